This design comes from an exercise in tuning for small area and a short achievable clock period on the open sky130 flow, not from production work.
At most, simulation tests tie the RTL to the original design; equivalence was not proved.
Order is by start time. A run may have started before the one above it ended, and the first run may already hold edits.
Some runs may be left out. An edit can pass the tests and still lose a function that they never use.
The RTL of runs 3, 6, 10 to 13, 15 to 18, 20, 21, 23, 24, 31 to 34, 37, 38, 41, 42, 45 and 47 was laid out without a check of its function.
Power figures rest on the tool's default switching activity, not on a simulated workload.

File: flow/design.v
module adder(clk, rst, in_valid, operand_1, operand_2, out_valid, Sum);
input clk;
input rst;
input in_valid;
input [31:0] operand_1;
input [31:0] operand_2;
output out_valid;
output [31:0] Sum;
reg [31:0] sum;
reg [7:0] exponent_final;
reg [23:0] mantissa_final;
reg [24:0] mantissa_sum;
reg [23:0] shifted_mantissa_1,shifted_mantissa_2;
reg [7:0] tmp_new_exponent;
reg [7:0] exponent_sum;
reg sign_1, sign_2, sign_3;
reg valid_1, valid_2, valid_3, valid_4;
wire [7:0] diff_1 = operand_1[30:23]-operand_2[30:23];
wire [7:0] diff_2 = operand_2[30:23]-operand_1[30:23];
always @(posedge clk)
begin
    if(rst)
    begin
        valid_1<=0;
        valid_2<=0;
        valid_3<=0;
        valid_4<=0;
    end
    else begin
        valid_1<=in_valid;
        valid_2<=valid_1;
        valid_3<=valid_2;
        valid_4<=valid_3;
    end
end
always @(posedge clk)
begin
    sign_1<=operand_1[31];
    if(operand_1[30:23] == operand_2[30:23])
    begin
        shifted_mantissa_1<={1'b1,operand_1[22:0]};
        shifted_mantissa_2<={1'b1,operand_2[22:0]};
        tmp_new_exponent<=operand_1[30:23]+1'b1;
    end
    else if(operand_1[30:23]>operand_2[30:23])
    begin
        shifted_mantissa_1<={1'b1,operand_1[22:0]};
        shifted_mantissa_2<=({1'b1,operand_2[22:0]}>>diff_1);
        tmp_new_exponent<=operand_1[30:23]+1'b1;
    end
    else
    begin
        shifted_mantissa_2<={1'b1,operand_2[22:0]};
        shifted_mantissa_1<=({1'b1,operand_1[22:0]}>>diff_2);
        tmp_new_exponent<=operand_2[30:23]+1'b1;
    end
end
always @(posedge clk)
begin
    sign_2<=sign_1;
    mantissa_sum<=shifted_mantissa_1+shifted_mantissa_2;
    exponent_sum<=tmp_new_exponent;
end
always @(posedge clk)
begin
    sign_3<=sign_2;
    if(mantissa_sum[24]==0)
    begin
        mantissa_final<=(mantissa_sum[24:1]<<1'b1);
        exponent_final<=exponent_sum-1'b1;
    end
    else begin
        mantissa_final<=mantissa_sum[24:1];
        exponent_final<=exponent_sum;
    end
end
always @(posedge clk)
begin
    sum<={sign_3,exponent_final,mantissa_final[22:0]};
end
assign Sum = sum;
assign out_valid = valid_4;
endmodule
File: flow/run.sh
#!/bin/bash
# synth_recipe.tcl (not shown) runs the flow's synth.tcl, then flattens the netlist and writes it again
# the make line also repeats each setting of config.mk as NAME=value (left out here)
make -C /OpenROAD-flow-scripts/flow DESIGN_CONFIG=/design/flow/config.mk WORK_HOME=/design/flow/orfs CLKGATE_MAP_FILE= SYNTH_SCRIPT=/design/flow/synth_recipe.tcl finish
File: flow/config.mk
export PLATFORM = sky130hd
export DESIGN_NAME = adder
export DESIGN_NICKNAME = adder
export VERILOG_FILES = /design/flow/design.v
export SDC_FILE = /design/flow/constraint.sdc
export NUM_CORES = 4
export LEC_CHECK = 0
export CAP_MARGIN = 20
export CORE_MARGIN = 2
export CORE_UTILIZATION = 40
export SLEW_MARGIN = 20
File: flow/constraint.sdc
create_clock -name core_clock -period 4.0 [get_ports {clk}]
set_input_delay 0.8000 -clock core_clock [delete_from_list [all_inputs] [get_ports {clk}]]
set_output_delay 0.8000 -clock core_clock [all_outputs]
set_load 0.01 [all_outputs]
==> key figures, run 1 <==
Status
  • Status: timing/DRC/antenna clean

Final layout
  • Ant diodes: 0
  • Synthesis-to-finish area growth: 25.27%
  • Fraction of layout cells with a size suffix above 1: 13.86%
  • Nets: 1133
  • Final Non-Filler Cells: 1302
  • Util after Layout: 51.54%

STA
  • Fin Clk Skew: 10.17 ps
  • Final hold vios: 0
  • Setup Viol. Count Final: 0
  • Final setup TNS: 0 ps
  • Max-slew violations: 0
  • Unrepaired setup endpoints after global routing: false
  • Final worst slack: 546.0 ps
  • Worst slew pin tran: 655.4 ps
  • Final Critical Period: 3454 ps
  • Slew headroom: 55.85%
  • Fmax: 289.5 MHz
  • Final worst path period share: 86.35%

Synthesis
  • Syn_nets: 1022
  • Seq/Total Area, Yosys: 37.75%
  • Seq cells post-synth: 158
  • Syn avg cell area: 9.217 um2
  • Post-synth cell types: 72
  • Cell count after synthesis: 909
  • Warnings, synthesis: 1
  • Number of synthesized flops with an enable pin: 0
  • Main synth FF type: dfxtp_1
  • Syn Std Cell Area: 8378 um2
  • Post-synth ARST share: 0%

Clock tree
  • Max clock buf depth: 2
  • Root Buffer: clkbuf_16
  • CTS tree: built
  • CTS Sinks: 158
  • Clock transition at path regs: 60 ps
  • Post-CTS Setup Bufs: 0
  • Post-CTS Resized: 0
  • Hold Buf Count CTS: 0
  • CTS buffer count: 17
  • Worst skew pair latency: 430 ps
  • H-tree depth: 4

Placement
  • Placed Cells: 1271
  • Dpl hpwl: 17890 um
  • Pre-CTS setup slack: 144.7 ps
  • GP Congestion: 0.9106
  • Port buffer count: 98

Setup path
  • Critical-path cell with the highest stage delay: clkdlybuf4s50_1
  • Worst EP arrival: 3800 ps
  • Crit path launch type: input pin
  • CP peak stage delay: 530 ps
  • Most common cell on crit path: a21oi_1
  • Max FO, Critical Path: 5
  • WP data required: 4350 ps
  • WS Path Type: input pin to flip-flop
  • Critical-path cell list: clkdlybuf4s50_1 > inv_1 > ha_1 > fa_1 > and2b_1 > o21ai_2 > a21oi_1 > o311a_1 > o21a_1 > nand2_1 > or3_1 > a21oi_1
  • CP endpoint kind: flip-flop

Min path
  • Min-Delay Path Class: flip-flop to flip-flop

Global route
  • Largest net degree at the start of global routing: 42
  • Total GRT Usage: 21.15%
  • First-pass GRT wire length: 35860 um
  • Grt total ovfl: 0
  • Initial antenna violation count: 0
  • Vias in the first global route: 6759

Floorplan
  • DIE WIDTH: 148.7 um
  • Initial core utilization: 41.14%
  • Die height: 148.7 um
  • Core area: 20360 um2
  • # IOs: 100
  • Die area: 22120 um2
  • Site Rows: 52

Route
  • Vias per cell: 5.355
  • DRC Markers: 0
  • Drt wl/cell: 17.46 um
  • Router iterations before antenna repair: 5
  • Number of DRC markers in iteration 0: 367
  • Vias: 6972
  • Antenna viol nets, final: 0
  • Final wirelength: 22740 um

Power
  • Leakage power: 0.004370 uW
  • Pwr/cell area: 538.0 nW/um2
  • Worst VDD drop: 315.4 uV
  • Final Power: 5646 uW

Job
  • Max Cap Viol: 0
-- routing by layer --
layer | up-vias | wire length, um | GRT usage (%)
li1 | 3473 | - | -
met1 | 3221 | 10250 | 27.96
met2 | 233 | 10470 | 34.14
met3 | 45 | 1294 | 3.620
met4 | 0 | 717 | 9.143
met5 | - | 0 | 0
-- cell usage in the layout (no fill, tap or decap), drive strengths merged, types with 19 or more instances in the layout --
cell type        n
dfxtp          158
nand2          116
clkdlybuf4s50   98
o21ai           66
a21oi           58
nor2            46
inv             45
ha              43
xnor2           41
buf             39
mux2i           35
mux2            27
nand3           20
nor2b           19
-- power by group --
group	internal (uW)	switching, uW
Sequential	1990	135
Clock	992	662
Combinational	901	967
Total	3880	1770
-- path summary, 6_finish.rpt --
check | cells after the start | end | slack, ps | from
worst max register to register | 9 | mantissa_sum[24]$_DFF_P_ | 1290 | shifted_mantissa_1[9]$_DFF_P_
worst min register to register | 0 | exponent_sum[2]$_DFF_P_ | 320 | tmp_new_exponent[2]$_DFF_P_
worst max-delay path | 12 | shifted_mantissa_2[4]$_DFF_P_ | 550 | operand_1[23]
worst min-delay path | 0 | exponent_sum[2]$_DFF_P_ | 320 | tmp_new_exponent[2]$_DFF_P_
-- sequential cells by signal, indices dropped and copies added (netlist names) --
signal,flops
sum,32
mantissa_sum,24
shifted_mantissa_1,24
shifted_mantissa_2,24
mantissa_final,23
exponent_final,8
exponent_sum,8
tmp_new_exponent,8
sign_1,1
sign_2,1
sign_3,1
valid_1,1
valid_2,1
valid_3,1
valid_4,1
-- critical path, delay by kind of cell --
kind            cells  cell delay (ps)
compound gates      5              980
fa+ha+maj           2              600
buf+inv             2              640
simple gates        3              790
-- stage by stage --
step	area, um2	hold slack [ps]
4_1_cts	10500	322.4
3_5_place_dp	9888	312.1
6_report	10500	323.0
3_3_place_gp	9888	310.2
5_1_grt	10500	330.3
2_1_floorplan	8378	309.6
-- layout make-up --
type	instances	area [um2]
fill	1937	9869
inverter	40	150.1
clock inverter	14	181.4
timing repair buffer	137	1361
sequential	158	3163
tap	270	337.8
multi-input combinational	666	4876
clock buffer	17	425.4
-- kinds of logic after synthesis --
| kind of cell | count (synthesis) | share of synthesized area (%) |
|---|---|---|
| compound gates | 227 | 18.07 |
| xor+xnor | 52 | 5.526 |
| fa+ha+maj | 46 | 7.139 |
| buf+inv | 85 | 4.241 |
| flops | 158 | 37.75 |
| mux | 80 | 12.65 |
| simple gates | 261 | 14.62 |
-- synth_stat cells, types with 3 or more instances --
library cell,n,area [um2]
a311oi_1,3,26.28
a32o_1,6,60.06
o21bai_1,5,37.54
nor3_1,16,80.08
mux4_2,18,405.4
o21ai_0,52,260.3
a211oi_1,7,52.55
nand4_1,7,43.79
nand2_1,115,431.7
a221oi_1,7,61.31
nand3_1,20,100.1
nand2b_1,5,31.28
o31ai_1,6,45.04
buf_1,6,22.52
nor2_1,45,168.9
mux2i_1,35,350.3
o31a_1,4,35.03
o21ai_2,12,105.1
a22o_1,7,61.31
inv_1,38,142.6
fa_1,3,60.06
a21o_1,8,60.06
xnor2_1,40,350.3
o21a_1,10,75.07
xor2_1,11,96.34
clkbuf_1,22,82.58
buf_2,14,70.07
and3_1,6,37.54
nor2b_1,19,118.9
and2_1,7,43.79
a31oi_1,11,68.82
a32oi_1,4,35.03
o211ai_1,7,52.55
ha_1,43,538.0
mux2_2,27,304.0
dfxtp_1,158,3163
nor4_1,3,18.77
a21oi_1,57,285.3
==> run 2: changes to the inputs <==
==> flow/design.v (replaced) <==
module adder(clk, rst, in_valid, operand_1, operand_2, out_valid, Sum);
input clk;
input rst;
input in_valid;
input [31:0] operand_1;
input [31:0] operand_2;
output out_valid;
output [31:0] Sum;
reg [1:0] valid;
always @(posedge clk)
    if (rst) valid <= 0;
    else valid <= {valid[0:0], in_valid};
assign out_valid = valid[1];
wire [30:0] op2_iw = operand_2[30:0];
wire [31:0] a = operand_1;
wire [30:0] b = op2_iw;
wire [8:0] d12 = {1'b0, a[30:23]} - {1'b0, b[30:23]};
wire [7:0] d21 = b[30:23] - a[30:23];
wire ge = ~d12[8];
wire [7:0] dd = ge ? d12[7:0] : d21;
wire [0:0] sgn_aw = a[31];
wire [7:0] emax_aw = ge ? a[30:23] : b[30:23];
wire [22:0] fb_aw = ge ? a[22:0] : b[22:0];
wire [22:0] fs_aw = ge ? b[22:0] : a[22:0];
wire [4:0] sh_aw = dd[4:0];
wire [0:0] shz_aw = (dd[7:5] != 3'd0) || (dd[4:3] == 2'b11);
wire [23:0] x0 = shz_aw ? 24'd0 : {1'b1, fs_aw};
wire [23:0] x1 = sh_aw[0] ? (x0 >> 1) : x0;
wire [23:0] x2 = sh_aw[1] ? (x1 >> 2) : x1;
reg [0:0] sgn_s2;
reg [7:0] emax_s2;
reg [22:0] fb_s2;
reg [23:0] xs_s2;
reg [4:0] sh_s2;
always @(posedge clk) begin
    sgn_s2 <= sgn_aw;
    emax_s2 <= emax_aw;
    fb_s2 <= fb_aw;
    xs_s2 <= x2;
    sh_s2 <= sh_aw;
end
wire [23:0] x3 = sh_s2[2] ? (xs_s2 >> 4) : xs_s2;
wire [23:0] x4 = sh_s2[3] ? (x3 >> 8) : x3;
wire [23:0] x5 = sh_s2[4] ? (x4 >> 16) : x4;
wire [23:0] sml = x5;
wire [24:0] ms = {1'b1, fb_s2} + sml;
reg [0:0] sgn_c;
reg [7:0] emax_c;
reg [23:0] ms_c;
always @(posedge clk) begin
    sgn_c <= sgn_s2;
    emax_c <= emax_s2;
    ms_c <= ms[24:1];
end
wire [23:0] msn = ms_c;
wire [7:0] e = emax_c + {7'd0, msn[23]};
wire [22:0] f = msn[23] ? msn[22:0] : {msn[21:0], 1'b0};
wire [31:0] res_dw = {sgn_c, e, f};
assign Sum = res_dw;
endmodule
==> flow/flow/run.sh (new file) <==
#!/bin/bash
# Standard layout, with plain buf_1 cells as the port buffers.
export BUFFER_PORTS_ARGS="-buffer_cell sky130_fd_sc_hd__buf_1"
bash standard.sh > standard.log 2>&1
==> flow/standard.sh (new file) <==
#!/bin/bash
# synth_recipe.tcl (not shown) runs the flow's synth.tcl, then flattens the netlist and writes it again
# the make line also repeats each setting of config.mk as NAME=value (left out here)
make -C /OpenROAD-flow-scripts/flow DESIGN_CONFIG=/design/flow/config.mk WORK_HOME=/design/flow/orfs CLKGATE_MAP_FILE= SYNTH_SCRIPT=/design/flow/synth_recipe.tcl "${@:-finish}"
--- a/flow/config.mk
+++ b/flow/config.mk
@@ -6,6 +6,8 @@
 export NUM_CORES = 4
 export LEC_CHECK = 0
+export ABC_AREA = 1
 export CAP_MARGIN = 20
 export CORE_MARGIN = 2
 export CORE_UTILIZATION = 40
+export SETUP_SLACK_MARGIN = 1.3
 export SLEW_MARGIN = 20
removed: flow/run.sh
==> run 2 against run 1 <==
Hold slack worse by 1.1 ps. Sequential share of layout area is 6.0 points lower. Clock-buffer cell count is 6 lower. Sequential power is 42% lower. Global-route usage is 0.13 points higher. Routed wire length is 21% lower. Sequential cell count is 64 lower. First-iteration DRC count is 30% higher. Non-clock buffer count is 5 lower. Fmax is 31% higher. Register-to-register slack better by 70 ps. Critical endpoint is now ms_c[23]$_DFF_P_. Largest cell class unchanged.
==> key figures, run 2 <==
Status
  • Status: timing/DRC/antenna clean

Power
  • Worst VDD drop: 228.2 uV
  • Pwr/cell area: 470.3 nW/um2
  • Leakage power: 0.003720 uW

Route
  • Vias per cell: 4.923
  • Antenna viol nets, final: 0
  • Final wirelength: 17880 um
  • Router iterations before antenna repair: 5
  • Number of DRC markers in iteration 0: 477
  • Vias: 6488
  • Drt wl/cell: 13.57 um
  • DRC Markers: 0

Final layout
  • Layout Cell Area excl Fill: 7824 um2
  • Fraction of layout cells with a size suffix above 1: 11.92%
  • Commonest non-fill, non-tap cell in the layout: nand2_1
  • Synthesis-to-finish area growth: 24.04%
  • Nets: 1212
  • Util after Layout: 51.09%
  • Biggest regs: ms_c (24), xs_s2 (24), fb_s2 (23)
  • Most frequent cells in the layout: nand2_1 (341), inv_1 (111), dfxtp_1 (93)
  • Ant diodes: 0

Placement
  • Port buffer count: 98
  • Instance area at placement: 6853 um2
  • GP Congestion: 0.9296
  • Dpl hpwl: 13230 um

Setup path
  • Max FO, Critical Path: 19
  • Worst EP arrival: 2870 ps
  • CP endpoint kind: flip-flop
  • WP data required: 4230 ps
  • Critical R2R Launch: sh_s2[2]$_DFF_P_
  • WS Path Type: flip-flop to flip-flop
  • CP startpoint: sh_s2[2]$_DFF_P_
  • Crit path launch type: flip-flop

Clock tree
  • CTS Sinks: 94
  • Hold Buf Count CTS: 0
  • Worst skew pair latency: 350 ps
  • Root Buffer: clkbuf_16
  • CTS tree: built
  • H-tree depth: 3
  • CTS buffer count: 9
  • Max clock buf depth: 2
  • Clock transition at path regs: 60 ps

Synthesis
  • Post-synth ARST share: 0%
  • Cell taking the most area after synthesis: dfxtp_1
  • Warnings, synthesis: 1
  • Post-synth cell types: 37
  • Most frequent cells after synthesis: nand2_1 (344), inv_1 (114), o21ai_0 (108), dfxtp_1 (94), nor2_1 (55)
  • Seq/Total Area, Yosys: 29.84%
  • Syn Std Cell Area: 6307 um2
  • Cell count after synthesis: 997
  • Number of synthesized flops with an enable pin: 0
  • Synth area leaders: dfxtp_1 (30%), nand2_1 (20%), o21ai_0 (8.6%)
  • Syn_nets: 1106
  • Count leader, synth: nand2_1
  • Syn avg cell area: 6.326 um2
  • Main synth FF type: dfxtp_1
  • Top cell type's share of synthesized area: 29.84%
  • Seq cells post-synth: 94

Min path
  • Min-Delay Path Class: flip-flop to flip-flop
  • Worst Hold Launch: emax_s2[2]$_DFF_P_

STA
  • Fmax: 378.8 MHz
  • Final worst path period share: 66.00%
  • Worst slew pin tran: 671.8 ps
  • Unrepaired setup endpoints after global routing: true
  • Slew headroom: 55.17%
  • Final hold vios: 0
  • Setup Viol. Count Final: 0
  • Final setup TNS: 0 ps
  • Final Critical Period: 2640 ps
  • Max-slew violations: 0
  • Fin Clk Skew: 7.081 ps

Global route
  • Vias in the first global route: 5790
  • Total GRT Usage: 21.28%
  • Met3 usage: 3.922%
  • First-pass GRT wire length: 28080 um
  • Grt total ovfl: 0
  • Met1 Track Usage GR: 29.60%
  • Largest net degree at the start of global routing: 46
  • GR Layer Usage met2: 33.66%
  • Grt peak-use layer: met2
  • Initial antenna violation count: 0

Floorplan
  • DIE WIDTH: 129.6 um
  • Initial core utilization: 41.18%
  • # IOs: 100
  • Die area: 16790 um2
  • Die height: 129.6 um
  • Core area: 15310 um2
  • Site Rows: 45

Job
  • Max Cap Viol: 0
## run 2: changes by cell type after synthesis, moves of 12 or more
cell and change:
mux2i_1 -35, dfxtp_1 -64, xor2_1 +12, nand3_1 +28, o21ai_2 -12, o21ai_0 +56
inv_1 +76, mux2_2 -27, nand2_1 +229, xnor2_1 -35, nor2b_1 -19, mux4_2 -18
## run 2: repair_timing
item | in CTS | in global routing
resized for setup | 21 | 87
pin swaps | 6 | 15
gates cloned | 4 | 3
buffers inserted | 6 | 13
endpoints found under the setup margin | 41 | 41
endpoints found under the hold margin | 0 | 0
## run 2: final cells by class
| cell class | count | area (um2) |
|---|---|---|
| multi-input cells | 747 | 4144 |
| clock buffers | 11 | 242.7 |
| clock inverters | 4 | 56.30 |
| inverters | 119 | 454.2 |
| flip-flops and latches | 94 | 1886 |
| well taps | 211 | 264.0 |
| fillers | 1613 | 7491 |
| repair buffers | 132 | 777.0 |
## run 2: critical path: stages (launching register included)
cell and delay, ps:
dfxtp_1 320, clkinv_1 50, buf_4 210, nand2_1 100
nand3_1 70, o21ai_0 90, o21ai_0 300, ha_1 340
a21oi_1 220, o21ai_2 110, a21oi_4 190, inv_1 80
nand3_1 70, nand3_1 140, a21oi_1 160, nand2_1 70
## run 2: worst paths after layout
path	end	depth (start not counted)	slack, ps
setup / recovery	ms_c[23]$_DFF_P_	15	1360
hold / removal	emax_c[2]$_DFF_P_	0	320
setup reg to reg	ms_c[23]$_DFF_P_	15	1360
hold reg to reg	emax_c[2]$_DFF_P_	0	320
## run 2: cells by family (layout without fill, tap and decap cells)
group / after synthesis / in the layout / synth area share, %
fa+ha+maj: 42 / 42 / 8.689
flops: 94 / 94 / 29.84
xor+xnor: 28 / 28 / 3.888
simple gates: 482 / 486 / 31.07
buf+inv: 160 / 266 / 10.32
compound gates: 191 / 191 / 16.21
## run 2: report_power, final
| part | leakage (uW) | switching [uW] | internal [uW] |
|---|---|---|---|
| combinational | 0.00279 | 992 | 586 |
| sequential | 0.000785 | 106 | 1140 |
| clock | 0.000146 | 354 | 502 |
| total | 0.00372 | 1450 | 2230 |
## run 2: per-stage QoR
stage | hold slack, ps | total power [uW] | std cells | setup WS (ps)
floorplan | 309.6 | 2188 | 997 | 1324
global placement | 310.7 | 2559 | 1277 | 574.7
detailed placement | 312.1 | 2565 | 1277 | 567.8
CTS | 319.4 | 3525 | 1302 | 1300
global route | 321.3 | 3957 | 1318 | 1210
finish | 321.9 | 3679 | 1318 | 1360
## run 2: routing by layer
metal  up-vias  share of wire (%)
li1       3397                  -
met1      2906                 49
met2       167                 46
met3        18                4.2
met4         0                1.5
met5         -                  0
==> run 3: changes to the inputs <==
--- a/flow/design.v
+++ b/flow/design.v
@@ -44,5 +44,6 @@
 wire [23:0] x5 = sh_s2[4] ? (x4 >> 16) : x4;
 wire [23:0] sml = x5;
-wire [24:0] ms = {1'b1, fb_s2} + sml;
+wire [24:0] ms;
+madd u_madd(.a({1'b1, fb_s2}), .b(sml), .s(ms));
 reg [0:0] sgn_c;
 reg [7:0] emax_c;
@@ -59,2 +60,116 @@
 assign Sum = res_dw;
 endmodule
+module madd(a, b, s);
+input [23:0] a;
+input [23:0] b;
+output [24:0] s;
+wire [23:0] g0 = a & b;
+wire [23:0] p0 = a ^ b;
+wire g1_1 = g0[1] | (p0[1] & g0[0]);
+wire p1_1 = p0[1] & p0[0];
+wire g3_1 = g0[3] | (p0[3] & g0[2]);
+wire p3_1 = p0[3] & p0[2];
+wire g5_1 = g0[5] | (p0[5] & g0[4]);
+wire p5_1 = p0[5] & p0[4];
+wire g7_1 = g0[7] | (p0[7] & g0[6]);
+wire p7_1 = p0[7] & p0[6];
+wire g9_1 = g0[9] | (p0[9] & g0[8]);
+wire p9_1 = p0[9] & p0[8];
+wire g11_1 = g0[11] | (p0[11] & g0[10]);
+wire p11_1 = p0[11] & p0[10];
+wire g13_1 = g0[13] | (p0[13] & g0[12]);
+wire p13_1 = p0[13] & p0[12];
+wire g15_1 = g0[15] | (p0[15] & g0[14]);
+wire p15_1 = p0[15] & p0[14];
+wire g17_1 = g0[17] | (p0[17] & g0[16]);
+wire p17_1 = p0[17] & p0[16];
+wire g19_1 = g0[19] | (p0[19] & g0[18]);
+wire p19_1 = p0[19] & p0[18];
+wire g21_1 = g0[21] | (p0[21] & g0[20]);
+wire p21_1 = p0[21] & p0[20];
+wire g23_1 = g0[23] | (p0[23] & g0[22]);
+wire p23_1 = p0[23] & p0[22];
+wire g3_2 = g3_1 | (p3_1 & g1_1);
+wire p3_2 = p3_1 & p1_1;
+wire g7_2 = g7_1 | (p7_1 & g5_1);
+wire p7_2 = p7_1 & p5_1;
+wire g11_2 = g11_1 | (p11_1 & g9_1);
+wire p11_2 = p11_1 & p9_1;
+wire g15_2 = g15_1 | (p15_1 & g13_1);
+wire p15_2 = p15_1 & p13_1;
+wire g19_2 = g19_1 | (p19_1 & g17_1);
+wire p19_2 = p19_1 & p17_1;
+wire g23_2 = g23_1 | (p23_1 & g21_1);
+wire p23_2 = p23_1 & p21_1;
+wire g7_3 = g7_2 | (p7_2 & g3_2);
+wire p7_3 = p7_2 & p3_2;
+wire g15_3 = g15_2 | (p15_2 & g11_2);
+wire p15_3 = p15_2 & p11_2;
+wire g23_3 = g23_2 | (p23_2 & g19_2);
+wire p23_3 = p23_2 & p19_2;
+wire g15_4 = g15_3 | (p15_3 & g7_3);
+wire p15_4 = p15_3 & p7_3;
+wire g23_4 = g23_3 | (p23_3 & g15_4);
+wire p23_4 = p23_3 & p15_4;
+wire g11_3 = g11_2 | (p11_2 & g7_3);
+wire p11_3 = p11_2 & p7_3;
+wire g19_3 = g19_2 | (p19_2 & g15_4);
+wire p19_3 = p19_2 & p15_4;
+wire g5_2 = g5_1 | (p5_1 & g3_2);
+wire p5_2 = p5_1 & p3_2;
+wire g9_2 = g9_1 | (p9_1 & g7_3);
+wire p9_2 = p9_1 & p7_3;
+wire g13_2 = g13_1 | (p13_1 & g11_3);
+wire p13_2 = p13_1 & p11_3;
+wire g17_2 = g17_1 | (p17_1 & g15_4);
+wire p17_2 = p17_1 & p15_4;
+wire g21_2 = g21_1 | (p21_1 & g19_3);
+wire p21_2 = p21_1 & p19_3;
+wire g2_1 = g0[2] | (p0[2] & g1_1);
+wire p2_1 = p0[2] & p1_1;
+wire g4_1 = g0[4] | (p0[4] & g3_2);
+wire p4_1 = p0[4] & p3_2;
+wire g6_1 = g0[6] | (p0[6] & g5_2);
+wire p6_1 = p0[6] & p5_2;
+wire g8_1 = g0[8] | (p0[8] & g7_3);
+wire p8_1 = p0[8] & p7_3;
+wire g10_1 = g0[10] | (p0[10] & g9_2);
+wire p10_1 = p0[10] & p9_2;
+wire g12_1 = g0[12] | (p0[12] & g11_3);
+wire p12_1 = p0[12] & p11_3;
+wire g14_1 = g0[14] | (p0[14] & g13_2);
+wire p14_1 = p0[14] & p13_2;
+wire g16_1 = g0[16] | (p0[16] & g15_4);
+wire p16_1 = p0[16] & p15_4;
+wire g18_1 = g0[18] | (p0[18] & g17_2);
+wire p18_1 = p0[18] & p17_2;
+wire g20_1 = g0[20] | (p0[20] & g19_3);
+wire p20_1 = p0[20] & p19_3;
+wire g22_1 = g0[22] | (p0[22] & g21_2);
+wire p22_1 = p0[22] & p21_2;
+assign s[0] = p0[0];
+assign s[1] = p0[1] ^ g0[0];
+assign s[2] = p0[2] ^ g1_1;
+assign s[3] = p0[3] ^ g2_1;
+assign s[4] = p0[4] ^ g3_2;
+assign s[5] = p0[5] ^ g4_1;
+assign s[6] = p0[6] ^ g5_2;
+assign s[7] = p0[7] ^ g6_1;
+assign s[8] = p0[8] ^ g7_3;
+assign s[9] = p0[9] ^ g8_1;
+assign s[10] = p0[10] ^ g9_2;
+assign s[11] = p0[11] ^ g10_1;
+assign s[12] = p0[12] ^ g11_3;
+assign s[13] = p0[13] ^ g12_1;
+assign s[14] = p0[14] ^ g13_2;
+assign s[15] = p0[15] ^ g14_1;
+assign s[16] = p0[16] ^ g15_4;
+assign s[17] = p0[17] ^ g16_1;
+assign s[18] = p0[18] ^ g17_2;
+assign s[19] = p0[19] ^ g18_1;
+assign s[20] = p0[20] ^ g19_3;
+assign s[21] = p0[21] ^ g20_1;
+assign s[22] = p0[22] ^ g21_2;
+assign s[23] = p0[23] ^ g22_1;
+assign s[24] = g23_4;
+endmodule
==> run 3 against run 2 <==
Fmax shrank 11%. Critical endpoint is now ms_c[14]$_DFF_P_. Global-route usage shrank 1.0 points. Clock power is 7.6% higher. Critical path depth up 4. Cell count is 6.8% lower. Critical path type unchanged. Synthesized cell count decreased by 11%.
==> key figures, run 3 <==
Status
  • Status: timing/DRC/antenna clean

Route
  • Antenna viol nets, final: 0
  • Number of DRC markers in iteration 0: 569
  • DRC Markers: 0
  • Router iterations before antenna repair: 7
  • Vias per cell: 5.068
  • Final wirelength: 18130 um
  • Vias: 6223
  • Drt wl/cell: 14.76 um

Synthesis
  • Seq cells post-synth: 94
  • Cell taking the most area after synthesis: dfxtp_1
  • Count leader, synth: nand2_1
  • Seq/Total Area, Yosys: 31.04%
  • Top cell type's share of synthesized area: 31.04%
  • Main synth FF type: dfxtp_1
  • Warnings, synthesis: 1
  • Synth area leaders: dfxtp_1 (31%), nand2_1 (18%), ha_1 (7.8%)
  • Syn Std Cell Area: 6063 um2
  • Post-synth ARST share: 0%
  • Syn_nets: 1011
  • Post-synth cell types: 33
  • Cell count after synthesis: 892
  • Number of synthesized flops with an enable pin: 0
  • Most frequent cells after synthesis: nand2_1 (290), inv_1 (108), dfxtp_1 (94), o21ai_0 (76), nor2_1 (49)
  • Syn avg cell area: 6.797 um2

Clock tree
  • Max clock buf depth: 2
  • Hold Buf Count CTS: 0
  • CTS tree: built
  • Worst skew pair latency: 360 ps
  • Root Buffer: clkbuf_16
  • CTS Sinks: 94
  • H-tree depth: 3
  • Clock transition at path regs: 70 ps
  • CTS buffer count: 9

STA
  • Fin Clk Skew: 9.004 ps
  • Final hold vios: 0
  • Final setup TNS: 0 ps
  • Final Critical Period: 2977 ps
  • Final worst path period share: 74.42%
  • Max-slew violations: 0
  • Slew headroom: 51.62%
  • WHS: 326.8 ps
  • Setup Viol. Count Final: 0
  • Final worst slack: 1023 ps
  • Unrepaired setup endpoints after global routing: true
  • Worst slew pin tran: 725.0 ps
  • Fmax: 335.9 MHz

Final layout
  • Layout Cell Area excl Fill: 8112 um2
  • Fraction of layout cells with a size suffix above 1: 19.81%
  • Register Area: 1889 um2
  • Ant diodes: 0
  • Commonest non-fill, non-tap cell in the layout: nand2_1
  • Synthesis-to-finish area growth: 33.78%
  • Area occupied by multi-input gates: 3936 um2
  • Final Non-Filler Cells: 1228
  • Most frequent cells in the layout: nand2_1 (267), inv_1 (97), buf_1 (96)
  • Nets: 1155
  • Biggest regs: ms_c (24), xs_s2 (24), fb_s2 (23)
  • # fillers: 1451

Setup path
  • R2R setup slack: 1020 ps
  • CP endpoint kind: flip-flop
  • Worst EP arrival: 3220 ps
  • CP startpoint: sh_s2[2]$_DFF_P_
  • Max FO, Critical Path: 11
  • R2r worst-path depth: 19
  • Reg2reg end: ms_c[14]$_DFF_P_
  • WS Path Type: flip-flop to flip-flop
  • WP data required: 4240 ps
  • Crit path launch type: flip-flop
  • Critical R2R Launch: sh_s2[2]$_DFF_P_

Global route
  • Vias in the first global route: 5264
  • First-pass GRT wire length: 25900 um
  • Met1 Track Usage GR: 27.54%
  • Initial antenna violation count: 0
  • Met3 usage: 2.931%
  • Grt total ovfl: 0
  • Grt peak-use layer: met2
  • Total GRT Usage: 20.28%
  • Largest net degree at the start of global routing: 46
  • GR Layer Usage met2: 32.57%

Power
  • Leakage power: 0.003909 uW
  • Pwr/cell area: 500.8 nW/um2
  • Worst VDD drop: 267.3 uV

Min path
  • Min-Delay Path Class: flip-flop to flip-flop
  • Worst Hold End: emax_c[2]$_DFF_P_
  • Worst hold stages: 0
  • Worst Hold Launch: emax_s2[2]$_DFF_P_

Floorplan
  • Initial core utilization: 40.33%
  • Die area: 16160 um2
  • Site Rows: 45
  • Core area: 15030 um2
  • Die height: 127.1 um
  • # IOs: 100
  • DIE WIDTH: 127.1 um

Placement
  • GP Congestion: 0.8536
  • Instance area at placement: 6485 um2
  • Dpl hpwl: 11310 um
  • Port buffer count: 98
  • Placed Cells: 1135
  • Pre-CTS setup slack: 552.8 ps

Job
  • Max Cap Viol: 0
run 3: final cells by class:
class,count,area share [%]
clock buffers,9,2.776
clock inverters,6,1.064
inverters,109,5.399
multi-input cells,643,48.53
flip-flops and latches,94,23.29
well taps,188,2.900
repair buffers,177,15.84
repair inverters,2,0.2005
run 3: worst max-delay path, cell delays in order, from the launching register on:
cell	delay, ps
dfxtp_4	390
buf_8	150
clkinv_8	80
nand2_1	70
nand2_2	60
nand2_2	100
inv_2	40
o21ai_2	140
inv_1	60
ha_1	280
nand2_1	50
nor2_1	140
a211oi_2	90
o21ai_2	210
buf_4	150
inv_4	30
o21bai_4	170
a31oi_4	100
fa_1	410
xnor2_1	130
run 3: kinds of logic (layout without fill, tap and decap cells):
group                    count (synthesis)  after routing  synth area share, %
XOR/XNOR                                22             22                3.178
buffers and inverters                  162            303                11.51
AO/OA/AOI/OAI                          134            134                12.07
AND/OR/NAND/NOR                        428            435                29.74
adder cells (fa/ha/maj)                 52             52                12.46
flip-flops                              94             94                31.04
run 3: power by group:
part	switching, uW	internal, uW
logic	1080	823
clock network	376	544
registers	103	1130
run 3: how the worst max path moves through the flow:
stage,depth (start not counted),end
global route,19,ms_c[13]$_DFF_P_
global placement,20,ms_c[22]$_DFF_P_
finish,19,ms_c[14]$_DFF_P_
CTS,20,ms_c[22]$_DFF_P_
detailed placement,20,ms_c[22]$_DFF_P_
floorplan,21,ms_c[22]$_DFF_P_
run 3: metal layers:
metal	vias to the layer above	part of all wire (%)
met5	-	0
met4	0	3.5
met2	213	48
li1	3147	-
met1	2815	44
met3	48	5.0
run 3: through the flow:
step	power (uW)	utilization, %
finish	4062	53.96
global route	4314	53.96
CTS	3690	49.17
detailed placement	2481	43.14
floorplan	2192	-
global placement	2464	43.14
run 3: what timing repair did:
item | 4_1_cts | 5_1_grt
cloned | 8 | 10
setup endpoints to repair | 45 | 58
gates resized for setup | 47 | 108
pin swaps | 19 | 49
setup buffers | 42 | 18
==> run 4: changes to the inputs <==
==> flow/design.v (replaced) <==
module adder(clk, rst, in_valid, operand_1, operand_2, out_valid, Sum);
input clk;
input rst;
input in_valid;
input [31:0] operand_1;
input [31:0] operand_2;
output out_valid;
output [31:0] Sum;
reg [1:0] valid;
always @(posedge clk)
    if (rst) valid <= 0;
    else valid <= {valid[0:0], in_valid};
assign out_valid = valid[1];
wire [30:0] op2_iw = operand_2[30:0];
wire [31:0] a = operand_1;
wire [30:0] b = op2_iw;
wire [8:0] d12 = {1'b0, a[30:23]} - {1'b0, b[30:23]};
wire [7:0] d21 = b[30:23] - a[30:23];
wire ge = ~d12[8];
wire [7:0] dd = ge ? d12[7:0] : d21;
wire [0:0] sgn_aw = a[31];
wire [7:0] emax_aw = ge ? a[30:23] : b[30:23];
wire [22:0] fb_aw = ge ? a[22:0] : b[22:0];
wire [22:0] fs_aw = ge ? b[22:0] : a[22:0];
wire [4:0] sh_aw = dd[4:0];
wire [0:0] shz_aw = (dd[7:5] != 3'd0) || (dd[4:3] == 2'b11);
wire [23:0] x0 = shz_aw ? 24'd0 : {1'b1, fs_aw};
wire [23:0] x1 = sh_aw[0] ? (x0 >> 1) : x0;
wire [23:0] x2 = sh_aw[1] ? (x1 >> 2) : x1;
reg [0:0] sgn_s2;
reg [7:0] emax_s2;
reg [22:0] fb_s2;
reg [23:0] xs_s2;
reg [4:0] sh_s2;
always @(posedge clk) begin
    sgn_s2 <= sgn_aw;
    emax_s2 <= emax_aw;
    fb_s2 <= fb_aw;
    xs_s2 <= x2;
    sh_s2 <= sh_aw;
end
wire [23:0] x3 = sh_s2[2] ? (xs_s2 >> 4) : xs_s2;
wire [23:0] x4 = sh_s2[3] ? (x3 >> 8) : x3;
wire [23:0] x5 = sh_s2[4] ? (x4 >> 16) : x4;
wire [23:0] sml = x5;
wire [24:0] ms = {1'b1, fb_s2} + sml;
reg [0:0] sgn_c;
reg [7:0] emax_c;
reg [23:0] ms_c;
always @(posedge clk) begin
    sgn_c <= sgn_s2;
    emax_c <= emax_s2;
    ms_c <= ms[24:1];
end
wire [23:0] msn = ms_c;
wire [7:0] e = emax_c + {7'd0, msn[23]};
wire [22:0] f = msn[23] ? msn[22:0] : {msn[21:0], 1'b0};
wire [31:0] res_dw = {sgn_c, e, f};
assign Sum = res_dw;
endmodule
--- a/flow/config.mk
+++ b/flow/config.mk
@@ -6,5 +6,5 @@
 export NUM_CORES = 4
 export LEC_CHECK = 0
-export ABC_AREA = 1
+export ABC_AREA = 0
 export CAP_MARGIN = 20
 export CORE_MARGIN = 2
==> run 4 against run 3 <==
Still clean on timing, DRC and antenna. Synthesized cell count is 26% lower. Global-route usage is 0.31 points lower. Final area is 3.9% lower. Register-to-register slack worse by 100 ps. Clock skew is 3.6 ps higher. Hold slack better by 0.99 ps. Utilization is 0.11 points higher. Sequential power hardly changed. Combinational power is 21% lower. Via count is 19% lower. Clock-buffer cell count is 1 higher. First-iteration DRC count is 63% lower. Largest power group unchanged. Highest routed layer unchanged.
==> key figures, run 4 <==
Setup path
  • CP endpoint kind: flip-flop
  • WP data required: 4220 ps
  • Critical-path cell list: buf_6 > mux2i_2 > nor4_2 > nor2_1 > inv_1 > fa_2 > a21o_1 > a21oi_4 > o22ai_2 > a2111o_1 > a21oi_2 > o21bai_1 > a21oi_2 > o211ai_1
  • Critical R2R Launch: sh_s2[3]$_DFF_P_
  • R2r worst-path depth: 14
  • Worst EP arrival: 3300 ps
  • Most common cell on crit path: a21oi_2
  • Crit path launch type: flip-flop
  • Max FO, Critical Path: 6
  • Reg2reg end: ms_c[23]$_DFF_P_
  • WS Path Type: flip-flop to flip-flop
  • R2R setup slack: 920 ps
  • CP peak stage delay: 420 ps
  • Critical-path cell with the highest stage delay: a2111o_1

Power
  • Pwr/cell area: 460.4 nW/um2
  • Worst VDD drop: 236.8 uV
  • Leakage power: 0.003440 uW

Clock tree
  • H-tree depth: 3
  • Root Buffer: clkbuf_16
  • CTS tree: built
  • Worst skew pair latency: 350 ps
  • Hold Buf Count CTS: 0
  • CTS buffer count: 9
  • Clock transition at path regs: 70 ps
  • Max clock buf depth: 2
  • CTS Sinks: 94

Route
  • DRC Markers: 0
  • Antenna viol nets, final: 0
  • Number of DRC markers in iteration 0: 208
  • Drt wl/cell: 15.82 um
  • Router iterations before antenna repair: 5
  • Vias per cell: 5.149
  • Vias: 5056
  • Final wirelength: 15540 um

Placement
  • GP Congestion: 0.8869
  • Instance area at placement: 6506 um2
  • Port buffer count: 98
  • Placed Cells: 926
  • Dpl hpwl: 11310 um

STA
  • Fmax: 325.0 MHz
  • Fin Clk Skew: 12.64 ps
  • Slew headroom: 69.40%
  • Worst slew pin tran: 459.1 ps
  • Setup Viol. Count Final: 0
  • Max-slew violations: 0
  • Final hold vios: 0
  • Final Critical Period: 3077 ps
  • Final setup TNS: 0 ps
  • Unrepaired setup endpoints after global routing: true
  • Final worst path period share: 76.92%

Min path
  • Worst Hold Launch: emax_s2[7]$_DFF_P_
  • Worst hold stages: 0
  • Worst Hold End: emax_c[7]$_DFF_P_
  • Min-Delay Path Class: flip-flop to flip-flop

Synthesis
  • Warnings, synthesis: 1
  • Cell count after synthesis: 663
  • Syn avg cell area: 8.836 um2
  • Count leader, synth: nand2_1
  • Number of synthesized flops with an enable pin: 0
  • Syn Std Cell Area: 5858 um2
  • Seq cells post-synth: 94
  • Most frequent cells after synthesis: nand2_1 (96), dfxtp_1 (94), mux2i_1 (84), nor2_1 (57), ha_1 (39)
  • Seq/Total Area, Yosys: 32.12%
  • Synth area leaders: dfxtp_1 (32%), mux2i_1 (14%), ha_1 (8.3%)
  • Post-synth cell types: 61
  • Post-synth ARST share: 0%
  • Syn_nets: 772
  • Top cell type's share of synthesized area: 32.12%
  • Cell taking the most area after synthesis: dfxtp_1
  • Main synth FF type: dfxtp_1

Final layout
  • Nets: 903
  • Most frequent cells in the layout: nand2_1 (94), buf_1 (92), dfxtp_1 (91)
  • Biggest regs: ms_c (24), xs_s2 (24), fb_s2 (23)
  • Fraction of layout cells with a size suffix above 1: 25.81%
  • Ant diodes: 0
  • Final Non-Filler Cells: 982
  • Synthesis-to-finish area growth: 33.13%
  • Util after Layout: 54.07%
  • # fillers: 1338
  • Layout Cell Area excl Fill: 7799 um2
  • Commonest non-fill, non-tap cell in the layout: nand2_1

Status
  • Status: timing/DRC/antenna clean

Floorplan
  • Die area: 15630 um2
  • Die height: 125.0 um
  • # IOs: 100
  • Initial core utilization: 40.61%
  • DIE WIDTH: 125.0 um
  • Site Rows: 44
  • Core area: 14420 um2

Global route
  • Largest net degree at the start of global routing: 29
  • First-pass GRT wire length: 25450 um
  • Grt total ovfl: 0
  • Total GRT Usage: 19.97%
  • Initial antenna violation count: 0
  • Vias in the first global route: 5165

Job
  • Max Cap Viol: 0
==> run 4: final cells by class <==
class,count,area (um2),share of cell area [%]
multi-input cells,513,4339,55.64
inverters,27,113.9,1.460
flip-flops and latches,94,1888,24.21
repair buffers,149,938.4,12.03
well taps,184,230.2,2.952
clock inverters,5,60.06,0.7701
clock buffers,10,229.0,2.936
==> run 4: how the worst max path moves through the flow <==
stage / start / end / slack, ps / cells past startpoint
4_1_cts: sh_s2[3]$_DFF_P_ / ms_c[23]$_DFF_P_ / 960 / 14
6_report: sh_s2[3]$_DFF_P_ / ms_c[23]$_DFF_P_ / 920 / 14
3_3_place_gp: operand_1[23] / xs_s2[8]$_DFF_P_ / 390 / 13
5_1_grt: sh_s2[3]$_DFF_P_ / ms_c[22]$_DFF_P_ / 820 / 14
2_1_floorplan: sh_s2[3]$_DFF_P_ / ms_c[13]$_DFF_P_ / 1080 / 15
3_5_place_dp: operand_1[23] / xs_s2[0]$_DFF_P_ / 340 / 13
==> run 4: critical path: cells and delay by family (launching register included) <==
family / cells / cell delay [ps]
flip-flops: 1 / 410
buffers and inverters: 2 / 240
adder cells (fa/ha/maj): 1 / 370
AND/OR/NAND/NOR: 2 / 240
AO/OA/AOI/OAI: 8 / 1440
multiplexers: 1 / 250
==> run 4: routing by layer <==
layer	vias to the layer above	global-route usage, %	share of wire, %
met4	0	8.301	2.5
met2	116	33.66	48
met5	-	0	0
li1	2573	-	-
met1	2337	25.53	45
met3	30	3.124	4.0
==> run 4: logic make-up after synthesis <==
kind of cell,after synthesis,share of synthesized area (%)
flops,94,32.12
mux,113,20.16
xor+xnor,32,4.784
simple gates,200,14.82
buf+inv,56,4.357
fa+ha+maj,42,9.355
compound gates,126,14.40
==> run 4: timing repair <==
item	in CTS	in global routing
gates cloned	2	0
buffers inserted	35	4
setup endpoints to repair	55	41
pin swaps	32	16
gates resized for setup	87	67
endpoints found under the hold margin	0	0
==> run 4: where the power goes <==
group          internal (uW)  leakage [uW]  switching, uW
Combinational            722       0.00252            775
Sequential              1110      0.000784            124
Clock                    484      0.000139            373
==> run 4: stage by stage <==
stage,hold slack (ps),total power [uW],worst slack (ps)
3_5_place_dp,312.1,2379,342.3
3_3_place_gp,310.9,2356,392.3
4_1_cts,328.2,3494,959.9
6_report,327.8,3590,923.0
2_1_floorplan,309.6,2102,1079
5_1_grt,332.3,3793,816.5
==> run 5: changes to the inputs <==
--- a/flow/config.mk
+++ b/flow/config.mk
@@ -6,8 +6,9 @@
 export NUM_CORES = 4
 export LEC_CHECK = 0
-export ABC_AREA = 0
+export ABC_AREA = 1
 export CAP_MARGIN = 20
 export CORE_MARGIN = 2
 export CORE_UTILIZATION = 40
+export CTS_BUF_LIST = sky130_fd_sc_hd__clkbuf_4 sky130_fd_sc_hd__clkbuf_8
 export SETUP_SLACK_MARGIN = 1.3
 export SLEW_MARGIN = 20
==> run 5 against run 4 <==
Still clean on timing, DRC and antenna. Die area increased by 7.4%. Clock-buffer cell count up 1. First-iteration DRC count increased by 120%. Non-clock buffer count fell by 13. Cell count rose by 35%. Global-route usage up 1.0 points. Clock skew fell by 2.3 ps. Power down 3.6%. Fmax up 18%. Register-to-register slack better by 500 ps. Synthesized cell count grew 50%. Final area fell by 1.4%. Highest routed layer unchanged.
==> key figures, run 5 <==
Status
  • Status: timing/DRC/antenna clean

Clock tree
  • CTS buffer count: 9
  • Worst skew pair latency: 380 ps
  • Hold Buf Count CTS: 0
  • H-tree depth: 3
  • CTS Sinks: 94
  • Max clock buf depth: 2
  • CTS tree: built
  • Clock transition at path regs: 90 ps
  • Root Buffer: clkbuf_8

Min path
  • Worst Hold End: emax_c[2]$_DFF_P_
  • Worst Hold Launch: emax_s2[2]$_DFF_P_
  • Min-Delay Path Class: flip-flop to flip-flop
  • Worst hold stages: 0

Floorplan
  • Initial core utilization: 41.18%
  • Die height: 129.6 um
  • Core area: 15310 um2
  • Site Rows: 45
  • Die area: 16790 um2
  • # IOs: 100
  • DIE WIDTH: 129.6 um

Power
  • Pwr/cell area: 450.2 nW/um2
  • Leakage power: 0.003675 uW
  • Worst VDD drop: 187.3 uV

Global route
  • Largest net degree at the start of global routing: 46
  • Vias in the first global route: 5748
  • Initial antenna violation count: 0
  • First-pass GRT wire length: 27790 um
  • Grt total ovfl: 0
  • Total GRT Usage: 21.00%

STA
  • Final Critical Period: 2605 ps
  • Final worst path period share: 65.13%
  • Fin Clk Skew: 10.35 ps
  • Setup Viol. Count Final: 0
  • Fmax: 383.9 MHz
  • Final hold vios: 0
  • Max-slew violations: 0
  • Final setup TNS: 0 ps
  • Slew headroom: 54.55%
  • Final worst slack: 1395 ps
  • Worst slew pin tran: 681.0 ps
  • Unrepaired setup endpoints after global routing: true

Synthesis
  • Most frequent cells after synthesis: nand2_1 (344), inv_1 (114), o21ai_0 (108), dfxtp_1 (94), nor2_1 (55)
  • Seq cells post-synth: 94
  • Seq/Total Area, Yosys: 29.84%
  • Cell taking the most area after synthesis: dfxtp_1
  • Syn avg cell area: 6.326 um2
  • Syn Std Cell Area: 6307 um2
  • Main synth FF type: dfxtp_1
  • Synth area leaders: dfxtp_1 (30%), nand2_1 (20%), o21ai_0 (8.6%)
  • Cell count after synthesis: 997
  • Post-synth ARST share: 0%
  • Number of synthesized flops with an enable pin: 0
  • Syn_nets: 1106
  • Warnings, synthesis: 1
  • Post-synth cell types: 37
  • Count leader, synth: nand2_1
  • Top cell type's share of synthesized area: 29.84%

Job
  • Max Cap Viol: 0

Route
  • Drt wl/cell: 13.57 um
  • Router iterations before antenna repair: 5
  • Number of DRC markers in iteration 0: 451
  • Final wirelength: 17940 um
  • Vias: 6515
  • DRC Markers: 0
  • Antenna viol nets, final: 0
  • Vias per cell: 4.928

Placement
  • Placed Cells: 1277
  • GP Congestion: 0.9296
  • Dpl hpwl: 13230 um
  • Pre-CTS setup slack: 567.8 ps
  • Port buffer count: 98
  • Instance area at placement: 6853 um2

Setup path
  • Crit path launch type: input pin
  • Worst EP arrival: 2940 ps
  • Reg2reg end: ms_c[20]$_DFF_P_
  • Critical R2R Launch: sh_s2[2]$_DFF_P_
  • R2R setup slack: 1420 ps
  • R2r worst-path depth: 14
  • WS Path Type: input pin to flip-flop
  • CP endpoint kind: flip-flop
  • Max FO, Critical Path: 9
  • WP data required: 4330 ps

Final layout
  • Ant diodes: 0
  • Nets: 1216
  • Final Non-Filler Cells: 1322
  • Commonest non-fill, non-tap cell in the layout: nand2_1
  • Biggest regs: ms_c (24), xs_s2 (24), fb_s2 (23)
  • # fillers: 1636
  • Most frequent cells in the layout: nand2_1 (341), inv_1 (113), buf_1 (95)
  • Synthesis-to-finish area growth: 21.92%
  • Fraction of layout cells with a size suffix above 1: 11.79%
  • Layout Cell Area excl Fill: 7690 um2
==> run 5: repair_timing <==
item,4_1_cts,5_1_grt
buffers inserted,4,17
pin swaps,5,18
endpoints found under the setup margin,41,40
endpoints found under the hold margin,0,0
gates cloned,3,6
gates resized for setup,17,90
==> run 5: logic make-up (layout without fill, tap and decap cells) <==
| family | count (synthesis) | in the layout | share of synthesized area (%) |
|---|---|---|---|
| compound gates | 191 | 192 | 16.21 |
| xor+xnor | 28 | 28 | 3.888 |
| fa+ha+maj | 42 | 42 | 8.689 |
| buf+inv | 160 | 270 | 10.32 |
| flops | 94 | 94 | 29.84 |
| simple gates | 482 | 485 | 31.07 |
==> run 5: layer usage <==
metal | global-route usage [%] | vias to the layer above | share of wire [%]
met2 | 33.35 | 191 | 45
met1 | 29.48 | 2903 | 49
met3 | 3.716 | 20 | 4.9
met5 | 0 | - | 0
li1 | - | 3401 | -
met4 | 5.440 | 0 | 1.6
==> run 5: area by class of cell <==
type | count | area [um2] | area share, %
Clock buffer | 11 | 145.1 | 1.887
Clock inverter | 4 | 56.30 | 0.7322
Inverter | 119 | 449.2 | 5.841
Multi-Input combinational cell | 747 | 4121 | 53.60
Sequential cell | 94 | 1886 | 24.52
Tap cell | 211 | 264.0 | 3.433
Timing Repair Buffer | 136 | 768.2 | 9.990
==> run 5: worst max path at each step <==
stage	startpoint	end	slack, ps	cells past startpoint
5_1_grt	operand_1[23]	xs_s2[5]$_DFF_P_	1260	16
6_report	operand_1[23]	xs_s2[18]$_DFF_P_	1390	17
3_3_place_gp	operand_1[23]	xs_s2[5]$_DFF_P_	570	17
2_1_floorplan	operand_1[23]	xs_s2[16]$_DFF_P_	1320	18
4_1_cts	sh_s2[2]$_DFF_P_	ms_c[15]$_DFF_P_	1310	14
3_5_place_dp	operand_1[26]	xs_s2[5]$_DFF_P_	570	17
==> run 5: report_power, final <==
group,total [uW],switching [uW],internal [uW]
clock,644,330,314
combinational,1570,990,584
sequential,1240,107,1140
total,3460,1430,2040
==> run 5: worst max-delay path, stage by stage <==
cell      delay, ps
clkbuf_2        100
inv_1            50
ha_2            210
fa_2            340
inv_2           100
nand3_4         110
nand2_8         130
a21oi_4         100
buf_4           150
nand2_1          60
nand2_1          90
nor2_4          190
buf_6           140
nand2_8          80
a21oi_4         140
nand2_1          80
nand2_1          60
==> run 5: stage by stage <==
step / util, % / hold WS [ps] / power (uW)
final: 50.21 / 326.0 / 3462
after global routing: 50.21 / 322.5 / 3730
after detailed placement: 44.75 / 312.1 / 2565
after global placement: 44.75 / 310.7 / 2559
after floorplan: - / 309.6 / 2188
after CTS: 46.94 / 323.7 / 3269
==> run 6: changes to the inputs <==
==> flow/design.v (replaced) <==
module adder(clk, rst, in_valid, operand_1, operand_2, out_valid, Sum);
input clk;
input rst;
input in_valid;
input [31:0] operand_1;
input [31:0] operand_2;
output out_valid;
output [31:0] Sum;
reg [2:0] valid;
always @(posedge clk)
    if (rst) valid <= 0;
    else valid <= {valid[1:0], in_valid};
assign out_valid = valid[2];
wire [30:0] op2_iw = operand_2[30:0];
wire [31:0] a = operand_1;
wire [30:0] b = op2_iw;
wire [8:0] d12 = {1'b0, a[30:23]} - {1'b0, b[30:23]};
wire [7:0] d21 = b[30:23] - a[30:23];
wire ge = ~d12[8];
wire [7:0] dd = ge ? d12[7:0] : d21;
reg [0:0] sgn_a;
reg [7:0] emax_a;
reg [22:0] fb_a;
reg [22:0] fs_a;
reg [4:0] sh_a;
reg [0:0] shz_a;
always @(posedge clk) begin
    sgn_a <= a[31];
    emax_a <= ge ? a[30:23] : b[30:23];
    fb_a <= ge ? a[22:0] : b[22:0];
    fs_a <= ge ? b[22:0] : a[22:0];
    sh_a <= dd[4:0];
    shz_a <= (dd[7:5] != 3'd0) || (dd[4:3] == 2'b11);
end
wire [23:0] x0 = shz_a ? 24'd0 : {1'b1, fs_a};
wire [23:0] x1 = sh_a[0] ? (x0 >> 1) : x0;
wire [23:0] x2 = sh_a[1] ? (x1 >> 2) : x1;
wire [23:0] x3 = sh_a[2] ? (x2 >> 4) : x2;
wire [23:0] x4 = sh_a[3] ? (x3 >> 8) : x3;
wire [23:0] x5 = sh_a[4] ? (x4 >> 16) : x4;
wire [23:0] sml = x5;
reg [0:0] sgn_b;
reg [7:0] emax_b;
reg [22:0] fb_b;
reg [23:0] sml_b;
always @(posedge clk) begin
    sgn_b <= sgn_a;
    emax_b <= emax_a;
    fb_b <= fb_a;
    sml_b <= sml;
end
wire [24:0] ms = {1'b1, fb_b} + sml_b;
reg [0:0] sgn_c;
reg [7:0] emax_c;
reg [23:0] ms_c;
always @(posedge clk) begin
    sgn_c <= sgn_b;
    emax_c <= emax_b;
    ms_c <= ms[24:1];
end
wire [23:0] msn = ms_c;
wire [7:0] e = emax_c + {7'd0, msn[23]};
wire [22:0] f = msn[23] ? msn[22:0] : {msn[21:0], 1'b0};
wire [31:0] res_dw = {sgn_c, e, f};
assign Sum = res_dw;
endmodule
--- a/flow/config.mk
+++ b/flow/config.mk
@@ -11,4 +11,4 @@
 export CORE_UTILIZATION = 40
 export CTS_BUF_LIST = sky130_fd_sc_hd__clkbuf_4 sky130_fd_sc_hd__clkbuf_8
-export SETUP_SLACK_MARGIN = 1.3
+export SETUP_SLACK_MARGIN = 1.8
 export SLEW_MARGIN = 20
==> run 6 against run 5 <==
Power increased by 48%. Die area is 20% higher. Via count increased by 5.3%. Synthesized area grew 21%. Still clean on timing, DRC and antenna. Register-to-register slack better by 550 ps. Largest cell class unchanged. Sequential share of layout area rose by 10 points. Global-route usage shrank 2.1 points. Hold slack better by 5.6 ps. Non-clock buffer count decreased by 24. Clock-buffer cell count grew 7. Routed wire length up 6.9%. Final area grew 14%.
==> key figures, run 6 <==
Clock tree
  • CTS buffer count: 17
  • Worst skew pair latency: 470 ps
  • Root Buffer: clkbuf_8
  • Clock transition at path regs: 90 ps
  • CTS Sinks: 153
  • CTS tree: built
  • Max clock buf depth: 2
  • H-tree depth: 4
  • Hold Buf Count CTS: 0

Global route
  • Grt peak-use layer: met2
  • Total GRT Usage: 18.95%
  • Grt total ovfl: 0
  • Largest net degree at the start of global routing: 46
  • First-pass GRT wire length: 29990 um
  • Met3 usage: 4.139%
  • GR Layer Usage met2: 32.93%
  • Met1 Track Usage GR: 23.24%
  • Initial antenna violation count: 1
  • Vias in the first global route: 6326

Synthesis
  • Synth area leaders: dfxtp_1 (40%), nand2_1 (12%), nand3_1 (8.1%)
  • Cell count after synthesis: 1046
  • Top cell type's share of synthesized area: 40.17%
  • Post-synth ARST share: 0%
  • Seq cells post-synth: 153
  • Warnings, synthesis: 1
  • Post-synth cell types: 36
  • Syn avg cell area: 7.289 um2
  • Cell taking the most area after synthesis: dfxtp_1
  • Seq/Total Area, Yosys: 40.17%
  • Most frequent cells after synthesis: nand2_1 (253), dfxtp_1 (153), inv_1 (126), nand3_1 (123), o21ai_0 (77)
  • Syn_nets: 1155
  • Main synth FF type: dfxtp_1
  • Number of synthesized flops with an enable pin: 0
  • Count leader, synth: nand2_1
  • Syn Std Cell Area: 7625 um2

Floorplan
  • # IOs: 100
  • Core area: 18710 um2
  • Die area: 20180 um2
  • Site Rows: 50
  • Initial core utilization: 40.76%
  • Die height: 142.1 um
  • DIE WIDTH: 142.1 um

Route
  • Final wirelength: 19170 um
  • Router iterations before antenna repair: 5
  • Antenna viol nets, final: 0
  • Vias: 6859
  • Drt wl/cell: 13.88 um
  • Vias per cell: 4.967
  • Number of DRC markers in iteration 0: 440
  • DRC Markers: 0

STA
  • Final worst path period share: 62.78%
  • Setup Viol. Count Final: 0
  • Final worst slack: 1489 ps
  • Final Critical Period: 2511 ps
  • Final hold vios: 0
  • Final setup TNS: 0 ps
  • Slew headroom: 39.31%
  • Unrepaired setup endpoints after global routing: true
  • Max-slew violations: 0
  • Worst slew pin tran: 909.4 ps
  • Fmax: 398.2 MHz
  • WHS: 331.5 ps
  • Fin Clk Skew: 12.14 ps

Final layout
  • Final Non-Filler Cells: 1381
  • Fraction of layout cells with a size suffix above 1: 8.195%
  • Synthesis-to-finish area growth: 15.00%
  • Biggest regs: ms_c (24), sml_b (24)
  • Ant diodes: 0
  • Nets: 1243
  • Most frequent cells in the layout: nand2_1 (251), dfxtp_1 (150), inv_1 (125)
  • Commonest non-fill, non-tap cell in the layout: nand2_1

Setup path
  • Crit path launch type: flip-flop
  • CP endpoint kind: output pin
  • WP data required: 3200 ps
  • WS Path Type: flip-flop to output pin
  • Worst EP arrival: 1710 ps
  • Max FO, Critical Path: 2

Power
  • Leakage power: 0.004192 uW
  • Pwr/cell area: 584.1 nW/um2
  • Worst VDD drop: 254.7 uV

Min path
  • Min-Delay Path Class: flip-flop to flip-flop

Placement
  • Pre-CTS setup slack: 1178 ps
  • Placed Cells: 1336
  • Dpl hpwl: 14020 um
  • Port buffer count: 98
  • GP Congestion: 0.9235

Job
  • Max Cap Viol: 0

Status
  • Status: timing/DRC/antenna clean
run 6: layer usage:
layer	part of all wire, %	wire (um)
met1	45	8674
met2	48	9144
met3	4.7	909
met4	2.2	425
met5	0.068	13
run 6: path summary, 6_finish.rpt:
check                    startpoint              endpoint  slack, ps  cells after the start
setup / recovery   ms_c[23]$_DFF_P_               Sum[29]       1490                      6
hold / removal    emax_b[7]$_DFF_P_     emax_c[7]$_DFF_P_        330                      0
setup reg to reg      shz_a$_DFF_P_  sml_b[10]$_SDFF_PP0_       1970                     11
hold reg to reg   emax_b[7]$_DFF_P_     emax_c[7]$_DFF_P_        330                      0
run 6: layout make-up:
class | instances | area [um2]
tap | 234 | 292.8
clock inverter | 14 | 178.9
inverter | 128 | 481.7
multi-input combinational | 722 | 3973
clock buffer | 18 | 247.7
sequential | 153 | 3069
fill | 1903 | 9937
timing repair buffer | 112 | 525.5
run 6: report_power, final:
part           leakage, uW  internal [uW]  switching [uW]  total [uW]
combinational      0.00269            641            1180        1820
clock             0.000219            601             651        1250
sequential         0.00128           1870             185        2050
run 6: critical path, cell delays in order (launching register included):
cell and delay [ps]:
dfxtp_4 390, ha_4 170, ha_4 150, nand3_2 100, nor2_2 120, xor2_1 160
buf_2 150
run 6: logic make-up after synthesis:
family	synth area share, %
compound gates	13.06
xor+xnor	2.872
fa+ha+maj	7.187
buf+inv	9.649
flops	40.17
mux	0.1313
simple gates	26.93
run 6: stage by stage:
stage,instance area [um2],util [%],total power (uW)
3_5_place_dp,8065,43.12,3831
6_report,8768,46.88,5121
3_3_place_gp,8065,43.12,3815
5_1_grt,8768,46.88,5506
4_1_cts,8571,45.82,5102
2_1_floorplan,7630,-,3374
run 6: what timing repair did:
item | CTS | global route
cloned | 1 | 3
setup buffers | 1 | 8
setup endpoints to repair | 46 | 60
pin swaps | 2 | 8
gates resized for setup | 22 | 19
==> run 7: changes to the inputs <==
==> flow/design.v (replaced) <==
module adder(clk, rst, in_valid, operand_1, operand_2, out_valid, Sum);
input clk;
input rst;
input in_valid;
input [31:0] operand_1;
input [31:0] operand_2;
output out_valid;
output [31:0] Sum;
reg [1:0] valid;
always @(posedge clk)
    if (rst) valid <= 0;
    else valid <= {valid[0:0], in_valid};
assign out_valid = valid[1];
wire [30:0] op2_iw = operand_2[30:0];
wire [31:0] a = operand_1;
wire [30:0] b = op2_iw;
wire [8:0] d12 = {1'b0, a[30:23]} - {1'b0, b[30:23]};
wire [7:0] d21 = b[30:23] - a[30:23];
wire ge = ~d12[8];
wire [7:0] dd = ge ? d12[7:0] : d21;
wire [0:0] sgn_aw = a[31];
wire [7:0] emax_aw = ge ? a[30:23] : b[30:23];
wire [22:0] fb_aw = ge ? a[22:0] : b[22:0];
wire [22:0] fs_aw = ge ? b[22:0] : a[22:0];
wire [4:0] sh_aw = dd[4:0];
wire [0:0] shz_aw = (dd[7:5] != 3'd0) || (dd[4:3] == 2'b11);
wire [23:0] x0 = shz_aw ? 24'd0 : {1'b1, fs_aw};
wire [23:0] x1 = sh_aw[0] ? (x0 >> 1) : x0;
wire [23:0] x2 = sh_aw[1] ? (x1 >> 2) : x1;
reg [0:0] sgn_s2;
reg [7:0] emax_s2;
reg [22:0] fb_s2;
reg [23:0] xs_s2;
reg [4:0] sh_s2;
always @(posedge clk) begin
    sgn_s2 <= sgn_aw;
    emax_s2 <= emax_aw;
    fb_s2 <= fb_aw;
    xs_s2 <= x2;
    sh_s2 <= sh_aw;
end
wire [23:0] x3 = sh_s2[2] ? (xs_s2 >> 4) : xs_s2;
wire [23:0] x4 = sh_s2[3] ? (x3 >> 8) : x3;
wire [23:0] x5 = sh_s2[4] ? (x4 >> 16) : x4;
wire [23:0] sml = x5;
wire [24:0] ms = {1'b1, fb_s2} + sml;
reg [0:0] sgn_c;
reg [7:0] emax_c;
reg [23:0] ms_c;
always @(posedge clk) begin
    sgn_c <= sgn_s2;
    emax_c <= emax_s2;
    ms_c <= ms[24:1];
end
wire [23:0] msn = ms_c;
wire [7:0] e = emax_c + {7'd0, msn[23]};
wire [22:0] f = msn[23] ? msn[22:0] : {msn[21:0], 1'b0};
wire [31:0] res_dw = {sgn_c, e, f};
assign Sum = res_dw;
endmodule
--- a/flow/config.mk
+++ b/flow/config.mk
@@ -11,4 +11,4 @@
 export CORE_UTILIZATION = 40
 export CTS_BUF_LIST = sky130_fd_sc_hd__clkbuf_4 sky130_fd_sc_hd__clkbuf_8
-export SETUP_SLACK_MARGIN = 1.8
+export SETUP_SLACK_MARGIN = 1.1
 export SLEW_MARGIN = 20
==> run 7 against run 6 <==
Hold slack worse by 3.3 ps. Cell count down 5.1%. Power is 33% lower. Largest power group is now combinational logic. Critical path depth up 11. Clock power down about 40%. Still clean. Sequential power down about 40%. Register-to-register slack got worse by 650 ps. Clock skew up 3.1 ps. Synthesized cell count fell by 4.7%. Sequential share of layout area shrank 9.5 points. Sequential cell count shrank 59.
==> key figures, run 7 <==
Final layout
  • Most frequent cells in the layout: nand2_1 (344), inv_1 (113), buf_1 (97)
  • Ant diodes: 0
  • Final Non-Filler Cells: 1310
  • Biggest regs: ms_c (24), xs_s2 (24), fb_s2 (23)
  • Fraction of layout cells with a size suffix above 1: 7.643%
  • Commonest non-fill, non-tap cell in the layout: nand2_1
  • Nets: 1203
  • Synthesis-to-finish area growth: 16.92%

Power
  • Sequential power share: 36.3%
  • Sw frac: 39.81%
  • Combinational share of power: 41.8%
  • Clk network pwr share: 22.0%
  • Worst VDD drop: 197.8 uV
  • Switching power: 1364 uW
  • P_int: 2063 uW
  • Final Power: 3427 uW
  • Leakage power: 0.003594 uW
  • Pwr/cell area: 464.7 nW/um2

Synthesis
  • Post-synth cell types: 37
  • Count leader, synth: nand2_1
  • Seq/Total Area, Yosys: 29.84%
  • Main synth FF type: dfxtp_1
  • Top cell type's share of synthesized area: 29.84%
  • Number of synthesized flops with an enable pin: 0
  • Most frequent cells after synthesis: nand2_1 (344), inv_1 (114), o21ai_0 (108), dfxtp_1 (94), nor2_1 (55)
  • Warnings, synthesis: 1
  • Cell taking the most area after synthesis: dfxtp_1
  • Syn Std Cell Area: 6307 um2
  • Syn_nets: 1106
  • Post-synth ARST share: 0%
  • Seq cells post-synth: 94
  • Synth area leaders: dfxtp_1 (30%), nand2_1 (20%), o21ai_0 (8.6%)
  • Cell count after synthesis: 997
  • Syn avg cell area: 6.326 um2

Global route
  • Vias in the first global route: 5699
  • Initial antenna violation count: 0
  • Total GRT Usage: 20.42%
  • First-pass GRT wire length: 27130 um
  • Largest net degree at the start of global routing: 48
  • Grt total ovfl: 0

Setup path
  • Crit path launch type: input pin
  • R2r worst-path depth: 15
  • R2R setup slack: 1320 ps
  • Delay-heaviest family, CP: simple AND/OR/NAND/NOR gates
  • Critical R2R Launch: sh_s2[2]$_DFF_P_
  • Critical-path cell list: clkbuf_2 > inv_1 > ha_1 > fa_1 > inv_2 > nand3_1 > nand2_4 > nand2_4 > nand2_8 > nand2_1 > nand3_1 > nand2_2 > nor2_4 > nand2_4 > a21oi_1 > nand2_1 > nand2_1
  • CP startpoint: operand_1[23]
  • CP peak stage delay: 390 ps
  • WP data required: 4320 ps
  • CP Depth: 17
  • WS Path Type: input pin to flip-flop
  • CP endpoint kind: flip-flop
  • Max FO, Critical Path: 9
  • Critical path buffer and inverter count: 3
  • Reg2reg end: ms_c[23]$_DFF_P_
  • Critical-path cell with the highest stage delay: fa_1
  • Crit path to: xs_s2[13]$_DFF_P_
  • Worst EP arrival: 3090 ps

Min path
  • Worst Hold Launch: emax_s2[2]$_DFF_P_
  • Min-Delay Path Class: flip-flop to flip-flop
  • Worst hold stages: 0
  • Worst Hold End: emax_c[2]$_DFF_P_

Clock tree
  • CTS Sinks: 94
  • Hold Buf Count CTS: 0
  • Max clock buf depth: 2
  • Clock transition at path regs: 90 ps
  • Worst skew pair latency: 380 ps
  • CTS tree: built
  • H-tree depth: 3
  • Root Buffer: clkbuf_8
  • CTS buffer count: 9

Placement
  • Port buffer count: 98
  • GP Congestion: 0.9236
  • Placed Cells: 1278
  • Dpl hpwl: 13270 um

Route
  • Antenna viol nets, final: 0
  • Drt wl/cell: 13.22 um
  • Router iterations before antenna repair: 5
  • Final wirelength: 17310 um
  • Vias: 6407
  • DRC Markers: 0
  • Number of DRC markers in iteration 0: 397
  • Vias per cell: 4.891

STA
  • Fmax: 360.4 MHz
  • Unrepaired setup endpoints after global routing: true
  • Final setup TNS: 0 ps
  • Final hold vios: 0
  • Final worst path period share: 69.36%
  • Max-slew violations: 0
  • Slew headroom: 54.88%
  • WHS: 328.2 ps
  • Fin Clk Skew: 15.23 ps
  • Setup Viol. Count Final: 0
  • Worst slew pin tran: 676.1 ps
  • Final Critical Period: 2774 ps

Floorplan
  • Die height: 129.6 um
  • DIE WIDTH: 129.6 um
  • Die area: 16790 um2
  • Initial core utilization: 41.18%
  • Core area: 15310 um2
  • Site Rows: 45
  • # IOs: 100

Job
  • Max Cap Viol: 0

Status
  • Status: timing/DRC/antenna clean
[run 7: cell types whose count changed after synthesis, sizes merged, moves of 6 or more]
cell	before	now
o21ai	88	111
nand2	264	350
inv	128	117
a211oi	0	6
dfxtp	153	94
clkbuf	14	22
a21oi	46	59
nand3	124	48
buf	32	19
o211ai	30	1
[run 7: worst reg2reg max path, stage by stage (launching register included)]
cell and delay [ps]:
dfxtp_1 360, clkinv_1 80, buf_4 210, nand2_1 100, nand2_1 60, nand2_1 140
a21boi_1 80, nand2_1 200, inv_1 80, fa_1 500, a21oi_4 230, inv_1 80
nand3_1 70, nand3_1 130, a21oi_1 160, nand2_1 80
[run 7: timing repair]
action | in CTS | in global routing
cloned | 1 | 4
setup buffers | 2 | 9
gates resized for setup | 3 | 45
endpoints found under the setup margin | 21 | 41
pin swaps | 1 | 7
[run 7: power groups by stage]
stage / Combinational (uW) / Sequential [uW] / Clock (uW)
floorplan: 971 / 1220 / 0
global route: 1630 / 1260 / 812
detailed placement: 1300 / 1260 / 0
finish: 1430 / 1240 / 753
global placement: 1300 / 1260 / 0
CTS: 1330 / 1240 / 775
[run 7: metrics by stage]
stage | area (um2) | util (%) | setup WS (ps)
after floorplan | 6307 | - | 1233
after global placement | 6853 | 44.75 | 598.5
after detailed placement | 6853 | 44.75 | 549.8
after CTS | 7129 | 46.55 | 1096
after global routing | 7375 | 48.15 | 1079
final | 7375 | 48.15 | 1226
[run 7: metal layers]
metal | vias to the layer above | global-route usage (%) | share of wire, % | wire [um]
met4 | 0 | 7.021 | 2.8 | 477
met1 | 2811 | 28.66 | 50 | 8575
met3 | 36 | 3.055 | 4.8 | 835
met5 | - | 0 | 0 | 0
li1 | 3369 | - | - | -
met2 | 191 | 32.03 | 43 | 7423
[run 7: final cells by class]
type	instances	area [um2]
clock inverter	6	108.9
clock buffer	10	131.4
tap	211	264.0
inverter	119	446.7
fill	1669	7940
multi-input combinational	746	3909
timing repair buffer	124	631.9
sequential	94	1883
[run 7: cell families (layout without fill, tap and decap cells)]
group	after synthesis	in the layout	share of synthesized area, %
xor gates and xnor gates	28	28	3.888
and+or+nand+nor	482	484	31.07
DFF	94	94	29.84
adders and majority gates	42	42	8.689
AOI/OAI and AO/OA	191	192	16.21
buffers and inverters	160	259	10.32
==> run 8: changes to the inputs <==
--- a/flow/config.mk
+++ b/flow/config.mk
@@ -11,4 +11,4 @@
 export CORE_UTILIZATION = 40
 export CTS_BUF_LIST = sky130_fd_sc_hd__clkbuf_4 sky130_fd_sc_hd__clkbuf_8
-export SETUP_SLACK_MARGIN = 1.1
+export SETUP_SLACK_MARGIN = 1.5
 export SLEW_MARGIN = 20
==> run 8 against run 7 <==
Critical path depth rose by 1. Final area rose by 16%. Clock power fell by 7.6%. Worst setup slack improved by 280 ps. Combinational power is 31% higher. Clock-buffer cell count fell by 1. Utilization up 7.7 points. Sequential power about the same. Critical endpoint is now xs_s2[9]$_DFF_P_. Highest routed layer unchanged.
==> key figures, run 8 <==
Clock tree
  • Worst skew pair latency: 380 ps
  • CTS Sinks: 94
  • CTS buffer count: 9
  • Max clock buf depth: 2
  • Root Buffer: clkbuf_8
  • Clock transition at path regs: 90 ps
  • CTS tree: built
  • H-tree depth: 3

Synthesis
  • Post-synth ARST share: 0%
  • Cell taking the most area after synthesis: dfxtp_1
  • Main synth FF type: dfxtp_1
  • Synth area leaders: dfxtp_1 (30%), nand2_1 (20%), o21ai_0 (8.6%)
  • Cell count after synthesis: 997
  • Number of synthesized flops with an enable pin: 0
  • Most frequent cells after synthesis: nand2_1 (344), inv_1 (114), o21ai_0 (108), dfxtp_1 (94), nor2_1 (55)
  • Syn avg cell area: 6.326 um2
  • Seq cells post-synth: 94
  • Count leader, synth: nand2_1
  • Syn Std Cell Area: 6307 um2
  • Syn_nets: 1106
  • Post-synth cell types: 37
  • Top cell type's share of synthesized area: 29.84%
  • Warnings, synthesis: 1
  • Seq/Total Area, Yosys: 29.84%

Route
  • Vias per cell: 4.963
  • DRC Markers: 0
  • Antenna viol nets, final: 0
  • Final wirelength: 19410 um
  • Number of DRC markers in iteration 0: 443
  • Drt wl/cell: 14.31 um
  • Vias: 6730
  • Router iterations before antenna repair: 6

Global route
  • Largest net degree at the start of global routing: 46
  • Vias in the first global route: 5994
  • Total GRT Usage: 22.12%
  • Initial antenna violation count: 0
  • Grt total ovfl: 0
  • First-pass GRT wire length: 28990 um

Final layout
  • Fraction of layout cells with a size suffix above 1: 23.06%
  • Commonest non-fill, non-tap cell in the layout: nand2_1
  • Biggest regs: ms_c (24), xs_s2 (24), fb_s2 (23)
  • Synthesis-to-finish area growth: 35.55%
  • Ant diodes: 0
  • Most frequent cells in the layout: nand2_1 (322), inv_1 (105), dfxtp_1 (89)
  • Nets: 1249
  • # fillers: 1539
  • Util after Layout: 55.83%

Status
  • Status: timing/DRC/antenna clean

Floorplan
  • Site Rows: 45
  • Die area: 16790 um2
  • Die height: 129.6 um
  • DIE WIDTH: 129.6 um
  • Core area: 15310 um2
  • # IOs: 100
  • Initial core utilization: 41.18%

Placement
  • GP Congestion: 0.9027
  • Port buffer count: 98
  • Dpl hpwl: 13330 um

STA
  • Setup Viol. Count Final: 0
  • Unrepaired setup endpoints after global routing: true
  • Slew headroom: 50.45%
  • Final setup TNS: 0 ps
  • Worst slew pin tran: 742.4 ps
  • Fmax: 400.5 MHz
  • Max-slew violations: 0
  • Fin Clk Skew: 10.49 ps
  • Final worst path period share: 62.42%
  • Final Critical Period: 2497 ps
  • Final hold vios: 0

Setup path
  • Worst EP arrival: 2770 ps
  • CP endpoint kind: flip-flop
  • WP data required: 4270 ps
  • Critical-path cell with the highest stage delay: fa_2
  • R2r worst-path depth: 16
  • WS Path Type: input pin to flip-flop
  • CP peak stage delay: 350 ps
  • Most common cell on crit path: nand2_8
  • Critical-path cell list: buf_4 > ha_4 > fa_2 > inv_2 > nand3_4 > nand2_8 > nand2_8 > nand2_8 > nand2_2 > nand2_2 > inv_1 > nor2_4 > nor2_4 > buf_12 > nand2_4 > nor2_2 > nand2_1 > nand2_1
  • Max FO, Critical Path: 7
  • Crit path launch type: input pin

Power
  • Leakage power: 0.003985 uW
  • Pwr/cell area: 448.1 nW/um2
  • Worst VDD drop: 177.6 uV

Min path
  • Worst hold stages: 0
  • Min-Delay Path Class: flip-flop to flip-flop

Job
  • Max Cap Viol: 0
-- run 8: logic make-up after synthesis --
family	share of synthesized area [%]
AOI/OAI and AO/OA	16.21
xor gates and xnor gates	3.888
DFF	29.84
buffers and inverters	10.32
adders and majority gates	8.689
and+or+nand+nor	31.07
-- run 8: power by group --
| group | total, uW | switching, uW | internal (uW) |
|---|---|---|---|
| registers | 1260 | 124 | 1140 |
| logic | 1870 | 1100 | 767 |
| clock network | 696 | 343 | 354 |
| total | 3830 | 1570 | 2260 |
-- run 8: path summary, 6_finish.rpt --
kind / from / endpoint / slack, ps
setup / recovery: operand_2[23] / xs_s2[9]$_DFF_P_ / 1500
hold / removal: emax_s2[0]$_DFF_P_ / emax_c[0]$_DFF_P_ / 330
setup reg to reg: sh_s2[2]$_DFF_P_ / ms_c[19]$_DFF_P_ / 1590
hold reg to reg: emax_s2[0]$_DFF_P_ / emax_c[0]$_DFF_P_ / 330
-- run 8: routing by layer --
layer,global-route usage (%),vias up,part of all wire (%)
met2,35.20,181,46
met4,7.843,0,2.4
met5,0,-,0
li1,-,3486,-
met1,30.11,3030,46
met3,4.005,33,5.1
-- run 8: what timing repair did --
| action | in CTS | in global routing |
|---|---|---|
| setup endpoints to repair | 44 | 44 |
| pin swaps | 19 | 60 |
| hold buffers | 0 | 0 |
| buffers inserted | 20 | 29 |
| gates resized for setup | 75 | 176 |
| cloned | 8 | 5 |
-- run 8: critical path, delay by kind of cell --
family / cells / cell delay (ps)
adder cells (fa/ha/maj): 2 / 510
buffers and inverters: 4 / 420
AND/OR/NAND/NOR: 12 / 1030
-- run 8: final cells by class --
cell class,instances,area [um2],share of cell area [%]
clock inverter,7,97.59,1.142
clock buffer,9,123.9,1.449
multi-input combinational,749,4547,53.18
timing repair buffer,167,1157,13.54
tap,211,264.0,3.088
sequential,94,1893,22.14
inverter,119,466.7,5.459
-- run 8: through the flow --
stage	setup slack, ps	total power [uW]	cell area, um2	hold slack (ps)	cells
floorplan	1410	2198	6349	309.6	997
global placement	631.5	2573	6888	311.1	1278
detailed placement	606.2	2579	6888	313.5	1278
CTS	1465	3484	7626	325.0	1322
global route	1432	4108	8549	324.9	1356
finish	1503	3831	8549	325.3	1356
==> run 9: changes to the inputs <==
--- a/flow/config.mk
+++ b/flow/config.mk
@@ -9,6 +9,6 @@
 export CAP_MARGIN = 20
 export CORE_MARGIN = 2
-export CORE_UTILIZATION = 40
+export CORE_UTILIZATION = 60
 export CTS_BUF_LIST = sky130_fd_sc_hd__clkbuf_4 sky130_fd_sc_hd__clkbuf_8
-export SETUP_SLACK_MARGIN = 1.5
+export SETUP_SLACK_MARGIN = 1.3
 export SLEW_MARGIN = 20
==> run 9 against run 8 <==
Critical path depth is 1 lower. Critical endpoint is now xs_s2[0]$_DFF_P_. Worst setup slack worse by 210 ps. Clock-buffer cell count stayed put. Final area decreased by 10%. Via count about the same. Synthesized area stayed put. Routed wire length fell by 7.9%. First-iteration DRC count up 23%. Critical path type unchanged. Cell count shrank 7.2%. Combinational power down 15%.
==> key figures, run 9 <==
Setup path
  • Worst EP arrival: 3040 ps
  • Max FO, Critical Path: 5
  • WS Path Type: input pin to flip-flop
  • Crit path launch type: input pin
  • Crit path to: xs_s2[0]$_DFF_P_
  • Reg2reg end: ms_c[20]$_DFF_P_
  • Critical R2R Launch: sh_s2[3]$_DFF_P_
  • R2r worst-path depth: 13
  • WP data required: 4320 ps
  • CP endpoint kind: flip-flop
  • R2R setup slack: 1410 ps
  • CP startpoint: operand_1[23]

Job
  • Max Cap Viol: 0

Synthesis
  • Seq/Total Area, Yosys: 29.84%
  • Top cell type's share of synthesized area: 29.84%
  • Seq cells post-synth: 94
  • Post-synth ARST share: 0%
  • Most frequent cells after synthesis: nand2_1 (344), inv_1 (114), o21ai_0 (108), dfxtp_1 (94), nor2_1 (55)
  • Syn Std Cell Area: 6307 um2
  • Warnings, synthesis: 1
  • Main synth FF type: dfxtp_1
  • Syn_nets: 1106
  • Syn avg cell area: 6.326 um2
  • Cell count after synthesis: 997
  • Cell taking the most area after synthesis: dfxtp_1
  • Synth area leaders: dfxtp_1 (30%), nand2_1 (20%), o21ai_0 (8.6%)
  • Count leader, synth: nand2_1
  • Post-synth cell types: 37
  • Number of synthesized flops with an enable pin: 0

Clock tree
  • Max clock buf depth: 2
  • H-tree depth: 3
  • Hold Buf Count CTS: 0
  • CTS tree: built
  • Clock transition at path regs: 100 ps
  • CTS Sinks: 94
  • CTS buffer count: 9
  • Root Buffer: clkbuf_8
  • Worst skew pair latency: 380 ps

Route
  • M1 wire length: 7685 um
  • Number of DRC markers in iteration 0: 547
  • Met3 wire len: 1226 um
  • Vias per cell: 5.341
  • Router iterations before antenna repair: 5
  • DRC Markers: 0
  • Drt wl/cell: 14.20 um
  • Top Metal Used: met4
  • Vias: 6724
  • Antenna viol nets, final: 0
  • DR WL met2: 8345 um
  • Final wirelength: 17880 um

Power
  • Leakage power: 0.003694 uW
  • Final Power: 3449 uW
  • Pwr/cell area: 448.5 nW/um2
  • Worst VDD drop: 296.2 uV

Final layout
  • Most frequent cells in the layout: nand2_1 (341), inv_1 (111), buf_1 (94)
  • Commonest non-fill, non-tap cell in the layout: nand2_1
  • Fraction of layout cells with a size suffix above 1: 13.54%
  • # fillers: 891
  • Biggest regs: ms_c (24), xs_s2 (24), fb_s2 (23)
  • Ant diodes: 0
  • Layout Cell Area excl Fill: 7690 um2
  • Nets: 1227
  • Final Non-Filler Cells: 1259
  • Synthesis-to-finish area growth: 21.92%

STA
  • Final worst path period share: 67.79%
  • Final Critical Period: 2712 ps
  • Unrepaired setup endpoints after global routing: false
  • Final hold vios: 0
  • Worst slew pin tran: 756.1 ps
  • Max-slew violations: 0
  • Fmax: 368.8 MHz
  • WHS: 333.4 ps
  • Setup Viol. Count Final: 0
  • Slew headroom: 49.54%
  • Final setup TNS: 0 ps
  • Fin Clk Skew: 9.496 ps

Placement
  • Instance area at placement: 6746 um2
  • GP Congestion: 0.9894
  • Placed Cells: 1202
  • Dpl hpwl: 12620 um
  • Port buffer count: 98

Global route
  • Met3 usage: 4.292%
  • Grt peak-use layer: met2
  • Vias in the first global route: 5750
  • GR Layer Usage met2: 48.31%
  • Initial antenna violation count: 0
  • Total GRT Usage: 29.88%
  • Grt total ovfl: 0
  • Largest net degree at the start of global routing: 29
  • First-pass GRT wire length: 26740 um
  • Met1 Track Usage GR: 39.86%

Min path
  • Min-Delay Path Class: flip-flop to flip-flop

Floorplan
  • Die height: 106.5 um
  • Initial core utilization: 61.37%
  • Die area: 11350 um2
  • Core area: 10280 um2
  • DIE WIDTH: 106.5 um
  • Site Rows: 37
  • # IOs: 100

Status
  • Status: timing/DRC/antenna clean
-- run 9: cell counts after synthesis --
Identical to the previous run, type by type.
-- run 9: power breakdown --
part	internal, uW	total (uW)	switching, uW	leakage (uW)
sequential	1140	1250	109	0.000786
clock	240	608	368	0.0000903
combinational	600	1590	994	0.00282
total	1980	3450	1470	0.00369
-- run 9: kinds of logic (layout without fill, tap and decap cells) --
group / count (synthesis) / count (layout) / synth area share [%]
buf+inv: 160 / 280 / 10.32
xor+xnor: 28 / 28 / 3.888
flops: 94 / 94 / 29.84
fa+ha+maj: 42 / 42 / 8.689
simple gates: 482 / 486 / 31.07
compound gates: 191 / 193 / 16.21
-- run 9: metrics by stage --
step	util (%)	worst slack, ps
final	74.82	1288
after global routing	74.82	1248
after CTS	70.11	1297
after detailed placement	65.64	480.1
after global placement	65.64	545.6
after floorplan	-	1324
-- run 9: worst max-delay path, cell delays in order --
cell,delay [ps]
buf_2,120
inv_2,50
ha_4,170
fa_2,330
inv_2,90
nand3_2,100
nand2_4,130
buf_4,140
a21oi_4,80
buf_4,160
o21ai_0,430
inv_1,90
nor2_1,100
nand3_1,80
nand2_1,60
nor2_1,40
nor2_1,70
-- run 9: timing repair --
action | 4_1_cts | 5_1_grt
cloned | 5 | 4
pin swaps | 6 | 28
setup buffers | 11 | 21
resized for setup | 31 | 79
setup endpoints to repair | 41 | 49
-- run 9: how the worst min path moves through the flow --
stage	depth (start not counted)	startpoint	slack, ps	end
final	0	emax_s2[0]$_DFF_P_	330	emax_c[0]$_DFF_P_
after detailed placement	0	emax_s2[0]$_DFF_P_	310	emax_c[0]$_DFF_P_
after floorplan	0	emax_s2[0]$_DFF_P_	310	emax_c[0]$_DFF_P_
after global placement	0	emax_s2[0]$_DFF_P_	310	emax_c[0]$_DFF_P_
after CTS	0	emax_s2[0]$_DFF_P_	330	emax_c[0]$_DFF_P_
after global routing	0	emax_s2[1]$_DFF_P_	340	emax_c[1]$_DFF_P_
-- run 9: layout make-up --
| type | instances | area (um2) | share of cell area (%) |
|---|---|---|---|
| timing repair buffer | 144 | 849.6 | 11.05 |
| inverter | 119 | 455.4 | 5.923 |
| clock buffer | 9 | 123.9 | 1.611 |
| clock inverter | 7 | 63.81 | 0.8298 |
| multi-input combinational | 749 | 4129 | 53.69 |
| sequential | 94 | 1891 | 24.59 |
| tap | 136 | 170.2 | 2.213 |
| timing repair inverter | 1 | 7.507 | 0.09762 |
==> run 10: changes to the inputs <==
--- a/flow/design.v
+++ b/flow/design.v
@@ -25,5 +25,5 @@
 wire [4:0] sh_aw = dd[4:0];
 wire [0:0] shz_aw = (dd[7:5] != 3'd0) || (dd[4:3] == 2'b11);
-wire [23:0] x0 = shz_aw ? 24'd0 : {1'b1, fs_aw};
+wire [23:0] x0 = {1'b1, fs_aw};
 wire [23:0] x1 = sh_aw[0] ? (x0 >> 1) : x0;
 wire [23:0] x2 = sh_aw[1] ? (x1 >> 2) : x1;
@@ -33,4 +33,5 @@
 reg [23:0] xs_s2;
 reg [4:0] sh_s2;
+reg [0:0] shz_s2;
 always @(posedge clk) begin
     sgn_s2 <= sgn_aw;
@@ -39,6 +40,8 @@
     xs_s2 <= x2;
     sh_s2 <= sh_aw;
+    shz_s2 <= shz_aw;
 end
-wire [23:0] x3 = sh_s2[2] ? (xs_s2 >> 4) : xs_s2;
+wire [23:0] xz2 = shz_s2 ? 24'd0 : xs_s2;
+wire [23:0] x3 = sh_s2[2] ? (xz2 >> 4) : xz2;
 wire [23:0] x4 = sh_s2[3] ? (x3 >> 8) : x3;
 wire [23:0] x5 = sh_s2[4] ? (x4 >> 16) : x4;
--- a/flow/config.mk
+++ b/flow/config.mk
@@ -9,5 +9,5 @@
 export CAP_MARGIN = 20
 export CORE_MARGIN = 2
-export CORE_UTILIZATION = 60
+export CORE_UTILIZATION = 40
 export CTS_BUF_LIST = sky130_fd_sc_hd__clkbuf_4 sky130_fd_sc_hd__clkbuf_8
 export SETUP_SLACK_MARGIN = 1.3
==> run 10 against run 9 <==
Largest power group unchanged. Clock power barely moved. Final area grew 2.9%. Via count down 8.0%. Cell count shrank 0.95%. Clock-buffer cell count unchanged. Non-clock buffer count increased by 1. Sequential cell count is 1 higher. Hold slack is essentially flat. Worst setup slack gained 30 ps. Utilization shrank 25 points.
==> key figures, run 10 <==
Synthesis
  • Syn Std Cell Area: 6466 um2
  • Synth area leaders: dfxtp_1 (29%), nand2_1 (11%), ha_1 (7.5%)
  • Seq cells post-synth: 95
  • Top cell type's share of synthesized area: 29.41%
  • Post-synthesis mux area share: 0%
  • Most frequent cells after synthesis: nand2_1 (192), inv_1 (121), dfxtp_1 (95), o21ai_0 (86), nor2_1 (57)
  • Post-synthesis simple-gate area fraction: 21.40%
  • Main synth FF type: dfxtp_1
  • Seq/Total Area, Yosys: 29.41%
  • Count leader, synth: nand2_1
  • Post-synth ARST share: 0%
  • Post-Synth XOR/XNOR Area: 4.063%
  • Cell count after synthesis: 912
  • Syn_nets: 1021
  • Cell taking the most area after synthesis: dfxtp_1
  • Number of synthesized flops with an enable pin: 0
  • Synth Area in Compound Gates: 25.43%
  • Warnings, synthesis: 1
  • Syn avg cell area: 7.090 um2
  • Post-synth cell types: 42
  • Synth Area in Adders: 8.475%
  • Largest family of logic cells by synthesized area: compound AO/OA/AOI/OAI gates

Placement
  • Port buffer count: 98
  • Placed Cells: 1190
  • Dpl hpwl: 12260 um
  • GP Congestion: 0.9555

Clock tree
  • Max clock buf depth: 2
  • Clock transition at path regs: 100 ps
  • H-tree depth: 3
  • Worst skew pair latency: 380 ps
  • CTS Sinks: 95
  • CTS tree: built
  • CTS buffer count: 9
  • Root Buffer: clkbuf_8
  • Hold Buf Count CTS: 0

STA
  • Fin Clk Skew: 16.65 ps
  • Setup Viol. Count Final: 0
  • Worst slew pin tran: 627.1 ps
  • Max-slew violations: 0
  • Unrepaired setup endpoints after global routing: true
  • Fmax: 372.9 MHz
  • Final setup TNS: 0 ps
  • Slew headroom: 58.19%
  • Final Critical Period: 2682 ps
  • Final worst path period share: 67.05%
  • Final hold vios: 0

Global route
  • Largest net degree at the start of global routing: 64
  • First-pass GRT wire length: 26820 um
  • Grt total ovfl: 0
  • Total GRT Usage: 18.77%
  • Vias in the first global route: 5534
  • Initial antenna violation count: 0

Power
  • Leakage power: 0.003609 uW
  • Worst VDD drop: 173.9 uV
  • Sequential power share: 35.7%
  • Pwr/cell area: 469.0 nW/um2
  • Final Power: 3712 uW
  • Combinational share of power: 47.9%
  • P_int: 2130 uW
  • Sw frac: 42.60%
  • Clk network pwr share: 16.4%
  • Switching power: 1581 uW

Route
  • Router iterations before antenna repair: 5
  • Antenna viol nets, final: 0
  • Vias: 6185
  • Drt wl/cell: 13.29 um
  • Number of DRC markers in iteration 0: 383
  • Final wirelength: 16570 um
  • Vias per cell: 4.960
  • DRC Markers: 0

Final layout
  • Util after Layout: 50.00%
  • Fraction of layout cells with a size suffix above 1: 18.43%
  • Ant diodes: 0
  • Commonest non-fill, non-tap cell in the layout: nand2_1
  • Nets: 1135
  • Biggest regs: ms_c (24), xs_s2 (24), fb_s2 (23)
  • Synthesis-to-finish area growth: 22.39%
  • # fillers: 1631
  • Most frequent cells in the layout: nand2_1 (186), inv_1 (116), buf_1 (98)
  • Final Non-Filler Cells: 1247

Job
  • Max Cap Viol: 0

Min path
  • Min-Delay Path Class: flip-flop to flip-flop

Floorplan
  • Die height: 131.1 um
  • DIE WIDTH: 131.1 um
  • # IOs: 100
  • Die area: 17200 um2
  • Core area: 15830 um2
  • Initial core utilization: 40.85%
  • Site Rows: 46

Setup path
  • Worst EP arrival: 2940 ps
  • Crit path launch type: flip-flop
  • Max FO, Critical Path: 6
  • CP endpoint kind: flip-flop
  • WP data required: 4260 ps
  • WS Path Type: flip-flop to flip-flop

Status
  • Status: timing/DRC/antenna clean
## run 10: changes by cell type after synthesis, sizes merged, moves of 4 or more
cell,before,now
a211oi,6,1
a21o,2,7
inv,117,124
nand3,48,25
o22ai,0,9
nand2,350,211
nor4,0,4
o211ai,1,67
buf,19,23
a21oi,59,53
## run 10: layer usage
| layer | vias up | share of wire (%) | global-route usage [%] |
|---|---|---|---|
| li1 | 3292 | - | - |
| met1 | 2677 | 50 | 27.16 |
| met2 | 188 | 43 | 29.27 |
| met3 | 28 | 4.7 | 2.238 |
| met4 | 0 | 2.0 | 5.556 |
| met5 | - | 0 | 0 |
## run 10: cells by family after synthesis
| kind of cell | Yosys count |
|---|---|
| flops | 95 |
| buf+inv | 169 |
| simple gates | 317 |
| xor+xnor | 30 |
| compound gates | 259 |
| fa+ha+maj | 42 |
## run 10: layout make-up
class	instances	area, um2	share of cell area [%]
well taps	216	270.3	3.415
inverters	124	476.7	6.024
flip-flops and latches	95	1912	24.16
repair inverters	1	7.507	0.09486
clock inverters	7	63.81	0.8063
clock buffers	9	123.9	1.565
multi-input cells	650	4239	53.57
repair buffers	145	820.8	10.37
## run 10: path summary, 6_finish.rpt
| check | start | to | slack [ps] | depth (start not counted) |
|---|---|---|---|---|
| min reg2reg | emax_s2[0]$_DFF_P_ | emax_c[0]$_DFF_P_ | 330 | 0 |
| max | shz_s2$_DFF_P_ | ms_c[11]$_DFF_P_ | 1320 | 15 |
| min | emax_s2[0]$_DFF_P_ | emax_c[0]$_DFF_P_ | 330 | 0 |
| max reg2reg | shz_s2$_DFF_P_ | ms_c[11]$_DFF_P_ | 1320 | 15 |
## run 10: what timing repair did
item / CTS / global route
buffers inserted: 10 / 25
pin swaps: 7 / 27
setup endpoints to repair: 50 / 62
cloned: 2 / 4
resized for setup: 27 / 80
## run 10: critical path, cell delays in order (launching register included)
cell	delay, ps
dfxtp_2	370
nor2_4	150
clkinvlp_4	190
buf_6	170
o22ai_4	160
a21oi_2	80
a22oi_2	220
ha_4	260
a21oi_4	180
o21ai_4	90
a21oi_4	220
inv_2	60
a21o_1	170
nand2_1	60
nand2_1	50
xor2_1	150
## run 10: per-stage QoR
step | hold WS, ps | cell area (um2) | setup slack [ps]
floorplan | 309.6 | 6466 | 1403
global placement | 310.3 | 6932 | 736.2
detailed placement | 312.1 | 6932 | 750.0
CTS | 335.0 | 7333 | 1273
global route | 346.0 | 7914 | 1179
finish | 333.5 | 7914 | 1318
## run 10: power by group through the flow
stage               sequential, uW  clock (uW)  combinational (uW)
global placement              1330           0                1420
floorplan                     1280           0                1120
CTS                           1320         627                1520
finish                        1330         608                1780
global route                  1350         664                1990
detailed placement            1340           0                1430
==> run 11: changes to the inputs <==
--- a/flow/design.v
+++ b/flow/design.v
@@ -28,30 +28,30 @@
 wire [23:0] x1 = sh_aw[0] ? (x0 >> 1) : x0;
 wire [23:0] x2 = sh_aw[1] ? (x1 >> 2) : x1;
-reg [0:0] sgn_s2;
-reg [7:0] emax_s2;
-reg [22:0] fb_s2;
-reg [23:0] xs_s2;
-reg [4:0] sh_s2;
-reg [0:0] shz_s2;
+wire [23:0] x3 = sh_aw[2] ? (x2 >> 4) : x2;
+reg [0:0] sgn_s3;
+reg [7:0] emax_s3;
+reg [22:0] fb_s3;
+reg [23:0] xs_s3;
+reg [4:0] sh_s3;
+reg [0:0] shz_s3;
 always @(posedge clk) begin
-    sgn_s2 <= sgn_aw;
-    emax_s2 <= emax_aw;
-    fb_s2 <= fb_aw;
-    xs_s2 <= x2;
-    sh_s2 <= sh_aw;
-    shz_s2 <= shz_aw;
+    sgn_s3 <= sgn_aw;
+    emax_s3 <= emax_aw;
+    fb_s3 <= fb_aw;
+    xs_s3 <= x3;
+    sh_s3 <= sh_aw;
+    shz_s3 <= shz_aw;
 end
-wire [23:0] xz2 = shz_s2 ? 24'd0 : xs_s2;
-wire [23:0] x3 = sh_s2[2] ? (xz2 >> 4) : xz2;
-wire [23:0] x4 = sh_s2[3] ? (x3 >> 8) : x3;
-wire [23:0] x5 = sh_s2[4] ? (x4 >> 16) : x4;
+wire [23:0] xz3 = shz_s3 ? 24'd0 : xs_s3;
+wire [23:0] x4 = sh_s3[3] ? (xz3 >> 8) : xz3;
+wire [23:0] x5 = sh_s3[4] ? (x4 >> 16) : x4;
 wire [23:0] sml = x5;
-wire [24:0] ms = {1'b1, fb_s2} + sml;
+wire [24:0] ms = {1'b1, fb_s3} + sml;
 reg [0:0] sgn_c;
 reg [7:0] emax_c;
 reg [23:0] ms_c;
 always @(posedge clk) begin
-    sgn_c <= sgn_s2;
-    emax_c <= emax_s2;
+    sgn_c <= sgn_s3;
+    emax_c <= emax_s3;
     ms_c <= ms[24:1];
 end
==> run 11 against run 10 <==
Combinational power down 19%. Power fell by 10%. Non-clock buffer count is 21 lower. Largest cell class unchanged. Clock skew fell by 3.7 ps. Largest power group unchanged. Sequential share of layout area is 1.4 points higher. Cell count increased by 4.4%. Sequential power barely moved.
==> key figures, run 11 <==
Setup path
  • CP peak stage delay: 410 ps
  • Max FO, Critical Path: 31
  • Worst EP arrival: 2800 ps
  • R2R setup slack: 1540 ps
  • Critical-path cell with the highest stage delay: fa_2
  • Critical path buffer and inverter count: 5
  • WP data required: 4220 ps
  • CP endpoint kind: flip-flop
  • Critical R2R Launch: sh_s3[3]$_DFF_P_
  • Most common cell on crit path: inv_1
  • Critical-path cell list: buf_1 > inv_1 > ha_1 > inv_1 > fa_2 > nand3_1 > nand3_2 > nand2_4 > nand2_8 > buf_4 > clkbuf_16 > o21ai_0
  • Reg2reg end: ms_c[21]$_DFF_P_
  • Delay-heaviest family, CP: buffers and inverters
  • R2r worst-path depth: 12
  • Crit path launch type: input pin
  • WS Path Type: input pin to flip-flop

STA
  • Final Critical Period: 2576 ps
  • Max-slew violations: 0
  • Final hold vios: 0
  • Worst slew pin tran: 771.1 ps
  • Slew headroom: 48.54%
  • Final worst path period share: 64.40%
  • Unrepaired setup endpoints after global routing: false
  • Final worst slack: 1424 ps
  • Fin Clk Skew: 12.90 ps
  • Final setup TNS: 0 ps
  • Fmax: 388.2 MHz
  • Setup Viol. Count Final: 0

Route
  • Drt wl/cell: 12.90 um
  • Vias per cell: 4.840
  • Antenna viol nets, final: 0
  • DRC Markers: 0
  • Number of DRC markers in iteration 0: 394
  • Final wirelength: 16790 um
  • Vias: 6302
  • Router iterations before antenna repair: 5

Power
  • Pwr/cell area: 451.5 nW/um2
  • Worst VDD drop: 153.3 uV
  • Leakage power: 0.003584 uW

Global route
  • Initial antenna violation count: 0
  • Total GRT Usage: 19.64%
  • Largest net degree at the start of global routing: 63
  • First-pass GRT wire length: 26710 um
  • Vias in the first global route: 5468
  • Grt total ovfl: 0

Clock tree
  • CTS buffer count: 9
  • CTS Sinks: 94
  • Hold Buf Count CTS: 0
  • CTS tree: built
  • Worst skew pair latency: 360 ps
  • Root Buffer: clkbuf_8
  • H-tree depth: 3
  • Clock transition at path regs: 90 ps
  • Max clock buf depth: 2

Status
  • Status: timing/DRC/antenna clean

Floorplan
  • Site Rows: 46
  • DIE WIDTH: 130.4 um
  • Die area: 17010 um2
  • Die height: 130.4 um
  • Initial core utilization: 40.55%
  • Core area: 15770 um2
  • # IOs: 100

Synthesis
  • Seq cells post-synth: 94
  • Post-synth ARST share: 0%
  • Synth area leaders: dfxtp_1 (29%), nand2_1 (15%), nand3_1 (13%)
  • Syn Std Cell Area: 6395 um2
  • Cell count after synthesis: 986
  • Post-synth cell types: 34
  • Most frequent cells after synthesis: nand2_1 (252), nand3_1 (162), inv_1 (100), dfxtp_1 (94), nor2_1 (65)
  • Cell taking the most area after synthesis: dfxtp_1
  • Seq/Total Area, Yosys: 29.43%
  • Syn avg cell area: 6.486 um2
  • Main synth FF type: dfxtp_1
  • Top cell type's share of synthesized area: 29.43%
  • Warnings, synthesis: 1
  • Number of synthesized flops with an enable pin: 0
  • Count leader, synth: nand2_1
  • Syn_nets: 1095

Placement
  • GP Congestion: 0.9598
  • Port buffer count: 98
  • Pre-CTS setup slack: 691.7 ps
  • Dpl hpwl: 12800 um

Min path
  • Worst Hold End: emax_c[4]$_DFF_P_
  • Min-Delay Path Class: flip-flop to flip-flop
  • Worst hold stages: 0
  • Worst Hold Launch: emax_s3[4]$_DFF_P_

Final layout
  • Util after Layout: 46.88%
  • Nets: 1190
  • Synthesis-to-finish area growth: 15.61%
  • Biggest regs: ms_c (24), xs_s3 (24), fb_s3 (23)
  • Most frequent cells in the layout: nand2_1 (250), nand3_1 (160), inv_1 (100)
  • Fraction of layout cells with a size suffix above 1: 6.814%
  • Ant diodes: 0
  • Commonest non-fill, non-tap cell in the layout: nand2_1

Job
  • Max Cap Viol: 0
run 11: changes by cell type in the layout (fill, tap and decap cells not counted), moves of 14 or more:
cell	before	now
buf_4	38	21
o21ai_1	16	2
nand2_1	186	250
nand3_1	19	160
a21oi_1	41	61
inv_1	116	100
nand3b_1	0	23
o211ai_1	55	2
run 11: logic make-up (layout without fill, tap and decap cells):
family | count (synthesis) | in the layout | share of synthesized area (%)
xor gates and xnor gates | 29 | 29 | 3.972
AOI/OAI and AO/OA | 142 | 144 | 11.95
adders and majority gates | 42 | 42 | 8.570
and+or+nand+nor | 529 | 530 | 36.39
DFF | 94 | 94 | 29.43
buffers and inverters | 150 | 247 | 9.685
run 11: cell type report:
class	instances	area (um2)
Fill cell	1690	8377
Timing Repair Buffer	124	634.4
Inverter	105	411.6
Sequential cell	94	1892
Tap cell	216	270.3
Multi-Input combinational cell	745	3991
Timing Repair inverter	2	12.51
Clock inverter	7	57.56
Clock buffer	9	123.9
run 11: routing by layer:
metal | global-route usage [%] | up-vias | wire, um
met1 | 29.11 | 2716 | 8672
met5 | 0 | - | 0
li1 | - | 3416 | -
met4 | 3.755 | 0 | 176
met2 | 30.83 | 159 | 7253
met3 | 2.565 | 11 | 689
run 11: worst max-delay path by stage:
stage | start | to | cells past startpoint
finish | operand_1[23] | fb_s3[5]$_DFF_P_ | 12
global route | sh_s3[3]$_DFF_P_ | ms_c[21]$_DFF_P_ | 12
CTS | shz_s3$_DFF_P_ | ms_c[17]$_DFF_P_ | 14
detailed placement | operand_1[23] | xs_s3[10]$_DFF_P_ | 13
global placement | operand_1[23] | xs_s3[12]$_DFF_P_ | 13
floorplan | sh_s3[3]$_DFF_P_ | ms_c[17]$_DFF_P_ | 15
run 11: timing repair:
action                                  in CTS  in global routing
buffers inserted                             1                 15
endpoints found under the setup margin      33                 36
pin swaps                                    3                  5
endpoints found under the hold margin        0                  0
gates cloned                                 3                  4
resized for setup                           13                 25
run 11: where the power goes:
group	total [uW]	switching, uW	internal [uW]	leakage [uW]
Combinational	1440	909	527	0.00270
Sequential	1310	131	1180	0.000792
Clock	592	356	236	0.0000934
Total	3340	1400	1940	0.00358
run 11: through the flow:
| stage | area, um2 | power (uW) | instances | hold WS (ps) |
|---|---|---|---|---|
| after floorplan | 6395 | 2290 | 986 | 309.6 |
| after CTS | 7144 | 3254 | 1283 | 337.6 |
| after global placement | 6880 | 2629 | 1263 | 311.2 |
| after detailed placement | 6880 | 2630 | 1263 | 312.1 |
| final | 7393 | 3338 | 1302 | 334.8 |
| after global routing | 7393 | 3630 | 1302 | 346.8 |
==> run 12: changes to the inputs <==
--- a/flow/config.mk
+++ b/flow/config.mk
@@ -11,4 +11,4 @@
 export CORE_UTILIZATION = 40
 export CTS_BUF_LIST = sky130_fd_sc_hd__clkbuf_4 sky130_fd_sc_hd__clkbuf_8
-export SETUP_SLACK_MARGIN = 1.3
+export SETUP_SLACK_MARGIN = 1.4
 export SLEW_MARGIN = 20
==> run 12 against run 11 <==
Largest cell class unchanged. Synthesized area unchanged. Register-to-register slack better by 40 ps. Sequential cell count unchanged. Global-route usage down 0.22 points. Final area up 2.3%. Critical endpoint is now fb_s3[9]$_DFF_P_. Utilization up 1.1 points. Clock skew up 1.3 ps. Via count up 0.86%. Hold slack worse by 1.5 ps. Worst setup slack better by 9.1 ps. Highest routed layer unchanged. Sequential power about the same.
==> key figures, run 12 <==
Synthesis
  • Warnings, synthesis: 1
  • Cell taking the most area after synthesis: dfxtp_1
  • Number of synthesized flops with an enable pin: 0
  • Synth area leaders: dfxtp_1 (29%), nand2_1 (15%), nand3_1 (13%)
  • Top cell type's share of synthesized area: 29.43%
  • Syn avg cell area: 6.486 um2
  • Post-synth cell types: 34
  • Seq cells post-synth: 94
  • Count leader, synth: nand2_1
  • Post-synth ARST share: 0%
  • Seq/Total Area, Yosys: 29.43%
  • Most frequent cells after synthesis: nand2_1 (252), nand3_1 (162), inv_1 (100), dfxtp_1 (94), nor2_1 (65)
  • Syn_nets: 1095
  • Syn Std Cell Area: 6395 um2
  • Cell count after synthesis: 986
  • Main synth FF type: dfxtp_1

Global route
  • Vias in the first global route: 5392
  • Total GRT Usage: 19.43%
  • Largest net degree at the start of global routing: 63
  • Initial antenna violation count: 0
  • First-pass GRT wire length: 26210 um
  • Grt total ovfl: 0

STA
  • Worst slew pin tran: 755.8 ps
  • Max-slew violations: 0
  • Final worst path period share: 64.18%
  • Final hold vios: 0
  • Final setup TNS: 0 ps
  • Slew headroom: 49.56%
  • Final Critical Period: 2567 ps
  • Unrepaired setup endpoints after global routing: true
  • Fin Clk Skew: 14.18 ps
  • Fmax: 389.5 MHz
  • Setup Viol. Count Final: 0
  • WHS: 333.3 ps

Route
  • Router iterations before antenna repair: 5
  • DRC Markers: 0
  • M1 wire length: 8845 um
  • Top Metal Used: met4
  • Final wirelength: 17310 um
  • DR WL met2: 7525 um
  • Vias: 6356
  • Met3 wire len: 694 um
  • Drt wl/cell: 13.23 um
  • Number of DRC markers in iteration 0: 324
  • Antenna viol nets, final: 0
  • Vias per cell: 4.859

Final layout
  • Nets: 1196
  • Most frequent cells in the layout: nand2_1 (250), nand3_1 (152), inv_1 (99)
  • Final Non-Filler Cells: 1308
  • Biggest regs: ms_c (24), xs_s3 (24), fb_s3 (23)
  • Fraction of layout cells with a size suffix above 1: 8.883%
  • Commonest non-fill, non-tap cell in the layout: nand2_1
  • Synthesis-to-finish area growth: 18.31%
  • Ant diodes: 0

Clock tree
  • CTS tree: built
  • Worst skew pair latency: 370 ps
  • Clock transition at path regs: 100 ps
  • H-tree depth: 3
  • CTS Sinks: 94
  • CTS buffer count: 9
  • Max clock buf depth: 2
  • Root Buffer: clkbuf_8
  • Hold Buf Count CTS: 0

Setup path
  • WP data required: 4230 ps
  • WS Path Type: input pin to flip-flop
  • Max FO, Critical Path: 31
  • Crit path launch type: input pin
  • Worst EP arrival: 2800 ps
  • CP endpoint kind: flip-flop

Status
  • Status: timing/DRC/antenna clean

Power
  • Pwr/cell area: 448.8 nW/um2
  • Leakage power: 0.003643 uW
  • Worst VDD drop: 158.8 uV

Floorplan
  • # IOs: 100
  • DIE WIDTH: 130.4 um
  • Die area: 17010 um2
  • Initial core utilization: 40.55%
  • Core area: 15770 um2
  • Die height: 130.4 um
  • Site Rows: 46

Min path
  • Min-Delay Path Class: flip-flop to flip-flop

Placement
  • Dpl hpwl: 12850 um
  • Placed Cells: 1262
  • Port buffer count: 98
  • GP Congestion: 0.9357

Job
  • Max Cap Viol: 0
run 12: stage by stage:
stage	util, %	area [um2]	setup slack [ps]	total power (uW)
CTS	45.35	7152	1406	3263
floorplan	-	6397	1407	2291
global route	47.98	7566	1355	3671
finish	47.98	7566	1433	3395
detailed placement	43.60	6875	777.1	2631
global placement	43.60	6875	778.0	2627
run 12: worst paths after layout:
check,start,end,slack [ps],cells after the start
setup / recovery,operand_1[23],fb_s3[9]$_DFF_P_,1430,12
hold / removal,emax_s3[6]$_DFF_P_,emax_c[6]$_DFF_P_,330,0
setup reg to reg,shz_s3$_DFF_P_,ms_c[17]$_DFF_P_,1580,13
hold reg to reg,emax_s3[6]$_DFF_P_,emax_c[6]$_DFF_P_,330,0
run 12: area by class of cell:
cell class,count,area (um2)
Tap cell,216,270.3
Fill cell,1686,8204
Sequential cell,94,1894
Inverter,105,416.7
Clock inverter,7,55.05
Clock buffer,9,123.9
Timing Repair Buffer,129,711.9
Multi-Input combinational cell,746,4081
Timing Repair inverter,2,12.51
run 12: power by group:
group	switching, uW	internal (uW)
Clock	355	234
Sequential	131	1180
Combinational	938	558
Total	1420	1970
run 12: cells by family after synthesis:
group                      after synthesis  synth area share [%]
buffers and inverters                  150                 9.685
adders and majority gates               42                 8.570
AOI/OAI and AO/OA                      142                 11.95
DFF                                     94                 29.43
and+or+nand+nor                        529                 36.39
xor gates and xnor gates                29                 3.972
run 12: metal layers:
metal  GRT usage (%)  vias up
met4           5.382        0
met3           2.362       19
met5               0        -
met1           28.54     2731
li1                -     3440
met2           30.12      166
run 12: critical path, cell delays in order:
cell	delay (ps)
buf_1	100
inv_1	70
ha_2	160
inv_2	50
fa_2	400
nand3_2	80
nand3_2	100
nand2_4	160
nand2_8	120
buf_4	170
clkbuf_16	180
o21ai_0	390
run 12: timing repair:
action | CTS | global route
endpoints found under the setup margin | 45 | 40
gates cloned | 3 | 6
gates resized for setup | 20 | 42
pin swaps | 3 | 16
buffers inserted | 1 | 20
==> run 13: changes to the inputs <==
--- a/flow/config.mk
+++ b/flow/config.mk
@@ -11,4 +11,4 @@
 export CORE_UTILIZATION = 40
 export CTS_BUF_LIST = sky130_fd_sc_hd__clkbuf_4 sky130_fd_sc_hd__clkbuf_8
-export SETUP_SLACK_MARGIN = 1.4
+export SETUP_SLACK_MARGIN = 1.5
 export SLEW_MARGIN = 20
==> run 13 against run 12 <==
Die area stayed put. Largest power group unchanged. Fmax is 2.5% higher. Routed wire length is 1.8% higher. Hold slack worse by 0.75 ps. First-iteration DRC count is 15% higher. Sequential cell count stayed put. Still clean on timing, DRC and antenna. Cell count is 0.31% higher. Synthesized cell count stayed put. Via count is 2.0% higher. Largest cell class unchanged. Worst setup slack better by 62 ps.
==> key figures, run 13 <==
Clock tree
  • Clock transition at path regs: 90 ps
  • Max clock buf depth: 2
  • CTS buffer count: 9
  • H-tree depth: 3
  • Worst skew pair latency: 380 ps
  • Hold Buf Count CTS: 0
  • CTS tree: built
  • Root Buffer: clkbuf_8
  • CTS Sinks: 94

Route
  • Antenna viol nets, final: 0
  • Met3 wire len: 884 um
  • Final wirelength: 17610 um
  • Vias: 6484
  • Top Metal Used: met4
  • M1 wire length: 8611 um
  • Drt wl/cell: 13.42 um
  • DRC Markers: 0
  • Number of DRC markers in iteration 0: 374
  • Vias per cell: 4.942
  • Router iterations before antenna repair: 5
  • DR WL met2: 7819 um

Setup path
  • Crit path launch type: input pin
  • Critical path buffer and inverter count: 5
  • Delay-heaviest family, CP: buffers and inverters
  • R2r worst-path depth: 14
  • Critical-path cell list: buf_2 > inv_12 > ha_4 > inv_4 > fa_2 > nand3_2 > nand3_4 > nand2_8 > nand2_8 > buf_4 > clkbuf_16 > o21ai_0
  • R2R setup slack: 1630 ps
  • CP endpoint kind: flip-flop
  • CP peak stage delay: 390 ps
  • Max FO, Critical Path: 31
  • Reg2reg end: ms_c[21]$_DFF_P_
  • Worst EP arrival: 2720 ps
  • WP data required: 4220 ps
  • Most common cell on crit path: nand2_8
  • Critical R2R Launch: sh_s3[3]$_DFF_P_
  • Critical-path cell with the highest stage delay: fa_2
  • WS Path Type: input pin to flip-flop

STA
  • Final hold vios: 0
  • Fmax: 399.3 MHz
  • Max-slew violations: 0
  • Setup Viol. Count Final: 0
  • Final setup TNS: 0 ps
  • Final Critical Period: 2505 ps
  • Final worst path period share: 62.62%
  • Fin Clk Skew: 21.40 ps
  • Unrepaired setup endpoints after global routing: true
  • Slew headroom: 48.62%
  • Worst slew pin tran: 769.9 ps

Synthesis
  • Synth area leaders: dfxtp_1 (29%), nand2_1 (15%), nand3_1 (13%)
  • Post-synth ARST share: 0%
  • Syn_nets: 1095
  • Cell count after synthesis: 986
  • Syn Std Cell Area: 6395 um2
  • Seq/Total Area, Yosys: 29.43%
  • Warnings, synthesis: 1
  • Seq cells post-synth: 94
  • Post-synth cell types: 34
  • Number of synthesized flops with an enable pin: 0
  • Cell taking the most area after synthesis: dfxtp_1
  • Count leader, synth: nand2_1
  • Most frequent cells after synthesis: nand2_1 (252), nand3_1 (162), inv_1 (100), dfxtp_1 (94), nor2_1 (65)
  • Syn avg cell area: 6.486 um2
  • Top cell type's share of synthesized area: 29.43%
  • Main synth FF type: dfxtp_1

Min path
  • Worst Hold End: emax_c[6]$_DFF_P_
  • Worst hold stages: 0
  • Min-Delay Path Class: flip-flop to flip-flop
  • Worst Hold Launch: emax_s3[6]$_DFF_P_

Global route
  • Total GRT Usage: 20.00%
  • Largest net degree at the start of global routing: 63
  • Grt total ovfl: 0
  • First-pass GRT wire length: 27030 um
  • Vias in the first global route: 5618
  • Initial antenna violation count: 0

Floorplan
  • # IOs: 100
  • Site Rows: 46
  • Die height: 130.4 um
  • Initial core utilization: 40.55%
  • DIE WIDTH: 130.4 um
  • Core area: 15770 um2
  • Die area: 17010 um2

Final layout
  • Commonest non-fill, non-tap cell in the layout: nand2_1
  • Final Non-Filler Cells: 1312
  • Most frequent cells in the layout: nand2_1 (248), nand3_1 (146), inv_1 (98)
  • Synthesis-to-finish area growth: 22.15%
  • Biggest regs: ms_c (24), xs_s3 (24), fb_s3 (23)
  • Fraction of layout cells with a size suffix above 1: 12.04%
  • Ant diodes: 0
  • Nets: 1200

Placement
  • Port buffer count: 98
  • Placed Cells: 1261
  • GP Congestion: 0.9199
  • Dpl hpwl: 12950 um

Power
  • Leakage power: 0.003709 uW
  • Worst VDD drop: 178.3 uV
  • Pwr/cell area: 453.3 nW/um2

Status
  • Status: timing/DRC/antenna clean

Job
  • Max Cap Viol: 0
==> run 13: layout make-up <==
class                   count  area [um2]
fillers                  1704        7959
multi-input cells         745        4219
flip-flops and latches     94        1894
repair buffers            134       775.7
inverters                 105       429.2
well taps                 216       270.3
clock buffers              11       145.1
clock inverters             5       63.81
repair inverters            2       13.76
==> run 13: through the flow <==
stage / hold WS, ps / power (uW) / utilization (%) / setup slack, ps / cell area, um2
after global routing: 337.9 / 3826 / 49.53 / 1443 / 7811
after floorplan: 309.6 / 2303 / - / 1450 / 6471
after CTS: 334.8 / 3381 / 46.65 / 1473 / 7357
after detailed placement: 312.1 / 2649 / 44.01 / 531.8 / 6940
final: 332.6 / 3540 / 49.53 / 1495 / 7811
after global placement: 310.4 / 2643 / 44.01 / 551.9 / 6940
==> run 13: layer usage <==
layer / track usage [%] / vias up
met5: 0 / -
met4: 5.069 / 0
met3: 3.909 / 25
met2: 31.78 / 177
met1: 28.04 / 2836
li1: - / 3446
==> run 13: power breakdown <==
part | total (uW) | internal, uW | switching, uW
clock | 669 | 319 | 350
sequential | 1300 | 1180 | 122
combinational | 1570 | 598 | 972
==> run 13: kinds of logic after synthesis <==
kind of cell / share of synthesized area [%]
compound gates: 11.95
flops: 29.43
buf+inv: 9.685
xor+xnor: 3.972
simple gates: 36.39
fa+ha+maj: 8.570
==> run 13: repair_timing <==
| item | in CTS | in global routing |
|---|---|---|
| setup buffers | 6 | 20 |
| pin swaps | 6 | 18 |
| endpoints found under the setup margin | 76 | 49 |
| gates cloned | 3 | 6 |
| resized for setup | 37 | 53 |
==> run 13: worst max path at each step <==
stage                             end              from  slack [ps]  cells after the start
floorplan            xs_s3[8]$_DFF_P_     operand_1[23]        1450                     14
global placement    xs_s3[12]$_DFF_P_     operand_1[23]         550                     15
detailed placement  xs_s3[10]$_DFF_P_     operand_1[23]         530                     16
CTS                           Sum[30]  ms_c[23]$_DFF_P_        1470                      6
global route         ms_c[21]$_DFF_P_  sh_s3[3]$_DFF_P_        1440                     14
finish               fb_s3[6]$_DFF_P_     operand_1[23]        1500                     12
==> run 14: changes to the inputs <==
--- a/flow/design.v
+++ b/flow/design.v
@@ -17,5 +17,18 @@
 wire [8:0] d12 = {1'b0, a[30:23]} - {1'b0, b[30:23]};
 wire [7:0] d21 = b[30:23] - a[30:23];
-wire ge = ~d12[8];
+wire [7:0] cgt = a[30:23] & ~b[30:23];
+wire [7:0] ceq = ~(a[30:23] ^ b[30:23]);
+wire [3:0] cgt1, ceq1;
+wire [1:0] cgt2, ceq2;
+genvar ci;
+generate for (ci = 0; ci < 4; ci = ci + 1) begin : cmp1
+    assign cgt1[ci] = cgt[2*ci+1] | (ceq[2*ci+1] & cgt[2*ci]);
+    assign ceq1[ci] = ceq[2*ci+1] & ceq[2*ci];
+end endgenerate
+generate for (ci = 0; ci < 2; ci = ci + 1) begin : cmp2
+    assign cgt2[ci] = cgt1[2*ci+1] | (ceq1[2*ci+1] & cgt1[2*ci]);
+    assign ceq2[ci] = ceq1[2*ci+1] & ceq1[2*ci];
+end endgenerate
+wire ge = cgt2[1] | (ceq2[1] & (cgt2[0] | ceq2[0]));
 wire [7:0] dd = ge ? d12[7:0] : d21;
 wire [0:0] sgn_aw = a[31];
==> run 14 against run 13 <==
Routed wire length increased by 2.0%. Utilization rose by 0.78 points. Non-clock buffer count shrank 5. Via count increased by 1.7%. Final area rose by 2.0%. Clock power increased by 3.9%. Register-to-register slack about the same. Power rose by 7.7%. Cell count is 1.4% higher. Worst setup slack improved by 4.0 ps. Critical path depth is 3 higher. Critical endpoint is now xs_s3[1]$_DFF_P_.
==> key figures, run 14 <==
Clock tree
  • CTS buffer count: 9
  • Hold Buf Count CTS: 0
  • CTS Sinks: 94
  • CTS tree: built
  • Max clock buf depth: 2
  • Clock transition at path regs: 90 ps
  • H-tree depth: 3
  • Worst skew pair latency: 370 ps
  • Root Buffer: clkbuf_8

STA
  • Final hold vios: 0
  • Fmax: 399.9 MHz
  • WHS: 329.8 ps
  • Fin Clk Skew: 11.16 ps
  • Final worst path period share: 62.52%
  • Final Critical Period: 2501 ps
  • Final setup TNS: 0 ps
  • Max-slew violations: 0
  • Unrepaired setup endpoints after global routing: true
  • Worst slew pin tran: 470.1 ps
  • Setup Viol. Count Final: 0
  • Slew headroom: 68.33%

Setup path
  • Critical R2R Launch: sh_s3[3]$_DFF_P_
  • Worst EP arrival: 2770 ps
  • CP endpoint kind: flip-flop
  • Max FO, Critical Path: 6
  • WS Path Type: input pin to flip-flop
  • R2R setup slack: 1640 ps
  • WP data required: 4260 ps
  • Reg2reg end: ms_c[16]$_DFF_P_
  • R2r worst-path depth: 12
  • Crit path launch type: input pin

Power
  • Leakage power: 0.003876 uW
  • Sequential power share: 35.1%
  • Combinational share of power: 46.6%
  • Switching power: 1579 uW
  • Clk network pwr share: 18.2%
  • P_int: 2235 uW
  • Pwr/cell area: 479.0 nW/um2
  • Worst VDD drop: 221.5 uV
  • Sw frac: 41.40%

Floorplan
  • # IOs: 100
  • Die height: 131.1 um
  • Core area: 15830 um2
  • DIE WIDTH: 131.1 um
  • Die area: 17190 um2
  • Initial core utilization: 40.83%
  • Site Rows: 46

Global route
  • First-pass GRT wire length: 27560 um
  • Vias in the first global route: 5768
  • Initial antenna violation count: 0
  • Total GRT Usage: 19.46%
  • Largest net degree at the start of global routing: 46
  • Grt total ovfl: 0

Final layout
  • Fraction of layout cells with a size suffix above 1: 14.36%
  • # fillers: 1614
  • Synthesis-to-finish area growth: 23.23%
  • Nets: 1218
  • Area occupied by multi-input gates: 4229 um2
  • Register Area: 1896 um2
  • Most frequent cells in the layout: nand2_1 (221), nand3_1 (149), inv_1 (125)
  • Biggest regs: ms_c (24), xs_s3 (24), fb_s3 (23)
  • Commonest non-fill, non-tap cell in the layout: nand2_1
  • Ant diodes: 0

Route
  • Final wirelength: 17970 um
  • Router iterations before antenna repair: 5
  • Vias per cell: 4.956
  • Number of DRC markers in iteration 0: 437
  • Antenna viol nets, final: 0
  • Vias: 6591
  • Drt wl/cell: 13.51 um
  • DRC Markers: 0

Placement
  • GP Congestion: 0.9337
  • Port buffer count: 98
  • Dpl hpwl: 12830 um

Synthesis
  • Seq cells post-synth: 94
  • Count leader, synth: nand2_1
  • Warnings, synthesis: 1
  • Top cell type's share of synthesized area: 29.12%
  • Post-synth cell types: 38
  • Post-synth ARST share: 0%
  • Seq/Total Area, Yosys: 29.12%
  • Cell taking the most area after synthesis: dfxtp_1
  • Number of synthesized flops with an enable pin: 0
  • Cell count after synthesis: 1005
  • Main synth FF type: dfxtp_1
  • Synth area leaders: dfxtp_1 (29%), nand3_1 (14%), nand2_1 (13%)
  • Syn_nets: 1114
  • Syn Std Cell Area: 6462 um2
  • Syn avg cell area: 6.430 um2
  • Most frequent cells after synthesis: nand2_1 (228), nand3_1 (182), inv_1 (129), dfxtp_1 (94), nor2_1 (68)

Min path
  • Min-Delay Path Class: flip-flop to flip-flop
  • Worst hold stages: 0
  • Worst Hold Launch: emax_s3[2]$_DFF_P_
  • Worst Hold End: emax_c[2]$_DFF_P_

Job
  • Max Cap Viol: 0

Status
  • Status: timing/DRC/antenna clean
run 14: through the flow:
stage                     setup WS (ps)  power, uW  util, %  instances  area (um2)
final                              1499       3814    50.32       1330        7964
after global routing               1380       4105    50.32       1330        7964
after CTS                          1482       3591    46.46       1308        7353
after detailed placement          866.1       2816    43.87       1283        6944
after global placement            869.8       2811    43.87       1283        6944
after floorplan                    1514       2442        -       1005        6474
run 14: area by class of cell:
cell class | instances | area share (%)
Inverter | 135 | 6.646
Timing Repair inverter | 4 | 0.3142
Timing Repair Buffer | 129 | 9.914
Tap cell | 216 | 3.394
Multi-Input combinational cell | 736 | 53.10
Clock buffer | 10 | 1.650
Clock inverter | 6 | 1.178
Sequential cell | 94 | 23.80
run 14: logic make-up (layout without fill, tap and decap cells):
kind of cell | Yosys count | in the layout | share of synthesized area [%]
compound gates | 148 | 149 | 12.62
xor+xnor | 28 | 28 | 3.795
fa+ha+maj | 42 | 42 | 8.480
buf+inv | 178 | 284 | 11.31
flops | 94 | 94 | 29.12
simple gates | 515 | 517 | 34.68
run 14: critical path, cell delays in order:
cell and delay, ps:
clkbuf_2 100, inv_2 50, ha_4 160, fa_2 380, inv_2 70, nand2_1 50, nand2_1 60, nand2_2 60
nand2_4 120, nand2_8 90, o21ai_4 310, clkbuf_16 230, nand3_2 110, nand3_2 100, nand2_1 50
run 14: timing repair:
| item | CTS | global route |
|---|---|---|
| cloned | 4 | 9 |
| gates resized for setup | 25 | 91 |
| endpoints found under the setup margin | 46 | 43 |
| pin swaps | 5 | 20 |
| buffers inserted | 5 | 13 |
run 14: layer usage:
layer | track usage (%) | up-vias | routed length (um) | part of all wire [%]
met3 | 2.431 | 26 | 968 | 5.4
met1 | 27.55 | 2870 | 8563 | 48
met4 | 5.012 | 0 | 308 | 1.7
met2 | 31.40 | 219 | 8129 | 45
li1 | - | 3476 | - | -
met5 | 0 | - | 0 | 0
run 14: worst max path at each step:
stage                     cells after the start          endpoint  slack [ps]              from
final                                        15  xs_s3[1]$_DFF_P_        1500     operand_2[23]
after global routing                         15  xs_s3[1]$_DFF_P_        1380     operand_2[23]
after CTS                                    14  ms_c[15]$_DFF_P_        1480  sh_s3[3]$_DFF_P_
after detailed placement                     16  xs_s3[6]$_DFF_P_         870     operand_2[23]
after global placement                       16  xs_s3[6]$_DFF_P_         870     operand_2[23]
after floorplan                              17    shz_s3$_DFF_P_        1510     operand_2[23]
run 14: power by group through the flow:
stage	registers [uW]	logic (uW)	clock network (uW)
finish	1340	1780	695
global placement	1350	1460	0
detailed placement	1350	1460	0
floorplan	1290	1150	0
global route	1360	1990	750
CTS	1340	1530	717
==> run 15: changes to the inputs <==
--- a/flow/design.v
+++ b/flow/design.v
@@ -17,18 +17,5 @@
 wire [8:0] d12 = {1'b0, a[30:23]} - {1'b0, b[30:23]};
 wire [7:0] d21 = b[30:23] - a[30:23];
-wire [7:0] cgt = a[30:23] & ~b[30:23];
-wire [7:0] ceq = ~(a[30:23] ^ b[30:23]);
-wire [3:0] cgt1, ceq1;
-wire [1:0] cgt2, ceq2;
-genvar ci;
-generate for (ci = 0; ci < 4; ci = ci + 1) begin : cmp1
-    assign cgt1[ci] = cgt[2*ci+1] | (ceq[2*ci+1] & cgt[2*ci]);
-    assign ceq1[ci] = ceq[2*ci+1] & ceq[2*ci];
-end endgenerate
-generate for (ci = 0; ci < 2; ci = ci + 1) begin : cmp2
-    assign cgt2[ci] = cgt1[2*ci+1] | (ceq1[2*ci+1] & cgt1[2*ci]);
-    assign ceq2[ci] = ceq1[2*ci+1] & ceq1[2*ci];
-end endgenerate
-wire ge = cgt2[1] | (ceq2[1] & (cgt2[0] | ceq2[0]));
+wire ge = ~d12[8];
 wire [7:0] dd = ge ? d12[7:0] : d21;
 wire [0:0] sgn_aw = a[31];
==> flow/flow/run.sh (replaced) <==
#!/bin/bash
# Standard layout with two changes:
#  - the ABC script that maps the logic (ABC_AREA=1) is flow/abc_area.script,
#    an area-oriented mapping; the registers are untouched by it;
#  - plain buf_1 cells as the port buffers.
set -e
rm -rf scripts
cp -r "$FLOW_HOME/scripts" scripts
cp flow/abc_area.script scripts/abc_area.script
export BUFFER_PORTS_ARGS="-buffer_cell sky130_fd_sc_hd__buf_1"
bash standard.sh SCRIPTS_DIR="$PWD/scripts" finish > standard.log 2>&1
==> flow/flow/abc_area.script (new file) <==
strash
dch
map -a
topo
stime -c
buffer -c
upsize -c
dnsize -c
--- a/flow/config.mk
+++ b/flow/config.mk
@@ -11,4 +11,4 @@
 export CORE_UTILIZATION = 40
 export CTS_BUF_LIST = sky130_fd_sc_hd__clkbuf_4 sky130_fd_sc_hd__clkbuf_8
-export SETUP_SLACK_MARGIN = 1.5
+export SETUP_SLACK_MARGIN = 1.3
 export SLEW_MARGIN = 20
==> run 15 against run 14 <==
Final area decreased by 2.5%. Critical endpoint is now xs_s3[8]$_DFF_P_. Critical path depth up 1. Critical path type unchanged. Largest cell class unchanged. Clock-buffer cell count stayed put.
==> key figures, run 15 <==
Route
  • Vias per cell: 5.054
  • Vias: 5762
  • Antenna viol nets, final: 0
  • Drt wl/cell: 14.97 um
  • DRC Markers: 0
  • Number of DRC markers in iteration 0: 293
  • Router iterations before antenna repair: 6
  • Final wirelength: 17060 um

Clock tree
  • Max clock buf depth: 2
  • Root Buffer: clkbuf_8
  • Clock transition at path regs: 90 ps
  • CTS Sinks: 94
  • CTS buffer count: 9
  • H-tree depth: 3
  • Worst skew pair latency: 390 ps
  • CTS tree: built
  • Hold Buf Count CTS: 0

Final layout
  • # fillers: 1378
  • Synthesis-to-finish area growth: 33.24%
  • Register Area: 1893 um2
  • Commonest non-fill, non-tap cell in the layout: nand2_1
  • Final Non-Filler Cells: 1140
  • Fraction of layout cells with a size suffix above 1: 20.92%
  • Most frequent cells in the layout: nand2_1 (170), buf_1 (92), dfxtp_1 (91)
  • Ant diodes: 0
  • Layout Cell Area excl Fill: 7769 um2
  • Biggest regs: ms_c (24), xs_s3 (24), fb_s3 (23)
  • Nets: 1060
  • Area occupied by multi-input gates: 4056 um2
  • Util after Layout: 54.07%

Power
  • Sequential power share: 35.0%
  • Clk network pwr share: 17.1%
  • Pwr/cell area: 504.0 nW/um2
  • P_int: 2299 uW
  • Switching power: 1616 uW
  • Leakage power: 0.003509 uW
  • Worst VDD drop: 224.7 uV
  • Combinational share of power: 48.0%
  • Sw frac: 41.28%

STA
  • Worst slew pin tran: 526.6 ps
  • Slew headroom: 64.85%
  • Final worst slack: 1256 ps
  • Setup Viol. Count Final: 0
  • Unrepaired setup endpoints after global routing: true
  • Fmax: 364.5 MHz
  • Final worst path period share: 68.59%
  • Fin Clk Skew: 13.10 ps
  • Final setup TNS: 0 ps
  • Max-slew violations: 0
  • Final hold vios: 0
  • Final Critical Period: 2744 ps

Synthesis
  • Synth area leaders: dfxtp_1 (32%), nand2_1 (11%), a21oi_1 (9.4%)
  • Cell taking the most area after synthesis: dfxtp_1
  • Cell count after synthesis: 823
  • Count leader, synth: nand2_1
  • Seq cells post-synth: 94
  • Syn avg cell area: 7.085 um2
  • Seq/Total Area, Yosys: 32.27%
  • Syn_nets: 932
  • Number of synthesized flops with an enable pin: 0
  • Post-synth cell types: 43
  • Syn Std Cell Area: 5831 um2
  • Top cell type's share of synthesized area: 32.27%
  • Post-synth ARST share: 0%
  • Most frequent cells after synthesis: nand2_1 (177), a21oi_1 (109), dfxtp_1 (94), nor2_1 (94), inv_1 (79)
  • Main synth FF type: dfxtp_1
  • Warnings, synthesis: 1

Floorplan
  • Site Rows: 44
  • Die height: 124.7 um
  • DIE WIDTH: 124.7 um
  • # IOs: 100
  • Initial core utilization: 40.58%
  • Core area: 14370 um2
  • Die area: 15560 um2

Setup path
  • WS Path Type: input pin to flip-flop
  • Critical-path cell list: buf_8 > inv_4 > ha_4 > inv_2 > fa_2 > a21oi_2 > o21bai_2 > nand4_2 > nand3_4 > buf_12 > clkbuf_16 > nor2_4 > a21oi_4 > mux2i_2 > mux2i_4 > mux2i_1
  • WP data required: 4300 ps
  • Crit path launch type: input pin
  • CP endpoint kind: flip-flop
  • Worst EP arrival: 3040 ps
  • Max FO, Critical Path: 8
  • Critical-path cell with the highest stage delay: fa_2
  • CP peak stage delay: 350 ps

Global route
  • Largest net degree at the start of global routing: 41
  • First-pass GRT wire length: 24650 um
  • Vias in the first global route: 5048
  • Grt total ovfl: 0
  • Total GRT Usage: 19.62%
  • Initial antenna violation count: 0

Placement
  • Port buffer count: 98
  • GP Congestion: 0.9188
  • Placed Cells: 1075
  • Instance area at placement: 6320 um2
  • Pre-CTS setup slack: 429.4 ps
  • Dpl hpwl: 11390 um

Job
  • Max Cap Viol: 0

Min path
  • Min-Delay Path Class: flip-flop to flip-flop

Status
  • Status: timing/DRC/antenna clean
run 15: cell count changes after synthesis, sizes merged, moves of 11 or more:
cell   before  now
a21oi      60  111
inv       134   85
nor2       68   94
mux2i       0   27
nor3       16    5
nand2     242  177
nand3     182   28
run 15: critical path: cells and delay by family:
family                     cells  cell delay (ps)
buffers and inverters          5              530
and+or+nand+nor                3              320
adders and majority gates      2              470
AOI/OAI and AO/OA              3              320
muxes                          3              570
run 15: final timing paths:
path,cells after the start,from,slack [ps],to
worst max register to register,13,sh_s3[3]$_DFF_P_,1400,ms_c[17]$_DFF_P_
worst min register to register,0,emax_s3[1]$_DFF_P_,330,emax_c[1]$_DFF_P_
worst min-delay path,0,emax_s3[1]$_DFF_P_,330,emax_c[1]$_DFF_P_
worst max-delay path,16,operand_1[23],1260,xs_s3[8]$_DFF_P_
run 15: area by class of cell:
class	count	share of cell area [%]
Timing Repair inverter	1	0.09663
Sequential cell	94	24.37
Clock buffer	10	1.772
Inverter	87	4.606
Tap cell	184	2.963
Multi-Input combinational cell	609	52.21
Timing Repair Buffer	149	13.05
Clock inverter	6	0.9341
run 15: timing repair:
| item | CTS | global route |
|---|---|---|
| setup buffers | 12 | 24 |
| pin swaps | 4 | 10 |
| cloned | 4 | 9 |
| gates resized for setup | 30 | 156 |
| setup endpoints to repair | 64 | 39 |
run 15: power groups by stage:
stage,clock (uW),sequential [uW],combinational (uW)
after floorplan,0,1310,1100
after global placement,0,1380,1390
after detailed placement,0,1380,1400
after CTS,682,1360,1500
after global routing,717,1400,2080
final,668,1370,1880
run 15: kinds of logic after synthesis:
kind of cell,synth area share [%]
and+or+nand+nor,21.05
AOI/OAI and AO/OA,18.54
buffers and inverters,8.863
DFF,32.27
adders and majority gates,9.399
xor gates and xnor gates,5.236
muxes,4.635
run 15: metal layers:
metal  GRT usage (%)  vias up  share of wire [%]
met3           2.921       39                5.3
met5               0        -                  0
li1                -     2960                  -
met2           32.30      212                 47
met1           26.14     2551                 44
met4           6.940        0                2.9
run 15: metrics by stage:
| stage | hold WS, ps | total power, uW |
|---|---|---|
| 2_1_floorplan | 309.6 | 2412 |
| 3_3_place_gp | 312.2 | 2769 |
| 3_5_place_dp | 312.1 | 2775 |
| 4_1_cts | 333.7 | 3550 |
| 5_1_grt | 342.3 | 4191 |
| 6_report | 333.1 | 3916 |
==> run 16: changes to the inputs <==
==> flow/flow/abc_area.script (replaced) <==
strash
dch
amap
topo
stime -c
buffer -c
upsize -c
dnsize -c
==> run 16 against run 15 <==
Still clean. Critical path depth is 2 lower. Routed wire length up 2.4%. Global-route usage up 3.1 points. Register-to-register slack lost 470 ps. Cell count fell by 11%. Non-clock buffer count increased by 18. Utilization is 4.5 points higher. Synthesized area decreased by 5.8%. Sequential cell count is the same. Sequential share of layout area down 0.18 points. Hold slack barely moved. Clock power down 12%. Critical endpoint is now ms_c[23]$_DFF_P_. Highest routed layer unchanged.
==> key figures, run 16 <==
Clock tree
  • CTS tree: built
  • Worst skew pair latency: 370 ps
  • CTS Sinks: 94
  • Clock transition at path regs: 90 ps
  • Max clock buf depth: 2
  • CTS buffer count: 9
  • H-tree depth: 3
  • Hold Buf Count CTS: 0
  • Root Buffer: clkbuf_8

Setup path
  • Max FO, Critical Path: 6
  • CP peak stage delay: 380 ps
  • Most common cell on crit path: o31ai_4
  • R2r worst-path depth: 14
  • CP startpoint: shz_s3$_DFF_P_
  • CP Depth: 14
  • Critical-path cell with the highest stage delay: dfxtp_4
  • Delay-heaviest family, CP: simple AND/OR/NAND/NOR gates
  • Crit path launch type: flip-flop
  • Critical-path cell list: buf_6 > or2_4 > o22ai_4 > inv_2 > fa_2 > nor2_4 > a221oi_4 > o31ai_4 > and3_4 > nor2b_4 > o31ai_4 > nor3b_4 > nor2_2 > o311ai_1
  • Critical path buffer and inverter count: 2
  • WS Path Type: flip-flop to flip-flop
  • Critical R2R Launch: shz_s3$_DFF_P_
  • WP data required: 4270 ps
  • Worst EP arrival: 3340 ps
  • CP endpoint kind: flip-flop

Route
  • DRC Markers: 0
  • Vias per cell: 5.680
  • Number of DRC markers in iteration 0: 298
  • Final wirelength: 17470 um
  • Antenna viol nets, final: 0
  • Vias: 5794
  • Router iterations before antenna repair: 5
  • Drt wl/cell: 17.12 um

Final layout
  • Nets: 948
  • Most frequent cells in the layout: dfxtp_1 (91), buf_1 (90), inv_1 (71)
  • Ant diodes: 0
  • Commonest non-fill, non-tap cell in the layout: dfxtp_1
  • Synthesis-to-finish area growth: 42.25%
  • Util after Layout: 58.55%
  • Layout Cell Area excl Fill: 7815 um2
  • Fraction of layout cells with a size suffix above 1: 27.37%
  • Biggest regs: ms_c (24), xs_s3 (24), fb_s3 (23)

Power
  • P_int: 2223 uW
  • Final Power: 3655 uW
  • Worst VDD drop: 239.1 uV
  • Leakage power: 0.003162 uW
  • Clk network pwr share: 16.1%
  • Sw frac: 39.17%
  • Combinational share of power: 49.8%
  • Sequential power share: 34.1%
  • Pwr/cell area: 467.6 nW/um2
  • Switching power: 1431 uW

STA
  • Setup Viol. Count Final: 0
  • Fmax: 326.3 MHz
  • Final Critical Period: 3065 ps
  • Final setup TNS: 0 ps
  • Fin Clk Skew: 14.51 ps
  • Max-slew violations: 0
  • Worst slew pin tran: 627.3 ps
  • Unrepaired setup endpoints after global routing: true
  • Slew headroom: 58.14%
  • WHS: 332.9 ps
  • Final hold vios: 0
  • Final worst path period share: 76.63%

Synthesis
  • Seq/Total Area, Yosys: 34.25%
  • Warnings, synthesis: 1
  • Syn avg cell area: 7.793 um2
  • Number of synthesized flops with an enable pin: 0
  • Post-synthesis mux area share: 0%
  • Count leader, synth: dfxtp_1
  • Synth area leaders: dfxtp_1 (34%), o22ai_1 (9.8%), ha_1 (8.9%)
  • Cell taking the most area after synthesis: dfxtp_1
  • Syn Std Cell Area: 5494 um2
  • Post-synth cell types: 46
  • Largest family of logic cells by synthesized area: compound AO/OA/AOI/OAI gates
  • Synth Area in Compound Gates: 34.32%
  • Post-Synth XOR/XNOR Area: 0.1594%
  • Most frequent cells after synthesis: dfxtp_1 (94), o22ai_1 (86), inv_1 (83), nor2_1 (62), o21ai_0 (51)
  • Synth Area in Adders: 9.975%
  • Seq cells post-synth: 94
  • Cell count after synthesis: 705
  • Main synth FF type: dfxtp_1
  • Post-synth ARST share: 0%
  • Post-synthesis simple-gate area fraction: 12.05%
  • Top cell type's share of synthesized area: 34.25%
  • Syn_nets: 814

Floorplan
  • Die area: 14690 um2
  • Die height: 121.2 um
  • Core area: 13350 um2
  • # IOs: 100
  • Initial core utilization: 41.16%
  • DIE WIDTH: 121.2 um
  • Site Rows: 42

Min path
  • Min-Delay Path Class: flip-flop to flip-flop
  • Worst Hold Launch: sgn_s3$_DFF_P_
  • Worst hold stages: 0

Global route
  • First-pass GRT wire length: 26320 um
  • Largest net degree at the start of global routing: 26
  • Total GRT Usage: 22.67%
  • Vias in the first global route: 5387
  • Grt total ovfl: 0
  • Initial antenna violation count: 0

Placement
  • Dpl hpwl: 12120 um
  • GP Congestion: 0.9497
  • Instance area at placement: 6128 um2
  • Port buffer count: 98

Status
  • Status: timing/DRC/antenna clean

Job
  • Max Cap Viol: 0
run 16: cell families after synthesis:
family | count (synthesis)
adder cells (fa/ha/maj) | 42
AO/OA/AOI/OAI | 282
buffers and inverters | 134
flip-flops | 94
XOR/XNOR | 1
AND/OR/NAND/NOR | 152
run 16: repair_timing:
action / in CTS / in global routing
cloned: 9 / 4
buffers inserted: 28 / 20
endpoints found under the hold margin: 0 / 0
setup endpoints to repair: 41 / 40
resized for setup: 115 / 72
pin swaps: 42 / 28
run 16: metrics by stage:
stage	cells	setup WS [ps]
floorplan	705	1007
global placement	943	539.4
detailed placement	943	485.3
CTS	996	926.1
global route	1020	766.8
finish	1020	935.0
run 16: layout make-up:
class | count | area (um2)
repair buffers | 167 | 1279
repair inverters | 4 | 30.03
inverters | 86 | 357.8
clock inverters | 5 | 41.29
multi-input cells | 477 | 3851
clock buffers | 11 | 145.1
well taps | 176 | 220.2
fillers | 1192 | 5533
flip-flops and latches | 94 | 1891
run 16: path summary, 6_finish.rpt:
check	end	slack [ps]
worst min-delay path	sgn_c$_DFF_P_	330
worst min register to register	sgn_c$_DFF_P_	330
worst max register to register	ms_c[23]$_DFF_P_	930
worst max-delay path	ms_c[23]$_DFF_P_	930
run 16: power by group through the flow:
| stage | Clock [uW] | Combinational [uW] | Sequential (uW) |
|---|---|---|---|
| 5_1_grt | 646 | 1970 | 1270 |
| 3_5_place_dp | 0 | 1240 | 1260 |
| 3_3_place_gp | 0 | 1230 | 1260 |
| 4_1_cts | 598 | 1560 | 1240 |
| 6_report | 589 | 1820 | 1240 |
| 2_1_floorplan | 0 | 936 | 1230 |
run 16: per-layer routing:
metal | vias to the layer above | track usage [%] | routed length [um]
li1 | 2830 | - | -
met1 | 2660 | 29.65 | 7776
met2 | 255 | 37.43 | 8081
met3 | 49 | 3.947 | 1013
met4 | 0 | 8.405 | 595
met5 | - | 0 | 0
==> run 17: changes to the inputs <==
==> flow/design.v (replaced) <==
module adder(clk, rst, in_valid, operand_1, operand_2, out_valid, Sum);
input clk;
input rst;
input in_valid;
input [31:0] operand_1;
input [31:0] operand_2;
output out_valid;
output [31:0] Sum;
reg [1:0] valid;
always @(posedge clk)
    if (rst) valid <= 0;
    else valid <= {valid[0:0], in_valid};
assign out_valid = valid[1];
wire [30:0] op2_iw = operand_2[30:0];
wire [31:0] a = operand_1;
wire [30:0] b = op2_iw;
wire [8:0] d12 = {1'b0, a[30:23]} - {1'b0, b[30:23]};
wire [7:0] d21 = b[30:23] - a[30:23];
wire [7:0] cgt = a[30:23] & ~b[30:23];
wire [7:0] ceq = ~(a[30:23] ^ b[30:23]);
wire [3:0] cgt1, ceq1;
wire [1:0] cgt2, ceq2;
genvar ci;
generate for (ci = 0; ci < 4; ci = ci + 1) begin : cmp1
    assign cgt1[ci] = cgt[2*ci+1] | (ceq[2*ci+1] & cgt[2*ci]);
    assign ceq1[ci] = ceq[2*ci+1] & ceq[2*ci];
end endgenerate
generate for (ci = 0; ci < 2; ci = ci + 1) begin : cmp2
    assign cgt2[ci] = cgt1[2*ci+1] | (ceq1[2*ci+1] & cgt1[2*ci]);
    assign ceq2[ci] = ceq1[2*ci+1] & ceq1[2*ci];
end endgenerate
wire ge = cgt2[1] | (ceq2[1] & (cgt2[0] | ceq2[0]));
wire [7:0] dd = ge ? d12[7:0] : d21;
wire [0:0] sgn_aw = a[31];
wire [7:0] emax_aw = ge ? a[30:23] : b[30:23];
wire [22:0] fb_aw = ge ? a[22:0] : b[22:0];
wire [22:0] fs_aw = ge ? b[22:0] : a[22:0];
wire [4:0] sh_aw = dd[4:0];
wire [0:0] shz_aw = (dd[7:5] != 3'd0) || (dd[4:3] == 2'b11);
wire [23:0] x0 = {1'b1, fs_aw};
wire [23:0] x1 = sh_aw[0] ? (x0 >> 1) : x0;
wire [23:0] x2 = sh_aw[1] ? (x1 >> 2) : x1;
reg [0:0] sgn_s2;
reg [7:0] emax_s2;
reg [22:0] fb_s2;
reg [23:0] xs_s2;
reg [4:0] sh_s2;
reg [0:0] shz_s2;
always @(posedge clk) begin
    sgn_s2 <= sgn_aw;
    emax_s2 <= emax_aw;
    fb_s2 <= fb_aw;
    xs_s2 <= x2;
    sh_s2 <= sh_aw;
    shz_s2 <= shz_aw;
end
wire [23:0] xz2 = shz_s2 ? 24'd0 : xs_s2;
wire [23:0] x3 = sh_s2[2] ? (xz2 >> 4) : xz2;
wire [23:0] x4 = sh_s2[3] ? (x3 >> 8) : x3;
wire [23:0] x5 = sh_s2[4] ? (x4 >> 16) : x4;
wire [23:0] sml = x5;
wire [16:0] sl = {1'b0, fb_s2[15:0]} + {1'b0, sml[15:0]};
wire [8:0] sh_top = {1'b1, fb_s2[22:16]} + {1'b0, sml[23:16]};
reg [0:0] sgn_c;
reg [7:0] emax_c;
reg [14:0] msl_c;
reg [0:0] cl_c;
reg [8:0] mst_c;
reg [7:0] emaxp_c;
always @(posedge clk) begin
    sgn_c <= sgn_s2;
    emax_c <= emax_s2;
    msl_c <= sl[15:1];
    cl_c <= sl[16];
    mst_c <= sh_top;
    emaxp_c <= emax_s2 + 8'd1;
end
wire [8:0] mt = mst_c;
wire [8:0] mti;
assign mti[0] = mt[0] ^ cl_c;
assign mti[1] = mt[1] ^ (cl_c & (&mt[0:0]));
assign mti[2] = mt[2] ^ (cl_c & (&mt[1:0]));
assign mti[3] = mt[3] ^ (cl_c & (&mt[2:0]));
assign mti[4] = mt[4] ^ (cl_c & (&mt[3:0]));
assign mti[5] = mt[5] ^ (cl_c & (&mt[4:0]));
assign mti[6] = mt[6] ^ (cl_c & (&mt[5:0]));
assign mti[7] = mt[7] ^ (cl_c & (&mt[6:0]));
assign mti[8] = mt[8] ^ (cl_c & (&mt[7:0]));
wire [24:0] ms = {mti, msl_c, 1'b0};
wire [23:0] msn = ms[24:1];
wire [7:0] e = msn[23] ? emaxp_c : emax_c;
wire [22:0] f = msn[23] ? msn[22:0] : {msn[21:0], 1'b0};
wire [31:0] res_dw = {sgn_c, e, f};
assign Sum = res_dw;
endmodule
==> flow/flow/run.sh (replaced) <==
#!/bin/bash
# Standard layout, with plain buf_1 cells as the port buffers.
export BUFFER_PORTS_ARGS="-buffer_cell sky130_fd_sc_hd__buf_1"
bash standard.sh > standard.log 2>&1
--- a/flow/config.mk
+++ b/flow/config.mk
@@ -11,4 +11,4 @@
 export CORE_UTILIZATION = 40
 export CTS_BUF_LIST = sky130_fd_sc_hd__clkbuf_4 sky130_fd_sc_hd__clkbuf_8
-export SETUP_SLACK_MARGIN = 1.3
+export SETUP_SLACK_MARGIN = 1.4
 export SLEW_MARGIN = 20
removed: flow/flow/abc_area.script
==> run 17 against run 16 <==
Worst setup slack better by 96 ps. First-iteration DRC count up 45%. Power up 9.5%. Synthesized cell count up 31%. Synthesized area up 14%. Critical path type is now flip-flop to output pin.
==> key figures, run 17 <==
STA
  • Slew headroom: 49.10%
  • Final worst path period share: 74.23%
  • Worst slew pin tran: 762.6 ps
  • Setup Viol. Count Final: 0
  • Max-slew violations: 0
  • Fmax: 336.8 MHz
  • Final setup TNS: 0 ps
  • Final Critical Period: 2969 ps
  • Final worst slack: 1031 ps
  • Unrepaired setup endpoints after global routing: true
  • Final hold vios: 0
  • Fin Clk Skew: 9.739 ps

Clock tree
  • Hold Buf Count CTS: 0
  • Worst skew pair latency: 390 ps
  • H-tree depth: 3
  • CTS tree: built
  • Clock transition at path regs: 100 ps
  • Root Buffer: clkbuf_8
  • CTS Sinks: 104
  • Max clock buf depth: 2
  • CTS buffer count: 9

Floorplan
  • Die area: 16620 um2
  • Initial core utilization: 41.05%
  • Core area: 15200 um2
  • DIE WIDTH: 128.9 um
  • # IOs: 100
  • Site Rows: 45
  • Die height: 128.9 um

Route
  • Drt wl/cell: 13.94 um
  • Vias: 6184
  • M1 wire length: 8102 um
  • Router iterations before antenna repair: 5
  • Top Metal Used: met4
  • Number of DRC markers in iteration 0: 431
  • Met3 wire len: 1001 um
  • DRC Markers: 0
  • Antenna viol nets, final: 0
  • Vias per cell: 4.983
  • Final wirelength: 17300 um
  • DR WL met2: 7815 um

Synthesis
  • Largest family of logic cells by synthesized area: simple AND/OR/NAND/NOR gates
  • Count leader, synth: nand2_1
  • Number of synthesized flops with an enable pin: 0
  • Syn avg cell area: 6.762 um2
  • Syn_nets: 1033
  • Cell taking the most area after synthesis: dfxtp_1
  • Post-synthesis mux area share: 0%
  • Syn Std Cell Area: 6241 um2
  • Post-Synth XOR/XNOR Area: 4.771%
  • Cell count after synthesis: 923
  • Synth Area in Compound Gates: 11.85%
  • Seq/Total Area, Yosys: 33.36%
  • Post-synth cell types: 38
  • Most frequent cells after synthesis: nand2_1 (323), dfxtp_1 (104), nand3_1 (104), inv_1 (80), o21ai_0 (49)
  • Warnings, synthesis: 1
  • Main synth FF type: dfxtp_1
  • Synth Area in Adders: 9.102%
  • Seq cells post-synth: 104
  • Post-synth ARST share: 0%
  • Post-synthesis simple-gate area fraction: 32.38%
  • Synth area leaders: dfxtp_1 (33%), nand2_1 (19%), nand3_1 (8.3%)
  • Top cell type's share of synthesized area: 33.36%

Final layout
  • # fillers: 1517
  • Max FFs per register: 24
  • Biggest regs: xs_s2 (24), fb_s2 (23), msl_c (15)
  • Nets: 1158
  • Reg with most FFs: xs_s2
  • Fraction of layout cells with a size suffix above 1: 21.75%
  • Commonest non-fill, non-tap cell in the layout: nand2_1
  • Most frequent cells in the layout: nand2_1 (290), dfxtp_1 (97), nand3_1 (90)
  • Synthesis-to-finish area growth: 29.81%
  • Ant diodes: 0

Job
  • Max Cap Viol: 0

Setup path
  • CP endpoint kind: output pin
  • Crit path launch type: flip-flop
  • WP data required: 3200 ps
  • WS Path Type: flip-flop to output pin
  • Worst EP arrival: 2170 ps
  • Max FO, Critical Path: 7

Min path
  • Min-Delay Path Class: flip-flop to flip-flop

Global route
  • Initial antenna violation count: 0
  • Total GRT Usage: 20.17%
  • Grt total ovfl: 0
  • Largest net degree at the start of global routing: 47
  • First-pass GRT wire length: 26330 um
  • Vias in the first global route: 5330

Power
  • Final Power: 4002 uW
  • Pwr/cell area: 494.0 nW/um2
  • Worst VDD drop: 172.3 uV
  • Leakage power: 0.003879 uW

Placement
  • Port buffer count: 98
  • GP Congestion: 0.9230
  • Pre-CTS setup slack: 654.3 ps
  • Dpl hpwl: 11890 um

Status
  • Status: timing/DRC/antenna clean
run 17: kinds of logic after synthesis:
logic type | Yosys count
AND/OR/NAND/NOR | 488
flip-flops | 104
AO/OA/AOI/OAI | 129
XOR/XNOR | 34
buffers and inverters | 125
adder cells (fa/ha/maj) | 43
run 17: layout make-up:
| type | count | area [um2] | share of cell area (%) |
|---|---|---|---|
| Multi-Input combinational cell | 696 | 4173 | 51.51 |
| Sequential cell | 104 | 2096 | 25.87 |
| Timing Repair Buffer | 146 | 968.4 | 11.95 |
| Inverter | 84 | 352.8 | 4.355 |
| Tap cell | 188 | 235.2 | 2.903 |
| Clock buffer | 9 | 123.9 | 1.529 |
| Clock inverter | 7 | 83.83 | 1.035 |
| Timing Repair inverter | 7 | 68.82 | 0.8494 |
run 17: layer usage:
metal  global-route usage (%)  up-vias
met5                        0        -
met4                    7.225        0
met3                    2.827       27
met2                    31.34      196
met1                    28.63     2706
li1                         -     3255
run 17: final timing paths:
| check | start | end | slack (ps) | cells past startpoint |
|---|---|---|---|---|
| setup / recovery | mst_c[1]$_DFF_P_ | Sum[1] | 1030 | 15 |
| hold / removal | sgn_s2$_DFF_P_ | sgn_c$_DFF_P_ | 340 | 0 |
| hold reg to reg | sgn_s2$_DFF_P_ | sgn_c$_DFF_P_ | 340 | 0 |
| setup reg to reg | sh_s2[2]$_DFF_P_ | cl_c$_DFF_P_ | 1420 | 13 |
run 17: report_power, final:
group / switching (uW) / total, uW / internal (uW)
Clock: 391 / 695 / 304
Combinational: 1070 / 1840 / 771
Sequential: 166 / 1470 / 1300
run 17: metrics by stage:
stage,utilization (%),hold WS (ps),area [um2],instances
2_1_floorplan,-,309.6,6250,923
4_1_cts,48.81,339.4,7421,1216
5_1_grt,53.29,350.1,8102,1241
3_5_place_dp,43.99,322.4,6688,1175
3_3_place_gp,43.99,313.1,6688,1175
6_report,53.29,335.1,8102,1241
run 17: what timing repair did:
action / CTS / global route
endpoints found under the setup margin: 73 / 64
resized for setup: 91 / 141
pin swaps: 12 / 49
gates cloned: 9 / 2
setup buffers: 16 / 23
run 17: critical path, stage by stage (launching register included):
cell and delay, ps:
dfxtp_2 350, nand2_2 60, nor2_4 90, nand2_2 80
nor2_4 110, nand2_2 70, nor2_4 120, nand2_2 80
nor2_4 120, inv_2 80, nand2_8 100, nand2_8 120
buf_12 160, nand2_2 40, o21ai_1 50, buf_2 140
==> run 18: changes to the inputs <==
--- a/flow/design.v
+++ b/flow/design.v
@@ -41,25 +41,25 @@
 wire [23:0] x1 = sh_aw[0] ? (x0 >> 1) : x0;
 wire [23:0] x2 = sh_aw[1] ? (x1 >> 2) : x1;
-reg [0:0] sgn_s2;
-reg [7:0] emax_s2;
-reg [22:0] fb_s2;
-reg [23:0] xs_s2;
-reg [4:0] sh_s2;
-reg [0:0] shz_s2;
+wire [23:0] x3 = sh_aw[2] ? (x2 >> 4) : x2;
+reg [0:0] sgn_s3;
+reg [7:0] emax_s3;
+reg [22:0] fb_s3;
+reg [23:0] xs_s3;
+reg [4:0] sh_s3;
+reg [0:0] shz_s3;
 always @(posedge clk) begin
-    sgn_s2 <= sgn_aw;
-    emax_s2 <= emax_aw;
-    fb_s2 <= fb_aw;
-    xs_s2 <= x2;
-    sh_s2 <= sh_aw;
-    shz_s2 <= shz_aw;
+    sgn_s3 <= sgn_aw;
+    emax_s3 <= emax_aw;
+    fb_s3 <= fb_aw;
+    xs_s3 <= x3;
+    sh_s3 <= sh_aw;
+    shz_s3 <= shz_aw;
 end
-wire [23:0] xz2 = shz_s2 ? 24'd0 : xs_s2;
-wire [23:0] x3 = sh_s2[2] ? (xz2 >> 4) : xz2;
-wire [23:0] x4 = sh_s2[3] ? (x3 >> 8) : x3;
-wire [23:0] x5 = sh_s2[4] ? (x4 >> 16) : x4;
+wire [23:0] xz3 = shz_s3 ? 24'd0 : xs_s3;
+wire [23:0] x4 = sh_s3[3] ? (xz3 >> 8) : xz3;
+wire [23:0] x5 = sh_s3[4] ? (x4 >> 16) : x4;
 wire [23:0] sml = x5;
-wire [16:0] sl = {1'b0, fb_s2[15:0]} + {1'b0, sml[15:0]};
-wire [8:0] sh_top = {1'b1, fb_s2[22:16]} + {1'b0, sml[23:16]};
+wire [16:0] sl = {1'b0, fb_s3[15:0]} + {1'b0, sml[15:0]};
+wire [8:0] sh_top = {1'b1, fb_s3[22:16]} + {1'b0, sml[23:16]};
 reg [0:0] sgn_c;
 reg [7:0] emax_c;
@@ -69,10 +69,10 @@
 reg [7:0] emaxp_c;
 always @(posedge clk) begin
-    sgn_c <= sgn_s2;
-    emax_c <= emax_s2;
+    sgn_c <= sgn_s3;
+    emax_c <= emax_s3;
     msl_c <= sl[15:1];
     cl_c <= sl[16];
     mst_c <= sh_top;
-    emaxp_c <= emax_s2 + 8'd1;
+    emaxp_c <= emax_s3 + 8'd1;
 end
 wire [8:0] mt = mst_c;
==> run 18 against run 17 <==
Still clean on timing, DRC and antenna. Combinational power decreased by 9.8%. Power decreased by 3.8%. Worst setup slack better by 52 ps. Fmax up 1.8%. Synthesized cell count rose by 6.8%. Global-route usage is 0.58 points lower. Largest power group unchanged.
==> key figures, run 18 <==
Final layout
  • Nets: 1203
  • Reg with most FFs: xs_s3
  • Fraction of layout cells with a size suffix above 1: 13.95%
  • Most frequent cells in the layout: nand2_1 (278), nand3_1 (170), inv_1 (100)
  • # fillers: 1735
  • Biggest regs: xs_s3 (24), fb_s3 (23), msl_c (15)
  • Area occupied by multi-input gates: 4139 um2
  • Final Non-Filler Cells: 1313
  • Synthesis-to-finish area growth: 21.69%
  • Max FFs per register: 24
  • Register Area: 2071 um2
  • Ant diodes: 0
  • Commonest non-fill, non-tap cell in the layout: nand2_1

Synthesis
  • Cell count after synthesis: 986
  • Number of synthesized flops with an enable pin: 0
  • Syn avg cell area: 6.670 um2
  • Post-synthesis simple-gate area fraction: 35.71%
  • Post-Synth XOR/XNOR Area: 4.528%
  • Warnings, synthesis: 1
  • Syn_nets: 1097
  • Post-synthesis mux area share: 0%
  • Seq cells post-synth: 103
  • Most frequent cells after synthesis: nand2_1 (298), nand3_1 (171), inv_1 (104), dfxtp_1 (103), o21ai_0 (55)
  • Synth Area in Compound Gates: 9.532%
  • Post-synth ARST share: 0%
  • Post-synth cell types: 37
  • Top cell type's share of synthesized area: 31.35%
  • Count leader, synth: nand2_1
  • Largest family of logic cells by synthesized area: simple AND/OR/NAND/NOR gates
  • Synth area leaders: dfxtp_1 (31%), nand2_1 (17%), nand3_1 (13%)
  • Seq/Total Area, Yosys: 31.35%
  • Cell taking the most area after synthesis: dfxtp_1
  • Synth Area in Adders: 8.828%
  • Syn Std Cell Area: 6576 um2
  • Main synth FF type: dfxtp_1

Status
  • Status: timing/DRC/antenna clean

Clock tree
  • CTS Sinks: 103
  • CTS buffer count: 9
  • H-tree depth: 3
  • Max clock buf depth: 2
  • Root Buffer: clkbuf_8
  • Clock transition at path regs: 90 ps
  • Worst skew pair latency: 370 ps
  • CTS tree: built
  • Hold Buf Count CTS: 0

Floorplan
  • Core area: 16000 um2
  • # IOs: 100
  • Die area: 17480 um2
  • Site Rows: 46
  • DIE WIDTH: 132.2 um
  • Initial core utilization: 41.10%
  • Die height: 132.2 um

Power
  • Combinational share of power: 43.0%
  • Seq pwr: 1470 uW
  • Switching power: 1539 uW
  • P_int: 2310 uW
  • Worst VDD drop: 179.0 uV
  • Top power group: combinational logic
  • Comb. pwr: 1660 uW
  • Sequential power share: 38.1%
  • Sw frac: 39.98%
  • Pwr/cell area: 480.9 nW/um2
  • Leakage power: 0.003966 uW
  • Power Clock: 728 uW
  • Clk network pwr share: 18.9%

STA
  • Final Critical Period: 2917 ps
  • Unrepaired setup endpoints after global routing: true
  • Max-slew violations: 0
  • Final setup TNS: 0 ps
  • Final hold vios: 0
  • Final worst path period share: 72.93%
  • Fmax: 342.8 MHz
  • Worst slew pin tran: 537.2 ps
  • Fin Clk Skew: 13.07 ps
  • Slew headroom: 63.81%
  • Setup Viol. Count Final: 0

Route
  • DRC Markers: 0
  • Final wirelength: 17820 um
  • Vias: 6471
  • Vias per cell: 4.928
  • Antenna viol nets, final: 0
  • Router iterations before antenna repair: 5
  • Drt wl/cell: 13.57 um
  • Number of DRC markers in iteration 0: 524

Setup path
  • Worst EP arrival: 2120 ps
  • WP data required: 3200 ps
  • Crit path launch type: flip-flop
  • WS Path Type: flip-flop to output pin
  • Max FO, Critical Path: 21
  • CP endpoint kind: output pin
  • R2R setup slack: 1550 ps

Placement
  • Dpl hpwl: 12510 um
  • Placed Cells: 1262
  • GP Congestion: 0.9057
  • Port buffer count: 98

Global route
  • Vias in the first global route: 5840
  • Initial antenna violation count: 0
  • Grt total ovfl: 0
  • First-pass GRT wire length: 27980 um
  • Total GRT Usage: 19.60%
  • Largest net degree at the start of global routing: 55

Job
  • Max Cap Viol: 0

Min path
  • Min-Delay Path Class: flip-flop to flip-flop
==> run 18: cell count changes after synthesis, moves of 6 or more <==
cell      before  now
nand3_1      104  171
nand2_1      323  298
inv_1         80  104
o211ai_1      17    3
a21oi_1       36   45
clkbuf_1      11   19
nor2_1        38   30
nor3_1         4   12
o22ai_1        8    0
buf_2         19   12
buf_4          2    9
a31oi_1        6    0
o21ai_0       49   55
==> run 18: worst paths after layout <==
check / from / to / cells after the start
hold / removal: sgn_s3$_DFF_P_ / sgn_c$_DFF_P_ / 0
setup reg to reg: shz_s3$_DFF_P_ / msl_c[11]$_DFF_P_ / 12
setup / recovery: cl_c$_DFF_P_ / Sum[15] / 13
hold reg to reg: sgn_s3$_DFF_P_ / sgn_c$_DFF_P_ / 0
==> run 18: area by class of cell <==
class                           count  area share [%]
Clock inverter                      6           1.141
Inverter                          107           5.253
Tap cell                          216           3.377
Sequential cell                   103           25.88
Clock buffer                       10           1.720
Multi-Input combinational cell    736           51.72
Timing Repair inverter              4          0.3752
Timing Repair Buffer              131           10.54
==> run 18: through the flow <==
stage / setup WS (ps) / hold WS, ps / instance area (um2) / power [uW] / utilization (%)
2_1_floorplan: 1471 / 309.6 / 6578 / 2521 / -
3_3_place_gp: 544.6 / 312.7 / 7030 / 2887 / 43.94
3_5_place_dp: 522.6 / 320.0 / 7030 / 2896 / 43.94
4_1_cts: 1025 / 339.2 / 7686 / 3750 / 48.04
5_1_grt: 929.4 / 352.0 / 8003 / 4149 / 50.02
6_report: 1083 / 334.5 / 8003 / 3849 / 50.02
==> run 18: logic make-up (layout without fill, tap and decap cells) <==
group                      after synthesis  count (layout)
buffers and inverters                  153             258
adders and majority gates               44              44
xor gates and xnor gates                34              34
DFF                                    103             103
and+or+nand+nor                        538             541
AOI/OAI and AO/OA                      114             117
==> run 18: routing by layer <==
metal	GRT usage, %	share of wire (%)	up-vias
li1	-	-	3411
met1	26.95	46	2811
met2	31.31	45	213
met3	2.691	6.0	36
met4	7.348	2.6	0
met5	0	0	-
==> run 18: worst max-delay path, cell delays in order (launching register included) <==
cell	delay, ps
dfxtp_2	340
nand2_2	60
nor2_4	100
nand2_2	60
nor2_2	100
nand2_2	80
nor2_4	110
nand3_4	110
buf_6	150
xor2_4	200
buf_12	170
nand2_1	70
nand2_1	60
buf_1	140
==> run 18: what timing repair did <==
| action | 4_1_cts | 5_1_grt |
|---|---|---|
| buffers inserted | 10 | 11 |
| endpoints found under the setup margin | 81 | 63 |
| cloned | 10 | 4 |
| gates resized for setup | 71 | 52 |
| pin swaps | 9 | 11 |
==> run 19: changes to the inputs <==
--- a/flow/design.v
+++ b/flow/design.v
@@ -60,34 +60,15 @@
 wire [23:0] x5 = sh_s3[4] ? (x4 >> 16) : x4;
 wire [23:0] sml = x5;
-wire [16:0] sl = {1'b0, fb_s3[15:0]} + {1'b0, sml[15:0]};
-wire [8:0] sh_top = {1'b1, fb_s3[22:16]} + {1'b0, sml[23:16]};
+wire [24:0] ms = {1'b1, fb_s3} + sml;
 reg [0:0] sgn_c;
 reg [7:0] emax_c;
-reg [14:0] msl_c;
-reg [0:0] cl_c;
-reg [8:0] mst_c;
-reg [7:0] emaxp_c;
+reg [23:0] ms_c;
 always @(posedge clk) begin
     sgn_c <= sgn_s3;
     emax_c <= emax_s3;
-    msl_c <= sl[15:1];
-    cl_c <= sl[16];
-    mst_c <= sh_top;
-    emaxp_c <= emax_s3 + 8'd1;
+    ms_c <= ms[24:1];
 end
-wire [8:0] mt = mst_c;
-wire [8:0] mti;
-assign mti[0] = mt[0] ^ cl_c;
-assign mti[1] = mt[1] ^ (cl_c & (&mt[0:0]));
-assign mti[2] = mt[2] ^ (cl_c & (&mt[1:0]));
-assign mti[3] = mt[3] ^ (cl_c & (&mt[2:0]));
-assign mti[4] = mt[4] ^ (cl_c & (&mt[3:0]));
-assign mti[5] = mt[5] ^ (cl_c & (&mt[4:0]));
-assign mti[6] = mt[6] ^ (cl_c & (&mt[5:0]));
-assign mti[7] = mt[7] ^ (cl_c & (&mt[6:0]));
-assign mti[8] = mt[8] ^ (cl_c & (&mt[7:0]));
-wire [24:0] ms = {mti, msl_c, 1'b0};
-wire [23:0] msn = ms[24:1];
-wire [7:0] e = msn[23] ? emaxp_c : emax_c;
+wire [23:0] msn = ms_c;
+wire [7:0] e = emax_c + {7'd0, msn[23]};
 wire [22:0] f = msn[23] ? msn[22:0] : {msn[21:0], 1'b0};
 wire [31:0] res_dw = {sgn_c, e, f};
--- a/flow/config.mk
+++ b/flow/config.mk
@@ -11,4 +11,4 @@
 export CORE_UTILIZATION = 40
 export CTS_BUF_LIST = sky130_fd_sc_hd__clkbuf_4 sky130_fd_sc_hd__clkbuf_8
-export SETUP_SLACK_MARGIN = 1.4
+export SETUP_SLACK_MARGIN = 1.3
 export SLEW_MARGIN = 20
==> run 19 against run 18 <==
Still clean. Critical path depth rose by 3. Sequential power down 9%. Synthesized area is 1.7% lower. Non-clock buffer count shrank 14. Clock-buffer cell count did not move. Worst setup slack improved by 350 ps. Die area down 1.7%. Critical path type is now input pin to flip-flop. Largest power group unchanged.
==> key figures, run 19 <==
Route
  • Vias: 6352
  • Router iterations before antenna repair: 5
  • Antenna viol nets, final: 0
  • DRC Markers: 0
  • Drt wl/cell: 12.62 um
  • Final wirelength: 16560 um
  • Number of DRC markers in iteration 0: 479
  • Vias per cell: 4.841

Floorplan
  • Site Rows: 46
  • DIE WIDTH: 131.1 um
  • Die height: 131.1 um
  • Initial core utilization: 40.83%
  • # IOs: 100
  • Die area: 17190 um2
  • Core area: 15830 um2

Synthesis
  • Number of synthesized flops with an enable pin: 0
  • Post-synth cell types: 38
  • Seq/Total Area, Yosys: 29.12%
  • Seq cells post-synth: 94
  • Cell count after synthesis: 1005
  • Post-synth ARST share: 0%
  • Count leader, synth: nand2_1
  • Warnings, synthesis: 1
  • Top cell type's share of synthesized area: 29.12%
  • Synth area leaders: dfxtp_1 (29%), nand3_1 (14%), nand2_1 (13%)
  • Main synth FF type: dfxtp_1
  • Syn avg cell area: 6.430 um2
  • Syn_nets: 1114
  • Syn Std Cell Area: 6462 um2
  • Cell taking the most area after synthesis: dfxtp_1
  • Most frequent cells after synthesis: nand2_1 (228), nand3_1 (182), inv_1 (129), dfxtp_1 (94), nor2_1 (68)

Clock tree
  • CTS buffer count: 9
  • Clock transition at path regs: 90 ps
  • H-tree depth: 3
  • CTS tree: built
  • Root Buffer: clkbuf_8
  • Max clock buf depth: 2
  • Hold Buf Count CTS: 0
  • CTS Sinks: 94
  • Worst skew pair latency: 370 ps

Final layout
  • Util after Layout: 46.55%
  • Synthesis-to-finish area growth: 14.02%
  • Biggest regs: ms_c (24), xs_s3 (24), fb_s3 (23)
  • Layout Cell Area excl Fill: 7368 um2
  • Ant diodes: 0
  • Fraction of layout cells with a size suffix above 1: 6.661%
  • Commonest non-fill, non-tap cell in the layout: nand2_1
  • Nets: 1202
  • Most frequent cells in the layout: nand2_1 (228), nand3_1 (180), inv_1 (129)

STA
  • Worst slew pin tran: 751.7 ps
  • Unrepaired setup endpoints after global routing: true
  • Slew headroom: 49.83%
  • Setup Viol. Count Final: 0
  • Final setup TNS: 0 ps
  • Final Critical Period: 2567 ps
  • WHS: 331.2 ps
  • Fin Clk Skew: 7.065 ps
  • Max-slew violations: 0
  • Final worst path period share: 64.17%
  • Final hold vios: 0
  • Fmax: 389.6 MHz

Global route
  • Largest net degree at the start of global routing: 92
  • Initial antenna violation count: 0
  • Vias in the first global route: 5676
  • First-pass GRT wire length: 26700 um
  • Total GRT Usage: 18.84%
  • Grt total ovfl: 0

Setup path
  • Crit path launch type: input pin
  • Worst EP arrival: 2830 ps
  • WS Path Type: input pin to flip-flop
  • CP endpoint kind: flip-flop
  • WP data required: 4270 ps
  • Max FO, Critical Path: 20
  • R2R setup slack: 1530 ps

Placement
  • Port buffer count: 98
  • Dpl hpwl: 12860 um
  • GP Congestion: 0.9306
  • Instance area at placement: 6942 um2

Status
  • Status: timing/DRC/antenna clean

Power
  • Leakage power: 0.003675 uW
  • Worst VDD drop: 191.6 uV
  • Pwr/cell area: 485.1 nW/um2

Min path
  • Min-Delay Path Class: flip-flop to flip-flop

Job
  • Max Cap Viol: 0
[run 19: power breakdown]
group          leakage, uW  switching [uW]  internal (uW)
logic              0.00278             997            568
registers         0.000793             139           1200
clock network     0.000104             309            361
total              0.00367            1450           2130
[run 19: timing repair]
item / in CTS / in global routing
setup buffers: 0 / 11
cloned: 1 / 3
resized for setup: 9 / 18
pin swaps: 0 / 3
setup endpoints to repair: 35 / 36
[run 19: layer usage]
metal	global-route usage [%]	up-vias	part of all wire, %	routed length (um)
met1	27.03	2716	50	8253
met4	5.495	0	2.0	337
met2	28.98	185	43	7085
li1	-	3424	-	-
met5	0	-	0	0
met3	3.241	27	5.3	883
[run 19: final timing paths]
kind	start	to	depth (start not counted)
setup / recovery	operand_2[23]	xs_s3[6]$_DFF_P_	16
hold / removal	emax_s3[3]$_DFF_P_	emax_c[3]$_DFF_P_	0
setup reg to reg	sh_s3[3]$_DFF_P_	ms_c[15]$_DFF_P_	14
hold reg to reg	emax_s3[3]$_DFF_P_	emax_c[3]$_DFF_P_	0
[run 19: final cells by class]
type | count | area [um2]
timing repair inverter | 1 | 7.507
tap | 216 | 270.3
clock buffer | 10 | 137.6
clock inverter | 4 | 72.57
multi-input combinational | 735 | 3905
inverter | 135 | 516.7
fill | 1680 | 8459
timing repair buffer | 117 | 565.5
sequential | 94 | 1893
[run 19: cells by family after synthesis]
family | count (synthesis) | share of synthesized area [%]
simple gates | 515 | 34.68
buf+inv | 178 | 11.31
compound gates | 148 | 12.62
xor+xnor | 28 | 3.795
flops | 94 | 29.12
fa+ha+maj | 42 | 8.480
[run 19: critical path: stages]
cell and delay (ps):
buf_1 100, inv_1 60, ha_1 200, fa_1 360
inv_1 110, nand2_1 70, nand2_1 50, nand2_1 60
nand2_2 90, nand2_4 140, inv_2 150, nand3_2 160
nand2_4 170, inv_4 110, nand3_1 120, nand2_1 70
[run 19: through the flow]
stage	power (uW)	setup WS (ps)	cells
4_1_cts	3512	1328	1298
3_3_place_gp	2812	834.8	1283
6_report	3574	1433	1312
2_1_floorplan	2437	1450	1005
5_1_grt	3877	1291	1312
3_5_place_dp	2821	811.2	1283
==> run 20: changes to the inputs <==
--- a/flow/design.v
+++ b/flow/design.v
@@ -63,12 +63,14 @@
 reg [0:0] sgn_c;
 reg [7:0] emax_c;
+reg [7:0] emaxp_c;
 reg [23:0] ms_c;
 always @(posedge clk) begin
     sgn_c <= sgn_s3;
     emax_c <= emax_s3;
+    emaxp_c <= emax_s3 + 8'd1;
     ms_c <= ms[24:1];
 end
 wire [23:0] msn = ms_c;
-wire [7:0] e = emax_c + {7'd0, msn[23]};
+wire [7:0] e = msn[23] ? emaxp_c : emax_c;
 wire [22:0] f = msn[23] ? msn[22:0] : {msn[21:0], 1'b0};
 wire [31:0] res_dw = {sgn_c, e, f};
--- a/flow/config.mk
+++ b/flow/config.mk
@@ -11,4 +11,4 @@
 export CORE_UTILIZATION = 40
 export CTS_BUF_LIST = sky130_fd_sc_hd__clkbuf_4 sky130_fd_sc_hd__clkbuf_8
-export SETUP_SLACK_MARGIN = 1.3
+export SETUP_SLACK_MARGIN = 1.4
 export SLEW_MARGIN = 20
==> run 20 against run 19 <==
Still clean on timing, DRC and antenna. Fmax increased by 1.1%. Synthesized area increased by 3.6%. Power increased by 6.5%. Critical endpoint is now xs_s3[9]$_DFF_P_. Largest cell class unchanged. Highest routed layer unchanged.
==> key figures, run 20 <==
Job
  • Max Cap Viol: 0

Global route
  • Total GRT Usage: 20.32%
  • Initial antenna violation count: 0
  • Grt total ovfl: 0
  • Largest net degree at the start of global routing: 54
  • Vias in the first global route: 6074
  • First-pass GRT wire length: 29260 um

Floorplan
  • Site Rows: 47
  • Die area: 17800 um2
  • # IOs: 100
  • Core area: 16470 um2
  • Initial core utilization: 40.68%
  • DIE WIDTH: 133.4 um
  • Die height: 133.4 um

Route
  • Vias per cell: 4.930
  • Drt wl/cell: 13.21 um
  • DRC Markers: 0
  • Number of DRC markers in iteration 0: 380
  • Final wirelength: 17910 um
  • Antenna viol nets, final: 0
  • Router iterations before antenna repair: 5
  • Vias: 6685

Clock tree
  • Clock transition at path regs: 100 ps
  • Max clock buf depth: 2
  • Root Buffer: clkbuf_8
  • CTS Sinks: 102
  • CTS buffer count: 9
  • Worst skew pair latency: 390 ps
  • H-tree depth: 3
  • CTS tree: built
  • Hold Buf Count CTS: 0

Synthesis
  • Seq/Total Area, Yosys: 30.49%
  • Syn Std Cell Area: 6698 um2
  • Warnings, synthesis: 1
  • Post-synth cell types: 35
  • Main synth FF type: dfxtp_1
  • Count leader, synth: nand2_1
  • Syn avg cell area: 6.490 um2
  • Seq cells post-synth: 102
  • Synth area leaders: dfxtp_1 (30%), nand2_1 (15%), nand3_1 (13%)
  • Syn_nets: 1140
  • Post-synth ARST share: 0%
  • Cell taking the most area after synthesis: dfxtp_1
  • Cell count after synthesis: 1032
  • Number of synthesized flops with an enable pin: 0
  • Most frequent cells after synthesis: nand2_1 (261), nand3_1 (179), inv_1 (129), dfxtp_1 (102), nor2_1 (67)
  • Top cell type's share of synthesized area: 30.49%

Setup path
  • Most common cell on crit path: nand2_1
  • CP endpoint kind: flip-flop
  • R2R setup slack: 1620 ps
  • WP data required: 4280 ps
  • Delay-heaviest family, CP: buffers and inverters
  • Critical R2R Launch: sh_s3[3]$_DFF_P_
  • CP peak stage delay: 330 ps
  • Critical-path cell list: buf_1 > inv_1 > ha_2 > fa_2 > inv_2 > nand2_1 > nand2_1 > nand2_2 > nand2_4 > nand2_8 > buf_16 > o21ai_4 > buf_6 > buf_16 > nand3_2 > nand3_2 > nand2_1
  • Max FO, Critical Path: 12
  • Critical path buffer and inverter count: 6
  • Worst EP arrival: 2820 ps
  • CP startpoint: operand_2[23]
  • Crit path launch type: input pin
  • WS Path Type: input pin to flip-flop
  • Critical-path cell with the highest stage delay: fa_2

STA
  • Unrepaired setup endpoints after global routing: true
  • Final hold vios: 0
  • Final worst path period share: 63.47%
  • Final setup TNS: 0 ps
  • Final worst slack: 1461 ps
  • Max-slew violations: 0
  • Worst slew pin tran: 484.6 ps
  • Final Critical Period: 2539 ps
  • Setup Viol. Count Final: 0
  • Fin Clk Skew: 10.62 ps
  • Slew headroom: 67.63%
  • WHS: 336.6 ps
  • Fmax: 393.9 MHz

Power
  • Final Power: 3807 uW
  • Worst VDD drop: 195.0 uV
  • Sequential power share: 38.0%
  • Switching power: 1608 uW
  • Clk network pwr share: 16.5%
  • Leakage power: 0.003931 uW
  • Sw frac: 42.24%
  • Combinational share of power: 45.6%
  • Pwr/cell area: 474.9 nW/um2
  • P_int: 2199 uW

Final layout
  • Synthesis-to-finish area growth: 19.69%
  • Util after Layout: 48.69%
  • Fraction of layout cells with a size suffix above 1: 11.53%
  • Final Non-Filler Cells: 1356
  • Nets: 1239
  • # fillers: 1761
  • Layout Cell Area excl Fill: 8016 um2
  • Most frequent cells in the layout: nand2_1 (258), nand3_1 (143), inv_1 (126)
  • Ant diodes: 0
  • Commonest non-fill, non-tap cell in the layout: nand2_1
  • Biggest regs: ms_c (24), xs_s3 (24), fb_s3 (23)

Placement
  • Port buffer count: 98
  • GP Congestion: 0.8685
  • Pre-CTS setup slack: 400.7 ps
  • Placed Cells: 1314
  • Instance area at placement: 7166 um2
  • Dpl hpwl: 13090 um

Min path
  • Min-Delay Path Class: flip-flop to flip-flop
  • Worst Hold Launch: sgn_s3$_DFF_P_

Status
  • Status: timing/DRC/antenna clean
-- run 20: cell count changes in the layout (fill, tap and decap cells not counted), sizes merged, moves of 3 or more --
| cell | previous run | this run |
|---|---|---|
| buf | 115 | 124 |
| clkbuf | 12 | 9 |
| clkinvlp | 2 | 6 |
| dfxtp | 94 | 102 |
| mux2 | 0 | 8 |
| nand2 | 243 | 268 |
| nand3 | 182 | 179 |
| o21ai | 71 | 68 |
-- run 20: cell families after synthesis --
kind of cell	synth area share, %
flip-flops	30.49
XOR/XNOR	3.400
buffers and inverters	10.98
AND/OR/NAND/NOR	34.32
adder cells (fa/ha/maj)	7.996
AO/OA/AOI/OAI	11.47
multiplexers	1.345
-- run 20: cell type report --
type,instances,area [um2],share of cell area (%)
flip-flops and latches,102,2053,25.61
repair inverters,3,22.52,0.2809
well taps,220,275.3,3.434
repair buffers,126,730.7,9.115
inverters,133,511.7,6.384
clock inverters,7,65.06,0.8116
clock buffers,9,123.9,1.545
multi-input cells,756,4234,52.82
-- run 20: path summary, 6_finish.rpt --
kind,to,cells past startpoint
worst max-delay path,xs_s3[9]$_DFF_P_,17
worst min-delay path,sgn_c$_DFF_P_,0
worst max register to register,ms_c[15]$_DFF_P_,15
worst min register to register,sgn_c$_DFF_P_,0
-- run 20: repair_timing --
action                                  4_1_cts  5_1_grt
endpoints found under the setup margin       56       35
pin swaps                                     6       26
cloned                                       10        0
resized for setup                            36       59
setup buffers                                 9        7
-- run 20: worst reg2reg max path, delay by kind of cell (launching register included) --
family | cells | cell delay [ps]
XOR/XNOR | 1 | 150
AND/OR/NAND/NOR | 7 | 620
adder cells (fa/ha/maj) | 1 | 390
flip-flops | 1 | 370
buffers and inverters | 4 | 460
AO/OA/AOI/OAI | 2 | 350
-- run 20: power groups by stage --
stage	sequential (uW)	combinational [uW]	clock [uW]
finish	1450	1730	627
global route	1480	1960	691
CTS	1450	1620	643
detailed placement	1470	1470	0
global placement	1460	1460	0
floorplan	1390	1160	0
-- run 20: routing by layer --
| layer | vias up | track usage, % | part of all wire, % |
|---|---|---|---|
| li1 | 3534 | - | - |
| met1 | 2955 | 28.79 | 49 |
| met2 | 173 | 32.33 | 45 |
| met3 | 23 | 3.234 | 4.8 |
| met4 | 0 | 5.142 | 1.3 |
| met5 | - | 0 | 0 |
==> run 21: changes to the inputs <==
--- a/flow/design.v
+++ b/flow/design.v
@@ -38,7 +38,8 @@
 wire [4:0] sh_aw = dd[4:0];
 wire [0:0] shz_aw = (dd[7:5] != 3'd0) || (dd[4:3] == 2'b11);
-wire [23:0] x0 = {1'b1, fs_aw};
-wire [23:0] x1 = sh_aw[0] ? (x0 >> 1) : x0;
-wire [23:0] x2 = sh_aw[1] ? (x1 >> 2) : x1;
+wire [23:0] pa = {1'b1, a[22:0]} >> d21[1:0];
+wire [23:0] pb = {1'b1, b[22:0]} >> d12[1:0];
+wire [23:0] fsp = ge ? pb : pa;
+wire [23:0] x2 = fsp;
 wire [23:0] x3 = sh_aw[2] ? (x2 >> 4) : x2;
 reg [0:0] sgn_s3;
@@ -63,14 +64,12 @@
 reg [0:0] sgn_c;
 reg [7:0] emax_c;
-reg [7:0] emaxp_c;
 reg [23:0] ms_c;
 always @(posedge clk) begin
     sgn_c <= sgn_s3;
     emax_c <= emax_s3;
-    emaxp_c <= emax_s3 + 8'd1;
     ms_c <= ms[24:1];
 end
 wire [23:0] msn = ms_c;
-wire [7:0] e = msn[23] ? emaxp_c : emax_c;
+wire [7:0] e = emax_c + {7'd0, msn[23]};
 wire [22:0] f = msn[23] ? msn[22:0] : {msn[21:0], 1'b0};
 wire [31:0] res_dw = {sgn_c, e, f};
==> run 21 against run 20 <==
Power decreased by 6.8%. Sequential power decreased by 9%. Cell count up 0.44%. Non-clock buffer count shrank 14. Critical endpoint is now xs_s3[16]$_DFF_P_.
==> key figures, run 21 <==
STA
  • Fin Clk Skew: 11.36 ps
  • Final Critical Period: 2425 ps
  • Unrepaired setup endpoints after global routing: true
  • Final worst path period share: 60.63%
  • Slew headroom: 63.37%
  • Final hold vios: 0
  • Max-slew violations: 0
  • Setup Viol. Count Final: 0
  • WHS: 329.2 ps
  • Fmax: 412.4 MHz
  • Final setup TNS: 0 ps
  • Worst slew pin tran: 543.7 ps

Floorplan
  • Site Rows: 47
  • Die height: 133.7 um
  • DIE WIDTH: 133.7 um
  • Die area: 17870 um2
  • # IOs: 100
  • Core area: 16520 um2
  • Initial core utilization: 40.70%

Status
  • Status: timing/DRC/antenna clean

Clock tree
  • Max clock buf depth: 2
  • Worst skew pair latency: 370 ps
  • CTS tree: built
  • Hold Buf Count CTS: 0
  • H-tree depth: 3
  • Root Buffer: clkbuf_8
  • CTS Sinks: 94
  • Clock transition at path regs: 90 ps
  • CTS buffer count: 9

Final layout
  • Util after Layout: 46.15%
  • Most frequent cells in the layout: nand2_1 (315), o21ai_0 (131), inv_1 (115)
  • Nets: 1246
  • Area occupied by multi-input gates: 4218 um2
  • Ant diodes: 0
  • Biggest regs: ms_c (24), xs_s3 (24), fb_s3 (23)
  • # fillers: 1777
  • Commonest non-fill, non-tap cell in the layout: nand2_1
  • Register Area: 1891 um2
  • Layout Cell Area excl Fill: 7626 um2
  • Synthesis-to-finish area growth: 13.40%
  • Fraction of layout cells with a size suffix above 1: 7.618%

Route
  • Vias per cell: 4.821
  • DRC Markers: 0
  • Drt wl/cell: 12.76 um
  • Router iterations before antenna repair: 5
  • Final wirelength: 17380 um
  • Vias: 6566
  • Number of DRC markers in iteration 0: 374
  • Antenna viol nets, final: 0

Placement
  • Dpl hpwl: 13810 um
  • GP Congestion: 0.8824
  • Instance area at placement: 7186 um2
  • Port buffer count: 98

Power
  • Combinational share of power: 44.0%
  • Sw frac: 42.31%
  • Final Power: 3548 uW
  • P_int: 2046 uW
  • Sequential power share: 37.2%
  • Pwr/cell area: 465.2 nW/um2
  • Worst VDD drop: 207.2 uV
  • Clk network pwr share: 18.7%
  • Switching power: 1501 uW
  • Leakage power: 0.003673 uW

Synthesis
  • Top cell type's share of synthesized area: 27.98%
  • Seq cells post-synth: 94
  • Main synth FF type: dfxtp_1
  • Syn Std Cell Area: 6725 um2
  • Syn avg cell area: 6.339 um2
  • Warnings, synthesis: 1
  • Most frequent cells after synthesis: nand2_1 (315), o21ai_0 (135), inv_1 (117), dfxtp_1 (94), nor2_1 (86)
  • Count leader, synth: nand2_1
  • Post-synth ARST share: 0%
  • Post-synth cell types: 39
  • Cell count after synthesis: 1061
  • Seq/Total Area, Yosys: 27.98%
  • Syn_nets: 1170
  • Cell taking the most area after synthesis: dfxtp_1
  • Number of synthesized flops with an enable pin: 0
  • Synth area leaders: dfxtp_1 (28%), nand2_1 (18%), o21ai_0 (10%)

Global route
  • First-pass GRT wire length: 28510 um
  • Initial antenna violation count: 0
  • Total GRT Usage: 19.48%
  • Grt total ovfl: 0
  • Vias in the first global route: 6034
  • Largest net degree at the start of global routing: 62

Setup path
  • CP endpoint kind: flip-flop
  • Critical R2R Launch: sh_s3[3]$_DFF_P_
  • CP startpoint: operand_2[23]
  • WS Path Type: input pin to flip-flop
  • WP data required: 4250 ps
  • R2r worst-path depth: 14
  • R2R setup slack: 1600 ps
  • Crit path to: xs_s3[16]$_DFF_P_
  • Crit path launch type: input pin
  • Worst EP arrival: 2670 ps
  • Reg2reg end: ms_c[21]$_DFF_P_
  • Max FO, Critical Path: 7

Job
  • Max Cap Viol: 0

Min path
  • Min-Delay Path Class: flip-flop to flip-flop
  • Worst Hold Launch: emax_s3[4]$_DFF_P_
[run 21: stage by stage]
stage          std cells  worst slack, ps
6_report            1362             1575
3_3_place_gp        1339            881.0
5_1_grt             1362             1381
2_1_floorplan       1061             1562
4_1_cts             1355             1396
3_5_place_dp        1339            860.2
[run 21: worst min path at each step]
stage / end / cells past startpoint
2_1_floorplan: emax_c[0]$_DFF_P_ / 0
3_3_place_gp: emax_c[0]$_DFF_P_ / 0
3_5_place_dp: emax_c[2]$_DFF_P_ / 0
4_1_cts: emax_c[4]$_DFF_P_ / 0
5_1_grt: emax_c[5]$_DFF_P_ / 0
6_report: emax_c[4]$_DFF_P_ / 0
[run 21: cell type report]
type                       count  area share (%)
inverter                     121           6.284
timing repair buffer         112           7.039
clock buffer                   9           1.624
timing repair inverter         2          0.1969
sequential                    94           24.79
tap                          220           3.610
multi-input combinational    797           55.31
clock inverter                 7           1.148
[run 21: metal layers]
| metal | track usage [%] | up-vias | routed length, um |
|---|---|---|---|
| li1 | - | 3561 | - |
| met1 | 28.61 | 2821 | 8986 |
| met2 | 29.73 | 156 | 7399 |
| met3 | 2.397 | 28 | 639 |
| met4 | 5.969 | 0 | 352 |
| met5 | 0 | - | 0 |
[run 21: critical path, stage by stage]
cell,delay [ps]
buf_1,100
inv_1,60
ha_1,200
fa_2,650
clkinvlp_4,200
buf_4,210
nand2_1,60
o21ai_0,60
o21ai_0,230
o21ai_0,110
[run 21: power by group through the flow]
stage                     registers, uW  logic [uW]  clock network [uW]
final                              1320        1560                 664
after global routing               1360        1800                 727
after CTS                          1310        1490                 681
after detailed placement           1330        1470                   0
after global placement             1330        1460                   0
after floorplan                    1270        1140                   0
[run 21: logic make-up after synthesis]
| logic type | count (synthesis) | share of synthesized area, % |
|---|---|---|
| AO/OA/AOI/OAI | 253 | 20.52 |
| XOR/XNOR | 25 | 3.256 |
| adder cells (fa/ha/maj) | 42 | 8.149 |
| buffers and inverters | 170 | 10.53 |
| flip-flops | 94 | 27.98 |
| multiplexers | 13 | 1.935 |
| AND/OR/NAND/NOR | 464 | 27.63 |
[run 21: repair_timing]
action | 4_1_cts | 5_1_grt
setup buffers | 0 | 4
resized for setup | 12 | 40
cloned | 0 | 3
hold endpoints to repair | 0 | 0
pin swaps | 0 | 4
setup endpoints to repair | 39 | 49
==> run 22: changes to the inputs <==
--- a/flow/design.v
+++ b/flow/design.v
@@ -38,8 +38,7 @@
 wire [4:0] sh_aw = dd[4:0];
 wire [0:0] shz_aw = (dd[7:5] != 3'd0) || (dd[4:3] == 2'b11);
-wire [23:0] pa = {1'b1, a[22:0]} >> d21[1:0];
-wire [23:0] pb = {1'b1, b[22:0]} >> d12[1:0];
-wire [23:0] fsp = ge ? pb : pa;
-wire [23:0] x2 = fsp;
+wire [23:0] x0 = {1'b1, fs_aw};
+wire [23:0] x1 = sh_aw[0] ? (x0 >> 1) : x0;
+wire [23:0] x2 = sh_aw[1] ? (x1 >> 2) : x1;
 wire [23:0] x3 = sh_aw[2] ? (x2 >> 4) : x2;
 reg [0:0] sgn_s3;
@@ -61,5 +60,6 @@
 wire [23:0] x5 = sh_s3[4] ? (x4 >> 16) : x4;
 wire [23:0] sml = x5;
-wire [24:0] ms = {1'b1, fb_s3} + sml;
+wire [24:0] ms;
+madd u_madd(.a({1'b1, fb_s3}), .b(sml), .s(ms));
 reg [0:0] sgn_c;
 reg [7:0] emax_c;
@@ -76,2 +76,116 @@
 assign Sum = res_dw;
 endmodule
+module madd(a, b, s);
+input [23:0] a;
+input [23:0] b;
+output [24:0] s;
+wire [23:0] g0 = a & b;
+wire [23:0] p0 = a ^ b;
+wire g1_1 = g0[1] | (p0[1] & g0[0]);
+wire p1_1 = p0[1] & p0[0];
+wire g3_1 = g0[3] | (p0[3] & g0[2]);
+wire p3_1 = p0[3] & p0[2];
+wire g5_1 = g0[5] | (p0[5] & g0[4]);
+wire p5_1 = p0[5] & p0[4];
+wire g7_1 = g0[7] | (p0[7] & g0[6]);
+wire p7_1 = p0[7] & p0[6];
+wire g9_1 = g0[9] | (p0[9] & g0[8]);
+wire p9_1 = p0[9] & p0[8];
+wire g11_1 = g0[11] | (p0[11] & g0[10]);
+wire p11_1 = p0[11] & p0[10];
+wire g13_1 = g0[13] | (p0[13] & g0[12]);
+wire p13_1 = p0[13] & p0[12];
+wire g15_1 = g0[15] | (p0[15] & g0[14]);
+wire p15_1 = p0[15] & p0[14];
+wire g17_1 = g0[17] | (p0[17] & g0[16]);
+wire p17_1 = p0[17] & p0[16];
+wire g19_1 = g0[19] | (p0[19] & g0[18]);
+wire p19_1 = p0[19] & p0[18];
+wire g21_1 = g0[21] | (p0[21] & g0[20]);
+wire p21_1 = p0[21] & p0[20];
+wire g23_1 = g0[23] | (p0[23] & g0[22]);
+wire p23_1 = p0[23] & p0[22];
+wire g3_2 = g3_1 | (p3_1 & g1_1);
+wire p3_2 = p3_1 & p1_1;
+wire g7_2 = g7_1 | (p7_1 & g5_1);
+wire p7_2 = p7_1 & p5_1;
+wire g11_2 = g11_1 | (p11_1 & g9_1);
+wire p11_2 = p11_1 & p9_1;
+wire g15_2 = g15_1 | (p15_1 & g13_1);
+wire p15_2 = p15_1 & p13_1;
+wire g19_2 = g19_1 | (p19_1 & g17_1);
+wire p19_2 = p19_1 & p17_1;
+wire g23_2 = g23_1 | (p23_1 & g21_1);
+wire p23_2 = p23_1 & p21_1;
+wire g7_3 = g7_2 | (p7_2 & g3_2);
+wire p7_3 = p7_2 & p3_2;
+wire g15_3 = g15_2 | (p15_2 & g11_2);
+wire p15_3 = p15_2 & p11_2;
+wire g23_3 = g23_2 | (p23_2 & g19_2);
+wire p23_3 = p23_2 & p19_2;
+wire g15_4 = g15_3 | (p15_3 & g7_3);
+wire p15_4 = p15_3 & p7_3;
+wire g23_4 = g23_3 | (p23_3 & g15_4);
+wire p23_4 = p23_3 & p15_4;
+wire g11_3 = g11_2 | (p11_2 & g7_3);
+wire p11_3 = p11_2 & p7_3;
+wire g19_3 = g19_2 | (p19_2 & g15_4);
+wire p19_3 = p19_2 & p15_4;
+wire g5_2 = g5_1 | (p5_1 & g3_2);
+wire p5_2 = p5_1 & p3_2;
+wire g9_2 = g9_1 | (p9_1 & g7_3);
+wire p9_2 = p9_1 & p7_3;
+wire g13_2 = g13_1 | (p13_1 & g11_3);
+wire p13_2 = p13_1 & p11_3;
+wire g17_2 = g17_1 | (p17_1 & g15_4);
+wire p17_2 = p17_1 & p15_4;
+wire g21_2 = g21_1 | (p21_1 & g19_3);
+wire p21_2 = p21_1 & p19_3;
+wire g2_1 = g0[2] | (p0[2] & g1_1);
+wire p2_1 = p0[2] & p1_1;
+wire g4_1 = g0[4] | (p0[4] & g3_2);
+wire p4_1 = p0[4] & p3_2;
+wire g6_1 = g0[6] | (p0[6] & g5_2);
+wire p6_1 = p0[6] & p5_2;
+wire g8_1 = g0[8] | (p0[8] & g7_3);
+wire p8_1 = p0[8] & p7_3;
+wire g10_1 = g0[10] | (p0[10] & g9_2);
+wire p10_1 = p0[10] & p9_2;
+wire g12_1 = g0[12] | (p0[12] & g11_3);
+wire p12_1 = p0[12] & p11_3;
+wire g14_1 = g0[14] | (p0[14] & g13_2);
+wire p14_1 = p0[14] & p13_2;
+wire g16_1 = g0[16] | (p0[16] & g15_4);
+wire p16_1 = p0[16] & p15_4;
+wire g18_1 = g0[18] | (p0[18] & g17_2);
+wire p18_1 = p0[18] & p17_2;
+wire g20_1 = g0[20] | (p0[20] & g19_3);
+wire p20_1 = p0[20] & p19_3;
+wire g22_1 = g0[22] | (p0[22] & g21_2);
+wire p22_1 = p0[22] & p21_2;
+assign s[0] = p0[0];
+assign s[1] = p0[1] ^ g0[0];
+assign s[2] = p0[2] ^ g1_1;
+assign s[3] = p0[3] ^ g2_1;
+assign s[4] = p0[4] ^ g3_2;
+assign s[5] = p0[5] ^ g4_1;
+assign s[6] = p0[6] ^ g5_2;
+assign s[7] = p0[7] ^ g6_1;
+assign s[8] = p0[8] ^ g7_3;
+assign s[9] = p0[9] ^ g8_1;
+assign s[10] = p0[10] ^ g9_2;
+assign s[11] = p0[11] ^ g10_1;
+assign s[12] = p0[12] ^ g11_3;
+assign s[13] = p0[13] ^ g12_1;
+assign s[14] = p0[14] ^ g13_2;
+assign s[15] = p0[15] ^ g14_1;
+assign s[16] = p0[16] ^ g15_4;
+assign s[17] = p0[17] ^ g16_1;
+assign s[18] = p0[18] ^ g17_2;
+assign s[19] = p0[19] ^ g18_1;
+assign s[20] = p0[20] ^ g19_3;
+assign s[21] = p0[21] ^ g20_1;
+assign s[22] = p0[22] ^ g21_2;
+assign s[23] = p0[23] ^ g22_1;
+assign s[24] = g23_4;
+endmodule
--- a/flow/config.mk
+++ b/flow/config.mk
@@ -11,4 +11,4 @@
 export CORE_UTILIZATION = 40
 export CTS_BUF_LIST = sky130_fd_sc_hd__clkbuf_4 sky130_fd_sc_hd__clkbuf_8
-export SETUP_SLACK_MARGIN = 1.4
+export SETUP_SLACK_MARGIN = 1.3
 export SLEW_MARGIN = 20
==> run 22 against run 21 <==
Still clean on timing, DRC and antenna. Clock skew down 3.6 ps. Routed wire length down 12%. Synthesized area shrank 12%. Non-clock buffer count is 16 higher. First-iteration DRC count stayed put. Sequential power hardly changed. Clock-buffer cell count up 3. Cell count is 16% lower. Via count fell by 15%. Fmax is 12% lower. Sequential cell count stayed put. Utilization rose by 3.1 points. Critical path type is now flip-flop to flip-flop. Critical endpoint is now ms_c[20]$_DFF_P_. Largest cell class unchanged.
==> key figures, run 22 <==
Final layout
  • Nets: 1070
  • Area occupied by multi-input gates: 3695 um2
  • # fillers: 1486
  • Ant diodes: 0
  • Commonest non-fill, non-tap cell in the layout: nand2_1
  • Layout Cell Area excl Fill: 7124 um2
  • Util after Layout: 49.21%
  • Final Non-Filler Cells: 1139
  • Synthesis-to-finish area growth: 20.46%
  • Register Area: 1893 um2
  • Most frequent cells in the layout: nand2_1 (185), nand3_1 (162), inv_1 (101)
  • Fraction of layout cells with a size suffix above 1: 11.94%
  • Biggest regs: ms_c (24), xs_s3 (24), fb_s3 (23)

Synthesis
  • Post-synth ARST share: 0%
  • Cell taking the most area after synthesis: dfxtp_1
  • Syn_nets: 965
  • Cell count after synthesis: 845
  • Warnings, synthesis: 1
  • Seq/Total Area, Yosys: 31.82%
  • Main synth FF type: dfxtp_1
  • Synth area leaders: dfxtp_1 (32%), nand3_1 (14%), nand2_1 (12%)
  • Seq cells post-synth: 94
  • Syn avg cell area: 6.999 um2
  • Top cell type's share of synthesized area: 31.82%
  • Syn Std Cell Area: 5914 um2
  • Post-synth cell types: 36
  • Most frequent cells after synthesis: nand2_1 (195), nand3_1 (167), inv_1 (107), dfxtp_1 (94), o21ai_0 (52)
  • Count leader, synth: nand2_1
  • Number of synthesized flops with an enable pin: 0

Setup path
  • Crit path launch type: flip-flop
  • Crit path to: ms_c[20]$_DFF_P_
  • Max FO, Critical Path: 7
  • Reg2reg end: ms_c[20]$_DFF_P_
  • R2r worst-path depth: 16
  • Critical R2R Launch: sh_s3[3]$_DFF_P_
  • WS Path Type: flip-flop to flip-flop
  • WP data required: 4240 ps
  • Worst EP arrival: 2990 ps
  • CP startpoint: sh_s3[3]$_DFF_P_
  • CP endpoint kind: flip-flop
  • R2R setup slack: 1250 ps

Route
  • Drt wl/cell: 13.42 um
  • Final wirelength: 15280 um
  • Number of DRC markers in iteration 0: 374
  • Router iterations before antenna repair: 5
  • Antenna viol nets, final: 0
  • DRC Markers: 0
  • Vias per cell: 4.909
  • Vias: 5591

Floorplan
  • Die area: 15770 um2
  • Initial core utilization: 40.85%
  • # IOs: 100
  • Die height: 125.6 um
  • DIE WIDTH: 125.6 um
  • Site Rows: 44
  • Core area: 14480 um2

Clock tree
  • Clock transition at path regs: 80 ps
  • Hold Buf Count CTS: 0
  • H-tree depth: 3
  • CTS tree: built
  • CTS buffer count: 9
  • Root Buffer: clkbuf_8
  • Worst skew pair latency: 360 ps
  • CTS Sinks: 94
  • Max clock buf depth: 2

STA
  • Setup Viol. Count Final: 0
  • Fmax: 363.5 MHz
  • Final setup TNS: 0 ps
  • Unrepaired setup endpoints after global routing: true
  • Final Critical Period: 2751 ps
  • Final hold vios: 0
  • Fin Clk Skew: 7.737 ps
  • Worst slew pin tran: 476.5 ps
  • Slew headroom: 67.90%
  • Max-slew violations: 0
  • Final worst path period share: 68.77%

Power
  • Pwr/cell area: 446.3 nW/um2
  • Combinational share of power: 40.7%
  • Leakage power: 0.003440 uW
  • Sw frac: 38.97%
  • Clk network pwr share: 18.7%
  • Worst VDD drop: 149.6 uV
  • P_int: 1940 uW
  • Switching power: 1239 uW
  • Sequential power share: 40.6%
  • Final Power: 3179 uW

Job
  • Max Cap Viol: 0

Status
  • Status: timing/DRC/antenna clean

Placement
  • Instance area at placement: 6355 um2
  • Dpl hpwl: 11160 um
  • GP Congestion: 0.8701
  • Port buffer count: 98
  • Placed Cells: 1093

Global route
  • Initial antenna violation count: 0
  • Total GRT Usage: 18.91%
  • First-pass GRT wire length: 24320 um
  • Vias in the first global route: 5062
  • Largest net degree at the start of global routing: 60
  • Grt total ovfl: 0

Min path
  • Min-Delay Path Class: flip-flop to flip-flop
-- run 22: cell families (layout without fill, tap and decap cells) --
logic type	Yosys count	count (layout)	synth area share [%]
AO/OA/AOI/OAI	108	111	10.35
adder cells (fa/ha/maj)	53	53	12.99
XOR/XNOR	26	26	3.850
buffers and inverters	152	256	10.58
AND/OR/NAND/NOR	412	415	30.42
flip-flops	94	94	31.82
-- run 22: worst min-delay path by stage --
stage	from	end	depth (start not counted)	slack, ps
6_report	emax_s3[6]$_DFF_P_	emax_c[6]$_DFF_P_	0	330
5_1_grt	emax_s3[7]$_DFF_P_	emax_c[7]$_DFF_P_	0	340
4_1_cts	emax_s3[6]$_DFF_P_	emax_c[6]$_DFF_P_	0	330
3_5_place_dp	emax_s3[2]$_DFF_P_	emax_c[2]$_DFF_P_	0	310
3_3_place_gp	emax_s3[3]$_DFF_P_	emax_c[3]$_DFF_P_	0	310
2_1_floorplan	emax_s3[0]$_DFF_P_	emax_c[0]$_DFF_P_	0	310
-- run 22: cell type report --
type | instances | share of cell area (%)
inverter | 112 | 6.112
clock inverter | 4 | 0.4215
timing repair buffer | 128 | 9.484
multi-input combinational | 605 | 51.86
clock buffer | 12 | 2.318
tap | 184 | 3.231
sequential | 94 | 26.57
-- run 22: layer usage --
layer,track usage (%),share of wire [%],vias up
li1,-,-,2966
met1,27.19,47,2429
met2,29.28,45,171
met3,2.910,6.1,25
met4,5.686,2.2,0
met5,0,0,-
-- run 22: stage by stage --
| step | hold slack [ps] | worst slack (ps) |
|---|---|---|
| 6_report | 332.0 | 1249 |
| 2_1_floorplan | 309.6 | 1284 |
| 5_1_grt | 337.1 | 1123 |
| 3_3_place_gp | 311.5 | 353.1 |
| 4_1_cts | 333.0 | 1276 |
| 3_5_place_dp | 312.1 | 332.2 |
-- run 22: power by group through the flow --
| stage | clock network [uW] | logic [uW] | registers (uW) |
|---|---|---|---|
| after detailed placement | 0 | 1080 | 1310 |
| final | 593 | 1290 | 1290 |
| after global routing | 649 | 1460 | 1320 |
| after CTS | 609 | 1210 | 1290 |
| after global placement | 0 | 1080 | 1300 |
| after floorplan | 0 | 828 | 1260 |
-- run 22: timing repair --
item,CTS,global route
setup endpoints to repair,60,37
pin swaps,18,19
resized for setup,56,28
cloned,4,3
setup buffers,17,6
-- run 22: worst max-delay path, cell delays in order, from the launching register on --
cell	delay, ps
dfxtp_4	370
buf_6	130
buf_4	130
a21oi_1	100
o21ai_0	130
o21ai_2	120
ha_4	230
a21o_1	210
a21boi_2	180
nand2_4	90
nand3_2	80
nand2_2	60
nand2_2	80
nand2_4	60
buf_6	130
fa_2	370
xor2_1	170
==> run 23: changes to the inputs <==
--- a/flow/design.v
+++ b/flow/design.v
@@ -38,7 +38,8 @@
 wire [4:0] sh_aw = dd[4:0];
 wire [0:0] shz_aw = (dd[7:5] != 3'd0) || (dd[4:3] == 2'b11);
-wire [23:0] x0 = {1'b1, fs_aw};
-wire [23:0] x1 = sh_aw[0] ? (x0 >> 1) : x0;
-wire [23:0] x2 = sh_aw[1] ? (x1 >> 2) : x1;
+wire [23:0] pa = {1'b1, a[22:0]} >> d21[1:0];
+wire [23:0] pb = {1'b1, b[22:0]} >> d12[1:0];
+wire [23:0] fsp = ge ? pb : pa;
+wire [23:0] x2 = fsp;
 wire [23:0] x3 = sh_aw[2] ? (x2 >> 4) : x2;
 reg [0:0] sgn_s3;
@@ -106,62 +107,84 @@
 wire g23_1 = g0[23] | (p0[23] & g0[22]);
 wire p23_1 = p0[23] & p0[22];
+wire g2_1 = g0[2] | (p0[2] & g1_1);
+wire p2_1 = p0[2] & p1_1;
 wire g3_2 = g3_1 | (p3_1 & g1_1);
 wire p3_2 = p3_1 & p1_1;
+wire g6_1 = g0[6] | (p0[6] & g5_1);
+wire p6_1 = p0[6] & p5_1;
 wire g7_2 = g7_1 | (p7_1 & g5_1);
 wire p7_2 = p7_1 & p5_1;
+wire g10_1 = g0[10] | (p0[10] & g9_1);
+wire p10_1 = p0[10] & p9_1;
 wire g11_2 = g11_1 | (p11_1 & g9_1);
 wire p11_2 = p11_1 & p9_1;
+wire g14_1 = g0[14] | (p0[14] & g13_1);
+wire p14_1 = p0[14] & p13_1;
 wire g15_2 = g15_1 | (p15_1 & g13_1);
 wire p15_2 = p15_1 & p13_1;
+wire g18_1 = g0[18] | (p0[18] & g17_1);
+wire p18_1 = p0[18] & p17_1;
 wire g19_2 = g19_1 | (p19_1 & g17_1);
 wire p19_2 = p19_1 & p17_1;
+wire g22_1 = g0[22] | (p0[22] & g21_1);
+wire p22_1 = p0[22] & p21_1;
 wire g23_2 = g23_1 | (p23_1 & g21_1);
 wire p23_2 = p23_1 & p21_1;
+wire g4_1 = g0[4] | (p0[4] & g3_2);
+wire p4_1 = p0[4] & p3_2;
+wire g5_2 = g5_1 | (p5_1 & g3_2);
+wire p5_2 = p5_1 & p3_2;
+wire g6_2 = g6_1 | (p6_1 & g3_2);
+wire p6_2 = p6_1 & p3_2;
 wire g7_3 = g7_2 | (p7_2 & g3_2);
 wire p7_3 = p7_2 & p3_2;
+wire g12_1 = g0[12] | (p0[12] & g11_2);
+wire p12_1 = p0[12] & p11_2;
+wire g13_2 = g13_1 | (p13_1 & g11_2);
+wire p13_2 = p13_1 & p11_2;
+wire g14_2 = g14_1 | (p14_1 & g11_2);
+wire p14_2 = p14_1 & p11_2;
 wire g15_3 = g15_2 | (p15_2 & g11_2);
 wire p15_3 = p15_2 & p11_2;
+wire g20_1 = g0[20] | (p0[20] & g19_2);
+wire p20_1 = p0[20] & p19_2;
+wire g21_2 = g21_1 | (p21_1 & g19_2);
+wire p21_2 = p21_1 & p19_2;
+wire g22_2 = g22_1 | (p22_1 & g19_2);
+wire p22_2 = p22_1 & p19_2;
 wire g23_3 = g23_2 | (p23_2 & g19_2);
 wire p23_3 = p23_2 & p19_2;
+wire g8_1 = g0[8] | (p0[8] & g7_3);
+wire p8_1 = p0[8] & p7_3;
+wire g9_2 = g9_1 | (p9_1 & g7_3);
+wire p9_2 = p9_1 & p7_3;
+wire g10_2 = g10_1 | (p10_1 & g7_3);
+wire p10_2 = p10_1 & p7_3;
+wire g11_3 = g11_2 | (p11_2 & g7_3);
+wire p11_3 = p11_2 & p7_3;
+wire g12_2 = g12_1 | (p12_1 & g7_3);
+wire p12_2 = p12_1 & p7_3;
+wire g13_3 = g13_2 | (p13_2 & g7_3);
+wire p13_3 = p13_2 & p7_3;
+wire g14_3 = g14_2 | (p14_2 & g7_3);
+wire p14_3 = p14_2 & p7_3;
 wire g15_4 = g15_3 | (p15_3 & g7_3);
 wire p15_4 = p15_3 & p7_3;
+wire g16_1 = g0[16] | (p0[16] & g15_4);
+wire p16_1 = p0[16] & p15_4;
+wire g17_2 = g17_1 | (p17_1 & g15_4);
+wire p17_2 = p17_1 & p15_4;
+wire g18_2 = g18_1 | (p18_1 & g15_4);
+wire p18_2 = p18_1 & p15_4;
+wire g19_3 = g19_2 | (p19_2 & g15_4);
+wire p19_3 = p19_2 & p15_4;
+wire g20_2 = g20_1 | (p20_1 & g15_4);
+wire p20_2 = p20_1 & p15_4;
+wire g21_3 = g21_2 | (p21_2 & g15_4);
+wire p21_3 = p21_2 & p15_4;
+wire g22_3 = g22_2 | (p22_2 & g15_4);
+wire p22_3 = p22_2 & p15_4;
 wire g23_4 = g23_3 | (p23_3 & g15_4);
 wire p23_4 = p23_3 & p15_4;
-wire g11_3 = g11_2 | (p11_2 & g7_3);
-wire p11_3 = p11_2 & p7_3;
-wire g19_3 = g19_2 | (p19_2 & g15_4);
-wire p19_3 = p19_2 & p15_4;
-wire g5_2 = g5_1 | (p5_1 & g3_2);
-wire p5_2 = p5_1 & p3_2;
-wire g9_2 = g9_1 | (p9_1 & g7_3);
-wire p9_2 = p9_1 & p7_3;
-wire g13_2 = g13_1 | (p13_1 & g11_3);
-wire p13_2 = p13_1 & p11_3;
-wire g17_2 = g17_1 | (p17_1 & g15_4);
-wire p17_2 = p17_1 & p15_4;
-wire g21_2 = g21_1 | (p21_1 & g19_3);
-wire p21_2 = p21_1 & p19_3;
-wire g2_1 = g0[2] | (p0[2] & g1_1);
-wire p2_1 = p0[2] & p1_1;
-wire g4_1 = g0[4] | (p0[4] & g3_2);
-wire p4_1 = p0[4] & p3_2;
-wire g6_1 = g0[6] | (p0[6] & g5_2);
-wire p6_1 = p0[6] & p5_2;
-wire g8_1 = g0[8] | (p0[8] & g7_3);
-wire p8_1 = p0[8] & p7_3;
-wire g10_1 = g0[10] | (p0[10] & g9_2);
-wire p10_1 = p0[10] & p9_2;
-wire g12_1 = g0[12] | (p0[12] & g11_3);
-wire p12_1 = p0[12] & p11_3;
-wire g14_1 = g0[14] | (p0[14] & g13_2);
-wire p14_1 = p0[14] & p13_2;
-wire g16_1 = g0[16] | (p0[16] & g15_4);
-wire p16_1 = p0[16] & p15_4;
-wire g18_1 = g0[18] | (p0[18] & g17_2);
-wire p18_1 = p0[18] & p17_2;
-wire g20_1 = g0[20] | (p0[20] & g19_3);
-wire p20_1 = p0[20] & p19_3;
-wire g22_1 = g0[22] | (p0[22] & g21_2);
-wire p22_1 = p0[22] & p21_2;
 assign s[0] = p0[0];
 assign s[1] = p0[1] ^ g0[0];
@@ -171,21 +194,21 @@
 assign s[5] = p0[5] ^ g4_1;
 assign s[6] = p0[6] ^ g5_2;
-assign s[7] = p0[7] ^ g6_1;
+assign s[7] = p0[7] ^ g6_2;
 assign s[8] = p0[8] ^ g7_3;
 assign s[9] = p0[9] ^ g8_1;
 assign s[10] = p0[10] ^ g9_2;
-assign s[11] = p0[11] ^ g10_1;
+assign s[11] = p0[11] ^ g10_2;
 assign s[12] = p0[12] ^ g11_3;
-assign s[13] = p0[13] ^ g12_1;
-assign s[14] = p0[14] ^ g13_2;
-assign s[15] = p0[15] ^ g14_1;
+assign s[13] = p0[13] ^ g12_2;
+assign s[14] = p0[14] ^ g13_3;
+assign s[15] = p0[15] ^ g14_3;
 assign s[16] = p0[16] ^ g15_4;
 assign s[17] = p0[17] ^ g16_1;
 assign s[18] = p0[18] ^ g17_2;
-assign s[19] = p0[19] ^ g18_1;
+assign s[19] = p0[19] ^ g18_2;
 assign s[20] = p0[20] ^ g19_3;
-assign s[21] = p0[21] ^ g20_1;
-assign s[22] = p0[22] ^ g21_2;
-assign s[23] = p0[23] ^ g22_1;
+assign s[21] = p0[21] ^ g20_2;
+assign s[22] = p0[22] ^ g21_3;
+assign s[23] = p0[23] ^ g22_3;
 assign s[24] = g23_4;
 endmodule
--- a/flow/config.mk
+++ b/flow/config.mk
@@ -11,4 +11,4 @@
 export CORE_UTILIZATION = 40
 export CTS_BUF_LIST = sky130_fd_sc_hd__clkbuf_4 sky130_fd_sc_hd__clkbuf_8
-export SETUP_SLACK_MARGIN = 1.3
+export SETUP_SLACK_MARGIN = 1.5
 export SLEW_MARGIN = 20
==> run 23 against run 22 <==
Still clean. Global-route usage is 0.68 points lower. Utilization fell by 2.3 points. Synthesized cell count increased by 18%. Power grew 2.4%. Sequential cell count did not move. Fmax grew 12%. Register-to-register slack better by 350 ps. Sequential power about the same. Non-clock buffer count is 16 lower. Critical path depth fell by 4. Routed wire length rose by 4.6%. Clock skew down 0.87 ps. Critical endpoint is now fb_s3[19]$_DFF_P_.
==> key figures, run 23 <==
Clock tree
  • Clock transition at path regs: 90 ps
  • Worst skew pair latency: 360 ps
  • CTS tree: built
  • Root Buffer: clkbuf_8
  • CTS Sinks: 94
  • CTS buffer count: 9
  • Hold Buf Count CTS: 0
  • H-tree depth: 3
  • Max clock buf depth: 2

STA
  • Final setup TNS: 0 ps
  • Final worst path period share: 61.40%
  • Setup Viol. Count Final: 0
  • Fmax: 407.1 MHz
  • Slew headroom: 69.03%
  • Max-slew violations: 0
  • Final Critical Period: 2456 ps
  • WHS: 332.5 ps
  • Worst slew pin tran: 459.8 ps
  • Unrepaired setup endpoints after global routing: true
  • Fin Clk Skew: 6.871 ps
  • Final hold vios: 0

Final layout
  • Area occupied by multi-input gates: 3998 um2
  • Biggest regs: ms_c (24), xs_s3 (24), fb_s3 (23)
  • Register Area: 1892 um2
  • Commonest non-fill, non-tap cell in the layout: nand2_1
  • Nets: 1194
  • Final Non-Filler Cells: 1304
  • Layout Cell Area excl Fill: 7417 um2
  • Fraction of layout cells with a size suffix above 1: 8.740%
  • Synthesis-to-finish area growth: 14.68%
  • # fillers: 1705
  • Util after Layout: 46.86%
  • Most frequent cells in the layout: nand2_1 (307), inv_1 (116), buf_1 (96)

Setup path
  • CP startpoint: operand_2[23]
  • CP endpoint kind: flip-flop
  • WP data required: 4220 ps
  • Worst EP arrival: 2670 ps
  • Crit path launch type: input pin
  • Max FO, Critical Path: 37
  • Critical R2R Launch: shz_s3$_DFF_P_
  • WS Path Type: input pin to flip-flop

Power
  • Combinational share of power: 39.2%
  • Sequential power share: 39.1%
  • Switching power: 1284 uW
  • Clk network pwr share: 21.6%
  • Leakage power: 0.003663 uW
  • Pwr/cell area: 439.2 nW/um2
  • P_int: 1973 uW
  • Sw frac: 39.42%
  • Worst VDD drop: 236.6 uV

Floorplan
  • # IOs: 100
  • Core area: 15830 um2
  • Site Rows: 46
  • DIE WIDTH: 131.2 um
  • Die area: 17200 um2
  • Die height: 131.2 um
  • Initial core utilization: 40.86%

Synthesis
  • Cell taking the most area after synthesis: dfxtp_1
  • Count leader, synth: nand2_1
  • Post-synth ARST share: 0%
  • Most frequent cells after synthesis: nand2_1 (314), inv_1 (121), dfxtp_1 (94), nor2_1 (91), o21ai_0 (90)
  • Synth area leaders: dfxtp_1 (29%), nand2_1 (18%), ha_1 (7.4%)
  • Syn avg cell area: 6.467 um2
  • Syn_nets: 1112
  • Warnings, synthesis: 1
  • Syn Std Cell Area: 6467 um2
  • Seq/Total Area, Yosys: 29.10%
  • Main synth FF type: dfxtp_1
  • Seq cells post-synth: 94
  • Post-synth cell types: 39
  • Top cell type's share of synthesized area: 29.10%
  • Number of synthesized flops with an enable pin: 0
  • Cell count after synthesis: 1000

Global route
  • Initial antenna violation count: 0
  • Total GRT Usage: 18.22%
  • Grt total ovfl: 0
  • Largest net degree at the start of global routing: 81
  • Vias in the first global route: 5365
  • First-pass GRT wire length: 26080 um

Route
  • Vias per cell: 4.661
  • Antenna viol nets, final: 0
  • Vias: 6078
  • Drt wl/cell: 12.25 um
  • Final wirelength: 15980 um
  • Number of DRC markers in iteration 0: 389
  • Router iterations before antenna repair: 5
  • DRC Markers: 0

Job
  • Max Cap Viol: 0

Min path
  • Min-Delay Path Class: flip-flop to flip-flop
  • Worst Hold Launch: emax_s3[4]$_DFF_P_

Status
  • Status: timing/DRC/antenna clean

Placement
  • Port buffer count: 98
  • GP Congestion: 0.8861
  • Instance area at placement: 6875 um2
  • Placed Cells: 1275
  • Dpl hpwl: 12070 um
run 23: critical path, cell delays in order:
cell     delay, ps
buf_1          100
inv_1           60
ha_1           210
fa_2           350
inv_1          100
nand2_1         70
nand2_2         60
nand2_2         90
nand2_4        130
nand2_8        120
buf_12         190
o21ai_0        380
run 23: cell families after synthesis:
family	synth area share (%)
compound gates	15.28
xor+xnor	2.708
fa+ha+maj	9.518
buf+inv	11.82
flops	29.10
mux	2.012
simple gates	29.56
run 23: final timing paths:
path	to	slack (ps)	depth (start not counted)
worst max register to register	ms_c[8]$_DFF_P_	1600	10
worst max-delay path	fb_s3[19]$_DFF_P_	1540	12
worst min register to register	emax_c[4]$_DFF_P_	330	0
worst min-delay path	emax_c[4]$_DFF_P_	330	0
run 23: stage by stage:
stage / total power [uW] / setup slack [ps]
floorplan: 2159 / 1477
global placement: 2437 / 843.4
detailed placement: 2445 / 814.7
CTS: 3199 / 1463
global route: 3525 / 1471
finish: 3257 / 1544
run 23: layout make-up:
class,count,area share (%)
inverter,126,6.680
timing repair inverter,2,0.2024
antenna,1,0.03374
multi-input combinational,737,53.90
clock inverter,7,1.383
sequential,94,25.51
clock buffer,9,1.670
tap,216,3.644
timing repair buffer,112,6.984
run 23: metal layers:
| layer | GRT usage (%) | up-vias | wire, um |
|---|---|---|---|
| met2 | 25.79 | 115 | 6453 |
| met3 | 2.894 | 11 | 602 |
| met1 | 28.41 | 2625 | 8725 |
| li1 | - | 3327 | - |
| met5 | 0 | - | 0 |
| met4 | 4.589 | 0 | 199 |
run 23: timing repair:
item,in CTS,in global routing
endpoints found under the hold margin,0,0
buffers inserted,2,5
resized for setup,33,38
setup endpoints to repair,53,39
gates cloned,1,4
pin swaps,2,5
run 23: power by group through the flow:
stage                     logic (uW)  clock network [uW]  registers (uW)
after floorplan                  914                   0            1240
after global placement          1150                   0            1290
after detailed placement        1160                   0            1290
after CTS                       1200                 725            1270
after global routing            1460                 764            1300
final                           1280                 704            1270
==> run 24: changes to the inputs <==
--- a/flow/design.v
+++ b/flow/design.v
@@ -38,9 +38,8 @@
 wire [4:0] sh_aw = dd[4:0];
 wire [0:0] shz_aw = (dd[7:5] != 3'd0) || (dd[4:3] == 2'b11);
-wire [23:0] pa = {1'b1, a[22:0]} >> d21[1:0];
-wire [23:0] pb = {1'b1, b[22:0]} >> d12[1:0];
+wire [23:0] pa = {1'b1, a[22:0]} >> d21[2:0];
+wire [23:0] pb = {1'b1, b[22:0]} >> d12[2:0];
 wire [23:0] fsp = ge ? pb : pa;
-wire [23:0] x2 = fsp;
-wire [23:0] x3 = sh_aw[2] ? (x2 >> 4) : x2;
+wire [23:0] x3 = fsp;
 reg [0:0] sgn_s3;
 reg [7:0] emax_s3;
==> run 24 against run 23 <==
Register-to-register slack worse by 60 ps. Worst setup slack better by 1.1 ps. Power up 4.8%. Die area up 1.2%. Sequential power about the same. Critical path type is now flip-flop to flip-flop. Largest cell class unchanged.
==> key figures, run 24 <==
Global route
  • First-pass GRT wire length: 27590 um
  • Vias in the first global route: 5496
  • Total GRT Usage: 19.30%
  • GR Layer Usage met2: 27.92%
  • Met3 usage: 2.422%
  • Grt peak-use layer: met1
  • Initial antenna violation count: 0
  • Largest net degree at the start of global routing: 73
  • Met1 Track Usage GR: 29.72%
  • Grt total ovfl: 0

Placement
  • Pre-CTS setup slack: 676.5 ps
  • Dpl hpwl: 13350 um
  • GP Congestion: 0.8841
  • Port buffer count: 98
  • Placed Cells: 1305

Setup path
  • CP endpoint kind: flip-flop
  • Crit path to: ms_c[16]$_DFF_P_
  • CP startpoint: sh_s3[3]$_DFF_P_
  • R2R setup slack: 1540 ps
  • WP data required: 4250 ps
  • Worst EP arrival: 2710 ps
  • Max FO, Critical Path: 8
  • Crit path launch type: flip-flop
  • Reg2reg end: ms_c[16]$_DFF_P_
  • Critical R2R Launch: sh_s3[3]$_DFF_P_
  • WS Path Type: flip-flop to flip-flop
  • R2r worst-path depth: 10

STA
  • Final hold vios: 0
  • Unrepaired setup endpoints after global routing: true
  • Fin Clk Skew: 11.13 ps
  • Max-slew violations: 0
  • Final worst path period share: 61.38%
  • Final setup TNS: 0 ps
  • WHS: 331.4 ps
  • Setup Viol. Count Final: 0
  • Fmax: 407.3 MHz
  • Final Critical Period: 2455 ps
  • Final worst slack: 1545 ps
  • Worst slew pin tran: 459.8 ps
  • Slew headroom: 69.02%

Floorplan
  • DIE WIDTH: 132.0 um
  • Die height: 132.0 um
  • Initial core utilization: 41.08%
  • Site Rows: 46
  • Core area: 15940 um2
  • Die area: 17410 um2
  • # IOs: 100

Synthesis
  • Post-synth ARST share: 0%
  • Most frequent cells after synthesis: nand2_1 (358), o21ai_0 (128), inv_1 (120), dfxtp_1 (94), nand3_1 (62)
  • Warnings, synthesis: 1
  • Seq/Total Area, Yosys: 28.74%
  • Top cell type's share of synthesized area: 28.74%
  • Syn_nets: 1144
  • Main synth FF type: dfxtp_1
  • Count leader, synth: nand2_1
  • Synth area leaders: dfxtp_1 (29%), nand2_1 (21%), o21ai_0 (9.8%)
  • Seq cells post-synth: 94
  • Cell taking the most area after synthesis: dfxtp_1
  • Syn avg cell area: 6.346 um2
  • Cell count after synthesis: 1032
  • Number of synthesized flops with an enable pin: 0
  • Post-synth cell types: 38
  • Syn Std Cell Area: 6549 um2

Final layout
  • Most frequent cells in the layout: nand2_1 (350), inv_1 (112), buf_1 (96)
  • Ant diodes: 0
  • Final Non-Filler Cells: 1359
  • Util after Layout: 49.27%
  • Commonest non-fill, non-tap cell in the layout: nand2_1
  • Synthesis-to-finish area growth: 19.95%
  • Biggest regs: ms_c (24), xs_s3 (24), fb_s3 (23)
  • Nets: 1250
  • Fraction of layout cells with a size suffix above 1: 11.64%

Power
  • Clk network pwr share: 18.7%
  • Combinational share of power: 44.3%
  • Worst VDD drop: 163.9 uV
  • Leakage power: 0.003783 uW
  • Sw frac: 40.26%
  • Pwr/cell area: 434.5 nW/um2
  • Switching power: 1374 uW
  • Sequential power share: 37.1%
  • P_int: 2039 uW

Route
  • DRC Markers: 0
  • Router iterations before antenna repair: 5
  • Number of DRC markers in iteration 0: 453
  • Drt wl/cell: 13.08 um
  • Antenna viol nets, final: 0
  • Vias per cell: 4.815
  • Vias: 6543
  • Final wirelength: 17770 um

Clock tree
  • Worst skew pair latency: 370 ps
  • Clock transition at path regs: 90 ps
  • CTS Sinks: 94
  • Root Buffer: clkbuf_8
  • H-tree depth: 3
  • Max clock buf depth: 2
  • CTS buffer count: 9
  • CTS tree: built

Status
  • Status: timing/DRC/antenna clean

Min path
  • Min-Delay Path Class: flip-flop to flip-flop

Job
  • Max Cap Viol: 0
[run 24: power groups by stage]
stage | Sequential (uW) | Combinational (uW) | Clock (uW)
CTS | 1270 | 1320 | 663
detailed placement | 1290 | 1250 | 0
global route | 1290 | 1700 | 701
floorplan | 1240 | 946 | 0
finish | 1260 | 1510 | 637
global placement | 1290 | 1240 | 0
[run 24: cell families after synthesis]
logic type                 share of synthesized area, %
buffers and inverters                             11.08
adders and majority gates                         9.400
DFF                                               28.74
muxes                                            0.4586
AOI/OAI and AO/OA                                 17.44
xor gates and xnor gates                          3.076
and+or+nand+nor                                   29.81
[run 24: final cells by class]
type	instances	area, um2
fillers	1716	8088
multi-input cells	767	4203
flip-flops and latches	94	1894
repair buffers	138	770.7
inverters	124	485.5
well taps	216	270.3
clock buffers	11	138.9
clock inverters	5	65.06
repair inverters	4	27.53
[run 24: routing by layer]
| layer | vias to the layer above | share of wire, % |
|---|---|---|
| met5 | - | 0 |
| met1 | 2806 | 50 |
| li1 | 3519 | - |
| met4 | 0 | 1.9 |
| met3 | 22 | 5.6 |
| met2 | 196 | 42 |
[run 24: timing repair]
action | CTS | global route
setup endpoints to repair | 66 | 57
pin swaps | 5 | 28
setup buffers | 10 | 21
gates cloned | 2 | 5
hold buffers | 0 | 0
resized for setup | 38 | 83
[run 24: per-stage QoR]
step                      area (um2)  total power [uW]
after floorplan                 6550              2191
final                           7855              3413
after global routing            7855              3688
after detailed placement        6994              2536
after CTS                       7406              3253
after global placement          6994              2532
[run 24: how the worst min path moves through the flow]
stage                                  start                 to  slack (ps)  depth (start not counted)
after global placement    emax_s3[6]$_DFF_P_  emax_c[6]$_DFF_P_         310                          0
after detailed placement  emax_s3[6]$_DFF_P_  emax_c[6]$_DFF_P_         320                          0
final                         sgn_s3$_DFF_P_      sgn_c$_DFF_P_         330                          0
after global routing          sgn_s3$_DFF_P_      sgn_c$_DFF_P_         340                          0
after CTS                 emax_s3[6]$_DFF_P_  emax_c[6]$_DFF_P_         340                          0
after floorplan           emax_s3[0]$_DFF_P_  emax_c[0]$_DFF_P_         310                          0
[run 24: worst max-delay path, stage by stage, from the launching register on]
cell      delay, ps
dfxtp_4         370
clkbuf_4        170
nand2_2         160
a22oi_1         270
ha_1            320
nand3_1         110
nand2_2         100
a21oi_2         200
nand2_4          80
fa_1            410
xor2_1          150
==> run 25: changes to the inputs <==
--- a/flow/design.v
+++ b/flow/design.v
@@ -38,8 +38,8 @@
 wire [4:0] sh_aw = dd[4:0];
 wire [0:0] shz_aw = (dd[7:5] != 3'd0) || (dd[4:3] == 2'b11);
-wire [23:0] pa = {1'b1, a[22:0]} >> d21[2:0];
-wire [23:0] pb = {1'b1, b[22:0]} >> d12[2:0];
-wire [23:0] fsp = ge ? pb : pa;
-wire [23:0] x3 = fsp;
+wire [23:0] x0 = {1'b1, fs_aw};
+wire [23:0] x1 = sh_aw[0] ? (x0 >> 1) : x0;
+wire [23:0] x2 = sh_aw[1] ? (x1 >> 2) : x1;
+wire [23:0] x3 = sh_aw[2] ? (x2 >> 4) : x2;
 reg [0:0] sgn_s3;
 reg [7:0] emax_s3;
--- a/flow/config.mk
+++ b/flow/config.mk
@@ -11,4 +11,4 @@
 export CORE_UTILIZATION = 40
 export CTS_BUF_LIST = sky130_fd_sc_hd__clkbuf_4 sky130_fd_sc_hd__clkbuf_8
-export SETUP_SLACK_MARGIN = 1.5
+export SETUP_SLACK_MARGIN = 1.4
 export SLEW_MARGIN = 20
==> run 25 against run 24 <==
Fmax fell by 2.4%. Critical path depth did not move. Die area fell by 8.8%. Power fell by 3.7%. Clock skew fell by 1.4 ps. Sequential share of layout area rose by 2.6 points. Synthesized cell count fell by 14%. Sequential cell count did not move. Register-to-register slack got worse by 60 ps. Critical endpoint unchanged. Largest cell class unchanged.
==> key figures, run 25 <==
Status
  • Status: timing/DRC/antenna clean

Global route
  • Initial antenna violation count: 0
  • Grt total ovfl: 0
  • First-pass GRT wire length: 23360 um
  • Largest net degree at the start of global routing: 58
  • Vias in the first global route: 4845
  • Total GRT Usage: 18.14%

Setup path
  • CP peak stage delay: 410 ps
  • Delay-heaviest family, CP: compound AO/OA/AOI/OAI gates
  • Worst EP arrival: 2790 ps
  • CP endpoint kind: flip-flop
  • Critical-path cell list: nor2_2 > inv_2 > o32ai_2 > ha_1 > a21oi_1 > o21ai_1 > a21oi_1 > nand3_2 > fa_1 > xor2_1
  • R2r worst-path depth: 10
  • Max FO, Critical Path: 12
  • CP startpoint: sh_s3[4]$_DFF_P_
  • Crit path launch type: flip-flop
  • Crit path to: ms_c[16]$_DFF_P_
  • Critical path buffer and inverter count: 1
  • Critical R2R Launch: sh_s3[4]$_DFF_P_
  • Reg2reg end: ms_c[16]$_DFF_P_
  • WS Path Type: flip-flop to flip-flop
  • Most common cell on crit path: a21oi_1
  • Critical-path cell with the highest stage delay: fa_1
  • R2R setup slack: 1480 ps
  • CP Depth: 10
  • WP data required: 4280 ps

STA
  • Fmax: 397.4 MHz
  • Fin Clk Skew: 9.754 ps
  • Unrepaired setup endpoints after global routing: false
  • Final setup TNS: 0 ps
  • Max-slew violations: 0
  • Final Critical Period: 2516 ps
  • Worst slew pin tran: 745.4 ps
  • Setup Viol. Count Final: 0
  • WHS: 334.2 ps
  • Final worst path period share: 62.91%
  • Slew headroom: 50.25%
  • Final hold vios: 0

Synthesis
  • Cell taking the most area after synthesis: dfxtp_1
  • Syn Std Cell Area: 5952 um2
  • Most frequent cells after synthesis: nand2_1 (223), nand3_1 (174), inv_1 (127), dfxtp_1 (94), o21ai_0 (59)
  • Seq/Total Area, Yosys: 31.62%
  • Post-synth ARST share: 0%
  • Top cell type's share of synthesized area: 31.62%
  • Syn avg cell area: 6.673 um2
  • Synth area leaders: dfxtp_1 (32%), nand3_1 (15%), nand2_1 (14%)
  • Cell count after synthesis: 892
  • Seq cells post-synth: 94
  • Syn_nets: 1004
  • Post-synth cell types: 35
  • Count leader, synth: nand2_1
  • Number of synthesized flops with an enable pin: 0
  • Main synth FF type: dfxtp_1
  • Warnings, synthesis: 1

Final layout
  • Biggest regs: ms_c (24), xs_s3 (24), fb_s3 (23)
  • Nets: 1108
  • Commonest non-fill, non-tap cell in the layout: nand2_1
  • Synthesis-to-finish area growth: 19.09%
  • # fillers: 1530
  • Ant diodes: 0
  • Fraction of layout cells with a size suffix above 1: 10.29%
  • Most frequent cells in the layout: nand2_1 (219), nand3_1 (164), inv_1 (122)

Route
  • Vias: 5891
  • DRC Markers: 0
  • Vias per cell: 4.971
  • Router iterations before antenna repair: 5
  • Antenna viol nets, final: 0
  • Drt wl/cell: 12.69 um
  • Final wirelength: 15030 um
  • Number of DRC markers in iteration 0: 376

Placement
  • Dpl hpwl: 11200 um
  • GP Congestion: 0.8617
  • Port buffer count: 98

Floorplan
  • Die height: 126.0 um
  • DIE WIDTH: 126.0 um
  • Initial core utilization: 40.95%
  • Site Rows: 44
  • Die area: 15870 um2
  • Core area: 14530 um2
  • # IOs: 100

Power
  • Pwr/cell area: 463.7 nW/um2
  • Worst VDD drop: 203.0 uV
  • Leakage power: 0.003598 uW

Clock tree
  • CTS buffer count: 9
  • Worst skew pair latency: 380 ps
  • Max clock buf depth: 2
  • Root Buffer: clkbuf_8
  • CTS tree: built
  • H-tree depth: 3
  • Clock transition at path regs: 100 ps
  • CTS Sinks: 94

Min path
  • Min-Delay Path Class: flip-flop to flip-flop

Job
  • Max Cap Viol: 0
## run 25: cell count changes after synthesis, sizes merged, moves of 6 or more
cell	delta
o211ai	-8
nand2	-139
nor2	-9
o21ai	-67
nand3	+111
a21oi	-9
inv	+6
buf	-8
a31oi	-9
## run 25: logic make-up (layout without fill, tap and decap cells)
group                    Yosys count  count (layout)  share of synthesized area (%)
buffers and inverters            167             272                          11.39
AO/OA/AOI/OAI                    116             117                          11.18
AND/OR/NAND/NOR                  450             453                          32.52
XOR/XNOR                          20              20                          2.943
adder cells (fa/ha/maj)           45              45                          10.34
flip-flops                        94              94                          31.62
## run 25: layout make-up
type | count | area (um2) | area share [%]
Inverter | 130 | 499.2 | 7.043
Sequential cell | 94 | 1894 | 26.73
Clock inverter | 7 | 88.84 | 1.253
Timing Repair inverter | 3 | 22.52 | 0.3177
Clock buffer | 9 | 123.9 | 1.748
Multi-Input combinational cell | 635 | 3601 | 50.80
Timing Repair Buffer | 123 | 628.1 | 8.861
Tap cell | 184 | 230.2 | 3.248
## run 25: how the worst min path moves through the flow
stage / start / end / slack, ps / cells after the start
4_1_cts: emax_s3[6]$_DFF_P_ / emax_c[6]$_DFF_P_ / 330 / 0
2_1_floorplan: emax_s3[0]$_DFF_P_ / emax_c[0]$_DFF_P_ / 310 / 0
3_3_place_gp: sgn_s3$_DFF_P_ / sgn_c$_DFF_P_ / 310 / 0
3_5_place_dp: emax_s3[2]$_DFF_P_ / emax_c[2]$_DFF_P_ / 310 / 0
5_1_grt: emax_s3[5]$_DFF_P_ / emax_c[5]$_DFF_P_ / 340 / 0
6_report: emax_s3[2]$_DFF_P_ / emax_c[2]$_DFF_P_ / 330 / 0
## run 25: report_power, final
part / switching, uW / leakage, uW / internal (uW)
registers: 119 / 0.000792 / 1180
logic: 833 / 0.00270 / 488
clock network: 363 / 0.000104 / 302
total: 1310 / 0.00360 / 1970
## run 25: layer usage
metal	part of all wire, %	GRT usage, %
met1	48	25.92
met2	45	28.62
met3	5.8	3.144
met4	0.96	4.266
met5	0	0
## run 25: repair_timing
item                       4_1_cts  5_1_grt
pin swaps                        5       14
resized for setup               29       41
hold buffers                     0        0
cloned                           5        3
setup endpoints to repair       39       36
setup buffers                    4       12
## run 25: per-stage QoR
step | instances | instance area, um2 | total power (uW) | setup slack (ps) | utilization [%]
final | 1185 | 7088 | 3287 | 1484 | 48.77
after global placement | 1145 | 6430 | 2476 | 755.5 | 44.24
after CTS | 1170 | 6800 | 3213 | 1413 | 46.79
after floorplan | 892 | 5964 | 2166 | 1398 | -
after detailed placement | 1145 | 6430 | 2484 | 719.3 | 44.24
after global routing | 1185 | 7088 | 3538 | 1368 | 48.77
==> run 26: changes to the inputs <==
--- a/flow/config.mk
+++ b/flow/config.mk
@@ -11,4 +11,4 @@
 export CORE_UTILIZATION = 40
 export CTS_BUF_LIST = sky130_fd_sc_hd__clkbuf_4 sky130_fd_sc_hd__clkbuf_8
-export SETUP_SLACK_MARGIN = 1.4
+export SETUP_SLACK_MARGIN = 1.2
 export SLEW_MARGIN = 20
==> run 26 against run 25 <==
Clock power down 2%. Final area down 3.4%. Synthesized area unchanged. Routed wire length down 2.3%. Largest cell class unchanged. Critical path type is now input pin to flip-flop.
==> key figures, run 26 <==
STA
  • Setup Viol. Count Final: 0
  • Final Critical Period: 2648 ps
  • Fmax: 377.7 MHz
  • Final hold vios: 0
  • Fin Clk Skew: 9.876 ps
  • Worst slew pin tran: 742.8 ps
  • Max-slew violations: 0
  • Final worst path period share: 66.19%
  • Final setup TNS: 0 ps
  • Final worst slack: 1352 ps
  • Slew headroom: 50.42%
  • Unrepaired setup endpoints after global routing: false

Placement
  • Pre-CTS setup slack: 695.3 ps
  • Port buffer count: 98
  • Dpl hpwl: 11310 um
  • GP Congestion: 0.8615

Clock tree
  • Clock transition at path regs: 90 ps
  • Worst skew pair latency: 380 ps
  • H-tree depth: 3
  • Max clock buf depth: 2
  • Hold Buf Count CTS: 0
  • CTS Sinks: 94
  • CTS buffer count: 9
  • CTS tree: built
  • Root Buffer: clkbuf_8

Setup path
  • CP endpoint kind: flip-flop
  • WP data required: 4280 ps
  • R2R setup slack: 1360 ps
  • Critical-path cell with the highest stage delay: ha_1
  • Critical R2R Launch: sh_s3[3]$_DFF_P_
  • R2r worst-path depth: 12
  • Worst EP arrival: 2930 ps
  • Most common cell on crit path: nand2_1
  • Critical-path cell list: buf_1 > inv_1 > ha_1 > nand2_1 > nand2_1 > a21oi_4 > nand2_8 > inv_4 > nand3_1 > nand2_4 > clkinvlp_4 > nand3_1 > nand2_1
  • Reg2reg end: ms_c[16]$_DFF_P_
  • Crit path launch type: input pin
  • CP peak stage delay: 370 ps
  • Max FO, Critical Path: 11
  • WS Path Type: input pin to flip-flop

Route
  • Router iterations before antenna repair: 7
  • DRC Markers: 0
  • Vias per cell: 4.787
  • Number of DRC markers in iteration 0: 428
  • Met3 wire len: 639 um
  • Final wirelength: 14690 um
  • Vias: 5596
  • M1 wire length: 7330 um
  • Drt wl/cell: 12.57 um
  • Antenna viol nets, final: 0
  • Top Metal Used: met4
  • DR WL met2: 6562 um

Floorplan
  • Site Rows: 44
  • # IOs: 100
  • Die height: 126.0 um
  • Initial core utilization: 40.95%
  • Die area: 15870 um2
  • Core area: 14530 um2
  • DIE WIDTH: 126.0 um

Synthesis
  • Post-synth ARST share: 0%
  • Main synth FF type: dfxtp_1
  • Syn Std Cell Area: 5952 um2
  • Post-synth cell types: 35
  • Number of synthesized flops with an enable pin: 0
  • Seq cells post-synth: 94
  • Syn_nets: 1004
  • Synth area leaders: dfxtp_1 (32%), nand3_1 (15%), nand2_1 (14%)
  • Seq/Total Area, Yosys: 31.62%
  • Most frequent cells after synthesis: nand2_1 (223), nand3_1 (174), inv_1 (127), dfxtp_1 (94), o21ai_0 (59)
  • Cell taking the most area after synthesis: dfxtp_1
  • Syn avg cell area: 6.673 um2
  • Top cell type's share of synthesized area: 31.62%
  • Count leader, synth: nand2_1
  • Warnings, synthesis: 1
  • Cell count after synthesis: 892

Power
  • Sw frac: 39.55%
  • Pwr/cell area: 466.5 nW/um2
  • Combinational share of power: 39.2%
  • P_int: 1930 uW
  • Leakage power: 0.003489 uW
  • Worst VDD drop: 162.9 uV
  • Clk network pwr share: 20.4%
  • Switching power: 1263 uW
  • Sequential power share: 40.4%

Final layout
  • Synthesis-to-finish area growth: 14.99%
  • Most frequent cells in the layout: nand2_1 (221), nand3_1 (171), inv_1 (124)
  • Util after Layout: 47.09%
  • Biggest regs: ms_c (24), xs_s3 (24), fb_s3 (23)
  • Commonest non-fill, non-tap cell in the layout: nand2_1
  • Ant diodes: 0
  • Fraction of layout cells with a size suffix above 1: 6.193%
  • Nets: 1092

Status
  • Status: timing/DRC/antenna clean

Job
  • Max Cap Viol: 0

Min path
  • Worst Hold End: emax_c[7]$_DFF_P_
  • Worst hold stages: 0
  • Worst Hold Launch: emax_s3[7]$_DFF_P_
  • Min-Delay Path Class: flip-flop to flip-flop

Global route
  • First-pass GRT wire length: 23870 um
  • Largest net degree at the start of global routing: 58
  • Total GRT Usage: 18.63%
  • Grt total ovfl: 0
  • Initial antenna violation count: 0
  • Vias in the first global route: 4887
-- run 26: cell counts after synthesis --
No cell type changed its count.
-- run 26: power groups by stage --
stage / logic, uW / registers (uW) / clock network (uW)
6_report: 1250 / 1290 / 652
5_1_grt: 1430 / 1310 / 720
4_1_cts: 1220 / 1290 / 672
3_5_place_dp: 1180 / 1300 / 0
3_3_place_gp: 1170 / 1300 / 0
2_1_floorplan: 897 / 1270 / 0
-- run 26: layer usage --
| metal | GRT usage (%) | vias up |
|---|---|---|
| met2 | 28.37 | 117 |
| li1 | - | 3050 |
| met4 | 5.430 | 0 |
| met5 | 0 | - |
| met3 | 3.144 | 11 |
| met1 | 27.12 | 2418 |
-- run 26: how the worst max path moves through the flow --
| stage | end | startpoint | depth (start not counted) |
|---|---|---|---|
| after floorplan | ms_c[16]$_DFF_P_ | sh_s3[3]$_DFF_P_ | 12 |
| after global placement | xs_s3[14]$_DFF_P_ | operand_2[23] | 14 |
| after detailed placement | xs_s3[7]$_DFF_P_ | operand_2[23] | 14 |
| after CTS | ms_c[16]$_DFF_P_ | sh_s3[3]$_DFF_P_ | 11 |
| after global routing | xs_s3[14]$_DFF_P_ | operand_2[23] | 16 |
| final | xs_s3[17]$_DFF_P_ | operand_1[28] | 13 |
-- run 26: area by class of cell --
class                      instances  area, um2
fill                            1521       7690
sequential                        94       1887
tap                              184      230.2
multi-input combinational        634       3525
clock inverter                     6      67.56
timing repair inverter             3      22.52
inverter                         130      499.2
timing repair buffer             108      475.5
clock buffer                      10      137.6
-- run 26: stage by stage --
step | std cells | instance area (um2) | power (uW) | hold WS, ps
after global routing | 1169 | 6844 | 3466 | 338.5
after CTS | 1165 | 6714 | 3176 | 330.3
after global placement | 1145 | 6420 | 2475 | 310.2
final | 1169 | 6844 | 3192 | 330.1
after floorplan | 892 | 5953 | 2163 | 309.6
after detailed placement | 1145 | 6420 | 2484 | 312.1
-- run 26: cell families after synthesis --
logic type | Yosys count | share of synthesized area (%)
DFF | 94 | 31.62
buffers and inverters | 167 | 11.39
adders and majority gates | 45 | 10.34
xor gates and xnor gates | 20 | 2.943
AOI/OAI and AO/OA | 116 | 11.18
and+or+nand+nor | 450 | 32.52
-- run 26: what timing repair did --
item	4_1_cts	5_1_grt
gates resized for setup	19	23
buffers inserted	0	2
cloned	4	2
endpoints found under the setup margin	31	27
pin swaps	1	3
-- run 26: critical path: cells and delay by family --
family,cells,cell delay [ps]
AND/OR/NAND/NOR,7,910
buffers and inverters,4,500
adder cells (fa/ha/maj),1,370
AO/OA/AOI/OAI,1,330
==> run 27: changes to the inputs <==
--- a/flow/config.mk
+++ b/flow/config.mk
@@ -11,4 +11,4 @@
 export CORE_UTILIZATION = 40
 export CTS_BUF_LIST = sky130_fd_sc_hd__clkbuf_4 sky130_fd_sc_hd__clkbuf_8
-export SETUP_SLACK_MARGIN = 1.2
+export SETUP_SLACK_MARGIN = 1.3
 export SLEW_MARGIN = 20
==> run 27 against run 26 <==
Register-to-register slack improved by 70 ps. Clock-buffer cell count is 1 higher. Non-clock buffer count rose by 3. Critical path depth decreased by 2. Cell count is 0.26% higher. Hold slack gained 2.5 ps. Global-route usage decreased by 0.079 points. Clock skew increased by 0.73 ps. Critical endpoint is now ms_c[16]$_DFF_P_. Highest routed layer unchanged.
==> key figures, run 27 <==
STA
  • Final worst path period share: 64.35%
  • Fin Clk Skew: 10.61 ps
  • Final hold vios: 0
  • Slew headroom: 52.02%
  • Final setup TNS: 0 ps
  • Unrepaired setup endpoints after global routing: false
  • Worst slew pin tran: 718.9 ps
  • WHS: 332.6 ps
  • Setup Viol. Count Final: 0
  • Max-slew violations: 0
  • Final Critical Period: 2574 ps
  • Fmax: 388.5 MHz

Setup path
  • R2r worst-path depth: 11
  • Crit path to: ms_c[16]$_DFF_P_
  • CP startpoint: sh_s3[3]$_DFF_P_
  • Reg2reg end: ms_c[16]$_DFF_P_
  • Crit path launch type: flip-flop
  • Critical-path cell with the highest stage delay: fa_1
  • R2R setup slack: 1430 ps
  • WS Path Type: flip-flop to flip-flop
  • CP peak stage delay: 410 ps
  • Critical-path cell list: buf_6 > nor2_2 > inv_2 > o32ai_1 > ha_1 > a21oi_2 > o21ai_1 > a21oi_1 > nand3_2 > fa_1 > xor2_1
  • Critical R2R Launch: sh_s3[3]$_DFF_P_
  • Max FO, Critical Path: 18
  • WP data required: 4260 ps
  • Worst EP arrival: 2830 ps
  • CP endpoint kind: flip-flop

Route
  • Vias per cell: 4.829
  • Met3 wire len: 611 um
  • DRC Markers: 0
  • DR WL met2: 6364 um
  • Vias: 5660
  • Antenna viol nets, final: 0
  • Drt wl/cell: 12.49 um
  • Number of DRC markers in iteration 0: 402
  • Router iterations before antenna repair: 5
  • M1 wire length: 7563 um
  • Final wirelength: 14640 um
  • Top Metal Used: met4

Clock tree
  • CTS buffer count: 9
  • Root Buffer: clkbuf_8
  • Worst skew pair latency: 370 ps
  • H-tree depth: 3
  • CTS Sinks: 94
  • Max clock buf depth: 2
  • CTS tree: built
  • Clock transition at path regs: 90 ps
  • Hold Buf Count CTS: 0

Synthesis
  • Cell count after synthesis: 892
  • Syn_nets: 1004
  • Warnings, synthesis: 1
  • Post-synth cell types: 35
  • Seq/Total Area, Yosys: 31.62%
  • Post-synth ARST share: 0%
  • Synth area leaders: dfxtp_1 (32%), nand3_1 (15%), nand2_1 (14%)
  • Seq cells post-synth: 94
  • Top cell type's share of synthesized area: 31.62%
  • Syn avg cell area: 6.673 um2
  • Count leader, synth: nand2_1
  • Cell taking the most area after synthesis: dfxtp_1
  • Syn Std Cell Area: 5952 um2
  • Main synth FF type: dfxtp_1
  • Most frequent cells after synthesis: nand2_1 (223), nand3_1 (174), inv_1 (127), dfxtp_1 (94), o21ai_0 (59)
  • Number of synthesized flops with an enable pin: 0

Power
  • Clk network pwr share: 19.0%
  • Switching power: 1262 uW
  • Combinational share of power: 40.0%
  • Leakage power: 0.003498 uW
  • Final Power: 3151 uW
  • Worst VDD drop: 173.8 uV
  • Sw frac: 40.03%
  • Sequential power share: 41.0%
  • P_int: 1890 uW
  • Pwr/cell area: 460.5 nW/um2

Global route
  • First-pass GRT wire length: 23950 um
  • Grt total ovfl: 0
  • Initial antenna violation count: 0
  • Vias in the first global route: 4885
  • Largest net degree at the start of global routing: 58
  • Total GRT Usage: 18.55%

Final layout
  • Commonest non-fill, non-tap cell in the layout: nand2_1
  • Nets: 1095
  • Biggest regs: ms_c (24), xs_s3 (24), fb_s3 (23)
  • Most frequent cells in the layout: nand2_1 (220), nand3_1 (171), inv_1 (124)
  • Synthesis-to-finish area growth: 14.97%
  • # fillers: 1660
  • Layout Cell Area excl Fill: 6843 um2
  • Ant diodes: 0
  • Fraction of layout cells with a size suffix above 1: 6.781%
  • Final Non-Filler Cells: 1172

Floorplan
  • DIE WIDTH: 126.0 um
  • Site Rows: 44
  • # IOs: 100
  • Core area: 14530 um2
  • Initial core utilization: 40.95%
  • Die area: 15870 um2
  • Die height: 126.0 um

Placement
  • Placed Cells: 1145
  • Instance area at placement: 6420 um2
  • GP Congestion: 0.8468
  • Port buffer count: 98
  • Dpl hpwl: 11180 um

Status
  • Status: timing/DRC/antenna clean

Min path
  • Min-Delay Path Class: flip-flop to flip-flop

Job
  • Max Cap Viol: 0
[run 27: what timing repair did]
action / 4_1_cts / 5_1_grt
resized for setup: 23 / 24
gates cloned: 5 / 1
pin swaps: 2 / 6
setup buffers: 1 / 4
endpoints found under the setup margin: 37 / 34
[run 27: worst max-delay path, delay by kind of cell (launching register included)]
kind / cells / cell delay (ps)
adder cells (fa/ha/maj): 2 / 740
AND/OR/NAND/NOR: 2 / 240
AO/OA/AOI/OAI: 4 / 740
flip-flops: 1 / 310
XOR/XNOR: 1 / 160
buffers and inverters: 2 / 270
[run 27: routing by layer]
layer  vias up  GRT usage, %
met5         -             0
met4         0         4.072
met3         9         2.761
met2       133         28.15
met1      2460         27.86
li1       3058             -
[run 27: cell families (layout without fill, tap and decap cells)]
| family | after synthesis | after routing | synth area share (%) |
|---|---|---|---|
| AOI/OAI and AO/OA | 116 | 117 | 11.18 |
| xor gates and xnor gates | 20 | 20 | 2.943 |
| adders and majority gates | 45 | 45 | 10.34 |
| buffers and inverters | 167 | 260 | 11.39 |
| DFF | 94 | 94 | 31.62 |
| and+or+nand+nor | 450 | 452 | 32.52 |
[run 27: worst min path at each step]
stage,from,end,slack [ps],cells after the start
4_1_cts,emax_s3[6]$_DFF_P_,emax_c[6]$_DFF_P_,330,0
6_report,emax_s3[7]$_DFF_P_,emax_c[7]$_DFF_P_,330,0
5_1_grt,sgn_s3$_DFF_P_,sgn_c$_DFF_P_,340,0
3_3_place_gp,sgn_s3$_DFF_P_,sgn_c$_DFF_P_,310,0
3_5_place_dp,emax_s3[0]$_DFF_P_,emax_c[0]$_DFF_P_,310,0
2_1_floorplan,emax_s3[0]$_DFF_P_,emax_c[0]$_DFF_P_,310,0
[run 27: cell type report]
type | count | area (um2) | share of cell area [%]
multi-input cells | 634 | 3525 | 51.51
flip-flops and latches | 94 | 1886 | 27.56
inverters | 130 | 499.2 | 7.296
repair buffers | 111 | 490.5 | 7.168
well taps | 184 | 230.2 | 3.364
clock buffers | 11 | 151.4 | 2.212
clock inverters | 5 | 38.79 | 0.5668
repair inverters | 3 | 22.52 | 0.3291
[run 27: through the flow]
step           utilization, %  setup WS (ps)
2_1_floorplan               -           1309
3_3_place_gp            44.17          734.7
3_5_place_dp            44.17          714.7
4_1_cts                 46.31           1289
5_1_grt                 47.08           1298
6_report                47.08           1426
[run 27: power groups by stage]
stage                     Sequential, uW  Clock, uW  Combinational, uW
after floorplan                     1270          0                898
after global placement              1300          0               1170
after detailed placement            1310          0               1180
after CTS                           1290        620               1230
after global routing                1320        665               1440
final                               1290        598               1260
==> run 28: changes to the inputs <==
--- a/flow/config.mk
+++ b/flow/config.mk
@@ -7,8 +7,8 @@
 export LEC_CHECK = 0
 export ABC_AREA = 1
-export CAP_MARGIN = 20
+export CAP_MARGIN = 0
 export CORE_MARGIN = 2
 export CORE_UTILIZATION = 40
 export CTS_BUF_LIST = sky130_fd_sc_hd__clkbuf_4 sky130_fd_sc_hd__clkbuf_8
 export SETUP_SLACK_MARGIN = 1.3
-export SLEW_MARGIN = 20
+export SLEW_MARGIN = 0
==> run 28 against run 27 <==
Still clean on timing, DRC and antenna. Power did not move. Combinational power barely moved. Synthesized cell count did not move. Sequential power barely moved. Utilization did not move. Clock power barely moved. Die area did not move. Clock-buffer cell count did not move. Hold slack did not move. Clock skew did not move. Register-to-register slack barely moved. Largest cell class unchanged.
==> key figures, run 28 <==
Status
  • Status: timing/DRC/antenna clean

Synthesis
  • Post-synth cell types: 35
  • Warnings, synthesis: 1
  • Count leader, synth: nand2_1
  • Seq cells post-synth: 94
  • Post-synth ARST share: 0%
  • Cell taking the most area after synthesis: dfxtp_1
  • Syn avg cell area: 6.673 um2
  • Cell count after synthesis: 892
  • Synth area leaders: dfxtp_1 (32%), nand3_1 (15%), nand2_1 (14%)
  • Top cell type's share of synthesized area: 31.62%
  • Most frequent cells after synthesis: nand2_1 (223), nand3_1 (174), inv_1 (127), dfxtp_1 (94), o21ai_0 (59)
  • Syn Std Cell Area: 5952 um2
  • Main synth FF type: dfxtp_1
  • Number of synthesized flops with an enable pin: 0
  • Syn_nets: 1004
  • Seq/Total Area, Yosys: 31.62%

STA
  • Fmax: 388.5 MHz
  • Unrepaired setup endpoints after global routing: false
  • Final hold vios: 0
  • Fin Clk Skew: 10.61 ps
  • Max-slew violations: 0
  • Final worst path period share: 64.35%
  • Final Critical Period: 2574 ps
  • Final setup TNS: 0 ps
  • Slew headroom: 52.02%
  • Worst slew pin tran: 718.9 ps
  • Setup Viol. Count Final: 0

Setup path
  • Reg2reg end: ms_c[16]$_DFF_P_
  • Critical-path cell list: buf_6 > nor2_2 > inv_2 > o32ai_1 > ha_1 > a21oi_2 > o21ai_1 > a21oi_1 > nand3_2 > fa_1 > xor2_1
  • WS Path Type: flip-flop to flip-flop
  • R2r worst-path depth: 11
  • R2R setup slack: 1430 ps
  • Crit path to: ms_c[16]$_DFF_P_
  • CP endpoint kind: flip-flop
  • Critical-path cell with the highest stage delay: fa_1
  • Max FO, Critical Path: 18
  • CP peak stage delay: 410 ps
  • Crit path launch type: flip-flop
  • Critical R2R Launch: sh_s3[3]$_DFF_P_
  • Worst EP arrival: 2830 ps
  • WP data required: 4260 ps
  • CP startpoint: sh_s3[3]$_DFF_P_

Route
  • Final wirelength: 14640 um
  • DRC Markers: 0
  • Vias: 5660
  • Router iterations before antenna repair: 5
  • Antenna viol nets, final: 0
  • Vias per cell: 4.829
  • Drt wl/cell: 12.49 um
  • Number of DRC markers in iteration 0: 402

Final layout
  • Layout Cell Area excl Fill: 6843 um2
  • Synthesis-to-finish area growth: 14.97%
  • Commonest non-fill, non-tap cell in the layout: nand2_1
  • Biggest regs: ms_c (24), xs_s3 (24), fb_s3 (23)
  • # fillers: 1660
  • Most frequent cells in the layout: nand2_1 (220), nand3_1 (171), inv_1 (124)
  • Fraction of layout cells with a size suffix above 1: 6.781%
  • Nets: 1095
  • Ant diodes: 0

Floorplan
  • Core area: 14530 um2
  • Initial core utilization: 40.95%
  • DIE WIDTH: 126.0 um
  • Site Rows: 44
  • # IOs: 100
  • Die area: 15870 um2
  • Die height: 126.0 um

Power
  • Worst VDD drop: 173.8 uV
  • Leakage power: 0.003498 uW
  • Pwr/cell area: 460.5 nW/um2

Clock tree
  • Hold Buf Count CTS: 0
  • CTS buffer count: 9
  • CTS Sinks: 94
  • Root Buffer: clkbuf_8
  • Max clock buf depth: 2
  • H-tree depth: 3
  • Clock transition at path regs: 90 ps
  • CTS tree: built
  • Worst skew pair latency: 370 ps

Global route
  • Vias in the first global route: 4885
  • Largest net degree at the start of global routing: 58
  • Grt total ovfl: 0
  • First-pass GRT wire length: 23950 um
  • Total GRT Usage: 18.55%
  • Initial antenna violation count: 0

Min path
  • Worst hold stages: 0
  • Min-Delay Path Class: flip-flop to flip-flop

Placement
  • Dpl hpwl: 11180 um
  • Instance area at placement: 6420 um2
  • Port buffer count: 98
  • GP Congestion: 0.8468

Job
  • Max Cap Viol: 0
-- run 28: cell counts after synthesis --
Identical to the previous run, type by type.
-- run 28: how the worst min path moves through the flow --
stage	from	end	slack (ps)
2_1_floorplan	emax_s3[0]$_DFF_P_	emax_c[0]$_DFF_P_	310
3_3_place_gp	sgn_s3$_DFF_P_	sgn_c$_DFF_P_	310
3_5_place_dp	emax_s3[0]$_DFF_P_	emax_c[0]$_DFF_P_	310
4_1_cts	emax_s3[6]$_DFF_P_	emax_c[6]$_DFF_P_	330
5_1_grt	sgn_s3$_DFF_P_	sgn_c$_DFF_P_	340
6_report	emax_s3[7]$_DFF_P_	emax_c[7]$_DFF_P_	330
-- run 28: logic make-up (layout without fill, tap and decap cells) --
kind of cell,after synthesis,after routing,share of synthesized area [%]
flip-flops,94,94,31.62
adder cells (fa/ha/maj),45,45,10.34
buffers and inverters,167,260,11.39
XOR/XNOR,20,20,2.943
AO/OA/AOI/OAI,116,117,11.18
AND/OR/NAND/NOR,450,452,32.52
-- run 28: layout make-up --
cell class / instances / area, um2 / share of cell area [%]
inverter: 130 / 499.2 / 7.296
sequential: 94 / 1886 / 27.56
clock inverter: 5 / 38.79 / 0.5668
tap: 184 / 230.2 / 3.364
multi-input combinational: 634 / 3525 / 51.51
timing repair buffer: 111 / 490.5 / 7.168
timing repair inverter: 3 / 22.52 / 0.3291
clock buffer: 11 / 151.4 / 2.212
-- run 28: per-stage QoR --
step	util [%]	hold WS (ps)	cells	worst slack, ps	total power [uW]
after floorplan	-	309.6	892	1309	2164
after global placement	44.17	310.0	1145	734.7	2475
after detailed placement	44.17	313.5	1145	714.7	2481
after CTS	46.31	334.4	1167	1289	3135
after global routing	47.08	343.5	1172	1298	3422
final	47.08	332.6	1172	1426	3151
-- run 28: repair_timing --
item	CTS	global route
setup buffers	1	4
pin swaps	2	6
gates cloned	5	1
gates resized for setup	23	24
endpoints found under the setup margin	37	34
-- run 28: per-layer routing --
layer	vias up	global-route usage (%)	part of all wire, %
met5	-	0	0
met4	0	4.072	0.69
met3	9	2.761	4.2
met2	133	28.15	43
met1	2460	27.86	52
li1	3058	-	-
-- run 28: critical path: cells and delay by family (launching register included) --
family	cells	cell delay, ps
compound gates	4	740
buf+inv	2	270
fa+ha+maj	2	740
xor+xnor	1	160
flops	1	310
simple gates	2	240
-- run 28: where the power goes --
part	switching, uW	internal, uW	leakage, uW
clock network	333	264	0.0000963
logic	815	446	0.00261
registers	113	1180	0.000791
total	1260	1890	0.00350
==> run 29: changes to the inputs <==
--- a/flow/config.mk
+++ b/flow/config.mk
@@ -7,8 +7,8 @@
 export LEC_CHECK = 0
 export ABC_AREA = 1
-export CAP_MARGIN = 0
+export CAP_MARGIN = 20
 export CORE_MARGIN = 2
-export CORE_UTILIZATION = 40
+export CORE_UTILIZATION = 30
 export CTS_BUF_LIST = sky130_fd_sc_hd__clkbuf_4 sky130_fd_sc_hd__clkbuf_8
 export SETUP_SLACK_MARGIN = 1.3
-export SLEW_MARGIN = 0
+export SLEW_MARGIN = 20
==> run 29 against run 28 <==
Still clean on timing, DRC and antenna. Synthesized cell count unchanged. Non-clock buffer count increased by 2. Final area increased by 2.8%. Fmax decreased by 1.2%. Clock skew increased by 1.7 ps. Synthesized area unchanged. Clock power increased by 12%. Utilization decreased by 11 points. Worst setup slack got worse by 32 ps. Register-to-register slack improved by 30 ps. Global-route usage decreased by 3.7 points. Cell count increased by 6.9%. Critical path type is now flip-flop to output pin. Critical endpoint is now Sum[29]. Largest power group unchanged.
==> key figures, run 29 <==
Clock tree
  • Root Buffer: clkbuf_8
  • CTS Sinks: 94
  • CTS buffer count: 9
  • Worst skew pair latency: 360 ps
  • Hold Buf Count CTS: 0
  • Clock transition at path regs: 100 ps
  • Max clock buf depth: 2
  • H-tree depth: 3
  • CTS tree: built

Final layout
  • Synthesis-to-finish area growth: 18.23%
  • Fraction of layout cells with a size suffix above 1: 7.591%
  • Biggest regs: ms_c (24), xs_s3 (24), fb_s3 (23)
  • Util after Layout: 36.16%
  • Commonest non-fill, non-tap cell in the layout: nand2_1
  • Ant diodes: 0
  • Layout Cell Area excl Fill: 7037 um2
  • Most frequent cells in the layout: nand2_1 (217), nand3_1 (171), inv_1 (123)
  • Nets: 1095

Route
  • Final wirelength: 15830 um
  • Number of DRC markers in iteration 0: 372
  • Router iterations before antenna repair: 5
  • Vias per cell: 4.560
  • Vias: 5714
  • DRC Markers: 0
  • Antenna viol nets, final: 0
  • Drt wl/cell: 12.63 um

Synthesis
  • Warnings, synthesis: 1
  • Cell taking the most area after synthesis: dfxtp_1
  • Number of synthesized flops with an enable pin: 0
  • Post-synth cell types: 35
  • Syn Std Cell Area: 5952 um2
  • Count leader, synth: nand2_1
  • Cell count after synthesis: 892
  • Top cell type's share of synthesized area: 31.62%
  • Syn_nets: 1004
  • Post-synth ARST share: 0%
  • Synth area leaders: dfxtp_1 (32%), nand3_1 (15%), nand2_1 (14%)
  • Syn avg cell area: 6.673 um2
  • Main synth FF type: dfxtp_1
  • Most frequent cells after synthesis: nand2_1 (223), nand3_1 (174), inv_1 (127), dfxtp_1 (94), o21ai_0 (59)
  • Seq cells post-synth: 94
  • Seq/Total Area, Yosys: 31.62%

Placement
  • Pre-CTS setup slack: 818.6 ps
  • GP Congestion: 0.8674
  • Dpl hpwl: 12120 um
  • Instance area at placement: 6534 um2
  • Port buffer count: 98

Floorplan
  • # IOs: 100
  • Die height: 144.9 um
  • Core area: 19460 um2
  • DIE WIDTH: 144.9 um
  • Die area: 20980 um2
  • Site Rows: 51
  • Initial core utilization: 30.58%

Global route
  • Total GRT Usage: 14.81%
  • Grt total ovfl: 0
  • Largest net degree at the start of global routing: 81
  • Vias in the first global route: 5148
  • Initial antenna violation count: 0
  • First-pass GRT wire length: 24720 um

Setup path
  • Max FO, Critical Path: 23
  • R2r worst-path depth: 11
  • Worst EP arrival: 1810 ps
  • CP endpoint kind: output pin
  • R2R setup slack: 1460 ps
  • Crit path launch type: flip-flop
  • WS Path Type: flip-flop to output pin
  • WP data required: 3200 ps
  • Reg2reg end: ms_c[16]$_DFF_P_
  • Crit path to: Sum[29]
  • Critical R2R Launch: sh_s3[3]$_DFF_P_
  • CP startpoint: ms_c[23]$_DFF_P_

STA
  • Final Critical Period: 2606 ps
  • Final setup TNS: 0 ps
  • Setup Viol. Count Final: 0
  • Final hold vios: 0
  • Fmax: 383.7 MHz
  • Fin Clk Skew: 12.33 ps
  • Worst slew pin tran: 759.3 ps
  • Unrepaired setup endpoints after global routing: true
  • Final worst path period share: 65.16%
  • Max-slew violations: 0
  • Slew headroom: 49.32%
  • Final worst slack: 1394 ps

Power
  • Worst VDD drop: 174.9 uV
  • Leakage power: 0.003515 uW
  • Final Power: 3255 uW
  • Pwr/cell area: 462.5 nW/um2

Job
  • Max Cap Viol: 0

Status
  • Status: timing/DRC/antenna clean

Min path
  • Min-Delay Path Class: flip-flop to flip-flop
==> run 29: cell types whose count changed in the layout (fill, tap and decap cells not counted), sizes merged <==
| cell | delta |
|---|---|
| bufbuf | +1 |
| inv | +1 |
| nand2 | -2 |
| buf | -1 |
| bufinv | +1 |
==> run 29: kinds of logic (layout without fill, tap and decap cells) <==
logic type | after synthesis | count (layout) | synth area share, %
DFF | 94 | 94 | 31.62
AOI/OAI and AO/OA | 116 | 117 | 11.18
and+or+nand+nor | 450 | 450 | 32.52
buffers and inverters | 167 | 262 | 11.39
adders and majority gates | 45 | 45 | 10.34
xor gates and xnor gates | 20 | 20 | 2.943
==> run 29: what timing repair did <==
item	4_1_cts	5_1_grt
setup endpoints to repair	35	29
gates resized for setup	18	40
setup buffers	0	5
pin swaps	1	7
cloned	2	4
==> run 29: worst min-delay path by stage <==
stage,cells after the start,slack (ps),start,endpoint
2_1_floorplan,0,310,emax_s3[0]$_DFF_P_,emax_c[0]$_DFF_P_
3_3_place_gp,0,310,emax_s3[6]$_DFF_P_,emax_c[6]$_DFF_P_
3_5_place_dp,0,310,emax_s3[6]$_DFF_P_,emax_c[6]$_DFF_P_
4_1_cts,0,340,emax_s3[7]$_DFF_P_,emax_c[7]$_DFF_P_
5_1_grt,0,340,emax_s3[7]$_DFF_P_,emax_c[7]$_DFF_P_
6_report,0,330,emax_s3[7]$_DFF_P_,emax_c[7]$_DFF_P_
==> run 29: per-stage QoR <==
| stage | instances | hold WS [ps] |
|---|---|---|
| floorplan | 892 | 309.6 |
| global placement | 1226 | 310.6 |
| detailed placement | 1226 | 312.1 |
| CTS | 1244 | 336.2 |
| global route | 1253 | 340.6 |
| finish | 1253 | 333.2 |
==> run 29: area by class of cell <==
class	instances	area, um2
Multi-Input combinational cell	632	3510
Fill cell	2137	12430
Timing Repair Buffer	113	569.3
Timing Repair inverter	3	22.52
Clock buffer	9	123.9
Tap cell	265	331.6
Clock inverter	7	88.84
Inverter	130	499.2
Sequential cell	94	1892
==> run 29: critical path, cell delays in order (launching register included) <==
cell	delay (ps)
dfxtp_2	370
buf_12	160
ha_2	210
ha_2	210
nand2_1	60
nor2_1	120
xor2_1	160
clkbuf_2	150
==> run 29: metal layers <==
metal	global-route usage, %	wire, um
met3	1.941	713
met4	4.854	342
met5	0	0
met2	24.58	7315
met1	19.89	7460
==> run 29: where the power goes <==
part / leakage [uW] / internal (uW) / switching [uW]
Clock: 0.000104 / 302 / 370
Sequential: 0.000792 / 1180 / 122
Combinational: 0.00262 / 458 / 820
Total: 0.00352 / 1940 / 1310
==> run 30: changes to the inputs <==
--- a/flow/config.mk
+++ b/flow/config.mk
@@ -9,6 +9,8 @@
 export CAP_MARGIN = 20
 export CORE_MARGIN = 2
-export CORE_UTILIZATION = 30
+export CORE_UTILIZATION = 40
 export CTS_BUF_LIST = sky130_fd_sc_hd__clkbuf_4 sky130_fd_sc_hd__clkbuf_8
+export CTS_CLUSTER_DIAMETER = 100
+export CTS_CLUSTER_SIZE = 30
 export SETUP_SLACK_MARGIN = 1.3
 export SLEW_MARGIN = 20
==> run 30 against run 29 <==
Critical path depth increased by 4. Critical path type is now flip-flop to flip-flop. Hold slack got worse by 0.58 ps. Synthesized cell count unchanged. Still clean on timing, DRC and antenna.
==> key figures, run 30 <==
Global route
  • First-pass GRT wire length: 23950 um
  • Grt total ovfl: 0
  • Initial antenna violation count: 0
  • Largest net degree at the start of global routing: 58
  • GR Layer Usage met2: 28.15%
  • Vias in the first global route: 4885
  • Total GRT Usage: 18.55%
  • Met3 usage: 2.761%
  • Met1 Track Usage GR: 27.86%
  • Grt peak-use layer: met2

Route
  • Vias per cell: 4.829
  • Router iterations before antenna repair: 5
  • DRC Markers: 0
  • Antenna viol nets, final: 0
  • Drt wl/cell: 12.49 um
  • Vias: 5660
  • Number of DRC markers in iteration 0: 402
  • Final wirelength: 14640 um

Floorplan
  • Site Rows: 44
  • Die area: 15870 um2
  • Core area: 14530 um2
  • Initial core utilization: 40.95%
  • Die height: 126.0 um
  • # IOs: 100
  • DIE WIDTH: 126.0 um

STA
  • Final Critical Period: 2574 ps
  • Fin Clk Skew: 10.61 ps
  • Slew headroom: 52.02%
  • Max-slew violations: 0
  • Fmax: 388.5 MHz
  • Worst slew pin tran: 718.9 ps
  • Final worst path period share: 64.35%
  • Setup Viol. Count Final: 0
  • Final hold vios: 0
  • Unrepaired setup endpoints after global routing: false
  • Final setup TNS: 0 ps

Clock tree
  • H-tree depth: 3
  • CTS Sinks: 94
  • CTS tree: built
  • Max clock buf depth: 2
  • Clock transition at path regs: 90 ps
  • Worst skew pair latency: 370 ps
  • Root Buffer: clkbuf_8
  • CTS buffer count: 9

Power
  • Clk network pwr share: 19.0%
  • Sequential power share: 41.0%
  • Switching power: 1262 uW
  • Sw frac: 40.03%
  • Leakage power: 0.003498 uW
  • Worst VDD drop: 173.8 uV
  • Pwr/cell area: 460.5 nW/um2
  • Combinational share of power: 40.0%
  • Final Power: 3151 uW
  • P_int: 1890 uW

Placement
  • GP Congestion: 0.8468
  • Port buffer count: 98
  • Dpl hpwl: 11180 um
  • Placed Cells: 1145

Setup path
  • R2r worst-path depth: 11
  • CP startpoint: sh_s3[3]$_DFF_P_
  • Crit path launch type: flip-flop
  • Crit path to: ms_c[16]$_DFF_P_
  • Max FO, Critical Path: 18
  • R2R setup slack: 1430 ps
  • Worst EP arrival: 2830 ps
  • CP endpoint kind: flip-flop
  • WP data required: 4260 ps
  • Critical R2R Launch: sh_s3[3]$_DFF_P_
  • WS Path Type: flip-flop to flip-flop
  • Reg2reg end: ms_c[16]$_DFF_P_

Min path
  • Min-Delay Path Class: flip-flop to flip-flop
  • Worst Hold Launch: emax_s3[7]$_DFF_P_

Synthesis
  • Seq/Total Area, Yosys: 31.62%
  • Post-synth cell types: 35
  • Syn Std Cell Area: 5952 um2
  • Seq cells post-synth: 94
  • Main synth FF type: dfxtp_1
  • Number of synthesized flops with an enable pin: 0
  • Most frequent cells after synthesis: nand2_1 (223), nand3_1 (174), inv_1 (127), dfxtp_1 (94), o21ai_0 (59)
  • Count leader, synth: nand2_1
  • Warnings, synthesis: 1
  • Syn_nets: 1004
  • Synth area leaders: dfxtp_1 (32%), nand3_1 (15%), nand2_1 (14%)
  • Cell count after synthesis: 892
  • Top cell type's share of synthesized area: 31.62%
  • Post-synth ARST share: 0%
  • Syn avg cell area: 6.673 um2
  • Cell taking the most area after synthesis: dfxtp_1

Final layout
  • Most frequent cells in the layout: nand2_1 (220), nand3_1 (171), inv_1 (124)
  • # fillers: 1660
  • Final Non-Filler Cells: 1172
  • Fraction of layout cells with a size suffix above 1: 6.781%
  • Util after Layout: 47.08%
  • Nets: 1095
  • Commonest non-fill, non-tap cell in the layout: nand2_1
  • Biggest regs: ms_c (24), xs_s3 (24), fb_s3 (23)
  • Synthesis-to-finish area growth: 14.97%
  • Ant diodes: 0

Status
  • Status: timing/DRC/antenna clean

Job
  • Max Cap Viol: 0
-- run 30: cell counts after synthesis --
Identical to the previous run, type by type.
-- run 30: critical path, cell delays in order (launching register included) --
cell and delay (ps):
dfxtp_1 310, buf_6 150, nor2_2 120, inv_2 120
o32ai_1 270, ha_1 330, a21oi_2 180, o21ai_1 110
a21oi_1 180, nand3_2 120, fa_1 410, xor2_1 160
-- run 30: cell type report --
cell class              instances  area [um2]  area share, %
well taps                     184       230.2          3.364
flip-flops and latches         94        1886          27.56
repair buffers                111       490.5          7.168
clock buffers                  11       151.4          2.212
repair inverters                3       22.52         0.3291
clock inverters                 5       38.79         0.5668
multi-input cells             634        3525          51.51
inverters                     130       499.2          7.296
-- run 30: power by group through the flow --
stage	combinational [uW]	clock, uW	sequential [uW]
global placement	1170	0	1300
floorplan	898	0	1270
CTS	1230	620	1290
finish	1260	598	1290
global route	1440	665	1320
detailed placement	1180	0	1310
-- run 30: worst min path at each step --
stage / end / slack [ps] / cells past startpoint
after detailed placement: emax_c[0]$_DFF_P_ / 310 / 0
after floorplan: emax_c[0]$_DFF_P_ / 310 / 0
final: emax_c[7]$_DFF_P_ / 330 / 0
after global placement: sgn_c$_DFF_P_ / 310 / 0
after global routing: sgn_c$_DFF_P_ / 340 / 0
after CTS: emax_c[6]$_DFF_P_ / 330 / 0
-- run 30: layer usage --
metal | share of wire, % | up-vias
li1 | - | 3058
met2 | 43 | 133
met3 | 4.2 | 9
met5 | 0 | -
met1 | 52 | 2460
met4 | 0.69 | 0
-- run 30: timing repair --
action,in CTS,in global routing
resized for setup,23,24
cloned,5,1
pin swaps,2,6
buffers inserted,1,4
hold buffers,0,0
setup endpoints to repair,37,34
-- run 30: kinds of logic (layout without fill, tap and decap cells) --
logic type / after synthesis / in the layout / share of synthesized area, %
AO/OA/AOI/OAI: 116 / 117 / 11.18
buffers and inverters: 167 / 260 / 11.39
AND/OR/NAND/NOR: 450 / 452 / 32.52
XOR/XNOR: 20 / 20 / 2.943
flip-flops: 94 / 94 / 31.62
adder cells (fa/ha/maj): 45 / 45 / 10.34
-- run 30: per-stage QoR --
step / worst slack (ps) / hold slack, ps / instance area, um2
floorplan: 1309 / 309.6 / 5954
global placement: 734.7 / 310.0 / 6420
detailed placement: 714.7 / 313.5 / 6420
CTS: 1289 / 334.4 / 6730
global route: 1298 / 343.5 / 6843
finish: 1426 / 332.6 / 6843
==> run 31: changes to the inputs <==
--- a/flow/design.v
+++ b/flow/design.v
@@ -38,7 +38,8 @@
 wire [4:0] sh_aw = dd[4:0];
 wire [0:0] shz_aw = (dd[7:5] != 3'd0) || (dd[4:3] == 2'b11);
-wire [23:0] x0 = {1'b1, fs_aw};
-wire [23:0] x1 = sh_aw[0] ? (x0 >> 1) : x0;
-wire [23:0] x2 = sh_aw[1] ? (x1 >> 2) : x1;
+wire [23:0] pa = {1'b1, a[22:0]} >> d21[1:0];
+wire [23:0] pb = {1'b1, b[22:0]} >> d12[1:0];
+wire [23:0] fsp = ge ? pb : pa;
+wire [23:0] x2 = fsp;
 wire [23:0] x3 = sh_aw[2] ? (x2 >> 4) : x2;
 reg [0:0] sgn_s3;
--- a/flow/config.mk
+++ b/flow/config.mk
@@ -11,6 +11,4 @@
 export CORE_UTILIZATION = 40
 export CTS_BUF_LIST = sky130_fd_sc_hd__clkbuf_4 sky130_fd_sc_hd__clkbuf_8
-export CTS_CLUSTER_DIAMETER = 100
-export CTS_CLUSTER_SIZE = 30
-export SETUP_SLACK_MARGIN = 1.3
+export SETUP_SLACK_MARGIN = 1.4
 export SLEW_MARGIN = 20
==> run 31 against run 30 <==
Via count rose by 7.4%. Sequential cell count did not move. Largest cell class unchanged. Synthesized cell count is 12% higher. Global-route usage fell by 0.57 points. Critical path type is now input pin to flip-flop. Die area up 8.4%. Still clean on timing, DRC and antenna. Cell count up 11%. Hold slack about the same. Routed wire length rose by 9.6%.
==> key figures, run 31 <==
Synthesis
  • Cell count after synthesis: 1000
  • Seq/Total Area, Yosys: 29.10%
  • Count leader, synth: nand2_1
  • Post-synth ARST share: 0%
  • Top cell type's share of synthesized area: 29.10%
  • Cell taking the most area after synthesis: dfxtp_1
  • Synth area leaders: dfxtp_1 (29%), nand2_1 (18%), ha_1 (7.4%)
  • Syn_nets: 1112
  • Warnings, synthesis: 1
  • Most frequent cells after synthesis: nand2_1 (314), inv_1 (121), dfxtp_1 (94), nor2_1 (91), o21ai_0 (90)
  • Seq cells post-synth: 94
  • Syn avg cell area: 6.467 um2
  • Post-synth cell types: 39
  • Number of synthesized flops with an enable pin: 0
  • Syn Std Cell Area: 6467 um2
  • Main synth FF type: dfxtp_1

Status
  • Status: timing/DRC/antenna clean

Clock tree
  • Worst skew pair latency: 350 ps
  • CTS buffer count: 9
  • CTS Sinks: 94
  • H-tree depth: 3
  • Clock transition at path regs: 90 ps
  • CTS tree: built
  • Root Buffer: clkbuf_8
  • Max clock buf depth: 2

Setup path
  • WP data required: 4200 ps
  • CP endpoint kind: flip-flop
  • Worst EP arrival: 2740 ps
  • WS Path Type: input pin to flip-flop
  • Max FO, Critical Path: 35
  • Crit path launch type: input pin

Floorplan
  • Core area: 15830 um2
  • Initial core utilization: 40.86%
  • Die height: 131.2 um
  • # IOs: 100
  • Site Rows: 46
  • DIE WIDTH: 131.2 um
  • Die area: 17200 um2

STA
  • Worst slew pin tran: 551.3 ps
  • Slew headroom: 63.25%
  • Fmax: 392.6 MHz
  • Final Critical Period: 2547 ps
  • Final hold vios: 0
  • Fin Clk Skew: 14.13 ps
  • Final worst path period share: 63.68%
  • Max-slew violations: 0
  • Unrepaired setup endpoints after global routing: true
  • Setup Viol. Count Final: 0
  • Final setup TNS: 0 ps

Route
  • Vias: 6078
  • Number of DRC markers in iteration 0: 425
  • Antenna viol nets, final: 0
  • Drt wl/cell: 12.32 um
  • Vias per cell: 4.668
  • Final wirelength: 16040 um
  • DRC Markers: 0
  • Router iterations before antenna repair: 7

Power
  • Pwr/cell area: 425.5 nW/um2
  • Leakage power: 0.003645 uW
  • Worst VDD drop: 146.1 uV

Final layout
  • Nets: 1194
  • Register Area: 1891 um2
  • # fillers: 1720
  • Layout Cell Area excl Fill: 7375 um2
  • Commonest non-fill, non-tap cell in the layout: nand2_1
  • Area occupied by multi-input gates: 4003 um2
  • Most frequent cells in the layout: nand2_1 (306), inv_1 (116), buf_1 (97)
  • Util after Layout: 46.59%
  • Synthesis-to-finish area growth: 14.03%
  • Ant diodes: 0
  • Biggest regs: ms_c (24), xs_s3 (24), fb_s3 (23)
  • Fraction of layout cells with a size suffix above 1: 8.471%

Global route
  • Grt total ovfl: 0
  • Total GRT Usage: 17.98%
  • Largest net degree at the start of global routing: 81
  • First-pass GRT wire length: 25850 um
  • Initial antenna violation count: 0
  • Vias in the first global route: 5423

Placement
  • Instance area at placement: 6874 um2
  • Dpl hpwl: 12150 um
  • Port buffer count: 98
  • GP Congestion: 0.9061

Job
  • Max Cap Viol: 0

Min path
  • Min-Delay Path Class: flip-flop to flip-flop
-- run 31: cell count changes after synthesis, moves of 8 or more --
cell,delta
nand2_2,+8
o21ai_1,+26
nand2_1,+91
mux2i_1,+13
nor2_1,+48
o21ai_0,+31
nand3_1,-128
-- run 31: cell type report --
type / count / area share (%)
clock buffer: 11 / 2.053
tap: 216 / 3.665
clock inverter: 4 / 0.4072
sequential: 94 / 25.64
multi-input combinational: 737 / 54.28
inverter: 126 / 6.753
timing repair buffer: 113 / 7.109
timing repair inverter: 1 / 0.1018
-- run 31: timing repair --
action / 4_1_cts / 5_1_grt
endpoints found under the setup margin: 33 / 39
cloned: 0 / 5
resized for setup: 24 / 36
buffers inserted: 0 / 8
hold buffers: 0 / 0
pin swaps: 1 / 4
-- run 31: logic make-up after synthesis --
logic type	after synthesis	share of synthesized area, %
adders and majority gates	45	9.518
buffers and inverters	172	11.82
AOI/OAI and AO/OA	182	15.28
muxes	13	2.012
DFF	94	29.10
xor gates and xnor gates	20	2.708
and+or+nand+nor	474	29.56
-- run 31: layer usage --
metal | vias up | global-route usage, % | wire length, um
met3 | 13 | 2.585 | 726
li1 | 3327 | - | -
met5 | - | 0 | 0
met2 | 132 | 26.46 | 6672
met1 | 2606 | 27.39 | 8446
met4 | 0 | 4.469 | 198
-- run 31: path summary, 6_finish.rpt --
| kind | startpoint | endpoint | slack [ps] | cells after the start |
|---|---|---|---|---|
| max | operand_2[23] | fb_s3[14]$_DFF_P_ | 1450 | 12 |
| min | emax_s3[0]$_DFF_P_ | emax_c[0]$_DFF_P_ | 330 | 0 |
| max reg2reg | shz_s3$_DFF_P_ | ms_c[16]$_DFF_P_ | 1510 | 11 |
| min reg2reg | emax_s3[0]$_DFF_P_ | emax_c[0]$_DFF_P_ | 330 | 0 |
-- run 31: through the flow --
step	power [uW]	setup slack, ps	cells	hold slack [ps]
5_1_grt	3412	1380	1302	337.2
6_report	3138	1453	1302	332.4
3_5_place_dp	2447	798.3	1274	312.1
3_3_place_gp	2438	847.8	1274	311.4
4_1_cts	3055	1405	1289	328.5
2_1_floorplan	2155	1408	1000	309.6
-- run 31: power by group --
group	internal, uW	leakage (uW)	switching, uW
combinational	451	0.00276	836
clock	260	0.0000922	317
sequential	1160	0.000791	109
-- run 31: critical path: stages --
cell and delay, ps:
buf_1 90, inv_1 60, ha_1 210, fa_2 350, inv_1 100, nand2_1 70, nand2_2 60, nand2_2 90
nand2_4 130, nand2_8 120, buf_16 200, o21ai_0 450
==> run 32: changes to the inputs <==
--- a/flow/design.v
+++ b/flow/design.v
@@ -38,8 +38,9 @@
 wire [4:0] sh_aw = dd[4:0];
 wire [0:0] shz_aw = (dd[7:5] != 3'd0) || (dd[4:3] == 2'b11);
-wire [23:0] pa = {1'b1, a[22:0]} >> d21[1:0];
-wire [23:0] pb = {1'b1, b[22:0]} >> d12[1:0];
+wire [23:0] pa = {1'b1, a[22:0]} >> d21[0:0];
+wire [23:0] pb = {1'b1, b[22:0]} >> d12[0:0];
 wire [23:0] fsp = ge ? pb : pa;
-wire [23:0] x2 = fsp;
+wire [23:0] x1 = fsp;
+wire [23:0] x2 = sh_aw[1] ? (x1 >> 2) : x1;
 wire [23:0] x3 = sh_aw[2] ? (x2 >> 4) : x2;
 reg [0:0] sgn_s3;
==> run 32 against run 31 <==
Largest power group is now sequential cells. Still clean on timing, DRC and antenna. Cell count is 2.2% lower. Clock power is 27% higher. Global-route usage is 0.92 points higher. Routed wire length is 2.8% lower. First-iteration DRC count is 8.5% lower.
==> key figures, run 32 <==
Status
  • Status: timing/DRC/antenna clean

Setup path
  • Worst EP arrival: 2790 ps
  • Max FO, Critical Path: 31
  • Critical R2R Launch: shz_s3$_DFF_P_
  • CP endpoint kind: flip-flop
  • WP data required: 4330 ps
  • R2r worst-path depth: 11
  • CP startpoint: operand_2[23]
  • Crit path launch type: input pin
  • R2R setup slack: 1540 ps
  • WS Path Type: input pin to flip-flop
  • Reg2reg end: ms_c[16]$_DFF_P_

Route
  • Vias per cell: 4.696
  • Number of DRC markers in iteration 0: 389
  • Drt wl/cell: 12.24 um
  • DRC Markers: 0
  • Final wirelength: 15590 um
  • Antenna viol nets, final: 0
  • Router iterations before antenna repair: 4
  • Vias: 5983

Synthesis
  • Synth Area in Adders: 9.651%
  • Count leader, synth: nand2_1
  • Warnings, synthesis: 1
  • Seq cells post-synth: 94
  • Cell taking the most area after synthesis: dfxtp_1
  • Syn avg cell area: 6.583 um2
  • Post-Synth XOR/XNOR Area: 2.746%
  • Seq/Total Area, Yosys: 29.50%
  • Post-synth cell types: 37
  • Synth Area in Compound Gates: 10.91%
  • Main synth FF type: dfxtp_1
  • Syn Std Cell Area: 6379 um2
  • Post-synthesis simple-gate area fraction: 32.86%
  • Synth area leaders: dfxtp_1 (30%), nand2_1 (19%), nand3_1 (7.6%)
  • Top cell type's share of synthesized area: 29.50%
  • Syn_nets: 1081
  • Most frequent cells after synthesis: nand2_1 (327), inv_1 (117), nand3_1 (97), dfxtp_1 (94), o21ai_0 (61)
  • Post-synth ARST share: 0%
  • Post-synthesis mux area share: 2.825%
  • Cell count after synthesis: 969
  • Number of synthesized flops with an enable pin: 0
  • Largest family of logic cells by synthesized area: simple AND/OR/NAND/NOR gates

Clock tree
  • Root Buffer: clkbuf_8
  • CTS tree: built
  • Hold Buf Count CTS: 0
  • Worst skew pair latency: 380 ps
  • Clock transition at path regs: 90 ps
  • H-tree depth: 3
  • CTS buffer count: 9
  • Max clock buf depth: 2
  • CTS Sinks: 94

STA
  • Final worst path period share: 61.58%
  • Unrepaired setup endpoints after global routing: true
  • Final setup TNS: 0 ps
  • Setup Viol. Count Final: 0
  • Fin Clk Skew: 10.35 ps
  • Fmax: 406.0 MHz
  • Max-slew violations: 0
  • Worst slew pin tran: 502.9 ps
  • Slew headroom: 66.47%
  • Final hold vios: 0
  • Final Critical Period: 2463 ps

Final layout
  • Nets: 1165
  • Fraction of layout cells with a size suffix above 1: 8.318%
  • Synthesis-to-finish area growth: 14.54%
  • Most frequent cells in the layout: nand2_1 (319), inv_1 (113), buf_1 (97)
  • # fillers: 1701
  • Layout Cell Area excl Fill: 7306 um2
  • Ant diodes: 0
  • Biggest regs: ms_c (24), xs_s3 (24), fb_s3 (23)
  • Util after Layout: 46.50%
  • Commonest non-fill, non-tap cell in the layout: nand2_1
  • Final Non-Filler Cells: 1274

Placement
  • Placed Cells: 1245
  • Instance area at placement: 6769 um2
  • Port buffer count: 98
  • Dpl hpwl: 11920 um
  • GP Congestion: 0.8637

Global route
  • Vias in the first global route: 5207
  • Total GRT Usage: 18.90%
  • Grt total ovfl: 0
  • First-pass GRT wire length: 25100 um
  • Largest net degree at the start of global routing: 69
  • Initial antenna violation count: 1

Floorplan
  • DIE WIDTH: 130.3 um
  • Die area: 16970 um2
  • Die height: 130.3 um
  • Site Rows: 46
  • # IOs: 100
  • Core area: 15710 um2
  • Initial core utilization: 40.60%

Power
  • Leakage power: 0.003673 uW
  • Worst VDD drop: 213.7 uV
  • Pwr/cell area: 455.3 nW/um2

Min path
  • Min-Delay Path Class: flip-flop to flip-flop
  • Worst hold stages: 0
  • Worst Hold End: emax_c[1]$_DFF_P_
  • Worst Hold Launch: emax_s3[1]$_DFF_P_

Job
  • Max Cap Viol: 0
run 32: critical path, cell delays in order:
cell,delay (ps)
buf_1,100
inv_1,60
ha_1,210
fa_2,360
inv_1,100
nand2_1,60
nand2_1,90
nand2_4,100
nand2_8,110
nand2_4,70
buf_12,180
nand2_2,110
nand2_8,130
nand2_1,120
nand3_1,90
nand2_1,80
run 32: cell type report:
cell class              count  area, um2  share of cell area, %
clock buffers              12      158.9                  2.175
clock inverters             4      77.57                  1.062
inverters                 121      467.9                  6.405
multi-input cells         715       3938                  53.90
flip-flops and latches     94       1891                  25.88
well taps                 216      270.3                  3.699
repair buffers            112      503.0                  6.885
run 32: what timing repair did:
| action | 4_1_cts | 5_1_grt |
|---|---|---|
| buffers inserted | 5 | 5 |
| resized for setup | 31 | 30 |
| gates cloned | 3 | 0 |
| pin swaps | 5 | 5 |
| endpoints found under the setup margin | 45 | 34 |
| endpoints found under the hold margin | 0 | 0 |
run 32: per-stage QoR:
step	hold slack, ps	worst slack (ps)	power [uW]
floorplan	309.6	1400	2214
global route	339.5	1391	3590
detailed placement	315.1	734.8	2502
global placement	310.6	734.0	2492
finish	327.2	1537	3326
CTS	331.3	1423	3310
run 32: power by group:
part | internal (uW) | total, uW | switching, uW
combinational | 459 | 1280 | 825
sequential | 1180 | 1310 | 128
clock | 397 | 733 | 337
run 32: worst max path at each step:
stage,endpoint,depth (start not counted)
after global routing,xs_s3[6]$_DFF_P_,16
after global placement,ms_c[16]$_DFF_P_,11
after detailed placement,ms_c[16]$_DFF_P_,11
final,xs_s3[16]$_DFF_P_,16
after floorplan,ms_c[16]$_DFF_P_,12
after CTS,xs_s3[6]$_DFF_P_,15
run 32: cells by family (layout without fill, tap and decap cells):
logic type | after synthesis | after routing
DFF | 94 | 94
buffers and inverters | 163 | 249
xor gates and xnor gates | 20 | 20
adders and majority gates | 45 | 45
AOI/OAI and AO/OA | 131 | 131
muxes | 18 | 18
and+or+nand+nor | 498 | 501
run 32: metal layers:
metal | GRT usage (%) | wire (um) | vias up
li1 | - | - | 3251
met1 | 26.87 | 7958 | 2579
met2 | 28.77 | 6515 | 132
met3 | 3.034 | 743 | 21
met4 | 7.147 | 375 | 0
met5 | 0 | 0 | -
==> run 33: changes to the inputs <==
--- a/flow/design.v
+++ b/flow/design.v
@@ -38,36 +38,34 @@
 wire [4:0] sh_aw = dd[4:0];
 wire [0:0] shz_aw = (dd[7:5] != 3'd0) || (dd[4:3] == 2'b11);
-wire [23:0] pa = {1'b1, a[22:0]} >> d21[0:0];
-wire [23:0] pb = {1'b1, b[22:0]} >> d12[0:0];
-wire [23:0] fsp = ge ? pb : pa;
-wire [23:0] x1 = fsp;
+wire [23:0] x0 = {1'b1, fs_aw};
+wire [23:0] x1 = sh_aw[0] ? (x0 >> 1) : x0;
 wire [23:0] x2 = sh_aw[1] ? (x1 >> 2) : x1;
-wire [23:0] x3 = sh_aw[2] ? (x2 >> 4) : x2;
-reg [0:0] sgn_s3;
-reg [7:0] emax_s3;
-reg [22:0] fb_s3;
-reg [23:0] xs_s3;
-reg [4:0] sh_s3;
-reg [0:0] shz_s3;
+reg [0:0] sgn_s2;
+reg [7:0] emax_s2;
+reg [22:0] fb_s2;
+reg [23:0] xs_s2;
+reg [4:0] sh_s2;
+reg [0:0] shz_s2;
 always @(posedge clk) begin
-    sgn_s3 <= sgn_aw;
-    emax_s3 <= emax_aw;
-    fb_s3 <= fb_aw;
-    xs_s3 <= x3;
-    sh_s3 <= sh_aw;
-    shz_s3 <= shz_aw;
+    sgn_s2 <= sgn_aw;
+    emax_s2 <= emax_aw;
+    fb_s2 <= fb_aw;
+    xs_s2 <= x2;
+    sh_s2 <= sh_aw;
+    shz_s2 <= shz_aw;
 end
-wire [23:0] xz3 = shz_s3 ? 24'd0 : xs_s3;
-wire [23:0] x4 = sh_s3[3] ? (xz3 >> 8) : xz3;
-wire [23:0] x5 = sh_s3[4] ? (x4 >> 16) : x4;
+wire [23:0] xz2 = shz_s2 ? 24'd0 : xs_s2;
+wire [23:0] x3 = sh_s2[2] ? (xz2 >> 4) : xz2;
+wire [23:0] x4 = sh_s2[3] ? (x3 >> 8) : x3;
+wire [23:0] x5 = sh_s2[4] ? (x4 >> 16) : x4;
 wire [23:0] sml = x5;
 wire [24:0] ms;
-madd u_madd(.a({1'b1, fb_s3}), .b(sml), .s(ms));
+madd u_madd(.a({1'b1, fb_s2}), .b(sml), .s(ms));
 reg [0:0] sgn_c;
 reg [7:0] emax_c;
 reg [23:0] ms_c;
 always @(posedge clk) begin
-    sgn_c <= sgn_s3;
-    emax_c <= emax_s3;
+    sgn_c <= sgn_s2;
+    emax_c <= emax_s2;
     ms_c <= ms[24:1];
 end
==> flow/flow/run.sh (replaced) <==
#!/bin/bash
# Standard layout with two changes:
#  - synthesis leaves the adder logic to ABC instead of first mapping it to
#    the library's full- and half-adder cells (ADDER_MAP_FILE empty); the
#    registers are not affected;
#  - plain buf_1 cells as the port buffers.
export BUFFER_PORTS_ARGS="-buffer_cell sky130_fd_sc_hd__buf_1"
bash standard.sh ADDER_MAP_FILE= finish > standard.log 2>&1
--- a/flow/config.mk
+++ b/flow/config.mk
@@ -11,4 +11,4 @@
 export CORE_UTILIZATION = 40
 export CTS_BUF_LIST = sky130_fd_sc_hd__clkbuf_4 sky130_fd_sc_hd__clkbuf_8
-export SETUP_SLACK_MARGIN = 1.4
+export SETUP_SLACK_MARGIN = 1.5
 export SLEW_MARGIN = 20
==> run 33 against run 32 <==
Still clean. Synthesized cell count increased by 3.6%. Via count is 2.1% higher. First-iteration DRC count shrank 19%. Clock skew fell by 3.6 ps. Register-to-register slack improved by 120 ps. Final area fell by 5.2%. Worst setup slack better by 15 ps. Critical endpoint is now Sum[30]. Largest cell class unchanged. Largest power group unchanged.
==> key figures, run 33 <==
Job
  • Max Cap Viol: 0

Synthesis
  • Seq cells post-synth: 95
  • Post-Synth XOR/XNOR Area: 3.248%
  • Largest family of logic cells by synthesized area: simple AND/OR/NAND/NOR gates
  • Synth area leaders: dfxtp_1 (32%), nand2_1 (25%), inv_1 (8.1%)
  • Top cell type's share of synthesized area: 32.06%
  • Synth Area in Compound Gates: 13.37%
  • Cell taking the most area after synthesis: dfxtp_1
  • Seq/Total Area, Yosys: 32.06%
  • Count leader, synth: nand2_1
  • Number of synthesized flops with an enable pin: 0
  • Syn_nets: 1071
  • Syn Std Cell Area: 5932 um2
  • Main synth FF type: dfxtp_1
  • Post-synth ARST share: 0%
  • Post-synthesis simple-gate area fraction: 39.11%
  • Syn avg cell area: 5.908 um2
  • Most frequent cells after synthesis: nand2_1 (393), inv_1 (128), dfxtp_1 (95), nor2_1 (70), o21ai_0 (68)
  • Synth Area in Adders: 0%
  • Post-synth cell types: 40
  • Cell count after synthesis: 1004
  • Post-synthesis mux area share: 0.1687%
  • Warnings, synthesis: 1

Setup path
  • CP endpoint kind: output pin
  • R2r worst-path depth: 14
  • WS Path Type: flip-flop to output pin
  • WP data required: 3200 ps
  • Critical-path cell with the highest stage delay: dfxtp_4
  • Max FO, Critical Path: 3
  • Reg2reg end: ms_c[22]$_DFF_P_
  • R2R setup slack: 1660 ps
  • Critical-path cell list: nand2_4 > nor2_4 > nand2_1 > nor2_2 > and2_4 > nand2_2 > xnor2_1 > buf_2
  • Crit path launch type: flip-flop
  • Worst EP arrival: 1650 ps
  • CP peak stage delay: 370 ps
  • Critical R2R Launch: shz_s2$_DFF_P_

STA
  • Final setup TNS: 0 ps
  • Final Critical Period: 2448 ps
  • Max-slew violations: 0
  • Fmax: 408.5 MHz
  • Fin Clk Skew: 6.789 ps
  • Final worst slack: 1552 ps
  • Final worst path period share: 61.20%
  • Final hold vios: 0
  • Unrepaired setup endpoints after global routing: true
  • WHS: 328.4 ps
  • Worst slew pin tran: 713.5 ps
  • Setup Viol. Count Final: 0
  • Slew headroom: 52.38%

Placement
  • Pre-CTS setup slack: 861.6 ps
  • Dpl hpwl: 11380 um
  • Port buffer count: 98
  • Instance area at placement: 6390 um2
  • GP Congestion: 0.9117

Global route
  • Grt total ovfl: 0
  • Largest net degree at the start of global routing: 48
  • Vias in the first global route: 5014
  • First-pass GRT wire length: 23890 um
  • Initial antenna violation count: 0
  • Total GRT Usage: 18.34%

Clock tree
  • CTS tree: built
  • Root Buffer: clkbuf_8
  • Clock transition at path regs: 80 ps
  • Worst skew pair latency: 370 ps
  • CTS Sinks: 95
  • CTS buffer count: 9
  • H-tree depth: 3
  • Max clock buf depth: 2

Floorplan
  • Die area: 15820 um2
  • # IOs: 100
  • Die height: 125.8 um
  • Initial core utilization: 40.81%
  • Site Rows: 44
  • DIE WIDTH: 125.8 um
  • Core area: 14530 um2

Min path
  • Worst hold stages: 0
  • Worst Hold Launch: emax_s2[0]$_DFF_P_
  • Min-Delay Path Class: flip-flop to flip-flop
  • Worst Hold End: emax_c[0]$_DFF_P_

Route
  • Final wirelength: 15180 um
  • Antenna viol nets, final: 0
  • Drt wl/cell: 11.79 um
  • Router iterations before antenna repair: 5
  • Vias: 6107
  • Number of DRC markers in iteration 0: 317
  • DRC Markers: 0
  • Vias per cell: 4.745

Final layout
  • Most frequent cells in the layout: nand2_1 (385), inv_1 (127), buf_1 (95)
  • Synthesis-to-finish area growth: 16.75%
  • Commonest non-fill, non-tap cell in the layout: nand2_1
  • Nets: 1166
  • Ant diodes: 0
  • Fraction of layout cells with a size suffix above 1: 9.519%
  • Biggest regs: ms_c (24), xs_s2 (24), fb_s2 (23)
  • Layout Cell Area excl Fill: 6925 um2

Power
  • Worst VDD drop: 156.4 uV
  • Leakage power: 0.003571 uW
  • Pwr/cell area: 444.8 nW/um2

Status
  • Status: timing/DRC/antenna clean
run 33: cell count changes after synthesis, sizes merged, moves of 6 or more:
cell	delta
fa	-7
ha	-38
nand3	-30
inv	+18
nand2	+60
mux2i	-17
buf	-6
nor2	+30
o21ai	+11
run 33: cells by family (layout without fill, tap and decap cells):
kind of cell / count (synthesis) / count (layout)
buf+inv: 177 / 276
compound gates: 143 / 143
xor+xnor: 22 / 22
simple gates: 566 / 566
flops: 95 / 95
mux: 1 / 1
run 33: worst max path at each step:
stage / endpoint / cells after the start / startpoint
2_1_floorplan: xs_s2[11]$_DFF_P_ / 17 / operand_2[24]
3_3_place_gp: xs_s2[1]$_DFF_P_ / 16 / operand_1[26]
3_5_place_dp: xs_s2[1]$_DFF_P_ / 16 / operand_1[26]
4_1_cts: Sum[30] / 8 / emax_c[1]$_DFF_P_
5_1_grt: Sum[30] / 8 / ms_c[23]$_DFF_P_
6_report: Sum[30] / 8 / emax_c[0]$_DFF_P_
run 33: worst max-delay path, delay by kind of cell, from the launching register on:
| family | cells | cell delay (ps) |
|---|---|---|
| buffers and inverters | 1 | 140 |
| AND/OR/NAND/NOR | 6 | 620 |
| flip-flops | 1 | 370 |
| XOR/XNOR | 1 | 140 |
run 33: layout make-up:
type                       count  area [um2]
sequential                    95        1916
timing repair inverter         2       15.01
timing repair buffer         120       643.1
multi-input combinational    732        3401
clock inverter                 3       20.02
clock buffer                  12       152.6
tap                          184       230.2
fill                        1619        7609
inverter                     139       548.0
run 33: per-stage QoR:
stage	instances	util, %	power (uW)
after floorplan	1004	-	2126
after global placement	1255	43.97	2409
after detailed placement	1255	43.97	2417
after CTS	1271	45.60	3018
after global routing	1287	47.65	3344
final	1287	47.65	3081
run 33: metal layers:
metal  vias to the layer above  GRT usage [%]  part of all wire (%)
met1                      2574          27.92                    50
met4                         0          5.818                   1.8
li1                       3310              -                     -
met2                       202          26.04                    42
met3                        21          3.314                   6.4
met5                         -              0                     0
run 33: what timing repair did:
action / in CTS / in global routing
gates cloned: 1 / 4
setup buffers: 0 / 12
gates resized for setup: 20 / 51
hold buffers: 0 / 0
pin swaps: 1 / 11
setup endpoints to repair: 50 / 53
run 33: power breakdown:
part | internal [uW] | switching [uW]
Combinational | 434 | 792
Clock | 252 | 318
Sequential | 1160 | 124
==> run 34: changes to the inputs <==
--- a/flow/config.mk
+++ b/flow/config.mk
@@ -11,4 +11,4 @@
 export CORE_UTILIZATION = 40
 export CTS_BUF_LIST = sky130_fd_sc_hd__clkbuf_4 sky130_fd_sc_hd__clkbuf_8
-export SETUP_SLACK_MARGIN = 1.5
+export SETUP_SLACK_MARGIN = 1.7
 export SLEW_MARGIN = 20
==> run 34 against run 33 <==
Die area stayed put. Final area up 11%. Clock power increased by 14%. Combinational power increased by 19%. Hold slack improved by 3.3 ps. Clock-buffer cell count is 1 lower. Sequential share of layout area shrank 2.7 points. Clock skew rose by 9.7 ps. Worst setup slack better by 120 ps. Power grew 11%. Critical path depth did not move. Sequential cell count unchanged. Critical path type unchanged. Critical endpoint unchanged.
==> key figures, run 34 <==
Setup path
  • Critical-path cell with the highest stage delay: dfxtp_2
  • Critical path buffer and inverter count: 1
  • Max FO, Critical Path: 3
  • R2r worst-path depth: 15
  • CP Depth: 8
  • Critical R2R Launch: shz_s2$_DFF_P_
  • WP data required: 3200 ps
  • CP startpoint: ms_c[23]$_DFF_P_
  • Delay-heaviest family, CP: simple AND/OR/NAND/NOR gates
  • Crit path launch type: flip-flop
  • WS Path Type: flip-flop to output pin
  • R2R setup slack: 1710 ps
  • Critical-path cell list: nand2_2 > nor2_4 > nand2_2 > nor2_2 > and2_4 > nand2_2 > xnor2_1 > buf_2
  • Most common cell on crit path: nand2_2
  • CP peak stage delay: 340 ps
  • CP endpoint kind: output pin
  • Worst EP arrival: 1530 ps
  • Crit path to: Sum[30]
  • Reg2reg end: ms_c[22]$_DFF_P_

STA
  • Fin Clk Skew: 16.48 ps
  • Final worst slack: 1672 ps
  • Unrepaired setup endpoints after global routing: true
  • Slew headroom: 55.40%
  • Final Critical Period: 2328 ps
  • Final hold vios: 0
  • Setup Viol. Count Final: 0
  • Final setup TNS: 0 ps
  • Max-slew violations: 0
  • Final worst path period share: 58.20%
  • Worst slew pin tran: 668.3 ps
  • Fmax: 429.5 MHz

Floorplan
  • Core area: 14530 um2
  • Site Rows: 44
  • DIE WIDTH: 125.8 um
  • # IOs: 100
  • Initial core utilization: 40.81%
  • Die area: 15820 um2
  • Die height: 125.8 um

Synthesis
  • Count leader, synth: nand2_1
  • Warnings, synthesis: 1
  • Seq cells post-synth: 95
  • Post-synth cell types: 40
  • Syn avg cell area: 5.908 um2
  • Syn Std Cell Area: 5932 um2
  • Main synth FF type: dfxtp_1
  • Post-synth ARST share: 0%
  • Cell taking the most area after synthesis: dfxtp_1
  • Syn_nets: 1071
  • Cell count after synthesis: 1004
  • Most frequent cells after synthesis: nand2_1 (393), inv_1 (128), dfxtp_1 (95), nor2_1 (70), o21ai_0 (68)
  • Number of synthesized flops with an enable pin: 0
  • Synth area leaders: dfxtp_1 (32%), nand2_1 (25%), inv_1 (8.1%)
  • Seq/Total Area, Yosys: 32.06%
  • Top cell type's share of synthesized area: 32.06%

Route
  • Vias: 6294
  • Number of DRC markers in iteration 0: 347
  • DRC Markers: 0
  • Drt wl/cell: 12.69 um
  • Final wirelength: 16800 um
  • Top Metal Used: met4
  • Met3 wire len: 847 um
  • M1 wire length: 8128 um
  • DR WL met2: 7448 um
  • Antenna viol nets, final: 0
  • Router iterations before antenna repair: 5
  • Vias per cell: 4.754

Power
  • Pwr/cell area: 442.7 nW/um2
  • Sequential power share: 38.1%
  • Leakage power: 0.003934 uW
  • P_int: 2029 uW
  • Combinational share of power: 42.9%
  • Sw frac: 40.48%
  • Clk network pwr share: 19.0%
  • Worst VDD drop: 191.7 uV
  • Switching power: 1380 uW
  • Final Power: 3410 uW

Final layout
  • # fillers: 1527
  • Biggest regs: ms_c (24), xs_s2 (24), fb_s2 (23)
  • Most frequent cells in the layout: nand2_1 (354), inv_1 (122), buf_1 (89)
  • Commonest non-fill, non-tap cell in the layout: nand2_1
  • Nets: 1203
  • Util after Layout: 52.99%
  • Layout Cell Area excl Fill: 7701 um2
  • Ant diodes: 0
  • Fraction of layout cells with a size suffix above 1: 19.82%
  • Synthesis-to-finish area growth: 29.83%

Min path
  • Min-Delay Path Class: flip-flop to flip-flop

Clock tree
  • Root Buffer: clkbuf_8
  • CTS tree: built
  • CTS Sinks: 95
  • Worst skew pair latency: 390 ps
  • H-tree depth: 3
  • Hold Buf Count CTS: 0
  • Max clock buf depth: 2
  • CTS buffer count: 9
  • Clock transition at path regs: 90 ps

Global route
  • Grt total ovfl: 0
  • Initial antenna violation count: 0
  • First-pass GRT wire length: 25250 um
  • Vias in the first global route: 5276
  • Largest net degree at the start of global routing: 54
  • Total GRT Usage: 19.70%

Placement
  • Port buffer count: 98
  • GP Congestion: 0.9308
  • Instance area at placement: 6435 um2
  • Pre-CTS setup slack: 624.9 ps
  • Dpl hpwl: 11460 um

Job
  • Max Cap Viol: 0

Status
  • Status: timing/DRC/antenna clean
## run 34: cell counts after synthesis
No cell type changed its count.
## run 34: what timing repair did
action / CTS / global route
pin swaps: 9 / 37
cloned: 8 / 3
resized for setup: 49 / 127
setup endpoints to repair: 84 / 95
setup buffers: 17 / 28
## run 34: power groups by stage
| stage | clock network (uW) | registers, uW | logic [uW] |
|---|---|---|---|
| 6_report | 649 | 1300 | 1460 |
| 5_1_grt | 710 | 1320 | 1630 |
| 4_1_cts | 669 | 1280 | 1240 |
| 3_5_place_dp | 0 | 1310 | 1120 |
| 3_3_place_gp | 0 | 1310 | 1110 |
| 2_1_floorplan | 0 | 1250 | 900 |
## run 34: how the worst min path moves through the flow
stage / depth (start not counted) / end / from / slack (ps)
after floorplan: 0 / emax_c[0]$_DFF_P_ / emax_s2[0]$_DFF_P_ / 310
after global placement: 0 / sgn_c$_DFF_P_ / sgn_s2$_DFF_P_ / 310
after detailed placement: 0 / emax_c[0]$_DFF_P_ / emax_s2[0]$_DFF_P_ / 310
after CTS: 0 / emax_c[0]$_DFF_P_ / emax_s2[0]$_DFF_P_ / 330
after global routing: 0 / emax_c[0]$_DFF_P_ / emax_s2[0]$_DFF_P_ / 340
final: 0 / emax_c[1]$_DFF_P_ / emax_s2[1]$_DFF_P_ / 330
## run 34: layout make-up
cell class	instances	area (um2)	area share [%]
clock buffers	11	145.1	1.885
clock inverters	4	55.05	0.7149
inverters	139	584.3	7.587
multi-input cells	733	3792	49.24
flip-flops and latches	95	1919	24.92
well taps	184	230.2	2.989
repair buffers	152	922.1	11.97
repair inverters	6	52.55	0.6824
## run 34: per-layer routing
metal | vias up | global-route usage [%]
met5 | - | 0
met4 | 0 | 5.947
met1 | 2706 | 27.98
li1 | 3386 | -
met3 | 27 | 4.588
met2 | 175 | 29.79
## run 34: cells by family after synthesis
family	share of synthesized area (%)
xor+xnor	3.248
flops	32.06
simple gates	39.11
buf+inv	12.04
mux	0.1687
compound gates	13.37
## run 34: per-stage QoR
stage          std cells  hold slack, ps
2_1_floorplan       1004           309.6
3_3_place_gp        1253           310.5
3_5_place_dp        1253           312.1
4_1_cts             1293           329.7
5_1_grt             1324           337.1
6_report            1324           331.7
==> run 35: changes to the inputs <==
--- a/flow/design.v
+++ b/flow/design.v
@@ -41,31 +41,31 @@
 wire [23:0] x1 = sh_aw[0] ? (x0 >> 1) : x0;
 wire [23:0] x2 = sh_aw[1] ? (x1 >> 2) : x1;
-reg [0:0] sgn_s2;
-reg [7:0] emax_s2;
-reg [22:0] fb_s2;
-reg [23:0] xs_s2;
-reg [4:0] sh_s2;
-reg [0:0] shz_s2;
+wire [23:0] x3 = sh_aw[2] ? (x2 >> 4) : x2;
+reg [0:0] sgn_s3;
+reg [7:0] emax_s3;
+reg [22:0] fb_s3;
+reg [23:0] xs_s3;
+reg [4:0] sh_s3;
+reg [0:0] shz_s3;
 always @(posedge clk) begin
-    sgn_s2 <= sgn_aw;
-    emax_s2 <= emax_aw;
-    fb_s2 <= fb_aw;
-    xs_s2 <= x2;
-    sh_s2 <= sh_aw;
-    shz_s2 <= shz_aw;
+    sgn_s3 <= sgn_aw;
+    emax_s3 <= emax_aw;
+    fb_s3 <= fb_aw;
+    xs_s3 <= x3;
+    sh_s3 <= sh_aw;
+    shz_s3 <= shz_aw;
 end
-wire [23:0] xz2 = shz_s2 ? 24'd0 : xs_s2;
-wire [23:0] x3 = sh_s2[2] ? (xz2 >> 4) : xz2;
-wire [23:0] x4 = sh_s2[3] ? (x3 >> 8) : x3;
-wire [23:0] x5 = sh_s2[4] ? (x4 >> 16) : x4;
+wire [23:0] xz3 = shz_s3 ? 24'd0 : xs_s3;
+wire [23:0] x4 = sh_s3[3] ? (xz3 >> 8) : xz3;
+wire [23:0] x5 = sh_s3[4] ? (x4 >> 16) : x4;
 wire [23:0] sml = x5;
 wire [24:0] ms;
-madd u_madd(.a({1'b1, fb_s2}), .b(sml), .s(ms));
+madd u_madd(.a({1'b1, fb_s3}), .b(sml), .s(ms));
 reg [0:0] sgn_c;
 reg [7:0] emax_c;
 reg [23:0] ms_c;
 always @(posedge clk) begin
-    sgn_c <= sgn_s2;
-    emax_c <= emax_s2;
+    sgn_c <= sgn_s3;
+    emax_c <= emax_s3;
     ms_c <= ms[24:1];
 end
==> run 35 against run 34 <==
Sequential cell count shrank 1. Critical path depth grew 6. Hold slack lost 2.3 ps. Non-clock buffer count is the same. Clock skew fell by 8.6 ps. Utilization is 0.64 points lower. Worst setup slack improved by 3.8 ps. Clock-buffer cell count up 2. Synthesized area is 2.5% higher. Die area up 2.4%. Cell count shrank 4.4%.
==> key figures, run 35 <==
Power
  • Leakage power: 0.003737 uW
  • Worst VDD drop: 161.2 uV
  • Pwr/cell area: 436.6 nW/um2

STA
  • Max-slew violations: 0
  • Final worst path period share: 58.11%
  • Setup Viol. Count Final: 0
  • Final Critical Period: 2324 ps
  • Unrepaired setup endpoints after global routing: true
  • Worst slew pin tran: 408.4 ps
  • WHS: 329.4 ps
  • Fmax: 430.2 MHz
  • Final hold vios: 0
  • Slew headroom: 72.49%
  • Final setup TNS: 0 ps
  • Fin Clk Skew: 7.876 ps

Final layout
  • Biggest regs: ms_c (24), xs_s3 (24), fb_s3 (23)
  • Ant diodes: 0
  • Commonest non-fill, non-tap cell in the layout: nand2_1
  • Most frequent cells in the layout: nand2_1 (262), inv_1 (94), buf_1 (88)
  • Synthesis-to-finish area growth: 29.45%
  • Fraction of layout cells with a size suffix above 1: 21.99%
  • Nets: 1140
  • # fillers: 1475

Synthesis
  • Cell taking the most area after synthesis: dfxtp_1
  • Count leader, synth: nand2_1
  • Main synth FF type: dfxtp_1
  • Syn_nets: 1017
  • Seq/Total Area, Yosys: 30.95%
  • Most frequent cells after synthesis: nand2_1 (270), nand3_1 (105), inv_1 (102), dfxtp_1 (94), nor2_1 (64)
  • Cell count after synthesis: 950
  • Seq cells post-synth: 94
  • Post-synth cell types: 42
  • Syn avg cell area: 6.400 um2
  • Post-synth ARST share: 0%
  • Syn Std Cell Area: 6080 um2
  • Synth area leaders: dfxtp_1 (31%), nand2_1 (17%), nand3_1 (8.6%)
  • Top cell type's share of synthesized area: 30.95%
  • Warnings, synthesis: 1
  • Number of synthesized flops with an enable pin: 0

Setup path
  • Crit path launch type: input pin
  • Critical path buffer and inverter count: 4
  • Max FO, Critical Path: 7
  • Worst EP arrival: 2580 ps
  • Delay-heaviest family, CP: simple AND/OR/NAND/NOR gates
  • Most common cell on crit path: nor2_4
  • CP endpoint kind: flip-flop
  • CP peak stage delay: 350 ps
  • WP data required: 4250 ps
  • WS Path Type: input pin to flip-flop
  • Critical-path cell list: buf_1 > inv_2 > nand2_4 > inv_4 > nor2_4 > a21oi_4 > nor2_4 > nor2_4 > nand2_8 > buf_6 > o211ai_1 > nand3_2 > nand3_1 > nand2_1
  • Critical-path cell with the highest stage delay: o211ai_1

Route
  • DRC Markers: 0
  • Router iterations before antenna repair: 5
  • Antenna viol nets, final: 0
  • Final wirelength: 16860 um
  • Drt wl/cell: 13.31 um
  • Number of DRC markers in iteration 0: 499
  • Vias: 6334
  • Vias per cell: 5.003

Clock tree
  • CTS buffer count: 9
  • H-tree depth: 3
  • CTS tree: built
  • Root Buffer: clkbuf_8
  • Worst skew pair latency: 360 ps
  • CTS Sinks: 94
  • Max clock buf depth: 2
  • Hold Buf Count CTS: 0
  • Clock transition at path regs: 90 ps

Job
  • Max Cap Viol: 0

Floorplan
  • Core area: 15030 um2
  • DIE WIDTH: 127.3 um
  • Die area: 16200 um2
  • Initial core utilization: 40.44%
  • Die height: 127.3 um
  • Site Rows: 45
  • # IOs: 100

Global route
  • Initial antenna violation count: 1
  • Total GRT Usage: 19.50%
  • Vias in the first global route: 5280
  • First-pass GRT wire length: 25700 um
  • Grt total ovfl: 0
  • Largest net degree at the start of global routing: 48

Min path
  • Min-Delay Path Class: flip-flop to flip-flop

Placement
  • GP Congestion: 0.8463
  • Dpl hpwl: 11540 um
  • Port buffer count: 98

Status
  • Status: timing/DRC/antenna clean
-- run 35: cell count changes after synthesis, moves of 6 or more --
cell	change
o21ai_0	-9
nor2_1	-6
inv_1	-26
nand3_1	+40
nand2_2	+13
o211ai_1	+38
o21ai_1	-9
nand2_1	-123
-- run 35: cell type report --
class	instances	area, um2	area share (%)
Clock buffer	13	178.9	2.273
Clock inverter	3	25.02	0.3180
Inverter	115	483.0	6.137
Multi-Input combinational cell	701	4059	51.57
Sequential cell	94	1898	24.12
Tap cell	188	235.2	2.989
Timing Repair Buffer	152	991.0	12.59
-- run 35: cell families after synthesis --
family,synth area share [%]
flops,30.95
xor+xnor,4.157
simple gates,36.98
compound gates,16.36
buf+inv,11.55
-- run 35: through the flow --
| stage | utilization [%] | worst slack (ps) | cells | total power [uW] | area (um2) |
|---|---|---|---|---|---|
| finish | 52.35 | 1676 | 1266 | 3436 | 7870 |
| floorplan | - | 1707 | 950 | 2225 | 6087 |
| global placement | 42.99 | 722.0 | 1198 | 2490 | 6462 |
| detailed placement | 42.99 | 719.0 | 1198 | 2500 | 6462 |
| global route | 52.35 | 1549 | 1266 | 3696 | 7870 |
| CTS | 47.27 | 1648 | 1240 | 3247 | 7106 |
-- run 35: worst reg2reg max path, stage by stage, from the launching register on --
cell      delay (ps)
dfxtp_4          400
buf_4            190
o211ai_1         290
nand2_1           90
nand2_1          100
nand2_1           70
inv_2             70
nand2_1           60
nor2_1           120
nand2_2           80
nand2_4          110
nand2_4           80
nand2_8          100
nand2_2           70
nand3_2           60
nand2_1           80
-- run 35: power by group --
part,total (uW),switching (uW),internal (uW)
sequential,1300,140,1160
clock,627,330,298
combinational,1510,937,571
total,3440,1410,2030
-- run 35: final timing paths --
| path | slack (ps) | depth (start not counted) | endpoint | startpoint |
|---|---|---|---|---|
| max reg2reg | 1900 | 15 | ms_c[22]$_DFF_P_ | sh_s3[3]$_DFF_P_ |
| min | 330 | 0 | emax_c[2]$_DFF_P_ | emax_s3[2]$_DFF_P_ |
| min reg2reg | 330 | 0 | emax_c[2]$_DFF_P_ | emax_s3[2]$_DFF_P_ |
| max | 1680 | 14 | xs_s3[7]$_DFF_P_ | operand_2[28] |
-- run 35: layer usage --
layer	part of all wire (%)	track usage, %	vias to the layer above	wire [um]
met3	5.5	2.303	21	929
met1	48	28.16	2759	8059
li1	-	-	3344	-
met5	0	0	-	0
met2	45	30.89	210	7648
met4	1.3	5.171	0	218
-- run 35: timing repair --
item | CTS | global route
setup endpoints to repair | 63 | 68
gates cloned | 5 | 6
gates resized for setup | 54 | 122
pin swaps | 16 | 67
buffers inserted | 21 | 20
==> run 36: changes to the inputs <==
--- a/flow/config.mk
+++ b/flow/config.mk
@@ -11,4 +11,4 @@
 export CORE_UTILIZATION = 40
 export CTS_BUF_LIST = sky130_fd_sc_hd__clkbuf_4 sky130_fd_sc_hd__clkbuf_8
-export SETUP_SLACK_MARGIN = 1.7
+export SETUP_SLACK_MARGIN = 1.5
 export SLEW_MARGIN = 20
==> run 36 against run 35 <==
Still clean. Fmax decreased by 3.0%. Global-route usage decreased by 0.81 points. Hold slack got worse by 1.9 ps. Sequential power about the same. Power decreased by 8.6%. Sequential share of layout area increased by 3.1 points. Via count decreased by 5.9%. Sequential cell count unchanged.
==> key figures, run 36 <==
Clock tree
  • Max clock buf depth: 2
  • CTS buffer count: 9
  • Worst skew pair latency: 370 ps
  • Hold Buf Count CTS: 0
  • CTS tree: built
  • Clock transition at path regs: 80 ps
  • CTS Sinks: 94
  • H-tree depth: 3
  • Root Buffer: clkbuf_8

Route
  • Router iterations before antenna repair: 5
  • Number of DRC markers in iteration 0: 338
  • DRC Markers: 0
  • Vias: 5958
  • Drt wl/cell: 12.49 um
  • Final wirelength: 15340 um
  • Vias per cell: 4.852
  • Antenna viol nets, final: 0

Synthesis
  • Main synth FF type: dfxtp_1
  • Post-Synth XOR/XNOR Area: 4.157%
  • Seq cells post-synth: 94
  • Cell taking the most area after synthesis: dfxtp_1
  • Seq/Total Area, Yosys: 30.95%
  • Warnings, synthesis: 1
  • Synth Area in Compound Gates: 16.36%
  • Number of synthesized flops with an enable pin: 0
  • Synth Area in Adders: 0%
  • Cell count after synthesis: 950
  • Top cell type's share of synthesized area: 30.95%
  • Post-synthesis mux area share: 0%
  • Syn_nets: 1017
  • Count leader, synth: nand2_1
  • Post-synth cell types: 42
  • Syn avg cell area: 6.400 um2
  • Syn Std Cell Area: 6080 um2
  • Most frequent cells after synthesis: nand2_1 (270), nand3_1 (105), inv_1 (102), dfxtp_1 (94), nor2_1 (64)
  • Synth area leaders: dfxtp_1 (31%), nand2_1 (17%), nand3_1 (8.6%)
  • Post-synthesis simple-gate area fraction: 36.98%
  • Post-synth ARST share: 0%
  • Largest family of logic cells by synthesized area: simple AND/OR/NAND/NOR gates

Placement
  • GP Congestion: 0.8229
  • Port buffer count: 98
  • Dpl hpwl: 11420 um

Setup path
  • Critical path buffer and inverter count: 1
  • Max FO, Critical Path: 3
  • Critical-path cell list: nand2_2 > nor2_4 > nand2_1 > nor2_2 > and2_4 > nand2_1 > xnor2_1 > buf_2
  • WP data required: 3200 ps
  • Critical-path cell with the highest stage delay: dfxtp_2
  • CP peak stage delay: 350 ps
  • Worst EP arrival: 1600 ps
  • CP endpoint kind: output pin
  • Crit path launch type: flip-flop
  • Delay-heaviest family, CP: simple AND/OR/NAND/NOR gates
  • WS Path Type: flip-flop to output pin
  • Most common cell on crit path: nand2_1

Floorplan
  • Site Rows: 45
  • Initial core utilization: 40.44%
  • Core area: 15030 um2
  • Die area: 16200 um2
  • Die height: 127.3 um
  • DIE WIDTH: 127.3 um
  • # IOs: 100

Power
  • Combinational share of power: 39.9%
  • Clk network pwr share: 18.5%
  • Sequential power share: 41.6%
  • Switching power: 1285 uW
  • P_int: 1854 uW
  • Sw frac: 40.94%
  • Worst VDD drop: 167.1 uV
  • Leakage power: 0.003335 uW
  • Pwr/cell area: 451.9 nW/um2

STA
  • Fmax: 417.3 MHz
  • Max-slew violations: 0
  • Final worst path period share: 59.91%
  • Final hold vios: 0
  • WHS: 327.5 ps
  • Slew headroom: 66.91%
  • Unrepaired setup endpoints after global routing: true
  • Worst slew pin tran: 491.1 ps
  • Final Critical Period: 2396 ps
  • Fin Clk Skew: 6.645 ps
  • Final setup TNS: 0 ps
  • Setup Viol. Count Final: 0

Global route
  • Initial antenna violation count: 0
  • Grt total ovfl: 0
  • Vias in the first global route: 5061
  • Total GRT Usage: 18.69%
  • First-pass GRT wire length: 24550 um
  • Largest net degree at the start of global routing: 48

Status
  • Status: timing/DRC/antenna clean

Final layout
  • Most frequent cells in the layout: nand2_1 (266), nand3_1 (105), inv_1 (100)
  • Nets: 1102
  • Fraction of layout cells with a size suffix above 1: 11.73%
  • Ant diodes: 0
  • Commonest non-fill, non-tap cell in the layout: nand2_1
  • Synthesis-to-finish area growth: 14.28%
  • Biggest regs: ms_c (24), xs_s3 (24), fb_s3 (23)

Job
  • Max Cap Viol: 0

Min path
  • Min-Delay Path Class: flip-flop to flip-flop
run 36: cell count changes in the layout (fill, tap and decap cells not counted), sizes merged:
cell | before | now
buf | 142 | 112
clkbuf | 22 | 13
clkinv | 2 | 4
nand2 | 293 | 292
run 36: layout make-up:
| type | instances | area [um2] |
|---|---|---|
| inverters | 115 | 449.2 |
| well taps | 188 | 235.2 |
| clock inverters | 5 | 35.03 |
| fillers | 1609 | 8085 |
| flip-flops and latches | 94 | 1893 |
| clock buffers | 11 | 145.1 |
| repair buffers | 115 | 575.6 |
| multi-input cells | 700 | 3615 |
run 36: worst reg2reg max path, delay by kind of cell, from the launching register on:
kind / cells / cell delay, ps
AND/OR/NAND/NOR: 15 / 1420
flip-flops: 1 / 420
buffers and inverters: 1 / 240
run 36: logic make-up after synthesis:
kind of cell    Yosys count
compound gates          163
simple gates            507
buf+inv                 158
xor+xnor                 28
flops                    94
run 36: final timing paths:
check	from	endpoint	slack, ps	cells past startpoint
setup / recovery	emax_c[0]$_DFF_P_	Sum[30]	1600	8
hold / removal	emax_s3[0]$_DFF_P_	emax_c[0]$_DFF_P_	330	0
setup reg to reg	shz_s3$_DFF_P_	ms_c[22]$_DFF_P_	1810	16
hold reg to reg	emax_s3[0]$_DFF_P_	emax_c[0]$_DFF_P_	330	0
run 36: power groups by stage:
stage | logic (uW) | registers [uW] | clock network (uW)
3_5_place_dp | 1180 | 1320 | 0
2_1_floorplan | 977 | 1250 | 0
4_1_cts | 1220 | 1300 | 599
6_report | 1250 | 1310 | 580
5_1_grt | 1420 | 1330 | 640
3_3_place_gp | 1180 | 1320 | 0
run 36: stage by stage:
step | power (uW) | util [%] | area [um2] | cells | worst slack (ps)
after floorplan | 2224 | - | 6080 | 950 | 1699
after global placement | 2495 | 43.02 | 6467 | 1198 | 811.9
after detailed placement | 2504 | 43.02 | 6467 | 1198 | 798.8
after CTS | 3117 | 44.99 | 6763 | 1218 | 1523
after global routing | 3394 | 46.22 | 6948 | 1228 | 1488
final | 3140 | 46.22 | 6948 | 1228 | 1604
run 36: what timing repair did:
action,in CTS,in global routing
buffers inserted,1,9
gates resized for setup,17,32
endpoints found under the setup margin,43,43
gates cloned,3,1
pin swaps,3,11
run 36: metal layers:
layer,GRT usage [%],wire [um]
met1,28.25,7885
met2,27.56,6526
met3,2.764,695
met4,5.171,229
met5,0,0
==> run 37: changes to the inputs <==
==> flow/design.v (replaced) <==
module adder(clk, rst, in_valid, operand_1, operand_2, out_valid, Sum);
input clk;
input rst;
input in_valid;
input [31:0] operand_1;
input [31:0] operand_2;
output out_valid;
output [31:0] Sum;
reg [1:0] valid;
always @(posedge clk)
    if (rst) valid <= 0;
    else valid <= {valid[0:0], in_valid};
assign out_valid = valid[1];
wire [30:0] op2_iw = operand_2[30:0];
wire [31:0] a = operand_1;
wire [30:0] b = op2_iw;
wire [8:0] d12 = {1'b0, a[30:23]} - {1'b0, b[30:23]};
wire [7:0] d21 = b[30:23] - a[30:23];
wire [7:0] cgt = a[30:23] & ~b[30:23];
wire [7:0] ceq = ~(a[30:23] ^ b[30:23]);
wire [3:0] cgt1, ceq1;
wire [1:0] cgt2, ceq2;
genvar ci;
generate for (ci = 0; ci < 4; ci = ci + 1) begin : cmp1
    assign cgt1[ci] = cgt[2*ci+1] | (ceq[2*ci+1] & cgt[2*ci]);
    assign ceq1[ci] = ceq[2*ci+1] & ceq[2*ci];
end endgenerate
generate for (ci = 0; ci < 2; ci = ci + 1) begin : cmp2
    assign cgt2[ci] = cgt1[2*ci+1] | (ceq1[2*ci+1] & cgt1[2*ci]);
    assign ceq2[ci] = ceq1[2*ci+1] & ceq1[2*ci];
end endgenerate
wire ge = cgt2[1] | (ceq2[1] & (cgt2[0] | ceq2[0]));
wire [7:0] dd = ge ? d12[7:0] : d21;
wire [0:0] sgn_aw = a[31];
wire [7:0] emax_aw = ge ? a[30:23] : b[30:23];
wire [22:0] fb_aw = ge ? a[22:0] : b[22:0];
wire [22:0] fs_aw = ge ? b[22:0] : a[22:0];
wire [4:0] sh_aw = dd[4:0];
wire [0:0] shz_aw = (dd[7:5] != 3'd0) || (dd[4:3] == 2'b11);
wire [23:0] x0 = {1'b1, fs_aw};
wire [23:0] x1 = sh_aw[0] ? (x0 >> 1) : x0;
wire [23:0] x2 = sh_aw[1] ? (x1 >> 2) : x1;
reg [0:0] sgn_s2;
reg [7:0] emax_s2;
reg [22:0] fb_s2;
reg [23:0] xs_s2;
reg [4:0] sh_s2;
reg [0:0] shz_s2;
always @(posedge clk) begin
    sgn_s2 <= sgn_aw;
    emax_s2 <= emax_aw;
    fb_s2 <= fb_aw;
    xs_s2 <= x2;
    sh_s2 <= sh_aw;
    shz_s2 <= shz_aw;
end
wire [23:0] xz2 = shz_s2 ? 24'd0 : xs_s2;
wire [23:0] x3 = sh_s2[2] ? (xz2 >> 4) : xz2;
wire [23:0] x4 = sh_s2[3] ? (x3 >> 8) : x3;
wire [23:0] x5 = sh_s2[4] ? (x4 >> 16) : x4;
wire [23:0] sml = x5;
wire [24:0] ms;
madd u_madd(.a({1'b1, fb_s2}), .b(sml), .s(ms));
reg [0:0] sgn_c;
reg [7:0] emax_c;
reg [23:0] ms_c;
always @(posedge clk) begin
    sgn_c <= sgn_s2;
    emax_c <= emax_s2;
    ms_c <= ms[24:1];
end
wire [23:0] msn = ms_c;
wire [7:0] e = emax_c + {7'd0, msn[23]};
wire [22:0] f = msn[23] ? msn[22:0] : {msn[21:0], 1'b0};
wire [31:0] res_dw = {sgn_c, e, f};
assign Sum = res_dw;
endmodule
module madd(a, b, s);
input [23:0] a;
input [23:0] b;
output [24:0] s;
wire [23:0] g0 = a & b;
wire [23:0] p0 = a ^ b;
wire g1_1 = g0[1] | (p0[1] & g0[0]);
wire p1_1 = p0[1] & p0[0];
wire g3_1 = g0[3] | (p0[3] & g0[2]);
wire p3_1 = p0[3] & p0[2];
wire g5_1 = g0[5] | (p0[5] & g0[4]);
wire p5_1 = p0[5] & p0[4];
wire g7_1 = g0[7] | (p0[7] & g0[6]);
wire p7_1 = p0[7] & p0[6];
wire g9_1 = g0[9] | (p0[9] & g0[8]);
wire p9_1 = p0[9] & p0[8];
wire g11_1 = g0[11] | (p0[11] & g0[10]);
wire p11_1 = p0[11] & p0[10];
wire g13_1 = g0[13] | (p0[13] & g0[12]);
wire p13_1 = p0[13] & p0[12];
wire g15_1 = g0[15] | (p0[15] & g0[14]);
wire p15_1 = p0[15] & p0[14];
wire g17_1 = g0[17] | (p0[17] & g0[16]);
wire p17_1 = p0[17] & p0[16];
wire g19_1 = g0[19] | (p0[19] & g0[18]);
wire p19_1 = p0[19] & p0[18];
wire g21_1 = g0[21] | (p0[21] & g0[20]);
wire p21_1 = p0[21] & p0[20];
wire g23_1 = g0[23] | (p0[23] & g0[22]);
wire p23_1 = p0[23] & p0[22];
wire g3_2 = g3_1 | (p3_1 & g1_1);
wire p3_2 = p3_1 & p1_1;
wire g7_2 = g7_1 | (p7_1 & g5_1);
wire p7_2 = p7_1 & p5_1;
wire g11_2 = g11_1 | (p11_1 & g9_1);
wire p11_2 = p11_1 & p9_1;
wire g15_2 = g15_1 | (p15_1 & g13_1);
wire p15_2 = p15_1 & p13_1;
wire g19_2 = g19_1 | (p19_1 & g17_1);
wire p19_2 = p19_1 & p17_1;
wire g23_2 = g23_1 | (p23_1 & g21_1);
wire p23_2 = p23_1 & p21_1;
wire g7_3 = g7_2 | (p7_2 & g3_2);
wire p7_3 = p7_2 & p3_2;
wire g15_3 = g15_2 | (p15_2 & g11_2);
wire p15_3 = p15_2 & p11_2;
wire g23_3 = g23_2 | (p23_2 & g19_2);
wire p23_3 = p23_2 & p19_2;
wire g15_4 = g15_3 | (p15_3 & g7_3);
wire p15_4 = p15_3 & p7_3;
wire g23_4 = g23_3 | (p23_3 & g15_4);
wire p23_4 = p23_3 & p15_4;
wire g11_3 = g11_2 | (p11_2 & g7_3);
wire p11_3 = p11_2 & p7_3;
wire g19_3 = g19_2 | (p19_2 & g15_4);
wire p19_3 = p19_2 & p15_4;
wire g5_2 = g5_1 | (p5_1 & g3_2);
wire p5_2 = p5_1 & p3_2;
wire g9_2 = g9_1 | (p9_1 & g7_3);
wire p9_2 = p9_1 & p7_3;
wire g13_2 = g13_1 | (p13_1 & g11_3);
wire p13_2 = p13_1 & p11_3;
wire g17_2 = g17_1 | (p17_1 & g15_4);
wire p17_2 = p17_1 & p15_4;
wire g21_2 = g21_1 | (p21_1 & g19_3);
wire p21_2 = p21_1 & p19_3;
wire g2_1 = g0[2] | (p0[2] & g1_1);
wire p2_1 = p0[2] & p1_1;
wire g4_1 = g0[4] | (p0[4] & g3_2);
wire p4_1 = p0[4] & p3_2;
wire g6_1 = g0[6] | (p0[6] & g5_2);
wire p6_1 = p0[6] & p5_2;
wire g8_1 = g0[8] | (p0[8] & g7_3);
wire p8_1 = p0[8] & p7_3;
wire g10_1 = g0[10] | (p0[10] & g9_2);
wire p10_1 = p0[10] & p9_2;
wire g12_1 = g0[12] | (p0[12] & g11_3);
wire p12_1 = p0[12] & p11_3;
wire g14_1 = g0[14] | (p0[14] & g13_2);
wire p14_1 = p0[14] & p13_2;
wire g16_1 = g0[16] | (p0[16] & g15_4);
wire p16_1 = p0[16] & p15_4;
wire g18_1 = g0[18] | (p0[18] & g17_2);
wire p18_1 = p0[18] & p17_2;
wire g20_1 = g0[20] | (p0[20] & g19_3);
wire p20_1 = p0[20] & p19_3;
wire g22_1 = g0[22] | (p0[22] & g21_2);
wire p22_1 = p0[22] & p21_2;
assign s[0] = p0[0];
assign s[1] = p0[1] ^ g0[0];
assign s[2] = p0[2] ^ g1_1;
assign s[3] = p0[3] ^ g2_1;
assign s[4] = p0[4] ^ g3_2;
assign s[5] = p0[5] ^ g4_1;
assign s[6] = p0[6] ^ g5_2;
assign s[7] = p0[7] ^ g6_1;
assign s[8] = p0[8] ^ g7_3;
assign s[9] = p0[9] ^ g8_1;
assign s[10] = p0[10] ^ g9_2;
assign s[11] = p0[11] ^ g10_1;
assign s[12] = p0[12] ^ g11_3;
assign s[13] = p0[13] ^ g12_1;
assign s[14] = p0[14] ^ g13_2;
assign s[15] = p0[15] ^ g14_1;
assign s[16] = p0[16] ^ g15_4;
assign s[17] = p0[17] ^ g16_1;
assign s[18] = p0[18] ^ g17_2;
assign s[19] = p0[19] ^ g18_1;
assign s[20] = p0[20] ^ g19_3;
assign s[21] = p0[21] ^ g20_1;
assign s[22] = p0[22] ^ g21_2;
assign s[23] = p0[23] ^ g22_1;
assign s[24] = g23_4;
endmodule
==> run 37 against run 36 <==
Fmax fell by 2.9%. Routed wire length fell by 0.89%. Hold slack barely moved. Utilization rose by 5.0 points. Synthesized area fell by 3.0%. Critical path type is now flip-flop to flip-flop.
==> key figures, run 37 <==
Synthesis
  • Synth area leaders: dfxtp_1 (32%), nand2_1 (17%), inv_1 (7.1%)
  • Syn avg cell area: 6.496 um2
  • Syn Std Cell Area: 5898 um2
  • Cell taking the most area after synthesis: dfxtp_1
  • Warnings, synthesis: 1
  • Syn_nets: 975
  • Most frequent cells after synthesis: nand2_1 (262), inv_1 (111), dfxtp_1 (95), o21ai_0 (75), nand3_1 (65)
  • Main synth FF type: dfxtp_1
  • Post-synth cell types: 48
  • Count leader, synth: nand2_1
  • Post-synth ARST share: 0%
  • Top cell type's share of synthesized area: 32.24%
  • Cell count after synthesis: 908
  • Seq cells post-synth: 95
  • Number of synthesized flops with an enable pin: 0
  • Seq/Total Area, Yosys: 32.24%

Final layout
  • # fillers: 1486
  • Nets: 1096
  • Fraction of layout cells with a size suffix above 1: 21.37%
  • Commonest non-fill, non-tap cell in the layout: nand2_1
  • Most frequent cells in the layout: nand2_1 (240), inv_1 (104), buf_1 (92)
  • Ant diodes: 0
  • Synthesis-to-finish area growth: 25.82%
  • Biggest regs: ms_c (24), xs_s2 (24), fb_s2 (23)

Global route
  • First-pass GRT wire length: 24350 um
  • Largest net degree at the start of global routing: 48
  • Initial antenna violation count: 0
  • Vias in the first global route: 5133
  • Total GRT Usage: 18.89%
  • Grt total ovfl: 0

Route
  • Antenna viol nets, final: 0
  • M1 wire length: 7302 um
  • Vias per cell: 4.865
  • Vias: 5926
  • DR WL met2: 6737 um
  • Met3 wire len: 797 um
  • Drt wl/cell: 12.48 um
  • Router iterations before antenna repair: 5
  • Top Metal Used: met4
  • Number of DRC markers in iteration 0: 360
  • DRC Markers: 0
  • Final wirelength: 15200 um

Setup path
  • Reg2reg end: ms_c[22]$_DFF_P_
  • R2R setup slack: 1530 ps
  • WS Path Type: flip-flop to flip-flop
  • Most common cell on crit path: nand2_4
  • Worst EP arrival: 2730 ps
  • WP data required: 4260 ps
  • Crit path launch type: flip-flop
  • Max FO, Critical Path: 6
  • CP endpoint kind: flip-flop
  • Critical-path cell list: nor2_4 > buf_6 > nand2_4 > a21oi_4 > o21ai_2 > or2_4 > nand2_4 > nor2_2 > inv_2 > nor2_2 > a21oi_2 > nand2_4 > nand2_4 > nand2_4 > nand2_2 > nand2_2 > nand2_2 > nand2_2 > nand2_1 > nand2_1
  • R2r worst-path depth: 20
  • CP startpoint: shz_s2$_DFF_P_
  • Critical-path cell with the highest stage delay: dfxtp_4
  • Crit path to: ms_c[22]$_DFF_P_
  • Critical R2R Launch: shz_s2$_DFF_P_
  • CP peak stage delay: 400 ps

Power
  • Final Power: 3494 uW
  • Pwr/cell area: 470.9 nW/um2
  • Worst VDD drop: 182.3 uV
  • Leakage power: 0.003517 uW

Clock tree
  • CTS buffer count: 9
  • Max clock buf depth: 2
  • CTS Sinks: 95
  • H-tree depth: 3
  • Clock transition at path regs: 90 ps
  • Hold Buf Count CTS: 0
  • CTS tree: built
  • Worst skew pair latency: 360 ps
  • Root Buffer: clkbuf_8

STA
  • Fmax: 405.0 MHz
  • Slew headroom: 57.22%
  • Fin Clk Skew: 14.02 ps
  • Setup Viol. Count Final: 0
  • Unrepaired setup endpoints after global routing: true
  • Final worst path period share: 61.72%
  • Final Critical Period: 2469 ps
  • Final hold vios: 0
  • Final setup TNS: 0 ps
  • Worst slew pin tran: 641.0 ps
  • Max-slew violations: 0

Floorplan
  • Initial core utilization: 40.74%
  • DIE WIDTH: 125.4 um
  • Core area: 14480 um2
  • # IOs: 100
  • Site Rows: 44
  • Die area: 15730 um2
  • Die height: 125.4 um

Min path
  • Min-Delay Path Class: flip-flop to flip-flop

Status
  • Status: timing/DRC/antenna clean

Placement
  • GP Congestion: 0.8762
  • Dpl hpwl: 11020 um
  • Port buffer count: 98

Job
  • Max Cap Viol: 0
## run 37: cell families (layout without fill, tap and decap cells)
group / after synthesis / in the layout / synth area share (%)
and+or+nand+nor: 455 / 456 / 34.79
AOI/OAI and AO/OA: 166 / 166 / 16.16
buffers and inverters: 157 / 282 / 11.41
DFF: 95 / 95 / 32.24
xor gates and xnor gates: 32 / 32 / 4.879
muxes: 3 / 3 / 0.5091
## run 37: per-stage QoR
step / cell area [um2] / setup WS [ps] / hold slack, ps / std cells / util [%]
final: 7421 / 1531 / 327.1 / 1218 / 51.25
after global routing: 7421 / 1387 / 326.0 / 1218 / 51.25
after CTS: 6897 / 1500 / 328.4 / 1195 / 47.63
after detailed placement: 6411 / 592.3 / 312.1 / 1159 / 44.28
after global placement: 6411 / 642.6 / 310.0 / 1159 / 44.28
after floorplan: 5979 / 1438 / 309.6 / 908 / -
## run 37: worst min-delay path by stage
stage | start | endpoint | slack [ps] | depth (start not counted)
2_1_floorplan | emax_s2[0]$_DFF_P_ | emax_c[0]$_DFF_P_ | 310 | 0
3_3_place_gp | sgn_s2$_DFF_P_ | sgn_c$_DFF_P_ | 310 | 0
3_5_place_dp | emax_s2[3]$_DFF_P_ | emax_c[3]$_DFF_P_ | 310 | 0
4_1_cts | emax_s2[6]$_DFF_P_ | emax_c[6]$_DFF_P_ | 330 | 0
5_1_grt | emax_s2[6]$_DFF_P_ | emax_c[6]$_DFF_P_ | 330 | 0
6_report | emax_s2[1]$_DFF_P_ | emax_c[1]$_DFF_P_ | 330 | 0
## run 37: worst max-delay path: cells and delay by family, from the launching register on
| kind | cells | cell delay, ps |
|---|---|---|
| AND/OR/NAND/NOR | 15 | 1310 |
| buffers and inverters | 2 | 240 |
| AO/OA/AOI/OAI | 3 | 410 |
| flip-flops | 1 | 400 |
## run 37: what timing repair did
item / in CTS / in global routing
cloned: 7 / 3
setup endpoints to repair: 42 / 38
pin swaps: 4 / 31
resized for setup: 35 / 113
buffers inserted: 13 / 20
## run 37: routing by layer
metal / track usage (%) / up-vias
li1: - / 3136
met1: 26.52 / 2594
met2: 29.67 / 164
met3: 3.252 / 32
met4: 5.817 / 0
met5: 0 / -
## run 37: layout make-up
type	instances	area, um2	area share (%)
multi-input cells	657	3676	49.54
flip-flops and latches	95	1918	25.85
repair buffers	144	857.1	11.55
inverters	117	474.2	6.390
well taps	184	230.2	3.102
clock buffers	10	137.6	1.855
clock inverters	6	90.09	1.214
repair inverters	5	37.54	0.5058
## run 37: where the power goes
part           leakage, uW  internal, uW  switching [uW]
logic              0.00260           571             900
clock network     0.000113           372             337
registers         0.000801          1170             141
total              0.00352          2120            1380
==> run 38: changes to the inputs <==
--- a/flow/design.v
+++ b/flow/design.v
@@ -38,34 +38,36 @@
 wire [4:0] sh_aw = dd[4:0];
 wire [0:0] shz_aw = (dd[7:5] != 3'd0) || (dd[4:3] == 2'b11);
-wire [23:0] x0 = {1'b1, fs_aw};
-wire [23:0] x1 = sh_aw[0] ? (x0 >> 1) : x0;
+wire [23:0] pa = {1'b1, a[22:0]} >> d21[0:0];
+wire [23:0] pb = {1'b1, b[22:0]} >> d12[0:0];
+wire [23:0] fsp = ge ? pb : pa;
+wire [23:0] x1 = fsp;
 wire [23:0] x2 = sh_aw[1] ? (x1 >> 2) : x1;
-reg [0:0] sgn_s2;
-reg [7:0] emax_s2;
-reg [22:0] fb_s2;
-reg [23:0] xs_s2;
-reg [4:0] sh_s2;
-reg [0:0] shz_s2;
+wire [23:0] x3 = sh_aw[2] ? (x2 >> 4) : x2;
+reg [0:0] sgn_s3;
+reg [7:0] emax_s3;
+reg [22:0] fb_s3;
+reg [23:0] xs_s3;
+reg [4:0] sh_s3;
+reg [0:0] shz_s3;
 always @(posedge clk) begin
-    sgn_s2 <= sgn_aw;
-    emax_s2 <= emax_aw;
-    fb_s2 <= fb_aw;
-    xs_s2 <= x2;
-    sh_s2 <= sh_aw;
-    shz_s2 <= shz_aw;
+    sgn_s3 <= sgn_aw;
+    emax_s3 <= emax_aw;
+    fb_s3 <= fb_aw;
+    xs_s3 <= x3;
+    sh_s3 <= sh_aw;
+    shz_s3 <= shz_aw;
 end
-wire [23:0] xz2 = shz_s2 ? 24'd0 : xs_s2;
-wire [23:0] x3 = sh_s2[2] ? (xz2 >> 4) : xz2;
-wire [23:0] x4 = sh_s2[3] ? (x3 >> 8) : x3;
-wire [23:0] x5 = sh_s2[4] ? (x4 >> 16) : x4;
+wire [23:0] xz3 = shz_s3 ? 24'd0 : xs_s3;
+wire [23:0] x4 = sh_s3[3] ? (xz3 >> 8) : xz3;
+wire [23:0] x5 = sh_s3[4] ? (x4 >> 16) : x4;
 wire [23:0] sml = x5;
 wire [24:0] ms;
-madd u_madd(.a({1'b1, fb_s2}), .b(sml), .s(ms));
+madd u_madd(.a({1'b1, fb_s3}), .b(sml), .s(ms));
 reg [0:0] sgn_c;
 reg [7:0] emax_c;
 reg [23:0] ms_c;
 always @(posedge clk) begin
-    sgn_c <= sgn_s2;
-    emax_c <= emax_s2;
+    sgn_c <= sgn_s3;
+    emax_c <= emax_s3;
     ms_c <= ms[24:1];
 end
==> run 38 against run 37 <==
Combinational power decreased by 3%. Sequential share of layout area rose by 0.15 points. Clock skew fell by 5.9 ps. Critical path depth is 2 lower. Hold slack improved by 3.9 ps. Fmax down 1.7%. Global-route usage is 0.41 points lower. Critical path type is now input pin to flip-flop. Critical endpoint is now xs_s3[19]$_DFF_P_.
==> key figures, run 38 <==
Setup path
  • Critical path buffer and inverter count: 7
  • Critical-path cell list: buf_1 > inv_2 > nor2_4 > inv_2 > o21a_4 > a21oi_4 > o21ai_4 > nand3_4 > nand2_8 > buf_12 > o21ai_4 > o21ai_4 > xor2_4 > buf_12 > buf_12 > buf_16 > nand2_1 > o21ai_1
  • CP endpoint kind: flip-flop
  • Delay-heaviest family, CP: buffers and inverters
  • CP peak stage delay: 180 ps
  • WS Path Type: input pin to flip-flop
  • Max FO, Critical Path: 6
  • WP data required: 4260 ps
  • Critical-path cell with the highest stage delay: nor2_4
  • Crit path launch type: input pin
  • Worst EP arrival: 2770 ps

Floorplan
  • Die area: 15900 um2
  • Site Rows: 44
  • Initial core utilization: 41.04%
  • # IOs: 100
  • DIE WIDTH: 126.1 um
  • Die height: 126.1 um
  • Core area: 14530 um2

Min path
  • Min-Delay Path Class: flip-flop to flip-flop

STA
  • Slew headroom: 65.99%
  • Worst slew pin tran: 504.9 ps
  • Final worst path period share: 62.82%
  • Unrepaired setup endpoints after global routing: true
  • Fmax: 398.0 MHz
  • Final hold vios: 0
  • Fin Clk Skew: 8.165 ps
  • Setup Viol. Count Final: 0
  • Max-slew violations: 0
  • Final Critical Period: 2513 ps
  • WHS: 331.0 ps
  • Final setup TNS: 0 ps

Synthesis
  • Cell count after synthesis: 957
  • Syn avg cell area: 6.232 um2
  • Syn Std Cell Area: 5964 um2
  • Top cell type's share of synthesized area: 31.55%
  • Warnings, synthesis: 1
  • Syn_nets: 1024
  • Synth area leaders: dfxtp_1 (32%), nand2_1 (21%), o21ai_0 (9.1%)
  • Seq cells post-synth: 94
  • Number of synthesized flops with an enable pin: 0
  • Most frequent cells after synthesis: nand2_1 (335), o21ai_0 (108), inv_1 (104), dfxtp_1 (94), nor2_1 (65)
  • Cell taking the most area after synthesis: dfxtp_1
  • Seq/Total Area, Yosys: 31.55%
  • Post-synth cell types: 44
  • Post-synth ARST share: 0%
  • Main synth FF type: dfxtp_1
  • Count leader, synth: nand2_1

Final layout
  • Nets: 1124
  • Ant diodes: 0
  • Fraction of layout cells with a size suffix above 1: 14.50%
  • Biggest regs: ms_c (24), xs_s3 (24), fb_s3 (23)
  • Synthesis-to-finish area growth: 22.42%
  • Most frequent cells in the layout: nand2_1 (326), inv_1 (96), o21ai_0 (94)
  • Util after Layout: 50.24%
  • Commonest non-fill, non-tap cell in the layout: nand2_1
  • # fillers: 1519

Clock tree
  • Hold Buf Count CTS: 0
  • CTS buffer count: 9
  • H-tree depth: 3
  • CTS tree: built
  • Max clock buf depth: 2
  • Worst skew pair latency: 370 ps
  • CTS Sinks: 94
  • Clock transition at path regs: 90 ps
  • Root Buffer: clkbuf_8

Power
  • Leakage power: 0.003525 uW
  • Worst VDD drop: 160.7 uV
  • Pwr/cell area: 461.0 nW/um2

Route
  • DRC Markers: 0
  • Drt wl/cell: 12.30 um
  • Vias: 5965
  • Number of DRC markers in iteration 0: 435
  • Router iterations before antenna repair: 5
  • Vias per cell: 4.787
  • Final wirelength: 15330 um
  • Antenna viol nets, final: 0

Global route
  • Grt total ovfl: 0
  • Largest net degree at the start of global routing: 58
  • Met1 Track Usage GR: 28.11%
  • Met3 usage: 1.912%
  • Grt peak-use layer: met1
  • GR Layer Usage met2: 27.20%
  • Total GRT Usage: 18.48%
  • First-pass GRT wire length: 24280 um
  • Initial antenna violation count: 1
  • Vias in the first global route: 5022

Placement
  • Dpl hpwl: 11450 um
  • Port buffer count: 98
  • GP Congestion: 0.8764

Job
  • Max Cap Viol: 0

Status
  • Status: timing/DRC/antenna clean
[run 38: cell count changes after synthesis, sizes merged, moves of 6 or more]
cell,before,now
nand2,288,350
nand3,79,51
o21a,16,2
o21ai,97,125
or2,7,0
xor2,21,27
[run 38: area by class of cell]
cell class,count,area [um2],share of cell area [%]
clock buffers,10,137.6,1.885
clock inverters,6,68.82,0.9424
inverters,114,473.0,6.477
multi-input cells,707,3681,50.41
flip-flops and latches,94,1898,25.99
well taps,184,230.2,3.153
repair buffers,129,795.8,10.90
repair inverters,2,17.52,0.2399
[run 38: worst paths after layout]
path / from / to / slack [ps] / cells after the start
setup / recovery: operand_2[24] / xs_s3[19]$_DFF_P_ / 1490 / 18
hold / removal: emax_s3[2]$_DFF_P_ / emax_c[2]$_DFF_P_ / 330 / 0
setup reg to reg: sh_s3[4]$_DFF_P_ / ms_c[22]$_DFF_P_ / 1730 / 21
hold reg to reg: emax_s3[2]$_DFF_P_ / emax_c[2]$_DFF_P_ / 330 / 0
[run 38: report_power, final]
group	switching [uW]	internal (uW)
clock network	330	309
registers	124	1180
logic	887	541
total	1340	2030
[run 38: layer usage]
layer	up-vias	part of all wire, %	routed length (um)
met5	-	0	0
met4	0	1.7	264
met3	21	4.6	704
met2	162	43	6587
met1	2551	51	7774
li1	3231	-	-
[run 38: repair_timing]
item	CTS	global route
resized for setup	37	111
buffers inserted	6	12
endpoints found under the setup margin	29	36
pin swaps	5	20
gates cloned	2	5
[run 38: stage by stage]
step	worst slack, ps	instances	power (uW)	area (um2)
after floorplan	1530	957	2200	5964
after global routing	1425	1246	3629	7302
after global placement	750.2	1205	2472	6359
final	1487	1246	3366	7302
after CTS	1503	1229	3197	6804
after detailed placement	725.5	1205	2484	6359
[run 38: cells by family (layout without fill, tap and decap cells)]
group           after synthesis  in the layout  share of synthesized area, %
flops                        94             94                         31.55
buf+inv                     157            261                         11.85
xor+xnor                     34             34                         5.433
mux                           3              3                        0.5035
simple gates                493            494                         34.19
compound gates              176            176                         16.47
==> run 39: changes to the inputs <==
--- a/flow/design.v
+++ b/flow/design.v
@@ -38,8 +38,6 @@
 wire [4:0] sh_aw = dd[4:0];
 wire [0:0] shz_aw = (dd[7:5] != 3'd0) || (dd[4:3] == 2'b11);
-wire [23:0] pa = {1'b1, a[22:0]} >> d21[0:0];
-wire [23:0] pb = {1'b1, b[22:0]} >> d12[0:0];
-wire [23:0] fsp = ge ? pb : pa;
-wire [23:0] x1 = fsp;
+wire [23:0] x0 = {1'b1, fs_aw};
+wire [23:0] x1 = sh_aw[0] ? (x0 >> 1) : x0;
 wire [23:0] x2 = sh_aw[1] ? (x1 >> 2) : x1;
 wire [23:0] x3 = sh_aw[2] ? (x2 >> 4) : x2;
==> run 39 against run 38 <==
Synthesized area shrank 1.7%. Clock skew increased by 1.7 ps. Utilization decreased by 2.9 points. Global-route usage decreased by 0.72 points. Fmax increased by 4.3%. Cell count is 2.3% lower. Power is 5.5% lower. First-iteration DRC count decreased by 35%. Synthesized cell count fell by 2.2%. Hold slack better by 1.7 ps. Largest cell class unchanged.
==> key figures, run 39 <==
Setup path
  • CP endpoint kind: output pin
  • R2R setup slack: 1740 ps
  • Max FO, Critical Path: 3
  • R2r worst-path depth: 18
  • Critical R2R Launch: sh_s3[3]$_DFF_P_
  • WS Path Type: flip-flop to output pin
  • Worst EP arrival: 1610 ps
  • Reg2reg end: ms_c[22]$_DFF_P_
  • Crit path launch type: flip-flop
  • WP data required: 3200 ps

Placement
  • Dpl hpwl: 10890 um
  • GP Congestion: 0.8842
  • Port buffer count: 98
  • Pre-CTS setup slack: 698.6 ps
  • Placed Cells: 1186

Synthesis
  • Seq cells post-synth: 94
  • Warnings, synthesis: 1
  • Top cell type's share of synthesized area: 32.10%
  • Count leader, synth: nand2_1
  • Cell taking the most area after synthesis: dfxtp_1
  • Seq/Total Area, Yosys: 32.10%
  • Syn Std Cell Area: 5863 um2
  • Synth area leaders: dfxtp_1 (32%), nand2_1 (22%), o21ai_0 (6.7%)
  • Post-synth ARST share: 0%
  • Number of synthesized flops with an enable pin: 0
  • Syn_nets: 1003
  • Syn avg cell area: 6.264 um2
  • Post-synth cell types: 44
  • Most frequent cells after synthesis: nand2_1 (338), inv_1 (104), dfxtp_1 (94), o21ai_0 (78), nor2_1 (59)
  • Cell count after synthesis: 936
  • Main synth FF type: dfxtp_1

Clock tree
  • Worst skew pair latency: 380 ps
  • Clock transition at path regs: 100 ps
  • Max clock buf depth: 2
  • CTS tree: built
  • CTS Sinks: 94
  • CTS buffer count: 9
  • Hold Buf Count CTS: 0
  • H-tree depth: 3
  • Root Buffer: clkbuf_8

STA
  • Fin Clk Skew: 9.854 ps
  • Final hold vios: 0
  • Max-slew violations: 0
  • Slew headroom: 52.11%
  • Setup Viol. Count Final: 0
  • Worst slew pin tran: 717.6 ps
  • Final worst path period share: 60.22%
  • Final worst slack: 1591 ps
  • Final setup TNS: 0 ps
  • Fmax: 415.1 MHz
  • Final Critical Period: 2409 ps
  • Unrepaired setup endpoints after global routing: true

Min path
  • Worst Hold Launch: emax_s3[1]$_DFF_P_
  • Worst hold stages: 0
  • Min-Delay Path Class: flip-flop to flip-flop
  • Worst Hold End: emax_c[1]$_DFF_P_

Final layout
  • Final Non-Filler Cells: 1217
  • Biggest regs: ms_c (24), xs_s3 (24), fb_s3 (23)
  • Ant diodes: 0
  • Commonest non-fill, non-tap cell in the layout: nand2_1
  • Util after Layout: 47.36%
  • Fraction of layout cells with a size suffix above 1: 11.52%
  • Most frequent cells in the layout: nand2_1 (331), inv_1 (104), buf_1 (95)
  • Nets: 1095
  • Synthesis-to-finish area growth: 16.52%

Floorplan
  • Die area: 15640 um2
  • DIE WIDTH: 125.1 um
  • # IOs: 100
  • Initial core utilization: 40.65%
  • Die height: 125.1 um
  • Core area: 14420 um2
  • Site Rows: 44

Route
  • Final wirelength: 14190 um
  • DRC Markers: 0
  • Router iterations before antenna repair: 6
  • Vias: 5640
  • Vias per cell: 4.634
  • Drt wl/cell: 11.66 um
  • Antenna viol nets, final: 0
  • Number of DRC markers in iteration 0: 283

Global route
  • Initial antenna violation count: 0
  • Total GRT Usage: 17.76%
  • Vias in the first global route: 4782
  • Grt total ovfl: 0
  • First-pass GRT wire length: 22770 um
  • Largest net degree at the start of global routing: 48

Power
  • Pwr/cell area: 465.8 nW/um2
  • Leakage power: 0.003391 uW
  • Worst VDD drop: 176.4 uV
  • Final Power: 3182 uW

Status
  • Status: timing/DRC/antenna clean

Job
  • Max Cap Viol: 0
==> run 39: cells by family (layout without fill, tap and decap cells) <==
| group | count (synthesis) | after routing | synth area share (%) |
|---|---|---|---|
| simple gates | 511 | 512 | 37.79 |
| mux | 1 | 1 | 0.1707 |
| compound gates | 146 | 146 | 13.53 |
| flops | 94 | 94 | 32.10 |
| xor+xnor | 33 | 33 | 5.378 |
| buf+inv | 151 | 247 | 11.03 |
==> run 39: worst max-delay path by stage <==
stage / startpoint / to / slack, ps / cells after the start
2_1_floorplan: operand_2[24] / xs_s3[2]$_DFF_P_ / 1520 / 15
3_3_place_gp: operand_2[26] / xs_s3[2]$_DFF_P_ / 760 / 17
3_5_place_dp: operand_1[26] / xs_s3[2]$_DFF_P_ / 700 / 17
4_1_cts: emax_c[1]$_DFF_P_ / Sum[30] / 1510 / 8
5_1_grt: operand_1[25] / xs_s3[16]$_DFF_P_ / 1470 / 15
6_report: emax_c[0]$_DFF_P_ / Sum[30] / 1590 / 8
==> run 39: critical path: stages (launching register included) <==
cell     delay [ps]
dfxtp_2         370
nand2_4          60
nor2_4          120
nand2_2          70
nor2_4          120
and2_4          170
nand2_2          50
xnor2_1         130
buf_2           140
==> run 39: timing repair <==
action,CTS,global route
buffers inserted,5,7
resized for setup,19,55
endpoints found under the hold margin,0,0
endpoints found under the setup margin,43,39
pin swaps,2,13
cloned,1,2
==> run 39: layout make-up <==
type	count	area [um2]
sequential	94	1898
clock buffer	9	123.9
fill	1578	7592
clock inverter	7	78.83
timing repair buffer	118	604.3
tap	184	230.2
multi-input combinational	692	3445
inverter	113	451.7
==> run 39: layer usage <==
layer / share of wire [%] / track usage, %
met4: 1.9 / 5.556
met2: 43 / 27.27
met3: 4.3 / 2.867
met1: 51 / 25.57
met5: 0 / 0
==> run 39: metrics by stage <==
step / hold slack (ps) / instance area [um2]
after CTS: 337.5 / 6603
after global routing: 338.3 / 6832
after detailed placement: 312.1 / 6284
final: 332.7 / 6832
after global placement: 311.9 / 6284
after floorplan: 309.6 / 5863
==> run 39: power breakdown <==
group,internal [uW],leakage [uW],switching [uW]
registers,1170,0.000792,148
logic,449,0.00250,794
clock network,247,0.000102,375
==> run 40: changes to the inputs <==
--- a/flow/config.mk
+++ b/flow/config.mk
@@ -11,4 +11,4 @@
 export CORE_UTILIZATION = 40
 export CTS_BUF_LIST = sky130_fd_sc_hd__clkbuf_4 sky130_fd_sc_hd__clkbuf_8
-export SETUP_SLACK_MARGIN = 1.5
+export SETUP_SLACK_MARGIN = 1.6
 export SLEW_MARGIN = 20
==> run 40 against run 39 <==
Register-to-register slack improved by 50 ps. Cell count is 2.0% higher. Clock skew increased by 1.2 ps. First-iteration DRC count up 34%. Final area rose by 10%. Sequential power about the same. Synthesized cell count stayed put. Global-route usage is 0.84 points higher. Critical path type is now input pin to flip-flop. Critical endpoint is now xs_s3[9]$_DFF_P_. Largest power group is now combinational logic.
==> key figures, run 40 <==
Status
  • Status: timing/DRC/antenna clean

Synthesis
  • Warnings, synthesis: 1
  • Cell count after synthesis: 936
  • Cell taking the most area after synthesis: dfxtp_1
  • Post-synth cell types: 44
  • Number of synthesized flops with an enable pin: 0
  • Seq/Total Area, Yosys: 32.10%
  • Syn avg cell area: 6.264 um2
  • Top cell type's share of synthesized area: 32.10%
  • Post-synth ARST share: 0%
  • Synth area leaders: dfxtp_1 (32%), nand2_1 (22%), o21ai_0 (6.7%)
  • Syn Std Cell Area: 5863 um2
  • Most frequent cells after synthesis: nand2_1 (338), inv_1 (104), dfxtp_1 (94), o21ai_0 (78), nor2_1 (59)
  • Seq cells post-synth: 94
  • Syn_nets: 1003
  • Main synth FF type: dfxtp_1
  • Count leader, synth: nand2_1

Final layout
  • Biggest regs: ms_c (24), xs_s3 (24), fb_s3 (23)
  • Final Non-Filler Cells: 1241
  • Most frequent cells in the layout: nand2_1 (312), inv_1 (99), buf_1 (92)
  • Ant diodes: 0
  • # fillers: 1464
  • Fraction of layout cells with a size suffix above 1: 19.21%
  • Layout Cell Area excl Fill: 7536 um2
  • Commonest non-fill, non-tap cell in the layout: nand2_1
  • Nets: 1120
  • Synthesis-to-finish area growth: 28.53%

Setup path
  • Critical-path cell with the highest stage delay: o21bai_4
  • WS Path Type: input pin to flip-flop
  • Max FO, Critical Path: 7
  • Critical-path cell list: clkbuf_2 > inv_1 > nand2_2 > buf_4 > a21oi_4 > o21bai_4 > nand3_4 > nand2_8 > buf_12 > clkbuf_16 > nand2_1 > o21ai_2 > nand2_1 > nand2_1 > nand2_1 > nand3_1 > nand2_1
  • Most common cell on crit path: nand2_1
  • WP data required: 4260 ps
  • CP endpoint kind: flip-flop
  • Worst EP arrival: 2650 ps
  • CP peak stage delay: 160 ps
  • Delay-heaviest family, CP: simple AND/OR/NAND/NOR gates
  • Critical path buffer and inverter count: 5
  • Crit path launch type: input pin

Route
  • DRC Markers: 0
  • Final wirelength: 15630 um
  • Vias per cell: 4.757
  • Number of DRC markers in iteration 0: 379
  • Antenna viol nets, final: 0
  • Drt wl/cell: 12.60 um
  • Vias: 5904
  • Router iterations before antenna repair: 5

STA
  • Unrepaired setup endpoints after global routing: true
  • Final hold vios: 0
  • Fmax: 418.7 MHz
  • Worst slew pin tran: 497.8 ps
  • Final setup TNS: 0 ps
  • Slew headroom: 66.46%
  • Final worst path period share: 59.70%
  • Fin Clk Skew: 11.00 ps
  • Max-slew violations: 0
  • Setup Viol. Count Final: 0
  • Final Critical Period: 2388 ps

Global route
  • Total GRT Usage: 18.60%
  • First-pass GRT wire length: 24050 um
  • Largest net degree at the start of global routing: 48
  • Initial antenna violation count: 0
  • Vias in the first global route: 4972
  • Grt total ovfl: 0

Clock tree
  • Hold Buf Count CTS: 0
  • Max clock buf depth: 2
  • Clock transition at path regs: 90 ps
  • CTS buffer count: 9
  • Worst skew pair latency: 370 ps
  • CTS tree: built
  • CTS Sinks: 94
  • Root Buffer: clkbuf_8
  • H-tree depth: 3

Power
  • Worst VDD drop: 167.2 uV
  • Leakage power: 0.003698 uW
  • Pwr/cell area: 476.8 nW/um2
  • Final Power: 3593 uW

Job
  • Max Cap Viol: 0

Floorplan
  • Site Rows: 44
  • Core area: 14420 um2
  • Initial core utilization: 40.65%
  • # IOs: 100
  • Die height: 125.1 um
  • Die area: 15640 um2
  • DIE WIDTH: 125.1 um

Placement
  • GP Congestion: 0.8937
  • Instance area at placement: 6307 um2
  • Port buffer count: 98
  • Placed Cells: 1187
  • Dpl hpwl: 10830 um

Min path
  • Min-Delay Path Class: flip-flop to flip-flop
[run 40: cell count changes in the layout (fill, tap and decap cells not counted), moves of 4 or more]
cell,previous run,this run
buf_12,2,7
buf_4,13,23
bufinv_16,0,4
inv_1,104,99
nand2_1,331,312
nand2_2,26,42
nand3_1,50,44
nand3_2,2,8
o21ai_0,66,53
o21ai_1,29,19
o21ai_2,2,23
[run 40: kinds of logic after synthesis]
logic type / after synthesis / share of synthesized area [%]
buffers and inverters: 151 / 11.03
and+or+nand+nor: 511 / 37.79
AOI/OAI and AO/OA: 146 / 13.53
muxes: 1 / 0.1707
xor gates and xnor gates: 33 / 5.378
DFF: 94 / 32.10
[run 40: timing repair]
| action | CTS | global route |
|---|---|---|
| cloned | 4 | 7 |
| pin swaps | 9 | 33 |
| buffers inserted | 9 | 19 |
| setup endpoints to repair | 44 | 38 |
| gates resized for setup | 48 | 119 |
[run 40: final cells by class]
class	count	area [um2]	area share, %
Multi-Input combinational cell	692	3700	49.10
Sequential cell	94	1894	25.14
Timing Repair Buffer	141	967.2	12.83
Inverter	113	470.5	6.243
Tap cell	184	230.2	3.055
Clock inverter	6	133.9	1.777
Clock buffer	9	123.9	1.644
Timing Repair inverter	2	16.27	0.2158
[run 40: path summary, 6_finish.rpt]
| check | startpoint | slack [ps] | cells past startpoint | end |
|---|---|---|---|---|
| worst max-delay path | operand_2[26] | 1610 | 17 | xs_s3[9]$_DFF_P_ |
| worst min-delay path | emax_s3[4]$_DFF_P_ | 320 | 0 | emax_c[4]$_DFF_P_ |
| worst max register to register | shz_s3$_DFF_P_ | 1790 | 16 | ms_c[22]$_DFF_P_ |
| worst min register to register | emax_s3[4]$_DFF_P_ | 320 | 0 | emax_c[4]$_DFF_P_ |
[run 40: stage by stage]
step	hold WS [ps]	worst slack, ps	util, %
after global placement	312.6	957.2	43.73
after floorplan	309.6	1599	-
after CTS	319.1	1586	47.73
final	324.3	1612	52.25
after global routing	321.4	1537	52.25
after detailed placement	312.1	960.8	43.73
[run 40: metal layers]
| layer | vias to the layer above | part of all wire (%) | global-route usage (%) |
|---|---|---|---|
| li1 | 3177 | - | - |
| met1 | 2527 | 49 | 27.77 |
| met2 | 175 | 44 | 27.91 |
| met3 | 25 | 5.1 | 2.311 |
| met4 | 0 | 2.0 | 5.686 |
| met5 | - | 0 | 0 |
[run 40: power by group]
| group | switching (uW) | internal [uW] |
|---|---|---|
| Sequential | 125 | 1170 |
| Combinational | 921 | 575 |
| Clock | 328 | 476 |
| Total | 1370 | 2220 |
==> run 41: changes to the inputs <==
--- a/flow/design.v
+++ b/flow/design.v
@@ -15,20 +15,10 @@
 wire [31:0] a = operand_1;
 wire [30:0] b = op2_iw;
-wire [8:0] d12 = {1'b0, a[30:23]} - {1'b0, b[30:23]};
-wire [7:0] d21 = b[30:23] - a[30:23];
-wire [7:0] cgt = a[30:23] & ~b[30:23];
-wire [7:0] ceq = ~(a[30:23] ^ b[30:23]);
-wire [3:0] cgt1, ceq1;
-wire [1:0] cgt2, ceq2;
-genvar ci;
-generate for (ci = 0; ci < 4; ci = ci + 1) begin : cmp1
-    assign cgt1[ci] = cgt[2*ci+1] | (ceq[2*ci+1] & cgt[2*ci]);
-    assign ceq1[ci] = ceq[2*ci+1] & ceq[2*ci];
-end endgenerate
-generate for (ci = 0; ci < 2; ci = ci + 1) begin : cmp2
-    assign cgt2[ci] = cgt1[2*ci+1] | (ceq1[2*ci+1] & cgt1[2*ci]);
-    assign ceq2[ci] = ceq1[2*ci+1] & ceq1[2*ci];
-end endgenerate
-wire ge = cgt2[1] | (ceq2[1] & (cgt2[0] | ceq2[0]));
+wire [9:0] s12, s21;
+esub u_s12(.a({a[30:23], 1'b1}), .b({~b[30:23], 1'b1}), .s(s12));
+esub u_s21(.a({b[30:23], 1'b1}), .b({~a[30:23], 1'b1}), .s(s21));
+wire [8:0] d12 = {~s12[9], s12[8:1]};
+wire [7:0] d21 = s21[8:1];
+wire ge = ~d12[8];
 wire [7:0] dd = ge ? d12[7:0] : d21;
 wire [0:0] sgn_aw = a[31];
@@ -75,4 +65,47 @@
 wire [31:0] res_dw = {sgn_c, e, f};
 assign Sum = res_dw;
+endmodule
+module esub(a, b, s);
+input [8:0] a;
+input [8:0] b;
+output [9:0] s;
+wire [8:0] g0 = a & b;
+wire [8:0] p0 = a ^ b;
+wire g1_1 = g0[1] | (p0[1] & g0[0]);
+wire p1_1 = p0[1] & p0[0];
+wire g3_1 = g0[3] | (p0[3] & g0[2]);
+wire p3_1 = p0[3] & p0[2];
+wire g5_1 = g0[5] | (p0[5] & g0[4]);
+wire p5_1 = p0[5] & p0[4];
+wire g7_1 = g0[7] | (p0[7] & g0[6]);
+wire p7_1 = p0[7] & p0[6];
+wire g2_1 = g0[2] | (p0[2] & g1_1);
+wire p2_1 = p0[2] & p1_1;
+wire g3_2 = g3_1 | (p3_1 & g1_1);
+wire p3_2 = p3_1 & p1_1;
+wire g6_1 = g0[6] | (p0[6] & g5_1);
+wire p6_1 = p0[6] & p5_1;
+wire g7_2 = g7_1 | (p7_1 & g5_1);
+wire p7_2 = p7_1 & p5_1;
+wire g4_1 = g0[4] | (p0[4] & g3_2);
+wire p4_1 = p0[4] & p3_2;
+wire g5_2 = g5_1 | (p5_1 & g3_2);
+wire p5_2 = p5_1 & p3_2;
+wire g6_2 = g6_1 | (p6_1 & g3_2);
+wire p6_2 = p6_1 & p3_2;
+wire g7_3 = g7_2 | (p7_2 & g3_2);
+wire p7_3 = p7_2 & p3_2;
+wire g8_1 = g0[8] | (p0[8] & g7_3);
+wire p8_1 = p0[8] & p7_3;
+assign s[0] = p0[0];
+assign s[1] = p0[1] ^ g0[0];
+assign s[2] = p0[2] ^ g1_1;
+assign s[3] = p0[3] ^ g2_1;
+assign s[4] = p0[4] ^ g3_2;
+assign s[5] = p0[5] ^ g4_1;
+assign s[6] = p0[6] ^ g5_2;
+assign s[7] = p0[7] ^ g6_2;
+assign s[8] = p0[8] ^ g7_3;
+assign s[9] = g8_1;
 endmodule
 module madd(a, b, s);
--- a/flow/config.mk
+++ b/flow/config.mk
@@ -11,4 +11,4 @@
 export CORE_UTILIZATION = 40
 export CTS_BUF_LIST = sky130_fd_sc_hd__clkbuf_4 sky130_fd_sc_hd__clkbuf_8
-export SETUP_SLACK_MARGIN = 1.6
+export SETUP_SLACK_MARGIN = 1.5
 export SLEW_MARGIN = 20
==> run 41 against run 40 <==
Sequential share of layout area increased by 0.42 points. Combinational power decreased by 3%. Clock power decreased by 21%. Worst setup slack got worse by 110 ps. Final area decreased by 1.6%. First-iteration DRC count decreased by 14%. Clock-buffer cell count increased by 1. Power decreased by 5.5%. Cell count decreased by 4.2%. Utilization increased by 0.99 points. Sequential cell count unchanged. Non-clock buffer count decreased by 17. Critical endpoint is now xs_s3[13]$_DFF_P_. Largest cell class unchanged.
==> key figures, run 41 <==
Status
  • Status: timing/DRC/antenna clean

Route
  • Number of DRC markers in iteration 0: 325
  • Antenna viol nets, final: 0
  • Final wirelength: 15760 um
  • Vias: 5836
  • DRC Markers: 0
  • Router iterations before antenna repair: 5
  • Drt wl/cell: 13.25 um
  • Vias per cell: 4.908

Setup path
  • Crit path launch type: input pin
  • Critical-path cell with the highest stage delay: or2_4
  • Reg2reg end: ms_c[22]$_DFF_P_
  • WS Path Type: input pin to flip-flop
  • Most common cell on crit path: nand2_2
  • Delay-heaviest family, CP: simple AND/OR/NAND/NOR gates
  • Max FO, Critical Path: 20
  • Worst EP arrival: 2770 ps
  • Critical-path cell list: buf_4 > inv_1 > nand2_2 > nand2_2 > nor2_2 > nand2_2 > nand2_2 > a21oi_2 > o21ai_1 > nand2_1 > nand2_4 > buf_6 > buf_16 > or2_4 > nand3_2 > nand3_2 > nand3_2 > nand2_1
  • Critical R2R Launch: sh_s3[3]$_DFF_P_
  • CP peak stage delay: 250 ps
  • CP Depth: 18
  • Critical path buffer and inverter count: 4
  • R2r worst-path depth: 20
  • R2R setup slack: 1690 ps
  • WP data required: 4270 ps
  • CP endpoint kind: flip-flop

Job
  • Max Cap Viol: 0

Power
  • Pwr/cell area: 457.9 nW/um2
  • Switching power: 1393 uW
  • P_int: 2004 uW
  • Final Power: 3397 uW
  • Leakage power: 0.003553 uW
  • Combinational share of power: 42.8%
  • Clk network pwr share: 18.8%
  • Sw frac: 41.02%
  • Sequential power share: 38.4%
  • Worst VDD drop: 164.9 uV

Final layout
  • Synthesis-to-finish area growth: 29.03%
  • Biggest regs: ms_c (24), xs_s3 (24), fb_s3 (23)
  • Commonest non-fill, non-tap cell in the layout: nand2_1
  • Ant diodes: 0
  • Util after Layout: 53.24%
  • Fraction of layout cells with a size suffix above 1: 24.08%
  • Nets: 1071
  • Most frequent cells in the layout: nand2_1 (237), inv_1 (92), buf_1 (92)
  • Final Non-Filler Cells: 1189

Clock tree
  • Clock transition at path regs: 90 ps
  • H-tree depth: 3
  • Worst skew pair latency: 370 ps
  • CTS Sinks: 94
  • Max clock buf depth: 2
  • CTS tree: built
  • Root Buffer: clkbuf_8
  • CTS buffer count: 9

Placement
  • Dpl hpwl: 10810 um
  • Pre-CTS setup slack: 576.2 ps
  • Placed Cells: 1145
  • GP Congestion: 0.8839
  • Port buffer count: 98

STA
  • Final Critical Period: 2501 ps
  • Final setup TNS: 0 ps
  • Final hold vios: 0
  • Setup Viol. Count Final: 0
  • Slew headroom: 24.09%
  • Final worst path period share: 62.54%
  • Max-slew violations: 0
  • Worst slew pin tran: 1137 ps
  • Unrepaired setup endpoints after global routing: true
  • Fmax: 399.8 MHz
  • Fin Clk Skew: 10.72 ps
  • Final worst slack: 1499 ps

Synthesis
  • Post-synthesis simple-gate area fraction: 40.65%
  • Number of synthesized flops with an enable pin: 0
  • Synth Area in Compound Gates: 10.45%
  • Main synth FF type: dfxtp_1
  • Cell taking the most area after synthesis: dfxtp_1
  • Most frequent cells after synthesis: nand2_1 (256), nand3_1 (137), inv_1 (96), dfxtp_1 (94), o21ai_0 (54)
  • Syn avg cell area: 6.388 um2
  • Post-synth ARST share: 0%
  • Seq/Total Area, Yosys: 32.73%
  • Post-synth cell types: 42
  • Synth Area in Adders: 0%
  • Syn_nets: 967
  • Synth area leaders: dfxtp_1 (33%), nand2_1 (17%), nand3_1 (12%)
  • Top cell type's share of synthesized area: 32.73%
  • Largest family of logic cells by synthesized area: simple AND/OR/NAND/NOR gates
  • Seq cells post-synth: 94
  • Count leader, synth: nand2_1
  • Syn Std Cell Area: 5749 um2
  • Post-Synth XOR/XNOR Area: 5.615%
  • Cell count after synthesis: 900
  • Warnings, synthesis: 1
  • Post-synthesis mux area share: 0%

Global route
  • Initial antenna violation count: 1
  • Grt total ovfl: 0
  • Largest net degree at the start of global routing: 48
  • First-pass GRT wire length: 23040 um
  • Vias in the first global route: 4825
  • Total GRT Usage: 19.35%

Min path
  • Worst hold stages: 0
  • Worst Hold End: sgn_c$_DFF_P_
  • Min-Delay Path Class: flip-flop to flip-flop
  • Worst Hold Launch: sgn_s3$_DFF_P_

Floorplan
  • # IOs: 100
  • Site Rows: 43
  • DIE WIDTH: 123.9 um
  • Die height: 123.9 um
  • Initial core utilization: 41.26%
  • Core area: 13930 um2
  • Die area: 15350 um2
run 41: cell families after synthesis:
kind of cell,Yosys count
XOR/XNOR,36
flip-flops,94
AO/OA/AOI/OAI,108
buffers and inverters,143
AND/OR/NAND/NOR,519
run 41: how the worst max path moves through the flow:
| stage | start | to | slack [ps] |
|---|---|---|---|
| global placement | operand_1[25] | xs_s3[13]$_DFF_P_ | 620 |
| floorplan | operand_2[27] | xs_s3[14]$_DFF_P_ | 1500 |
| detailed placement | operand_1[25] | xs_s3[13]$_DFF_P_ | 580 |
| finish | operand_1[24] | xs_s3[13]$_DFF_P_ | 1500 |
| global route | operand_1[24] | xs_s3[13]$_DFF_P_ | 1400 |
| CTS | operand_1[25] | fb_s3[16]$_DFF_P_ | 1510 |
run 41: metrics by stage:
step	hold slack, ps	area (um2)
final	331.4	7418
after global routing	340.9	7418
after CTS	333.0	6584
after detailed placement	312.1	6175
after global placement	309.9	6175
after floorplan	309.6	5761
run 41: cell type report:
cell class | count | area, um2
Inverter | 105 | 422.9
Multi-Input combinational cell | 666 | 3959
Timing Repair Buffer | 124 | 680.7
Fill cell | 1371 | 6516
Sequential cell | 94 | 1896
Tap cell | 180 | 225.2
Timing Repair inverter | 4 | 33.78
Clock inverter | 6 | 70.07
Clock buffer | 10 | 131.4
run 41: power by group through the flow:
| stage | registers (uW) | clock network (uW) | logic (uW) |
|---|---|---|---|
| 3_5_place_dp | 1330 | 0 | 1160 |
| 3_3_place_gp | 1320 | 0 | 1150 |
| 2_1_floorplan | 1260 | 0 | 937 |
| 4_1_cts | 1310 | 656 | 1230 |
| 6_report | 1300 | 637 | 1460 |
| 5_1_grt | 1330 | 698 | 1630 |
run 41: what timing repair did:
item	CTS	global route
pin swaps	4	31
gates cloned	6	3
gates resized for setup	33	172
setup endpoints to repair	62	52
buffers inserted	4	15
hold buffers	0	0
run 41: layer usage:
layer	global-route usage [%]	part of all wire (%)	wire [um]
met2	28.54	43	6811
met1	28.04	48	7540
met4	8.357	3.9	610
met3	2.747	5.1	797
met5	0	0	0
==> run 42: changes to the inputs <==
--- a/flow/design.v
+++ b/flow/design.v
@@ -20,5 +20,18 @@
 wire [8:0] d12 = {~s12[9], s12[8:1]};
 wire [7:0] d21 = s21[8:1];
-wire ge = ~d12[8];
+wire [7:0] cgt = a[30:23] & ~b[30:23];
+wire [7:0] ceq = ~(a[30:23] ^ b[30:23]);
+wire [3:0] cgt1, ceq1;
+wire [1:0] cgt2, ceq2;
+genvar ci;
+generate for (ci = 0; ci < 4; ci = ci + 1) begin : cmp1
+    assign cgt1[ci] = cgt[2*ci+1] | (ceq[2*ci+1] & cgt[2*ci]);
+    assign ceq1[ci] = ceq[2*ci+1] & ceq[2*ci];
+end endgenerate
+generate for (ci = 0; ci < 2; ci = ci + 1) begin : cmp2
+    assign cgt2[ci] = cgt1[2*ci+1] | (ceq1[2*ci+1] & cgt1[2*ci]);
+    assign ceq2[ci] = ceq1[2*ci+1] & ceq1[2*ci];
+end endgenerate
+wire ge = cgt2[1] | (ceq2[1] & (cgt2[0] | ceq2[0]));
 wire [7:0] dd = ge ? d12[7:0] : d21;
 wire [0:0] sgn_aw = a[31];
@@ -72,40 +85,56 @@
 wire [8:0] g0 = a & b;
 wire [8:0] p0 = a ^ b;
+wire g8_1 = g0[8] | (p0[8] & g0[7]);
+wire p8_1 = p0[8] & p0[7];
+wire g7_1 = g0[7] | (p0[7] & g0[6]);
+wire p7_1 = p0[7] & p0[6];
+wire g6_1 = g0[6] | (p0[6] & g0[5]);
+wire p6_1 = p0[6] & p0[5];
+wire g5_1 = g0[5] | (p0[5] & g0[4]);
+wire p5_1 = p0[5] & p0[4];
+wire g4_1 = g0[4] | (p0[4] & g0[3]);
+wire p4_1 = p0[4] & p0[3];
+wire g3_1 = g0[3] | (p0[3] & g0[2]);
+wire p3_1 = p0[3] & p0[2];
+wire g2_1 = g0[2] | (p0[2] & g0[1]);
+wire p2_1 = p0[2] & p0[1];
 wire g1_1 = g0[1] | (p0[1] & g0[0]);
 wire p1_1 = p0[1] & p0[0];
-wire g3_1 = g0[3] | (p0[3] & g0[2]);
-wire p3_1 = p0[3] & p0[2];
-wire g5_1 = g0[5] | (p0[5] & g0[4]);
-wire p5_1 = p0[5] & p0[4];
-wire g7_1 = g0[7] | (p0[7] & g0[6]);
-wire p7_1 = p0[7] & p0[6];
-wire g2_1 = g0[2] | (p0[2] & g1_1);
-wire p2_1 = p0[2] & p1_1;
+wire g8_2 = g8_1 | (p8_1 & g6_1);
+wire p8_2 = p8_1 & p6_1;
+wire g7_2 = g7_1 | (p7_1 & g5_1);
+wire p7_2 = p7_1 & p5_1;
+wire g6_2 = g6_1 | (p6_1 & g4_1);
+wire p6_2 = p6_1 & p4_1;
+wire g5_2 = g5_1 | (p5_1 & g3_1);
+wire p5_2 = p5_1 & p3_1;
+wire g4_2 = g4_1 | (p4_1 & g2_1);
+wire p4_2 = p4_1 & p2_1;
 wire g3_2 = g3_1 | (p3_1 & g1_1);
 wire p3_2 = p3_1 & p1_1;
-wire g6_1 = g0[6] | (p0[6] & g5_1);
-wire p6_1 = p0[6] & p5_1;
-wire g7_2 = g7_1 | (p7_1 & g5_1);
-wire p7_2 = p7_1 & p5_1;
-wire g4_1 = g0[4] | (p0[4] & g3_2);
-wire p4_1 = p0[4] & p3_2;
-wire g5_2 = g5_1 | (p5_1 & g3_2);
-wire p5_2 = p5_1 & p3_2;
-wire g6_2 = g6_1 | (p6_1 & g3_2);
-wire p6_2 = p6_1 & p3_2;
+wire g2_2 = g2_1 | (p2_1 & g0[0]);
+wire p2_2 = p2_1 & p0[0];
+wire g8_3 = g8_2 | (p8_2 & g4_2);
+wire p8_3 = p8_2 & p4_2;
 wire g7_3 = g7_2 | (p7_2 & g3_2);
 wire p7_3 = p7_2 & p3_2;
-wire g8_1 = g0[8] | (p0[8] & g7_3);
-wire p8_1 = p0[8] & p7_3;
+wire g6_3 = g6_2 | (p6_2 & g2_2);
+wire p6_3 = p6_2 & p2_2;
+wire g5_3 = g5_2 | (p5_2 & g1_1);
+wire p5_3 = p5_2 & p1_1;
+wire g4_3 = g4_2 | (p4_2 & g0[0]);
+wire p4_3 = p4_2 & p0[0];
+wire g8_4 = g8_3 | (p8_3 & g0[0]);
+wire p8_4 = p8_3 & p0[0];
 assign s[0] = p0[0];
 assign s[1] = p0[1] ^ g0[0];
 assign s[2] = p0[2] ^ g1_1;
-assign s[3] = p0[3] ^ g2_1;
+assign s[3] = p0[3] ^ g2_2;
 assign s[4] = p0[4] ^ g3_2;
-assign s[5] = p0[5] ^ g4_1;
-assign s[6] = p0[6] ^ g5_2;
-assign s[7] = p0[7] ^ g6_2;
+assign s[5] = p0[5] ^ g4_3;
+assign s[6] = p0[6] ^ g5_3;
+assign s[7] = p0[7] ^ g6_3;
 assign s[8] = p0[8] ^ g7_3;
-assign s[9] = g8_1;
+assign s[9] = g8_4;
 endmodule
 module madd(a, b, s);
==> run 42 against run 41 <==
Critical path depth shrank 9. Highest routed layer unchanged. Worst setup slack improved by 19 ps. Synthesized cell count grew 1.6%. Non-clock buffer count increased by 8. Still clean on timing, DRC and antenna. Sequential cell count unchanged. Global-route usage fell by 1.1 points. Synthesized area is 2.4% higher. Cell count is 1.8% higher. Register-to-register slack better by 50 ps. Via count is 0.24% lower. Clock-buffer cell count fell by 1. Power down 3.4%.
==> key figures, run 42 <==
Final layout
  • Synthesis-to-finish area growth: 20.65%
  • Most frequent cells in the layout: nand2_1 (282), inv_1 (101), buf_1 (94)
  • Biggest regs: ms_c (24), xs_s3 (24), fb_s3 (23)
  • Final Non-Filler Cells: 1210
  • Ant diodes: 0
  • Commonest non-fill, non-tap cell in the layout: nand2_1
  • Nets: 1088
  • Fraction of layout cells with a size suffix above 1: 14.33%

Setup path
  • Critical-path cell with the highest stage delay: o21ai_0
  • Crit path to: fb_s3[7]$_DFF_P_
  • Critical-path cell list: buf_1 > or2_4 > a21oi_1 > o21ai_4 > nand3_4 > nand2_4 > buf_4 > bufbuf_16 > o21ai_0
  • Reg2reg end: ms_c[22]$_DFF_P_
  • R2r worst-path depth: 20
  • CP startpoint: operand_1[26]
  • CP Depth: 9
  • Crit path launch type: input pin
  • Critical path buffer and inverter count: 3
  • Critical R2R Launch: sh_s3[4]$_DFF_P_
  • Max FO, Critical Path: 42
  • CP endpoint kind: flip-flop
  • Worst EP arrival: 2730 ps
  • Delay-heaviest family, CP: compound AO/OA/AOI/OAI gates
  • WP data required: 4240 ps
  • R2R setup slack: 1740 ps
  • CP peak stage delay: 390 ps
  • WS Path Type: input pin to flip-flop

Synthesis
  • Syn Std Cell Area: 5884 um2
  • Cell taking the most area after synthesis: dfxtp_1
  • Syn avg cell area: 6.438 um2
  • Seq cells post-synth: 94
  • Synth area leaders: dfxtp_1 (32%), nand2_1 (19%), inv_1 (6.5%)
  • Cell count after synthesis: 914
  • Post-synth cell types: 42
  • Seq/Total Area, Yosys: 31.98%
  • Main synth FF type: dfxtp_1
  • Most frequent cells after synthesis: nand2_1 (293), inv_1 (102), dfxtp_1 (94), o21ai_0 (70), nor2_1 (57)
  • Syn_nets: 981
  • Count leader, synth: nand2_1
  • Post-synth ARST share: 0%
  • Top cell type's share of synthesized area: 31.98%
  • Warnings, synthesis: 1
  • Number of synthesized flops with an enable pin: 0

Min path
  • Min-Delay Path Class: flip-flop to flip-flop
  • Worst hold stages: 0

Route
  • Router iterations before antenna repair: 5
  • Antenna viol nets, final: 0
  • DRC Markers: 0
  • Number of DRC markers in iteration 0: 327
  • Final wirelength: 15450 um
  • Vias: 5822
  • Drt wl/cell: 12.77 um
  • Vias per cell: 4.812

Floorplan
  • Core area: 14480 um2
  • Site Rows: 44
  • DIE WIDTH: 125.3 um
  • Die area: 15700 um2
  • # IOs: 100
  • Die height: 125.3 um
  • Initial core utilization: 40.64%

Clock tree
  • Root Buffer: clkbuf_8
  • Hold Buf Count CTS: 0
  • Worst skew pair latency: 380 ps
  • CTS Sinks: 94
  • CTS tree: built
  • Max clock buf depth: 2
  • H-tree depth: 3
  • Clock transition at path regs: 100 ps
  • CTS buffer count: 9

STA
  • Slew headroom: 66.92%
  • Final setup TNS: 0 ps
  • Max-slew violations: 0
  • Fmax: 402.9 MHz
  • Unrepaired setup endpoints after global routing: true
  • Final worst path period share: 62.05%
  • Final hold vios: 0
  • Fin Clk Skew: 14.54 ps
  • Setup Viol. Count Final: 0
  • Final Critical Period: 2482 ps
  • Worst slew pin tran: 495.6 ps

Status
  • Status: timing/DRC/antenna clean

Placement
  • GP Congestion: 0.8893
  • Placed Cells: 1160
  • Port buffer count: 98
  • Dpl hpwl: 10950 um

Job
  • Max Cap Viol: 0

Global route
  • Largest net degree at the start of global routing: 48
  • Initial antenna violation count: 0
  • Vias in the first global route: 4952
  • Total GRT Usage: 18.27%
  • Grt total ovfl: 0
  • First-pass GRT wire length: 23460 um

Power
  • Pwr/cell area: 462.5 nW/um2
  • Leakage power: 0.003413 uW
  • Worst VDD drop: 193.8 uV
## run 42: cells by family (layout without fill, tap and decap cells)
kind of cell,count (synthesis),in the layout,synth area share [%]
AOI/OAI and AO/OA,168,168,17.10
xor gates and xnor gates,34,34,5.061
buffers and inverters,149,258,11.55
DFF,94,94,31.98
muxes,1,1,0.1701
and+or+nand+nor,468,471,34.15
## run 42: worst reg2reg max path, stage by stage (launching register included)
cell     delay [ps]
dfxtp_4         430
nor2_4          230
nand3_1         140
nand2_1         100
nand2_1          60
nand2_2          70
nand2_1          60
nand2_2          80
nand2_1          70
nand2_2          90
nand2_1          70
nand2_2         120
nand2_2          70
nand2_2          90
nand2_2          60
nand2_2          90
nand2_1          60
nand2_1          90
nand2_2          70
nand3_2          70
nand2_1          50
## run 42: cell type report
cell class / count / area, um2
Tap cell: 184 / 230.2
Inverter: 109 / 444.2
Fill cell: 1491 / 7380
Sequential cell: 94 / 1898
Clock inverter: 7 / 65.06
Timing Repair Buffer: 132 / 795.8
Clock buffer: 9 / 123.9
Multi-Input combinational cell: 674 / 3536
Timing Repair inverter: 1 / 6.256
## run 42: worst min-delay path by stage
stage	startpoint	endpoint	slack (ps)
CTS	emax_s3[1]$_DFF_P_	emax_c[1]$_DFF_P_	330
global route	emax_s3[1]$_DFF_P_	emax_c[1]$_DFF_P_	320
detailed placement	emax_s3[0]$_DFF_P_	emax_c[0]$_DFF_P_	310
finish	emax_s3[1]$_DFF_P_	emax_c[1]$_DFF_P_	330
floorplan	emax_s3[0]$_DFF_P_	emax_c[0]$_DFF_P_	310
global placement	sgn_s3$_DFF_P_	sgn_c$_DFF_P_	310
## run 42: repair_timing
item	4_1_cts	5_1_grt
pin swaps	4	22
endpoints found under the setup margin	40	37
gates resized for setup	23	65
buffers inserted	11	12
cloned	4	7
## run 42: metal layers
layer	vias to the layer above	GRT usage, %	part of all wire [%]
li1	3138	-	-
met5	-	0	0
met1	2506	25.37	48
met2	146	28.20	44
met4	0	7.124	3.0
met3	32	3.338	5.0
## run 42: report_power, final
group	internal (uW)	switching (uW)	leakage (uW)
clock network	241	361	0.0000943
registers	1170	143	0.000792
logic	511	852	0.00253
## run 42: stage by stage
stage,util (%),instance area [um2],hold slack [ps],setup slack (ps),power [uW]
after floorplan,-,5887,309.6,1503,2230
after global placement,43.25,6262,310.8,729.4,2496
after detailed placement,43.25,6262,312.1,708.8,2504
after CTS,46.14,6680,328.7,1500,3170
after global routing,49.03,7099,320.3,1438,3546
final,49.03,7099,325.1,1518,3283
==> run 43: changes to the inputs <==
--- a/flow/design.v
+++ b/flow/design.v
@@ -85,56 +85,40 @@
 wire [8:0] g0 = a & b;
 wire [8:0] p0 = a ^ b;
-wire g8_1 = g0[8] | (p0[8] & g0[7]);
-wire p8_1 = p0[8] & p0[7];
+wire g1_1 = g0[1] | (p0[1] & g0[0]);
+wire p1_1 = p0[1] & p0[0];
+wire g3_1 = g0[3] | (p0[3] & g0[2]);
+wire p3_1 = p0[3] & p0[2];
+wire g5_1 = g0[5] | (p0[5] & g0[4]);
+wire p5_1 = p0[5] & p0[4];
 wire g7_1 = g0[7] | (p0[7] & g0[6]);
 wire p7_1 = p0[7] & p0[6];
-wire g6_1 = g0[6] | (p0[6] & g0[5]);
-wire p6_1 = p0[6] & p0[5];
-wire g5_1 = g0[5] | (p0[5] & g0[4]);
-wire p5_1 = p0[5] & p0[4];
-wire g4_1 = g0[4] | (p0[4] & g0[3]);
-wire p4_1 = p0[4] & p0[3];
-wire g3_1 = g0[3] | (p0[3] & g0[2]);
-wire p3_1 = p0[3] & p0[2];
-wire g2_1 = g0[2] | (p0[2] & g0[1]);
-wire p2_1 = p0[2] & p0[1];
-wire g1_1 = g0[1] | (p0[1] & g0[0]);
-wire p1_1 = p0[1] & p0[0];
-wire g8_2 = g8_1 | (p8_1 & g6_1);
-wire p8_2 = p8_1 & p6_1;
+wire g2_1 = g0[2] | (p0[2] & g1_1);
+wire p2_1 = p0[2] & p1_1;
+wire g3_2 = g3_1 | (p3_1 & g1_1);
+wire p3_2 = p3_1 & p1_1;
+wire g6_1 = g0[6] | (p0[6] & g5_1);
+wire p6_1 = p0[6] & p5_1;
 wire g7_2 = g7_1 | (p7_1 & g5_1);
 wire p7_2 = p7_1 & p5_1;
-wire g6_2 = g6_1 | (p6_1 & g4_1);
-wire p6_2 = p6_1 & p4_1;
-wire g5_2 = g5_1 | (p5_1 & g3_1);
-wire p5_2 = p5_1 & p3_1;
-wire g4_2 = g4_1 | (p4_1 & g2_1);
-wire p4_2 = p4_1 & p2_1;
-wire g3_2 = g3_1 | (p3_1 & g1_1);
-wire p3_2 = p3_1 & p1_1;
-wire g2_2 = g2_1 | (p2_1 & g0[0]);
-wire p2_2 = p2_1 & p0[0];
-wire g8_3 = g8_2 | (p8_2 & g4_2);
-wire p8_3 = p8_2 & p4_2;
+wire g4_1 = g0[4] | (p0[4] & g3_2);
+wire p4_1 = p0[4] & p3_2;
+wire g5_2 = g5_1 | (p5_1 & g3_2);
+wire p5_2 = p5_1 & p3_2;
+wire g6_2 = g6_1 | (p6_1 & g3_2);
+wire p6_2 = p6_1 & p3_2;
 wire g7_3 = g7_2 | (p7_2 & g3_2);
 wire p7_3 = p7_2 & p3_2;
-wire g6_3 = g6_2 | (p6_2 & g2_2);
-wire p6_3 = p6_2 & p2_2;
-wire g5_3 = g5_2 | (p5_2 & g1_1);
-wire p5_3 = p5_2 & p1_1;
-wire g4_3 = g4_2 | (p4_2 & g0[0]);
-wire p4_3 = p4_2 & p0[0];
-wire g8_4 = g8_3 | (p8_3 & g0[0]);
-wire p8_4 = p8_3 & p0[0];
+wire g8_1 = g0[8] | (p0[8] & g7_3);
+wire p8_1 = p0[8] & p7_3;
 assign s[0] = p0[0];
 assign s[1] = p0[1] ^ g0[0];
 assign s[2] = p0[2] ^ g1_1;
-assign s[3] = p0[3] ^ g2_2;
+assign s[3] = p0[3] ^ g2_1;
 assign s[4] = p0[4] ^ g3_2;
-assign s[5] = p0[5] ^ g4_3;
-assign s[6] = p0[6] ^ g5_3;
-assign s[7] = p0[7] ^ g6_3;
+assign s[5] = p0[5] ^ g4_1;
+assign s[6] = p0[6] ^ g5_2;
+assign s[7] = p0[7] ^ g6_2;
 assign s[8] = p0[8] ^ g7_3;
-assign s[9] = g8_4;
+assign s[9] = g8_1;
 endmodule
 module madd(a, b, s);
==> run 43 against run 42 <==
First-iteration DRC count is 16% lower. Critical endpoint is now Sum[30]. Highest routed layer unchanged. Utilization fell by 0.47 points. Sequential cell count unchanged. Sequential share of layout area increased by 1.4 points. Combinational power down 6%. Routed wire length down 10%. Non-clock buffer count is 13 lower.
==> key figures, run 43 <==
Global route
  • First-pass GRT wire length: 22370 um
  • Grt total ovfl: 0
  • Total GRT Usage: 18.71%
  • Vias in the first global route: 4650
  • Initial antenna violation count: 0
  • Largest net degree at the start of global routing: 48

STA
  • Fin Clk Skew: 11.77 ps
  • Final setup TNS: 0 ps
  • Final Critical Period: 2379 ps
  • Slew headroom: 58.74%
  • Fmax: 420.3 MHz
  • Final hold vios: 0
  • Max-slew violations: 0
  • Final worst path period share: 59.48%
  • Unrepaired setup endpoints after global routing: true
  • Setup Viol. Count Final: 0
  • Final worst slack: 1621 ps
  • Worst slew pin tran: 618.2 ps

Synthesis
  • Top cell type's share of synthesized area: 32.98%
  • Post-synth cell types: 41
  • Most frequent cells after synthesis: nand2_1 (353), inv_1 (100), dfxtp_1 (94), o21ai_0 (83), nand3_1 (52)
  • Syn_nets: 989
  • Cell count after synthesis: 922
  • Main synth FF type: dfxtp_1
  • Number of synthesized flops with an enable pin: 0
  • Cell taking the most area after synthesis: dfxtp_1
  • Seq/Total Area, Yosys: 32.98%
  • Synth area leaders: dfxtp_1 (33%), nand2_1 (23%), o21ai_0 (7.3%)
  • Syn Std Cell Area: 5705 um2
  • Syn avg cell area: 6.188 um2
  • Warnings, synthesis: 1
  • Count leader, synth: nand2_1
  • Seq cells post-synth: 94
  • Post-synth ARST share: 0%

Status
  • Status: timing/DRC/antenna clean

Final layout
  • Fraction of layout cells with a size suffix above 1: 10.76%
  • Ant diodes: 0
  • Util after Layout: 48.56%
  • Commonest non-fill, non-tap cell in the layout: nand2_1
  • # fillers: 1502
  • Biggest regs: ms_c (24), xs_s3 (24), fb_s3 (23)
  • Most frequent cells in the layout: nand2_1 (342), inv_1 (99), buf_1 (95)
  • Area occupied by multi-input gates: 3347 um2
  • Synthesis-to-finish area growth: 18.14%
  • Nets: 1084
  • Register Area: 1898 um2

Clock tree
  • CTS tree: built
  • Worst skew pair latency: 380 ps
  • Root Buffer: clkbuf_8
  • CTS Sinks: 94
  • H-tree depth: 3
  • CTS buffer count: 9
  • Max clock buf depth: 2
  • Hold Buf Count CTS: 0
  • Clock transition at path regs: 90 ps

Floorplan
  • Die area: 15240 um2
  • Initial core utilization: 41.10%
  • Core area: 13880 um2
  • Site Rows: 43
  • # IOs: 100
  • DIE WIDTH: 123.4 um
  • Die height: 123.4 um

Power
  • Worst VDD drop: 174.3 uV
  • Leakage power: 0.003334 uW
  • Pwr/cell area: 484.8 nW/um2

Route
  • Vias per cell: 4.647
  • Number of DRC markers in iteration 0: 276
  • Router iterations before antenna repair: 4
  • DRC Markers: 0
  • Final wirelength: 13860 um
  • Drt wl/cell: 11.53 um
  • Vias: 5586
  • Antenna viol nets, final: 0

Placement
  • Pre-CTS setup slack: 806.7 ps
  • Dpl hpwl: 10480 um
  • Port buffer count: 98
  • GP Congestion: 0.8482

Setup path
  • CP endpoint kind: output pin
  • WP data required: 3200 ps
  • Worst EP arrival: 1580 ps
  • R2R setup slack: 1740 ps
  • WS Path Type: flip-flop to output pin
  • Crit path launch type: flip-flop
  • Max FO, Critical Path: 3

Min path
  • Min-Delay Path Class: flip-flop to flip-flop

Job
  • Max Cap Viol: 0
run 43: final timing paths:
kind | from | endpoint | cells after the start
setup reg to reg | sh_s3[3]$_DFF_P_ | ms_c[22]$_DFF_P_ | 19
setup / recovery | emax_c[0]$_DFF_P_ | Sum[30] | 8
hold reg to reg | emax_s3[6]$_DFF_P_ | emax_c[6]$_DFF_P_ | 0
hold / removal | emax_s3[6]$_DFF_P_ | emax_c[6]$_DFF_P_ | 0
run 43: power by group:
group / internal, uW / switching [uW]
combinational: 464 / 820
clock: 332 / 338
sequential: 1180 / 135
run 43: worst max-delay path, stage by stage, from the launching register on:
cell	delay, ps
dfxtp_2	340
nand2_2	70
nor2_4	140
nand2_2	70
nor2_4	120
and2_4	160
nand2_1	60
xnor2_1	120
buf_2	140
run 43: per-layer routing:
metal	vias to the layer above	track usage (%)	wire length, um
li1	3091	-	-
met2	143	27.27	5795
met5	-	0	0
met3	19	2.952	713
met4	0	5.327	237
met1	2333	28.21	7116
run 43: area by class of cell:
cell class              count  area share [%]
multi-input cells         684           49.66
flip-flops and latches     94           28.16
repair buffers            119           9.133
inverters                 106           6.256
well taps                 180           3.341
clock buffers              12           2.358
clock inverters             4          0.7982
repair inverters            3          0.2970
run 43: logic make-up after synthesis:
| kind of cell | count (synthesis) | synth area share [%] |
|---|---|---|
| buffers and inverters | 145 | 10.70 |
| AND/OR/NAND/NOR | 508 | 37.08 |
| AO/OA/AOI/OAI | 138 | 13.40 |
| multiplexers | 1 | 0.1754 |
| flip-flops | 94 | 32.98 |
| XOR/XNOR | 36 | 5.658 |
run 43: stage by stage:
| step | area [um2] | cells | hold slack, ps | power, uW |
|---|---|---|---|---|
| after floorplan | 5705 | 922 | 309.6 | 2218 |
| after detailed placement | 6143 | 1167 | 312.1 | 2504 |
| after CTS | 6530 | 1193 | 335.6 | 3226 |
| final | 6740 | 1202 | 334.5 | 3268 |
| after global routing | 6740 | 1202 | 341.2 | 3542 |
| after global placement | 6143 | 1167 | 311.2 | 2491 |
run 43: timing repair:
| action | in CTS | in global routing |
|---|---|---|
| gates cloned | 5 | 1 |
| setup endpoints to repair | 34 | 39 |
| setup buffers | 5 | 8 |
| pin swaps | 3 | 10 |
| resized for setup | 25 | 51 |
==> run 44: changes to the inputs <==
--- a/flow/config.mk
+++ b/flow/config.mk
@@ -6,5 +6,5 @@
 export NUM_CORES = 4
 export LEC_CHECK = 0
-export ABC_AREA = 1
+export ABC_AREA = 0
 export CAP_MARGIN = 20
 export CORE_MARGIN = 2
==> run 44 against run 43 <==
Cell count shrank 16%. Final area increased by 28%. Clock skew grew 1.1 ps. Clock power shrank 6.9%. Synthesized area up 7.7%. Sequential share of layout area decreased by 6.1 points. Worst setup slack lost 680 ps.
==> key figures, run 44 <==
Status
  • Status: timing/DRC/antenna clean

Synthesis
  • Seq cells post-synth: 94
  • Count leader, synth: dfxtp_1
  • Top cell type's share of synthesized area: 30.62%
  • Syn Std Cell Area: 6146 um2
  • Cell count after synthesis: 655
  • Seq/Total Area, Yosys: 30.62%
  • Post-synth cell types: 71
  • Syn_nets: 722
  • Syn avg cell area: 9.383 um2
  • Synth area leaders: dfxtp_1 (31%), mux2_2 (14%), mux2i_1 (9.4%)
  • Post-synth ARST share: 0%
  • Most frequent cells after synthesis: dfxtp_1 (94), mux2_2 (78), mux2i_1 (58), xnor2_1 (43), nand2_1 (38)
  • Number of synthesized flops with an enable pin: 0
  • Warnings, synthesis: 1
  • Cell taking the most area after synthesis: dfxtp_1
  • Main synth FF type: dfxtp_1

STA
  • Worst slew pin tran: 559.0 ps
  • Fmax: 326.5 MHz
  • Setup Viol. Count Final: 0
  • Unrepaired setup endpoints after global routing: true
  • Max-slew violations: 0
  • Final Critical Period: 3063 ps
  • Slew headroom: 62.46%
  • Final worst slack: 937.5 ps
  • Final hold vios: 0
  • Final worst path period share: 76.56%
  • Fin Clk Skew: 12.92 ps
  • Final setup TNS: 0 ps

Placement
  • Instance area at placement: 6838 um2
  • GP Congestion: 0.8400
  • Pre-CTS setup slack: 395.1 ps
  • Dpl hpwl: 11460 um
  • Port buffer count: 98
  • Placed Cells: 914

Final layout
  • Fraction of layout cells with a size suffix above 1: 39.00%
  • Layout Cell Area excl Fill: 8594 um2
  • Nets: 880
  • Final Non-Filler Cells: 1006
  • Biggest regs: ms_c (24), xs_s3 (24), fb_s3 (23)
  • Commonest non-fill, non-tap cell in the layout: buf_1
  • Synthesis-to-finish area growth: 39.84%
  • Most frequent cells in the layout: buf_1 (93), dfxtp_1 (89), mux2_2 (51)
  • Ant diodes: 0

Min path
  • Min-Delay Path Class: flip-flop to flip-flop

Floorplan
  • Die area: 16370 um2
  • DIE WIDTH: 128.0 um
  • Core area: 15090 um2
  • Die height: 128.0 um
  • Site Rows: 45
  • # IOs: 100
  • Initial core utilization: 40.73%

Setup path
  • Worst EP arrival: 3330 ps
  • Max FO, Critical Path: 5
  • CP peak stage delay: 330 ps
  • Critical-path cell with the highest stage delay: maj3_2
  • CP endpoint kind: flip-flop
  • WP data required: 4270 ps
  • R2R setup slack: 950 ps
  • Crit path launch type: input pin
  • WS Path Type: input pin to flip-flop
  • Most common cell on crit path: mux2_4
  • Critical-path cell list: clkbuf_4 > nand2b_4 > maj3_2 > o221ai_4 > a31oi_4 > o221ai_2 > nand2_2 > mux2i_4 > xnor2_4 > buf_6 > buf_12 > buf_16 > mux2_4 > mux2_4

Route
  • Final wirelength: 17460 um
  • Vias per cell: 5.425
  • Antenna viol nets, final: 0
  • Drt wl/cell: 17.35 um
  • Vias: 5458
  • DRC Markers: 0
  • Router iterations before antenna repair: 4
  • Number of DRC markers in iteration 0: 210

Clock tree
  • CTS buffer count: 9
  • H-tree depth: 3
  • Root Buffer: clkbuf_8
  • Worst skew pair latency: 380 ps
  • Clock transition at path regs: 90 ps
  • Max clock buf depth: 2
  • CTS Sinks: 94
  • CTS tree: built

Power
  • Leakage power: 0.003352 uW
  • Worst VDD drop: 209.1 uV
  • Final Power: 3940 uW
  • Pwr/cell area: 458.5 nW/um2

Global route
  • Initial antenna violation count: 0
  • Largest net degree at the start of global routing: 76
  • Grt total ovfl: 0
  • First-pass GRT wire length: 25650 um
  • Total GRT Usage: 19.62%
  • Vias in the first global route: 5109

Job
  • Max Cap Viol: 0
## run 44: changes by cell type after synthesis, moves of 13 or more
cell,previous run,this run
nand2_1,353,38
inv_1,100,19
mux2_2,0,78
o21ai_0,83,15
mux2i_1,1,58
nand3_1,52,10
xnor2_1,10,43
nor2b_1,0,32
a211oi_1,0,25
nor2_1,51,29
xor2_1,25,10
buf_2,17,4
maj3_2,0,13
## run 44: worst paths after layout
kind	startpoint	to	depth (start not counted)
setup / recovery	operand_2[23]	xs_s3[2]$_DFF_P_	14
hold / removal	emax_s3[0]$_DFF_P_	emax_c[0]$_DFF_P_	0
setup reg to reg	sh_s3[3]$_DFF_P_	ms_c[10]$_DFF_P_	11
hold reg to reg	emax_s3[0]$_DFF_P_	emax_c[0]$_DFF_P_	0
## run 44: final cells by class
| class | count | area, um2 |
|---|---|---|
| fillers | 1264 | 6495 |
| multi-input cells | 504 | 4837 |
| repair buffers | 185 | 1369 |
| flip-flops and latches | 94 | 1893 |
| clock buffers | 10 | 137.6 |
| clock inverters | 6 | 51.30 |
| inverters | 19 | 71.32 |
| well taps | 188 | 235.2 |
## run 44: routing by layer
| metal | share of wire (%) | global-route usage (%) | wire length [um] |
|---|---|---|---|
| met1 | 46 | 27.38 | 8072 |
| met2 | 47 | 31.36 | 8173 |
| met3 | 4.4 | 1.962 | 764 |
| met4 | 2.6 | 7.498 | 447 |
| met5 | 0 | 0 | 0 |
## run 44: cell families after synthesis
kind of cell / count (synthesis) / share of synthesized area [%]
flip-flops: 94 / 30.62
adder cells (fa/ha/maj): 25 / 4.336
XOR/XNOR: 54 / 7.818
AND/OR/NAND/NOR: 160 / 13.84
multiplexers: 137 / 23.98
buffers and inverters: 57 / 4.703
AO/OA/AOI/OAI: 128 / 14.70
## run 44: power breakdown
part	switching, uW	leakage (uW)	internal, uW
registers	223	0.000792	1160
clock network	371	0.0000943	253
logic	899	0.00247	1040
total	1490	0.00335	2450
## run 44: through the flow
step | hold slack (ps) | util (%)
3_5_place_dp | 313.6 | 45.32
2_1_floorplan | 309.6 | -
3_3_place_gp | 310.9 | 45.32
5_1_grt | 346.0 | 56.96
6_report | 331.2 | 56.96
4_1_cts | 336.3 | 52.83
## run 44: critical path: cells and delay by family
family	cells	cell delay (ps)
XOR/XNOR	1	250
AND/OR/NAND/NOR	2	190
AO/OA/AOI/OAI	3	460
buffers and inverters	4	520
multiplexers	3	780
adder cells (fa/ha/maj)	1	330
## run 44: repair_timing
item	CTS	global route
buffers inserted	50	20
hold buffers	0	0
gates resized for setup	88	92
setup endpoints to repair	54	74
pin swaps	41	29
cloned	4	2
--- run 45: outline of the changes from run 44 ---
flow/design.v: 237 -> 259 lines; modules unchanged: 1
  adder: edited, 80 -> 80 lines, not shown
  madd: edited, 114 -> 136 lines, not shown
--- a/flow/config.mk
+++ b/flow/config.mk
@@ -6,9 +6,9 @@
 export NUM_CORES = 4
 export LEC_CHECK = 0
-export ABC_AREA = 0
+export ABC_AREA = 1
 export CAP_MARGIN = 20
 export CORE_MARGIN = 2
 export CORE_UTILIZATION = 40
 export CTS_BUF_LIST = sky130_fd_sc_hd__clkbuf_4 sky130_fd_sc_hd__clkbuf_8
-export SETUP_SLACK_MARGIN = 1.5
+export SETUP_SLACK_MARGIN = 1.6
 export SLEW_MARGIN = 20
==> run 45 against run 44 <==
Critical endpoint is now Sum[30]. Routed wire length is 12% lower. Synthesized cell count is 48% higher. Clock skew is 8.1 ps higher. Largest power group unchanged. Via count is 10% higher. Clock power is 7.1% higher. Clock-buffer cell count is 1 lower.
==> key figures, run 45 <==
Final layout
  • Biggest regs: ms_c (24), xs_s2 (24), fb_s2 (23)
  • Fraction of layout cells with a size suffix above 1: 13.41%
  • Ant diodes: 0
  • # fillers: 1544
  • Register Area: 1916 um2
  • Most frequent cells in the layout: nand2_1 (312), inv_1 (122), buf_1 (96)
  • Commonest non-fill, non-tap cell in the layout: nand2_1
  • Nets: 1143
  • Area occupied by multi-input gates: 3528 um2
  • Synthesis-to-finish area growth: 18.98%
  • Layout Cell Area excl Fill: 7098 um2

Route
  • Vias per cell: 4.752
  • Final wirelength: 15330 um
  • Vias: 6011
  • Router iterations before antenna repair: 6
  • Number of DRC markers in iteration 0: 289
  • Drt wl/cell: 12.12 um
  • DRC Markers: 0
  • Antenna viol nets, final: 0

Synthesis
  • Top cell type's share of synthesized area: 31.88%
  • Most frequent cells after synthesis: nand2_1 (322), inv_1 (124), nand3_1 (97), dfxtp_1 (95), o21ai_0 (81)
  • Count leader, synth: nand2_1
  • Post-synth cell types: 41
  • Number of synthesized flops with an enable pin: 0
  • Cell taking the most area after synthesis: dfxtp_1
  • Synth area leaders: dfxtp_1 (32%), nand2_1 (20%), nand3_1 (8.1%)
  • Main synth FF type: dfxtp_1
  • Seq/Total Area, Yosys: 31.88%
  • Warnings, synthesis: 1
  • Syn avg cell area: 6.150 um2
  • Cell count after synthesis: 970
  • Syn Std Cell Area: 5966 um2
  • Syn_nets: 1037
  • Seq cells post-synth: 95
  • Post-synth ARST share: 0%

Power
  • Worst VDD drop: 187.9 uV
  • Leakage power: 0.003559 uW
  • Pwr/cell area: 475.6 nW/um2

Global route
  • Largest net degree at the start of global routing: 48
  • Vias in the first global route: 5224
  • Initial antenna violation count: 0
  • Grt total ovfl: 0
  • Total GRT Usage: 19.10%
  • First-pass GRT wire length: 24830 um

STA
  • Final Critical Period: 2420 ps
  • Final worst slack: 1580 ps
  • Unrepaired setup endpoints after global routing: true
  • Max-slew violations: 0
  • Fmax: 413.2 MHz
  • Final hold vios: 0
  • Fin Clk Skew: 21.03 ps
  • Slew headroom: 51.84%
  • Final worst path period share: 60.50%
  • Final setup TNS: 0 ps
  • Setup Viol. Count Final: 0
  • Worst slew pin tran: 721.6 ps

Setup path
  • CP peak stage delay: 350 ps
  • Critical-path cell list: nand2_2 > nor2_4 > nand2_2 > nor2_4 > and2_4 > nand2_4 > xnor2_2 > buf_2
  • Crit path launch type: flip-flop
  • WS Path Type: flip-flop to output pin
  • CP endpoint kind: output pin
  • WP data required: 3200 ps
  • Critical-path cell with the highest stage delay: dfxtp_2
  • Max FO, Critical Path: 3
  • Worst EP arrival: 1620 ps

Floorplan
  • DIE WIDTH: 126.1 um
  • Core area: 14530 um2
  • # IOs: 100
  • Site Rows: 44
  • Die area: 15910 um2
  • Die height: 126.1 um
  • Initial core utilization: 41.05%

Placement
  • Pre-CTS setup slack: 764.5 ps
  • Instance area at placement: 6415 um2
  • GP Congestion: 0.8602
  • Dpl hpwl: 11040 um
  • Port buffer count: 98

Clock tree
  • Worst skew pair latency: 400 ps
  • Root Buffer: clkbuf_8
  • CTS buffer count: 9
  • Max clock buf depth: 2
  • H-tree depth: 3
  • Clock transition at path regs: 100 ps
  • CTS tree: built
  • Hold Buf Count CTS: 0
  • CTS Sinks: 95

Job
  • Max Cap Viol: 0

Min path
  • Min-Delay Path Class: flip-flop to flip-flop

Status
  • Status: timing/DRC/antenna clean
==> run 45: cell types whose count changed in the layout (fill, tap and decap cells not counted), moves of 24 or more <==
cell     before  now
nand3_1      10   95
xnor2_1      30    5
mux2i_1      40    0
o21ai_0      10   69
inv_1        19  122
nor2_1       24   59
nand2_1      35  312
mux2_2       51    0
buf_4        46   22
mux2_4       28    0
nor2b_1      29    0
==> run 45: kinds of logic after synthesis <==
kind of cell / synth area share (%)
simple gates: 39.41
buf+inv: 12.00
compound gates: 12.90
flops: 31.88
xor+xnor: 3.817
==> run 45: path summary, 6_finish.rpt <==
check / start / to / slack, ps / depth (start not counted)
setup / recovery: ms_c[23]$_DFF_P_ / Sum[30] / 1580 / 8
hold / removal: emax_s2[0]$_DFF_P_ / emax_c[0]$_DFF_P_ / 330 / 0
setup reg to reg: sh_s2[3]$_DFF_P_ / ms_c[22]$_DFF_P_ / 1790 / 14
hold reg to reg: emax_s2[0]$_DFF_P_ / emax_c[0]$_DFF_P_ / 330 / 0
==> run 45: report_power, final <==
part / switching, uW / internal, uW / total [uW]
Clock: 372 / 296 / 668
Sequential: 140 / 1180 / 1320
Combinational: 888 / 504 / 1390
==> run 45: final cells by class <==
class,count,area share [%]
clock inverter,7,1.111
timing repair inverter,5,0.5288
tap,184,3.243
multi-input combinational,705,49.71
inverter,135,7.492
clock buffer,9,1.745
sequential,95,26.99
timing repair buffer,125,9.184
==> run 45: per-layer routing <==
metal	vias up	global-route usage, %	wire, um	part of all wire [%]
li1	3267	-	-	-
met1	2551	27.36	7606	50
met2	166	29.03	6661	43
met3	27	2.761	741	4.8
met4	0	7.304	321	2.1
met5	-	0	0	0
==> run 45: worst max-delay path, delay by kind of cell, from the launching register on <==
family | cells | cell delay (ps)
xor gates and xnor gates | 1 | 130
and+or+nand+nor | 6 | 620
DFF | 1 | 350
buffers and inverters | 1 | 140
==> run 45: timing repair <==
item                       in CTS  in global routing
setup endpoints to repair      47                 78
pin swaps                       5                 13
cloned                          7                  3
gates resized for setup        29                 51
buffers inserted                6                 14
==> run 45: metrics by stage <==
stage	hold slack, ps	std cells	power [uW]	utilization, %
after floorplan	309.6	970	2268	-
after global placement	310.0	1219	2557	44.14
after detailed placement	312.1	1219	2566	44.14
after CTS	331.9	1248	3298	46.78
after global routing	334.0	1265	3643	48.84
final	331.6	1265	3376	48.84
==> run 46: changes to the inputs <==
==> flow/design.v: back to that of run 43 <==
--- a/flow/config.mk
+++ b/flow/config.mk
@@ -11,4 +11,4 @@
 export CORE_UTILIZATION = 40
 export CTS_BUF_LIST = sky130_fd_sc_hd__clkbuf_4 sky130_fd_sc_hd__clkbuf_8
-export SETUP_SLACK_MARGIN = 1.6
+export SETUP_SLACK_MARGIN = 1.55
 export SLEW_MARGIN = 20
==> run 46 against run 45 <==
Still clean. Utilization up 1.3 points. Final area fell by 2.0%. Clock power down 1%. Worst setup slack lost 8.2 ps. Register-to-register slack lost 90 ps. Sequential power barely moved. Largest cell class unchanged.
==> key figures, run 46 <==
Global route
  • First-pass GRT wire length: 23410 um
  • Grt total ovfl: 0
  • Vias in the first global route: 4847
  • Total GRT Usage: 19.51%
  • Initial antenna violation count: 0
  • Largest net degree at the start of global routing: 48

Synthesis
  • Synth area leaders: dfxtp_1 (33%), nand2_1 (23%), o21ai_0 (7.3%)
  • Warnings, synthesis: 1
  • Main synth FF type: dfxtp_1
  • Number of synthesized flops with an enable pin: 0
  • Post-synth cell types: 41
  • Count leader, synth: nand2_1
  • Seq/Total Area, Yosys: 32.98%
  • Syn Std Cell Area: 5705 um2
  • Post-synth ARST share: 0%
  • Cell count after synthesis: 922
  • Most frequent cells after synthesis: nand2_1 (353), inv_1 (100), dfxtp_1 (94), o21ai_0 (83), nand3_1 (52)
  • Top cell type's share of synthesized area: 32.98%
  • Syn_nets: 989
  • Seq cells post-synth: 94
  • Syn avg cell area: 6.188 um2
  • Cell taking the most area after synthesis: dfxtp_1

Floorplan
  • Site Rows: 43
  • Initial core utilization: 41.10%
  • Core area: 13880 um2
  • Die area: 15240 um2
  • # IOs: 100
  • Die height: 123.4 um
  • DIE WIDTH: 123.4 um

STA
  • Slew headroom: 60.11%
  • Fin Clk Skew: 10.88 ps
  • Max-slew violations: 0
  • Final setup TNS: 0 ps
  • Unrepaired setup endpoints after global routing: true
  • Final hold vios: 0
  • Final worst path period share: 60.71%
  • Fmax: 411.8 MHz
  • Final Critical Period: 2428 ps
  • Worst slew pin tran: 597.8 ps
  • Setup Viol. Count Final: 0

Power
  • Pwr/cell area: 481.0 nW/um2
  • Worst VDD drop: 168.4 uV
  • Leakage power: 0.003440 uW

Final layout
  • Commonest non-fill, non-tap cell in the layout: nand2_1
  • Fraction of layout cells with a size suffix above 1: 12.80%
  • Ant diodes: 0
  • Layout Cell Area excl Fill: 6959 um2
  • Synthesis-to-finish area growth: 21.97%
  • Biggest regs: ms_c (24), xs_s3 (24), fb_s3 (23)
  • Nets: 1093
  • Util after Layout: 50.14%
  • Most frequent cells in the layout: nand2_1 (338), inv_1 (98), buf_1 (95)

Setup path
  • Delay-heaviest family, CP: simple AND/OR/NAND/NOR gates
  • Critical-path cell list: nand2_2 > nor2_2 > nand2_1 > nor2_2 > and2_4 > nand2_4 > xnor2_2 > buf_2
  • Max FO, Critical Path: 3
  • CP endpoint kind: output pin
  • Most common cell on crit path: nor2_2
  • CP Depth: 8
  • Critical path buffer and inverter count: 1
  • Worst EP arrival: 1630 ps
  • Crit path launch type: flip-flop
  • Critical-path cell with the highest stage delay: dfxtp_2
  • WP data required: 3200 ps
  • CP peak stage delay: 350 ps
  • WS Path Type: flip-flop to output pin
  • R2r worst-path depth: 19

Route
  • Router iterations before antenna repair: 5
  • DRC Markers: 0
  • Vias: 5630
  • Vias per cell: 4.649
  • Final wirelength: 14890 um
  • Number of DRC markers in iteration 0: 248
  • Drt wl/cell: 12.30 um
  • Antenna viol nets, final: 0

Clock tree
  • CTS buffer count: 9
  • CTS Sinks: 94
  • CTS tree: built
  • Worst skew pair latency: 380 ps
  • H-tree depth: 3
  • Max clock buf depth: 2
  • Root Buffer: clkbuf_8
  • Clock transition at path regs: 90 ps

Placement
  • GP Congestion: 0.8518
  • Instance area at placement: 6151 um2
  • Port buffer count: 98
  • Dpl hpwl: 10400 um

Min path
  • Min-Delay Path Class: flip-flop to flip-flop
  • Worst hold stages: 0

Job
  • Max Cap Viol: 0

Status
  • Status: timing/DRC/antenna clean
[run 46: where the power goes]
group | switching [uW] | internal, uW | total (uW)
clock | 350 | 310 | 661
combinational | 854 | 515 | 1370
sequential | 139 | 1180 | 1320
[run 46: logic make-up (layout without fill, tap and decap cells)]
group	Yosys count	count (layout)	synth area share, %
buf+inv	145	251	10.70
compound gates	138	138	13.40
mux	1	1	0.1754
simple gates	508	511	37.08
xor+xnor	36	36	5.658
flops	94	94	32.98
[run 46: routing by layer]
layer | up-vias | part of all wire (%) | GRT usage, %
li1 | 3113 | - | -
met1 | 2356 | 49 | 28.28
met2 | 141 | 44 | 30.32
met3 | 20 | 4.5 | 2.537
met4 | 0 | 2.2 | 5.327
met5 | - | 0 | 0
[run 46: worst paths after layout]
kind / startpoint / end / slack, ps
max reg2reg: sh_s3[3]$_DFF_P_ / ms_c[22]$_DFF_P_ / 1700
min reg2reg: sgn_s3$_DFF_P_ / sgn_c$_DFF_P_ / 330
min: sgn_s3$_DFF_P_ / sgn_c$_DFF_P_ / 330
max: emax_c[1]$_DFF_P_ / Sum[30] / 1570
[run 46: cell type report]
class,count,area [um2]
clock buffer,10,137.6
fill,1442,6922
timing repair buffer,126,759.5
clock inverter,6,68.82
multi-input combinational,686,3420
inverter,106,429.2
timing repair inverter,3,22.52
sequential,94,1897
tap,180,225.2
[run 46: repair_timing]
| action | CTS | global route |
|---|---|---|
| setup buffers | 5 | 11 |
| hold buffers | 0 | 0 |
| pin swaps | 5 | 11 |
| cloned | 7 | 5 |
| gates resized for setup | 29 | 75 |
| setup endpoints to repair | 34 | 41 |
[run 46: through the flow]
step	cells	hold WS, ps	worst slack, ps	total power, uW
2_1_floorplan	922	309.6	1555	2219
3_3_place_gp	1167	311.3	872.8	2492
3_5_place_dp	1167	312.1	813.0	2502
4_1_cts	1195	331.6	1554	3248
5_1_grt	1211	335.6	1461	3624
6_report	1211	332.6	1572	3348
==> run 47: changes to the inputs <==
--- a/flow/design.v
+++ b/flow/design.v
@@ -44,35 +44,37 @@
 wire [23:0] x1 = sh_aw[0] ? (x0 >> 1) : x0;
 wire [23:0] x2 = sh_aw[1] ? (x1 >> 2) : x1;
-wire [23:0] x3 = sh_aw[2] ? (x2 >> 4) : x2;
-reg [0:0] sgn_s3;
-reg [7:0] emax_s3;
-reg [22:0] fb_s3;
-reg [23:0] xs_s3;
-reg [4:0] sh_s3;
-reg [0:0] shz_s3;
+reg [0:0] sgn_s2;
+reg [7:0] emax_s2;
+reg [22:0] fb_s2;
+reg [23:0] xs_s2;
+reg [4:0] sh_s2;
+reg [0:0] shz_s2;
 always @(posedge clk) begin
-    sgn_s3 <= sgn_aw;
-    emax_s3 <= emax_aw;
-    fb_s3 <= fb_aw;
-    xs_s3 <= x3;
-    sh_s3 <= sh_aw;
-    shz_s3 <= shz_aw;
+    sgn_s2 <= sgn_aw;
+    emax_s2 <= emax_aw;
+    fb_s2 <= fb_aw;
+    xs_s2 <= x2;
+    sh_s2 <= sh_aw;
+    shz_s2 <= shz_aw;
 end
-wire [23:0] xz3 = shz_s3 ? 24'd0 : xs_s3;
-wire [23:0] x4 = sh_s3[3] ? (xz3 >> 8) : xz3;
-wire [23:0] x5 = sh_s3[4] ? (x4 >> 16) : x4;
+wire [23:0] xz2 = shz_s2 ? 24'd0 : xs_s2;
+wire [23:0] x3 = sh_s2[2] ? (xz2 >> 4) : xz2;
+wire [23:0] x4 = sh_s2[3] ? (x3 >> 8) : x3;
+wire [23:0] x5 = sh_s2[4] ? (x4 >> 16) : x4;
 wire [23:0] sml = x5;
 wire [24:0] ms;
-madd u_madd(.a({1'b1, fb_s3}), .b(sml), .s(ms));
+madd u_madd(.a({1'b1, fb_s2}), .b(sml), .s(ms));
 reg [0:0] sgn_c;
 reg [7:0] emax_c;
+reg [7:0] emaxp_c;
 reg [23:0] ms_c;
 always @(posedge clk) begin
-    sgn_c <= sgn_s3;
-    emax_c <= emax_s3;
+    sgn_c <= sgn_s2;
+    emax_c <= emax_s2;
+    emaxp_c <= emax_s2 + 8'd1;
     ms_c <= ms[24:1];
 end
 wire [23:0] msn = ms_c;
-wire [7:0] e = emax_c + {7'd0, msn[23]};
+wire [7:0] e = msn[23] ? emaxp_c : emax_c;
 wire [22:0] f = msn[23] ? msn[22:0] : {msn[21:0], 1'b0};
 wire [31:0] res_dw = {sgn_c, e, f};
--- a/flow/config.mk
+++ b/flow/config.mk
@@ -11,4 +11,4 @@
 export CORE_UTILIZATION = 40
 export CTS_BUF_LIST = sky130_fd_sc_hd__clkbuf_4 sky130_fd_sc_hd__clkbuf_8
-export SETUP_SLACK_MARGIN = 1.55
+export SETUP_SLACK_MARGIN = 1.65
 export SLEW_MARGIN = 20
==> run 47 against run 46 <==
Worst setup slack better by 13 ps. Critical endpoint is now ms_c[20]$_DFF_P_. Combinational power up 29%. Non-clock buffer count up 47. Die area up 4.5%. Sequential power up 9%.
==> key figures, run 47 <==
Synthesis
  • Most frequent cells after synthesis: nand2_1 (273), inv_1 (111), dfxtp_1 (103), o21ai_0 (82), nand3_1 (72)
  • Warnings, synthesis: 1
  • Syn Std Cell Area: 5972 um2
  • Largest family of logic cells by synthesized area: simple AND/OR/NAND/NOR gates
  • Main synth FF type: dfxtp_1
  • Synth area leaders: dfxtp_1 (35%), nand2_1 (17%), inv_1 (7.0%)
  • Post-synth cell types: 43
  • Number of synthesized flops with an enable pin: 0
  • Post-synth ARST share: 0%
  • Cell count after synthesis: 925
  • Post-synthesis simple-gate area fraction: 32.41%
  • Count leader, synth: nand2_1
  • Seq/Total Area, Yosys: 34.53%
  • Top cell type's share of synthesized area: 34.53%
  • Synth Area in Adders: 0%
  • Syn avg cell area: 6.456 um2
  • Seq cells post-synth: 103
  • Synth Area in Compound Gates: 15.69%
  • Post-synthesis mux area share: 1.676%
  • Cell taking the most area after synthesis: dfxtp_1
  • Syn_nets: 992
  • Post-Synth XOR/XNOR Area: 4.672%

Clock tree
  • Clock transition at path regs: 110 ps
  • CTS buffer count: 9
  • Hold Buf Count CTS: 0
  • CTS Sinks: 103
  • Max clock buf depth: 2
  • Root Buffer: clkbuf_8
  • CTS tree: built
  • H-tree depth: 3
  • Worst skew pair latency: 400 ps

Setup path
  • WS Path Type: flip-flop to flip-flop
  • R2R setup slack: 1580 ps
  • WP data required: 4330 ps
  • R2r worst-path depth: 15
  • Critical R2R Launch: sh_s2[4]$_DFF_P_
  • CP startpoint: sh_s2[4]$_DFF_P_
  • Max FO, Critical Path: 12
  • Reg2reg end: ms_c[20]$_DFF_P_
  • Crit path launch type: flip-flop
  • CP endpoint kind: flip-flop
  • Worst EP arrival: 2740 ps

Floorplan
  • Core area: 14530 um2
  • # IOs: 100
  • Initial core utilization: 41.09%
  • Site Rows: 44
  • Die height: 126.2 um
  • Die area: 15920 um2
  • DIE WIDTH: 126.2 um

Min path
  • Worst Hold Launch: sgn_s2$_DFF_P_
  • Worst hold stages: 0
  • Min-Delay Path Class: flip-flop to flip-flop
  • Worst Hold End: sgn_c$_DFF_P_

Final layout
  • Biggest regs: ms_c (24), xs_s2 (24), fb_s2 (23)
  • Ant diodes: 0
  • Nets: 1141
  • Final Non-Filler Cells: 1263
  • Fraction of layout cells with a size suffix above 1: 25.02%
  • Most frequent cells in the layout: nand2_1 (233), inv_1 (102), dfxtp_1 (98)
  • Commonest non-fill, non-tap cell in the layout: nand2_1
  • Synthesis-to-finish area growth: 35.78%

Status
  • Status: timing/DRC/antenna clean

Route
  • DRC Markers: 0
  • Vias per cell: 4.882
  • Vias: 6166
  • Final wirelength: 17350 um
  • Number of DRC markers in iteration 0: 386
  • Drt wl/cell: 13.73 um
  • Antenna viol nets, final: 0
  • Router iterations before antenna repair: 5

Placement
  • Dpl hpwl: 10870 um
  • Port buffer count: 98
  • GP Congestion: 0.9088
  • Placed Cells: 1171

STA
  • Final Critical Period: 2415 ps
  • Fin Clk Skew: 8.928 ps
  • Max-slew violations: 0
  • Final worst path period share: 60.38%
  • Final setup TNS: 0 ps
  • Setup Viol. Count Final: 0
  • Slew headroom: 48.71%
  • Final hold vios: 0
  • Fmax: 414.0 MHz
  • Unrepaired setup endpoints after global routing: true
  • Worst slew pin tran: 768.5 ps

Power
  • Leakage power: 0.003832 uW
  • Pwr/cell area: 474.6 nW/um2
  • Final Power: 3848 uW
  • Worst VDD drop: 189.2 uV

Global route
  • Vias in the first global route: 5380
  • Largest net degree at the start of global routing: 81
  • Total GRT Usage: 19.81%
  • Initial antenna violation count: 0
  • Grt total ovfl: 0
  • First-pass GRT wire length: 25520 um

Job
  • Max Cap Viol: 0
## run 47: per-stage QoR
step	worst slack [ps]	instance area (um2)	util (%)	hold WS, ps
after floorplan	1454	6067	-	309.6
after global routing	1401	8109	55.79	350.2
after CTS	1596	7355	50.60	340.9
after detailed placement	756.2	6466	44.49	313.2
final	1585	8109	55.79	337.3
after global placement	780.4	6466	44.49	312.7
## run 47: repair_timing
item | CTS | global route
setup buffers | 33 | 28
pin swaps | 19 | 54
gates resized for setup | 96 | 141
setup endpoints to repair | 87 | 48
cloned | 10 | 5
## run 47: critical path, stage by stage (launching register included)
cell and delay (ps):
dfxtp_4 490, clkinvlp_4 200, buf_4 180, nand2_1 60
nor2_1 50, or2_1 230, and2_1 160, nand2_1 90
nand2_1 70, a21oi_2 160, nand2_2 90, nand2_2 90
nand2_4 60, buf_4 140, a21oi_2 150, xnor2_1 120
## run 47: kinds of logic (layout without fill, tap and decap cells)
| group | count (synthesis) | in the layout |
|---|---|---|
| AO/OA/AOI/OAI | 165 | 165 |
| XOR/XNOR | 31 | 31 |
| buffers and inverters | 160 | 314 |
| flip-flops | 103 | 103 |
| multiplexers | 9 | 9 |
| AND/OR/NAND/NOR | 457 | 457 |
## run 47: cell type report
type	count	area (um2)
inverter	119	506.7
clock inverter	7	78.83
multi-input combinational	662	3750
timing repair buffer	173	1281
timing repair inverter	6	57.56
tap	184	230.2
fill	1396	6425
sequential	103	2081
clock buffer	9	123.9
## run 47: report_power, final
group          leakage, uW  switching (uW)  internal, uW  total [uW]
Clock             0.000101             395           246         641
Sequential        0.000869             160          1280        1440
Combinational      0.00286            1040           730        1770
Total              0.00383            1590          2250        3850
## run 47: how the worst max path moves through the flow
stage | cells past startpoint | end | slack [ps]
2_1_floorplan | 17 | xs_s2[21]$_DFF_P_ | 1450
4_1_cts | 23 | ms_c[22]$_DFF_P_ | 1600
3_3_place_gp | 15 | xs_s2[2]$_DFF_P_ | 780
3_5_place_dp | 15 | xs_s2[2]$_DFF_P_ | 760
6_report | 15 | ms_c[20]$_DFF_P_ | 1580
5_1_grt | 22 | ms_c[22]$_DFF_P_ | 1400
## run 47: metal layers
| layer | up-vias | global-route usage (%) | wire length, um |
|---|---|---|---|
| met5 | - | 0 | 0 |
| li1 | 3242 | - | - |
| met4 | 0 | 7.304 | 398 |
| met1 | 2695 | 26.70 | 7696 |
| met2 | 194 | 31.21 | 8136 |
| met3 | 35 | 4.291 | 1115 |
==> run 48: changes to the inputs <==
--- a/flow/design.v
+++ b/flow/design.v
@@ -44,37 +44,35 @@
 wire [23:0] x1 = sh_aw[0] ? (x0 >> 1) : x0;
 wire [23:0] x2 = sh_aw[1] ? (x1 >> 2) : x1;
-reg [0:0] sgn_s2;
-reg [7:0] emax_s2;
-reg [22:0] fb_s2;
-reg [23:0] xs_s2;
-reg [4:0] sh_s2;
-reg [0:0] shz_s2;
+wire [23:0] x3 = sh_aw[2] ? (x2 >> 4) : x2;
+reg [0:0] sgn_s3;
+reg [7:0] emax_s3;
+reg [22:0] fb_s3;
+reg [23:0] xs_s3;
+reg [4:0] sh_s3;
+reg [0:0] shz_s3;
 always @(posedge clk) begin
-    sgn_s2 <= sgn_aw;
-    emax_s2 <= emax_aw;
-    fb_s2 <= fb_aw;
-    xs_s2 <= x2;
-    sh_s2 <= sh_aw;
-    shz_s2 <= shz_aw;
+    sgn_s3 <= sgn_aw;
+    emax_s3 <= emax_aw;
+    fb_s3 <= fb_aw;
+    xs_s3 <= x3;
+    sh_s3 <= sh_aw;
+    shz_s3 <= shz_aw;
 end
-wire [23:0] xz2 = shz_s2 ? 24'd0 : xs_s2;
-wire [23:0] x3 = sh_s2[2] ? (xz2 >> 4) : xz2;
-wire [23:0] x4 = sh_s2[3] ? (x3 >> 8) : x3;
-wire [23:0] x5 = sh_s2[4] ? (x4 >> 16) : x4;
+wire [23:0] xz3 = shz_s3 ? 24'd0 : xs_s3;
+wire [23:0] x4 = sh_s3[3] ? (xz3 >> 8) : xz3;
+wire [23:0] x5 = sh_s3[4] ? (x4 >> 16) : x4;
 wire [23:0] sml = x5;
 wire [24:0] ms;
-madd u_madd(.a({1'b1, fb_s2}), .b(sml), .s(ms));
+madd u_madd(.a({1'b1, fb_s3}), .b(sml), .s(ms));
 reg [0:0] sgn_c;
 reg [7:0] emax_c;
-reg [7:0] emaxp_c;
 reg [23:0] ms_c;
 always @(posedge clk) begin
-    sgn_c <= sgn_s2;
-    emax_c <= emax_s2;
-    emaxp_c <= emax_s2 + 8'd1;
+    sgn_c <= sgn_s3;
+    emax_c <= emax_s3;
     ms_c <= ms[24:1];
 end
 wire [23:0] msn = ms_c;
-wire [7:0] e = msn[23] ? emaxp_c : emax_c;
+wire [7:0] e = emax_c + {7'd0, msn[23]};
 wire [22:0] f = msn[23] ? msn[22:0] : {msn[21:0], 1'b0};
 wire [31:0] res_dw = {sgn_c, e, f};
--- a/flow/config.mk
+++ b/flow/config.mk
@@ -11,4 +11,4 @@
 export CORE_UTILIZATION = 40
 export CTS_BUF_LIST = sky130_fd_sc_hd__clkbuf_4 sky130_fd_sc_hd__clkbuf_8
-export SETUP_SLACK_MARGIN = 1.65
+export SETUP_SLACK_MARGIN = 1.45
 export SLEW_MARGIN = 20
==> run 48 against run 47 <==
Register-to-register slack improved by 95 ps. Global-route usage fell by 1.1 points. Critical path type is now flip-flop to output pin. Largest cell class unchanged. Worst setup slack improved by 2.1 ps.
==> key figures, run 48 <==
Route
  • Number of DRC markers in iteration 0: 292
  • Vias: 5586
  • Antenna viol nets, final: 0
  • Router iterations before antenna repair: 5
  • DRC Markers: 0
  • Vias per cell: 4.655
  • Drt wl/cell: 11.55 um
  • Final wirelength: 13860 um

Synthesis
  • Post-synth cell types: 41
  • Synth area leaders: dfxtp_1 (33%), nand2_1 (23%), o21ai_0 (7.3%)
  • Syn Std Cell Area: 5705 um2
  • Syn_nets: 989
  • Seq/Total Area, Yosys: 32.98%
  • Most frequent cells after synthesis: nand2_1 (353), inv_1 (100), dfxtp_1 (94), o21ai_0 (83), nand3_1 (52)
  • Syn avg cell area: 6.188 um2
  • Number of synthesized flops with an enable pin: 0
  • Top cell type's share of synthesized area: 32.98%
  • Post-synth ARST share: 0%
  • Count leader, synth: nand2_1
  • Seq cells post-synth: 94
  • Main synth FF type: dfxtp_1
  • Warnings, synthesis: 1
  • Cell taking the most area after synthesis: dfxtp_1
  • Cell count after synthesis: 922

Global route
  • Largest net degree at the start of global routing: 48
  • Grt total ovfl: 0
  • Total GRT Usage: 18.73%
  • Initial antenna violation count: 0
  • Vias in the first global route: 4656
  • First-pass GRT wire length: 22380 um

Power
  • Sw frac: 39.42%
  • Seq pwr: 1310 uW
  • Switching power: 1278 uW
  • Top power group: sequential cells
  • Clk network pwr share: 20.6%
  • Combinational share of power: 38.9%
  • Sequential power share: 40.5%
  • Power Clock: 667 uW
  • Pwr/cell area: 485.8 nW/um2
  • P_int: 1965 uW
  • Worst VDD drop: 173.3 uV
  • Comb. pwr: 1260 uW
  • Leakage power: 0.003308 uW

Final layout
  • Biggest regs: ms_c (24), xs_s3 (24), fb_s3 (23)
  • Most frequent cells in the layout: nand2_1 (345), inv_1 (99), buf_1 (96)
  • Commonest non-fill, non-tap cell in the layout: nand2_1
  • Synthesis-to-finish area growth: 17.00%
  • Nets: 1082
  • Ant diodes: 0
  • Fraction of layout cells with a size suffix above 1: 9.902%

STA
  • Unrepaired setup endpoints after global routing: true
  • Slew headroom: 58.80%
  • WHS: 334.6 ps
  • Setup Viol. Count Final: 0
  • Final hold vios: 0
  • Final Critical Period: 2413 ps
  • Final setup TNS: 0 ps
  • Worst slew pin tran: 617.4 ps
  • Final worst path period share: 60.33%
  • Fmax: 414.4 MHz
  • Fin Clk Skew: 10.19 ps
  • Max-slew violations: 0

Floorplan
  • Core area: 13880 um2
  • Die height: 123.4 um
  • # IOs: 100
  • Site Rows: 43
  • DIE WIDTH: 123.4 um
  • Initial core utilization: 41.10%
  • Die area: 15240 um2

Setup path
  • Crit path launch type: flip-flop
  • CP endpoint kind: output pin
  • WS Path Type: flip-flop to output pin
  • Max FO, Critical Path: 3
  • Worst EP arrival: 1610 ps
  • WP data required: 3200 ps

Clock tree
  • CTS tree: built
  • Worst skew pair latency: 370 ps
  • CTS Sinks: 94
  • H-tree depth: 3
  • Hold Buf Count CTS: 0
  • Clock transition at path regs: 90 ps
  • CTS buffer count: 9
  • Root Buffer: clkbuf_8
  • Max clock buf depth: 2

Job
  • Max Cap Viol: 0

Placement
  • Port buffer count: 98
  • Dpl hpwl: 10480 um
  • GP Congestion: 0.8482

Min path
  • Min-Delay Path Class: flip-flop to flip-flop

Status
  • Status: timing/DRC/antenna clean
## run 48: cell count changes in the layout (fill, tap and decap cells not counted), sizes merged, moves of 8 or more
cell / before / now
inv: 119 / 106
nand2: 281 / 367
o21a: 16 / 2
mux2: 8 / 0
dfxtp: 103 / 94
nor2: 72 / 54
nand3: 77 / 53
buf: 167 / 114
## run 48: final cells by class
type,instances,area (um2)
clock buffers,12,158.9
clock inverters,4,53.80
fillers,1515,7206
inverters,106,411.6
multi-input cells,684,3314
flip-flops and latches,94,1897
well taps,180,225.2
repair buffers,117,594.3
repair inverters,3,20.02
## run 48: per-stage QoR
| step | cells | instance area (um2) | total power [uW] | util [%] | setup WS (ps) |
|---|---|---|---|---|---|
| 5_1_grt | 1200 | 6675 | 3521 | 48.09 | 1408 |
| 6_report | 1200 | 6675 | 3243 | 48.09 | 1587 |
| 4_1_cts | 1193 | 6516 | 3223 | 46.94 | 1455 |
| 3_3_place_gp | 1167 | 6143 | 2491 | 44.26 | 830.0 |
| 2_1_floorplan | 922 | 5705 | 2218 | - | 1506 |
| 3_5_place_dp | 1167 | 6143 | 2504 | 44.26 | 806.7 |
## run 48: worst max-delay path: stages (launching register included)
cell,delay (ps)
dfxtp_2,350
nand2_2,70
nor2_4,120
nand2_1,70
nor2_2,140
and2_4,170
nand2_1,60
xnor2_1,120
buf_2,140
## run 48: kinds of logic after synthesis
| kind of cell | synth area share (%) |
|---|---|
| AO/OA/AOI/OAI | 13.40 |
| XOR/XNOR | 5.658 |
| buffers and inverters | 10.70 |
| flip-flops | 32.98 |
| multiplexers | 0.1754 |
| AND/OR/NAND/NOR | 37.08 |
## run 48: layer usage
layer / vias up / track usage, % / share of wire [%]
met2: 148 / 27.30 / 42
met3: 14 / 2.952 / 5.0
met4: 0 / 5.327 / 1.2
li1: 3087 / - / -
met1: 2337 / 28.24 / 51
met5: - / 0 / 0
## run 48: repair_timing
action	4_1_cts	5_1_grt
hold endpoints to repair	0	0
gates cloned	5	1
setup endpoints to repair	32	37
pin swaps	2	12
gates resized for setup	20	36
setup buffers	5	6
## run 48: worst paths after layout
kind,startpoint,end,slack (ps),cells after the start
worst max-delay path,emax_c[2]$_DFF_P_,Sum[30],1590,8
worst min-delay path,emax_s3[6]$_DFF_P_,emax_c[6]$_DFF_P_,330,0
worst max register to register,sh_s3[3]$_DFF_P_,ms_c[22]$_DFF_P_,1680,19
worst min register to register,emax_s3[6]$_DFF_P_,emax_c[6]$_DFF_P_,330,0
==> run 49: changes to the inputs <==
==> flow/flow/run.sh (replaced) <==
#!/bin/bash
# Standard layout with three changes:
#  - the ABC script that maps the logic (ABC_AREA=1) is flow/abc_area.script;
#  - synthesis leaves the adder logic to ABC (ADDER_MAP_FILE empty);
#  - plain buf_1 cells as the port buffers.
# None of them touches the registers.
set -e
rm -rf scripts
cp -r "$FLOW_HOME/scripts" scripts
cp flow/abc_area.script scripts/abc_area.script
export BUFFER_PORTS_ARGS="-buffer_cell sky130_fd_sc_hd__buf_1"
bash standard.sh SCRIPTS_DIR="$PWD/scripts" ADDER_MAP_FILE= finish > standard.log 2>&1
==> flow/flow/abc_area.script (new file) <==
strash
dch
map -a
topo
stime -c
buffer -c
upsize -c
dnsize -c
--- a/flow/config.mk
+++ b/flow/config.mk
@@ -11,4 +11,4 @@
 export CORE_UTILIZATION = 40
 export CTS_BUF_LIST = sky130_fd_sc_hd__clkbuf_4 sky130_fd_sc_hd__clkbuf_8
-export SETUP_SLACK_MARGIN = 1.45
+export SETUP_SLACK_MARGIN = 1.5
 export SLEW_MARGIN = 20
==> run 49 against run 48 <==
Utilization up 16 points. Power up 27%. Clock power down 3%. Hold slack worse by 2.7 ps. Still clean on timing, DRC and antenna. First-iteration DRC count up 45%. Non-clock buffer count up 85. Via count up 6.7%. Largest power group is now combinational logic. Synthesized area down 5.0%. Highest routed layer unchanged. Synthesized cell count down 12%. Sequential cell count unchanged.
==> key figures, run 49 <==
Power
  • Sw frac: 40.63%
  • Combinational share of power: 51.4%
  • P_int: 2440 uW
  • Sequential power share: 32.9%
  • Switching power: 1670 uW
  • Leakage power: 0.003726 uW
  • Pwr/cell area: 485.4 nW/um2
  • Clk network pwr share: 15.7%
  • Worst VDD drop: 207.1 uV

Synthesis
  • Syn_nets: 877
  • Top cell type's share of synthesized area: 34.72%
  • Post-synth ARST share: 0%
  • Seq cells post-synth: 94
  • Syn Std Cell Area: 5420 um2
  • Cell taking the most area after synthesis: dfxtp_1
  • Count leader, synth: nand2_1
  • Cell count after synthesis: 810
  • Warnings, synthesis: 1
  • Main synth FF type: dfxtp_1
  • Seq/Total Area, Yosys: 34.72%
  • Number of synthesized flops with an enable pin: 0
  • Synth area leaders: dfxtp_1 (35%), nand2_1 (12%), nor2_1 (10%)
  • Most frequent cells after synthesis: nand2_1 (172), nor2_1 (149), dfxtp_1 (94), inv_1 (92), a21oi_1 (89)
  • Syn avg cell area: 6.692 um2
  • Post-synth cell types: 47

Route
  • Vias per cell: 5.083
  • Final wirelength: 17950 um
  • DRC Markers: 0
  • Vias: 5962
  • Router iterations before antenna repair: 5
  • Antenna viol nets, final: 0
  • Number of DRC markers in iteration 0: 422
  • Drt wl/cell: 15.30 um

Setup path
  • Crit path launch type: input pin
  • WS Path Type: input pin to flip-flop
  • CP startpoint: operand_2[24]
  • Critical-path cell list: buf_6 > nand2_8 > inv_6 > nor2_4 > nor2_4 > a21oi_4 > a21oi_2 > inv_2 > nand4_1 > nand2_4 > buf_6 > buf_12 > buf_16 > nor2_4 > a21oi_2 > inv_1 > o21ai_2 > nor2_1 > a31oi_1 > inv_1 > nand2_1 > o21ai_1
  • CP Depth: 22
  • Critical R2R Launch: sh_s3[3]$_DFF_P_
  • Reg2reg end: ms_c[22]$_DFF_P_
  • R2r worst-path depth: 18
  • R2R setup slack: 1060 ps
  • CP peak stage delay: 240 ps
  • Worst EP arrival: 3320 ps
  • WP data required: 4280 ps
  • CP endpoint kind: flip-flop
  • Critical path buffer and inverter count: 8
  • Max FO, Critical Path: 6
  • Most common cell on crit path: nor2_4
  • Critical-path cell with the highest stage delay: a31oi_1
  • Delay-heaviest family, CP: compound AO/OA/AOI/OAI gates
  • Crit path to: xs_s3[14]$_DFF_P_

Job
  • Max Cap Viol: 0

Placement
  • Port buffer count: 98
  • GP Congestion: 0.9156
  • Dpl hpwl: 10110 um

Clock tree
  • Clock transition at path regs: 110 ps
  • CTS tree: built
  • Max clock buf depth: 2
  • CTS buffer count: 9
  • Worst skew pair latency: 380 ps
  • H-tree depth: 3
  • Hold Buf Count CTS: 0
  • Root Buffer: clkbuf_8
  • CTS Sinks: 94

Global route
  • Vias in the first global route: 5343
  • Largest net degree at the start of global routing: 34
  • First-pass GRT wire length: 25670 um
  • Grt total ovfl: 0
  • Initial antenna violation count: 1
  • Total GRT Usage: 22.24%

Floorplan
  • Core area: 13240 um2
  • Die area: 14500 um2
  • Site Rows: 42
  • Initial core utilization: 40.93%
  • DIE WIDTH: 120.4 um
  • # IOs: 100
  • Die height: 120.4 um

STA
  • Final Critical Period: 3040 ps
  • Final worst path period share: 75.99%
  • Unrepaired setup endpoints after global routing: true
  • Slew headroom: 56.60%
  • Max-slew violations: 0
  • Worst slew pin tran: 650.3 ps
  • Fin Clk Skew: 21.30 ps
  • Final setup TNS: 0 ps
  • Setup Viol. Count Final: 0
  • Fmax: 329.0 MHz
  • Final hold vios: 0

Status
  • Status: timing/DRC/antenna clean

Min path
  • Min-Delay Path Class: flip-flop to flip-flop

Final layout
  • Synthesis-to-finish area growth: 56.19%
  • Nets: 1058
  • Fraction of layout cells with a size suffix above 1: 32.53%
  • Biggest regs: ms_c (24), xs_s3 (24), fb_s3 (23)
  • Register Area: 1894 um2
  • Util after Layout: 63.93%
  • # fillers: 1112
  • Most frequent cells in the layout: nand2_1 (157), nor2_1 (107), dfxtp_1 (90)
  • Area occupied by multi-input gates: 4123 um2
  • Commonest non-fill, non-tap cell in the layout: nand2_1
run 49: cell types whose count changed after synthesis, sizes merged, moves of 16 or more:
cell | before | now
mux2i | 1 | 34
nand2 | 366 | 172
o21ai | 91 | 40
buf | 25 | 9
nor2 | 54 | 153
a21oi | 25 | 90
nand3 | 53 | 6
run 49: final cells by class:
type / count / share of cell area, %
flip-flops and latches: 94 / 22.38
diodes: 1 / 0.02956
repair inverters: 1 / 0.05912
clock buffers: 10 / 1.552
multi-input cells: 588 / 48.70
well taps: 176 / 2.601
clock inverters: 6 / 0.8129
repair buffers: 202 / 19.07
inverters: 95 / 4.803
run 49: per-stage QoR:
step                      total power [uW]  std cells  setup WS [ps]  cell area (um2)  hold slack [ps]
after floorplan                       2289        810           1183             5625            309.6
after global placement                2581       1057          465.6             6071            311.6
after detailed placement              2584       1057          444.6             6071            312.1
after CTS                             3722       1146          882.1             7707            333.7
after global routing                  4345       1172          828.5             8463            344.4
final                                 4109       1173          960.2             8466            331.8
run 49: power by group through the flow:
stage / Clock [uW] / Combinational [uW] / Sequential (uW)
after CTS: 654 / 1730 / 1330
after detailed placement: 0 / 1220 / 1370
after global placement: 0 / 1210 / 1370
final: 647 / 2110 / 1350
after floorplan: 0 / 995 / 1290
after global routing: 694 / 2270 / 1380
run 49: routing by layer:
metal | track usage, % | wire, um | share of wire (%)
met1 | 28.25 | 7390 | 41
met2 | 36.94 | 8540 | 48
met3 | 3.302 | 1203 | 6.7
met4 | 10.76 | 817 | 4.6
met5 | 0 | 0 | 0
run 49: how the worst min path moves through the flow:
stage / cells past startpoint / end / from / slack, ps
floorplan: 0 / emax_c[0]$_DFF_P_ / emax_s3[0]$_DFF_P_ / 310
CTS: 0 / emax_c[6]$_DFF_P_ / emax_s3[6]$_DFF_P_ / 330
finish: 0 / emax_c[2]$_DFF_P_ / emax_s3[2]$_DFF_P_ / 330
global route: 0 / emax_c[2]$_DFF_P_ / emax_s3[2]$_DFF_P_ / 340
global placement: 0 / emax_c[3]$_DFF_P_ / emax_s3[3]$_DFF_P_ / 310
detailed placement: 0 / emax_c[6]$_DFF_P_ / emax_s3[6]$_DFF_P_ / 310
run 49: logic make-up (layout without fill, tap and decap cells):
kind of cell,Yosys count,after routing,share of synthesized area (%)
AOI/OAI and AO/OA,158,158,17.13
xor gates and xnor gates,34,34,5.494
buffers and inverters,129,314,9.441
DFF,94,94,34.72
muxes,34,34,6.279
other,0,1,0
and+or+nand+nor,361,362,26.94
run 49: what timing repair did:
item                                    in CTS  in global routing
cloned                                      11                  1
pin swaps                                   40                 42
endpoints found under the setup margin      47                 60
setup buffers                               62                 25
resized for setup                          174                125
==> run 50: changes to the inputs <==
==> flow/flow/abc_area.script (replaced) <==
strash
dch
amap
topo
stime -c
buffer -c
upsize -c
dnsize -c
==> run 50 against run 49 <==
Still clean on timing, DRC and antenna. Non-clock buffer count rose by 13. Combinational power fell by 22%. Clock-buffer cell count fell by 1. Hold slack improved by 3.4 ps. Worst setup slack got worse by 79 ps. Critical path depth fell by 2. Routed wire length fell by 0.18%. Critical path type unchanged. Largest cell class unchanged. Largest power group unchanged. Highest routed layer unchanged.
==> key figures, run 50 <==
Status
  • Status: timing/DRC/antenna clean

STA
  • Fin Clk Skew: 13.44 ps
  • Worst slew pin tran: 708.7 ps
  • Max-slew violations: 0
  • WHS: 335.2 ps
  • Fmax: 320.7 MHz
  • Final setup TNS: 0 ps
  • Final Critical Period: 3118 ps
  • Unrepaired setup endpoints after global routing: true
  • Slew headroom: 52.70%
  • Final worst path period share: 77.96%
  • Final hold vios: 0
  • Setup Viol. Count Final: 0

Final layout
  • Layout Cell Area excl Fill: 7775 um2
  • Synthesis-to-finish area growth: 58.28%
  • Util after Layout: 64.73%
  • Ant diodes: 0
  • Fraction of layout cells with a size suffix above 1: 37.30%
  • Biggest regs: ms_c (24), xs_s3 (24), fb_s3 (23)
  • Most frequent cells in the layout: buf_1 (90), dfxtp_1 (89), buf_4 (84)
  • Nets: 920
  • Final Non-Filler Cells: 1005
  • Commonest non-fill, non-tap cell in the layout: buf_1

Global route
  • Vias in the first global route: 5215
  • Grt peak-use layer: met2
  • Grt total ovfl: 0
  • Total GRT Usage: 25.50%
  • Met1 Track Usage GR: 31.31%
  • Largest net degree at the start of global routing: 34
  • Initial antenna violation count: 0
  • GR Layer Usage met2: 44.62%
  • First-pass GRT wire length: 25920 um
  • Met3 usage: 3.216%

Synthesis
  • Post-Synth XOR/XNOR Area: 0.3566%
  • Synth area leaders: dfxtp_1 (38%), o22ai_1 (11%), nor2_1 (7.8%)
  • Post-synth ARST share: 0%
  • Synth Area in Compound Gates: 36.53%
  • Post-synthesis simple-gate area fraction: 15.79%
  • Post-synth cell types: 43
  • Warnings, synthesis: 1
  • Main synth FF type: dfxtp_1
  • Syn avg cell area: 7.431 um2
  • Number of synthesized flops with an enable pin: 0
  • Most frequent cells after synthesis: nor2_1 (102), dfxtp_1 (94), o22ai_1 (86), inv_1 (65), nand2_1 (53)
  • Post-synthesis mux area share: 0%
  • Largest family of logic cells by synthesized area: compound AO/OA/AOI/OAI gates
  • Top cell type's share of synthesized area: 38.31%
  • Syn Std Cell Area: 4912 um2
  • Synth Area in Adders: 0%
  • Syn_nets: 728
  • Count leader, synth: nor2_1
  • Cell count after synthesis: 661
  • Seq/Total Area, Yosys: 38.31%
  • Seq cells post-synth: 94
  • Cell taking the most area after synthesis: dfxtp_1

Route
  • Vias: 5703
  • Vias per cell: 5.675
  • Router iterations before antenna repair: 5
  • Number of DRC markers in iteration 0: 419
  • Final wirelength: 17920 um
  • DRC Markers: 0
  • Drt wl/cell: 17.83 um
  • Antenna viol nets, final: 0

Clock tree
  • Max clock buf depth: 2
  • Worst skew pair latency: 390 ps
  • CTS buffer count: 9
  • H-tree depth: 3
  • CTS tree: built
  • CTS Sinks: 94
  • Root Buffer: clkbuf_8
  • Clock transition at path regs: 100 ps

Floorplan
  • Site Rows: 40
  • # IOs: 100
  • Die height: 114.8 um
  • Initial core utilization: 40.90%
  • Die area: 13180 um2
  • DIE WIDTH: 114.8 um
  • Core area: 12010 um2

Setup path
  • Critical-path cell list: buf_12 > inv_12 > nor2_4 > nor2_4 > a21oi_2 > nor2_1 > nor2_1 > o21ai_1 > and3_4 > a221oi_4 > inv_2 > buf_6 > o22ai_4 > a21oi_2 > o21ai_2 > inv_2 > buf_6 > buf_12 > o22a_1 > o22ai_1
  • WP data required: 4310 ps
  • CP peak stage delay: 250 ps
  • Delay-heaviest family, CP: compound AO/OA/AOI/OAI gates
  • CP endpoint kind: flip-flop
  • Crit path launch type: input pin
  • Worst EP arrival: 3420 ps
  • WS Path Type: input pin to flip-flop
  • Critical path buffer and inverter count: 7
  • Max FO, Critical Path: 6
  • Critical-path cell with the highest stage delay: a221oi_4

Min path
  • Min-Delay Path Class: flip-flop to flip-flop

Placement
  • Dpl hpwl: 11310 um
  • Port buffer count: 98
  • Instance area at placement: 5680 um2
  • GP Congestion: 0.9655
  • Placed Cells: 885

Power
  • Pwr/cell area: 458.5 nW/um2
  • Leakage power: 0.003124 uW
  • Worst VDD drop: 191.4 uV

Job
  • Max Cap Viol: 0
==> run 50: path summary, 6_finish.rpt <==
kind | start | end | slack, ps | cells after the start
setup / recovery | operand_1[27] | xs_s3[13]$_DFF_P_ | 880 | 20
setup reg to reg | sh_s3[4]$_DFF_P_ | ms_c[18]$_DFF_P_ | 1330 | 16
hold reg to reg | sgn_s3$_DFF_P_ | sgn_c$_DFF_P_ | 340 | 0
hold / removal | sgn_s3$_DFF_P_ | sgn_c$_DFF_P_ | 340 | 0
==> run 50: cell families (layout without fill, tap and decap cells) <==
logic type,Yosys count,after routing
AO/OA/AOI/OAI,265,265
flip-flops,94,94
buffers and inverters,113,310
XOR/XNOR,2,2
AND/OR/NAND/NOR,187,187
==> run 50: power by group <==
group | internal, uW | leakage (uW) | switching, uW
Clock | 298 | 0.000102 | 371
Sequential | 1130 | 0.000792 | 111
Combinational | 749 | 0.00223 | 904
Total | 2180 | 0.00312 | 1390
==> run 50: metrics by stage <==
step | power [uW] | setup WS [ps]
finish | 3565 | 881.5
global route | 3728 | 740.0
CTS | 3307 | 1037
detailed placement | 2281 | 249.5
global placement | 2265 | 300.1
floorplan | 2000 | 916.5
==> run 50: area by class of cell <==
cell class              count  area [um2]
repair inverters            4       32.53
inverters                  75       325.3
well taps                 147       183.9
clock buffers               9       123.9
repair buffers            215        1577
fillers                  1000        4237
flip-flops and latches     94        1896
clock inverters             7       80.08
multi-input cells         454        3557
==> run 50: routing by layer <==
layer | wire (um) | up-vias
met4 | 435 | 0
li1 | - | 2761
met2 | 9117 | 204
met1 | 7467 | 2709
met3 | 896 | 29
met5 | 0 | -
==> run 50: timing repair <==
item | in CTS | in global routing
gates resized for setup | 148 | 103
hold buffers | 0 | 0
setup endpoints to repair | 95 | 86
gates cloned | 6 | 3
setup buffers | 71 | 24
pin swaps | 70 | 64

[static timing again, ports no longer ideal]
No port has a modelled driver above. Below, the same layouts with a new extraction and two added sets of constraints.
Step 1 sets driving cells, clkbuf_16 on the clock port and buf_2 on the other inputs (assumed; they add their load-dependent delay and slew).
Step 2 times the ports against the registers' clock, not the clock port: input delays grow and output delays shrink by t, the midpoint of the rising clock arrivals with the driver on.
a / b / c = no drivers / after step 1 / after step 2; a / b = the first two.
run | shift t [ns] | slack for setup (ns) | clock arrival spread, ns | worst data-port slew with drivers (ns) | cell pins on the clock port's net
run 1 | 0.467 | 0.546 / 0.566 / 0.099 | 0.012 / 0.011 | 0.07 | 1
run 2 | 0.388 | 1.360 / 1.360 / 1.027 | 0.011 / 0.011 | 0.04 | 1
run 3 | 0.394 | 1.023 / 1.023 / 0.871 | 0.009 / 0.009 | 0.06 | 1
run 4 | 0.392 | 0.923 / 0.923 / 0.626 | 0.016 / 0.015 | 0.06 | 1
run 5 | 0.412 | 1.395 / 1.397 / 0.984 | 0.011 / 0.011 | 0.04 | 1
run 6 | 0.502 | 1.489 / 1.451 / 1.463 | 0.013 / 0.014 | 0.05 | 1
run 7 | 0.404 | 1.226 / 1.224 / 0.819 | 0.015 / 0.015 | 0.04 | 1
run 8 | 0.414 | 1.503 / 1.495 / 1.081 | 0.011 / 0.011 | 0.06 | 1
run 9 | 0.411 | 1.288 / 1.282 / 0.871 | 0.010 / 0.010 | 0.05 | 1
run 10 | 0.401 | 1.318 / 1.318 / 0.998 | 0.017 / 0.017 | 0.05 | 1
run 11 | 0.390 | 1.424 / 1.436 / 1.046 | 0.014 / 0.014 | 0.04 | 1
run 12 | 0.399 | 1.433 / 1.444 / 1.045 | 0.014 / 0.014 | 0.04 | 1
run 13 | 0.406 | 1.495 / 1.505 / 1.105 | 0.022 / 0.022 | 0.04 | 1
run 14 | 0.403 | 1.499 / 1.514 / 1.111 | 0.012 / 0.012 | 0.04 | 1
run 15 | 0.421 | 1.256 / 1.255 / 0.834 | 0.014 / 0.014 | 0.05 | 1
run 16 | 0.399 | 0.935 / 0.935 / 0.609 | 0.014 / 0.015 | 0.06 | 1
run 17 | 0.412 | 1.031 / 0.999 / 0.980 | 0.010 / 0.011 | 0.05 | 1
run 18 | 0.391 | 1.083 / 1.054 / 1.063 | 0.015 / 0.016 | 0.05 | 1
run 19 | 0.400 | 1.433 / 1.422 / 1.048 | 0.009 / 0.009 | 0.04 | 1
run 20 | 0.422 | 1.461 / 1.476 / 1.054 | 0.013 / 0.012 | 0.03 | 1
run 21 | 0.396 | 1.575 / 1.540 / 1.171 | 0.011 / 0.011 | 0.05 | 1
run 22 | 0.383 | 1.249 / 1.249 / 1.041 | 0.008 / 0.008 | 0.04 | 1
run 23 | 0.392 | 1.544 / 1.539 / 1.147 | 0.009 / 0.010 | 0.04 | 1
run 24 | 0.393 | 1.545 / 1.545 / 1.167 | 0.012 / 0.013 | 0.04 | 1
run 25 | 0.407 | 1.484 / 1.484 / 1.130 | 0.010 / 0.010 | 0.04 | 1
run 26 | 0.406 | 1.352 / 1.348 / 0.953 | 0.011 / 0.012 | 0.04 | 1
run 27 | 0.398 | 1.426 / 1.426 / 1.077 | 0.010 / 0.011 | 0.04 | 1
run 28 | 0.398 | 1.426 / 1.426 / 1.077 | 0.010 / 0.011 | 0.04 | 1
run 29 | 0.392 | 1.394 / 1.359 / 1.081 | 0.015 / 0.014 | 0.06 | 1
run 30 | 0.398 | 1.426 / 1.426 / 1.077 | 0.010 / 0.011 | 0.04 | 1
run 31 | 0.375 | 1.453 / 1.442 / 1.067 | 0.014 / 0.014 | 0.08 | 1
run 32 | 0.406 | 1.537 / 1.511 / 1.138 | 0.012 / 0.012 | 0.05 | 1
run 33 | 0.401 | 1.552 / 1.518 / 1.239 | 0.007 / 0.008 | 0.06 | 1
run 34 | 0.417 | 1.672 / 1.637 / 1.337 | 0.016 / 0.016 | 0.06 | 1
run 35 | 0.395 | 1.676 / 1.661 / 1.291 | 0.008 / 0.008 | 0.05 | 1
run 36 | 0.401 | 1.604 / 1.568 / 1.226 | 0.008 / 0.008 | 0.06 | 1
run 37 | 0.395 | 1.531 / 1.531 / 1.165 | 0.015 / 0.015 | 0.04 | 1
run 38 | 0.394 | 1.487 / 1.497 / 1.103 | 0.009 / 0.008 | 0.05 | 1
run 39 | 0.408 | 1.591 / 1.560 / 1.213 | 0.011 / 0.012 | 0.04 | 1
run 40 | 0.393 | 1.612 / 1.623 / 1.231 | 0.011 / 0.011 | 0.04 | 1
run 41 | 0.399 | 1.499 / 1.499 / 1.100 | 0.010 / 0.010 | 0.06 | 1
run 42 | 0.411 | 1.518 / 1.527 / 1.116 | 0.014 / 0.014 | 0.04 | 1
run 43 | 0.401 | 1.621 / 1.590 / 1.236 | 0.012 / 0.012 | 0.04 | 1
run 44 | 0.405 | 0.937 / 0.934 / 0.529 | 0.014 / 0.014 | 0.05 | 1
run 45 | 0.421 | 1.580 / 1.545 / 1.302 | 0.021 / 0.021 | 0.04 | 1
run 46 | 0.399 | 1.572 / 1.542 / 1.203 | 0.012 / 0.012 | 0.04 | 1
run 47 | 0.431 | 1.585 / 1.585 / 1.194 | 0.012 / 0.012 | 0.05 | 1
run 48 | 0.399 | 1.587 / 1.556 / 1.203 | 0.010 / 0.011 | 0.04 | 1
run 49 | 0.399 | 0.960 / 0.926 / 0.526 | 0.021 / 0.021 | 0.06 | 1
run 50 | 0.414 | 0.882 / 0.856 / 0.442 | 0.013 / 0.014 | 0.06 | 1
After both steps every run listed still meets setup and hold. For run 1, which loses most, drivers alone change the setup slack by +0.020 ns; drivers and shift together by -0.447 ns.
